What follows belongs to an exercise in optimizing a design on an open flow for small area, a short achievable clock period and few clock cycles per item; a production flow would make more cautious choices.
Where RTL was checked, it was by simulation tests only, not by an equivalence proof against the original.
Order is by start time. A run may have started before the one above it ended, and the first run may already hold edits.
The series may have gaps, and a smaller design here may also do less where the tests do not look.
For runs 2, 6 to 9, 12 to 21, 26, 27, 31, 37, 40, 41, 43 and 44, only the layout was checked, not whether the RTL still works.
Power and IR drop assume default switching activity.

$ cat flow/design.v
module fft_4pt #(
    parameter DATA_WIDTH = 16
) (
    input clk,
    input rst_n,
    input data_valid_in,
    input  signed [DATA_WIDTH-1:0] x0_r,
    input  signed [DATA_WIDTH-1:0] x0_i,
    input  signed [DATA_WIDTH-1:0] x1_r,
    input  signed [DATA_WIDTH-1:0] x1_i,
    input  signed [DATA_WIDTH-1:0] x2_r,
    input  signed [DATA_WIDTH-1:0] x2_i,
    input  signed [DATA_WIDTH-1:0] x3_r,
    input  signed [DATA_WIDTH-1:0] x3_i,
    output data_valid_out,
    output signed [DATA_WIDTH+1:0] X0_r,
    output signed [DATA_WIDTH+1:0] X0_i,
    output signed [DATA_WIDTH+1:0] X1_r,
    output signed [DATA_WIDTH+1:0] X1_i,
    output signed [DATA_WIDTH+1:0] X2_r,
    output signed [DATA_WIDTH+1:0] X2_i,
    output signed [DATA_WIDTH+1:0] X3_r,
    output signed [DATA_WIDTH+1:0] X3_i
);
    localparam S1_WIDTH = DATA_WIDTH + 1;
    localparam S2_WIDTH = DATA_WIDTH + 2;
    reg signed [DATA_WIDTH-1:0] x0_r_reg, x0_i_reg;
    reg signed [DATA_WIDTH-1:0] x2_r_reg, x2_i_reg;
    reg signed [DATA_WIDTH-1:0] x1_r_reg, x1_i_reg;
    reg signed [DATA_WIDTH-1:0] x3_r_reg, x3_i_reg;
    reg valid_s0;
    always @(posedge clk or negedge rst_n) begin
        if (!rst_n) begin
            x0_r_reg <= 0; x0_i_reg <= 0;
            x2_r_reg <= 0; x2_i_reg <= 0;
            x1_r_reg <= 0; x1_i_reg <= 0;
            x3_r_reg <= 0; x3_i_reg <= 0;
            valid_s0 <= 1'b0;
        end else begin
            x0_r_reg <= x0_r; x0_i_reg <= x0_i;
            x2_r_reg <= x2_r; x2_i_reg <= x2_i;
            x1_r_reg <= x1_r; x1_i_reg <= x1_i;
            x3_r_reg <= x3_r; x3_i_reg <= x3_i;
            valid_s0 <= data_valid_in;
        end
    end
    wire signed [S1_WIDTH-1:0] A_r, A_i, B_r, B_i;
    wire signed [S1_WIDTH-1:0] C_r, C_i, D_r, D_i;
    assign A_r = x0_r_reg + x2_r_reg;
    assign A_i = x0_i_reg + x2_i_reg;
    assign B_r = x0_r_reg - x2_r_reg;
    assign B_i = x0_i_reg - x2_i_reg;
    assign C_r = x1_r_reg + x3_r_reg;
    assign C_i = x1_i_reg + x3_i_reg;
    assign D_r = x1_r_reg - x3_r_reg;
    assign D_i = x1_i_reg - x3_i_reg;
    reg signed [S1_WIDTH-1:0] A_r_reg, A_i_reg, B_r_reg, B_i_reg;
    reg signed [S1_WIDTH-1:0] C_r_reg, C_i_reg, D_r_reg, D_i_reg;
    reg valid_s1;
    always @(posedge clk or negedge rst_n) begin
        if (!rst_n) begin
            A_r_reg <= 0; A_i_reg <= 0;
            B_r_reg <= 0; B_i_reg <= 0;
            C_r_reg <= 0; C_i_reg <= 0;
            D_r_reg <= 0; D_i_reg <= 0;
            valid_s1 <= 1'b0;
        end else begin
            A_r_reg <= A_r; A_i_reg <= A_i;
            B_r_reg <= B_r; B_i_reg <= B_i;
            C_r_reg <= C_r; C_i_reg <= C_i;
            D_r_reg <= D_r; D_i_reg <= D_i;
            valid_s1 <= valid_s0;
        end
    end
    wire signed [S2_WIDTH-1:0] X0_r_w, X0_i_w;
    wire signed [S2_WIDTH-1:0] X1_r_w, X1_i_w;
    wire signed [S2_WIDTH-1:0] X2_r_w, X2_i_w;
    wire signed [S2_WIDTH-1:0] X3_r_w, X3_i_w;
    assign X0_r_w = A_r_reg + C_r_reg;
    assign X0_i_w = A_i_reg + C_i_reg;
    assign X1_r_w = B_r_reg + D_i_reg;
    assign X1_i_w = B_i_reg - D_r_reg;
    assign X2_r_w = A_r_reg - C_r_reg;
    assign X2_i_w = A_i_reg - C_i_reg;
    assign X3_r_w = B_r_reg - D_i_reg;
    assign X3_i_w = B_i_reg + D_r_reg;
    reg signed [S2_WIDTH-1:0] X0_r_reg, X0_i_reg;
    reg signed [S2_WIDTH-1:0] X1_r_reg, X1_i_reg;
    reg signed [S2_WIDTH-1:0] X2_r_reg, X2_i_reg;
    reg signed [S2_WIDTH-1:0] X3_r_reg, X3_i_reg;
    reg valid_s2;
    always @(posedge clk or negedge rst_n) begin
        if (!rst_n) begin
            X0_r_reg <= 0; X0_i_reg <= 0;
            X1_r_reg <= 0; X1_i_reg <= 0;
            X2_r_reg <= 0; X2_i_reg <= 0;
            X3_r_reg <= 0; X3_i_reg <= 0;
            valid_s2 <= 1'b0;
        end else begin
            X0_r_reg <= X0_r_w; X0_i_reg <= X0_i_w;
            X1_r_reg <= X1_r_w; X1_i_reg <= X1_i_w;
            X2_r_reg <= X2_r_w; X2_i_reg <= X2_i_w;
            X3_r_reg <= X3_r_w; X3_i_reg <= X3_i_w;
            valid_s2 <= valid_s1;
        end
    end
    assign X0_r = X0_r_reg;
    assign X0_i = X0_i_reg;
    assign X1_r = X1_r_reg;
    assign X1_i = X1_i_reg;
    assign X2_r = X2_r_reg;
    assign X2_i = X2_i_reg;
    assign X3_r = X3_r_reg;
    assign X3_i = X3_i_reg;
    assign data_valid_out = valid_s2;
endmodule
$ cat flow/run.sh
#!/bin/bash
# synth_recipe.tcl (not shown) runs the flow's synth.tcl, then flattens the netlist and writes it again
# the make line also repeats each setting of config.mk as NAME=value (left out here)
make -C /OpenROAD-flow-scripts/flow DESIGN_CONFIG=/design/flow/config.mk WORK_HOME=/design/flow/orfs CLKGATE_MAP_FILE= SYNTH_SCRIPT=/design/flow/synth_recipe.tcl finish
$ cat flow/config.mk
export PLATFORM = sky130hd
export DESIGN_NAME = fft_4pt
export DESIGN_NICKNAME = fft_4pt
export VERILOG_FILES = /design/flow/design.v
export SDC_FILE = /design/flow/constraint.sdc
export NUM_CORES = 4
export LEC_CHECK = 0
export CAP_MARGIN = 20
export CORE_MARGIN = 2
export CORE_UTILIZATION = 40
export SLEW_MARGIN = 20
$ cat flow/constraint.sdc
create_clock -name core_clock -period 3.0 [get_ports {clk}]
set_input_delay 0.6000 -clock core_clock [delete_from_list [all_inputs] [get_ports {clk}]]
set_output_delay 0.6000 -clock core_clock [all_outputs]
set_load 0.01 [all_outputs]
==> results of run 1 <==
[worst max-delay path, cell delays in order, from the launching register on]
cell and delay, ns:
dfrtp_1 0.40, inv_1 0.10, ha_1 0.18, inv_1 0.06, fa_1 0.40, a21o_1 0.19
a21oi_1 0.30, o21ai_0 0.21, a41oi_2 0.34, o21ba_2 0.19, o21ai_0 0.11, xnor2_1 0.15
[per-stage QoR]
step,cell area [um2],hold WS [ns],setup WS (ns)
after floorplan,23500,0.3044,0.6010
after global placement,27120,0.3387,0.1989
after detailed placement,27120,0.3372,0.1658
after CTS,28670,0.3500,0.1552
after global routing,28680,0.3593,0.07787
final,28680,0.3472,0.2322
[placed cells by master, fill, tap and decap left out, types with 10 or more instances in the layout]
cell	netlist	layout
xnor2_1	145	145
nand2_1	78	78
a21o_1	40	40
fa_1	16	16
o21ai_0	79	79
o31ai_1	25	25
a211oi_1	25	25
o31a_1	13	13
nor2b_1	42	42
xor2_1	45	45
a211o_1	10	10
o211ai_1	21	21
inv_1	261	261
nor4_1	24	24
buf_4	6	25
nor3_1	68	68
clkbuf_8	0	10
o21a_1	28	28
nand2b_1	42	42
clkbuf_16	0	49
nand4_1	10	10
nand3_1	29	29
or3_1	20	20
a21oi_1	184	184
a31oi_1	24	24
and3_1	12	12
nor2_1	184	184
o21ai_1	10	10
o21bai_1	34	34
dfrtp_1	403	403
clkdlybuf4s50_1	0	274
ha_1	264	264
[path summary, 6_finish.rpt]
kind / end / from
min in group asynchronous: X0_r_reg[9] / rst_n
max in group asynchronous: X2_i_reg[8] / rst_n
min: valid_s1 / valid_s0
min reg2reg: valid_s1 / valid_s0
max reg2reg: X1_i_reg[14] / B_i_reg[0]
max: X1_i_reg[14] / B_i_reg[0]
[power by group through the flow]
stage	clock (mW)	combinational, mW	sequential [mW]
after CTS	5.81	10.4	7.71
final	5.60	10.4	7.67
after detailed placement	0	10.3	7.77
after global placement	0	10.3	7.77
after floorplan	0	5.81	7.95
after global routing	6.02	11.4	7.81
[per-layer routing]
metal,wire (um),up-vias
li1,-,8644
met1,29360,8599
met2,28840,394
met3,3022,91
met4,1874,8
met5,47,-
[cell type report]
cell class / count / area (um2) / share of cell area (%)
inverters: 263 / 987.2 / 3.442
clock buffers: 66 / 1390 / 4.847
flip-flops and latches: 403 / 10080 / 35.16
well taps: 765 / 957.2 / 3.337
multi-input cells: 1613 / 12060 / 42.05
clock inverters: 17 / 146.4 / 0.5104
repair buffers: 306 / 3055 / 10.65
[timing repair]
| action | CTS | global route |
|---|---|---|
| resized for setup | 0 | 1 |
| endpoints found under the setup margin | 0 | 4 |
| buffers inserted | 0 | 1 |
| hold endpoints to repair | 11 | 0 |
| hold buffers | 1 | 0 |
[kinds of logic (layout without fill, tap and decap cells)]
family,Yosys count,in the layout,synth area share [%]
AOI/OAI and AO/OA,586,586,16.79
and+or+nand+nor,548,548,11.60
muxes,9,9,0.3886
adders and majority gates,280,280,15.42
buffers and inverters,350,652,5.813
xor gates and xnor gates,190,190,7.081
DFF,403,403,42.91
==> impl_metrics.env, run 1 <==
export IMPL_outcome="no timing/DRC/antenna violations"
export IMPL_place_inst=3348
export IMPL_clock_fmax_mhz=361.3
export IMPL_grt_pass1_vias=18060
export IMPL_io_buffers=275
export IMPL_worst_clock_skew_ns=0.01716
export IMPL_finalNetCount=3045
export IMPL_async_reset_ff_share_pct=100.0
export IMPL_die_y_um=246.4
export IMPL_final_setup_viol_count=0
export IMPL_seq_power_share_pct=32.4
export IMPL_synth_cell_area_um2=23500
export IMPL_cts_max_level=2
export IMPL_power_mw=23.65
export IMPL_synth_area_leaders="dfrtp_1, ha_1, xnor2_1"
export IMPL_drc=0
export IMPL_drive_above_1_share_pct=5.247
export IMPL_grt_overflow_total=0
export IMPL_worstPathArrival_ns=3.21
export IMPL_grt_pass1_wl_mm=99.42
export IMPL_clockRootBuffer="clkbuf_16"
export IMPL_drt_wl_total_mm=63.14
export IMPL_clockBufferDepth=3
export IMPL_max_slew_margin_rel_pct=55.55
export IMPL_antenna_found_initial=5
export IMPL_crit_required_ns=3.44
export IMPL_seq_area_frac_synth_pct=42.91
export IMPL_clock_sinks=403
export IMPL_fin_tns_setup_ns=0
export IMPL_path_class="flip-flop to flip-flop"
export IMPL_fin_crit_sh_pct=92.26
export IMPL_rsz0062_at_grt="no"
export IMPL_fp_dieW_um=246.4
export IMPL_num_rows=88
export IMPL_max_vdd_ir_drop_uv=509.9
export IMPL_final_hold_violation_count=0
export IMPL_synth_cells_most_frequent="dfrtp_1, ha_1, inv_1, a21oi_1, nor2_1"
export IMPL_ant_nets=0
export IMPL_clk_pin_slew_worst_paths_ns=0.06
export IMPL_n_fill_cell=5354
export IMPL_area_growth_pct=22.03
export IMPL_r2r_cells=11
export IMPL_synth_warnings=1
export IMPL_crit_fanout=3
export IMPL_drv_slew=0
export IMPL_yosysTopAreaCell="dfrtp_1"
export IMPL_power_switching_mw=8.622
export IMPL_grt_max_degree=74
export IMPL_synth_cells=2366
export IMPL_cts_buffers_inserted=47
export IMPL_insertion_delay_ns=0.58
export IMPL_hold_class="flip-flop to flip-flop"
export IMPL_synth_edf_count=0
export IMPL_power_internal_mw=15.03
export IMPL_fin_cells=3433
export IMPL_grt_use_met2_pct=33.30
export IMPL_synth_top_area_share_pct=42.91
export IMPL_hpwl_mm=49.25
export IMPL_p_comb_share_pct=43.9
export IMPL_antennaDiodeCount=0
export IMPL_dieArea_um2=60710
export IMPL_drv_cap=0
export IMPL_dominantRegCellSynth="dfrtp_1"
export IMPL_final_core_util_pct=49.52
export IMPL_ys_seq_elements=403
export IMPL_worstMarginPinSlew_ns=0.6582
export IMPL_via_count=17740
export IMPL_post_drt_wl_per_cell_um=18.39
export IMPL_drt_pre_antenna_iters=5
export IMPL_grt_use_met3_pct=3.486
export IMPL_synth_distinct_cells=87
export IMPL_sw_frac_of_total_pct=36.46
export IMPL_cellLeakagePower_nw=12.99
export IMPL_gp_congestion=0.8987
export IMPL_core_area_um2=57920
export IMPL_worstHoldPathCells=0
export IMPL_r2r_slack_ns=0.23
export IMPL_start_util_pct=40.58
export IMPL_drtIter0Drc=974
export IMPL_powerDensity_nw_per_um2=824.7
export IMPL_power_share_clock_pct=23.7
export IMPL_endpoint_kind="flip-flop"
export IMPL_syn_area_per_cell_um2=9.933
export IMPL_synth_most_common_cell="dfrtp_1"
export IMPL_avgViaCountPerCell=5.166
export IMPL_cts_tree="yes"
export IMPL_use_met1_pct=29.16
export IMPL_syn_nets=2777
export IMPL_busiest_layer="met2"
export IMPL_min_period_ns=2.768
export IMPL_start_kind="flip-flop"
export IMPL_ios=276
export IMPL_grt_usage_pct=20.99
Testbench counts, summed over its fixed seeds: cycles 8,024, items 8,000.
==> run 2, diff against run 1 <==
--- a/flow/design.v
+++ b/flow/design.v
@@ -31,16 +31,13 @@
     reg valid_s0;
     always @(posedge clk or negedge rst_n) begin
-        if (!rst_n) begin
-            x0_r_reg <= 0; x0_i_reg <= 0;
-            x2_r_reg <= 0; x2_i_reg <= 0;
-            x1_r_reg <= 0; x1_i_reg <= 0;
-            x3_r_reg <= 0; x3_i_reg <= 0;
-            valid_s0 <= 1'b0;
-        end else begin
+        if (!rst_n) valid_s0 <= 1'b0;
+        else        valid_s0 <= data_valid_in;
+    end
+    always @(posedge clk) begin
+        begin
             x0_r_reg <= x0_r; x0_i_reg <= x0_i;
             x2_r_reg <= x2_r; x2_i_reg <= x2_i;
             x1_r_reg <= x1_r; x1_i_reg <= x1_i;
             x3_r_reg <= x3_r; x3_i_reg <= x3_i;
-            valid_s0 <= data_valid_in;
         end
     end
@@ -59,16 +56,13 @@
     reg valid_s1;
     always @(posedge clk or negedge rst_n) begin
-        if (!rst_n) begin
-            A_r_reg <= 0; A_i_reg <= 0;
-            B_r_reg <= 0; B_i_reg <= 0;
-            C_r_reg <= 0; C_i_reg <= 0;
-            D_r_reg <= 0; D_i_reg <= 0;
-            valid_s1 <= 1'b0;
-        end else begin
+        if (!rst_n) valid_s1 <= 1'b0;
+        else        valid_s1 <= valid_s0;
+    end
+    always @(posedge clk) begin
+        begin
             A_r_reg <= A_r; A_i_reg <= A_i;
             B_r_reg <= B_r; B_i_reg <= B_i;
             C_r_reg <= C_r; C_i_reg <= C_i;
             D_r_reg <= D_r; D_i_reg <= D_i;
-            valid_s1 <= valid_s0;
         end
     end
@@ -91,16 +85,13 @@
     reg valid_s2;
     always @(posedge clk or negedge rst_n) begin
-        if (!rst_n) begin
-            X0_r_reg <= 0; X0_i_reg <= 0;
-            X1_r_reg <= 0; X1_i_reg <= 0;
-            X2_r_reg <= 0; X2_i_reg <= 0;
-            X3_r_reg <= 0; X3_i_reg <= 0;
-            valid_s2 <= 1'b0;
-        end else begin
+        if (!rst_n) valid_s2 <= 1'b0;
+        else        valid_s2 <= valid_s1;
+    end
+    always @(posedge clk) begin
+        begin
             X0_r_reg <= X0_r_w; X0_i_reg <= X0_i_w;
             X1_r_reg <= X1_r_w; X1_i_reg <= X1_i_w;
             X2_r_reg <= X2_r_w; X2_i_reg <= X2_i_w;
             X3_r_reg <= X3_r_w; X3_i_reg <= X3_i_w;
-            valid_s2 <= valid_s1;
         end
     end
==> impl_metrics.env, run 2 <==
export IMPL_outcome="no timing/DRC/antenna violations"
export IMPL_final_setup_viol_count=0
export IMPL_holdBufCountCts=0
export IMPL_cts_max_level=2
export IMPL_drc=0
export IMPL_dr_max_layer_used="met5"
export IMPL_core_area_um2=52660
export IMPL_cts_tree="yes"
export IMPL_rsz0062_at_grt="no"
export IMPL_antenna_found_initial=4
export IMPL_worst_clock_skew_ns=0.02298
export IMPL_via_count=16520
export IMPL_path_class="flip-flop to flip-flop"
export IMPL_grt_usage_pct=19.68
export IMPL_ios=276
export IMPL_drive_above_1_share_pct=4.784
export IMPL_clockRootBuffer="clkbuf_16"
export IMPL_final_hold_violation_count=0
export IMPL_wl_met3_mm=2.727
export IMPL_hpwl_mm=44.49
export IMPL_synth_top_area_share_pct=37.54
export IMPL_max_stage_delay_ns=0.45
export IMPL_crit_fanout=4
export IMPL_cts_buffers_inserted=45
export IMPL_reg2reg_from="D_i_reg[0]"
export IMPL_synth_cells_most_frequent="dfxtp_1, ha_1, inv_1, nor2_1, a21oi_1"
export IMPL_dp_slack_ns=0.3068
export IMPL_cp_startpoint="D_i_reg[0]"
export IMPL_seq_area_frac_synth_pct=37.90
export IMPL_syn_nets=2717
export IMPL_area_growth_pct=22.35
export IMPL_final_common_cell="dfxtp_1"
export IMPL_avgViaCountPerCell=5.034
export IMPL_crit_chain="ha_1, inv_1, fa_1, a21o_1, a21oi_2, o211ai_1, a221oi_2, o21ai_1, a211o_1"
export IMPL_grt_max_degree=21
export IMPL_start_kind="flip-flop"
export IMPL_clock_fmax_mhz=366.1
export IMPL_synth_area_leaders="dfxtp_1, ha_1, xnor2_1"
export IMPL_gp_congestion=0.8834
export IMPL_synth_warnings=1
export IMPL_ant_nets=0
export IMPL_io_buffers=275
export IMPL_clk_pin_slew_worst_paths_ns=0.06
export IMPL_fin_ws_ns=0.2684
export IMPL_cts_resized=0
export IMPL_r2r_slack_ns=0.27
export IMPL_clock_sinks=403
export IMPL_num_rows=84
export IMPL_grt_pass1_wl_mm=87.29
export IMPL_fp_dieW_um=234.9
export IMPL_clockBufferDepth=3
export IMPL_max_vdd_ir_drop_uv=538.3
export IMPL_hold_class="input port to asynchronous set/reset pin"
export IMPL_most_common_layout_cells="dfxtp_1, clkdlybuf4s50_1, ha_1"
export IMPL_dominantRegCellSynth="dfxtp_1"
export IMPL_drv_slew=0
export IMPL_wl_met1_mm=25.98
export IMPL_final_area_um2=26100
export IMPL_drv_cap=0
export IMPL_synth_cells=2306
export IMPL_drt_wl_total_mm=55.79
export IMPL_synth_edf_count=0
export IMPL_worstMarginPinSlew_ns=0.7862
export IMPL_synth_cell_area_um2=21330
export IMPL_endpoint_kind="flip-flop"
export IMPL_ys_seq_elements=403
export IMPL_yosysTopAreaCell="dfxtp_1"
export IMPL_cellLeakagePower_nw=11.44
export IMPL_synth_distinct_cells=90
export IMPL_post_drt_wl_per_cell_um=17.00
export IMPL_postCtsSetupRepairBufs=0
export IMPL_drtIter0Drc=962
export IMPL_max_slew_margin_rel_pct=47.03
export IMPL_syn_area_per_cell_um2=9.249
export IMPL_fin_tns_setup_ns=0
export IMPL_min_period_ns=2.732
export IMPL_start_util_pct=40.51
export IMPL_final_core_util_pct=49.56
export IMPL_synth_most_common_cell="dfxtp_1"
export IMPL_worstPathArrival_ns=3.19
export IMPL_die_y_um=234.9
export IMPL_crit_required_ns=3.46
export IMPL_powerDensity_nw_per_um2=889.3
export IMPL_grt_pass1_vias=16290
export IMPL_placed_area_um2=24600
export IMPL_fin_crit_sh_pct=91.05
export IMPL_grt_overflow_total=0
export IMPL_power_mw=23.21
export IMPL_slowest_stage="a221oi_2"
export IMPL_insertion_delay_ns=0.58
export IMPL_drt_pre_antenna_iters=6
export IMPL_dieArea_um2=55190
export IMPL_met2_length_mm=25.75
export IMPL_async_reset_ff_share_pct=0.7444
export IMPL_finalNetCount=2970
run 2: cell count changes after synthesis, sizes merged, moves of 9 or more:
cell    previous run  this run
dfrtp            403         3
dfxtp              0       400
clkbuf            59        47
nor3              68        57
a31oi             24        15
run 2: layer usage:
metal | vias up | global-route usage [%]
met3 | 75 | 3.454
met5 | - | 0
met2 | 371 | 32.38
li1 | 8380 | -
met4 | 4 | 5.792
met1 | 7685 | 26.33
run 2: final cells by class:
cell class	count	area [um2]
Antenna cell	1	2.502
Clock buffer	63	1304
Clock inverter	17	187.7
Fill cell	4918	26560
Inverter	263	987.2
Multi-Input combinational cell	1563	11860
Sequential cell	403	8083
Tap cell	688	860.8
Timing Repair Buffer	283	2813
run 2: critical path: cells and delay by family, from the launching register on:
family	cells	cell delay [ns]
flops	1	0.40
compound gates	6	1.50
buf+inv	1	0.07
fa+ha+maj	2	0.64
run 2: cells by family after synthesis:
logic type | Yosys count | synth area share [%]
xor+xnor | 192 | 7.884
buf+inv | 340 | 6.506
simple gates | 528 | 12.48
fa+ha+maj | 280 | 16.99
compound gates | 557 | 17.97
mux | 6 | 0.2816
flops | 403 | 37.90
run 2: stage by stage:
stage / hold slack (ns) / std cells
4_1_cts: 0.1810 / 3280
3_5_place_dp: 0.3389 / 3200
3_3_place_gp: 0.3421 / 3200
5_1_grt: 0.2034 / 3280
6_report: 0.2152 / 3281
2_1_floorplan: 0.3044 / 2306
run 2: final timing paths:
| path | endpoint | depth (start not counted) |
|---|---|---|
| max | X3_r_reg[16] | 9 |
| min | valid_s0 | 1 |
| max reg2reg | X3_r_reg[16] | 9 |
| min reg2reg | valid_s2 | 0 |
| max in group asynchronous | valid_s2 | 1 |
| min in group core_clock | valid_s2 | 0 |
run 2: report_power, final:
group	total (mW)	switching, mW	leakage (nW)	internal [mW]
combinational	10.0	5.27	7.31	4.76
sequential	7.63	0.747	3.41	6.88
clock	5.55	2.25	0.722	3.29
total	23.2	8.27	11.4	14.9
==> run 3, diff against run 2 <==
==> flow/design.v (replaced) <==
module fft_4pt #(
    parameter DATA_WIDTH = 16
) (
    input clk,
    input rst_n,
    input data_valid_in,
    input  signed [DATA_WIDTH-1:0] x0_r,
    input  signed [DATA_WIDTH-1:0] x0_i,
    input  signed [DATA_WIDTH-1:0] x1_r,
    input  signed [DATA_WIDTH-1:0] x1_i,
    input  signed [DATA_WIDTH-1:0] x2_r,
    input  signed [DATA_WIDTH-1:0] x2_i,
    input  signed [DATA_WIDTH-1:0] x3_r,
    input  signed [DATA_WIDTH-1:0] x3_i,
    output data_valid_out,
    output signed [DATA_WIDTH+1:0] X0_r,
    output signed [DATA_WIDTH+1:0] X0_i,
    output signed [DATA_WIDTH+1:0] X1_r,
    output signed [DATA_WIDTH+1:0] X1_i,
    output signed [DATA_WIDTH+1:0] X2_r,
    output signed [DATA_WIDTH+1:0] X2_i,
    output signed [DATA_WIDTH+1:0] X3_r,
    output signed [DATA_WIDTH+1:0] X3_i
);
    localparam S1 = DATA_WIDTH + 1;
    reg signed [S1-1:0] A_r, A_i, B_r, B_i, C_r, C_i, D_r, D_i;
    always @(posedge clk) begin
        A_r <= x0_r + x2_r;  A_i <= x0_i + x2_i;
        B_r <= x0_r - x2_r;  B_i <= x0_i - x2_i;
        C_r <= x1_r + x3_r;  C_i <= x1_i + x3_i;
        D_r <= x1_r - x3_r;  D_i <= x1_i - x3_i;
    end
    reg valid_s1;
    always @(posedge clk or negedge rst_n) begin
        if (!rst_n) valid_s1 <= 1'b0;
        else        valid_s1 <= data_valid_in;
    end
    reg signed [S1:0] Y0_r, Y0_i, Y1_r, Y1_i, Y2_r, Y2_i, Y3_r, Y3_i;
    always @(posedge clk) begin
        Y0_r <= A_r + C_r;  Y0_i <= A_i + C_i;
        Y1_r <= B_r + D_i;  Y1_i <= B_i - D_r;
        Y2_r <= A_r - C_r;  Y2_i <= A_i - C_i;
        Y3_r <= B_r - D_i;  Y3_i <= B_i + D_r;
    end
    reg valid_s2;
    always @(posedge clk or negedge rst_n) begin
        if (!rst_n) valid_s2 <= 1'b0;
        else        valid_s2 <= valid_s1;
    end
    assign X0_r = Y0_r;  assign X0_i = Y0_i;
    assign X1_r = Y1_r;  assign X1_i = Y1_i;
    assign X2_r = Y2_r;  assign X2_i = Y2_i;
    assign X3_r = Y3_r;  assign X3_i = Y3_i;
    assign data_valid_out = valid_s2;
endmodule
==> impl_metrics.env, run 3 <==
export IMPL_synth_distinct_cells=78
export IMPL_most_common_layout_cells="clkdlybuf4s50_1, dfxtp_1, ha_1"
export IMPL_core_area_um2=44320
export IMPL_io_buffers=275
export IMPL_max_vdd_ir_drop_uv=608.1
export IMPL_grt_max_degree=16
export IMPL_power_share_clock_pct=21.9
export IMPL_die_y_um=216.2
export IMPL_drt_wl_total_mm=53.28
export IMPL_syn_nets=2522
export IMPL_outcome="no timing/DRC/antenna violations"
export IMPL_grt_pass1_vias=15620
export IMPL_insertion_delay_ns=0.54
export IMPL_cts_buffers_inserted=34
export IMPL_seq_area_frac_synth_pct=30.51
export IMPL_p_comb_share_pct=49.5
export IMPL_final_hold_violation_count=0
export IMPL_postCtsSetupRepairBufs=0
export IMPL_synth_cells_most_frequent="dfxtp_1, ha_1, inv_1, nor2_1, a21oi_1"
export IMPL_grt_pass1_wl_mm=83.32
export IMPL_crit_required_ns=3.47
export IMPL_ys_seq_elements=274
export IMPL_via_count=15730
export IMPL_cts_resized=0
export IMPL_cts_tree="yes"
export IMPL_min_period_ns=2.848
export IMPL_drt_pre_antenna_iters=5
export IMPL_synth_top_area_share_pct=30.23
export IMPL_worst_clock_skew_ns=0.01314
export IMPL_cellLeakagePower_nw=10.55
export IMPL_finalNetCount=2879
export IMPL_worstMarginPinSlew_ns=0.5581
export IMPL_synth_warnings=1
export IMPL_grt_usage_pct=22.41
export IMPL_fin_crit_sh_pct=94.92
export IMPL_yosysTopAreaCell="dfxtp_1"
export IMPL_holdBufCountCts=0
export IMPL_drive_above_1_share_pct=8.868
export IMPL_hold_class="input port to asynchronous set/reset pin"
export IMPL_area_growth_pct=29.67
export IMPL_final_setup_viol_count=0
export IMPL_antenna_found_initial=0
export IMPL_whs_ns=0.2310
export IMPL_ios=276
export IMPL_synth_most_common_cell="dfxtp_1"
export IMPL_syn_area_per_cell_um2=8.531
export IMPL_sw_frac_of_total_pct=37.27
export IMPL_drv_cap=0
export IMPL_power_internal_mw=12.65
export IMPL_clock_sinks=274
export IMPL_post_drt_wl_per_cell_um=17.27
export IMPL_synth_area_leaders="dfxtp_1, ha_1, xnor2_1"
export IMPL_cts_max_level=2
export IMPL_worstPathArrival_ns=3.32
export IMPL_endpoint_kind="flip-flop"
export IMPL_synth_cell_area_um2=18010
export IMPL_drtIter0Drc=935
export IMPL_power_switching_mw=7.515
export IMPL_clockRootBuffer="clkbuf_16"
export IMPL_final_common_cell="clkdlybuf4s50_1"
export IMPL_crit_fanout=3
export IMPL_final_area_um2=23350
export IMPL_clockBufferDepth=3
export IMPL_clock_fmax_mhz=351.2
export IMPL_ant_nets=0
export IMPL_antennaDiodeCount=0
export IMPL_avgViaCountPerCell=5.101
export IMPL_gp_congestion=0.9550
export IMPL_drv_slew=0
export IMPL_synth_edf_count=0
export IMPL_num_rows=77
export IMPL_start_kind="flip-flop"
export IMPL_hpwl_mm=43.45
export IMPL_grt_overflow_total=0
export IMPL_r2r_slack_ns=0.15
export IMPL_drc=0
export IMPL_rsz0062_at_grt="yes"
export IMPL_start_util_pct=40.64
export IMPL_clk_pin_slew_worst_paths_ns=0.06
export IMPL_dominantRegCellSynth="dfxtp_1"
export IMPL_placed_area_um2=22140
export IMPL_max_slew_margin_rel_pct=61.83
export IMPL_synth_cells=2111
export IMPL_powerDensity_nw_per_um2=863.5
export IMPL_fp_dieW_um=216.2
export IMPL_path_class="flip-flop to flip-flop"
export IMPL_dieArea_um2=46740
export IMPL_seq_power_share_pct=28.6
export IMPL_async_reset_ff_share_pct=0.7299
==> run 3: cell types whose count changed in the layout (fill, tap and decap cells not counted), sizes merged, moves of 14 or more <==
| cell | previous run | this run |
|---|---|---|
| buf | 8 | 137 |
| clkbuf | 63 | 45 |
| dfxtp | 400 | 272 |
| inv | 266 | 246 |
| nor3 | 57 | 43 |
| o21a | 26 | 11 |
| xor2 | 43 | 59 |
==> run 3: path summary, 6_finish.rpt <==
check | endpoint | start | cells past startpoint
max in group asynchronous | valid_s2 | rst_n | 1
hold / removal | valid_s1 | rst_n | 1
setup reg to reg | Y1_i[16] | B_i[0] | 11
hold reg to reg | valid_s2 | valid_s1 | 0
min in group core_clock | valid_s2 | valid_s1 | 0
setup / recovery | Y1_i[16] | B_i[0] | 11
==> run 3: power by group through the flow <==
stage / clock network [mW] / logic, mW / registers, mW
2_1_floorplan: 0 / 5.37 / 6.08
3_3_place_gp: 0 / 9.93 / 5.84
3_5_place_dp: 0 / 9.92 / 5.85
4_1_cts: 4.54 / 10.0 / 5.80
5_1_grt: 4.66 / 10.9 / 5.90
6_report: 4.41 / 9.99 / 5.77
==> run 3: critical path, stage by stage, from the launching register on <==
cell,delay (ns)
dfxtp_1,0.35
inv_1,0.12
ha_1,0.21
inv_1,0.07
fa_1,0.40
a21oi_1,0.19
o21ai_0,0.21
o41ai_1,0.35
buf_4,0.20
nor4_1,0.06
o41ai_1,0.46
xnor2_1,0.16
==> run 3: cells by family (layout without fill, tap and decap cells) <==
| family | count (synthesis) | after routing | synth area share, % |
|---|---|---|---|
| AO/OA/AOI/OAI | 527 | 527 | 18.88 |
| AND/OR/NAND/NOR | 474 | 474 | 12.62 |
| buffers and inverters | 340 | 721 | 7.343 |
| adder cells (fa/ha/maj) | 280 | 280 | 20.12 |
| flip-flops | 274 | 274 | 30.51 |
| XOR/XNOR | 213 | 213 | 10.36 |
| multiplexers | 3 | 3 | 0.1667 |
==> run 3: per-layer routing <==
layer / GRT usage, % / routed length [um]
met5: 0 / 0
met4: 7.009 / 1518
met3: 3.593 / 2413
met2: 36.45 / 24110
met1: 30.39 / 25230
==> run 3: area by class of cell <==
cell class | count | area, um2
Clock buffer | 45 | 993.5
Clock inverter | 15 | 214.0
Fill cell | 4261 | 20970
Inverter | 249 | 934.6
Multi-Input combinational cell | 1497 | 11190
Sequential cell | 274 | 5497
Tap cell | 592 | 740.7
Timing Repair Buffer | 412 | 3781
==> run 3: stage by stage <==
step                       TNS, ns  util (%)  cells  total power, mW  setup slack (ns)
after floorplan                  0         -   2111            11.45            0.4837
after global placement      -1.733     49.97   3024            15.78           -0.2153
after detailed placement    -2.857     49.97   3024            15.78           -0.2666
after CTS                        0     52.69   3084            20.35            0.1269
after global routing      -0.01238     52.69   3084            21.49          -0.01238
final                            0     52.69   3084            20.16            0.1523
Testbench counts for the RTL of run 3, summed over its fixed seeds: cycles 8,016, items 8,000.
==> run 4, diff against run 3 <==
--- a/flow/config.mk
+++ b/flow/config.mk
@@ -8,4 +8,5 @@
 export CAP_MARGIN = 20
 export CORE_MARGIN = 2
-export CORE_UTILIZATION = 40
+export CORE_UTILIZATION = 65
+export CTS_BUF_LIST = sky130_fd_sc_hd__clkbuf_4 sky130_fd_sc_hd__clkbuf_8
 export SLEW_MARGIN = 20
==> impl_metrics.env, run 4 <==
export IMPL_drc=0
export IMPL_grt_max_degree=16
export IMPL_clockRootBuffer="clkbuf_8"
export IMPL_max_vdd_ir_drop_uv=661.9
export IMPL_syn_area_per_cell_um2=8.531
export IMPL_clk_pin_slew_worst_paths_ns=0.06
export IMPL_clockBufferDepth=3
export IMPL_core_area_um2=27100
export IMPL_outcome="no timing/DRC/antenna violations"
export IMPL_yosysTopAreaCell="dfxtp_1"
export IMPL_drt_wl_total_mm=51.58
export IMPL_powerDensity_nw_per_um2=851.5
export IMPL_die_y_um=170.5
export IMPL_crit_fanout=2
export IMPL_final_setup_viol_count=0
export IMPL_antennaDiodeCount=0
export IMPL_worstPathArrival_ns=3.32
export IMPL_crit_required_ns=3.45
export IMPL_post_drt_wl_per_cell_um=18.09
export IMPL_seq_area_frac_synth_pct=30.51
export IMPL_fp_dieW_um=170.5
export IMPL_worst_clock_skew_ns=0.01461
export IMPL_cts_resized=0
export IMPL_reg2reg_from="D_r[0]"
export IMPL_synth_area_leaders="dfxtp_1, ha_1, xnor2_1"
export IMPL_drt_pre_antenna_iters=6
export IMPL_hpwl_mm=40.27
export IMPL_cts_buffers_inserted=46
export IMPL_r2r_cells=9
export IMPL_seq_power_share_pct=29.7
export IMPL_synth_edf_count=0
export IMPL_synth_cells=2111
export IMPL_drive_above_1_share_pct=8.431
export IMPL_dieArea_um2=29050
export IMPL_insertion_delay_ns=0.56
export IMPL_power_mw=19.31
export IMPL_worstMarginPinSlew_ns=0.6791
export IMPL_drtIter0Drc=1477
export IMPL_synth_warnings=1
export IMPL_start_util_pct=66.45
export IMPL_endpoint_kind="flip-flop"
export IMPL_syn_nets=2522
export IMPL_synth_cell_area_um2=18010
export IMPL_antenna_found_initial=0
export IMPL_finalNetCount=2858
export IMPL_sw_frac_of_total_pct=37.82
export IMPL_avgViaCountPerCell=5.851
export IMPL_cts_max_level=2
export IMPL_fin_crit_sh_pct=95.52
export IMPL_ant_nets=0
export IMPL_postCtsSetupRepairBufs=0
export IMPL_r2r_slack_ns=0.16
export IMPL_io_buffers=275
export IMPL_grt_usage_pct=34.78
export IMPL_synth_cells_most_frequent="dfxtp_1, ha_1, inv_1, nor2_1, a21oi_1"
export IMPL_ys_seq_elements=274
export IMPL_clock_fmax_mhz=349.0
export IMPL_final_hold_violation_count=0
export IMPL_start_kind="input port"
export IMPL_hold_class="input port to asynchronous set/reset pin"
export IMPL_num_rows=60
export IMPL_synth_distinct_cells=78
export IMPL_grt_pass1_vias=16280
export IMPL_drv_cap=0
export IMPL_min_period_ns=2.866
export IMPL_p_comb_share_pct=51.2
export IMPL_dominantRegCellSynth="dfxtp_1"
export IMPL_async_reset_ff_share_pct=0.7299
export IMPL_grt_pass1_wl_mm=81.25
export IMPL_gp_congestion=1.012
export IMPL_grt_overflow_total=0
export IMPL_max_slew_margin_rel_pct=54.45
export IMPL_synth_top_area_share_pct=30.23
export IMPL_clock_sinks=274
export IMPL_most_common_layout_cells="clkdlybuf4s50_1, dfxtp_1, ha_1"
export IMPL_rsz0062_at_grt="no"
export IMPL_power_internal_mw=12.00
export IMPL_synth_most_common_cell="dfxtp_1"
export IMPL_fin_tns_setup_ns=0
export IMPL_cellLeakagePower_nw=10.35
export IMPL_holdBufCountCts=0
export IMPL_via_count=16680
export IMPL_final_common_cell="clkdlybuf4s50_1"
export IMPL_ios=276
export IMPL_n_fill_cell=1636
export IMPL_timing_rr_end="Y0_r[14]"
export IMPL_power_share_clock_pct=19.1
export IMPL_area_growth_pct=25.89
export IMPL_cts_tree="yes"
export IMPL_path_class="input port to flip-flop"
export IMPL_power_switching_mw=7.301
export IMPL_drv_slew=0
==> run 4: cell counts after synthesis <==
Identical to the previous run, type by type.
==> run 4: cells by family after synthesis <==
kind of cell    count (synthesis)  share of synthesized area, %
mux                             3                        0.1667
buf+inv                       340                         7.343
simple gates                  474                         12.62
flops                         274                         30.51
fa+ha+maj                     280                         20.12
xor+xnor                      213                         10.36
compound gates                527                         18.88
==> run 4: worst max-delay path: stages <==
cell             delay, ns
clkdlybuf4s50_1       0.47
inv_1                 0.06
ha_1                  0.22
fa_1                  0.42
nand2b_1              0.19
a21oi_1               0.20
o211a_1               0.22
o211ai_1              0.09
a21boi_0              0.32
o21ai_0               0.24
a31o_2                0.29
==> run 4: area by class of cell <==
cell class	instances	area (um2)	area share, %
clock inverter	6	82.58	0.3642
multi-input combinational	1497	11190	49.37
timing repair buffer	379	3533	15.59
sequential	274	5495	24.24
inverter	249	934.6	4.123
tap	372	465.4	2.053
clock buffer	74	968.4	4.272
==> run 4: worst max path at each step <==
stage / start / end / slack [ns] / depth (start not counted)
2_1_floorplan: x0_r[0] / B_r[16] / 0.48 / 10
3_3_place_gp: x0_r[0] / B_r[16] / -0.13 / 11
3_5_place_dp: x0_r[0] / B_r[16] / -0.21 / 11
4_1_cts: D_r[0] / Y0_r[14] / 0.20 / 9
5_1_grt: x0_r[0] / B_r[16] / 0.01 / 11
6_report: x0_r[0] / B_r[16] / 0.13 / 11
==> run 4: through the flow <==
step           std cells  setup slack, ns  util, %  hold slack (ns)  area (um2)
6_report            2851           0.1344    83.66           0.2024       22670
5_1_grt             2851          0.01006    83.66           0.2027       22670
4_1_cts             2851           0.2042    83.66           0.1941       22670
3_5_place_dp        2771          -0.2148    79.78           0.3509       21620
3_3_place_gp        2771          -0.1300    79.78           0.3422       21620
2_1_floorplan       2111           0.4837        -           0.3044       18010
==> run 4: per-layer routing <==
layer,track usage (%),wire [um],part of all wire [%]
met1,41.75,20500,40
met2,61.33,25060,49
met3,5.581,3843,7.5
met4,15.27,2184,4.2
met5,0,0,0
==> run 4: power groups by stage <==
stage	registers, mW	clock network [mW]	logic (mW)
floorplan	6.08	0	5.37
global placement	5.73	0	9.38
detailed placement	5.78	0	9.61
CTS	5.73	3.73	9.75
global route	5.83	3.90	10.6
finish	5.73	3.70	9.88
==> run 5, diff against run 4 <==
==> flow/flow/run.sh (new file) <==
#!/bin/bash
# The standard layout (standard.sh), with the port buffers that buffer_ports
# inserts made of plain buf_2 cells instead of its default delay buffer.
set -euo pipefail
cd "$(dirname "$0")/.."
echo "export BUFFER_PORTS_ARGS = -buffer_cell sky130_fd_sc_hd__buf_2" >> config.mk
bash standard.sh > standard.log 2>&1
==> flow/standard.sh (new file) <==
#!/bin/bash
# synth_recipe.tcl (not shown) runs the flow's synth.tcl, then flattens the netlist and writes it again
# the make line also repeats each setting of config.mk as NAME=value (left out here)
make -C /OpenROAD-flow-scripts/flow DESIGN_CONFIG=/design/flow/config.mk WORK_HOME=/design/flow/orfs CLKGATE_MAP_FILE= SYNTH_SCRIPT=/design/flow/synth_recipe.tcl "${@:-finish}"
--- a/flow/config.mk
+++ b/flow/config.mk
@@ -11,2 +11,3 @@
 export CTS_BUF_LIST = sky130_fd_sc_hd__clkbuf_4 sky130_fd_sc_hd__clkbuf_8
 export SLEW_MARGIN = 20
+export BUFFER_PORTS_ARGS = -buffer_cell sky130_fd_sc_hd__buf_2
removed: flow/run.sh
==> impl_metrics.env, run 5 <==
export IMPL_gp_congestion=0.9669
export IMPL_fp_dieW_um=170.5
export IMPL_dp_slack_ns=0.1545
export IMPL_n_fill_cell=2042
export IMPL_dieArea_um2=29050
export IMPL_grt_pass1_wl_mm=76.54
export IMPL_fin_tns_setup_ns=0
export IMPL_crit_required_ns=3.44
export IMPL_seq_area_frac_synth_pct=30.51
export IMPL_hold_class="input port to flip-flop"
export IMPL_num_rows=60
export IMPL_powerDensity_nw_per_um2=860.0
export IMPL_min_period_ns=2.725
export IMPL_area_growth_pct=14.42
export IMPL_drc=0
export IMPL_synth_cells=2111
export IMPL_worst_clock_skew_ns=0.03032
export IMPL_grt_pass1_vias=15390
export IMPL_drtIter0Drc=1235
export IMPL_final_hold_violation_count=0
export IMPL_drv_slew=0
export IMPL_avgViaCountPerCell=5.787
export IMPL_ant_nets=0
export IMPL_grt_overflow_total=0
export IMPL_async_reset_ff_share_pct=0.7299
export IMPL_syn_nets=2522
export IMPL_via_count=16050
export IMPL_clockRootBuffer="clkbuf_8"
export IMPL_synth_cells_most_frequent="dfxtp_1, ha_1, inv_1, nor2_1, a21oi_1"
export IMPL_post_drt_wl_per_cell_um=17.75
export IMPL_max_vdd_ir_drop_uv=585.1
export IMPL_synth_most_common_cell="dfxtp_1"
export IMPL_clockBufferDepth=3
export IMPL_finalNetCount=2779
export IMPL_start_kind="flip-flop"
export IMPL_path_class="flip-flop to flip-flop"
export IMPL_worstPathArrival_ns=3.17
export IMPL_die_y_um=170.5
export IMPL_synth_cell_area_um2=18010
export IMPL_max_slew_margin_rel_pct=56.82
export IMPL_synth_area_leaders="dfxtp_1, ha_1, xnor2_1"
export IMPL_insertion_delay_ns=0.56
export IMPL_ios=276
export IMPL_final_common_cell="buf_2"
export IMPL_yosysTopAreaCell="dfxtp_1"
export IMPL_cellLeakagePower_nw=9.942
export IMPL_drv_cap=0
export IMPL_place_inst=2693
export IMPL_grt_usage_pct=32.83
export IMPL_drive_above_1_share_pct=16.87
export IMPL_most_common_layout_cells="buf_2, dfxtp_1, ha_1"
export IMPL_endpoint_kind="flip-flop"
export IMPL_clock_sinks=274
export IMPL_synth_warnings=1
export IMPL_syn_area_per_cell_um2=8.531
export IMPL_crit_fanout=3
export IMPL_core_area_um2=27100
export IMPL_hpwl_mm=39.09
export IMPL_cts_tree="yes"
export IMPL_clock_fmax_mhz=367.0
export IMPL_fin_ws_ns=0.2750
export IMPL_synth_distinct_cells=78
export IMPL_fin_cells=2773
export IMPL_outcome="no timing/DRC/antenna violations"
export IMPL_cts_max_level=2
export IMPL_antenna_found_initial=0
export IMPL_final_setup_viol_count=0
export IMPL_rsz0062_at_grt="no"
export IMPL_io_buffers=275
export IMPL_synth_top_area_share_pct=30.23
export IMPL_r2r_slack_ns=0.28
export IMPL_grt_max_degree=16
export IMPL_cts_buffers_inserted=44
export IMPL_drt_pre_antenna_iters=6
export IMPL_worstMarginPinSlew_ns=0.6314
export IMPL_fin_crit_sh_pct=90.83
export IMPL_ys_seq_elements=274
export IMPL_clk_pin_slew_worst_paths_ns=0.07
export IMPL_synth_edf_count=0
export IMPL_dominantRegCellSynth="dfxtp_1"
export IMPL_antennaDiodeCount=0
export IMPL_start_util_pct=66.45
export IMPL_drt_wl_total_mm=49.22
## run 5: critical path, cell delays in order, from the launching register on
cell and delay (ns):
dfxtp_1 0.42, inv_1 0.11, ha_1 0.29, nor2b_1 0.15, o31ai_1 0.44, a21oi_1 0.20
and3_1 0.22, o22ai_1 0.27, o21ai_0 0.23, a221oi_1 0.29
## run 5: through the flow
step / instance area [um2] / hold WS (ns) / util, % / total power, mW
final: 20610 / 0.1766 / 76.03 / 17.72
after CTS: 20610 / 0.1570 / 76.03 / 17.67
after global placement: 19660 / 0.3426 / 72.54 / 14.02
after detailed placement: 19660 / 0.3386 / 72.54 / 14.21
after global routing: 20610 / 0.1575 / 76.03 / 18.85
after floorplan: 18010 / 0.3044 / - / 11.45
## run 5: layout make-up
class | instances | area, um2 | area share (%)
timing repair buffer | 302 | 1582 | 7.675
sequential | 274 | 5495 | 26.67
tap | 372 | 465.4 | 2.259
clock buffer | 65 | 838.3 | 4.068
clock inverter | 14 | 98.84 | 0.4797
inverter | 249 | 934.6 | 4.536
multi-input combinational | 1497 | 11190 | 54.31
## run 5: what timing repair did
action,in CTS,in global routing
gates resized for setup,0,0
buffers inserted,0,0
hold buffers,1,0
hold endpoints to repair,2,0
## run 5: worst paths after layout
kind,start,end,cells past startpoint
worst min-delay path,data_valid_in,valid_s1,1
worst max register to register,C_r[1],Y2_r[17],9
worst max-delay path,C_r[1],Y2_r[17],9
max in group asynchronous,rst_n,valid_s2,2
min in group asynchronous,rst_n,valid_s1,2
worst min register to register,valid_s1,valid_s2,0
## run 5: cells by family after synthesis
| family | after synthesis | share of synthesized area (%) |
|---|---|---|
| simple gates | 474 | 12.62 |
| xor+xnor | 213 | 10.36 |
| flops | 274 | 30.51 |
| buf+inv | 340 | 7.343 |
| compound gates | 527 | 18.88 |
| mux | 3 | 0.1667 |
| fa+ha+maj | 280 | 20.12 |
## run 5: report_power, final
part | switching, mW | total (mW) | leakage, nW | internal, mW
clock | 1.50 | 3.38 | 0.509 | 1.88
sequential | 0.611 | 5.68 | 2.32 | 5.07
combinational | 5.05 | 8.66 | 7.11 | 3.61
total | 7.15 | 17.7 | 9.94 | 10.6
## run 5: layer usage
metal  track usage [%]  wire length (um)  vias to the layer above
met2             56.47             23240                      692
li1                  -                 -                     7657
met1             41.24             20510                     7553
met3             5.116              3510                      144
met4             12.93              1953                        0
met5                 0                 0                        -
==> run 6, diff against run 5 <==
==> flow/design.v (replaced) <==
module fft_4pt #(
    parameter DATA_WIDTH = 16
) (
    input clk,
    input rst_n,
    input data_valid_in,
    input  signed [DATA_WIDTH-1:0] x0_r,
    input  signed [DATA_WIDTH-1:0] x0_i,
    input  signed [DATA_WIDTH-1:0] x1_r,
    input  signed [DATA_WIDTH-1:0] x1_i,
    input  signed [DATA_WIDTH-1:0] x2_r,
    input  signed [DATA_WIDTH-1:0] x2_i,
    input  signed [DATA_WIDTH-1:0] x3_r,
    input  signed [DATA_WIDTH-1:0] x3_i,
    output data_valid_out,
    output signed [DATA_WIDTH+1:0] X0_r,
    output signed [DATA_WIDTH+1:0] X0_i,
    output signed [DATA_WIDTH+1:0] X1_r,
    output signed [DATA_WIDTH+1:0] X1_i,
    output signed [DATA_WIDTH+1:0] X2_r,
    output signed [DATA_WIDTH+1:0] X2_i,
    output signed [DATA_WIDTH+1:0] X3_r,
    output signed [DATA_WIDTH+1:0] X3_i
);
    localparam K  = 8;                      
    localparam S1 = DATA_WIDTH + 1;         
    localparam HW = S1 - K;                 
    wire signed [S1-1:0] A_r = x0_r + x2_r, A_i = x0_i + x2_i;
    wire signed [S1-1:0] B_r = x0_r - x2_r, B_i = x0_i - x2_i;
    wire signed [S1-1:0] C_r = x1_r + x3_r, C_i = x1_i + x3_i;
    wire signed [S1-1:0] D_r = x1_r - x3_r, D_i = x1_i - x3_i;
    wire [K-1:0] Al_r = x0_r[K-1:0] + x2_r[K-1:0], Al_i = x0_i[K-1:0] + x2_i[K-1:0];
    wire [K-1:0] Bl_r = x0_r[K-1:0] - x2_r[K-1:0], Bl_i = x0_i[K-1:0] - x2_i[K-1:0];
    wire [K-1:0] Cl_r = x1_r[K-1:0] + x3_r[K-1:0], Cl_i = x1_i[K-1:0] + x3_i[K-1:0];
    wire [K-1:0] Dl_r = x1_r[K-1:0] - x3_r[K-1:0], Dl_i = x1_i[K-1:0] - x3_i[K-1:0];
    wire [K:0] L0_r = {1'b0, Al_r} + {1'b0, Cl_r};
    wire [K:0] L0_i = {1'b0, Al_i} + {1'b0, Cl_i};
    wire [K:0] L1_r = {1'b0, Bl_r} + {1'b0, Dl_i};
    wire [K:0] L1_i = {1'b0, Bl_i} + {1'b0, ~Dl_r} + 1'b1;
    wire [K:0] L2_r = {1'b0, Al_r} + {1'b0, ~Cl_r} + 1'b1;
    wire [K:0] L2_i = {1'b0, Al_i} + {1'b0, ~Cl_i} + 1'b1;
    wire [K:0] L3_r = {1'b0, Bl_r} + {1'b0, ~Dl_i} + 1'b1;
    wire [K:0] L3_i = {1'b0, Bl_i} + {1'b0, Dl_r};
    reg [K:0] R0_r, R0_i, R1_r, R1_i, R2_r, R2_i, R3_r, R3_i;
    reg [HW-1:0] Ah_r, Ah_i, Bh_r, Bh_i, Ch_r, Ch_i, Dh_r, Dh_i;
    always @(posedge clk) begin
        R0_r <= L0_r;  R0_i <= L0_i;  R1_r <= L1_r;  R1_i <= L1_i;
        R2_r <= L2_r;  R2_i <= L2_i;  R3_r <= L3_r;  R3_i <= L3_i;
        Ah_r <= A_r[S1-1:K];  Ah_i <= A_i[S1-1:K];
        Bh_r <= B_r[S1-1:K];  Bh_i <= B_i[S1-1:K];
        Ch_r <= C_r[S1-1:K];  Ch_i <= C_i[S1-1:K];
        Dh_r <= D_r[S1-1:K];  Dh_i <= D_i[S1-1:K];
    end
    reg valid_s1;
    always @(posedge clk or negedge rst_n) begin
        if (!rst_n) valid_s1 <= 1'b0;
        else        valid_s1 <= data_valid_in;
    end
    function automatic [HW:0] hadd(input [HW-1:0] p, input [HW-1:0] q, input ci);
        hadd = {p[HW-1], p} + {q[HW-1], q} + {{HW{1'b0}}, ci};
    endfunction
    wire [HW:0] H0_r = hadd(Ah_r,  Ch_r, R0_r[K]);
    wire [HW:0] H0_i = hadd(Ah_i,  Ch_i, R0_i[K]);
    wire [HW:0] H1_r = hadd(Bh_r,  Dh_i, R1_r[K]);
    wire [HW:0] H1_i = hadd(Bh_i, ~Dh_r, R1_i[K]);
    wire [HW:0] H2_r = hadd(Ah_r, ~Ch_r, R2_r[K]);
    wire [HW:0] H2_i = hadd(Ah_i, ~Ch_i, R2_i[K]);
    wire [HW:0] H3_r = hadd(Bh_r, ~Dh_i, R3_r[K]);
    wire [HW:0] H3_i = hadd(Bh_i,  Dh_r, R3_i[K]);
    assign X0_r = {H0_r, R0_r[K-1:0]};  assign X0_i = {H0_i, R0_i[K-1:0]};
    assign X1_r = {H1_r, R1_r[K-1:0]};  assign X1_i = {H1_i, R1_i[K-1:0]};
    assign X2_r = {H2_r, R2_r[K-1:0]};  assign X2_i = {H2_i, R2_i[K-1:0]};
    assign X3_r = {H3_r, R3_r[K-1:0]};  assign X3_i = {H3_i, R3_i[K-1:0]};
    assign data_valid_out = valid_s1;
endmodule
==> impl_metrics.env, run 6 <==
export IMPL_outcome="finished with violations"
export IMPL_so_violations="negative setup slack"
export IMPL_worstMarginPinSlew_ns=0.5818
export IMPL_fin_cells=2473
export IMPL_drt_pre_antenna_iters=5
export IMPL_num_rows=55
export IMPL_clk_pin_slew_worst_paths_ns=0.09
export IMPL_core_area_um2=22500
export IMPL_placed_area_um2=16760
export IMPL_grt_pass1_vias=12810
export IMPL_die_y_um=155.1
export IMPL_n_fill_cell=1606
export IMPL_dieArea_um2=24060
export IMPL_cts_max_level=4
export IMPL_rsz0062_at_grt="yes"
export IMPL_final_hold_violation_count=0
export IMPL_path_class="flip-flop to primary output"
export IMPL_max_vdd_ir_drop_uv=695.8
export IMPL_seq_power_share_pct=21.4
export IMPL_sw_frac_of_total_pct=44.59
export IMPL_synth_cell_area_um2=14840
export IMPL_grt_pass1_wl_mm=61.08
export IMPL_max_slew_margin_rel_pct=60.21
export IMPL_synth_top_area_share_pct=21.58
export IMPL_drv_slew=0
export IMPL_power_mw=13.92
export IMPL_clock_sinks=141
export IMPL_post_drt_wl_per_cell_um=16.00
export IMPL_final_common_cell="buf_2"
export IMPL_drive_above_1_share_pct=27.70
export IMPL_synth_distinct_cells=79
export IMPL_finalNetCount=2590
export IMPL_fin_tns_setup_ns=-1.323
export IMPL_via_count=13670
export IMPL_synth_cells=1839
export IMPL_power_internal_mw=7.714
export IMPL_place_inst=2396
export IMPL_crit_chain="inv_1, ha_2, inv_1, a21oi_1, o21bai_1, a21oi_2, a31oi_4, xnor2_1, buf_2"
export IMPL_grt_usage_pct=31.21
export IMPL_max_stage_delay_ns=0.38
export IMPL_seq_area_frac_synth_pct=19.05
export IMPL_fin_crit_sh_pct=105.7
export IMPL_clockRootBuffer="clkbuf_8"
export IMPL_ios=276
export IMPL_whs_ns=0.2418
export IMPL_syn_nets=2258
export IMPL_syn_area_per_cell_um2=8.071
export IMPL_cellLeakagePower_nw=9.001
export IMPL_power_switching_mw=6.208
export IMPL_yosysTopAreaCell="ha_1"
export IMPL_antenna_found_initial=4
export IMPL_drtIter0Drc=810
export IMPL_grt_max_degree=17
export IMPL_fin_ws_ns=-0.1705
export IMPL_cts_buffers_inserted=17
export IMPL_final_setup_viol_count=21
export IMPL_powerDensity_nw_per_um2=776.2
export IMPL_synth_most_common_cell="inv_1"
export IMPL_min_period_ns=3.171
export IMPL_final_area_um2=17940
export IMPL_worstHoldPathCells=1
export IMPL_crit_top_cell="inv_1"
export IMPL_slowest_stage="ha_2"
export IMPL_dominantRegCellSynth="dfxtp_1"
export IMPL_final_core_util_pct=79.71
export IMPL_crit_required_ns=2.40
export IMPL_power_share_clock_pct=11.2
export IMPL_drt_wl_total_mm=39.57
export IMPL_synth_warnings=1
export IMPL_most_common_layout_cells="buf_2, inv_1, ha_1"
export IMPL_drv_cap=0
export IMPL_clockBufferDepth=2
export IMPL_p_comb_share_pct=67.4
export IMPL_area_growth_pct=20.85
export IMPL_ys_seq_elements=141
export IMPL_endpoint_kind="primary output"
export IMPL_synth_cells_most_frequent="inv_1, ha_1, nor2_1, a21oi_1, xnor2_1"
export IMPL_grt_overflow_total=0
export IMPL_ant_nets=0
export IMPL_dp_slack_ns=-0.2130
export IMPL_synth_edf_count=0
export IMPL_gp_congestion=0.9513
export IMPL_cts_tree="yes"
export IMPL_async_reset_ff_share_pct=0.7092
export IMPL_fp_dieW_um=155.1
export IMPL_synth_area_leaders="ha_1, dfxtp_1, xnor2_1"
export IMPL_io_buffers=275
export IMPL_clock_fmax_mhz=315.4
export IMPL_hold_class="input port to flip-flop"
export IMPL_crit_fanout=5
export IMPL_start_util_pct=65.95
export IMPL_hpwl_mm=30.42
export IMPL_avgViaCountPerCell=5.527
export IMPL_drc=0
export IMPL_start_kind="flip-flop"
export IMPL_worstPathArrival_ns=2.57
-- run 6: worst max-delay path, delay by kind of cell, from the launching register on --
family                   cells  cell delay, ns
AO/OA/AOI/OAI                4            0.77
adder cells (fa/ha/maj)      1            0.38
buffers and inverters        3            0.32
flip-flops                   1            0.35
XOR/XNOR                     1            0.30
-- run 6: layer usage --
metal,global-route usage (%),vias to the layer above,share of wire [%]
met5,0,-,0
met4,9.259,0,2.6
met3,3.733,76,5.6
met2,54.56,488,48
met1,40.48,6342,44
li1,-,6763,-
-- run 6: timing repair --
item / 4_1_cts / 5_1_grt
hold endpoints to repair: 1 / 0
hold buffers: 1 / 0
buffers inserted: 21 / 21
resized for setup: 94 / 57
setup endpoints to repair: 33 / 33
cloned: 0 / 0
pin swaps: 44 / 52
-- run 6: final timing paths --
path                             to     startpoint
max in group asynchronous  valid_s1          rst_n
worst max-delay path       X0_i[15]        Ch_i[2]
worst min-delay path       valid_s1  data_valid_in
min in group asynchronous  valid_s1          rst_n
-- run 6: logic make-up (layout without fill, tap and decap cells) --
family | after synthesis | count (layout) | synth area share, %
other cells | 0 | 4 | 0
mux | 2 | 2 | 0.1349
compound gates | 444 | 444 | 19.37
buf+inv | 395 | 740 | 11.79
xor+xnor | 196 | 196 | 11.57
flops | 141 | 141 | 19.05
simple gates | 373 | 373 | 12.18
fa+ha+maj | 288 | 288 | 25.90
-- run 6: power by group through the flow --
stage / Combinational, mW / Clock, mW / Sequential, mW
after global routing: 10.2 / 1.66 / 3.03
after global placement: 7.99 / 0 / 2.97
after floorplan: 5.86 / 0 / 2.82
after CTS: 8.68 / 1.58 / 2.96
final: 9.38 / 1.56 / 2.98
after detailed placement: 8.17 / 0 / 2.97
-- run 6: area by class of cell --
| type | count | area [um2] | area share [%] |
|---|---|---|---|
| antenna | 4 | 10.01 | 0.05581 |
| clock buffer | 20 | 256.5 | 1.430 |
| clock inverter | 12 | 138.9 | 0.7743 |
| inverter | 271 | 1017 | 5.671 |
| multi-input combinational | 1303 | 10690 | 59.61 |
| sequential | 141 | 2860 | 15.95 |
| tap | 285 | 356.6 | 1.988 |
| timing repair buffer | 437 | 2605 | 14.52 |
==> run 7, diff against run 6 <==
--- a/flow/design.v
+++ b/flow/design.v
@@ -23,5 +23,5 @@
     output signed [DATA_WIDTH+1:0] X3_i
 );
-    localparam K  = 8;                      
+    localparam K  = 7;                      
     localparam S1 = DATA_WIDTH + 1;         
     localparam HW = S1 - K;                 
==> impl_metrics.env, run 7 <==
export IMPL_ys_seq_elements=141
export IMPL_crit_required_ns=2.40
export IMPL_drt_wl_total_mm=40.89
export IMPL_min_period_ns=3.466
export IMPL_fin_ws_ns=-0.4665
export IMPL_synth_fa_ha_area_share_pct=25.32
export IMPL_async_reset_ff_share_pct=0.7092
export IMPL_worstPathArrival_ns=2.87
export IMPL_cp_startpoint="Dh_i[0]"
export IMPL_start_util_pct=66.64
export IMPL_hpwl_mm=31.14
export IMPL_final_hold_violation_count=0
export IMPL_synth_simple_gate_area_share_pct=13.56
export IMPL_clock_sinks=141
export IMPL_hold_class="input port to flip-flop"
export IMPL_slowest_stage="or4_4"
export IMPL_synth_area_leaders="ha_1, dfxtp_1, xnor2_1"
export IMPL_syn_area_per_cell_um2=8.066
export IMPL_grt_max_degree=17
export IMPL_clk_pin_slew_worst_paths_ns=0.09
export IMPL_met2_length_mm=19.58
export IMPL_io_buffers=275
export IMPL_synth_cells=1882
export IMPL_clock_fmax_mhz=288.5
export IMPL_grt_pass1_vias=13080
export IMPL_cellLeakagePower_nw=8.820
export IMPL_drtIter0Drc=916
export IMPL_cts_buffers_inserted=17
export IMPL_max_slew_margin_rel_pct=61.98
export IMPL_clockBufferDepth=2
export IMPL_cp_num_buf_inv=2
export IMPL_final_setup_viol_count=38
export IMPL_post_drt_wl_per_cell_um=16.66
export IMPL_synth_most_common_cell="inv_1"
export IMPL_wl_met1_mm=17.32
export IMPL_die_y_um=156.8
export IMPL_clockRootBuffer="clkbuf_8"
export IMPL_hold_start="data_valid_in"
export IMPL_max_stage_delay_ns=0.46
export IMPL_synth_cell_area_um2=15180
export IMPL_synth_compound_area_share_pct=19.89
export IMPL_drive_above_1_share_pct=24.35
export IMPL_rsz0062_at_grt="yes"
export IMPL_synth_warnings=1
export IMPL_crit_fanout=3
export IMPL_most_common_layout_cells="buf_2, ha_1, inv_1"
export IMPL_ant_nets=0
export IMPL_so_violations="negative setup slack"
export IMPL_antenna_found_initial=1
export IMPL_register_area_um2=2854
export IMPL_start_kind="flip-flop"
export IMPL_crit_chain="inv_2, fa_2, a21oi_2, nor2b_1, o31a_1, or4_4, nand4_1, or3b_4, buf_6"
export IMPL_via_count=13740
export IMPL_synthMuxAreaShare_pct=0.3462
export IMPL_wl_met3_mm=2.523
export IMPL_synth_xor_area_share_pct=11.02
export IMPL_cp_top_family="simple AND/OR/NAND/NOR gates"
export IMPL_final_common_cell="buf_2"
export IMPL_dominantRegCellSynth="dfxtp_1"
export IMPL_synth_edf_count=0
export IMPL_powerDensity_nw_per_um2=799.2
export IMPL_fin_cells=2455
export IMPL_multiInputGateArea_um2=11130
export IMPL_dieArea_um2=24590
export IMPL_drt_pre_antenna_iters=5
export IMPL_fp_dieW_um=156.8
export IMPL_ios=276
export IMPL_finalNetCount=2546
export IMPL_core_area_um2=22780
export IMPL_grt_usage_pct=31.62
export IMPL_area_growth_pct=17.03
export IMPL_outcome="finished with violations"
export IMPL_cts_tree="yes"
export IMPL_fin_tns_setup_ns=-8.979
export IMPL_gp_congestion=0.9360
export IMPL_avgViaCountPerCell=5.598
export IMPL_synth_distinct_cells=79
export IMPL_synth_top_family_by_area="adder cells"
export IMPL_dr_max_layer_used="met4"
export IMPL_path_class="flip-flop to primary output"
export IMPL_syn_nets=2301
export IMPL_grt_pass1_wl_mm=62.38
export IMPL_place_inst=2386
export IMPL_max_vdd_ir_drop_uv=686.3
export IMPL_drv_cap=0
export IMPL_endpoint_kind="primary output"
export IMPL_synth_top_area_share_pct=21.10
export IMPL_synth_cells_most_frequent="inv_1, ha_1, a21oi_1, xnor2_1, dfxtp_1"
export IMPL_drc=0
export IMPL_drv_slew=0
export IMPL_fin_crit_sh_pct=115.5
export IMPL_num_rows=55
export IMPL_n_fill_cell=1617
export IMPL_cts_max_level=4
export IMPL_yosysTopAreaCell="ha_1"
export IMPL_worstMarginPinSlew_ns=0.5643
export IMPL_grt_overflow_total=0
export IMPL_seq_area_frac_synth_pct=18.63
run 7: cell count changes in the layout (fill, tap and decap cells not counted), moves of 10 or more:
cell      previous run  this run
a211oi_1            14         4
a21oi_1            124       139
a21oi_2             22        11
a31oi_1             12        22
buf_4              160        67
nand2_1             45        61
nor2_1             145       123
nor2b_1             25        37
o31a_1               9        19
run 7: power breakdown:
group	switching, mW	internal [mW]
combinational	5.29	4.37
sequential	0.357	2.56
clock	0.857	0.764
run 7: metal layers:
layer | global-route usage [%] | up-vias
li1 | - | 6761
met1 | 39.43 | 6389
met2 | 54.55 | 484
met3 | 5.566 | 108
met4 | 11.53 | 0
met5 | 0 | -
run 7: layout make-up:
cell class,count,share of cell area (%)
antenna,2,0.02817
clock buffer,18,1.359
clock inverter,14,0.8804
inverter,269,5.712
multi-input combinational,1349,62.65
sequential,141,16.07
tap,313,2.205
timing repair buffer,349,11.10
run 7: repair_timing:
item                                   4_1_cts  5_1_grt
setup buffers                               27       17
resized for setup                          108       46
endpoints found under the hold margin        1        0
hold buffers                                 1        0
setup endpoints to repair                   39       42
pin swaps                                   45       52
run 7: worst paths after layout:
kind | slack, ns | to | depth (start not counted)
max | -0.47 | X3_r[16] | 9
min | 0.22 | valid_s1 | 1
max in group asynchronous | 2.51 | valid_s1 | 2
min in group asynchronous | 0.41 | valid_s1 | 2
run 7: per-stage QoR:
stage	hold slack (ns)	util, %	setup WS [ns]	power [mW]	cell area [um2]
3_5_place_dp	0.3776	72.63	-0.05444	11.20	16540
4_1_cts	0.2083	76.63	-0.3525	13.53	17450
5_1_grt	0.2080	77.97	-0.5072	15.17	17760
6_report	0.2213	77.99	-0.4665	14.20	17760
2_1_floorplan	0.3044	-	0.2292	8.816	15180
3_3_place_gp	0.3750	72.63	0.01633	11.04	16540
run 7: kinds of logic after synthesis:
family	Yosys count
xor+xnor	191
mux	5
compound gates	457
flops	141
simple gates	408
buf+inv	392
fa+ha+maj	288
==> run 8, diff against run 7 <==
--- a/flow/design.v
+++ b/flow/design.v
@@ -23,5 +23,5 @@
     output signed [DATA_WIDTH+1:0] X3_i
 );
-    localparam K  = 7;                      
+    localparam K  = 9;                      
     localparam S1 = DATA_WIDTH + 1;         
     localparam HW = S1 - K;                 
==> flow/flow/run.sh (replaced) <==
#!/bin/bash
# The standard layout (standard.sh), with the port buffers that buffer_ports
# inserts made of plain buf_1 cells instead of its default delay buffer.
set -euo pipefail
cd "$(dirname "$0")/.."
echo "export BUFFER_PORTS_ARGS = -buffer_cell sky130_fd_sc_hd__buf_1" >> config.mk
bash standard.sh > standard.log 2>&1
--- a/flow/config.mk
+++ b/flow/config.mk
@@ -8,6 +8,8 @@
 export CAP_MARGIN = 20
 export CORE_MARGIN = 2
-export CORE_UTILIZATION = 65
+export CORE_UTILIZATION = 75
 export CTS_BUF_LIST = sky130_fd_sc_hd__clkbuf_4 sky130_fd_sc_hd__clkbuf_8
+export CTS_CLUSTER_DIAMETER = 80
+export CTS_CLUSTER_SIZE = 25
 export SLEW_MARGIN = 20
-export BUFFER_PORTS_ARGS = -buffer_cell sky130_fd_sc_hd__buf_2
+export BUFFER_PORTS_ARGS = -buffer_cell sky130_fd_sc_hd__buf_1
==> impl_metrics.env, run 8 <==
export IMPL_gp_congestion=0.9598
export IMPL_cts_buffers_inserted=17
export IMPL_yosysTopAreaCell="ha_1"
export IMPL_clockBufferDepth=2
export IMPL_synth_area_leaders="ha_1, dfxtp_1, xnor2_1"
export IMPL_synth_cells_most_frequent="inv_1, ha_1, nor2_1, xnor2_1, dfxtp_1"
export IMPL_grt_max_degree=17
export IMPL_seq_area_frac_synth_pct=18.75
export IMPL_dominantRegCellSynth="dfxtp_1"
export IMPL_clockRootBuffer="clkbuf_8"
export IMPL_error_line="[ERROR GRT-0232] Routing congestion too high. Check the congestion heatmap in the GUI."
export IMPL_num_rows=51
export IMPL_grt_overflow_total=117
export IMPL_cts_max_level=4
export IMPL_ys_seq_elements=141
export IMPL_synth_distinct_cells=82
export IMPL_async_reset_ff_share_pct=0.7092
export IMPL_synth_top_area_share_pct=21.24
export IMPL_start_util_pct=76.97
export IMPL_synth_warnings=1
export IMPL_die_y_um=145.8
export IMPL_synth_edf_count=0
export IMPL_syn_nets=2272
export IMPL_synth_cell_area_um2=15080
export IMPL_fp_dieW_um=145.8
export IMPL_postGrtWorstEndpoint="X1_i[17]"
export IMPL_lastStage="global routing"
export IMPL_ios=276
export IMPL_clock_sinks=141
export IMPL_outcome="aborted with a tool error"
export IMPL_io_buffers=275
export IMPL_synth_most_common_cell="inv_1"
export IMPL_syn_area_per_cell_um2=8.137
export IMPL_grt_usage_pct=81.47
export IMPL_hpwl_mm=36.30
export IMPL_worstEndpointType="primary output"
export IMPL_synth_cells=1853
==> run 8: cell count changes after synthesis, sizes merged, moves of 8 or more <==
cell     before  now
a2111oi      13    4
a211oi        7   15
a21oi       151  123
a221oi        5   17
buf          78   93
nand2        64   43
nand3        17    5
nor2        129  158
o211ai       16    5
o31a         19    7
xnor2       143  155
==> run 8: how the worst max path moves through the flow <==
stage	from	end	slack, ns	depth (start not counted)
CTS	Dh_r[0]	X1_i[17]	-0.16	11
detailed placement	x3_r[0]	R2_r[7]	-0.37	13
global placement	x0_r[0]	R1_r[9]	-0.26	15
floorplan	x2_r[2]	R3_r[8]	0.006	13
==> run 8: what timing repair did <==
item                                   4_1_cts
hold buffers                                 1
pin swaps                                   41
setup buffers                               23
resized for setup                          140
setup endpoints to repair                   33
endpoints found under the hold margin        1
gates cloned                                 0
==> run 8: metrics by stage <==
step / cells / hold slack (ns) / setup slack [ns] / instance area [um2]
detailed placement: 2467 / 0.3639 / -0.3703 / 17200
global placement: 2467 / 0.3619 / -0.2618 / 17200
floorplan: 1853 / 0.3044 / 0.005644 / 15100
CTS: 2523 / 0.2167 / -0.1591 / 18110
==> run 8: logic make-up after synthesis <==
| kind of cell | after synthesis | synth area share [%] |
|---|---|---|
| and+or+nand+nor | 384 | 12.51 |
| muxes | 6 | 0.3983 |
| buffers and inverters | 406 | 12.26 |
| adders and majority gates | 288 | 25.49 |
| AOI/OAI and AO/OA | 429 | 19.04 |
| xor gates and xnor gates | 199 | 11.56 |
| DFF | 141 | 18.75 |
==> run 8: layer usage <==
metal | GRT overflow | GRT usage, %
met5 | 0 | 35.91
met4 | 53 | 84.95
met2 | 58 | 96.72
met1 | 2 | 78.20
met3 | 4 | 70.50
==> run 8: power by group through the flow <==
| stage | registers [mW] | clock network [mW] | logic (mW) |
|---|---|---|---|
| global placement | 2.98 | 0 | 8.16 |
| floorplan | 2.87 | 0 | 6.07 |
| detailed placement | 3.01 | 0 | 8.62 |
| CTS | 3.02 | 1.52 | 9.41 |
==> run 9, diff against run 8 <==
--- a/flow/config.mk
+++ b/flow/config.mk
@@ -8,5 +8,5 @@
 export CAP_MARGIN = 20
 export CORE_MARGIN = 2
-export CORE_UTILIZATION = 75
+export CORE_UTILIZATION = 62
 export CTS_BUF_LIST = sky130_fd_sc_hd__clkbuf_4 sky130_fd_sc_hd__clkbuf_8
 export CTS_CLUSTER_DIAMETER = 80
==> impl_metrics.env, run 9 <==
export IMPL_fin_cells=2583
export IMPL_clock_fmax_mhz=320.5
export IMPL_synth_top_family_by_area="adder cells"
export IMPL_crit_fanout=2
export IMPL_max_vdd_ir_drop_uv=481.4
export IMPL_clockRootBuffer="clkbuf_8"
export IMPL_ys_seq_elements=141
export IMPL_hold_class="input port to flip-flop"
export IMPL_place_inst=2524
export IMPL_grt_usage_pct=29.60
export IMPL_clock_sinks=141
export IMPL_synth_area_leaders="ha_1, dfxtp_1, xnor2_1"
export IMPL_syn_nets=2272
export IMPL_core_area_um2=24110
export IMPL_io_buffers=275
export IMPL_whs_ns=0.2284
export IMPL_cts_tree="yes"
export IMPL_cts_buffers_inserted=17
export IMPL_hpwl_mm=31.76
export IMPL_ios=276
export IMPL_worstPathArrival_ns=2.52
export IMPL_drc=0
export IMPL_die_y_um=159.9
export IMPL_seq_area_frac_synth_pct=18.75
export IMPL_fin_crit_sh_pct=104.0
export IMPL_cellLeakagePower_nw=8.720
export IMPL_final_hold_violation_count=0
export IMPL_finalNetCount=2665
export IMPL_start_kind="flip-flop"
export IMPL_dominantRegCellSynth="dfxtp_1"
export IMPL_synth_fa_ha_area_share_pct=25.49
export IMPL_synth_xor_area_share_pct=11.56
export IMPL_synthMuxAreaShare_pct=0.3983
export IMPL_dp_slack_ns=-0.3797
export IMPL_drt_pre_antenna_iters=7
export IMPL_drtIter0Drc=776
export IMPL_min_period_ns=3.120
export IMPL_cts_max_level=4
export IMPL_avgViaCountPerCell=5.308
export IMPL_dieArea_um2=25580
export IMPL_max_slew_margin_rel_pct=68.26
export IMPL_grt_overflow_total=0
export IMPL_synth_cell_area_um2=15080
export IMPL_clk_pin_slew_worst_paths_ns=0.09
export IMPL_placed_area_um2=17260
export IMPL_worstMarginPinSlew_ns=0.4641
export IMPL_crit_required_ns=2.40
export IMPL_syn_area_per_cell_um2=8.137
export IMPL_area_growth_pct=21.89
export IMPL_cp_num_buf_inv=3
export IMPL_path_class="flip-flop to primary output"
export IMPL_drv_slew=0
export IMPL_synth_warnings=1
export IMPL_fp_dieW_um=159.9
export IMPL_synth_simple_gate_area_share_pct=12.51
export IMPL_synth_cells_most_frequent="inv_1, ha_1, nor2_1, xnor2_1, dfxtp_1"
export IMPL_outcome="finished with violations"
export IMPL_start_util_pct=62.55
export IMPL_ant_nets=0
export IMPL_grt_pass1_vias=13120
export IMPL_powerDensity_nw_per_um2=762.6
export IMPL_grt_max_degree=17
export IMPL_synth_most_common_cell="inv_1"
export IMPL_so_violations="negative setup slack"
export IMPL_most_common_layout_cells="ha_1, inv_1, buf_1"
export IMPL_final_area_um2=18380
export IMPL_max_stage_delay_ns=0.41
export IMPL_fin_ws_ns=-0.1198
export IMPL_synth_edf_count=0
export IMPL_crit_chain="inv_2, fa_2, buf_4, o21ba_2, o21ai_2, a221oi_2, o21bai_1, a21oi_1, xor2_1, buf_2"
export IMPL_endpoint_kind="primary output"
export IMPL_final_setup_viol_count=16
export IMPL_synth_cells=1853
export IMPL_synth_distinct_cells=82
export IMPL_synth_compound_area_share_pct=19.04
export IMPL_grt_pass1_wl_mm=61.67
export IMPL_final_core_util_pct=76.24
export IMPL_final_common_cell="ha_1"
export IMPL_slowest_stage="fa_2"
export IMPL_drive_above_1_share_pct=19.34
export IMPL_num_rows=57
export IMPL_antenna_found_initial=0
export IMPL_async_reset_ff_share_pct=0.7092
export IMPL_antennaDiodeCount=0
export IMPL_rsz0062_at_grt="yes"
export IMPL_post_drt_wl_per_cell_um=15.13
export IMPL_via_count=13710
export IMPL_cp_top_family="compound AO/OA/AOI/OAI gates"
export IMPL_gp_congestion=0.9694
export IMPL_drv_cap=0
export IMPL_yosysTopAreaCell="ha_1"
export IMPL_clockBufferDepth=2
export IMPL_synth_top_area_share_pct=21.24
export IMPL_drt_wl_total_mm=39.08
==> run 9: cell counts after synthesis <==
No cell type changed its count.
==> run 9: routing by layer <==
metal,vias up,routed length [um],track usage [%]
met1,6356,17130,36.63
li1,6928,-,-
met5,-,0,0
met3,50,2153,5.532
met2,377,18900,52.48
met4,0,889,8.600
==> run 9: stage by stage <==
stage,setup TNS [ns],power [mW]
floorplan,0,8.933
global placement,-5.868,11.24
detailed placement,-8.040,11.40
CTS,-0.9934,13.62
global route,-3.373,15.02
finish,-0.7626,14.02
==> run 9: final cells by class <==
class                   instances  area, um2
fillers                      1823       5727
well taps                     324      405.4
clock buffers                  19      255.2
repair buffers                508       2835
flip-flops and latches        141       2861
multi-input cells            1306      10830
inverters                     272       1023
clock inverters                13      166.4
==> run 9: cells by family after synthesis <==
family          count (synthesis)
buf+inv                       406
mux                             6
flops                         141
simple gates                  384
compound gates                429
xor+xnor                      199
fa+ha+maj                     288
==> run 9: timing repair <==
item	in CTS	in global routing
endpoints found under the hold margin	1	0
pin swaps	46	45
buffers inserted	15	11
resized for setup	112	55
hold buffers	1	0
setup endpoints to repair	29	39
==> run 9: worst paths after layout <==
| kind | start | end | slack (ns) | cells after the start |
|---|---|---|---|---|
| setup / recovery | Bh_i[0] | X3_i[16] | -0.12 | 10 |
| hold / removal | data_valid_in | valid_s1 | 0.23 | 1 |
| max in group asynchronous | rst_n | valid_s1 | 2.48 | 2 |
| min in group asynchronous | rst_n | valid_s1 | 0.42 | 2 |
==> run 9: power breakdown <==
group	internal (mW)	total, mW	switching (mW)
Sequential	2.64	2.97	0.333
Clock	0.857	1.65	0.793
Combinational	4.29	9.40	5.11
==> run 10, diff against run 9 <==
==> flow/design.v (replaced) <==
module fft_4pt #(
    parameter DATA_WIDTH = 16
) (
    input clk,
    input rst_n,
    input data_valid_in,
    input  signed [DATA_WIDTH-1:0] x0_r,
    input  signed [DATA_WIDTH-1:0] x0_i,
    input  signed [DATA_WIDTH-1:0] x1_r,
    input  signed [DATA_WIDTH-1:0] x1_i,
    input  signed [DATA_WIDTH-1:0] x2_r,
    input  signed [DATA_WIDTH-1:0] x2_i,
    input  signed [DATA_WIDTH-1:0] x3_r,
    input  signed [DATA_WIDTH-1:0] x3_i,
    output data_valid_out,
    output signed [DATA_WIDTH+1:0] X0_r,
    output signed [DATA_WIDTH+1:0] X0_i,
    output signed [DATA_WIDTH+1:0] X1_r,
    output signed [DATA_WIDTH+1:0] X1_i,
    output signed [DATA_WIDTH+1:0] X2_r,
    output signed [DATA_WIDTH+1:0] X2_i,
    output signed [DATA_WIDTH+1:0] X3_r,
    output signed [DATA_WIDTH+1:0] X3_i
);
    localparam S1 = DATA_WIDTH + 1;
    reg signed [S1-1:0] A_r, A_i, B_r, B_i, C_r, C_i, D_r, D_i;
    always @(posedge clk) begin
        A_r <= x0_r + x2_r;  A_i <= x0_i + x2_i;
        B_r <= x0_r - x2_r;  B_i <= x0_i - x2_i;
        C_r <= x1_r + x3_r;  C_i <= x1_i + x3_i;
        D_r <= x1_r - x3_r;  D_i <= x1_i - x3_i;
    end
    reg valid_s1;
    always @(posedge clk or negedge rst_n) begin
        if (!rst_n) valid_s1 <= 1'b0;
        else        valid_s1 <= data_valid_in;
    end
    reg signed [S1:0] Y0_r, Y0_i, Y1_r, Y1_i, Y2_r, Y2_i, Y3_r, Y3_i;
    always @(posedge clk) begin
        Y0_r <= A_r + C_r;  Y0_i <= A_i + C_i;
        Y1_r <= B_r + D_i;  Y1_i <= B_i - D_r;
        Y2_r <= A_r - C_r;  Y2_i <= A_i - C_i;
        Y3_r <= B_r - D_i;  Y3_i <= B_i + D_r;
    end
    reg valid_s2;
    always @(posedge clk or negedge rst_n) begin
        if (!rst_n) valid_s2 <= 1'b0;
        else        valid_s2 <= valid_s1;
    end
    assign X0_r = Y0_r;  assign X0_i = Y0_i;
    assign X1_r = Y1_r;  assign X1_i = Y1_i;
    assign X2_r = Y2_r;  assign X2_i = Y2_i;
    assign X3_r = Y3_r;  assign X3_i = Y3_i;
    assign data_valid_out = valid_s2;
endmodule
--- a/flow/config.mk
+++ b/flow/config.mk
@@ -10,6 +10,6 @@
 export CORE_UTILIZATION = 62
 export CTS_BUF_LIST = sky130_fd_sc_hd__clkbuf_4 sky130_fd_sc_hd__clkbuf_8
-export CTS_CLUSTER_DIAMETER = 80
-export CTS_CLUSTER_SIZE = 25
+export CTS_CLUSTER_DIAMETER = 60
+export CTS_CLUSTER_SIZE = 16
 export SLEW_MARGIN = 20
 export BUFFER_PORTS_ARGS = -buffer_cell sky130_fd_sc_hd__buf_1
==> impl_metrics.env, run 10 <==
export IMPL_outcome="no timing/DRC/antenna violations"
export IMPL_dominantRegCellSynth="dfxtp_1"
export IMPL_clockBufferDepth=3
export IMPL_max_slew_margin_rel_pct=60.96
export IMPL_synth_cells=2111
export IMPL_worstPathArrival_ns=3.26
export IMPL_hpwl_mm=38.27
export IMPL_clockRootBuffer="clkbuf_8"
export IMPL_drt_wl_total_mm=47.08
export IMPL_drc=0
export IMPL_async_reset_ff_share_pct=0.7299
export IMPL_synth_area_leaders="dfxtp_1, ha_1, xnor2_1"
export IMPL_fp_dieW_um=174.4
export IMPL_grt_pass1_vias=14840
export IMPL_drt_pre_antenna_iters=6
export IMPL_grt_usage_pct=30.24
export IMPL_slowest_stage="o41ai_1"
export IMPL_register_area_um2=5495
export IMPL_grt_pass1_wl_mm=75.35
export IMPL_fin_crit_sh_pct=91.58
export IMPL_clock_fmax_mhz=364.0
export IMPL_synth_distinct_cells=78
export IMPL_postCtsSetupRepairBufs=0
export IMPL_crit_required_ns=3.51
export IMPL_max_vdd_ir_drop_uv=570.8
export IMPL_final_common_cell="buf_1"
export IMPL_worstMarginPinSlew_ns=0.5709
export IMPL_dieArea_um2=30430
export IMPL_synth_cell_area_um2=18010
export IMPL_ant_nets=0
export IMPL_synth_most_common_cell="dfxtp_1"
export IMPL_crit_chain="inv_1, ha_1, nand2b_1, a221oi_1, nor2_1, o41ai_1, a21oi_1, a21oi_1, xnor2_1"
export IMPL_cellLeakagePower_nw=8.938
export IMPL_worstHoldPathCells=1
export IMPL_endpoint_kind="flip-flop"
export IMPL_cts_tree="yes"
export IMPL_clk_pin_slew_worst_paths_ns=0.09
export IMPL_drv_cap=0
export IMPL_crit_top_cell="a21oi_1"
export IMPL_rsz0062_at_grt="no"
export IMPL_r2r_cells=9
export IMPL_start_kind="flip-flop"
export IMPL_area_growth_pct=10.21
export IMPL_cts_buffers_inserted=24
export IMPL_final_hold_violation_count=0
export IMPL_final_core_util_pct=69.34
export IMPL_n_fill_cell=2409
export IMPL_antennaDiodeCount=0
export IMPL_gp_congestion=0.9726
export IMPL_drive_above_1_share_pct=3.893
export IMPL_ys_seq_elements=274
export IMPL_seq_area_frac_synth_pct=30.51
export IMPL_avgViaCountPerCell=5.620
export IMPL_antenna_found_initial=0
export IMPL_finalNetCount=2763
export IMPL_num_rows=62
export IMPL_via_count=15440
export IMPL_syn_nets=2522
export IMPL_max_stage_delay_ns=0.53
export IMPL_cts_resized=0
export IMPL_holdBufCountCts=1
export IMPL_multiInputGateArea_um2=11190
export IMPL_synth_edf_count=0
export IMPL_synth_warnings=1
export IMPL_min_period_ns=2.747
export IMPL_io_buffers=275
export IMPL_fin_tns_setup_ns=0
export IMPL_post_drt_wl_per_cell_um=17.14
export IMPL_cts_max_level=1
export IMPL_grt_max_degree=17
export IMPL_path_class="flip-flop to flip-flop"
export IMPL_powerDensity_nw_per_um2=816.1
export IMPL_start_util_pct=62.92
export IMPL_drv_slew=0
export IMPL_yosysTopAreaCell="dfxtp_1"
export IMPL_syn_area_per_cell_um2=8.531
export IMPL_worst_clock_skew_ns=0.02888
export IMPL_hold_class="input port to flip-flop"
export IMPL_core_area_um2=28630
export IMPL_synth_cells_most_frequent="dfxtp_1, ha_1, inv_1, nor2_1, a21oi_1"
export IMPL_final_setup_viol_count=0
export IMPL_grt_overflow_total=0
export IMPL_clock_sinks=274
export IMPL_die_y_um=174.4
export IMPL_most_common_layout_cells="buf_1, dfxtp_1, ha_1"
export IMPL_synth_top_area_share_pct=30.23
export IMPL_ios=276
export IMPL_crit_fanout=3
export IMPL_insertion_delay_ns=0.58
export IMPL_drtIter0Drc=952
## run 10: cell count changes after synthesis, moves of 22 or more
cell / before / now
inv_1: 268 / 244
buf_4: 74 / 5
o21ai_0: 58 / 98
o21ai_1: 24 / 1
dfxtp_1: 140 / 272
a21oi_1: 123 / 179
nand2_1: 43 / 81
nor2_1: 158 / 180
## run 10: path summary, 6_finish.rpt
check                               from       end  slack [ns]
setup reg to reg                  C_i[1]  Y0_i[15]        0.25
min in group asynchronous          rst_n  valid_s2        0.35
max in group asynchronous          rst_n  valid_s1        2.51
setup / recovery                  C_i[1]  Y0_i[15]        0.25
hold / removal             data_valid_in  valid_s1        0.14
hold reg to reg                 valid_s1  valid_s2        0.37
## run 10: where the power goes
group | total [mW] | switching, mW | internal [mW]
Combinational | 8.27 | 4.94 | 3.33
Clock | 2.23 | 1.28 | 0.951
Sequential | 5.70 | 0.639 | 5.06
Total | 16.2 | 6.86 | 9.34
## run 10: cells by family after synthesis
family | count (synthesis) | share of synthesized area, %
fa+ha+maj | 280 | 20.12
buf+inv | 340 | 7.343
mux | 3 | 0.1667
flops | 274 | 30.51
xor+xnor | 213 | 10.36
simple gates | 474 | 12.62
compound gates | 527 | 18.88
## run 10: cell type report
type,count,area share [%]
tap,384,2.421
clock inverter,8,0.4980
inverter,249,4.709
sequential,274,27.69
multi-input combinational,1497,56.39
clock buffer,29,1.916
timing repair buffer,306,6.386
## run 10: metrics by stage
stage | power (mW) | setup slack (ns) | cell area, um2 | instances | hold WS [ns]
2_1_floorplan | 11.45 | 0.4837 | 18010 | 2111 | 0.3044
3_3_place_gp | 13.78 | 0.2273 | 19360 | 2709 | 0.3432
3_5_place_dp | 13.94 | 0.09809 | 19360 | 2709 | 0.3425
4_1_cts | 16.22 | 0.2670 | 19850 | 2747 | 0.1056
5_1_grt | 17.35 | 0.04232 | 19850 | 2747 | 0.1063
6_report | 16.20 | 0.2526 | 19850 | 2747 | 0.1402
## run 10: worst max-delay path: cells and delay by family (launching register included)
| kind | cells | cell delay (ns) |
|---|---|---|
| xor+xnor | 1 | 0.13 |
| fa+ha+maj | 1 | 0.29 |
| simple gates | 2 | 0.35 |
| buf+inv | 1 | 0.10 |
| flops | 1 | 0.39 |
| compound gates | 4 | 1.44 |
## run 10: layer usage
layer	part of all wire [%]	track usage (%)	vias to the layer above	wire, um
li1	-	-	7610	-
met5	0	0	-	0
met1	44	39.81	7194	20480
met3	6.3	3.850	83	2984
met2	47	51.62	550	22080
met4	3.3	9.419	0	1531
Testbench counts for the RTL of run 10, summed over its fixed seeds: cycles 8,016, items 8,000.
==> run 11, diff against run 10 <==
--- a/flow/config.mk
+++ b/flow/config.mk
@@ -6,5 +6,5 @@
 export NUM_CORES = 4
 export LEC_CHECK = 0
-export CAP_MARGIN = 20
+export CAP_MARGIN = 0
 export CORE_MARGIN = 2
 export CORE_UTILIZATION = 62
@@ -12,4 +12,5 @@
 export CTS_CLUSTER_DIAMETER = 60
 export CTS_CLUSTER_SIZE = 16
-export SLEW_MARGIN = 20
+export GPL_TIMING_DRIVEN = 0
+export SLEW_MARGIN = 0
 export BUFFER_PORTS_ARGS = -buffer_cell sky130_fd_sc_hd__buf_1
==> impl_metrics.env, run 11 <==
export IMPL_synth_most_common_cell="dfxtp_1"
export IMPL_max_vdd_ir_drop_uv=650.9
export IMPL_async_reset_ff_share_pct=0.7299
export IMPL_p_comb_share_pct=50.2
export IMPL_start_util_pct=62.92
export IMPL_worst_clock_skew_ns=0.04238
export IMPL_crit_fanout=8
export IMPL_fin_crit_sh_pct=94.47
export IMPL_die_y_um=174.4
export IMPL_n_fill_cell=2374
export IMPL_whs_ns=0.1260
export IMPL_grt_pass1_vias=14980
export IMPL_clock_fmax_mhz=352.9
export IMPL_crit_required_ns=3.49
export IMPL_synth_cells=2111
export IMPL_synth_cells_most_frequent="dfxtp_1, ha_1, inv_1, nor2_1, a21oi_1"
export IMPL_ant_nets=0
export IMPL_dieArea_um2=30430
export IMPL_drt_wl_total_mm=46.04
export IMPL_grt_overflow_total=0
export IMPL_cts_max_level=1
export IMPL_avgViaCountPerCell=5.545
export IMPL_clk_pin_slew_worst_paths_ns=0.11
export IMPL_syn_area_per_cell_um2=8.531
export IMPL_clockRootBuffer="clkbuf_8"
export IMPL_grt_max_degree=17
export IMPL_final_setup_viol_count=0
export IMPL_gp_congestion=0.9509
export IMPL_antenna_found_initial=3
export IMPL_post_drt_wl_per_cell_um=16.35
export IMPL_synth_cell_area_um2=18010
export IMPL_synth_warnings=1
export IMPL_sw_frac_of_total_pct=41.94
export IMPL_path_class="flip-flop to flip-flop"
export IMPL_via_count=15610
export IMPL_seq_power_share_pct=35.0
export IMPL_most_common_layout_cells="buf_1, dfxtp_1, ha_1"
export IMPL_finalNetCount=2824
export IMPL_drive_above_1_share_pct=3.748
export IMPL_num_rows=62
export IMPL_yosysTopAreaCell="dfxtp_1"
export IMPL_outcome="no timing/DRC/antenna violations"
export IMPL_area_growth_pct=11.65
export IMPL_drv_slew=0
export IMPL_grt_usage_pct=29.47
export IMPL_min_period_ns=2.834
export IMPL_worstMarginPinSlew_ns=0.9211
export IMPL_postCtsSetupRepairBufs=0
export IMPL_core_area_um2=28630
export IMPL_clockBufferDepth=3
export IMPL_max_slew_margin_rel_pct=37.79
export IMPL_cts_buffers_inserted=24
export IMPL_drv_cap=0
export IMPL_final_common_cell="buf_1"
export IMPL_clock_sinks=274
export IMPL_synth_edf_count=0
export IMPL_cellLeakagePower_nw=9.016
export IMPL_power_switching_mw=6.837
export IMPL_rsz0062_at_grt="yes"
export IMPL_final_hold_violation_count=0
export IMPL_seq_area_frac_synth_pct=30.51
export IMPL_cts_tree="yes"
export IMPL_grt_pass1_wl_mm=73.13
export IMPL_endpoint_kind="flip-flop"
export IMPL_start_kind="flip-flop"
export IMPL_insertion_delay_ns=0.59
export IMPL_power_share_clock_pct=14.8
export IMPL_fp_dieW_um=174.4
export IMPL_drtIter0Drc=907
export IMPL_synth_area_leaders="dfxtp_1, ha_1, xnor2_1"
export IMPL_io_buffers=275
export IMPL_drt_pre_antenna_iters=7
export IMPL_ys_seq_elements=274
export IMPL_hpwl_mm=37.33
export IMPL_power_internal_mw=9.463
export IMPL_synth_top_area_share_pct=30.23
export IMPL_dominantRegCellSynth="dfxtp_1"
export IMPL_ios=276
export IMPL_final_area_um2=20110
export IMPL_synth_distinct_cells=78
export IMPL_hold_class="input port to flip-flop"
export IMPL_syn_nets=2522
export IMPL_placed_area_um2=19520
export IMPL_powerDensity_nw_per_um2=810.6
export IMPL_worstPathArrival_ns=3.33
export IMPL_drc=0
run 11: layout make-up:
cell class	count	area, um2	area share, %
Multi-Input combinational cell	1497	11210	55.76
Sequential cell	274	5495	27.33
Timing Repair Buffer	276	1042	5.183
Inverter	249	934.6	4.648
Tap cell	384	480.5	2.389
Clock buffer	29	399.1	1.985
Buffer	91	387.9	1.929
Clock inverter	12	148.9	0.7405
Antenna cell	3	7.507	0.03733
run 11: through the flow:
step | util, % | instances | setup slack [ns] | setup TNS (ns) | power, mW
2_1_floorplan | - | 2111 | 0.4837 | 0 | 11.45
3_3_place_gp | 68.20 | 2770 | -0.06632 | -0.1147 | 13.67
3_5_place_dp | 68.20 | 2770 | -0.1860 | -0.3627 | 13.83
4_1_cts | 70.15 | 2812 | 0.01630 | 0 | 16.30
5_1_grt | 70.25 | 2815 | -0.005384 | -0.005384 | 17.52
6_report | 70.25 | 2815 | 0.1660 | 0 | 16.30
run 11: layer usage:
| metal | up-vias | wire, um | GRT usage (%) | part of all wire, % |
|---|---|---|---|---|
| met5 | - | 0 | 0 | 0 |
| li1 | 7751 | - | - | - |
| met4 | 0 | 1686 | 11.55 | 3.7 |
| met1 | 7256 | 19660 | 37.10 | 43 |
| met2 | 505 | 22020 | 51.47 | 48 |
| met3 | 96 | 2665 | 3.456 | 5.8 |
run 11: repair_timing:
action / 4_1_cts / 5_1_grt
hold endpoints to repair: 2 / 0
endpoints found under the setup margin: 0 / 5
resized for setup: 0 / 3
hold buffers: 1 / 0
run 11: power by group through the flow:
stage	Sequential (mW)	Clock (mW)	Combinational [mW]
floorplan	6.08	0	5.37
global placement	5.75	0	7.92
detailed placement	5.78	0	8.04
CTS	5.71	2.46	8.13
global route	5.82	2.60	9.11
finish	5.71	2.41	8.18
run 11: path summary, 6_finish.rpt:
| path | slack, ns | from | cells past startpoint | endpoint |
|---|---|---|---|---|
| worst max register to register | 0.17 | D_r[2] | 10 | Y1_i[13] |
| min in group asynchronous | 0.34 | rst_n | 2 | valid_s2 |
| worst min register to register | 0.37 | valid_s1 | 0 | valid_s2 |
| worst max-delay path | 0.17 | D_r[2] | 10 | Y1_i[13] |
| max in group asynchronous | 2.53 | rst_n | 2 | valid_s1 |
| worst min-delay path | 0.13 | data_valid_in | 1 | valid_s1 |
run 11: cells by family after synthesis:
kind of cell	synth area share, %
AOI/OAI and AO/OA	18.88
xor gates and xnor gates	10.36
adders and majority gates	20.12
buffers and inverters	7.343
DFF	30.51
muxes	0.1667
and+or+nand+nor	12.62
run 11: worst max-delay path: stages (launching register included):
cell	delay (ns)
dfxtp_1	0.36
inv_1	0.05
ha_1	0.26
buf_2	0.19
o21a_1	0.13
o31a_2	0.17
nor4_1	0.07
o41ai_1	0.87
a21boi_1	0.21
o21ai_0	0.27
xnor2_1	0.15
==> run 12, diff against run 11 <==
==> flow/design.v: back to that of run 8 <==
==> impl_metrics.env, run 12 <==
export IMPL_dieArea_um2=25580
export IMPL_dominantRegCellSynth="dfxtp_1"
export IMPL_final_setup_viol_count=14
export IMPL_sw_frac_of_total_pct=45.22
export IMPL_so_violations="negative setup slack"
export IMPL_antennaDiodeCount=0
export IMPL_core_area_um2=24110
export IMPL_cts_max_level=4
export IMPL_worstMarginPinSlew_ns=0.7530
export IMPL_endpoint_kind="primary output"
export IMPL_crit_fanout=2
export IMPL_drc=0
export IMPL_die_y_um=159.9
export IMPL_clockBufferDepth=2
export IMPL_outcome="finished with violations"
export IMPL_via_count=13450
export IMPL_cellLeakagePower_nw=8.303
export IMPL_power_share_clock_pct=10.9
export IMPL_max_vdd_ir_drop_uv=475.6
export IMPL_crit_required_ns=2.40
export IMPL_syn_area_per_cell_um2=8.137
export IMPL_seq_area_frac_synth_pct=18.75
export IMPL_clock_sinks=141
export IMPL_power_mw=14.07
export IMPL_final_hold_violation_count=0
export IMPL_slowest_stage="dfxtp_4"
export IMPL_final_core_util_pct=74.72
export IMPL_io_buffers=275
export IMPL_ios=276
export IMPL_min_period_ns=3.085
export IMPL_area_growth_pct=19.46
export IMPL_grt_overflow_total=0
export IMPL_most_common_layout_cells="buf_1, inv_1, ha_1"
export IMPL_drive_above_1_share_pct=17.21
export IMPL_worstPathArrival_ns=2.49
export IMPL_grt_max_degree=17
export IMPL_multiInputGateArea_um2=11160
export IMPL_start_util_pct=62.55
export IMPL_drv_cap=0
export IMPL_avgViaCountPerCell=5.350
export IMPL_synth_distinct_cells=82
export IMPL_power_internal_mw=7.706
export IMPL_rsz0062_at_grt="yes"
export IMPL_drt_pre_antenna_iters=5
export IMPL_ys_seq_elements=141
export IMPL_cts_buffers_inserted=17
export IMPL_cts_tree="yes"
export IMPL_synth_warnings=1
export IMPL_start_kind="flip-flop"
export IMPL_max_stage_delay_ns=0.38
export IMPL_power_switching_mw=6.361
export IMPL_drt_wl_total_mm=38.90
export IMPL_crit_chain="inv_2, fa_2, inv_2, fa_2, nand2b_1, a21oi_2, o21ai_2, a21oi_2, o21bai_1, a22o_1, clkbuf_2"
export IMPL_grt_pass1_vias=12550
export IMPL_fin_ws_ns=-0.08503
export IMPL_async_reset_ff_share_pct=0.7092
export IMPL_register_area_um2=2863
export IMPL_drtIter0Drc=759
export IMPL_p_comb_share_pct=68.2
export IMPL_grt_usage_pct=28.66
export IMPL_whs_ns=0.2312
export IMPL_powerDensity_nw_per_um2=781.0
export IMPL_num_rows=57
export IMPL_fin_crit_sh_pct=102.8
export IMPL_drv_slew=0
export IMPL_syn_nets=2272
export IMPL_max_slew_margin_rel_pct=49.67
export IMPL_fp_dieW_um=159.9
export IMPL_clockRootBuffer="clkbuf_8"
export IMPL_synth_edf_count=0
export IMPL_hold_class="input port to flip-flop"
export IMPL_ant_nets=0
export IMPL_synth_cells=1853
export IMPL_synth_cells_most_frequent="inv_1, ha_1, nor2_1, xnor2_1, dfxtp_1"
export IMPL_gp_congestion=0.9202
export IMPL_post_drt_wl_per_cell_um=15.47
export IMPL_path_class="flip-flop to primary output"
export IMPL_final_common_cell="buf_1"
export IMPL_antenna_found_initial=0
export IMPL_hpwl_mm=31.04
export IMPL_clock_fmax_mhz=324.1
export IMPL_grt_pass1_wl_mm=59.67
export IMPL_synth_top_area_share_pct=21.24
export IMPL_n_fill_cell=1905
export IMPL_synth_cell_area_um2=15080
export IMPL_yosysTopAreaCell="ha_1"
export IMPL_synth_area_leaders="ha_1, dfxtp_1, xnor2_1"
export IMPL_clk_pin_slew_worst_paths_ns=0.09
export IMPL_synth_most_common_cell="inv_1"
export IMPL_seq_power_share_pct=21.0
export IMPL_finalNetCount=2597
==> run 12: cell count changes after synthesis, moves of 14 or more <==
cell and delta:
fa_1 +16, inv_1 +24, nor2_1 -22, clkbuf_1 -19, dfxtp_1 -132, nand2_1 -38, nand3_1 -14, buf_4 +69
a21oi_1 -56, o21ai_0 -40, o21ai_1 +23, xor2_1 -15
==> run 12: power by group through the flow <==
stage          clock (mW)  combinational [mW]  sequential (mW)
3_3_place_gp            0                8.13             2.94
2_1_floorplan           0                6.07             2.87
6_report             1.53                9.59             2.95
4_1_cts              1.56                8.79             2.95
5_1_grt              1.65                10.4             3.04
3_5_place_dp            0                8.28             2.96
==> run 12: cells by family after synthesis <==
logic type                 count (synthesis)  share of synthesized area [%]
AOI/OAI and AO/OA                        429                          19.04
xor gates and xnor gates                 199                          11.56
adders and majority gates                288                          25.49
buffers and inverters                    406                          12.26
DFF                                      141                          18.75
muxes                                      6                         0.3983
and+or+nand+nor                          384                          12.51
==> run 12: critical path: cells and delay by family (launching register included) <==
kind | cells | cell delay, ns
compound gates | 5 | 0.71
simple gates | 1 | 0.10
flops | 1 | 0.38
fa+ha+maj | 2 | 0.58
buf+inv | 3 | 0.24
==> run 12: layout make-up <==
type / count / share of cell area (%)
plain buffers: 127 / 4.460
clock buffers: 18 / 1.341
clock inverters: 14 / 0.8197
inverters: 272 / 5.668
multi-input cells: 1306 / 61.98
flip-flops and latches: 141 / 15.89
well taps: 324 / 2.251
repair buffers: 313 / 7.585
==> run 12: worst paths after layout <==
check	startpoint	endpoint	slack (ns)	cells past startpoint
setup / recovery	Ah_r[0]	X0_r[17]	-0.09	11
hold / removal	data_valid_in	valid_s1	0.23	1
max in group asynchronous	rst_n	valid_s1	2.48	2
min in group asynchronous	rst_n	valid_s1	0.42	2
==> run 12: what timing repair did <==
item	CTS	global route
endpoints found under the hold margin	1	0
pin swaps	36	68
gates resized for setup	107	122
hold buffers	1	0
setup endpoints to repair	36	53
buffers inserted	13	25
==> run 12: routing by layer <==
layer  vias to the layer above  wire length (um)  track usage [%]
met5                         -                 0                0
met1                      6243             17210            36.07
met3                        64              2043            4.909
li1                       6786                 -                -
met2                       361             18370            48.94
met4                         0              1285            11.30
==> run 12: per-stage QoR <==
stage / setup TNS, ns / area (um2) / worst slack (ns) / std cells
finish: -0.6020 / 18010 / -0.08503 / 2515
CTS: -0.5078 / 17340 / -0.08734 / 2498
floorplan: 0 / 15100 / 0.005644 / 1853
detailed placement: -13.11 / 16540 / -0.6005 / 2452
global placement: -11.47 / 16540 / -0.5501 / 2452
global route: -3.006 / 18010 / -0.2269 / 2515
==> run 13, diff against run 12 <==
==> flow/design.v (replaced) <==
module fft_4pt #(
    parameter DATA_WIDTH = 16
) (
    input clk,
    input rst_n,
    input data_valid_in,
    input  signed [DATA_WIDTH-1:0] x0_r,
    input  signed [DATA_WIDTH-1:0] x0_i,
    input  signed [DATA_WIDTH-1:0] x1_r,
    input  signed [DATA_WIDTH-1:0] x1_i,
    input  signed [DATA_WIDTH-1:0] x2_r,
    input  signed [DATA_WIDTH-1:0] x2_i,
    input  signed [DATA_WIDTH-1:0] x3_r,
    input  signed [DATA_WIDTH-1:0] x3_i,
    output data_valid_out,
    output signed [DATA_WIDTH+1:0] X0_r,
    output signed [DATA_WIDTH+1:0] X0_i,
    output signed [DATA_WIDTH+1:0] X1_r,
    output signed [DATA_WIDTH+1:0] X1_i,
    output signed [DATA_WIDTH+1:0] X2_r,
    output signed [DATA_WIDTH+1:0] X2_i,
    output signed [DATA_WIDTH+1:0] X3_r,
    output signed [DATA_WIDTH+1:0] X3_i
);
    localparam S1 = DATA_WIDTH + 1;    
    localparam S2 = DATA_WIDTH + 2;    
    localparam K  = 9;                 
    localparam HW = S2 - K;            
    reg signed [S1-1:0] A_r, A_i, B_r, B_i, C_r, C_i, D_r, D_i;
    always @(posedge clk) begin
        A_r <= x0_r + x2_r;  A_i <= x0_i + x2_i;
        B_r <= x0_r - x2_r;  B_i <= x0_i - x2_i;
        C_r <= x1_r + x3_r;  C_i <= x1_i + x3_i;
        D_r <= x1_r - x3_r;  D_i <= x1_i - x3_i;
    end
    function automatic [S2:0] bfly(input [S1-1:0] p, input [S1-1:0] q, input sub);
        reg [S1-1:0] qq;
        reg [K:0]    lo;
        reg [HW-1:0] hi;
        begin
            qq = sub ? ~q : q;
            lo = {1'b0, p[K-1:0]} + {1'b0, qq[K-1:0]} + {{K{1'b0}}, sub};
            hi = {p[S1-1], p[S1-1:K]} + {qq[S1-1], qq[S1-1:K]};
            bfly = {hi, lo};
        end
    endfunction
    reg [S2:0] Y0_r, Y0_i, Y1_r, Y1_i, Y2_r, Y2_i, Y3_r, Y3_i;
    always @(posedge clk) begin
        Y0_r <= bfly(A_r, C_r, 1'b0);  Y0_i <= bfly(A_i, C_i, 1'b0);
        Y1_r <= bfly(B_r, D_i, 1'b0);  Y1_i <= bfly(B_i, D_r, 1'b1);
        Y2_r <= bfly(A_r, C_r, 1'b1);  Y2_i <= bfly(A_i, C_i, 1'b1);
        Y3_r <= bfly(B_r, D_i, 1'b1);  Y3_i <= bfly(B_i, D_r, 1'b0);
    end
    reg valid_s1, valid_s2;
    always @(posedge clk or negedge rst_n) begin
        if (!rst_n) begin
            valid_s1 <= 1'b0;
            valid_s2 <= 1'b0;
        end else begin
            valid_s1 <= data_valid_in;
            valid_s2 <= valid_s1;
        end
    end
    function automatic [S2-1:0] fin(input [S2:0] y);
        fin = {y[S2:K+1] + {{(HW-1){1'b0}}, y[K]}, y[K-1:0]};
    endfunction
    assign X0_r = fin(Y0_r);  assign X0_i = fin(Y0_i);
    assign X1_r = fin(Y1_r);  assign X1_i = fin(Y1_i);
    assign X2_r = fin(Y2_r);  assign X2_i = fin(Y2_i);
    assign X3_r = fin(Y3_r);  assign X3_i = fin(Y3_i);
    assign data_valid_out = valid_s2;
endmodule
--- a/flow/config.mk
+++ b/flow/config.mk
@@ -13,4 +13,5 @@
 export CTS_CLUSTER_SIZE = 16
 export GPL_TIMING_DRIVEN = 0
+export SETUP_SLACK_MARGIN = 0.4
 export SLEW_MARGIN = 0
 export BUFFER_PORTS_ARGS = -buffer_cell sky130_fd_sc_hd__buf_1
==> impl_metrics.env, run 13 <==
export IMPL_fp_dieW_um=179.1
export IMPL_clock_fmax_mhz=399.7
export IMPL_whs_ns=0.1178
export IMPL_start_kind="flip-flop"
export IMPL_powerDensity_nw_per_um2=793.2
export IMPL_clk_pin_slew_worst_paths_ns=0.10
export IMPL_n_fill_cell=2596
export IMPL_crit_fanout=4
export IMPL_grt_usage_pct=26.59
export IMPL_antenna_found_initial=1
export IMPL_cp_num_buf_inv=1
export IMPL_hold_class="input port to flip-flop"
export IMPL_cts_max_level=1
export IMPL_slowest_stage="dfxtp_1"
export IMPL_synth_distinct_cells=75
export IMPL_power_mw=16.76
export IMPL_gp_congestion=0.9311
export IMPL_drive_above_1_share_pct=6.888
export IMPL_seq_area_frac_synth_pct=29.75
export IMPL_core_area_um2=30350
export IMPL_drtIter0Drc=830
export IMPL_final_area_um2=21130
export IMPL_max_stage_delay_ns=0.32
export IMPL_dominantRegCellSynth="dfxtp_1"
export IMPL_area_growth_pct=11.19
export IMPL_synth_area_leaders="dfxtp_1, ha_1, xnor2_1"
export IMPL_crit_chain="ha_1, ha_4, nand3_1, xnor2_1, buf_1"
export IMPL_synth_cells=2181
export IMPL_synth_cells_most_frequent="dfxtp_1, ha_1, inv_1, xnor2_1, nor2_1"
export IMPL_worstMarginPinSlew_ns=0.5844
export IMPL_grt_max_degree=18
export IMPL_path_class="flip-flop to primary output"
export IMPL_final_hold_violation_count=0
export IMPL_synth_cell_area_um2=19010
export IMPL_max_vdd_ir_drop_uv=806.8
export IMPL_fin_cells=2894
export IMPL_num_rows=64
export IMPL_hpwl_mm=35.80
export IMPL_synth_top_area_share_pct=29.49
export IMPL_async_reset_ff_share_pct=0.7092
export IMPL_drv_slew=0
export IMPL_final_core_util_pct=69.64
export IMPL_grt_pass1_wl_mm=68.88
export IMPL_fin_crit_sh_pct=83.39
export IMPL_drt_wl_total_mm=44.05
export IMPL_yosysTopAreaCell="dfxtp_1"
export IMPL_min_period_ns=2.502
export IMPL_die_y_um=179.1
export IMPL_ios=276
export IMPL_clockRootBuffer="clkbuf_8"
export IMPL_placed_area_um2=20530
export IMPL_drt_pre_antenna_iters=5
export IMPL_drv_cap=0
export IMPL_start_util_pct=62.63
export IMPL_avgViaCountPerCell=5.347
export IMPL_cellLeakagePower_nw=9.651
export IMPL_synth_warnings=1
export IMPL_crit_required_ns=2.40
export IMPL_final_setup_viol_count=0
export IMPL_final_common_cell="buf_1"
export IMPL_post_drt_wl_per_cell_um=15.22
export IMPL_ant_nets=0
export IMPL_worstPathArrival_ns=1.90
export IMPL_rsz0062_at_grt="no"
export IMPL_clock_sinks=282
export IMPL_most_common_layout_cells="buf_1, dfxtp_1, inv_1, ha_1, xnor2_1"
export IMPL_io_buffers=275
export IMPL_ys_seq_elements=282
export IMPL_cp_top_family="adder cells"
export IMPL_dieArea_um2=32070
export IMPL_place_inst=2852
export IMPL_grt_pass1_vias=14390
export IMPL_cts_tree="yes"
export IMPL_multiInputGateArea_um2=11600
export IMPL_synth_edf_count=0
export IMPL_clockBufferDepth=3
export IMPL_via_count=15470
export IMPL_drc=0
export IMPL_outcome="no timing/DRC/antenna violations"
export IMPL_syn_area_per_cell_um2=8.715
export IMPL_syn_nets=2616
export IMPL_worst_clock_skew_ns=0.01597
export IMPL_cts_buffers_inserted=25
export IMPL_grt_overflow_total=0
export IMPL_finalNetCount=2919
export IMPL_max_slew_margin_rel_pct=60.68
export IMPL_register_area_um2=5660
export IMPL_endpoint_kind="primary output"
export IMPL_insertion_delay_ns=0.57
## run 13: path summary, 6_finish.rpt
path | from | to | slack (ns) | cells past startpoint
max in group asynchronous | rst_n | valid_s2 | 2.55 | 2
min | data_valid_in | valid_s1 | 0.12 | 1
min reg2reg | valid_s1 | valid_s2 | 0.36 | 0
min in group asynchronous | rst_n | valid_s1 | 0.33 | 2
max reg2reg | B_r[0] | Y3_r[8] | 0.58 | 10
max | Y2_r[9] | X2_r[13] | 0.50 | 5
## run 13: metrics by stage
| stage | TNS (ns) | setup slack, ns |
|---|---|---|
| final | 0 | 0.4983 |
| after global routing | 0 | 0.4009 |
| after CTS | 0 | 0.4177 |
| after detailed placement | -0.04779 | -0.04779 |
| after global placement | 0 | 0.02617 |
| after floorplan | 0 | 0.4813 |
## run 13: kinds of logic (layout without fill, tap and decap cells)
kind of cell / after synthesis / in the layout / share of synthesized area [%]
simple gates: 491 / 491 / 12.80
buf+inv: 406 / 722 / 9.604
flops: 282 / 282 / 29.75
compound gates: 458 / 458 / 15.81
xor+xnor: 238 / 238 / 10.97
fa+ha+maj: 304 / 304 / 20.96
other cells: 0 / 1 / 0
mux: 2 / 2 / 0.1053
## run 13: layout make-up
class,instances,share of cell area (%)
Multi-Input combinational cell,1493,54.88
Timing Repair Buffer,276,4.955
Buffer,134,3.807
Clock buffer,30,1.865
Sequential cell,282,26.78
Clock inverter,10,0.5210
Tap cell,396,2.344
Inverter,272,4.831
Antenna cell,1,0.01184
## run 13: power by group
part,internal (mW),total [mW],switching (mW),leakage [nW]
sequential,5.21,6.10,0.886,2.38
combinational,3.81,8.37,4.55,7.00
clock,0.989,2.30,1.31,0.266
total,10.0,16.8,6.75,9.65
## run 13: per-layer routing
layer | track usage, % | vias up | routed length (um)
met5 | 0 | - | 0
met4 | 8.501 | 0 | 1317
met3 | 3.478 | 72 | 2610
met2 | 46.03 | 431 | 20580
met1 | 34.30 | 7131 | 19540
li1 | - | 7839 | -
## run 13: repair_timing
action,in CTS,in global routing
endpoints found under the hold margin,2,0
gates resized for setup,2,21
buffers inserted,0,0
hold buffers,1,0
endpoints found under the setup margin,2,14
pin swaps,0,1
gates cloned,0,0
==> run 14, diff against run 13 <==
--- a/flow/config.mk
+++ b/flow/config.mk
@@ -13,5 +13,4 @@
 export CTS_CLUSTER_SIZE = 16
 export GPL_TIMING_DRIVEN = 0
-export SETUP_SLACK_MARGIN = 0.4
 export SLEW_MARGIN = 0
 export BUFFER_PORTS_ARGS = -buffer_cell sky130_fd_sc_hd__buf_1
==> impl_metrics.env, run 14 <==
export IMPL_outcome="no timing/DRC/antenna violations"
export IMPL_via_count=15480
export IMPL_grt_pass1_wl_mm=68.90
export IMPL_drt_pre_antenna_iters=5
export IMPL_worst_clock_skew_ns=0.01624
export IMPL_drt_wl_total_mm=44.00
export IMPL_n_fill_cell=2612
export IMPL_final_common_cell="buf_1"
export IMPL_final_core_util_pct=69.36
export IMPL_syn_area_per_cell_um2=8.715
export IMPL_drive_above_1_share_pct=6.047
export IMPL_grt_usage_pct=26.59
export IMPL_post_drt_wl_per_cell_um=15.20
export IMPL_endpoint_kind="primary output"
export IMPL_io_buffers=275
export IMPL_async_reset_ff_share_pct=0.7092
export IMPL_max_vdd_ir_drop_uv=804.1
export IMPL_antenna_found_initial=1
export IMPL_fp_dieW_um=179.1
export IMPL_avgViaCountPerCell=5.347
export IMPL_start_util_pct=62.63
export IMPL_clockBufferDepth=3
export IMPL_powerDensity_nw_per_um2=792.4
export IMPL_fin_ws_ns=0.4016
export IMPL_reg2reg_from="B_r[0]"
export IMPL_area_growth_pct=10.76
export IMPL_clock_sinks=282
export IMPL_grt_overflow_total=0
export IMPL_gp_congestion=0.9311
export IMPL_start_kind="flip-flop"
export IMPL_ios=276
export IMPL_synth_top_area_share_pct=29.49
export IMPL_insertion_delay_ns=0.57
export IMPL_drtIter0Drc=855
export IMPL_placed_area_um2=20530
export IMPL_cts_tree="yes"
export IMPL_ys_seq_elements=282
export IMPL_dieArea_um2=32070
export IMPL_most_common_layout_cells="buf_1, dfxtp_1, ha_1"
export IMPL_synth_cell_area_um2=19010
export IMPL_fin_crit_sh_pct=86.61
export IMPL_crit_required_ns=2.40
export IMPL_dominantRegCellSynth="dfxtp_1"
export IMPL_min_period_ns=2.598
export IMPL_cellLeakagePower_nw=9.627
export IMPL_max_slew_margin_rel_pct=60.50
export IMPL_drv_slew=0
export IMPL_drc=0
export IMPL_power_mw=16.68
export IMPL_hold_class="input port to flip-flop"
export IMPL_cp_startpoint="Y0_r[9]"
export IMPL_fin_tns_setup_ns=0
export IMPL_syn_nets=2616
export IMPL_worstPathArrival_ns=2.00
export IMPL_hpwl_mm=35.80
export IMPL_drv_cap=0
export IMPL_synth_cells_most_frequent="dfxtp_1, ha_1, inv_1, xnor2_1, nor2_1"
export IMPL_cts_buffers_inserted=25
export IMPL_yosysTopAreaCell="dfxtp_1"
export IMPL_final_setup_viol_count=0
export IMPL_path_class="flip-flop to primary output"
export IMPL_dp_slack_ns=-0.04779
export IMPL_finalNetCount=2919
export IMPL_core_area_um2=30350
export IMPL_worstMarginPinSlew_ns=0.5871
export IMPL_final_hold_violation_count=0
export IMPL_crit_end="X0_r[17]"
export IMPL_r2r_slack_ns=0.58
export IMPL_synth_warnings=1
export IMPL_crit_fanout=4
export IMPL_clk_pin_slew_worst_paths_ns=0.10
export IMPL_clock_fmax_mhz=384.9
export IMPL_rsz0062_at_grt="no"
export IMPL_synth_cells=2181
export IMPL_grt_max_degree=18
export IMPL_timing_rr_end="Y3_r[8]"
export IMPL_synth_area_leaders="dfxtp_1, ha_1, xnor2_1"
export IMPL_synth_distinct_cells=75
export IMPL_final_area_um2=21050
export IMPL_cts_resized=0
export IMPL_num_rows=64
export IMPL_ant_nets=0
export IMPL_clockRootBuffer="clkbuf_8"
export IMPL_seq_area_frac_synth_pct=29.75
export IMPL_synth_edf_count=0
export IMPL_cts_max_level=1
export IMPL_die_y_um=179.1
export IMPL_grt_pass1_vias=14390
export IMPL_r2r_cells=10
[run 14: logic make-up after synthesis]
| group | Yosys count | synth area share, % |
|---|---|---|
| AO/OA/AOI/OAI | 458 | 15.81 |
| flip-flops | 282 | 29.75 |
| multiplexers | 2 | 0.1053 |
| XOR/XNOR | 238 | 10.97 |
| buffers and inverters | 406 | 9.604 |
| adder cells (fa/ha/maj) | 304 | 20.96 |
| AND/OR/NAND/NOR | 491 | 12.80 |
[run 14: repair_timing]
action,CTS,global route
setup buffers,0,0
hold endpoints to repair,2,0
hold buffers,1,0
[run 14: worst min-delay path by stage]
stage / start / endpoint / slack (ns) / cells past startpoint
2_1_floorplan: rst_n / valid_s1 / 0.30 / 0
3_3_place_gp: valid_s1 / valid_s2 / 0.34 / 0
3_5_place_dp: valid_s1 / valid_s2 / 0.34 / 0
4_1_cts: data_valid_in / valid_s1 / 0.07 / 1
5_1_grt: data_valid_in / valid_s1 / 0.09 / 1
6_report: data_valid_in / valid_s1 / 0.12 / 1
[run 14: worst max-delay path, cell delays in order, from the launching register on]
cell	delay (ns)
dfxtp_1	0.32
ha_1	0.24
ha_1	0.26
nand4_1	0.17
xnor2_1	0.17
buf_1	0.27
[run 14: routing by layer]
metal	track usage (%)	up-vias	share of wire (%)
li1	-	7846	-
met4	8.501	0	3.0
met3	3.478	72	5.9
met5	0	-	0
met2	46.04	431	47
met1	34.30	7126	44
[run 14: stage by stage]
stage | cells | hold slack, ns
final | 2894 | 0.1167
after global routing | 2893 | 0.08735
after CTS | 2893 | 0.06899
after detailed placement | 2852 | 0.3393
after global placement | 2852 | 0.3359
after floorplan | 2181 | 0.3044
[run 14: layout make-up]
class,instances,area (um2),share of cell area [%]
Antenna cell,1,2.502,0.01189
Buffer,134,804.5,3.822
Clock buffer,30,394.1,1.872
Clock inverter,10,110.1,0.5230
Inverter,272,1021,4.850
Multi-Input combinational cell,1493,11530,54.75
Sequential cell,282,5655,26.86
Tap cell,396,495.5,2.354
Timing Repair Buffer,276,1042,4.951
[run 14: power breakdown]
group / switching [mW] / internal, mW
registers: 0.867 / 5.20
clock network: 1.31 / 0.989
logic: 4.55 / 3.76
total: 6.73 / 9.95
==> run 15, diff against run 14 <==
--- a/flow/config.mk
+++ b/flow/config.mk
@@ -6,5 +6,5 @@
 export NUM_CORES = 4
 export LEC_CHECK = 0
-export CAP_MARGIN = 0
+export CAP_MARGIN = 20
 export CORE_MARGIN = 2
 export CORE_UTILIZATION = 62
@@ -12,5 +12,5 @@
 export CTS_CLUSTER_DIAMETER = 60
 export CTS_CLUSTER_SIZE = 16
-export GPL_TIMING_DRIVEN = 0
-export SLEW_MARGIN = 0
+export SETUP_SLACK_MARGIN = 0.7
+export SLEW_MARGIN = 20
 export BUFFER_PORTS_ARGS = -buffer_cell sky130_fd_sc_hd__buf_1
==> impl_metrics.env, run 15 <==
export IMPL_drt_wl_total_mm=45.81
export IMPL_drive_above_1_share_pct=11.81
export IMPL_die_y_um=179.1
export IMPL_antenna_found_initial=1
export IMPL_cellLeakagePower_nw=9.691
export IMPL_post_drt_wl_per_cell_um=16.30
export IMPL_start_kind="flip-flop"
export IMPL_synth_top_family_by_area="adder cells"
export IMPL_synth_cell_area_um2=19010
export IMPL_via_count=15380
export IMPL_max_slew_margin_rel_pct=63.66
export IMPL_avgViaCountPerCell=5.473
export IMPL_n_fill_cell=2501
export IMPL_reg2reg_from="D_r[10]"
export IMPL_gp_congestion=0.9080
export IMPL_endpoint_kind="primary output"
export IMPL_hpwl_mm=35.56
export IMPL_final_setup_viol_count=0
export IMPL_synthMuxAreaShare_pct=0.1053
export IMPL_clock_fmax_mhz=416.2
export IMPL_cp_top_family="simple AND/OR/NAND/NOR gates"
export IMPL_grt_use_met3_pct=4.750
export IMPL_powerDensity_nw_per_um2=825.6
export IMPL_start_util_pct=62.63
export IMPL_max_stage_delay_ns=0.36
export IMPL_crit_fanout=3
export IMPL_seq_area_frac_synth_pct=29.75
export IMPL_final_hold_violation_count=0
export IMPL_cts_buffers_inserted=27
export IMPL_worstMarginPinSlew_ns=0.5381
export IMPL_cp_startpoint="Y2_r[12]"
export IMPL_grt_overflow_total=0
export IMPL_fin_crit_sh_pct=80.10
export IMPL_drt_pre_antenna_iters=5
export IMPL_drc=0
export IMPL_clockBufferDepth=3
export IMPL_async_reset_ff_share_pct=0.7092
export IMPL_hold_start="data_valid_in"
export IMPL_use_met1_pct=35.10
export IMPL_crit_required_ns=2.40
export IMPL_worstPathArrival_ns=1.80
export IMPL_worst_clock_skew_ns=0.01380
export IMPL_syn_area_per_cell_um2=8.715
export IMPL_synth_fa_ha_area_share_pct=20.96
export IMPL_final_common_cell="inv_1"
export IMPL_synth_cells_most_frequent="dfxtp_1, ha_1, inv_1, xnor2_1, nor2_1"
export IMPL_crit_chain="and3_4, and2_4, buf_4, nand2_2, xnor2_2, buf_2"
export IMPL_synth_top_area_share_pct=29.49
export IMPL_drtIter0Drc=853
export IMPL_clockRootBuffer="clkbuf_8"
export IMPL_outcome="no timing/DRC/antenna violations"
export IMPL_place_inst=2726
export IMPL_synth_simple_gate_area_share_pct=12.80
export IMPL_area_growth_pct=12.80
export IMPL_clk_pin_slew_worst_paths_ns=0.09
export IMPL_placed_area_um2=19900
export IMPL_drv_cap=0
export IMPL_cts_max_level=1
export IMPL_path_class="flip-flop to primary output"
export IMPL_rsz0062_at_grt="yes"
export IMPL_grt_max_degree=17
export IMPL_synth_distinct_cells=75
export IMPL_dieArea_um2=32070
export IMPL_fin_cells=2811
export IMPL_slowest_stage="dfxtp_4"
export IMPL_dominantRegCellSynth="dfxtp_1"
export IMPL_io_buffers=275
export IMPL_drv_slew=0
export IMPL_power_mw=17.70
export IMPL_most_common_layout_cells="inv_1, ha_1, dfxtp_1"
export IMPL_synth_compound_area_share_pct=15.81
export IMPL_yosysTopAreaCell="dfxtp_1"
export IMPL_insertion_delay_ns=0.58
export IMPL_grt_pass1_wl_mm=70.87
export IMPL_max_vdd_ir_drop_uv=644.0
export IMPL_synth_area_leaders="dfxtp_1, ha_1, xnor2_1"
export IMPL_min_period_ns=2.403
export IMPL_fin_ws_ns=0.5971
export IMPL_num_rows=64
export IMPL_clock_sinks=282
export IMPL_ios=276
export IMPL_cp_num_buf_inv=2
export IMPL_synth_warnings=1
export IMPL_core_area_um2=30350
export IMPL_hold_class="input port to flip-flop"
export IMPL_grt_use_met2_pct=47.95
export IMPL_synth_xor_area_share_pct=10.97
export IMPL_grt_usage_pct=27.55
export IMPL_synth_cells=2181
export IMPL_synth_edf_count=0
export IMPL_cts_tree="yes"
export IMPL_fp_dieW_um=179.1
export IMPL_syn_nets=2616
export IMPL_grt_pass1_vias=14430
export IMPL_dp_slack_ns=0.2347
export IMPL_ant_nets=0
export IMPL_ys_seq_elements=282
export IMPL_busiest_layer="met2"
export IMPL_fin_tns_setup_ns=0
export IMPL_finalNetCount=2831
export IMPL_final_area_um2=21440
[run 15: cell count changes in the layout (fill, tap and decap cells not counted), moves of 9 or more]
cell and delta:
dfxtp_1 -42, ha_1 -20, buf_1 -56, buf_4 -30, dfxtp_2 +40, buf_2 +21, xnor2_2 +11, nand3_1 -9
xnor2_1 -11, ha_4 +19, clkbuf_1 -34
[run 15: report_power, final]
group,switching [mW],total [mW],internal (mW)
Clock,1.43,2.65,1.22
Combinational,4.78,8.75,3.97
Sequential,1.03,6.30,5.27
[run 15: cell families (layout without fill, tap and decap cells)]
logic type                 after synthesis  in the layout
and+or+nand+nor                        491            491
AOI/OAI and AO/OA                      458            458
buffers and inverters                  406            639
adders and majority gates              304            304
DFF                                    282            282
xor gates and xnor gates               238            238
muxes                                    2              2
other                                    0              1
[run 15: worst paths after layout]
check	cells past startpoint	end	slack, ns
max reg2reg	7	Y1_i[17]	0.76
min in group asynchronous	2	valid_s1	0.33
max in group asynchronous	2	valid_s2	2.54
max	6	X2_r[15]	0.60
min reg2reg	0	valid_s2	0.37
min	1	valid_s1	0.13
[run 15: cell type report]
type	count	area [um2]	area share, %
timing repair buffer	320	1456	6.793
clock buffer	30	406.6	1.897
clock inverter	17	203.9	0.9513
inverter	272	1033	4.821
tap	396	495.5	2.311
sequential	282	5713	26.65
multi-input combinational	1493	12130	56.57
antenna	1	2.502	0.01167
[run 15: through the flow]
step	hold slack (ns)	util (%)
detailed placement	0.3433	65.56
finish	0.1253	70.64
global placement	0.3447	65.56
CTS	0.1005	69.46
floorplan	0.3044	-
global route	0.09422	70.63
[run 15: what timing repair did]
action	4_1_cts	5_1_grt
endpoints found under the hold margin	2	0
setup endpoints to repair	46	59
gates resized for setup	121	98
pin swaps	27	48
hold buffers	1	0
setup buffers	22	14
[run 15: metal layers]
metal | routed length, um | vias to the layer above
li1 | - | 7674
met1 | 19680 | 7172
met2 | 22090 | 464
met3 | 2883 | 74
met4 | 1149 | 0
met5 | 0 | -
==> run 16, diff against run 15 <==
--- a/flow/config.mk
+++ b/flow/config.mk
@@ -6,5 +6,5 @@
 export NUM_CORES = 4
 export LEC_CHECK = 0
-export CAP_MARGIN = 20
+export CAP_MARGIN = 0
 export CORE_MARGIN = 2
 export CORE_UTILIZATION = 62
@@ -12,5 +12,6 @@
 export CTS_CLUSTER_DIAMETER = 60
 export CTS_CLUSTER_SIZE = 16
+export GPL_TIMING_DRIVEN = 0
 export SETUP_SLACK_MARGIN = 0.7
-export SLEW_MARGIN = 20
+export SLEW_MARGIN = 0
 export BUFFER_PORTS_ARGS = -buffer_cell sky130_fd_sc_hd__buf_1
==> impl_metrics.env, run 16 <==
export IMPL_powerDensity_nw_per_um2=809.8
export IMPL_clockRootBuffer="clkbuf_8"
export IMPL_avgViaCountPerCell=5.376
export IMPL_most_common_layout_cells="inv_1, ha_1, buf_1"
export IMPL_via_count=15770
export IMPL_crit_end="X2_r[16]"
export IMPL_drtIter0Drc=1023
export IMPL_worstMarginPinSlew_ns=0.5564
export IMPL_area_growth_pct=16.10
export IMPL_dieArea_um2=32070
export IMPL_synth_warnings=1
export IMPL_r2r_slack_ns=0.81
export IMPL_synth_top_area_share_pct=29.49
export IMPL_final_core_util_pct=72.71
export IMPL_reg2reg_from="B_r[0]"
export IMPL_power_share_clock_pct=12.9
export IMPL_finalNetCount=2958
export IMPL_syn_nets=2616
export IMPL_start_util_pct=62.63
export IMPL_clockBufferDepth=3
export IMPL_worst_clock_skew_ns=0.02912
export IMPL_post_drt_wl_per_cell_um=15.17
export IMPL_crit_required_ns=2.40
export IMPL_final_hold_violation_count=0
export IMPL_seq_area_frac_synth_pct=29.75
export IMPL_drc=0
export IMPL_clock_fmax_mhz=416.9
export IMPL_r2r_cells=10
export IMPL_cts_max_level=1
export IMPL_synth_cells_most_frequent="dfxtp_1, ha_1, inv_1, xnor2_1, nor2_1"
export IMPL_grt_pass1_wl_mm=69.01
export IMPL_synth_area_leaders="dfxtp_1, ha_1, xnor2_1"
export IMPL_antenna_found_initial=0
export IMPL_drt_pre_antenna_iters=5
export IMPL_cp_startpoint="Y2_r[12]"
export IMPL_hold_class="input port to flip-flop"
export IMPL_async_reset_ff_share_pct=0.7092
export IMPL_start_kind="flip-flop"
export IMPL_drive_above_1_share_pct=13.60
export IMPL_core_area_um2=30350
export IMPL_drv_cap=0
export IMPL_grt_pass1_vias=14690
export IMPL_max_vdd_ir_drop_uv=592.7
export IMPL_io_buffers=275
export IMPL_yosysTopAreaCell="dfxtp_1"
export IMPL_cellLeakagePower_nw=10.04
export IMPL_rsz0062_at_grt="yes"
export IMPL_path_class="flip-flop to primary output"
export IMPL_drt_wl_total_mm=44.49
export IMPL_synth_cell_area_um2=19010
export IMPL_p_comb_share_pct=52.5
export IMPL_power_internal_mw=10.70
export IMPL_worstHoldPathCells=1
export IMPL_antennaDiodeCount=0
export IMPL_cts_buffers_inserted=26
export IMPL_min_period_ns=2.398
export IMPL_fin_crit_sh_pct=79.95
export IMPL_clock_sinks=282
export IMPL_power_switching_mw=7.169
export IMPL_synth_edf_count=0
export IMPL_cts_tree="yes"
export IMPL_seq_power_share_pct=34.6
export IMPL_clk_pin_slew_worst_paths_ns=0.10
export IMPL_grt_overflow_total=0
export IMPL_grt_max_degree=18
export IMPL_hpwl_mm=35.25
export IMPL_gp_congestion=0.8965
export IMPL_worstPathArrival_ns=1.80
export IMPL_crit_fanout=3
export IMPL_timing_rr_end="Y2_r[8]"
export IMPL_drv_slew=0
export IMPL_dominantRegCellSynth="dfxtp_1"
export IMPL_outcome="no timing/DRC/antenna violations"
export IMPL_power_mw=17.87
export IMPL_fp_dieW_um=179.1
export IMPL_insertion_delay_ns=0.59
export IMPL_ant_nets=0
export IMPL_syn_area_per_cell_um2=8.715
export IMPL_final_setup_viol_count=0
export IMPL_max_slew_margin_rel_pct=62.52
export IMPL_synth_distinct_cells=75
export IMPL_ys_seq_elements=282
export IMPL_num_rows=64
export IMPL_ios=276
export IMPL_sw_frac_of_total_pct=40.12
export IMPL_grt_usage_pct=26.51
export IMPL_die_y_um=179.1
export IMPL_synth_cells=2181
export IMPL_fin_tns_setup_ns=0
export IMPL_endpoint_kind="primary output"
export IMPL_final_common_cell="inv_1"
-- run 16: cell count changes in the layout (fill, tap and decap cells not counted), sizes merged --
cell and change:
bufinv -2, diode -1, buf +94, clkinvlp +2, inv -4, clkbuf +33
-- run 16: cell families (layout without fill, tap and decap cells) --
kind of cell               count (synthesis)  in the layout  synth area share, %
and+or+nand+nor                          491            491                12.80
AOI/OAI and AO/OA                        458            458                15.81
DFF                                      282            282                29.75
buffers and inverters                    406            762                9.604
muxes                                      2              2               0.1053
adders and majority gates                304            304                20.96
xor gates and xnor gates                 238            238                10.97
-- run 16: worst max-delay path, stage by stage, from the launching register on --
cell	delay (ns)
dfxtp_2	0.34
and3_4	0.19
and2_4	0.14
nand4_1	0.14
xnor2_2	0.24
buf_2	0.18
-- run 16: routing by layer --
layer	track usage, %	part of all wire, %
met4	7.695	2.8
met3	3.478	5.9
met1	34.53	44
met5	0	0
met2	45.82	47
-- run 16: timing repair --
action	4_1_cts	5_1_grt
gates resized for setup	116	69
setup endpoints to repair	46	51
pin swaps	22	45
buffers inserted	22	16
endpoints found under the hold margin	2	0
hold buffers	1	0
-- run 16: power by group through the flow --
| stage | Sequential [mW] | Combinational (mW) | Clock (mW) |
|---|---|---|---|
| finish | 6.18 | 9.38 | 2.31 |
| global route | 6.34 | 10.4 | 2.51 |
| CTS | 6.17 | 8.95 | 2.38 |
| detailed placement | 6.15 | 8.29 | 0 |
| global placement | 6.10 | 8.16 | 0 |
| floorplan | 5.86 | 6.22 | 0 |
-- run 16: area by class of cell --
type | count | area, um2
Clock buffer | 29 | 380.4
Sequential cell | 282 | 5703
Timing Repair Buffer | 314 | 1401
Buffer | 134 | 804.5
Inverter | 272 | 1037
Multi-Input combinational cell | 1493 | 12110
Tap cell | 396 | 495.5
Fill cell | 2447 | 8282
Clock inverter | 13 | 133.9
-- run 16: how the worst min path moves through the flow --
stage,startpoint,to
2_1_floorplan,rst_n,valid_s1
3_3_place_gp,valid_s1,valid_s2
3_5_place_dp,valid_s1,valid_s2
4_1_cts,data_valid_in,valid_s1
5_1_grt,data_valid_in,valid_s1
6_report,data_valid_in,valid_s1
-- run 16: per-stage QoR --
step           cells  cell area [um2]  setup slack, ns  hold WS [ns]
2_1_floorplan   2181            19110           0.6484        0.3044
3_3_place_gp    2852            20640           0.1630        0.3445
3_5_place_dp    2852            20640           0.1050        0.3372
4_1_cts         2917            21720           0.5715       0.09786
5_1_grt         2933            22070           0.5228       0.09836
6_report        2933            22070           0.6016        0.1309
==> run 17, diff against run 16 <==
--- a/flow/config.mk
+++ b/flow/config.mk
@@ -6,12 +6,11 @@
 export NUM_CORES = 4
 export LEC_CHECK = 0
-export CAP_MARGIN = 0
+export CAP_MARGIN = 20
 export CORE_MARGIN = 2
-export CORE_UTILIZATION = 62
+export CORE_UTILIZATION = 68
 export CTS_BUF_LIST = sky130_fd_sc_hd__clkbuf_4 sky130_fd_sc_hd__clkbuf_8
 export CTS_CLUSTER_DIAMETER = 60
 export CTS_CLUSTER_SIZE = 16
-export GPL_TIMING_DRIVEN = 0
 export SETUP_SLACK_MARGIN = 0.7
-export SLEW_MARGIN = 0
+export SLEW_MARGIN = 20
 export BUFFER_PORTS_ARGS = -buffer_cell sky130_fd_sc_hd__buf_1
==> impl_metrics.env, run 17 <==
export IMPL_io_buffers=275
export IMPL_cp_num_buf_inv=3
export IMPL_antennaDiodeCount=0
export IMPL_worstPathArrival_ns=1.92
export IMPL_slowest_stage="dfxtp_2"
export IMPL_ys_seq_elements=282
export IMPL_syn_nets=2616
export IMPL_antenna_found_initial=0
export IMPL_fin_ws_ns=0.4780
export IMPL_cts_tree="yes"
export IMPL_ios=276
export IMPL_min_period_ns=2.522
export IMPL_drtIter0Drc=988
export IMPL_cp_top_family="buffers and inverters"
export IMPL_dp_slack_ns=0.2691
export IMPL_max_slew_margin_rel_pct=61.72
export IMPL_power_internal_mw=10.24
export IMPL_grt_pass1_wl_mm=69.82
export IMPL_worst_clock_skew_ns=0.02254
export IMPL_synth_edf_count=0
export IMPL_n_fill_cell=2088
export IMPL_clk_pin_slew_worst_paths_ns=0.11
export IMPL_p_comb_share_pct=50.0
export IMPL_cts_buffers_inserted=26
export IMPL_place_inst=2711
export IMPL_dominantRegCellSynth="dfxtp_1"
export IMPL_fin_crit_sh_pct=84.07
export IMPL_die_y_um=171.2
export IMPL_grt_overflow_total=0
export IMPL_clockBufferDepth=3
export IMPL_max_stage_delay_ns=0.34
export IMPL_crit_chain="and2_4, buf_4, buf_4, nand4_1, xnor2_1, buf_4"
export IMPL_syn_area_per_cell_um2=8.715
export IMPL_insertion_delay_ns=0.60
export IMPL_final_core_util_pct=76.98
export IMPL_cellLeakagePower_nw=9.606
export IMPL_finalNetCount=2834
export IMPL_rsz0062_at_grt="yes"
export IMPL_num_rows=61
export IMPL_start_util_pct=68.79
export IMPL_drv_slew=0
export IMPL_sw_frac_of_total_pct=41.23
export IMPL_via_count=15550
export IMPL_endpoint_kind="primary output"
export IMPL_seq_area_frac_synth_pct=29.75
export IMPL_outcome="no timing/DRC/antenna violations"
export IMPL_yosysTopAreaCell="dfxtp_1"
export IMPL_r2r_slack_ns=0.79
export IMPL_grt_max_degree=18
export IMPL_gp_congestion=0.9231
export IMPL_ant_nets=0
export IMPL_core_area_um2=27630
export IMPL_avgViaCountPerCell=5.569
export IMPL_worstMarginPinSlew_ns=0.5683
export IMPL_hold_class="input port to flip-flop"
export IMPL_dieArea_um2=29300
export IMPL_power_share_clock_pct=14.0
export IMPL_grt_usage_pct=29.57
export IMPL_drc=0
export IMPL_fin_tns_setup_ns=0
export IMPL_seq_power_share_pct=36.0
export IMPL_crit_required_ns=2.40
export IMPL_synth_distinct_cells=75
export IMPL_synth_cells_most_frequent="dfxtp_1, ha_1, inv_1, xnor2_1, nor2_1"
export IMPL_clock_fmax_mhz=396.5
export IMPL_synth_warnings=1
export IMPL_max_vdd_ir_drop_uv=595.0
export IMPL_async_reset_ff_share_pct=0.7092
export IMPL_drive_above_1_share_pct=10.77
export IMPL_drt_wl_total_mm=45.76
export IMPL_power_switching_mw=7.188
export IMPL_clock_sinks=282
export IMPL_synth_top_area_share_pct=29.49
export IMPL_grt_pass1_vias=14920
export IMPL_multiInputGateArea_um2=12030
export IMPL_crit_fanout=2
export IMPL_clockRootBuffer="clkbuf_8"
export IMPL_drt_pre_antenna_iters=7
export IMPL_final_common_cell="inv_1"
export IMPL_synth_area_leaders="dfxtp_1, ha_1, xnor2_1"
export IMPL_area_growth_pct=11.90
export IMPL_fp_dieW_um=171.2
export IMPL_powerDensity_nw_per_um2=819.6
export IMPL_path_class="flip-flop to primary output"
export IMPL_hpwl_mm=35.48
export IMPL_cts_max_level=1
export IMPL_register_area_um2=5709
export IMPL_drv_cap=0
export IMPL_synth_cell_area_um2=19010
export IMPL_fin_cells=2793
export IMPL_most_common_layout_cells="inv_1, ha_1, dfxtp_1"
export IMPL_post_drt_wl_per_cell_um=16.38
export IMPL_start_kind="flip-flop"
export IMPL_crit_top_cell="buf_4"
export IMPL_final_setup_viol_count=0
export IMPL_final_hold_violation_count=0
export IMPL_synth_cells=2181
-- run 17: cell count changes in the layout (fill, tap and decap cells not counted), sizes merged --
cell and delta:
inv +3, clkinvlp -3, buf -91, clkbuf -31
-- run 17: layer usage --
metal,share of wire [%],track usage [%],vias to the layer above,routed length [um]
li1,-,-,7678,-
met1,41,34.38,7273,18700
met2,49,54.00,495,22370
met3,6.8,6.075,107,3134
met4,3.4,9.912,0,1559
met5,0,0,-,0
-- run 17: worst paths after layout --
check | startpoint | end | cells after the start
max in group asynchronous | rst_n | valid_s2 | 2
worst min register to register | valid_s1 | valid_s2 | 0
worst min-delay path | data_valid_in | valid_s1 | 1
worst max-delay path | Y0_r[12] | X0_r[14] | 6
worst max register to register | D_r[11] | Y1_i[18] | 8
min in group asynchronous | rst_n | valid_s1 | 2
-- run 17: stage by stage --
stage                     instance area, um2  hold WS (ns)  total power [mW]
after global routing                   21270       0.07405             18.62
after floorplan                        19110        0.3044             12.08
after global placement                 19900        0.3438             13.62
final                                  21270       0.09217             17.43
after CTS                              20920       0.06975             16.89
after detailed placement               19900        0.3418             13.81
-- run 17: cell type report --
class                      instances  area share (%)
sequential                       282           26.84
tap                              378           2.224
timing repair buffer             324           6.983
clock inverter                    13          0.6236
multi-input combinational       1493           56.55
inverter                         272           4.859
clock buffer                      31           1.918
-- run 17: repair_timing --
action / 4_1_cts / 5_1_grt
pin swaps: 16 / 39
endpoints found under the setup margin: 46 / 48
buffers inserted: 17 / 20
hold buffers: 1 / 0
hold endpoints to repair: 2 / 0
resized for setup: 103 / 77
-- run 17: cells by family (layout without fill, tap and decap cells) --
group | count (synthesis) | in the layout | synth area share [%]
buf+inv | 406 | 640 | 9.604
mux | 2 | 2 | 0.1053
xor+xnor | 238 | 238 | 10.97
fa+ha+maj | 304 | 304 | 20.96
flops | 282 | 282 | 29.75
simple gates | 491 | 491 | 12.80
compound gates | 458 | 458 | 15.81
-- run 17: power groups by stage --
stage               registers, mW  clock network, mW  logic, mW
floorplan                    5.86                  0       6.22
global placement             6.14                  0       7.48
detailed placement           6.18                  0       7.63
CTS                          6.20               2.48       8.21
global route                 6.41               2.62       9.59
finish                       6.28               2.44       8.72
==> run 18, diff against run 17 <==
--- a/flow/config.mk
+++ b/flow/config.mk
@@ -8,9 +8,9 @@
 export CAP_MARGIN = 20
 export CORE_MARGIN = 2
-export CORE_UTILIZATION = 68
+export CORE_UTILIZATION = 62
 export CTS_BUF_LIST = sky130_fd_sc_hd__clkbuf_4 sky130_fd_sc_hd__clkbuf_8
 export CTS_CLUSTER_DIAMETER = 60
 export CTS_CLUSTER_SIZE = 16
-export SETUP_SLACK_MARGIN = 0.7
+export SETUP_SLACK_MARGIN = 1.0
 export SLEW_MARGIN = 20
 export BUFFER_PORTS_ARGS = -buffer_cell sky130_fd_sc_hd__buf_1
==> impl_metrics.env, run 18 <==
export IMPL_synth_edf_count=0
export IMPL_avgViaCountPerCell=5.511
export IMPL_cp_top_family="simple AND/OR/NAND/NOR gates"
export IMPL_clock_sinks=282
export IMPL_start_util_pct=62.63
export IMPL_endpoint_kind="primary output"
export IMPL_synth_top_area_share_pct=29.49
export IMPL_hold_class="input port to flip-flop"
export IMPL_path_class="flip-flop to primary output"
export IMPL_clock_fmax_mhz=399.6
export IMPL_grt_pass1_wl_mm=73.47
export IMPL_via_count=15750
export IMPL_outcome="no timing/DRC/antenna violations"
export IMPL_syn_nets=2616
export IMPL_drive_above_1_share_pct=24.10
export IMPL_grt_overflow_total=0
export IMPL_drc=0
export IMPL_dominantRegCellSynth="dfxtp_1"
export IMPL_drt_wl_total_mm=48.77
export IMPL_cts_max_level=1
export IMPL_grt_usage_pct=28.62
export IMPL_hpwl_mm=35.78
export IMPL_synth_cells_most_frequent="dfxtp_1, ha_1, inv_1, xnor2_1, nor2_1"
export IMPL_die_y_um=179.1
export IMPL_cp_num_buf_inv=1
export IMPL_syn_area_per_cell_um2=8.715
export IMPL_ant_nets=0
export IMPL_dieArea_um2=32070
export IMPL_most_common_layout_cells="inv_1, dfxtp_1, ha_1"
export IMPL_worstMarginPinSlew_ns=0.4985
export IMPL_drt_pre_antenna_iters=7
export IMPL_max_vdd_ir_drop_uv=662.0
export IMPL_crit_fanout=3
export IMPL_powerDensity_nw_per_um2=817.6
export IMPL_area_growth_pct=22.79
export IMPL_fin_crit_sh_pct=83.41
export IMPL_drtIter0Drc=787
export IMPL_seq_area_frac_synth_pct=29.75
export IMPL_final_setup_viol_count=0
export IMPL_async_reset_ff_share_pct=0.7092
export IMPL_drv_slew=0
export IMPL_cts_tree="yes"
export IMPL_antenna_found_initial=1
export IMPL_yosysTopAreaCell="dfxtp_1"
export IMPL_max_stage_delay_ns=0.35
export IMPL_min_period_ns=2.502
export IMPL_gp_congestion=0.9289
export IMPL_synth_cell_area_um2=19010
export IMPL_clockRootBuffer="clkbuf_8"
export IMPL_final_area_um2=23340
export IMPL_core_area_um2=30350
export IMPL_place_inst=2723
export IMPL_rsz0062_at_grt="yes"
export IMPL_synth_warnings=1
export IMPL_cellLeakagePower_nw=10.33
export IMPL_post_drt_wl_per_cell_um=17.07
export IMPL_io_buffers=275
export IMPL_power_mw=19.08
export IMPL_fp_dieW_um=179.1
export IMPL_num_rows=64
export IMPL_slowest_stage="xnor2_1"
export IMPL_grt_max_degree=17
export IMPL_clk_pin_slew_worst_paths_ns=0.09
export IMPL_cts_buffers_inserted=27
export IMPL_final_hold_violation_count=0
export IMPL_finalNetCount=2878
export IMPL_placed_area_um2=20540
export IMPL_grt_pass1_vias=15210
export IMPL_insertion_delay_ns=0.61
export IMPL_n_fill_cell=2154
export IMPL_start_kind="flip-flop"
export IMPL_clockBufferDepth=3
export IMPL_synth_cells=2181
export IMPL_crit_chain="and2_4, and3_4, nand2_1, xnor2_1, buf_1"
export IMPL_drv_cap=0
export IMPL_worst_clock_skew_ns=0.02438
export IMPL_crit_required_ns=2.40
export IMPL_worstPathArrival_ns=1.90
export IMPL_fin_cells=2858
export IMPL_max_slew_margin_rel_pct=66.70
export IMPL_synth_area_leaders="dfxtp_1, ha_1, xnor2_1"
export IMPL_ios=276
export IMPL_synth_distinct_cells=75
export IMPL_ys_seq_elements=282
export IMPL_final_common_cell="inv_1"
export IMPL_fin_tns_setup_ns=0
run 18: path summary, 6_finish.rpt:
check | from | endpoint | slack, ns | cells past startpoint
worst max-delay path | Y0_r[13] | X0_r[15] | 0.50 | 5
worst min-delay path | data_valid_in | valid_s1 | 0.1 | 1
worst max register to register | B_r[9] | Y3_r[16] | 0.96 | 9
worst min register to register | valid_s1 | valid_s2 | 0.38 | 0
max in group asynchronous | rst_n | valid_s1 | 2.54 | 2
min in group asynchronous | rst_n | valid_s2 | 0.33 | 2
run 18: area by class of cell:
type / instances / area, um2 / share of cell area [%]
Sequential cell: 282 / 5742 / 24.60
Clock inverter: 16 / 205.2 / 0.8792
Multi-Input combinational cell: 1493 / 13380 / 57.33
Timing Repair Buffer: 367 / 1993 / 8.540
Tap cell: 396 / 495.5 / 2.123
Antenna cell: 1 / 2.502 / 0.01072
Inverter: 272 / 1114 / 4.771
Clock buffer: 31 / 407.9 / 1.748
run 18: worst reg2reg max path: stages, from the launching register on:
cell	delay [ns]
dfxtp_4	0.39
ha_1	0.17
inv_1	0.06
fa_2	0.35
nor2b_2	0.13
o21ai_1	0.08
a21boi_1	0.20
o21ai_1	0.09
nand2b_1	0.15
xor2_1	0.31
run 18: per-stage QoR:
step | setup WS (ns) | util, % | hold WS (ns)
floorplan | 0.6537 | - | 0.3044
global placement | 0.3416 | 67.68 | 0.3432
detailed placement | 0.2530 | 67.68 | 0.3505
CTS | 0.4808 | 74.06 | 0.06469
global route | 0.4403 | 76.90 | 0.07434
finish | 0.4978 | 76.90 | 0.09725
run 18: cell families (layout without fill, tap and decap cells):
family | Yosys count | in the layout | synth area share (%)
muxes | 2 | 2 | 0.1053
xor gates and xnor gates | 238 | 238 | 10.97
other | 0 | 1 | 0
AOI/OAI and AO/OA | 458 | 458 | 15.81
and+or+nand+nor | 491 | 491 | 12.80
adders and majority gates | 304 | 304 | 20.96
DFF | 282 | 282 | 29.75
buffers and inverters | 406 | 686 | 9.604
run 18: timing repair:
item                                    CTS  global route
cloned                                    0             0
endpoints found under the setup margin   95           141
hold buffers                              1             0
hold endpoints to repair                  2             0
gates resized for setup                 281           166
setup buffers                            54            32
pin swaps                                94           108
run 18: power breakdown:
| part | switching (mW) | total [mW] | internal, mW | leakage [nW] |
|---|---|---|---|---|
| clock network | 1.47 | 2.69 | 1.22 | 0.307 |
| registers | 1.02 | 6.30 | 5.27 | 2.39 |
| logic | 5.28 | 10.1 | 4.82 | 7.63 |
run 18: routing by layer:
layer	vias up	global-route usage, %	part of all wire [%]
li1	7769	-	-
met1	7434	34.06	41
met2	445	51.22	50
met3	103	4.856	6.0
met4	0	11.06	3.7
met5	-	0	0
==> run 19, diff against run 18 <==
--- a/flow/design.v
+++ b/flow/design.v
@@ -25,5 +25,5 @@
     localparam S1 = DATA_WIDTH + 1;    
     localparam S2 = DATA_WIDTH + 2;    
-    localparam K  = 9;                 
+    localparam K  = 10;                 
     localparam HW = S2 - K;            
     reg signed [S1-1:0] A_r, A_i, B_r, B_i, C_r, C_i, D_r, D_i;
--- a/flow/config.mk
+++ b/flow/config.mk
@@ -12,5 +12,5 @@
 export CTS_CLUSTER_DIAMETER = 60
 export CTS_CLUSTER_SIZE = 16
-export SETUP_SLACK_MARGIN = 1.0
+export SETUP_SLACK_MARGIN = 0.7
 export SLEW_MARGIN = 20
 export BUFFER_PORTS_ARGS = -buffer_cell sky130_fd_sc_hd__buf_1
==> impl_metrics.env, run 19 <==
export IMPL_powerDensity_nw_per_um2=817.2
export IMPL_synth_top_area_share_pct=29.28
export IMPL_clockRootBuffer="clkbuf_8"
export IMPL_io_buffers=275
export IMPL_crit_chain="ha_4, and3_4, nand3_4, or2_4, xnor2_1, buf_2"
export IMPL_grt_max_degree=18
export IMPL_post_drt_wl_per_cell_um=16.37
export IMPL_grt_pass1_wl_mm=72.48
export IMPL_drtIter0Drc=738
export IMPL_dominantRegCellSynth="dfxtp_1"
export IMPL_start_kind="flip-flop"
export IMPL_endpoint_kind="primary output"
export IMPL_cellLeakagePower_nw=9.750
export IMPL_final_setup_viol_count=0
export IMPL_place_inst=2717
export IMPL_hold_class="input port to flip-flop"
export IMPL_fin_ws_ns=0.4959
export IMPL_drive_above_1_share_pct=11.17
export IMPL_yosysTopAreaCell="dfxtp_1"
export IMPL_cp_top_family="simple AND/OR/NAND/NOR gates"
export IMPL_cp_depth=6
export IMPL_n_fill_cell=2400
export IMPL_dp_slack_ns=0.2645
export IMPL_dieArea_um2=32300
export IMPL_start_util_pct=62.76
export IMPL_fin_crit_sh_pct=83.47
export IMPL_worstMarginPinSlew_ns=0.7522
export IMPL_max_slew_margin_rel_pct=49.22
export IMPL_synth_most_common_cell="inv_1"
export IMPL_clk_pin_slew_worst_paths_ns=0.10
export IMPL_most_common_layout_cells="inv_1, dfxtp_1, ha_1"
export IMPL_hpwl_mm=35.72
export IMPL_multiInputGateArea_um2=12200
export IMPL_async_reset_ff_share_pct=0.7092
export IMPL_crit_end="X2_i[17]"
export IMPL_grt_pass1_vias=14630
export IMPL_timing_rr_end="Y2_r[10]"
export IMPL_synth_cell_area_um2=19150
export IMPL_cp_startpoint="Y2_i[11]"
export IMPL_gp_congestion=0.9564
export IMPL_ant_nets=0
export IMPL_antenna_found_initial=1
export IMPL_drv_slew=0
export IMPL_grt_overflow_total=0
export IMPL_syn_nets=2619
export IMPL_drt_pre_antenna_iters=5
export IMPL_worst_clock_skew_ns=0.02048
export IMPL_fin_tns_setup_ns=0
export IMPL_final_common_cell="inv_1"
export IMPL_synth_area_leaders="dfxtp_1, ha_1, xnor2_1"
export IMPL_syn_area_per_cell_um2=8.767
export IMPL_r2r_slack_ns=0.75
export IMPL_placed_area_um2=19960
export IMPL_num_rows=64
export IMPL_via_count=15240
export IMPL_crit_required_ns=2.40
export IMPL_whs_ns=0.1103
export IMPL_ys_seq_elements=282
export IMPL_reg2reg_from="B_r[0]"
export IMPL_synth_edf_count=0
export IMPL_synth_warnings=1
export IMPL_path_class="flip-flop to primary output"
export IMPL_min_period_ns=2.504
export IMPL_worstHoldPathCells=1
export IMPL_cts_tree="yes"
export IMPL_worstPathArrival_ns=1.90
export IMPL_finalNetCount=2805
export IMPL_fin_cells=2787
export IMPL_crit_fanout=2
export IMPL_die_y_um=179.7
export IMPL_grt_usage_pct=26.92
export IMPL_area_growth_pct=12.29
export IMPL_synth_cells=2184
export IMPL_cts_buffers_inserted=28
export IMPL_max_vdd_ir_drop_uv=656.0
export IMPL_cts_max_level=1
export IMPL_final_area_um2=21500
export IMPL_register_area_um2=5685
export IMPL_ios=276
export IMPL_core_area_um2=30510
export IMPL_final_core_util_pct=70.47
export IMPL_max_stage_delay_ns=0.36
export IMPL_clock_fmax_mhz=399.4
export IMPL_final_hold_violation_count=0
export IMPL_drc=0
export IMPL_seq_area_frac_synth_pct=29.54
export IMPL_clockBufferDepth=3
export IMPL_fp_dieW_um=179.7
export IMPL_rsz0062_at_grt="yes"
export IMPL_outcome="no timing/DRC/antenna violations"
export IMPL_drv_cap=0
export IMPL_r2r_cells=10
export IMPL_drt_wl_total_mm=45.63
export IMPL_avgViaCountPerCell=5.467
export IMPL_synth_cells_most_frequent="inv_1, dfxtp_1, ha_1, xnor2_1, a21oi_1"
export IMPL_slowest_stage="dfxtp_2"
export IMPL_power_mw=17.57
export IMPL_cp_num_buf_inv=1
export IMPL_insertion_delay_ns=0.58
export IMPL_clock_sinks=282
export IMPL_synth_distinct_cells=80
run 19: cell count changes after synthesis, moves of 18 or more:
cell and delta:
nand2b_1 -24, nand2_1 -19, a21oi_1 +36, o21bai_1 +29
nor2b_1 -18, o21ai_0 -27, a21o_1 +18
run 19: final cells by class:
type | instances | area share (%)
Clock buffer | 37 | 2.223
Multi-Input combinational cell | 1466 | 56.75
Timing Repair Buffer | 307 | 6.338
Tap cell | 396 | 2.305
Inverter | 285 | 5.046
Clock inverter | 13 | 0.8788
Sequential cell | 282 | 26.44
Antenna cell | 1 | 0.01164
run 19: kinds of logic after synthesis:
group	count (synthesis)	share of synthesized area [%]
AND/OR/NAND/NOR	421	10.81
multiplexers	2	0.1111
XOR/XNOR	243	11.12
buffers and inverters	436	10.29
AO/OA/AOI/OAI	496	17.33
flip-flops	282	29.54
adder cells (fa/ha/maj)	304	20.81
run 19: worst min-delay path by stage:
stage                        startpoint  endpoint  slack, ns
after floorplan                   rst_n  valid_s1       0.30
after global placement         valid_s1  valid_s2       0.33
after detailed placement       valid_s1  valid_s2       0.35
after CTS                 data_valid_in  valid_s1       0.07
after global routing      data_valid_in  valid_s1       0.08
final                     data_valid_in  valid_s1       0.11
run 19: power breakdown:
part / switching, mW / internal (mW) / total [mW] / leakage [nW]
registers: 1.09 / 5.24 / 6.34 / 2.39
logic: 4.72 / 3.77 / 8.49 / 7.03
clock network: 1.46 / 1.28 / 2.74 / 0.335
total: 7.27 / 10.3 / 17.6 / 9.75
run 19: per-layer routing:
layer / track usage (%) / routed length, um / part of all wire [%]
met4: 9.919 / 1781 / 3.9
met1: 35.26 / 20260 / 44
met3: 3.971 / 2307 / 5.1
met2: 45.10 / 21290 / 47
met5: 0 / 0 / 0
run 19: what timing repair did:
item | 4_1_cts | 5_1_grt
hold buffers | 1 | 0
resized for setup | 114 | 79
endpoints found under the hold margin | 2 | 0
setup endpoints to repair | 43 | 50
gates cloned | 0 | 0
pin swaps | 32 | 31
buffers inserted | 7 | 11
==> run 20, diff against run 19 <==
--- a/flow/design.v
+++ b/flow/design.v
@@ -25,5 +25,5 @@
     localparam S1 = DATA_WIDTH + 1;    
     localparam S2 = DATA_WIDTH + 2;    
-    localparam K  = 10;                 
+    localparam K  = 9;                 
     localparam HW = S2 - K;            
     reg signed [S1-1:0] A_r, A_i, B_r, B_i, C_r, C_i, D_r, D_i;
--- a/flow/config.mk
+++ b/flow/config.mk
@@ -6,4 +6,5 @@
 export NUM_CORES = 4
 export LEC_CHECK = 0
+export ABC_AREA = 1
 export CAP_MARGIN = 20
 export CORE_MARGIN = 2
@@ -12,5 +13,5 @@
 export CTS_CLUSTER_DIAMETER = 60
 export CTS_CLUSTER_SIZE = 16
-export SETUP_SLACK_MARGIN = 0.7
+export SETUP_SLACK_MARGIN = 1.0
 export SLEW_MARGIN = 20
 export BUFFER_PORTS_ARGS = -buffer_cell sky130_fd_sc_hd__buf_1
==> impl_metrics.env, run 20 <==
export IMPL_reg2reg_from="C_i[0]"
export IMPL_antenna_found_initial=2
export IMPL_final_core_util_pct=71.02
export IMPL_grt_pass1_wl_mm=86.48
export IMPL_final_hold_violation_count=0
export IMPL_fin_cells=3763
export IMPL_die_y_um=189.2
export IMPL_hold_class="input port to flip-flop"
export IMPL_outcome="no timing/DRC/antenna violations"
export IMPL_final_area_um2=23870
export IMPL_grt_pass1_vias=18130
export IMPL_wl_met1_mm=23.65
export IMPL_synth_most_common_cell="nand2_1"
export IMPL_crit_required_ns=2.40
export IMPL_crit_fanout=2
export IMPL_min_period_ns=2.685
export IMPL_syn_nets=3506
export IMPL_synth_area_leaders="dfxtp_1, ha_1, nand2_1"
export IMPL_drive_above_1_share_pct=10.56
export IMPL_post_drt_wl_per_cell_um=14.56
export IMPL_ios=276
export IMPL_seq_area_frac_synth_pct=26.60
export IMPL_avgViaCountPerCell=5.001
export IMPL_grt_max_degree=17
export IMPL_ys_seq_elements=282
export IMPL_worstMarginPinSlew_ns=0.5409
export IMPL_whs_ns=0.09393
export IMPL_drt_wl_total_mm=54.79
export IMPL_fin_tns_setup_ns=0
export IMPL_finalNetCount=3728
export IMPL_synth_edf_count=0
export IMPL_area_growth_pct=12.29
export IMPL_grt_overflow_total=0
export IMPL_worstPathArrival_ns=2.09
export IMPL_insertion_delay_ns=0.62
export IMPL_start_kind="flip-flop"
export IMPL_synth_distinct_cells=33
export IMPL_async_reset_ff_share_pct=0.7092
export IMPL_synth_cells_most_frequent="nand2_1, inv_1, dfxtp_1, ha_1, nand3_1"
export IMPL_fp_dieW_um=189.2
export IMPL_clock_sinks=282
export IMPL_max_slew_margin_rel_pct=63.56
export IMPL_core_area_um2=33620
export IMPL_synth_cell_area_um2=21260
export IMPL_powerDensity_nw_per_um2=752.1
export IMPL_most_common_layout_cells="nand2_1, inv_1, ha_1"
export IMPL_io_buffers=275
export IMPL_cts_tree="yes"
export IMPL_path_class="flip-flop to primary output"
export IMPL_dieArea_um2=35790
export IMPL_final_setup_viol_count=0
export IMPL_endpoint_kind="primary output"
export IMPL_cts_buffers_inserted=29
export IMPL_dr_max_layer_used="met4"
export IMPL_grt_usage_pct=29.55
export IMPL_max_vdd_ir_drop_uv=768.2
export IMPL_cp_startpoint="Y2_i[9]"
export IMPL_drtIter0Drc=1084
export IMPL_dominantRegCellSynth="dfxtp_1"
export IMPL_n_fill_cell=2892
export IMPL_synth_warnings=1
export IMPL_rsz0062_at_grt="yes"
export IMPL_hold_start="data_valid_in"
export IMPL_wl_met3_mm=2.619
export IMPL_clk_pin_slew_worst_paths_ns=0.09
export IMPL_num_rows=67
export IMPL_synth_cells=3071
export IMPL_drv_cap=0
export IMPL_ant_nets=0
export IMPL_worst_clock_skew_ns=0.02305
export IMPL_cts_max_level=1
export IMPL_yosysTopAreaCell="dfxtp_1"
export IMPL_fin_crit_sh_pct=89.50
export IMPL_placed_area_um2=21910
export IMPL_via_count=18820
export IMPL_start_util_pct=63.24
export IMPL_hpwl_mm=42.34
export IMPL_clockRootBuffer="clkbuf_8"
export IMPL_drv_slew=0
export IMPL_gp_congestion=0.9862
export IMPL_synth_top_area_share_pct=26.37
export IMPL_drc=0
export IMPL_place_inst=3660
export IMPL_worstHoldPathCells=1
export IMPL_cellLeakagePower_nw=13.41
export IMPL_final_common_cell="nand2_1"
export IMPL_met2_length_mm=26.41
export IMPL_clockBufferDepth=3
export IMPL_drt_pre_antenna_iters=5
export IMPL_r2r_cells=7
export IMPL_syn_area_per_cell_um2=6.923
export IMPL_clock_fmax_mhz=372.4
run 20: cell count changes after synthesis, sizes merged, moves of 28 or more:
cell	change
nand2	+828
inv	+326
nor2b	-28
a21oi	-34
a21o	-33
nand3	+152
xnor2	-149
xor2	+98
nor2	+28
o21bai	-48
run 20: report_power, final:
part           total (mW)  switching (mW)  leakage, nW  internal (mW)
logic                9.00            5.41         10.7           3.60
registers            6.26            1.07         2.39           5.18
clock network        2.69            1.55        0.327           1.14
total                18.0            8.03         13.4           9.92
run 20: worst paths after layout:
check / end / slack, ns
worst max register to register: Y3_r[6] / 1.10
max in group asynchronous: valid_s1 / 2.57
worst min-delay path: valid_s1 / 0.09
worst max-delay path: X2_i[17] / 0.31
worst min register to register: valid_s2 / 0.37
min in group asynchronous: valid_s2 / 0.30
run 20: critical path, stage by stage, from the launching register on:
cell     delay [ns]
dfxtp_2        0.36
ha_4           0.16
ha_4           0.16
nand3_4        0.11
nor2_4         0.12
nand2_2        0.08
nor3_2         0.16
xor2_1         0.16
buf_2          0.15
run 20: kinds of logic (layout without fill, tap and decap cells):
family | after synthesis | count (layout) | synth area share (%)
flops | 282 | 282 | 26.60
xor+xnor | 192 | 192 | 7.910
buf+inv | 744 | 986 | 15.23
fa+ha+maj | 304 | 304 | 18.74
compound gates | 214 | 214 | 5.579
simple gates | 1335 | 1335 | 25.94
other cells | 0 | 2 | 0
run 20: cell type report:
class                      instances  area [um2]  share of cell area, %
multi-input combinational       2045       13000                  54.46
sequential                       282        5682                  23.80
inverter                         609        2286                  9.575
timing repair buffer             326        1713                  7.175
tap                              448       560.5                  2.348
clock buffer                      32       434.2                  1.819
clock inverter                    19       192.7                 0.8071
antenna                            2       5.005                0.02096
run 20: layer usage:
metal	global-route usage [%]	vias to the layer above
met4	11.00	0
met5	0	-
met3	3.744	114
met1	36.62	8492
met2	52.32	523
li1	-	9688
run 20: metrics by stage:
step | total power, mW | setup slack, ns
after floorplan | 12.02 | 1.028
after global placement | 13.60 | 0.7657
after detailed placement | 13.73 | 0.7496
after CTS | 17.36 | 0.3638
after global routing | 19.24 | 0.2343
final | 17.95 | 0.3149
run 20: repair_timing:
action	4_1_cts	5_1_grt
pin swaps	59	53
gates cloned	0	0
hold buffers	1	0
endpoints found under the setup margin	69	70
gates resized for setup	186	68
buffers inserted	27	22
hold endpoints to repair	2	0
==> run 21, diff against run 20 <==
--- a/flow/config.mk
+++ b/flow/config.mk
@@ -13,5 +13,5 @@
 export CTS_CLUSTER_DIAMETER = 60
 export CTS_CLUSTER_SIZE = 16
-export SETUP_SLACK_MARGIN = 1.0
+export SETUP_SLACK_MARGIN = 0.7
 export SLEW_MARGIN = 20
 export BUFFER_PORTS_ARGS = -buffer_cell sky130_fd_sc_hd__buf_1
==> impl_metrics.env, run 21 <==
export IMPL_seq_area_frac_synth_pct=26.60
export IMPL_worstHoldPathCells=1
export IMPL_grt_usage_pct=29.29
export IMPL_area_growth_pct=11.72
export IMPL_met2_length_mm=25.94
export IMPL_drv_cap=0
export IMPL_avgViaCountPerCell=4.996
export IMPL_most_common_layout_cells="nand2_1, inv_1, ha_1"
export IMPL_core_area_um2=33620
export IMPL_drt_wl_total_mm=54.03
export IMPL_worstMarginPinSlew_ns=0.5567
export IMPL_async_reset_ff_share_pct=0.7092
export IMPL_n_fill_cell=2912
export IMPL_clockBufferDepth=3
export IMPL_insertion_delay_ns=0.61
export IMPL_gp_congestion=0.9862
export IMPL_grt_overflow_total=0
export IMPL_synth_cells_most_frequent="nand2_1, inv_1, dfxtp_1, ha_1, nand3_1"
export IMPL_min_to="valid_s1"
export IMPL_max_vdd_ir_drop_uv=757.9
export IMPL_wl_met3_mm=2.774
export IMPL_syn_nets=3506
export IMPL_start_util_pct=63.24
export IMPL_drtIter0Drc=1020
export IMPL_synth_most_common_cell="nand2_1"
export IMPL_r2r_cells=8
export IMPL_synth_distinct_cells=33
export IMPL_fp_dieW_um=189.2
export IMPL_dominantRegCellSynth="dfxtp_1"
export IMPL_cts_max_level=1
export IMPL_io_buffers=275
export IMPL_hold_start="data_valid_in"
export IMPL_rsz0062_at_grt="yes"
export IMPL_post_drt_wl_per_cell_um=14.37
export IMPL_worst_clock_skew_ns=0.01877
export IMPL_wl_met1_mm=23.25
export IMPL_fin_tns_setup_ns=0
export IMPL_via_count=18790
export IMPL_drc=0
export IMPL_clock_fmax_mhz=383.9
export IMPL_dp_slack_ns=0.7496
export IMPL_final_setup_viol_count=0
export IMPL_synth_top_area_share_pct=26.37
export IMPL_r2r_slack_ns=1.08
export IMPL_synth_cell_area_um2=21260
export IMPL_synth_cells=3071
export IMPL_power_mw=17.62
export IMPL_ios=276
export IMPL_fin_cells=3760
export IMPL_grt_max_degree=17
export IMPL_dr_max_layer_used="met4"
export IMPL_crit_fanout=2
export IMPL_hpwl_mm=42.34
export IMPL_timing_rr_end="Y3_r[6]"
export IMPL_final_common_cell="nand2_1"
export IMPL_max_slew_margin_rel_pct=62.49
export IMPL_grt_pass1_vias=18040
export IMPL_syn_area_per_cell_um2=6.923
export IMPL_outcome="no timing/DRC/antenna violations"
export IMPL_drv_slew=0
export IMPL_clk_pin_slew_worst_paths_ns=0.09
export IMPL_dieArea_um2=35790
export IMPL_final_core_util_pct=70.65
export IMPL_path_class="flip-flop to primary output"
export IMPL_synth_area_leaders="dfxtp_1, ha_1, nand2_1"
export IMPL_cellLeakagePower_nw=13.33
export IMPL_drt_pre_antenna_iters=5
export IMPL_ant_nets=0
export IMPL_finalNetCount=3725
export IMPL_final_hold_violation_count=0
export IMPL_fin_crit_sh_pct=86.83
export IMPL_powerDensity_nw_per_um2=741.9
export IMPL_start_kind="flip-flop"
export IMPL_num_rows=67
export IMPL_fin_ws_ns=0.3951
export IMPL_place_inst=3660
export IMPL_endpoint_kind="primary output"
export IMPL_clockRootBuffer="clkbuf_8"
export IMPL_ys_seq_elements=282
export IMPL_worstPathArrival_ns=2.00
export IMPL_cts_buffers_inserted=29
export IMPL_crit_required_ns=2.40
export IMPL_cts_tree="yes"
export IMPL_drive_above_1_share_pct=10.00
export IMPL_synth_warnings=1
export IMPL_reg2reg_from="B_r[0]"
export IMPL_clock_sinks=282
export IMPL_min_period_ns=2.605
export IMPL_antenna_found_initial=2
export IMPL_grt_pass1_wl_mm=85.86
export IMPL_die_y_um=189.2
export IMPL_hold_class="input port to flip-flop"
export IMPL_synth_edf_count=0
export IMPL_yosysTopAreaCell="dfxtp_1"
## run 21: cell counts after synthesis
Identical to the previous run, type by type.
## run 21: report_power, final
group | switching (mW) | internal (mW) | leakage, nW | total (mW)
combinational | 5.35 | 3.35 | 10.6 | 8.70
sequential | 1.05 | 5.18 | 2.39 | 6.23
clock | 1.55 | 1.14 | 0.327 | 2.69
total | 7.94 | 9.68 | 13.3 | 17.6
## run 21: how the worst max path moves through the flow
stage,endpoint,startpoint,slack [ns]
after global placement,B_r[14],x0_r[0],0.77
after global routing,X1_r[17],Y1_r[10],0.28
after floorplan,X0_i[17],Y0_i[9],1.03
final,X2_i[17],Y2_i[9],0.40
after detailed placement,B_r[14],x0_r[0],0.75
after CTS,X0_i[17],Y0_i[10],0.36
## run 21: worst max-delay path, cell delays in order (launching register included)
cell and delay, ns:
dfxtp_2 0.36, ha_4 0.15, ha_4 0.15, nand3_4 0.09, nor2_4 0.10, nand2_2 0.07, nor3_2 0.14, xor2_1 0.17
buf_2 0.16
## run 21: logic make-up after synthesis
| kind of cell | synth area share (%) |
|---|---|
| buf+inv | 15.23 |
| fa+ha+maj | 18.74 |
| flops | 26.60 |
| xor+xnor | 7.910 |
| simple gates | 25.94 |
| compound gates | 5.579 |
## run 21: layout make-up
| type | instances | area [um2] | area share (%) |
|---|---|---|---|
| multi-input cells | 2045 | 13010 | 54.77 |
| flip-flops and latches | 282 | 5679 | 23.91 |
| inverters | 609 | 2286 | 9.625 |
| repair buffers | 323 | 1585 | 6.675 |
| well taps | 448 | 560.5 | 2.360 |
| clock buffers | 32 | 434.2 | 1.828 |
| clock inverters | 19 | 192.7 | 0.8113 |
| diodes | 2 | 5.005 | 0.02107 |
## run 21: stage by stage
stage / cell area, um2 / hold slack (ns)
2_1_floorplan: 21260 / 0.3044
3_3_place_gp: 21910 / 0.3399
3_5_place_dp: 21910 / 0.3562
4_1_cts: 23290 / 0.05470
5_1_grt: 23750 / 0.07055
6_report: 23750 / 0.09807
## run 21: routing by layer
metal | GRT usage (%) | vias to the layer above
met3 | 3.503 | 114
met4 | 10.46 | 0
met5 | 0 | -
met1 | 36.54 | 8442
met2 | 51.93 | 554
li1 | - | 9675
## run 21: what timing repair did
action	CTS	global route
hold endpoints to repair	2	0
gates resized for setup	146	83
endpoints found under the setup margin	43	53
pin swaps	53	46
setup buffers	26	20
hold buffers	1	0
==> run 22, diff against run 21 <==
--- a/flow/design.v
+++ b/flow/design.v
@@ -25,5 +25,5 @@
     localparam S1 = DATA_WIDTH + 1;    
     localparam S2 = DATA_WIDTH + 2;    
-    localparam K  = 9;                 
+    localparam K  = 11;                 
     localparam HW = S2 - K;            
     reg signed [S1-1:0] A_r, A_i, B_r, B_i, C_r, C_i, D_r, D_i;
--- a/flow/config.mk
+++ b/flow/config.mk
@@ -6,5 +6,4 @@
 export NUM_CORES = 4
 export LEC_CHECK = 0
-export ABC_AREA = 1
 export CAP_MARGIN = 20
 export CORE_MARGIN = 2
==> impl_metrics.env, run 22 <==
export IMPL_dieArea_um2=32570
export IMPL_antenna_found_initial=1
export IMPL_grt_overflow_total=0
export IMPL_outcome="no timing/DRC/antenna violations"
export IMPL_drtIter0Drc=941
export IMPL_drv_cap=0
export IMPL_hold_class="input port to flip-flop"
export IMPL_io_buffers=275
export IMPL_drc=0
export IMPL_yosysTopAreaCell="dfxtp_1"
export IMPL_synth_top_area_share_pct=29.03
export IMPL_drive_above_1_share_pct=10.05
export IMPL_cellLeakagePower_nw=9.601
export IMPL_rsz0062_at_grt="yes"
export IMPL_ys_seq_elements=282
export IMPL_synth_xor_area_share_pct=10.39
export IMPL_synth_cell_area_um2=19310
export IMPL_drv_slew=0
export IMPL_synth_area_leaders="dfxtp_1, ha_1, xnor2_1"
export IMPL_fin_tns_setup_ns=0
export IMPL_die_y_um=180.5
export IMPL_start_kind="flip-flop"
export IMPL_seq_area_frac_synth_pct=29.29
export IMPL_synth_fa_ha_area_share_pct=20.64
export IMPL_dominantRegCellSynth="dfxtp_1"
export IMPL_synth_cells=2206
export IMPL_fin_cells=2784
export IMPL_insertion_delay_ns=0.60
export IMPL_syn_area_per_cell_um2=8.752
export IMPL_synth_simple_gate_area_share_pct=12.42
export IMPL_gp_congestion=0.9604
export IMPL_crit_fanout=3
export IMPL_most_common_layout_cells="ha_1, inv_1, dfxtp_1, buf_1, xnor2_1"
export IMPL_endpoint_kind="primary output"
export IMPL_worstPathArrival_ns=1.80
export IMPL_avgViaCountPerCell=5.560
export IMPL_clockRootBuffer="clkbuf_8"
export IMPL_ios=276
export IMPL_drt_pre_antenna_iters=5
export IMPL_grt_max_degree=18
export IMPL_busiest_layer="met2"
export IMPL_cts_tree="yes"
export IMPL_worstMarginPinSlew_ns=0.6492
export IMPL_crit_required_ns=2.40
export IMPL_grt_pass1_wl_mm=74.26
export IMPL_whs_ns=0.1179
export IMPL_min_period_ns=2.403
export IMPL_synthMuxAreaShare_pct=0.4731
export IMPL_final_common_cell="ha_1"
export IMPL_start_util_pct=63.11
export IMPL_path_class="flip-flop to primary output"
export IMPL_cts_max_level=1
export IMPL_place_inst=2721
export IMPL_grt_use_met2_pct=45.33
export IMPL_hpwl_mm=36.89
export IMPL_post_drt_wl_per_cell_um=16.82
export IMPL_finalNetCount=2805
export IMPL_cts_buffers_inserted=27
export IMPL_grt_usage_pct=27.59
export IMPL_synth_compound_area_share_pct=16.18
export IMPL_core_area_um2=30590
export IMPL_clock_fmax_mhz=416.2
export IMPL_final_setup_viol_count=0
export IMPL_drt_wl_total_mm=46.83
export IMPL_area_growth_pct=10.02
export IMPL_final_hold_violation_count=0
export IMPL_fin_crit_sh_pct=80.09
export IMPL_via_count=15480
export IMPL_grt_use_met3_pct=3.416
export IMPL_fp_dieW_um=180.5
export IMPL_syn_nets=2641
export IMPL_clk_pin_slew_worst_paths_ns=0.09
export IMPL_powerDensity_nw_per_um2=826.6
export IMPL_grt_pass1_vias=14810
export IMPL_synth_warnings=1
export IMPL_async_reset_ff_share_pct=0.7092
export IMPL_synth_top_family_by_area="adder cells"
export IMPL_clockBufferDepth=3
export IMPL_max_vdd_ir_drop_uv=711.5
export IMPL_ant_nets=0
export IMPL_synth_cells_most_frequent="dfxtp_1, ha_1, inv_1, xnor2_1, nor2_1"
export IMPL_num_rows=64
export IMPL_use_met1_pct=36.82
export IMPL_r2r_slack_ns=0.78
export IMPL_max_slew_margin_rel_pct=55.60
export IMPL_synth_distinct_cells=79
export IMPL_synth_edf_count=0
export IMPL_worst_clock_skew_ns=0.03686
export IMPL_clock_sinks=282
run 22: changes by cell type in the layout (fill, tap and decap cells not counted), sizes merged, moves of 24 or more:
cell,before,now
xor2,157,48
xnor2,35,181
inv,619,285
nand2b,0,26
buf,322,292
nand2,900,59
a21o,4,31
nor2b,0,39
o31ai,0,24
o21bai,3,28
nand3,187,43
run 22: layer usage:
layer,vias up,routed length (um)
met3,117,2551
met5,-,0
met1,7135,20920
met2,563,21250
li1,7664,-
met4,0,2105
run 22: cell type report:
cell class | count | area, um2
well taps | 396 | 495.5
inverters | 280 | 1054
clock buffers | 30 | 400.4
repair buffers | 295 | 1234
fillers | 2492 | 9349
flip-flops and latches | 282 | 5710
clock inverters | 16 | 216.5
multi-input cells | 1484 | 12130
diodes | 1 | 2.502
run 22: final timing paths:
check,end,cells after the start,from
setup / recovery,X3_r[15],6,Y3_r[11]
hold / removal,valid_s1,1,data_valid_in
setup reg to reg,Y0_i[10],8,B_i[0]
hold reg to reg,valid_s2,0,valid_s1
max in group asynchronous,valid_s1,2,rst_n
min in group asynchronous,valid_s2,2,rst_n
run 22: worst max-delay path, cell delays in order (launching register included):
cell,delay (ns)
dfxtp_2,0.34
ha_4,0.17
ha_4,0.15
and3_4,0.18
buf_4,0.13
xor2_1,0.12
buf_2,0.13
run 22: stage by stage:
step / worst slack (ns) / util, % / cell area (um2) / total power [mW]
floorplan: 0.7065 / - / 19310 / 12.48
global placement: 0.3346 / 64.96 / 19870 / 13.96
detailed placement: 0.2767 / 64.96 / 19870 / 14.08
CTS: 0.5720 / 68.28 / 20890 / 17.21
global route: 0.5107 / 69.44 / 21240 / 18.83
finish: 0.5973 / 69.44 / 21240 / 17.56
run 22: timing repair:
item,4_1_cts,5_1_grt
hold buffers,1,0
buffers inserted,10,5
endpoints found under the setup margin,29,48
pin swaps,20,30
cloned,0,0
resized for setup,80,94
endpoints found under the hold margin,2,0
run 22: cells by family (layout without fill, tap and decap cells):
kind of cell,after synthesis,count (layout)
compound gates,460,460
xor+xnor,229,229
simple gates,482,482
buf+inv,440,621
flops,282,282
mux,9,9
other cells,0,1
fa+ha+maj,304,304
run 22: report_power, final:
part	total (mW)	switching, mW	internal (mW)
clock network	2.65	1.43	1.22
registers	6.23	0.970	5.26
logic	8.68	4.92	3.76
Testbench counts for the RTL of run 22, summed over its fixed seeds: cycles 8,016, items 8,000.
==> run 23, diff against run 22 <==
--- a/flow/design.v
+++ b/flow/design.v
@@ -63,5 +63,12 @@
     end
     function automatic [S2-1:0] fin(input [S2:0] y);
-        fin = {y[S2:K+1] + {{(HW-1){1'b0}}, y[K]}, y[K-1:0]};
+        reg [HW-1:0] h, t;
+        integer i;
+        begin
+            h = y[S2:K+1];
+            for (i = 0; i < HW; i = i + 1)
+                t[i] = y[K] & ((h & ((1 << i) - 1)) == ((1 << i) - 1));
+            fin = {h ^ t, y[K-1:0]};
+        end
     endfunction
     assign X0_r = fin(Y0_r);  assign X0_i = fin(Y0_i);
--- a/flow/config.mk
+++ b/flow/config.mk
@@ -9,5 +9,5 @@
 export CORE_MARGIN = 2
 export CORE_UTILIZATION = 62
-export CTS_BUF_LIST = sky130_fd_sc_hd__clkbuf_4 sky130_fd_sc_hd__clkbuf_8
+export CTS_BUF_LIST = sky130_fd_sc_hd__clkbuf_4 sky130_fd_sc_hd__clkbuf_8 sky130_fd_sc_hd__clkbuf_16
 export CTS_CLUSTER_DIAMETER = 60
 export CTS_CLUSTER_SIZE = 16
==> impl_metrics.env, run 23 <==
export IMPL_insertion_delay_ns=0.55
export IMPL_grt_pass1_vias=15030
export IMPL_drt_wl_total_mm=47.07
export IMPL_syn_nets=2664
export IMPL_cellLeakagePower_nw=9.849
export IMPL_ys_seq_elements=282
export IMPL_die_y_um=180.2
export IMPL_grt_pass1_wl_mm=74.89
export IMPL_dieArea_um2=32490
export IMPL_ios=276
export IMPL_rsz0062_at_grt="yes"
export IMPL_antennaDiodeCount=0
export IMPL_synth_area_leaders="dfxtp_1, ha_1, xnor2_1"
export IMPL_drc=0
export IMPL_endpoint_kind="primary output"
export IMPL_final_common_cell="ha_1"
export IMPL_seq_area_frac_synth_pct=29.37
export IMPL_start_util_pct=62.96
export IMPL_synth_top_area_share_pct=29.11
export IMPL_clk_pin_slew_worst_paths_ns=0.07
export IMPL_outcome="no timing/DRC/antenna violations"
export IMPL_synth_distinct_cells=75
export IMPL_io_buffers=275
export IMPL_synth_cells_most_frequent="dfxtp_1, ha_1, inv_1, nor2_1, xnor2_1"
export IMPL_gp_congestion=0.9654
export IMPL_drive_above_1_share_pct=10.24
export IMPL_finalNetCount=2858
export IMPL_fin_tns_setup_ns=0
export IMPL_cts_tree="yes"
export IMPL_syn_area_per_cell_um2=8.609
export IMPL_synth_warnings=1
export IMPL_fp_dieW_um=180.2
export IMPL_avgViaCountPerCell=5.540
export IMPL_cts_buffers_inserted=28
export IMPL_clock_fmax_mhz=430.1
export IMPL_area_growth_pct=13.75
export IMPL_place_inst=2763
export IMPL_cts_max_level=1
export IMPL_drv_slew=0
export IMPL_synth_cell_area_um2=19260
export IMPL_clock_sinks=282
export IMPL_drtIter0Drc=898
export IMPL_grt_max_degree=18
export IMPL_start_kind="flip-flop"
export IMPL_async_reset_ff_share_pct=0.7092
export IMPL_synth_edf_count=0
export IMPL_crit_required_ns=2.40
export IMPL_core_area_um2=30590
export IMPL_drt_pre_antenna_iters=5
export IMPL_worst_clock_skew_ns=0.02131
export IMPL_min_period_ns=2.325
export IMPL_num_rows=64
export IMPL_drv_cap=0
export IMPL_max_vdd_ir_drop_uv=637.0
export IMPL_hold_class="input port to flip-flop"
export IMPL_final_setup_viol_count=0
export IMPL_final_hold_violation_count=0
export IMPL_worstPathArrival_ns=1.73
export IMPL_clockRootBuffer="clkbuf_16"
export IMPL_powerDensity_nw_per_um2=848.3
export IMPL_grt_usage_pct=27.66
export IMPL_hpwl_mm=36.18
export IMPL_antenna_found_initial=0
export IMPL_synth_cells=2237
export IMPL_grt_overflow_total=0
export IMPL_crit_fanout=3
export IMPL_path_class="flip-flop to primary output"
export IMPL_yosysTopAreaCell="dfxtp_1"
export IMPL_worstMarginPinSlew_ns=0.6142
export IMPL_fin_crit_sh_pct=77.50
export IMPL_most_common_layout_cells="ha_1, inv_1, buf_1"
export IMPL_dominantRegCellSynth="dfxtp_1"
export IMPL_post_drt_wl_per_cell_um=16.53
export IMPL_ant_nets=0
export IMPL_synth_most_common_cell="dfxtp_1"
export IMPL_clockBufferDepth=3
export IMPL_via_count=15770
export IMPL_max_slew_margin_rel_pct=57.99
export IMPL_fin_cells=2847
run 23: timing repair:
action	4_1_cts	5_1_grt
hold endpoints to repair	2	0
endpoints found under the setup margin	28	44
gates cloned	0	0
gates resized for setup	65	77
pin swaps	16	34
hold buffers	1	0
buffers inserted	16	17
run 23: worst max-delay path, cell delays in order, from the launching register on:
cell and delay, ns:
dfxtp_2 0.34, and3_4 0.19, and3_4 0.22, nand2_1 0.09, xnor2_1 0.17, buf_2 0.17
run 23: area by class of cell:
type / count / area [um2]
clock buffers: 30 / 733.2
well taps: 396 / 495.5
flip-flops and latches: 282 / 5700
repair buffers: 327 / 1471
fillers: 2453 / 8683
multi-input cells: 1521 / 12140
inverters: 271 / 1030
clock inverters: 20 / 332.8
run 23: final timing paths:
kind                          startpoint        to  slack, ns  depth (start not counted)
setup / recovery                Y2_i[11]  X2_i[16]       0.67                          5
hold / removal             data_valid_in  valid_s1       0.14                          1
setup reg to reg                  D_i[0]  Y3_r[10]       0.67                         10
max in group asynchronous          rst_n  valid_s1       2.54                          2
min in group asynchronous          rst_n  valid_s2       0.35                          2
hold reg to reg                 valid_s1  valid_s2       0.36                          0
run 23: metrics by stage:
stage / area, um2 / total power [mW] / util (%) / hold slack [ns] / setup WS [ns]
final: 21910 / 18.58 / 71.61 / 0.1371 / 0.6749
after global routing: 21910 / 19.78 / 71.61 / 0.1375 / 0.5818
after CTS: 21480 / 18.21 / 70.23 / 0.1250 / 0.6908
after detailed placement: 20100 / 13.86 / 65.70 / 0.3418 / 0.2020
after global placement: 20100 / 13.71 / 65.70 / 0.3446 / 0.2361
after floorplan: 19420 / 12.28 / - / 0.3044 / 0.4979
run 23: cell families (layout without fill, tap and decap cells):
family                     Yosys count  after routing  share of synthesized area [%]
AOI/OAI and AO/OA                  450            450                          14.99
xor gates and xnor gates           234            234                          10.64
adders and majority gates          296            296                          20.17
buffers and inverters              434            648                          10.36
DFF                                282            282                          29.37
muxes                               11             11                         0.5977
and+or+nand+nor                    530            530                          13.88
run 23: power breakdown:
part	total [mW]	internal [mW]	switching (mW)
sequential	6.17	5.24	0.927
clock	3.98	2.41	1.57
combinational	8.43	3.67	4.77
run 23: layer usage:
layer	global-route usage, %	vias up	part of all wire [%]
met1	37.21	7425	45
met5	0	-	0
met4	7.355	0	2.8
met2	47.18	456	47
li1	-	7810	-
met3	3.173	81	5.0
Testbench counts for the RTL of run 23, summed over its fixed seeds: cycles 8,016, items 8,000.
==> run 24, diff against run 23 <==
--- a/flow/config.mk
+++ b/flow/config.mk
@@ -9,5 +9,5 @@
 export CORE_MARGIN = 2
 export CORE_UTILIZATION = 62
-export CTS_BUF_LIST = sky130_fd_sc_hd__clkbuf_4 sky130_fd_sc_hd__clkbuf_8 sky130_fd_sc_hd__clkbuf_16
+export CTS_BUF_LIST = sky130_fd_sc_hd__clkbuf_4 sky130_fd_sc_hd__clkbuf_8
 export CTS_CLUSTER_DIAMETER = 60
 export CTS_CLUSTER_SIZE = 16
==> impl_metrics.env, run 24 <==
export IMPL_start_kind="flip-flop"
export IMPL_synth_cells_most_frequent="dfxtp_1, ha_1, inv_1, nor2_1, xnor2_1"
export IMPL_drv_cap=0
export IMPL_min_to="valid_s1"
export IMPL_antennaDiodeCount=0
export IMPL_dieArea_um2=32490
export IMPL_power_internal_mw=10.52
export IMPL_syn_nets=2664
export IMPL_final_area_um2=21550
export IMPL_r2r_cells=10
export IMPL_worstHoldPathCells=1
export IMPL_sw_frac_of_total_pct=40.32
export IMPL_min_period_ns=2.359
export IMPL_synth_cell_area_um2=19260
export IMPL_ios=276
export IMPL_register_area_um2=5700
export IMPL_synth_cells=2237
export IMPL_r2r_slack_ns=0.70
export IMPL_synth_area_leaders="dfxtp_1, ha_1, xnor2_1"
export IMPL_gp_congestion=0.9654
export IMPL_final_common_cell="ha_1"
export IMPL_n_fill_cell=2525
export IMPL_clock_fmax_mhz=424.0
export IMPL_reg2reg_from="D_i[0]"
export IMPL_fin_crit_sh_pct=78.62
export IMPL_async_reset_ff_share_pct=0.7092
export IMPL_start_util_pct=62.96
export IMPL_ant_nets=0
export IMPL_avgViaCountPerCell=5.512
export IMPL_drt_wl_total_mm=46.50
export IMPL_outcome="no timing/DRC/antenna violations"
export IMPL_final_setup_viol_count=0
export IMPL_hpwl_mm=36.18
export IMPL_endpoint_kind="primary output"
export IMPL_worst_clock_skew_ns=0.02423
export IMPL_grt_overflow_total=0
export IMPL_rsz0062_at_grt="yes"
export IMPL_synth_distinct_cells=75
export IMPL_crit_chain="and3_4, and3_4, nand3_4, xnor2_2, buf_2"
export IMPL_antenna_found_initial=0
export IMPL_drv_slew=0
export IMPL_drtIter0Drc=854
export IMPL_clk_pin_slew_worst_paths_ns=0.09
export IMPL_yosysTopAreaCell="dfxtp_1"
export IMPL_via_count=15680
export IMPL_final_hold_violation_count=0
export IMPL_worstPathArrival_ns=1.76
export IMPL_p_comb_share_pct=47.9
export IMPL_whs_ns=0.09921
export IMPL_crit_top_cell="and3_4"
export IMPL_synth_xor_area_share_pct=10.64
export IMPL_grt_pass1_wl_mm=74.06
export IMPL_io_buffers=275
export IMPL_cts_buffers_inserted=28
export IMPL_post_drt_wl_per_cell_um=16.35
export IMPL_drc=0
export IMPL_seq_power_share_pct=35.0
export IMPL_finalNetCount=2856
export IMPL_crit_required_ns=2.40
export IMPL_synth_edf_count=0
export IMPL_synth_compound_area_share_pct=14.99
export IMPL_power_switching_mw=7.109
export IMPL_fp_dieW_um=180.2
export IMPL_seq_area_frac_synth_pct=29.37
export IMPL_synth_top_family_by_area="adder cells"
export IMPL_syn_area_per_cell_um2=8.609
export IMPL_cts_tree="yes"
export IMPL_cts_max_level=1
export IMPL_synth_top_area_share_pct=29.11
export IMPL_max_slew_margin_rel_pct=58.76
export IMPL_synth_simple_gate_area_share_pct=13.88
export IMPL_hold_class="input port to flip-flop"
export IMPL_grt_usage_pct=27.39
export IMPL_synth_fa_ha_area_share_pct=20.17
export IMPL_num_rows=64
export IMPL_synth_most_common_cell="dfxtp_1"
export IMPL_placed_area_um2=20100
export IMPL_multiInputGateArea_um2=12140
export IMPL_most_common_layout_cells="ha_1, inv_1, dfxtp_1"
export IMPL_timing_rr_end="Y0_i[10]"
export IMPL_fin_tns_setup_ns=0
export IMPL_drt_pre_antenna_iters=5
export IMPL_max_vdd_ir_drop_uv=685.0
export IMPL_path_class="flip-flop to primary output"
export IMPL_slowest_stage="dfxtp_2"
export IMPL_power_share_clock_pct=17.1
export IMPL_synth_warnings=1
export IMPL_insertion_delay_ns=0.59
export IMPL_hold_start="data_valid_in"
export IMPL_die_y_um=180.2
export IMPL_grt_max_degree=18
export IMPL_worstMarginPinSlew_ns=0.6031
export IMPL_cellLeakagePower_nw=9.741
export IMPL_core_area_um2=30590
export IMPL_dominantRegCellSynth="dfxtp_1"
export IMPL_clockRootBuffer="clkbuf_8"
export IMPL_clockBufferDepth=3
export IMPL_grt_pass1_vias=14900
export IMPL_max_stage_delay_ns=0.35
export IMPL_ys_seq_elements=282
export IMPL_clock_sinks=282
export IMPL_powerDensity_nw_per_um2=818.2
export IMPL_cp_startpoint="Y2_i[13]"
export IMPL_drive_above_1_share_pct=10.78
export IMPL_synthMuxAreaShare_pct=0.5977
export IMPL_area_growth_pct=11.90
export IMPL_crit_fanout=3
-- run 24: how the worst max path moves through the flow --
stage,endpoint,depth (start not counted)
2_1_floorplan,A_r[15],9
4_1_cts,X2_r[17],5
5_1_grt,X2_i[17],5
3_3_place_gp,A_r[15],8
3_5_place_dp,A_r[15],8
6_report,X2_i[17],5
-- run 24: timing repair --
action,4_1_cts,5_1_grt
setup endpoints to repair,32,47
hold endpoints to repair,2,0
pin swaps,19,32
hold buffers,1,0
gates resized for setup,83,69
gates cloned,0,0
buffers inserted,21,10
-- run 24: cells by family (layout without fill, tap and decap cells) --
group / Yosys count / in the layout
XOR/XNOR: 234 / 234
adder cells (fa/ha/maj): 296 / 296
buffers and inverters: 434 / 646
multiplexers: 11 / 11
AO/OA/AOI/OAI: 450 / 450
AND/OR/NAND/NOR: 530 / 530
flip-flops: 282 / 282
-- run 24: per-layer routing --
metal / vias to the layer above / GRT usage (%) / wire, um
met3: 74 / 3.112 / 2524
met2: 489 / 46.64 / 22070
met1: 7319 / 36.95 / 20600
met4: 0 / 7.226 / 1302
li1: 7799 / - / -
met5: - / 0 / 0
-- run 24: power groups by stage --
stage               logic, mW  registers (mW)  clock network, mW
floorplan                6.48            5.80                  0
global placement         7.63            6.08                  0
detailed placement       7.75            6.11                  0
CTS                      8.11            6.10               3.10
global route             9.30            6.31               3.22
finish                   8.44            6.18               3.01
-- run 24: worst max-delay path: cells and delay by family (launching register included) --
kind / cells / cell delay, ns
buf+inv: 1 / 0.16
xor+xnor: 1 / 0.14
flops: 1 / 0.35
simple gates: 3 / 0.53
-- run 24: final cells by class --
type,instances,share of cell area [%]
multi-input cells,1521,56.31
well taps,396,2.299
clock buffers,30,1.887
repair buffers,325,6.724
clock inverters,20,1.544
flip-flops and latches,282,26.45
inverters,271,4.779
-- run 24: per-stage QoR --
step | power, mW | instances | utilization, % | setup slack (ns)
after detailed placement | 13.86 | 2763 | 65.70 | 0.2020
after global routing | 18.84 | 2845 | 70.45 | 0.5641
final | 17.63 | 2845 | 70.45 | 0.6414
after global placement | 13.71 | 2763 | 65.70 | 0.2361
after CTS | 17.31 | 2835 | 69.35 | 0.6031
after floorplan | 12.28 | 2237 | - | 0.4979
==> run 25, diff against run 24 <==
--- a/flow/config.mk
+++ b/flow/config.mk
@@ -12,5 +12,5 @@
 export CTS_CLUSTER_DIAMETER = 60
 export CTS_CLUSTER_SIZE = 16
-export SETUP_SLACK_MARGIN = 0.7
+export SETUP_SLACK_MARGIN = 0.85
 export SLEW_MARGIN = 20
 export BUFFER_PORTS_ARGS = -buffer_cell sky130_fd_sc_hd__buf_1
==> impl_metrics.env, run 25 <==
export IMPL_outcome="no timing/DRC/antenna violations"
export IMPL_gp_congestion=0.9441
export IMPL_clk_pin_slew_worst_paths_ns=0.10
export IMPL_worstPathArrival_ns=1.89
export IMPL_drt_wl_total_mm=47.31
export IMPL_power_switching_mw=7.473
export IMPL_clock_sinks=282
export IMPL_grt_max_degree=18
export IMPL_synth_distinct_cells=75
export IMPL_drv_slew=0
export IMPL_max_stage_delay_ns=0.36
export IMPL_power_share_clock_pct=15.9
export IMPL_cp_top_family="simple AND/OR/NAND/NOR gates"
export IMPL_synth_warnings=1
export IMPL_min_period_ns=2.489
export IMPL_powerDensity_nw_per_um2=810.8
export IMPL_dominantRegCellSynth="dfxtp_1"
export IMPL_synth_top_area_share_pct=29.11
export IMPL_final_hold_violation_count=0
export IMPL_fin_cells=2868
export IMPL_synth_cell_area_um2=19260
export IMPL_final_common_cell="inv_1"
export IMPL_insertion_delay_ns=0.62
export IMPL_crit_top_cell="and3_4"
export IMPL_seq_area_frac_synth_pct=29.37
export IMPL_drtIter0Drc=840
export IMPL_max_slew_margin_rel_pct=67.00
export IMPL_synth_most_common_cell="dfxtp_1"
export IMPL_crit_required_ns=2.40
export IMPL_worst_clock_skew_ns=0.03586
export IMPL_synth_cells=2237
export IMPL_dp_slack_ns=0.1829
export IMPL_slowest_stage="dfxtp_1"
export IMPL_hpwl_mm=35.94
export IMPL_drc=0
export IMPL_start_util_pct=62.96
export IMPL_final_core_util_pct=73.45
export IMPL_fp_dieW_um=180.2
export IMPL_cts_buffers_inserted=29
export IMPL_async_reset_ff_share_pct=0.7092
export IMPL_syn_nets=2664
export IMPL_ant_nets=0
export IMPL_clockRootBuffer="clkbuf_8"
export IMPL_cellLeakagePower_nw=9.936
export IMPL_core_area_um2=30590
export IMPL_cp_num_buf_inv=1
export IMPL_rsz0062_at_grt="yes"
export IMPL_grt_pass1_vias=14790
export IMPL_drv_cap=0
export IMPL_endpoint_kind="primary output"
export IMPL_avgViaCountPerCell=5.512
export IMPL_die_y_um=180.2
export IMPL_antenna_found_initial=2
export IMPL_finalNetCount=2875
export IMPL_grt_overflow_total=0
export IMPL_clock_fmax_mhz=401.7
export IMPL_io_buffers=275
export IMPL_drt_pre_antenna_iters=5
export IMPL_syn_area_per_cell_um2=8.609
export IMPL_dieArea_um2=32490
export IMPL_max_vdd_ir_drop_uv=667.5
export IMPL_cts_tree="yes"
export IMPL_synth_cells_most_frequent="dfxtp_1, ha_1, inv_1, nor2_1, xnor2_1"
export IMPL_drive_above_1_share_pct=16.60
export IMPL_synth_area_leaders="dfxtp_1, ha_1, xnor2_1"
export IMPL_start_kind="flip-flop"
export IMPL_p_comb_share_pct=50.2
export IMPL_grt_pass1_wl_mm=73.13
export IMPL_hold_class="input port to flip-flop"
export IMPL_power_internal_mw=10.74
export IMPL_yosysTopAreaCell="dfxtp_1"
export IMPL_fin_crit_sh_pct=82.98
export IMPL_post_drt_wl_per_cell_um=16.49
export IMPL_cts_max_level=1
export IMPL_ios=276
export IMPL_worstMarginPinSlew_ns=0.4826
export IMPL_clockBufferDepth=3
export IMPL_fin_tns_setup_ns=0
export IMPL_crit_fanout=3
export IMPL_synth_edf_count=0
export IMPL_ys_seq_elements=282
export IMPL_via_count=15810
export IMPL_final_setup_viol_count=0
export IMPL_crit_chain="and3_4, and3_4, xor2_1, buf_1"
export IMPL_grt_usage_pct=27.22
export IMPL_fin_ws_ns=0.5105
export IMPL_sw_frac_of_total_pct=41.02
export IMPL_area_growth_pct=16.67
export IMPL_path_class="flip-flop to primary output"
export IMPL_most_common_layout_cells="inv_1, dfxtp_1, ha_1"
export IMPL_num_rows=64
export IMPL_place_inst=2756
export IMPL_seq_power_share_pct=33.8
## run 25: per-layer routing
layer  part of all wire (%)  track usage [%]  vias up  wire [um]
met5                      0                0        -          0
met4                    4.1            9.839        0       1936
met3                    4.5            2.546      124       2122
met2                     48            46.95      445      22660
met1                     44            35.53     7397      20590
li1                       -                -     7842          -
## run 25: per-stage QoR
| step | hold WS [ns] | instance area [um2] | total power [mW] |
|---|---|---|---|
| after CTS | 0.03098 | 21660 | 17.43 |
| after global routing | 0.04819 | 22470 | 19.41 |
| final | 0.06377 | 22470 | 18.22 |
| after global placement | 0.3443 | 20370 | 13.78 |
| after floorplan | 0.3044 | 19820 | 12.36 |
| after detailed placement | 0.3563 | 20370 | 13.94 |
## run 25: kinds of logic (layout without fill, tap and decap cells)
| group | after synthesis | count (layout) | synth area share (%) |
|---|---|---|---|
| compound gates | 450 | 450 | 14.99 |
| xor+xnor | 234 | 234 | 10.64 |
| fa+ha+maj | 296 | 296 | 20.17 |
| buf+inv | 434 | 667 | 10.36 |
| flops | 282 | 282 | 29.37 |
| mux | 11 | 11 | 0.5977 |
| other cells | 0 | 2 | 0 |
| simple gates | 530 | 530 | 13.88 |
## run 25: final cells by class
| cell class | count | area, um2 |
|---|---|---|
| well taps | 396 | 495.5 |
| repair buffers | 343 | 1695 |
| clock buffers | 34 | 455.4 |
| inverters | 271 | 1065 |
| diodes | 2 | 5.005 |
| multi-input cells | 1521 | 12790 |
| fillers | 2331 | 8120 |
| clock inverters | 19 | 244.0 |
| flip-flops and latches | 282 | 5715 |
## run 25: path summary, 6_finish.rpt
path,start,end,slack (ns),cells after the start
setup reg to reg,D_r[0],Y0_r[10],0.78,9
hold reg to reg,valid_s1,valid_s2,0.37,0
min in group asynchronous,rst_n,valid_s1,0.28,2
max in group asynchronous,rst_n,valid_s2,2.60,2
hold / removal,data_valid_in,valid_s1,0.06,1
setup / recovery,Y3_r[12],X3_r[15],0.51,4
## run 25: power groups by stage
stage	sequential, mW	clock (mW)	combinational, mW
floorplan	5.80	0	6.56
global placement	6.03	0	7.75
detailed placement	6.07	0	7.87
CTS	6.09	2.94	8.40
global route	6.30	3.09	10.0
finish	6.16	2.90	9.15
## run 25: worst register-to-register path, delay by kind of cell (launching register included)
kind,cells,cell delay [ns]
AO/OA/AOI/OAI,5,1.05
adder cells (fa/ha/maj),2,0.48
flip-flops,1,0.40
XOR/XNOR,1,0.19
buffers and inverters,1,0.04
## run 25: repair_timing
| item | in CTS | in global routing |
|---|---|---|
| hold buffers | 1 | 0 |
| pin swaps | 28 | 61 |
| hold endpoints to repair | 2 | 0 |
| endpoints found under the setup margin | 60 | 78 |
| gates resized for setup | 150 | 127 |
| setup buffers | 21 | 35 |
==> run 26, diff against run 25 <==
--- a/flow/design.v
+++ b/flow/design.v
@@ -27,28 +27,88 @@
     localparam K  = 11;                 
     localparam HW = S2 - K;            
+    function automatic [2*S1-1:0] sumdiff(input [S1-1:0] a, input [S1-1:0] b);
+        reg [S1-1:0] p, gs, gd, Gs, Ps, Gd, Pd, Gs2, Ps2, Gd2, Pd2;
+        integer i, d;
+        begin
+            p  = a ^ b;
+            gs = a & b;   Gs = gs;  Ps = p;
+            gd = a & ~b;  Gd = gd;  Pd = ~p;
+            Gd[0] = gd[0] | ~p[0];           
+            for (d = 1; d < S1; d = d * 2) begin
+                Gs2 = Gs;  Ps2 = Ps;  Gd2 = Gd;  Pd2 = Pd;
+                for (i = d; i < S1; i = i + 1) begin
+                    Gs2[i] = Gs[i] | (Ps[i] & Gs[i-d]);  Ps2[i] = Ps[i] & Ps[i-d];
+                    Gd2[i] = Gd[i] | (Pd[i] & Gd[i-d]);  Pd2[i] = Pd[i] & Pd[i-d];
+                end
+                Gs = Gs2;  Ps = Ps2;  Gd = Gd2;  Pd = Pd2;
+            end
+            sumdiff = {~p ^ {Gd[S1-2:0], 1'b1}, p ^ {Gs[S1-2:0], 1'b0}};
+        end
+    endfunction
+    wire [2*S1-1:0] ab_r = sumdiff({x0_r[DATA_WIDTH-1], x0_r}, {x2_r[DATA_WIDTH-1], x2_r});
+    wire [2*S1-1:0] ab_i = sumdiff({x0_i[DATA_WIDTH-1], x0_i}, {x2_i[DATA_WIDTH-1], x2_i});
+    wire [2*S1-1:0] cd_r = sumdiff({x1_r[DATA_WIDTH-1], x1_r}, {x3_r[DATA_WIDTH-1], x3_r});
+    wire [2*S1-1:0] cd_i = sumdiff({x1_i[DATA_WIDTH-1], x1_i}, {x3_i[DATA_WIDTH-1], x3_i});
     reg signed [S1-1:0] A_r, A_i, B_r, B_i, C_r, C_i, D_r, D_i;
     always @(posedge clk) begin
-        A_r <= x0_r + x2_r;  A_i <= x0_i + x2_i;
-        B_r <= x0_r - x2_r;  B_i <= x0_i - x2_i;
-        C_r <= x1_r + x3_r;  C_i <= x1_i + x3_i;
-        D_r <= x1_r - x3_r;  D_i <= x1_i - x3_i;
+        A_r <= ab_r[S1-1:0];  A_i <= ab_i[S1-1:0];
+        B_r <= ab_r[2*S1-1:S1];  B_i <= ab_i[2*S1-1:S1];
+        C_r <= cd_r[S1-1:0];  C_i <= cd_i[S1-1:0];
+        D_r <= cd_r[2*S1-1:S1];  D_i <= cd_i[2*S1-1:S1];
     end
-    function automatic [S2:0] bfly(input [S1-1:0] p, input [S1-1:0] q, input sub);
-        reg [S1-1:0] qq;
-        reg [K:0]    lo;
-        reg [HW-1:0] hi;
+    function automatic [2*K+1:0] lowsd(input [K-1:0] a, input [K-1:0] b);
+        reg [K-1:0] p, Gs, Ps, Gd, Pd, Gs2, Ps2, Gd2, Pd2;
+        integer i, d;
         begin
-            qq = sub ? ~q : q;
-            lo = {1'b0, p[K-1:0]} + {1'b0, qq[K-1:0]} + {{K{1'b0}}, sub};
-            hi = {p[S1-1], p[S1-1:K]} + {qq[S1-1], qq[S1-1:K]};
-            bfly = {hi, lo};
+            p  = a ^ b;
+            Gs = a & b;   Ps = p;
+            Gd = a & ~b;  Pd = ~p;
+            Gd[0] = Gd[0] | ~p[0];
+            for (d = 1; d < K; d = d * 2) begin
+                Gs2 = Gs;  Ps2 = Ps;  Gd2 = Gd;  Pd2 = Pd;
+                for (i = d; i < K; i = i + 1) begin
+                    Gs2[i] = Gs[i] | (Ps[i] & Gs[i-d]);  Ps2[i] = Ps[i] & Ps[i-d];
+                    Gd2[i] = Gd[i] | (Pd[i] & Gd[i-d]);  Pd2[i] = Pd[i] & Pd[i-d];
+                end
+                Gs = Gs2;  Ps = Ps2;  Gd = Gd2;  Pd = Pd2;
+            end
+            lowsd = {Gd[K-1], ~p ^ {Gd[K-2:0], 1'b1}, Gs[K-1], p ^ {Gs[K-2:0], 1'b0}};
         end
     endfunction
+    function automatic [2*HW-1:0] highsd(input [HW-1:0] a, input [HW-1:0] b);
+        reg [HW-1:0] p, Gs, Ps, Gd, Pd, Gs2, Ps2, Gd2, Pd2;
+        integer i, d;
+        begin
+            p  = a ^ b;
+            Gs = a & b;   Ps = p;
+            Gd = a & ~b;  Pd = ~p;
+            for (d = 1; d < HW; d = d * 2) begin
+                Gs2 = Gs;  Ps2 = Ps;  Gd2 = Gd;  Pd2 = Pd;
+                for (i = d; i < HW; i = i + 1) begin
+                    Gs2[i] = Gs[i] | (Ps[i] & Gs[i-d]);  Ps2[i] = Ps[i] & Ps[i-d];
+                    Gd2[i] = Gd[i] | (Pd[i] & Gd[i-d]);  Pd2[i] = Pd[i] & Pd[i-d];
+                end
+                Gs = Gs2;  Ps = Ps2;  Gd = Gd2;  Pd = Pd2;
+            end
+            highsd = {~p ^ {Gd[HW-2:0], 1'b0}, p ^ {Gs[HW-2:0], 1'b0}};
+        end
+    endfunction
+    function automatic [2*S2+1:0] bfly2(input [S1-1:0] p, input [S1-1:0] q);
+        reg [2*K+1:0]  lo;
+        reg [2*HW-1:0] hi;
+        begin
+            lo = lowsd(p[K-1:0], q[K-1:0]);
+            hi = highsd({p[S1-1], p[S1-1:K]}, {q[S1-1], q[S1-1:K]});
+            bfly2 = {hi[2*HW-1:HW], lo[2*K+1:K+1], hi[HW-1:0], lo[K:0]};
+        end
+    endfunction
+    wire [2*S2+1:0] ac_r = bfly2(A_r, C_r), ac_i = bfly2(A_i, C_i);
+    wire [2*S2+1:0] bd_r = bfly2(B_r, D_i), bd_i = bfly2(B_i, D_r);
     reg [S2:0] Y0_r, Y0_i, Y1_r, Y1_i, Y2_r, Y2_i, Y3_r, Y3_i;
     always @(posedge clk) begin
-        Y0_r <= bfly(A_r, C_r, 1'b0);  Y0_i <= bfly(A_i, C_i, 1'b0);
-        Y1_r <= bfly(B_r, D_i, 1'b0);  Y1_i <= bfly(B_i, D_r, 1'b1);
-        Y2_r <= bfly(A_r, C_r, 1'b1);  Y2_i <= bfly(A_i, C_i, 1'b1);
-        Y3_r <= bfly(B_r, D_i, 1'b1);  Y3_i <= bfly(B_i, D_r, 1'b0);
+        Y0_r <= ac_r[S2:0];  Y2_r <= ac_r[2*S2+1:S2+1];
+        Y0_i <= ac_i[S2:0];  Y2_i <= ac_i[2*S2+1:S2+1];
+        Y1_r <= bd_r[S2:0];  Y3_r <= bd_r[2*S2+1:S2+1];
+        Y3_i <= bd_i[S2:0];  Y1_i <= bd_i[2*S2+1:S2+1];
     end
     reg valid_s1, valid_s2;
--- a/flow/config.mk
+++ b/flow/config.mk
@@ -12,5 +12,5 @@
 export CTS_CLUSTER_DIAMETER = 60
 export CTS_CLUSTER_SIZE = 16
-export SETUP_SLACK_MARGIN = 0.85
+export SETUP_SLACK_MARGIN = 0.7
 export SLEW_MARGIN = 20
 export BUFFER_PORTS_ARGS = -buffer_cell sky130_fd_sc_hd__buf_1
==> impl_metrics.env, run 26 <==
export IMPL_hold_class="input port to flip-flop"
export IMPL_timing_rr_end="Y1_i[10]"
export IMPL_ys_seq_elements=282
export IMPL_die_y_um=178.5
export IMPL_drv_slew=0
export IMPL_synth_warnings=1
export IMPL_crit_fanout=3
export IMPL_synth_cell_area_um2=18870
export IMPL_yosysTopAreaCell="dfxtp_1"
export IMPL_power_share_clock_pct=13.9
export IMPL_max_vdd_ir_drop_uv=606.7
export IMPL_dp_slack_ns=0.03744
export IMPL_synth_edf_count=0
export IMPL_hpwl_mm=34.06
export IMPL_dr_max_layer_used="met4"
export IMPL_num_rows=63
export IMPL_min_period_ns=2.392
export IMPL_grt_usage_pct=26.14
export IMPL_synth_cells=2178
export IMPL_ant_nets=0
export IMPL_drt_wl_total_mm=43.74
export IMPL_r2r_cells=10
export IMPL_seq_area_frac_synth_pct=29.97
export IMPL_most_common_layout_cells="inv_1, ha_1, buf_1"
export IMPL_async_reset_ff_share_pct=0.7092
export IMPL_drt_pre_antenna_iters=7
export IMPL_path_class="flip-flop to flip-flop"
export IMPL_finalNetCount=2824
export IMPL_start_util_pct=63.32
export IMPL_clockRootBuffer="clkbuf_8"
export IMPL_core_area_um2=29800
export IMPL_synth_distinct_cells=71
export IMPL_whs_ns=0.1386
export IMPL_synth_cells_most_frequent="dfxtp_1, ha_1, inv_1, xnor2_1, a21oi_1"
export IMPL_seq_power_share_pct=35.6
export IMPL_gp_congestion=0.9776
export IMPL_sw_frac_of_total_pct=40.83
export IMPL_wl_met3_mm=1.888
export IMPL_area_growth_pct=14.89
export IMPL_avgViaCountPerCell=5.386
export IMPL_power_mw=17.27
export IMPL_final_setup_viol_count=0
export IMPL_fin_tns_setup_ns=0
export IMPL_cts_max_level=1
export IMPL_cts_buffers_inserted=26
export IMPL_dominantRegCellSynth="dfxtp_1"
export IMPL_io_buffers=275
export IMPL_ios=276
export IMPL_clock_sinks=282
export IMPL_dieArea_um2=31840
export IMPL_drtIter0Drc=692
export IMPL_max_slew_margin_rel_pct=66.07
export IMPL_worstHoldPathCells=1
export IMPL_outcome="no timing/DRC/antenna violations"
export IMPL_endpoint_kind="flip-flop"
export IMPL_final_common_cell="inv_1"
export IMPL_met2_length_mm=21.67
export IMPL_post_drt_wl_per_cell_um=15.59
export IMPL_clock_fmax_mhz=418.1
export IMPL_fp_dieW_um=178.5
export IMPL_grt_overflow_total=0
export IMPL_synth_area_leaders="dfxtp_1, ha_1, xnor2_1"
export IMPL_final_area_um2=21680
export IMPL_syn_nets=2605
export IMPL_final_hold_violation_count=0
export IMPL_placed_area_um2=19950
export IMPL_start_kind="flip-flop"
export IMPL_clockBufferDepth=3
export IMPL_power_internal_mw=10.22
export IMPL_wl_met1_mm=18.77
export IMPL_grt_pass1_vias=14210
export IMPL_drive_above_1_share_pct=15.41
export IMPL_drc=0
export IMPL_rsz0062_at_grt="yes"
export IMPL_worst_clock_skew_ns=0.01674
export IMPL_antenna_found_initial=1
export IMPL_power_switching_mw=7.052
export IMPL_insertion_delay_ns=0.57
export IMPL_cts_tree="yes"
export IMPL_via_count=15110
export IMPL_fin_ws_ns=0.6084
export IMPL_clk_pin_slew_worst_paths_ns=0.09
export IMPL_powerDensity_nw_per_um2=796.7
export IMPL_min_to="valid_s1"
export IMPL_hold_start="data_valid_in"
export IMPL_drv_cap=0
export IMPL_syn_area_per_cell_um2=8.663
export IMPL_synth_top_area_share_pct=29.71
export IMPL_r2r_slack_ns=0.61
export IMPL_grt_max_degree=17
export IMPL_grt_pass1_wl_mm=67.38
export IMPL_cellLeakagePower_nw=9.765
export IMPL_n_fill_cell=2316
export IMPL_worstPathArrival_ns=2.83
export IMPL_synth_most_common_cell="dfxtp_1"
export IMPL_reg2reg_from="B_i[0]"
export IMPL_worstMarginPinSlew_ns=0.5043
export IMPL_fin_crit_sh_pct=79.72
export IMPL_crit_required_ns=3.44
export IMPL_p_comb_share_pct=50.5
export IMPL_cp_startpoint="B_i[0]"
==> run 26: cell count changes in the layout (fill, tap and decap cells not counted), sizes merged, moves of 7 or more <==
| cell | previous run | this run |
|---|---|---|
| nor2b | 52 | 42 |
| a21oi | 166 | 154 |
| o21ai | 72 | 93 |
| a2111oi | 12 | 5 |
| clkinv | 12 | 5 |
| xor2 | 66 | 58 |
| nand2 | 64 | 95 |
| o31ai | 18 | 6 |
| nand3 | 29 | 22 |
| nor3 | 58 | 51 |
| nor2 | 171 | 135 |
==> run 26: timing repair <==
item                                    CTS  global route
endpoints found under the setup margin   41            52
setup buffers                            30            25
hold buffers                              1             0
pin swaps                                36            73
endpoints found under the hold margin     2             0
gates resized for setup                 115           109
==> run 26: cell type report <==
type                       count  area, um2  share of cell area (%)
inverter                     271       1072                   4.947
tap                          390      488.0                   2.251
timing repair buffer         345       1624                   7.492
sequential                   282       5715                   26.37
clock buffer                  32      415.4                   1.916
multi-input combinational   1471      12230                   56.40
clock inverter                13      131.4                  0.6061
antenna                        2      5.005                 0.02309
==> run 26: worst max-delay path, stage by stage, from the launching register on <==
cell	delay [ns]
dfxtp_2	0.35
inv_2	0.06
ha_2	0.20
fa_2	0.37
nor2b_2	0.13
o21ai_2	0.08
a21boi_2	0.19
o21ai_2	0.10
a21oi_2	0.21
nor4_1	0.06
or4_1	0.50
==> run 26: how the worst max path moves through the flow <==
stage	cells past startpoint	slack (ns)	endpoint
after CTS	10	0.55	Y1_i[10]
final	10	0.61	Y1_i[10]
after detailed placement	12	0.04	D_r[16]
after global routing	10	0.48	Y1_i[10]
after global placement	12	0.1	D_r[16]
after floorplan	11	0.48	D_r[10]
==> run 26: logic make-up after synthesis <==
kind of cell    after synthesis  share of synthesized area (%)
fa+ha+maj                   296                          20.58
flops                       282                          29.97
mux                           3                         0.1592
compound gates              460                          15.50
buf+inv                     425                          10.34
simple gates                484                          12.86
xor+xnor                    228                          10.58
==> run 26: power by group through the flow <==
stage	combinational [mW]	clock (mW)	sequential (mW)
after floorplan	6.43	0	5.80
after global placement	7.59	0	6.05
after detailed placement	7.74	0	6.08
after CTS	8.22	2.47	6.09
after global routing	9.63	2.63	6.32
final	8.72	2.40	6.15
==> run 26: routing by layer <==
metal  up-vias  track usage, %
li1       7627               -
met1      7064           32.91
met2       339           46.54
met3        84           2.749
met4         0           8.638
met5         -               0
==> run 26: metrics by stage <==
| stage | instances | utilization [%] |
|---|---|---|
| final | 2806 | 72.75 |
| after global routing | 2804 | 72.73 |
| after CTS | 2779 | 70.76 |
| after detailed placement | 2703 | 66.94 |
| after global placement | 2703 | 66.94 |
| after floorplan | 2178 | - |
==> run 27, diff against run 26 <==
--- a/flow/design.v
+++ b/flow/design.v
@@ -57,58 +57,21 @@
         D_r <= cd_r[2*S1-1:S1];  D_i <= cd_i[2*S1-1:S1];
     end
-    function automatic [2*K+1:0] lowsd(input [K-1:0] a, input [K-1:0] b);
-        reg [K-1:0] p, Gs, Ps, Gd, Pd, Gs2, Ps2, Gd2, Pd2;
-        integer i, d;
+    function automatic [S2:0] bfly(input [S1-1:0] p, input [S1-1:0] q, input sub);
+        reg [S1-1:0] qq;
+        reg [K:0]    lo;
+        reg [HW-1:0] hi;
         begin
-            p  = a ^ b;
-            Gs = a & b;   Ps = p;
-            Gd = a & ~b;  Pd = ~p;
-            Gd[0] = Gd[0] | ~p[0];
-            for (d = 1; d < K; d = d * 2) begin
-                Gs2 = Gs;  Ps2 = Ps;  Gd2 = Gd;  Pd2 = Pd;
-                for (i = d; i < K; i = i + 1) begin
-                    Gs2[i] = Gs[i] | (Ps[i] & Gs[i-d]);  Ps2[i] = Ps[i] & Ps[i-d];
-                    Gd2[i] = Gd[i] | (Pd[i] & Gd[i-d]);  Pd2[i] = Pd[i] & Pd[i-d];
-                end
-                Gs = Gs2;  Ps = Ps2;  Gd = Gd2;  Pd = Pd2;
-            end
-            lowsd = {Gd[K-1], ~p ^ {Gd[K-2:0], 1'b1}, Gs[K-1], p ^ {Gs[K-2:0], 1'b0}};
+            qq = sub ? ~q : q;
+            lo = {1'b0, p[K-1:0]} + {1'b0, qq[K-1:0]} + {{K{1'b0}}, sub};
+            hi = {p[S1-1], p[S1-1:K]} + {qq[S1-1], qq[S1-1:K]};
+            bfly = {hi, lo};
         end
     endfunction
-    function automatic [2*HW-1:0] highsd(input [HW-1:0] a, input [HW-1:0] b);
-        reg [HW-1:0] p, Gs, Ps, Gd, Pd, Gs2, Ps2, Gd2, Pd2;
-        integer i, d;
-        begin
-            p  = a ^ b;
-            Gs = a & b;   Ps = p;
-            Gd = a & ~b;  Pd = ~p;
-            for (d = 1; d < HW; d = d * 2) begin
-                Gs2 = Gs;  Ps2 = Ps;  Gd2 = Gd;  Pd2 = Pd;
-                for (i = d; i < HW; i = i + 1) begin
-                    Gs2[i] = Gs[i] | (Ps[i] & Gs[i-d]);  Ps2[i] = Ps[i] & Ps[i-d];
-                    Gd2[i] = Gd[i] | (Pd[i] & Gd[i-d]);  Pd2[i] = Pd[i] & Pd[i-d];
-                end
-                Gs = Gs2;  Ps = Ps2;  Gd = Gd2;  Pd = Pd2;
-            end
-            highsd = {~p ^ {Gd[HW-2:0], 1'b0}, p ^ {Gs[HW-2:0], 1'b0}};
-        end
-    endfunction
-    function automatic [2*S2+1:0] bfly2(input [S1-1:0] p, input [S1-1:0] q);
-        reg [2*K+1:0]  lo;
-        reg [2*HW-1:0] hi;
-        begin
-            lo = lowsd(p[K-1:0], q[K-1:0]);
-            hi = highsd({p[S1-1], p[S1-1:K]}, {q[S1-1], q[S1-1:K]});
-            bfly2 = {hi[2*HW-1:HW], lo[2*K+1:K+1], hi[HW-1:0], lo[K:0]};
-        end
-    endfunction
-    wire [2*S2+1:0] ac_r = bfly2(A_r, C_r), ac_i = bfly2(A_i, C_i);
-    wire [2*S2+1:0] bd_r = bfly2(B_r, D_i), bd_i = bfly2(B_i, D_r);
     reg [S2:0] Y0_r, Y0_i, Y1_r, Y1_i, Y2_r, Y2_i, Y3_r, Y3_i;
     always @(posedge clk) begin
-        Y0_r <= ac_r[S2:0];  Y2_r <= ac_r[2*S2+1:S2+1];
-        Y0_i <= ac_i[S2:0];  Y2_i <= ac_i[2*S2+1:S2+1];
-        Y1_r <= bd_r[S2:0];  Y3_r <= bd_r[2*S2+1:S2+1];
-        Y3_i <= bd_i[S2:0];  Y1_i <= bd_i[2*S2+1:S2+1];
+        Y0_r <= bfly(A_r, C_r, 1'b0);  Y0_i <= bfly(A_i, C_i, 1'b0);
+        Y1_r <= bfly(B_r, D_i, 1'b0);  Y1_i <= bfly(B_i, D_r, 1'b1);
+        Y2_r <= bfly(A_r, C_r, 1'b1);  Y2_i <= bfly(A_i, C_i, 1'b1);
+        Y3_r <= bfly(B_r, D_i, 1'b1);  Y3_i <= bfly(B_i, D_r, 1'b0);
     end
     reg valid_s1, valid_s2;
==> impl_metrics.env, run 27 <==
export IMPL_synth_area_leaders="dfxtp_1, ha_1, xnor2_1"
export IMPL_cts_tree="yes"
export IMPL_power_switching_mw=6.992
export IMPL_r2r_cells=10
export IMPL_clockRootBuffer="clkbuf_8"
export IMPL_r2r_slack_ns=0.57
export IMPL_rsz0062_at_grt="yes"
export IMPL_synth_most_common_cell="dfxtp_1"
export IMPL_synth_warnings=1
export IMPL_synth_top_area_share_pct=29.89
export IMPL_cts_buffers_inserted=27
export IMPL_max_vdd_ir_drop_uv=600.2
export IMPL_hold_class="input port to flip-flop"
export IMPL_powerDensity_nw_per_um2=811.5
export IMPL_drive_above_1_share_pct=12.27
export IMPL_min_period_ns=2.426
export IMPL_worst_clock_skew_ns=0.03487
export IMPL_power_share_clock_pct=14.8
export IMPL_num_rows=63
export IMPL_clk_pin_slew_worst_paths_ns=0.10
export IMPL_drv_cap=0
export IMPL_grt_overflow_total=0
export IMPL_final_common_cell="ha_1"
export IMPL_drt_wl_total_mm=42.06
export IMPL_worstMarginPinSlew_ns=0.5275
export IMPL_finalNetCount=2788
export IMPL_async_reset_ff_share_pct=0.7092
export IMPL_area_growth_pct=11.96
export IMPL_insertion_delay_ns=0.59
export IMPL_p_comb_share_pct=49.2
export IMPL_synth_cells=2153
export IMPL_final_core_util_pct=70.65
export IMPL_hpwl_mm=33.04
export IMPL_endpoint_kind="flip-flop"
export IMPL_seq_area_frac_synth_pct=30.16
export IMPL_start_kind="flip-flop"
export IMPL_antenna_found_initial=6
export IMPL_grt_pass1_wl_mm=65.76
export IMPL_start_util_pct=63.11
export IMPL_core_area_um2=29720
export IMPL_syn_area_per_cell_um2=8.711
export IMPL_synth_cells_most_frequent="dfxtp_1, ha_1, inv_1, xnor2_1, a21oi_1"
export IMPL_ys_seq_elements=282
export IMPL_yosysTopAreaCell="dfxtp_1"
export IMPL_ant_nets=0
export IMPL_min_to="valid_s1"
export IMPL_final_hold_violation_count=0
export IMPL_synth_distinct_cells=76
export IMPL_synth_cell_area_um2=18750
export IMPL_fin_crit_sh_pct=80.87
export IMPL_grt_usage_pct=25.76
export IMPL_n_fill_cell=2431
export IMPL_path_class="flip-flop to flip-flop"
export IMPL_via_count=14590
export IMPL_ios=276
export IMPL_worstPathArrival_ns=2.93
export IMPL_grt_pass1_vias=13840
export IMPL_clock_fmax_mhz=412.2
export IMPL_grt_max_degree=18
export IMPL_drc=0
export IMPL_synth_edf_count=0
export IMPL_post_drt_wl_per_cell_um=15.15
export IMPL_crit_fanout=4
export IMPL_fin_tns_setup_ns=0
export IMPL_timing_rr_end="Y2_i[10]"
export IMPL_gp_congestion=0.8648
export IMPL_sw_frac_of_total_pct=41.03
export IMPL_power_internal_mw=10.05
export IMPL_drt_pre_antenna_iters=5
export IMPL_dominantRegCellSynth="dfxtp_1"
export IMPL_io_buffers=275
export IMPL_cellLeakagePower_nw=9.705
export IMPL_syn_nets=2580
export IMPL_clockBufferDepth=3
export IMPL_final_setup_viol_count=0
export IMPL_most_common_layout_cells="ha_1, dfxtp_1, inv_1"
export IMPL_crit_required_ns=3.50
export IMPL_dieArea_um2=31660
export IMPL_seq_power_share_pct=36.0
export IMPL_drv_slew=0
export IMPL_max_slew_margin_rel_pct=63.92
export IMPL_worstHoldPathCells=1
export IMPL_cts_max_level=1
export IMPL_reg2reg_from="D_i[0]"
export IMPL_clock_sinks=282
export IMPL_fp_dieW_um=177.9
export IMPL_drtIter0Drc=680
export IMPL_outcome="no timing/DRC/antenna violations"
export IMPL_hold_start="data_valid_in"
export IMPL_die_y_um=177.9
export IMPL_avgViaCountPerCell=5.254
-- run 27: cell count changes after synthesis, moves of 10 or more --
cell      before  now
a21boi_0      10    0
inv_2          0   12
o21ai_1        4   43
nor2b_1       42   29
nor3_1        51   61
nor2_1       135  154
o21ai_0       89   32
inv_1        271  258
-- run 27: repair_timing --
item	CTS	global route
gates resized for setup	88	74
hold endpoints to repair	2	0
buffers inserted	35	10
gates cloned	0	0
endpoints found under the setup margin	35	47
pin swaps	35	41
hold buffers	1	0
-- run 27: per-layer routing --
| metal | vias up | track usage [%] | routed length [um] |
|---|---|---|---|
| li1 | 7467 | - | - |
| met1 | 6647 | 34.12 | 19110 |
| met2 | 402 | 43.44 | 19380 |
| met3 | 70 | 3.642 | 2358 |
| met4 | 0 | 7.787 | 1218 |
| met5 | - | 0 | 0 |
-- run 27: cell type report --
cell class / instances / area, um2 / share of cell area [%]
inverter: 271 / 1032 / 4.916
tap: 390 / 488.0 / 2.324
clock buffer: 33 / 429.2 / 2.044
clock inverter: 15 / 155.1 / 0.7389
sequential: 282 / 5695 / 27.13
timing repair buffer: 325 / 1458 / 6.942
multi-input combinational: 1454 / 11720 / 55.84
antenna: 6 / 15.01 / 0.07151
-- run 27: metrics by stage --
stage | cell area [um2] | hold slack (ns) | instances | setup slack (ns) | power, mW
4_1_cts | 20630 | 0.06359 | 2760 | 0.6221 | 16.70
3_3_place_gp | 19520 | 0.3396 | 2676 | 0.1243 | 13.57
5_1_grt | 21000 | 0.07137 | 2776 | 0.4906 | 18.35
2_1_floorplan | 18890 | 0.3044 | 2153 | 0.6218 | 12.20
6_report | 21000 | 0.1111 | 2776 | 0.5740 | 17.04
3_5_place_dp | 19520 | 0.3630 | 2676 | 0.1061 | 13.69
-- run 27: logic make-up after synthesis --
| kind of cell | share of synthesized area, % |
|---|---|
| buffers and inverters | 10.23 |
| AOI/OAI and AO/OA | 15.25 |
| and+or+nand+nor | 12.30 |
| muxes | 0.3269 |
| DFF | 30.16 |
| xor gates and xnor gates | 11.02 |
| adders and majority gates | 20.71 |
-- run 27: worst max-delay path, stage by stage (launching register included) --
cell and delay, ns:
dfxtp_4 0.42, ha_4 0.15, inv_2 0.03, fa_2 0.34
a21o_1 0.19, a21oi_2 0.14, o21bai_1 0.10, a2111o_1 0.41
a31o_1 0.26, a21oi_2 0.16, xnor2_1 0.13
-- run 27: how the worst max path moves through the flow --
stage            start       end  slack (ns)  cells past startpoint
2_1_floorplan  x3_i[2]   C_i[16]        0.62                     10
3_3_place_gp   x1_r[0]   D_r[16]        0.12                     12
3_5_place_dp   x1_r[0]   D_r[16]        0.11                     12
4_1_cts         D_i[0]  Y2_i[10]        0.62                     10
5_1_grt         B_r[0]  Y2_r[10]        0.49                     11
6_report        D_i[0]  Y2_i[10]        0.57                     10
-- run 27: power by group through the flow --
stage	registers, mW	clock network, mW	logic, mW
2_1_floorplan	5.79	0	6.41
3_3_place_gp	6.05	0	7.51
3_5_place_dp	6.09	0	7.60
4_1_cts	6.08	2.59	8.03
5_1_grt	6.28	2.73	9.34
6_report	6.13	2.52	8.39
==> run 28, diff against run 27 <==
--- a/flow/design.v
+++ b/flow/design.v
@@ -27,33 +27,10 @@
     localparam K  = 11;                 
     localparam HW = S2 - K;            
-    function automatic [2*S1-1:0] sumdiff(input [S1-1:0] a, input [S1-1:0] b);
-        reg [S1-1:0] p, gs, gd, Gs, Ps, Gd, Pd, Gs2, Ps2, Gd2, Pd2;
-        integer i, d;
-        begin
-            p  = a ^ b;
-            gs = a & b;   Gs = gs;  Ps = p;
-            gd = a & ~b;  Gd = gd;  Pd = ~p;
-            Gd[0] = gd[0] | ~p[0];           
-            for (d = 1; d < S1; d = d * 2) begin
-                Gs2 = Gs;  Ps2 = Ps;  Gd2 = Gd;  Pd2 = Pd;
-                for (i = d; i < S1; i = i + 1) begin
-                    Gs2[i] = Gs[i] | (Ps[i] & Gs[i-d]);  Ps2[i] = Ps[i] & Ps[i-d];
-                    Gd2[i] = Gd[i] | (Pd[i] & Gd[i-d]);  Pd2[i] = Pd[i] & Pd[i-d];
-                end
-                Gs = Gs2;  Ps = Ps2;  Gd = Gd2;  Pd = Pd2;
-            end
-            sumdiff = {~p ^ {Gd[S1-2:0], 1'b1}, p ^ {Gs[S1-2:0], 1'b0}};
-        end
-    endfunction
-    wire [2*S1-1:0] ab_r = sumdiff({x0_r[DATA_WIDTH-1], x0_r}, {x2_r[DATA_WIDTH-1], x2_r});
-    wire [2*S1-1:0] ab_i = sumdiff({x0_i[DATA_WIDTH-1], x0_i}, {x2_i[DATA_WIDTH-1], x2_i});
-    wire [2*S1-1:0] cd_r = sumdiff({x1_r[DATA_WIDTH-1], x1_r}, {x3_r[DATA_WIDTH-1], x3_r});
-    wire [2*S1-1:0] cd_i = sumdiff({x1_i[DATA_WIDTH-1], x1_i}, {x3_i[DATA_WIDTH-1], x3_i});
     reg signed [S1-1:0] A_r, A_i, B_r, B_i, C_r, C_i, D_r, D_i;
     always @(posedge clk) begin
-        A_r <= ab_r[S1-1:0];  A_i <= ab_i[S1-1:0];
-        B_r <= ab_r[2*S1-1:S1];  B_i <= ab_i[2*S1-1:S1];
-        C_r <= cd_r[S1-1:0];  C_i <= cd_i[S1-1:0];
-        D_r <= cd_r[2*S1-1:S1];  D_i <= cd_i[2*S1-1:S1];
+        A_r <= x0_r + x2_r;  A_i <= x0_i + x2_i;
+        B_r <= x0_r - x2_r;  B_i <= x0_i - x2_i;
+        C_r <= x1_r + x3_r;  C_i <= x1_i + x3_i;
+        D_r <= x1_r - x3_r;  D_i <= x1_i - x3_i;
     end
     function automatic [S2:0] bfly(input [S1-1:0] p, input [S1-1:0] q, input sub);
--- a/flow/config.mk
+++ b/flow/config.mk
@@ -12,5 +12,5 @@
 export CTS_CLUSTER_DIAMETER = 60
 export CTS_CLUSTER_SIZE = 16
-export SETUP_SLACK_MARGIN = 0.7
+export SETUP_SLACK_MARGIN = 0.6
 export SLEW_MARGIN = 20
 export BUFFER_PORTS_ARGS = -buffer_cell sky130_fd_sc_hd__buf_1
==> impl_metrics.env, run 28 <==
export IMPL_most_common_layout_cells="ha_1, inv_1, buf_1"
export IMPL_avgViaCountPerCell=5.512
export IMPL_gp_congestion=1.003
export IMPL_ant_nets=0
export IMPL_drive_above_1_share_pct=7.623
export IMPL_grt_usage_pct=26.55
export IMPL_placed_area_um2=20020
export IMPL_start_util_pct=62.96
export IMPL_finalNetCount=2838
export IMPL_powerDensity_nw_per_um2=788.6
export IMPL_outcome="no timing/DRC/antenna violations"
export IMPL_core_area_um2=30590
export IMPL_antenna_found_initial=2
export IMPL_cts_max_level=1
export IMPL_area_growth_pct=8.842
export IMPL_min_period_ns=2.422
export IMPL_worst_clock_skew_ns=0.03246
export IMPL_cellLeakagePower_nw=9.445
export IMPL_clockRootBuffer="clkbuf_8"
export IMPL_async_reset_ff_share_pct=0.7092
export IMPL_whs_ns=0.08769
export IMPL_syn_nets=2664
export IMPL_yosysTopAreaCell="dfxtp_1"
export IMPL_seq_area_frac_synth_pct=29.37
export IMPL_clock_sinks=282
export IMPL_clockBufferDepth=3
export IMPL_ys_seq_elements=282
export IMPL_crit_top_cell="and3_4"
export IMPL_worstMarginPinSlew_ns=0.7004
export IMPL_syn_area_per_cell_um2=8.609
export IMPL_endpoint_kind="primary output"
export IMPL_drt_wl_total_mm=45.39
export IMPL_r2r_slack_ns=0.65
export IMPL_slowest_stage="dfxtp_2"
export IMPL_drtIter0Drc=900
export IMPL_grt_overflow_total=0
export IMPL_num_rows=64
export IMPL_hold_class="input port to flip-flop"
export IMPL_io_buffers=275
export IMPL_final_common_cell="ha_1"
export IMPL_synth_top_area_share_pct=29.11
export IMPL_path_class="flip-flop to primary output"
export IMPL_drt_pre_antenna_iters=5
export IMPL_max_vdd_ir_drop_uv=630.6
export IMPL_die_y_um=180.2
export IMPL_via_count=15570
export IMPL_cts_tree="yes"
export IMPL_synth_most_common_cell="dfxtp_1"
export IMPL_synth_cells=2237
export IMPL_ios=276
export IMPL_synth_cell_area_um2=19260
export IMPL_drc=0
export IMPL_drv_slew=0
export IMPL_synth_area_leaders="dfxtp_1, ha_1, xnor2_1"
export IMPL_dominantRegCellSynth="dfxtp_1"
export IMPL_final_hold_violation_count=0
export IMPL_dieArea_um2=32490
export IMPL_drv_cap=0
export IMPL_fin_crit_sh_pct=80.74
export IMPL_crit_chain="and3_4, and3_4, buf_4, xor2_1, buf_1"
export IMPL_grt_pass1_wl_mm=71.72
export IMPL_synth_warnings=1
export IMPL_final_area_um2=20960
export IMPL_synth_cells_most_frequent="dfxtp_1, ha_1, inv_1, nor2_1, xnor2_1"
export IMPL_crit_required_ns=2.40
export IMPL_final_core_util_pct=68.53
export IMPL_insertion_delay_ns=0.60
export IMPL_fin_tns_setup_ns=0
export IMPL_clock_fmax_mhz=412.8
export IMPL_clk_pin_slew_worst_paths_ns=0.10
export IMPL_max_stage_delay_ns=0.34
export IMPL_hpwl_mm=36.23
export IMPL_synth_edf_count=0
export IMPL_cts_buffers_inserted=26
export IMPL_worstPathArrival_ns=1.82
export IMPL_crit_fanout=3
export IMPL_fp_dieW_um=180.2
export IMPL_final_setup_viol_count=0
export IMPL_max_slew_margin_rel_pct=52.10
export IMPL_start_kind="flip-flop"
export IMPL_rsz0062_at_grt="yes"
export IMPL_post_drt_wl_per_cell_um=16.07
export IMPL_grt_max_degree=17
export IMPL_synth_distinct_cells=75
export IMPL_grt_pass1_vias=14660
-- run 28: cell types whose count changed after synthesis, sizes merged, moves of 8 or more --
cell,previous run,this run
nor4,12,22
a221oi,4,12
nor2,154,171
or3,7,15
nor2b,29,52
o21bai,47,34
o21a,11,19
clkbuf,44,55
nand2b,27,40
a21o,29,16
nand2,94,64
-- run 28: metal layers --
| metal | up-vias | wire length, um | global-route usage (%) |
|---|---|---|---|
| met2 | 525 | 21100 | 45.27 |
| met3 | 110 | 2494 | 3.517 |
| met4 | 0 | 1874 | 9.839 |
| met5 | - | 0 | 0 |
| li1 | 7751 | - | - |
| met1 | 7185 | 19910 | 34.31 |
-- run 28: report_power, final --
group	leakage (nW)	total, mW	internal [mW]	switching [mW]
logic	6.78	8.05	3.48	4.56
clock network	0.273	2.34	0.986	1.36
registers	2.39	6.14	5.23	0.907
total	9.45	16.5	9.70	6.83
-- run 28: stage by stage --
step | cells | setup WS, ns | power, mW
final | 2825 | 0.5777 | 16.53
after global routing | 2825 | 0.5026 | 17.76
after CTS | 2816 | 0.5928 | 16.41
after detailed placement | 2765 | 0.1748 | 13.81
after global placement | 2765 | 0.2195 | 13.67
after floorplan | 2237 | 0.4979 | 12.26
-- run 28: cell type report --
| class | count | area, um2 |
|---|---|---|
| Clock buffer | 28 | 379.1 |
| Timing Repair Buffer | 309 | 1310 |
| Tap cell | 396 | 495.5 |
| Fill cell | 2564 | 9628 |
| Multi-Input combinational cell | 1521 | 11900 |
| Antenna cell | 2 | 5.005 |
| Inverter | 271 | 1030 |
| Sequential cell | 282 | 5689 |
| Clock inverter | 16 | 148.9 |
-- run 28: logic make-up after synthesis --
logic type / Yosys count / synth area share, %
multiplexers: 11 / 0.5977
AND/OR/NAND/NOR: 530 / 13.88
adder cells (fa/ha/maj): 296 / 20.17
flip-flops: 282 / 29.37
AO/OA/AOI/OAI: 450 / 14.99
XOR/XNOR: 234 / 10.64
buffers and inverters: 434 / 10.36
-- run 28: what timing repair did --
action | 4_1_cts | 5_1_grt
setup buffers | 6 | 7
endpoints found under the hold margin | 2 | 0
pin swaps | 5 | 15
endpoints found under the setup margin | 20 | 28
resized for setup | 47 | 48
hold buffers | 1 | 0
-- run 28: worst max-delay path, delay by kind of cell (launching register included) --
kind,cells,cell delay [ns]
xor gates and xnor gates,1,0.19
buffers and inverters,2,0.29
and+or+nand+nor,2,0.41
DFF,1,0.34
-- run 28: path summary, 6_finish.rpt --
kind                       cells past startpoint        to           from
hold / removal                                 1  valid_s1  data_valid_in
setup reg to reg                              10  Y0_i[10]         B_i[0]
hold reg to reg                                0  valid_s2       valid_s1
max in group asynchronous                      2  valid_s2          rst_n
min in group asynchronous                      2  valid_s1          rst_n
setup / recovery                               5  X3_i[15]       Y3_i[13]
Testbench counts for the RTL of run 28, summed over its fixed seeds: cycles 8,016, items 8,000.
==> run 29, diff against run 28 <==
--- a/flow/design.v
+++ b/flow/design.v
@@ -27,10 +27,94 @@
     localparam K  = 11;                 
     localparam HW = S2 - K;            
+    function automatic [17:0] add17(input [16:0] a, input [16:0] b, input ci);
+        reg [16:0] p, G, P, G2, P2;
+        integer i, d;
+        begin
+            p = a ^ b;  G = a & b;  P = p;
+            G[0] = G[0] | (p[0] & ci);
+            for (d = 1; d < 17; d = d * 2) begin
+                G2 = G;  P2 = P;
+                for (i = 0; i < 17; i = i + 1)
+                    if (((i + 1) % (2 * d)) == 0) begin
+                        G2[i] = G[i] | (P[i] & G[i-d]);  P2[i] = P[i] & P[i-d];
+                    end
+                G = G2;  P = P2;
+            end
+            for (d = 16; d >= 1; d = d / 2) begin
+                G2 = G;  P2 = P;
+                for (i = 0; i < 17; i = i + 1)
+                    if (((i + 1) % (2 * d)) == d && i >= 2 * d) begin
+                        G2[i] = G[i] | (P[i] & G[i-d]);  P2[i] = P[i] & P[i-d];
+                    end
+                G = G2;  P = P2;
+            end
+            add17 = {G[16], p ^ {G[15:0], ci}};
+        end
+    endfunction
+    function automatic [11:0] addk(input [10:0] a, input [10:0] b, input ci);
+        reg [10:0] p, G, P, G2, P2;
+        integer i, d;
+        begin
+            p = a ^ b;  G = a & b;  P = p;
+            G[0] = G[0] | (p[0] & ci);
+            for (d = 1; d < 11; d = d * 2) begin
+                G2 = G;  P2 = P;
+                for (i = 0; i < 11; i = i + 1)
+                    if (((i + 1) % (2 * d)) == 0) begin
+                        G2[i] = G[i] | (P[i] & G[i-d]);  P2[i] = P[i] & P[i-d];
+                    end
+                G = G2;  P = P2;
+            end
+            for (d = 16; d >= 1; d = d / 2) begin
+                G2 = G;  P2 = P;
+                for (i = 0; i < 11; i = i + 1)
+                    if (((i + 1) % (2 * d)) == d && i >= 2 * d) begin
+                        G2[i] = G[i] | (P[i] & G[i-d]);  P2[i] = P[i] & P[i-d];
+                    end
+                G = G2;  P = P2;
+            end
+            addk = {G[10], p ^ {G[9:0], ci}};
+        end
+    endfunction
+    function automatic [7:0] addh(input [6:0] a, input [6:0] b, input ci);
+        reg [6:0] p, G, P, G2, P2;
+        integer i, d;
+        begin
+            p = a ^ b;  G = a & b;  P = p;
+            G[0] = G[0] | (p[0] & ci);
+            for (d = 1; d < 7; d = d * 2) begin
+                G2 = G;  P2 = P;
+                for (i = 0; i < 7; i = i + 1)
+                    if (((i + 1) % (2 * d)) == 0) begin
+                        G2[i] = G[i] | (P[i] & G[i-d]);  P2[i] = P[i] & P[i-d];
+                    end
+                G = G2;  P = P2;
+            end
+            for (d = 16; d >= 1; d = d / 2) begin
+                G2 = G;  P2 = P;
+                for (i = 0; i < 7; i = i + 1)
+                    if (((i + 1) % (2 * d)) == d && i >= 2 * d) begin
+                        G2[i] = G[i] | (P[i] & G[i-d]);  P2[i] = P[i] & P[i-d];
+                    end
+                G = G2;  P = P2;
+            end
+            addh = {G[6], p ^ {G[5:0], ci}};
+        end
+    endfunction
+    function automatic [S1-1:0] bf1(input [DATA_WIDTH-1:0] a, input [DATA_WIDTH-1:0] b, input sub);
+        reg [S1-1:0] bb;
+        reg [S1:0]   t;
+        begin
+            bb = {b[DATA_WIDTH-1], b} ^ {S1{sub}};
+            t = add17({a[DATA_WIDTH-1], a}, bb, sub);
+            bf1 = t[S1-1:0];
+        end
+    endfunction
     reg signed [S1-1:0] A_r, A_i, B_r, B_i, C_r, C_i, D_r, D_i;
     always @(posedge clk) begin
-        A_r <= x0_r + x2_r;  A_i <= x0_i + x2_i;
-        B_r <= x0_r - x2_r;  B_i <= x0_i - x2_i;
-        C_r <= x1_r + x3_r;  C_i <= x1_i + x3_i;
-        D_r <= x1_r - x3_r;  D_i <= x1_i - x3_i;
+        A_r <= bf1(x0_r, x2_r, 1'b0);  A_i <= bf1(x0_i, x2_i, 1'b0);
+        B_r <= bf1(x0_r, x2_r, 1'b1);  B_i <= bf1(x0_i, x2_i, 1'b1);
+        C_r <= bf1(x1_r, x3_r, 1'b0);  C_i <= bf1(x1_i, x3_i, 1'b0);
+        D_r <= bf1(x1_r, x3_r, 1'b1);  D_i <= bf1(x1_i, x3_i, 1'b1);
     end
     function automatic [S2:0] bfly(input [S1-1:0] p, input [S1-1:0] q, input sub);
@@ -40,6 +124,6 @@
         begin
             qq = sub ? ~q : q;
-            lo = {1'b0, p[K-1:0]} + {1'b0, qq[K-1:0]} + {{K{1'b0}}, sub};
-            hi = {p[S1-1], p[S1-1:K]} + {qq[S1-1], qq[S1-1:K]};
+            lo = addk(p[K-1:0], qq[K-1:0], sub);
+            hi = addh({p[S1-1], p[S1-1:K]}, {qq[S1-1], qq[S1-1:K]}, 1'b0);
             bfly = {hi, lo};
         end
--- a/flow/config.mk
+++ b/flow/config.mk
@@ -12,5 +12,5 @@
 export CTS_CLUSTER_DIAMETER = 60
 export CTS_CLUSTER_SIZE = 16
-export SETUP_SLACK_MARGIN = 0.6
+export SETUP_SLACK_MARGIN = 0.8
 export SLEW_MARGIN = 20
 export BUFFER_PORTS_ARGS = -buffer_cell sky130_fd_sc_hd__buf_1
==> impl_metrics.env, run 29 <==
export IMPL_drv_cap=0
export IMPL_synth_cells_most_frequent="inv_1, dfxtp_1, ha_1, fa_1, xnor2_1"
export IMPL_synth_cell_area_um2=17520
export IMPL_n_fill_cell=2043
export IMPL_final_area_um2=20890
export IMPL_synth_edf_count=0
export IMPL_post_drt_wl_per_cell_um=15.18
export IMPL_via_count=11750
export IMPL_clockRootBuffer="clkbuf_8"
export IMPL_syn_area_per_cell_um2=10.11
export IMPL_synth_distinct_cells=48
export IMPL_gp_congestion=0.8656
export IMPL_drive_above_1_share_pct=22.61
export IMPL_final_setup_viol_count=0
export IMPL_rsz0062_at_grt="yes"
export IMPL_ys_seq_elements=282
export IMPL_endpoint_kind="flip-flop"
export IMPL_cp_startpoint="B_i[0]"
export IMPL_max_slew_margin_rel_pct=76.46
export IMPL_placed_area_um2=19040
export IMPL_powerDensity_nw_per_um2=784.8
export IMPL_fin_crit_sh_pct=81.32
export IMPL_cts_max_level=1
export IMPL_synth_cells=1734
export IMPL_insertion_delay_ns=0.60
export IMPL_drtIter0Drc=389
export IMPL_core_area_um2=27780
export IMPL_final_hold_violation_count=0
export IMPL_clockBufferDepth=3
export IMPL_power_mw=16.39
export IMPL_min_period_ns=2.440
export IMPL_grt_overflow_total=0
export IMPL_reg2reg_from="B_i[0]"
export IMPL_dominantRegCellSynth="dfxtp_1"
export IMPL_synth_area_leaders="dfxtp_1, ha_1, fa_1"
export IMPL_clock_sinks=282
export IMPL_fin_cells=2389
export IMPL_drc=0
export IMPL_worstPathArrival_ns=2.93
export IMPL_fp_dieW_um=172.1
export IMPL_start_kind="flip-flop"
export IMPL_ant_nets=0
export IMPL_num_rows=61
export IMPL_yosysTopAreaCell="dfxtp_1"
export IMPL_antenna_found_initial=2
export IMPL_syn_nets=2241
export IMPL_drt_pre_antenna_iters=6
export IMPL_hold_start="data_valid_in"
export IMPL_crit_fanout=3
export IMPL_grt_usage_pct=24.07
export IMPL_most_common_layout_cells="inv_1, dfxtp_1, buf_1"
export IMPL_clk_pin_slew_worst_paths_ns=0.10
export IMPL_cts_buffers_inserted=28
export IMPL_cts_tree="yes"
export IMPL_drt_wl_total_mm=36.26
export IMPL_synth_warnings=1
export IMPL_drv_slew=0
export IMPL_hpwl_mm=28.37
export IMPL_synth_top_area_share_pct=31.99
export IMPL_synth_most_common_cell="inv_1"
export IMPL_grt_pass1_vias=11900
export IMPL_multiInputGateArea_um2=11020
export IMPL_register_area_um2=5702
export IMPL_place_inst=2290
export IMPL_ios=276
export IMPL_die_y_um=172.1
export IMPL_start_util_pct=63.07
export IMPL_hold_class="input port to flip-flop"
export IMPL_crit_required_ns=3.49
export IMPL_max_vdd_ir_drop_uv=707.9
export IMPL_io_buffers=275
export IMPL_worstMarginPinSlew_ns=0.3531
export IMPL_path_class="flip-flop to flip-flop"
export IMPL_final_common_cell="inv_1"
export IMPL_outcome="no timing/DRC/antenna violations"
export IMPL_clock_fmax_mhz=409.9
export IMPL_seq_area_frac_synth_pct=32.27
export IMPL_finalNetCount=2496
export IMPL_grt_pass1_wl_mm=56.01
export IMPL_area_growth_pct=19.20
export IMPL_worst_clock_skew_ns=0.03765
export IMPL_avgViaCountPerCell=4.918
export IMPL_grt_max_degree=17
export IMPL_cellLeakagePower_nw=9.933
export IMPL_dieArea_um2=29620
export IMPL_async_reset_ff_share_pct=0.7092
[run 29: changes by cell type after synthesis, moves of 31 or more]
cell / previous run / this run
o21ai_0: 72 / 31
nor2b_1: 52 / 16
xnor2_1: 168 / 104
clkbuf_1: 53 / 9
ha_1: 272 / 240
nor2_1: 171 / 56
nor3_1: 58 / 27
inv_1: 263 / 367
fa_1: 24 / 136
a21oi_1: 166 / 91
[run 29: cell families after synthesis]
logic type	after synthesis	share of synthesized area, %
DFF	282	32.27
xor gates and xnor gates	152	7.597
muxes	8	0.4855
and+or+nand+nor	219	6.405
adders and majority gates	376	32.67
AOI/OAI and AO/OA	221	8.111
buffers and inverters	476	12.45
[run 29: area by class of cell]
class                      count  share of cell area [%]
sequential                   282                   27.30
clock inverter                18                  0.8506
antenna                        3                 0.03594
multi-input combinational    976                   52.74
timing repair buffer         330                   7.667
inverter                     371                   7.104
tap                          378                   2.264
clock buffer                  31                   2.043
[run 29: metrics by stage]
stage	util (%)	setup slack, ns	hold WS, ns	setup TNS [ns]
6_report	75.18	0.5604	0.09307	0
4_1_cts	73.08	0.5335	0.06229	0
2_1_floorplan	-	0.5412	0.3044	0
3_5_place_dp	68.52	-0.03452	0.3472	-0.05042
3_3_place_gp	68.52	-0.01009	0.3393	-0.01009
5_1_grt	75.18	0.4860	0.08008	0
[run 29: critical path: stages, from the launching register on]
cell and delay, ns:
dfxtp_4 0.38, ha_1 0.15, inv_1 0.05, fa_2 0.35
o21ba_4 0.21, o21ai_4 0.15, a21oi_4 0.09, a2111oi_4 0.32
nor3_2 0.09, fa_1 0.49, inv_1 0.04
[run 29: final timing paths]
check	end	slack [ns]	cells after the start
worst max-delay path	Y3_i[10]	0.56	10
worst min-delay path	valid_s1	0.09	1
worst max register to register	Y3_i[10]	0.56	10
worst min register to register	valid_s2	0.37	0
max in group asynchronous	valid_s2	2.57	2
min in group asynchronous	valid_s1	0.31	2
[run 29: what timing repair did]
action / 4_1_cts / 5_1_grt
setup endpoints to repair: 85 / 106
hold buffers: 1 / 0
buffers inserted: 22 / 24
pin swaps: 47 / 58
hold endpoints to repair: 2 / 0
resized for setup: 152 / 110
[run 29: metal layers]
metal | vias up | routed length [um] | track usage (%)
met4 | 0 | 1217 | 7.563
met3 | 77 | 1609 | 3.365
met1 | 5644 | 15310 | 30.37
met5 | - | 0 | 0
met2 | 244 | 18120 | 42.74
li1 | 5783 | - | -
[run 29: report_power, final]
| group | internal, mW | switching, mW |
|---|---|---|
| Combinational | 3.51 | 4.02 |
| Clock | 1.11 | 1.50 |
| Sequential | 5.23 | 1.02 |
Testbench counts for the RTL of run 29, summed over its fixed seeds: cycles 8,016, items 8,000.
==> run 30, diff against run 29 <==
--- a/flow/config.mk
+++ b/flow/config.mk
@@ -12,5 +12,5 @@
 export CTS_CLUSTER_DIAMETER = 60
 export CTS_CLUSTER_SIZE = 16
-export SETUP_SLACK_MARGIN = 0.8
+export SETUP_SLACK_MARGIN = 0.6
 export SLEW_MARGIN = 20
 export BUFFER_PORTS_ARGS = -buffer_cell sky130_fd_sc_hd__buf_1
==> impl_metrics.env, run 30 <==
export IMPL_synth_cells_most_frequent="inv_1, dfxtp_1, ha_1, fa_1, xnor2_1"
export IMPL_cts_max_level=1
export IMPL_die_y_um=172.1
export IMPL_synth_cell_area_um2=17520
export IMPL_grt_pass1_wl_mm=53.82
export IMPL_finalNetCount=2467
export IMPL_grt_pass1_vias=11390
export IMPL_fp_dieW_um=172.1
export IMPL_dieArea_um2=29620
export IMPL_crit_required_ns=3.47
export IMPL_seq_area_frac_synth_pct=32.27
export IMPL_drv_slew=0
export IMPL_r2r_slack_ns=0.59
export IMPL_cp_startpoint="A_r[0]"
export IMPL_cellLeakagePower_nw=9.473
export IMPL_cts_buffers_inserted=27
export IMPL_clockRootBuffer="clkbuf_8"
export IMPL_synth_cells=1734
export IMPL_syn_nets=2241
export IMPL_most_common_layout_cells="inv_1, buf_1, dfxtp_1"
export IMPL_via_count=11430
export IMPL_grt_overflow_total=0
export IMPL_synth_top_area_share_pct=31.99
export IMPL_crit_chain="ha_2, fa_2, nand2b_1, a21oi_2, o31ai_4, nand2b_1, a221o_1, fa_2, xnor2_2"
export IMPL_crit_end="Y0_r[9]"
export IMPL_gp_congestion=0.8647
export IMPL_outcome="no timing/DRC/antenna violations"
export IMPL_min_period_ns=2.406
export IMPL_cp_top_family="adder cells"
export IMPL_syn_area_per_cell_um2=10.11
export IMPL_synth_distinct_cells=48
export IMPL_worstPathArrival_ns=2.87
export IMPL_core_area_um2=27780
export IMPL_synth_edf_count=0
export IMPL_area_growth_pct=13.46
export IMPL_final_hold_violation_count=0
export IMPL_place_inst=2285
export IMPL_clockBufferDepth=3
export IMPL_antenna_found_initial=3
export IMPL_num_rows=61
export IMPL_powerDensity_nw_per_um2=786.0
export IMPL_synth_warnings=1
export IMPL_max_stage_delay_ns=0.37
export IMPL_final_common_cell="inv_1"
export IMPL_ant_nets=0
export IMPL_drtIter0Drc=401
export IMPL_drc=0
export IMPL_drv_cap=0
export IMPL_rsz0062_at_grt="yes"
export IMPL_slowest_stage="dfxtp_4"
export IMPL_hold_class="input port to flip-flop"
export IMPL_fin_ws_ns=0.5939
export IMPL_insertion_delay_ns=0.59
export IMPL_timing_rr_end="Y0_r[9]"
export IMPL_clock_fmax_mhz=415.6
export IMPL_r2r_cells=9
export IMPL_grt_max_degree=17
export IMPL_cts_tree="yes"
export IMPL_endpoint_kind="flip-flop"
export IMPL_cp_depth=9
export IMPL_fin_tns_setup_ns=0
export IMPL_ys_seq_elements=282
export IMPL_reg2reg_from="A_r[0]"
export IMPL_io_buffers=275
export IMPL_worst_clock_skew_ns=0.01599
export IMPL_hpwl_mm=27.51
export IMPL_grt_usage_pct=23.22
export IMPL_async_reset_ff_share_pct=0.7092
export IMPL_max_vdd_ir_drop_uv=479.6
export IMPL_yosysTopAreaCell="dfxtp_1"
export IMPL_fin_crit_sh_pct=80.20
export IMPL_dp_slack_ns=0.02534
export IMPL_post_drt_wl_per_cell_um=14.45
export IMPL_final_core_util_pct=71.56
export IMPL_fin_cells=2359
export IMPL_n_fill_cell=2195
export IMPL_crit_fanout=3
export IMPL_drive_above_1_share_pct=13.56
export IMPL_drt_wl_total_mm=34.10
export IMPL_synth_most_common_cell="inv_1"
export IMPL_ios=276
export IMPL_path_class="flip-flop to flip-flop"
export IMPL_final_setup_viol_count=0
export IMPL_drt_pre_antenna_iters=4
export IMPL_clock_sinks=282
export IMPL_avgViaCountPerCell=4.845
export IMPL_start_kind="flip-flop"
export IMPL_dominantRegCellSynth="dfxtp_1"
export IMPL_worstMarginPinSlew_ns=0.3841
export IMPL_start_util_pct=63.07
export IMPL_synth_area_leaders="dfxtp_1, ha_1, fa_1"
export IMPL_clk_pin_slew_worst_paths_ns=0.10
export IMPL_max_slew_margin_rel_pct=74.16
export IMPL_cp_num_buf_inv=0
## run 30: changes by cell type in the layout (fill, tap and decap cells not counted), moves of 16 or more
| cell | change |
|---|---|
| buf_1 | +41 |
| buf_2 | -31 |
| buf_6 | -16 |
| fa_1 | +26 |
| fa_2 | -26 |
| inv_1 | +17 |
## run 30: per-stage QoR
step / power [mW] / hold slack [ns] / instance area [um2]
final: 15.63 / 0.09736 / 19880
after global routing: 16.96 / 0.07277 / 19880
after CTS: 15.45 / 0.05758 / 19540
after detailed placement: 12.41 / 0.3434 / 18600
after global placement: 12.25 / 0.3381 / 18600
after floorplan: 11.06 / 0.3044 / 17860
## run 30: what timing repair did
item | 4_1_cts | 5_1_grt
pin swaps | 31 | 34
endpoints found under the hold margin | 2 | 0
setup buffers | 8 | 15
gates resized for setup | 79 | 69
endpoints found under the setup margin | 45 | 44
hold buffers | 1 | 0
## run 30: worst min-delay path by stage
| stage | slack [ns] | cells past startpoint | to | startpoint |
|---|---|---|---|---|
| floorplan | 0.30 | 0 | valid_s1 | rst_n |
| global placement | 0.34 | 0 | valid_s2 | valid_s1 |
| detailed placement | 0.34 | 0 | valid_s2 | valid_s1 |
| CTS | 0.06 | 1 | valid_s1 | data_valid_in |
| global route | 0.07 | 1 | valid_s1 | data_valid_in |
| finish | 0.1 | 1 | valid_s1 | data_valid_in |
## run 30: cell type report
type / instances / area, um2 / share of cell area [%]
clock buffer: 29 / 392.9 / 1.976
multi-input combinational: 976 / 10380 / 52.22
clock inverter: 17 / 206.4 / 1.038
tap: 378 / 473.0 / 2.379
timing repair buffer: 302 / 1262 / 6.350
inverter: 371 / 1453 / 7.306
antenna: 4 / 10.01 / 0.05035
sequential: 282 / 5702 / 28.68
## run 30: metal layers
layer  track usage, %  wire length, um  part of all wire [%]
met4            7.673             1195                   3.5
met1            29.04            14690                    43
met2            41.17            16680                    49
met5                0                0                     0
met3            3.502             1530                   4.5
## run 30: worst reg2reg max path, stage by stage, from the launching register on
cell      delay [ns]
dfxtp_4         0.37
ha_2            0.18
fa_2            0.37
nand2b_1        0.11
a21oi_2         0.08
o31ai_4         0.24
nand2b_1        0.12
a221o_1         0.33
fa_2            0.36
xnor2_2         0.14
## run 30: where the power goes
| part | switching (mW) | internal (mW) | total (mW) |
|---|---|---|---|
| clock | 1.44 | 1.20 | 2.64 |
| combinational | 3.77 | 3.08 | 6.84 |
| sequential | 0.913 | 5.23 | 6.15 |
| total | 6.12 | 9.51 | 15.6 |
## run 30: cell families (layout without fill, tap and decap cells)
group	after synthesis	in the layout	synth area share, %
mux	8	8	0.4855
xor+xnor	152	152	7.597
compound gates	221	221	8.111
buf+inv	476	719	12.45
other cells	0	4	0
fa+ha+maj	376	376	32.67
flops	282	282	32.27
simple gates	219	219	6.405
==> run 31, diff against run 30 <==
--- a/flow/design.v
+++ b/flow/design.v
@@ -25,5 +25,5 @@
     localparam S1 = DATA_WIDTH + 1;    
     localparam S2 = DATA_WIDTH + 2;    
-    localparam K  = 11;                 
+    localparam K  = 10;                 
     localparam HW = S2 - K;            
     function automatic [17:0] add17(input [16:0] a, input [16:0] b, input ci);
@@ -52,13 +52,13 @@
         end
     endfunction
-    function automatic [11:0] addk(input [10:0] a, input [10:0] b, input ci);
-        reg [10:0] p, G, P, G2, P2;
+    function automatic [10:0] addk(input [9:0] a, input [9:0] b, input ci);
+        reg [9:0] p, G, P, G2, P2;
         integer i, d;
         begin
             p = a ^ b;  G = a & b;  P = p;
             G[0] = G[0] | (p[0] & ci);
-            for (d = 1; d < 11; d = d * 2) begin
+            for (d = 1; d < 10; d = d * 2) begin
                 G2 = G;  P2 = P;
-                for (i = 0; i < 11; i = i + 1)
+                for (i = 0; i < 10; i = i + 1)
                     if (((i + 1) % (2 * d)) == 0) begin
                         G2[i] = G[i] | (P[i] & G[i-d]);  P2[i] = P[i] & P[i-d];
@@ -68,5 +68,5 @@
             for (d = 16; d >= 1; d = d / 2) begin
                 G2 = G;  P2 = P;
-                for (i = 0; i < 11; i = i + 1)
+                for (i = 0; i < 10; i = i + 1)
                     if (((i + 1) % (2 * d)) == d && i >= 2 * d) begin
                         G2[i] = G[i] | (P[i] & G[i-d]);  P2[i] = P[i] & P[i-d];
@@ -74,16 +74,16 @@
                 G = G2;  P = P2;
             end
-            addk = {G[10], p ^ {G[9:0], ci}};
+            addk = {G[9], p ^ {G[8:0], ci}};
         end
     endfunction
-    function automatic [7:0] addh(input [6:0] a, input [6:0] b, input ci);
-        reg [6:0] p, G, P, G2, P2;
+    function automatic [8:0] addh(input [7:0] a, input [7:0] b, input ci);
+        reg [7:0] p, G, P, G2, P2;
         integer i, d;
         begin
             p = a ^ b;  G = a & b;  P = p;
             G[0] = G[0] | (p[0] & ci);
-            for (d = 1; d < 7; d = d * 2) begin
+            for (d = 1; d < 8; d = d * 2) begin
                 G2 = G;  P2 = P;
-                for (i = 0; i < 7; i = i + 1)
+                for (i = 0; i < 8; i = i + 1)
                     if (((i + 1) % (2 * d)) == 0) begin
                         G2[i] = G[i] | (P[i] & G[i-d]);  P2[i] = P[i] & P[i-d];
@@ -93,5 +93,5 @@
             for (d = 16; d >= 1; d = d / 2) begin
                 G2 = G;  P2 = P;
-                for (i = 0; i < 7; i = i + 1)
+                for (i = 0; i < 8; i = i + 1)
                     if (((i + 1) % (2 * d)) == d && i >= 2 * d) begin
                         G2[i] = G[i] | (P[i] & G[i-d]);  P2[i] = P[i] & P[i-d];
@@ -99,5 +99,5 @@
                 G = G2;  P = P2;
             end
-            addh = {G[6], p ^ {G[5:0], ci}};
+            addh = {G[7], p ^ {G[6:0], ci}};
         end
     endfunction
==> impl_metrics.env, run 31 <==
export IMPL_gp_congestion=0.8764
export IMPL_die_y_um=172.9
export IMPL_drt_wl_total_mm=36.07
export IMPL_cts_buffers_inserted=29
export IMPL_synth_cells_most_frequent="inv_1, dfxtp_1, ha_1, fa_1, xnor2_1"
export IMPL_outcome="no timing/DRC/antenna violations"
export IMPL_synth_area_leaders="dfxtp_1, ha_1, fa_1"
export IMPL_post_drt_wl_per_cell_um=14.91
export IMPL_drive_above_1_share_pct=17.75
export IMPL_async_reset_ff_share_pct=0.7092
export IMPL_synth_edf_count=0
export IMPL_via_count=11830
export IMPL_dominantRegCellSynth="dfxtp_1"
export IMPL_r2r_cells=9
export IMPL_drv_slew=0
export IMPL_powerDensity_nw_per_um2=790.6
export IMPL_yosysTopAreaCell="dfxtp_1"
export IMPL_hold_start="data_valid_in"
export IMPL_grt_max_degree=17
export IMPL_most_common_layout_cells="inv_1, buf_1, dfxtp_1"
export IMPL_clk_pin_slew_worst_paths_ns=0.09
export IMPL_fin_ws_ns=0.4840
export IMPL_antenna_found_initial=2
export IMPL_grt_overflow_total=0
export IMPL_r2r_slack_ns=0.48
export IMPL_min_to="valid_s1"
export IMPL_num_rows=61
export IMPL_syn_area_per_cell_um2=10.17
export IMPL_synth_top_area_share_pct=31.70
export IMPL_syn_nets=2254
export IMPL_worstHoldPathCells=1
export IMPL_final_area_um2=20700
export IMPL_clock_sinks=282
export IMPL_endpoint_kind="flip-flop"
export IMPL_dp_slack_ns=0.06962
export IMPL_placed_area_um2=18810
export IMPL_timing_rr_end="Y0_r[9]"
export IMPL_io_buffers=275
export IMPL_hpwl_mm=27.69
export IMPL_synth_warnings=1
export IMPL_ant_nets=0
export IMPL_synth_most_common_cell="inv_1"
export IMPL_max_vdd_ir_drop_uv=621.2
export IMPL_final_setup_viol_count=0
export IMPL_worstPathArrival_ns=3.02
export IMPL_reg2reg_from="B_r[0]"
export IMPL_cts_max_level=1
export IMPL_max_slew_margin_rel_pct=65.07
export IMPL_rsz0062_at_grt="yes"
export IMPL_drtIter0Drc=401
export IMPL_clockRootBuffer="clkbuf_8"
export IMPL_dieArea_um2=29890
export IMPL_grt_usage_pct=23.61
export IMPL_synth_cells=1739
export IMPL_worstMarginPinSlew_ns=0.5107
export IMPL_ys_seq_elements=282
export IMPL_core_area_um2=27930
export IMPL_seq_area_frac_synth_pct=31.98
export IMPL_hold_class="input port to flip-flop"
export IMPL_grt_pass1_wl_mm=57.24
export IMPL_cp_startpoint="B_r[0]"
export IMPL_place_inst=2293
export IMPL_area_growth_pct=17.08
export IMPL_clockBufferDepth=3
export IMPL_min_period_ns=2.516
export IMPL_drc=0
export IMPL_insertion_delay_ns=0.62
export IMPL_final_hold_violation_count=0
export IMPL_final_core_util_pct=74.12
export IMPL_worst_clock_skew_ns=0.03592
export IMPL_n_fill_cell=2039
export IMPL_path_class="flip-flop to flip-flop"
export IMPL_final_common_cell="inv_1"
export IMPL_fin_crit_sh_pct=83.87
export IMPL_synth_distinct_cells=46
export IMPL_avgViaCountPerCell=4.889
export IMPL_crit_fanout=3
export IMPL_finalNetCount=2531
export IMPL_cellLeakagePower_nw=9.870
export IMPL_ios=276
export IMPL_fin_tns_setup_ns=0
export IMPL_fin_cells=2420
export IMPL_start_util_pct=63.31
export IMPL_drv_cap=0
export IMPL_synth_cell_area_um2=17680
export IMPL_clock_fmax_mhz=397.5
export IMPL_drt_pre_antenna_iters=4
export IMPL_crit_required_ns=3.50
export IMPL_fp_dieW_um=172.9
export IMPL_cts_tree="yes"
export IMPL_grt_pass1_vias=12320
export IMPL_start_kind="flip-flop"
==> run 31: cell types whose count changed after synthesis, moves of 6 or more <==
cell and delta:
fa_1 +8, nor2_1 +10, nor3_1 -15, a21oi_1 +6, nand3_1 +8, nand2b_1 -8
buf_4 -8, o21bai_1 +11, inv_1 -7, and3_1 -8, xnor2_1 +16, xor2_1 -8
==> run 31: how the worst max path moves through the flow <==
stage	end	cells after the start
final	Y0_r[9]	9
after global routing	Y0_r[9]	9
after CTS	Y0_i[9]	9
after detailed placement	D_r[15]	11
after global placement	C_r[15]	10
after floorplan	C_i[10]	10
==> run 31: cells by family (layout without fill, tap and decap cells) <==
group	Yosys count	count (layout)	synth area share, %
AO/OA/AOI/OAI	235	235	8.504
XOR/XNOR	160	160	7.924
adder cells (fa/ha/maj)	384	384	33.28
buffers and inverters	464	764	11.94
flip-flops	282	282	31.98
multiplexers	4	4	0.2264
other	0	3	0
AND/OR/NAND/NOR	210	210	6.148
==> run 31: per-stage QoR <==
stage | hold WS (ns) | power, mW
final | 0.1177 | 16.37
after global routing | 0.08402 | 17.62
after CTS | 0.07533 | 15.95
after detailed placement | 0.3536 | 12.54
after global placement | 0.3448 | 12.36
after floorplan | 0.3044 | 11.11
==> run 31: worst max-delay path, stage by stage (launching register included) <==
cell and delay [ns]:
dfxtp_4 0.38, ha_4 0.16, fa_2 0.38, nor2b_4 0.14
o21bai_4 0.14, a221oi_2 0.10, or2_4 0.26, a221o_1 0.32
fa_2 0.39, xnor2_1 0.12
==> run 31: where the power goes <==
| group | total [mW] | switching, mW | internal (mW) |
|---|---|---|---|
| Sequential | 6.35 | 1.10 | 5.25 |
| Clock | 2.69 | 1.55 | 1.14 |
| Combinational | 7.32 | 3.93 | 3.39 |
| Total | 16.4 | 6.59 | 9.78 |
==> run 31: layout make-up <==
| type | count | area [um2] | area share, % |
|---|---|---|---|
| multi-input cells | 993 | 10830 | 52.32 |
| inverters | 364 | 1425 | 6.883 |
| flip-flops and latches | 282 | 5712 | 27.59 |
| diodes | 3 | 7.507 | 0.03626 |
| clock inverters | 21 | 202.7 | 0.9790 |
| well taps | 378 | 473.0 | 2.284 |
| clock buffers | 33 | 435.4 | 2.103 |
| repair buffers | 346 | 1617 | 7.808 |
==> run 31: routing by layer <==
| metal | vias up | track usage, % | routed length (um) |
|---|---|---|---|
| met5 | - | 0 | 0 |
| met4 | 0 | 8.651 | 1408 |
| met3 | 87 | 3.540 | 1597 |
| met2 | 278 | 41.42 | 17660 |
| met1 | 5611 | 29.59 | 15410 |
| li1 | 5856 | - | - |
==> run 31: what timing repair did <==
item	in CTS	in global routing
hold endpoints to repair	2	0
pin swaps	53	37
endpoints found under the setup margin	46	54
buffers inserted	53	16
hold buffers	1	0
gates resized for setup	122	88
==> run 32, diff against run 31 <==
--- a/flow/design.v
+++ b/flow/design.v
@@ -25,5 +25,5 @@
     localparam S1 = DATA_WIDTH + 1;    
     localparam S2 = DATA_WIDTH + 2;    
-    localparam K  = 10;                 
+    localparam K  = 12;                 
     localparam HW = S2 - K;            
     function automatic [17:0] add17(input [16:0] a, input [16:0] b, input ci);
@@ -52,13 +52,13 @@
         end
     endfunction
-    function automatic [10:0] addk(input [9:0] a, input [9:0] b, input ci);
-        reg [9:0] p, G, P, G2, P2;
+    function automatic [12:0] addk(input [11:0] a, input [11:0] b, input ci);
+        reg [11:0] p, G, P, G2, P2;
         integer i, d;
         begin
             p = a ^ b;  G = a & b;  P = p;
             G[0] = G[0] | (p[0] & ci);
-            for (d = 1; d < 10; d = d * 2) begin
+            for (d = 1; d < 12; d = d * 2) begin
                 G2 = G;  P2 = P;
-                for (i = 0; i < 10; i = i + 1)
+                for (i = 0; i < 12; i = i + 1)
                     if (((i + 1) % (2 * d)) == 0) begin
                         G2[i] = G[i] | (P[i] & G[i-d]);  P2[i] = P[i] & P[i-d];
@@ -68,5 +68,5 @@
             for (d = 16; d >= 1; d = d / 2) begin
                 G2 = G;  P2 = P;
-                for (i = 0; i < 10; i = i + 1)
+                for (i = 0; i < 12; i = i + 1)
                     if (((i + 1) % (2 * d)) == d && i >= 2 * d) begin
                         G2[i] = G[i] | (P[i] & G[i-d]);  P2[i] = P[i] & P[i-d];
@@ -74,16 +74,16 @@
                 G = G2;  P = P2;
             end
-            addk = {G[9], p ^ {G[8:0], ci}};
+            addk = {G[11], p ^ {G[10:0], ci}};
         end
     endfunction
-    function automatic [8:0] addh(input [7:0] a, input [7:0] b, input ci);
-        reg [7:0] p, G, P, G2, P2;
+    function automatic [6:0] addh(input [5:0] a, input [5:0] b, input ci);
+        reg [5:0] p, G, P, G2, P2;
         integer i, d;
         begin
             p = a ^ b;  G = a & b;  P = p;
             G[0] = G[0] | (p[0] & ci);
-            for (d = 1; d < 8; d = d * 2) begin
+            for (d = 1; d < 6; d = d * 2) begin
                 G2 = G;  P2 = P;
-                for (i = 0; i < 8; i = i + 1)
+                for (i = 0; i < 6; i = i + 1)
                     if (((i + 1) % (2 * d)) == 0) begin
                         G2[i] = G[i] | (P[i] & G[i-d]);  P2[i] = P[i] & P[i-d];
@@ -93,5 +93,5 @@
             for (d = 16; d >= 1; d = d / 2) begin
                 G2 = G;  P2 = P;
-                for (i = 0; i < 8; i = i + 1)
+                for (i = 0; i < 6; i = i + 1)
                     if (((i + 1) % (2 * d)) == d && i >= 2 * d) begin
                         G2[i] = G[i] | (P[i] & G[i-d]);  P2[i] = P[i] & P[i-d];
@@ -99,5 +99,5 @@
                 G = G2;  P = P2;
             end
-            addh = {G[7], p ^ {G[6:0], ci}};
+            addh = {G[5], p ^ {G[4:0], ci}};
         end
     endfunction
==> impl_metrics.env, run 32 <==
export IMPL_die_y_um=172.9
export IMPL_fin_crit_sh_pct=81.89
export IMPL_antenna_found_initial=3
export IMPL_synth_top_area_share_pct=31.68
export IMPL_drt_pre_antenna_iters=5
export IMPL_fp_dieW_um=172.9
export IMPL_clock_sinks=282
export IMPL_grt_usage_pct=23.38
export IMPL_clock_fmax_mhz=407.0
export IMPL_outcome="no timing/DRC/antenna violations"
export IMPL_hold_start="data_valid_in"
export IMPL_seq_area_frac_synth_pct=31.96
export IMPL_crit_fanout=3
export IMPL_min_period_ns=2.457
export IMPL_synth_cells_most_frequent="inv_1, dfxtp_1, ha_1, fa_1, xnor2_1"
export IMPL_ant_nets=0
export IMPL_rsz0062_at_grt="yes"
export IMPL_drt_wl_total_mm=34.87
export IMPL_final_core_util_pct=69.63
export IMPL_cts_max_level=1
export IMPL_synth_warnings=1
export IMPL_reg2reg_from="A_r[0]"
export IMPL_start_kind="flip-flop"
export IMPL_synth_distinct_cells=52
export IMPL_crit_required_ns=3.50
export IMPL_synth_cell_area_um2=17700
export IMPL_area_growth_pct=9.920
export IMPL_syn_area_per_cell_um2=10.09
export IMPL_post_drt_wl_per_cell_um=14.86
export IMPL_grt_max_degree=17
export IMPL_ios=276
export IMPL_synth_edf_count=0
export IMPL_drc=0
export IMPL_worstMarginPinSlew_ns=0.4339
export IMPL_dominantRegCellSynth="dfxtp_1"
export IMPL_start_util_pct=63.35
export IMPL_powerDensity_nw_per_um2=778.9
export IMPL_endpoint_kind="flip-flop"
export IMPL_avgViaCountPerCell=4.893
export IMPL_whs_ns=0.1122
export IMPL_grt_overflow_total=0
export IMPL_fin_tns_setup_ns=0
export IMPL_hpwl_mm=28.69
export IMPL_drv_slew=0
export IMPL_final_area_um2=19450
export IMPL_max_vdd_ir_drop_uv=622.5
export IMPL_final_common_cell="inv_1"
export IMPL_insertion_delay_ns=0.60
export IMPL_finalNetCount=2463
export IMPL_num_rows=61
export IMPL_cts_buffers_inserted=27
export IMPL_drtIter0Drc=523
export IMPL_clockBufferDepth=3
export IMPL_most_common_layout_cells="inv_1, dfxtp_1, buf_1"
export IMPL_worstPathArrival_ns=2.95
export IMPL_cp_startpoint="A_r[0]"
export IMPL_ys_seq_elements=282
export IMPL_syn_nets=2269
export IMPL_async_reset_ff_share_pct=0.7092
export IMPL_grt_pass1_vias=11830
export IMPL_synth_cells=1754
export IMPL_synth_area_leaders="dfxtp_1, ha_1, fa_1"
export IMPL_grt_pass1_wl_mm=56.39
export IMPL_via_count=11480
export IMPL_placed_area_um2=18510
export IMPL_cellLeakagePower_nw=9.309
export IMPL_cts_tree="yes"
export IMPL_gp_congestion=0.8817
export IMPL_core_area_um2=27930
export IMPL_drive_above_1_share_pct=8.952
export IMPL_clockRootBuffer="clkbuf_8"
export IMPL_synth_most_common_cell="inv_1"
export IMPL_worst_clock_skew_ns=0.02181
export IMPL_clk_pin_slew_worst_paths_ns=0.09
export IMPL_path_class="flip-flop to flip-flop"
export IMPL_final_setup_viol_count=0
export IMPL_drv_cap=0
export IMPL_io_buffers=275
export IMPL_max_slew_margin_rel_pct=71.02
export IMPL_hold_class="input port to flip-flop"
export IMPL_yosysTopAreaCell="dfxtp_1"
export IMPL_final_hold_violation_count=0
export IMPL_dieArea_um2=29910
-- run 32: changes by cell type in the layout (fill, tap and decap cells not counted), moves of 10 or more --
cell and change:
a31oi_1 +16, buf_4 -49, a21oi_1 -14, nand4_1 +22, buf_2 -20, buf_1 +26
nand3_1 +15, o31ai_1 +12, dfxtp_1 +29, xnor2_2 -10, nor2_1 +16, inv_1 +16
dfxtp_2 -25
-- run 32: final timing paths --
check,end,slack [ns],cells after the start
max in group asynchronous,valid_s1,2.54,2
worst min-delay path,valid_s1,0.11,1
worst max register to register,Y3_r[10],0.54,10
min in group asynchronous,valid_s2,0.34,2
worst max-delay path,Y3_r[10],0.54,10
worst min register to register,valid_s2,0.36,0
-- run 32: layout make-up --
type | count | area (um2)
Antenna cell | 3 | 7.507
Clock buffer | 32 | 415.4
Clock inverter | 15 | 145.1
Fill cell | 2274 | 8483
Inverter | 372 | 1424
Multi-Input combinational cell | 972 | 10150
Sequential cell | 282 | 5665
Tap cell | 378 | 473.0
Timing Repair Buffer | 293 | 1171
-- run 32: repair_timing --
item,in CTS,in global routing
hold buffers,1,0
pin swaps,19,18
hold endpoints to repair,2,0
setup endpoints to repair,31,36
gates resized for setup,40,36
setup buffers,9,6
-- run 32: per-stage QoR --
step	instances	power (mW)	worst slack, ns
6_report	2347	15.15	0.5432
3_5_place_dp	2281	12.52	0.004020
3_3_place_gp	2281	12.35	0.05654
2_1_floorplan	1754	11.21	0.5388
5_1_grt	2347	16.42	0.4478
4_1_cts	2338	15.24	0.5342
-- run 32: where the power goes --
group	switching, mW	internal, mW	total (mW)
logic	3.72	2.85	6.56
registers	0.909	5.20	6.11
clock network	1.42	1.05	2.48
total	6.05	9.10	15.1
-- run 32: cell families (layout without fill, tap and decap cells) --
group	count (synthesis)	count (layout)	share of synthesized area [%]
AO/OA/AOI/OAI	223	223	8.174
XOR/XNOR	144	144	7.127
adder cells (fa/ha/maj)	384	384	33.26
buffers and inverters	500	712	12.95
flip-flops	282	282	31.96
multiplexers	4	4	0.2263
other	0	3	0
AND/OR/NAND/NOR	217	217	6.307
-- run 32: per-layer routing --
layer | wire [um] | part of all wire [%] | vias up | global-route usage [%]
li1 | - | - | 5726 | -
met1 | 15520 | 44 | 5431 | 29.87
met3 | 1493 | 4.3 | 71 | 3.364
met4 | 1098 | 3.1 | 0 | 7.451
met5 | 0 | 0 | - | 0
met2 | 16760 | 48 | 255 | 40.95
-- run 32: worst max-delay path, stage by stage, from the launching register on --
cell	delay, ns
dfxtp_4	0.43
inv_6	0.06
ha_2	0.18
fa_2	0.36
inv_2	0.05
a21o_1	0.12
a21oi_2	0.07
o211a_1	0.27
o211a_1	0.24
fa_2	0.53
inv_1	0.04
Testbench counts for the RTL of run 32, summed over its fixed seeds: cycles 8,016, items 8,000.
==> run 33, diff against run 32 <==
==> flow/design.v: back to that of run 29 <==
--- a/flow/config.mk
+++ b/flow/config.mk
@@ -6,4 +6,5 @@
 export NUM_CORES = 4
 export LEC_CHECK = 0
+export ABC_AREA = 1
 export CAP_MARGIN = 20
 export CORE_MARGIN = 2
@@ -12,5 +13,5 @@
 export CTS_CLUSTER_DIAMETER = 60
 export CTS_CLUSTER_SIZE = 16
-export SETUP_SLACK_MARGIN = 0.6
+export SETUP_SLACK_MARGIN = 0.9
 export SLEW_MARGIN = 20
 export BUFFER_PORTS_ARGS = -buffer_cell sky130_fd_sc_hd__buf_1
==> impl_metrics.env, run 33 <==
export IMPL_crit_fanout=3
export IMPL_post_drt_wl_per_cell_um=13.67
export IMPL_slowest_stage="dfxtp_2"
export IMPL_clock_fmax_mhz=413.8
export IMPL_register_area_um2=5713
export IMPL_synth_top_area_share_pct=30.90
export IMPL_crit_required_ns=2.40
export IMPL_seq_power_share_pct=37.7
export IMPL_synth_cells=2009
export IMPL_ios=276
export IMPL_via_count=12430
export IMPL_synth_distinct_cells=38
export IMPL_start_util_pct=63.03
export IMPL_clockBufferDepth=3
export IMPL_final_area_um2=21360
export IMPL_cp_top_family="simple AND/OR/NAND/NOR gates"
export IMPL_cp_startpoint="Y0_r[13]"
export IMPL_powerDensity_nw_per_um2=785.2
export IMPL_clock_sinks=282
export IMPL_drc=0
export IMPL_cellLeakagePower_nw=10.96
export IMPL_drt_wl_total_mm=36.66
export IMPL_place_inst=2561
export IMPL_power_switching_mw=6.788
export IMPL_ant_nets=0
export IMPL_area_growth_pct=17.73
export IMPL_dp_slack_ns=0.1878
export IMPL_cts_tree="yes"
export IMPL_ys_seq_elements=282
export IMPL_fin_cells=2681
export IMPL_placed_area_um2=19180
export IMPL_cts_max_level=1
export IMPL_path_class="flip-flop to primary output"
export IMPL_seq_area_frac_synth_pct=31.17
export IMPL_multiInputGateArea_um2=10680
export IMPL_min_period_ns=2.416
export IMPL_synth_edf_count=0
export IMPL_worstPathArrival_ns=1.82
export IMPL_power_internal_mw=9.983
export IMPL_reg2reg_from="C_i[0]"
export IMPL_endpoint_kind="primary output"
export IMPL_crit_end="X0_r[16]"
export IMPL_synth_cells_most_frequent="inv_1, dfxtp_1, nand2_1, ha_1, fa_1"
export IMPL_p_comb_share_pct=46.1
export IMPL_fin_ws_ns=0.5836
export IMPL_most_common_layout_cells="inv_1, dfxtp_1, nand2_1"
export IMPL_worstMarginPinSlew_ns=0.3487
export IMPL_async_reset_ff_share_pct=0.7092
export IMPL_dieArea_um2=30640
export IMPL_start_kind="flip-flop"
export IMPL_yosysTopAreaCell="dfxtp_1"
export IMPL_r2r_slack_ns=0.74
export IMPL_synth_warnings=1
export IMPL_final_setup_viol_count=0
export IMPL_num_rows=62
export IMPL_antenna_found_initial=0
export IMPL_clockRootBuffer="clkbuf_8"
export IMPL_final_common_cell="inv_1"
export IMPL_crit_chain="nand3_4, nor2_4, nand2_1, nor2_2, buf_4, xor2_2, buf_2"
export IMPL_drv_slew=0
export IMPL_timing_rr_end="Y2_i[8]"
export IMPL_drtIter0Drc=528
export IMPL_grt_pass1_vias=12320
export IMPL_grt_overflow_total=0
export IMPL_grt_pass1_wl_mm=58.45
export IMPL_syn_area_per_cell_um2=9.030
export IMPL_cts_buffers_inserted=28
export IMPL_power_share_clock_pct=16.2
export IMPL_cp_num_buf_inv=2
export IMPL_synth_most_common_cell="inv_1"
export IMPL_sw_frac_of_total_pct=40.48
export IMPL_rsz0062_at_grt="yes"
export IMPL_worstHoldPathCells=1
export IMPL_outcome="no timing/DRC/antenna violations"
export IMPL_fp_dieW_um=175.1
export IMPL_clk_pin_slew_worst_paths_ns=0.09
export IMPL_worst_clock_skew_ns=0.03590
export IMPL_drv_cap=0
export IMPL_whs_ns=0.1106
export IMPL_max_slew_margin_rel_pct=76.75
export IMPL_r2r_cells=9
export IMPL_die_y_um=175.1
export IMPL_grt_usage_pct=23.72
export IMPL_fin_crit_sh_pct=80.55
export IMPL_hold_class="input port to flip-flop"
export IMPL_io_buffers=275
export IMPL_final_core_util_pct=74.21
export IMPL_core_area_um2=28780
export IMPL_n_fill_cell=2149
export IMPL_avgViaCountPerCell=4.638
export IMPL_gp_congestion=0.8933
export IMPL_cp_depth=7
export IMPL_max_stage_delay_ns=0.37
export IMPL_dominantRegCellSynth="dfxtp_1"
export IMPL_antennaDiodeCount=0
export IMPL_hpwl_mm=28.46
export IMPL_power_mw=16.77
export IMPL_finalNetCount=2785
export IMPL_max_vdd_ir_drop_uv=649.1
export IMPL_insertion_delay_ns=0.61
export IMPL_drt_pre_antenna_iters=4
export IMPL_drive_above_1_share_pct=20.24
export IMPL_syn_nets=2516
export IMPL_synth_cell_area_um2=18140
export IMPL_final_hold_violation_count=0
export IMPL_fin_tns_setup_ns=0
export IMPL_grt_max_degree=18
export IMPL_synth_area_leaders="dfxtp_1, ha_1, fa_1"
==> run 33: cell types whose count changed in the layout (fill, tap and decap cells not counted), moves of 23 or more <==
cell / change
buf_6: +36
nand2_2: +49
nand2_1: +216
inv_1: +126
nand2b_1: -30
dfxtp_1: -28
a21oi_1: -30
buf_2: +40
inv_2: +35
dfxtp_2: +23
buf_1: -50
==> run 33: worst min-delay path by stage <==
| stage | slack (ns) | startpoint | end |
|---|---|---|---|
| after floorplan | 0.30 | rst_n | valid_s1 |
| after global placement | 0.34 | valid_s1 | valid_s2 |
| after detailed placement | 0.37 | valid_s1 | valid_s2 |
| after CTS | 0.08 | data_valid_in | valid_s1 |
| after global routing | 0.09 | data_valid_in | valid_s1 |
| final | 0.11 | data_valid_in | valid_s1 |
==> run 33: cells by family (layout without fill, tap and decap cells) <==
family / Yosys count / after routing / share of synthesized area [%]
buffers and inverters: 640 / 928 / 15.37
and+or+nand+nor: 444 / 444 / 10.75
adders and majority gates: 376 / 376 / 31.56
DFF: 282 / 282 / 31.17
xor gates and xnor gates: 145 / 145 / 7.000
AOI/OAI and AO/OA: 122 / 122 / 4.138
==> run 33: power by group through the flow <==
stage	logic (mW)	registers, mW	clock network [mW]
after detailed placement	6.43	6.20	0
after CTS	7.13	6.25	2.79
final	7.74	6.32	2.72
after global placement	6.27	6.19	0
after floorplan	5.33	5.90	0
after global routing	8.73	6.47	2.92
==> run 33: timing repair <==
action | in CTS | in global routing
cloned | 0 | 0
endpoints found under the hold margin | 2 | 0
pin swaps | 76 | 85
gates resized for setup | 178 | 133
setup buffers | 39 | 31
setup endpoints to repair | 89 | 104
hold buffers | 1 | 0
==> run 33: layout make-up <==
class | count | area share, %
Tap cell | 384 | 2.250
Clock inverter | 16 | 0.9256
Multi-Input combinational cell | 1087 | 50.02
Timing Repair Buffer | 346 | 8.342
Clock buffer | 33 | 2.097
Sequential cell | 282 | 26.75
Inverter | 533 | 9.613
==> run 33: layer usage <==
layer,up-vias,global-route usage (%),part of all wire [%]
met5,-,0,0
met2,249,41.77,49
met1,5796,30.47,43
li1,6325,-,-
met3,64,3.438,4.9
met4,0,6.563,2.6
Testbench counts for the RTL of run 33, summed over its fixed seeds: cycles 8,016, items 8,000.
==> run 34, diff against run 33 <==
--- a/flow/config.mk
+++ b/flow/config.mk
@@ -13,5 +13,5 @@
 export CTS_CLUSTER_DIAMETER = 60
 export CTS_CLUSTER_SIZE = 16
-export SETUP_SLACK_MARGIN = 0.9
+export SETUP_SLACK_MARGIN = 0.6
 export SLEW_MARGIN = 20
 export BUFFER_PORTS_ARGS = -buffer_cell sky130_fd_sc_hd__buf_1
==> impl_metrics.env, run 34 <==
export IMPL_worstMarginPinSlew_ns=0.3585
export IMPL_finalNetCount=2749
export IMPL_grt_overflow_total=0
export IMPL_p_comb_share_pct=42.9
export IMPL_clock_fmax_mhz=426.9
export IMPL_grt_pass1_wl_mm=56.21
export IMPL_fin_crit_sh_pct=78.07
export IMPL_grt_pass1_vias=12210
export IMPL_async_reset_ff_share_pct=0.7092
export IMPL_r2r_slack_ns=0.69
export IMPL_powerDensity_nw_per_um2=784.4
export IMPL_final_hold_violation_count=0
export IMPL_drt_pre_antenna_iters=5
export IMPL_synth_cells_most_frequent="inv_1, dfxtp_1, nand2_1, ha_1, fa_1"
export IMPL_syn_nets=2516
export IMPL_hold_start="data_valid_in"
export IMPL_io_buffers=275
export IMPL_hpwl_mm=28.31
export IMPL_dieArea_um2=30640
export IMPL_grt_use_met2_pct=39.97
export IMPL_whs_ns=0.1115
export IMPL_final_common_cell="inv_1"
export IMPL_dominantRegCellSynth="dfxtp_1"
export IMPL_crit_chain="nand3_4, nor2_4, nand2_2, nor2_4, nand2_2, xnor2_2, buf_2"
export IMPL_most_common_layout_cells="inv_1, buf_1, dfxtp_1"
export IMPL_clock_sinks=282
export IMPL_grt_usage_pct=22.90
export IMPL_synth_area_leaders="dfxtp_1, ha_1, fa_1"
export IMPL_n_fill_cell=2383
export IMPL_clockRootBuffer="clkbuf_8"
export IMPL_sw_frac_of_total_pct=40.51
export IMPL_crit_fanout=3
export IMPL_max_slew_margin_rel_pct=76.10
export IMPL_drv_slew=0
export IMPL_worstHoldPathCells=1
export IMPL_timing_rr_end="Y2_r[6]"
export IMPL_drive_above_1_share_pct=11.26
export IMPL_cts_max_level=1
export IMPL_cts_tree="yes"
export IMPL_slowest_stage="dfxtp_2"
export IMPL_fin_tns_setup_ns=0
export IMPL_synth_warnings=1
export IMPL_max_stage_delay_ns=0.36
export IMPL_via_count=12150
export IMPL_crit_required_ns=2.40
export IMPL_synth_cells=2009
export IMPL_seq_power_share_pct=39.4
export IMPL_path_class="flip-flop to primary output"
export IMPL_register_area_um2=5697
export IMPL_busiest_layer="met2"
export IMPL_power_share_clock_pct=17.7
export IMPL_hold_class="input port to flip-flop"
export IMPL_synth_cell_area_um2=18140
export IMPL_worstPathArrival_ns=1.74
export IMPL_drc=0
export IMPL_drtIter0Drc=370
export IMPL_core_area_um2=28780
export IMPL_cts_buffers_inserted=29
export IMPL_antenna_found_initial=2
export IMPL_power_switching_mw=6.401
export IMPL_multiInputGateArea_um2=9955
export IMPL_synth_most_common_cell="inv_1"
export IMPL_post_drt_wl_per_cell_um=13.03
export IMPL_num_rows=62
export IMPL_rsz0062_at_grt="yes"
export IMPL_ios=276
export IMPL_die_y_um=175.1
export IMPL_area_growth_pct=11.04
export IMPL_ant_nets=0
export IMPL_reg2reg_from="A_r[0]"
export IMPL_drt_wl_total_mm=34.54
export IMPL_clk_pin_slew_worst_paths_ns=0.10
export IMPL_clockBufferDepth=3
export IMPL_synth_distinct_cells=38
export IMPL_ys_seq_elements=282
export IMPL_min_to="valid_s1"
export IMPL_synth_edf_count=0
export IMPL_start_kind="flip-flop"
export IMPL_avgViaCountPerCell=4.582
export IMPL_use_met1_pct=29.51
export IMPL_syn_area_per_cell_um2=9.030
export IMPL_cellLeakagePower_nw=10.63
export IMPL_r2r_cells=10
export IMPL_worst_clock_skew_ns=0.02090
export IMPL_min_period_ns=2.342
export IMPL_outcome="no timing/DRC/antenna violations"
export IMPL_insertion_delay_ns=0.59
export IMPL_seq_area_frac_synth_pct=31.17
export IMPL_gp_congestion=0.8888
export IMPL_fp_dieW_um=175.1
export IMPL_grt_max_degree=17
export IMPL_power_internal_mw=9.400
export IMPL_synth_top_area_share_pct=30.90
export IMPL_final_setup_viol_count=0
export IMPL_grt_use_met3_pct=3.503
export IMPL_endpoint_kind="primary output"
export IMPL_yosysTopAreaCell="dfxtp_1"
export IMPL_start_util_pct=63.03
export IMPL_max_vdd_ir_drop_uv=555.3
export IMPL_drv_cap=0
==> run 34: what timing repair did <==
| item | CTS | global route |
|---|---|---|
| setup endpoints to repair | 21 | 42 |
| pin swaps | 21 | 31 |
| hold endpoints to repair | 2 | 0 |
| hold buffers | 1 | 0 |
| gates resized for setup | 58 | 50 |
| buffers inserted | 20 | 13 |
==> run 34: cell families after synthesis <==
family | share of synthesized area, %
compound gates | 4.138
xor+xnor | 7.000
fa+ha+maj | 31.56
buf+inv | 15.37
flops | 31.17
simple gates | 10.75
==> run 34: power groups by stage <==
stage	clock network, mW	logic [mW]	registers, mW
floorplan	0	5.29	5.90
global placement	0	6.25	6.16
detailed placement	0	6.38	6.18
CTS	2.88	6.66	6.20
global route	3.06	7.75	6.39
finish	2.80	6.77	6.23
==> run 34: worst max path at each step <==
| stage | startpoint | to | slack (ns) | depth (start not counted) |
|---|---|---|---|---|
| after floorplan | x0_i[0] | B_i[15] | 0.69 | 13 |
| after global placement | x0_i[0] | B_i[15] | 0.36 | 14 |
| after detailed placement | x1_r[0] | D_r[15] | 0.32 | 14 |
| after CTS | Y0_r[12] | X0_r[17] | 0.55 | 7 |
| after global routing | Y3_i[11] | X3_i[17] | 0.52 | 7 |
| final | Y0_r[12] | X0_r[17] | 0.66 | 7 |
==> run 34: cell type report <==
class	count	share of cell area [%]
multi-input combinational	1087	49.42
sequential	282	28.28
inverter	533	9.932
timing repair buffer	309	6.528
tap	384	2.385
clock buffer	35	2.329
clock inverter	18	1.093
antenna	3	0.03727
==> run 34: metal layers <==
layer / up-vias / part of all wire, %
met4: 0 / 2.3
met3: 44 / 5.2
met5: - / 0
met2: 250 / 48
li1: 6255 / -
met1: 5599 / 44
==> run 34: critical path: cells and delay by family (launching register included) <==
family,cells,cell delay (ns)
and+or+nand+nor,5,0.50
DFF,1,0.36
xor gates and xnor gates,1,0.15
buffers and inverters,1,0.15
==> run 34: through the flow <==
step                      area, um2  setup slack [ns]  cells  power (mW)  utilization, %
after detailed placement      18870            0.3166   2561       12.56           65.55
after CTS                     19890            0.5478   2635       15.75           69.12
after global placement        18870            0.3558   2561       12.41           65.55
after floorplan               18140            0.6868   2009       11.19               -
final                         20140            0.6578   2651       15.80           69.99
after global routing          20140            0.5216   2650       17.20           69.99
==> run 35, diff against run 34 <==
--- a/flow/config.mk
+++ b/flow/config.mk
@@ -13,5 +13,5 @@
 export CTS_CLUSTER_DIAMETER = 60
 export CTS_CLUSTER_SIZE = 16
-export SETUP_SLACK_MARGIN = 0.6
+export SETUP_SLACK_MARGIN = 0.45
 export SLEW_MARGIN = 20
 export BUFFER_PORTS_ARGS = -buffer_cell sky130_fd_sc_hd__buf_1
==> impl_metrics.env, run 35 <==
export IMPL_min_period_ns=2.412
export IMPL_synth_warnings=1
export IMPL_cts_tree="yes"
export IMPL_io_buffers=275
export IMPL_max_slew_margin_rel_pct=70.55
export IMPL_cts_buffers_inserted=29
export IMPL_worstPathArrival_ns=2.90
export IMPL_synth_top_area_share_pct=30.90
export IMPL_drc=0
export IMPL_hold_class="input port to flip-flop"
export IMPL_grt_max_degree=17
export IMPL_antenna_found_initial=2
export IMPL_crit_required_ns=3.48
export IMPL_whs_ns=0.1160
export IMPL_synth_cells=2009
export IMPL_yosysTopAreaCell="dfxtp_1"
export IMPL_synth_distinct_cells=38
export IMPL_finalNetCount=2719
export IMPL_outcome="no timing/DRC/antenna violations"
export IMPL_synth_cell_area_um2=18140
export IMPL_max_vdd_ir_drop_uv=521.5
export IMPL_hpwl_mm=28.31
export IMPL_final_hold_violation_count=0
export IMPL_r2r_slack_ns=0.59
export IMPL_timing_rr_end="Y3_i[10]"
export IMPL_ant_nets=0
export IMPL_final_common_cell="inv_1"
export IMPL_grt_overflow_total=0
export IMPL_seq_area_frac_synth_pct=31.17
export IMPL_powerDensity_nw_per_um2=779.8
export IMPL_start_util_pct=63.03
export IMPL_r2r_cells=9
export IMPL_fin_tns_setup_ns=0
export IMPL_fp_dieW_um=175.1
export IMPL_path_class="flip-flop to flip-flop"
export IMPL_synth_cells_most_frequent="inv_1, dfxtp_1, nand2_1, ha_1, fa_1"
export IMPL_ys_seq_elements=282
export IMPL_drv_slew=0
export IMPL_drv_cap=0
export IMPL_clk_pin_slew_worst_paths_ns=0.09
export IMPL_clock_fmax_mhz=414.6
export IMPL_gp_congestion=0.8888
export IMPL_num_rows=62
export IMPL_grt_usage_pct=22.63
export IMPL_final_core_util_pct=68.46
export IMPL_worst_clock_skew_ns=0.01890
export IMPL_post_drt_wl_per_cell_um=12.90
export IMPL_drt_wl_total_mm=33.80
export IMPL_clockRootBuffer="clkbuf_8"
export IMPL_start_kind="flip-flop"
export IMPL_grt_pass1_vias=12060
export IMPL_synth_edf_count=0
export IMPL_clock_sinks=282
export IMPL_clockBufferDepth=3
export IMPL_worstMarginPinSlew_ns=0.4372
export IMPL_synth_area_leaders="dfxtp_1, ha_1, fa_1"
export IMPL_power_mw=15.36
export IMPL_drive_above_1_share_pct=7.565
export IMPL_ios=276
export IMPL_min_to="valid_s1"
export IMPL_fin_crit_sh_pct=80.39
export IMPL_drt_pre_antenna_iters=5
export IMPL_syn_nets=2516
export IMPL_reg2reg_from="D_r[0]"
export IMPL_final_area_um2=19700
export IMPL_die_y_um=175.1
export IMPL_hold_start="data_valid_in"
export IMPL_via_count=11970
export IMPL_grt_pass1_wl_mm=55.59
export IMPL_avgViaCountPerCell=4.568
export IMPL_async_reset_ff_share_pct=0.7092
export IMPL_final_setup_viol_count=0
export IMPL_synth_most_common_cell="inv_1"
export IMPL_drtIter0Drc=356
export IMPL_area_growth_pct=8.607
export IMPL_worstHoldPathCells=1
export IMPL_placed_area_um2=18870
export IMPL_cts_max_level=1
export IMPL_insertion_delay_ns=0.58
export IMPL_dieArea_um2=30640
export IMPL_cellLeakagePower_nw=10.43
export IMPL_dominantRegCellSynth="dfxtp_1"
export IMPL_most_common_layout_cells="inv_1, dfxtp_1, buf_1"
export IMPL_crit_fanout=4
export IMPL_syn_area_per_cell_um2=9.030
export IMPL_endpoint_kind="flip-flop"
export IMPL_core_area_um2=28780
export IMPL_rsz0062_at_grt="yes"
## run 35: worst max-delay path by stage
stage,start,to,slack [ns]
2_1_floorplan,x0_i[0],B_i[15],0.69
3_3_place_gp,x0_i[0],B_i[15],0.36
6_report,D_r[0],Y3_i[10],0.59
5_1_grt,Y3_i[11],X3_i[17],0.38
4_1_cts,Y0_r[11],X0_r[16],0.45
3_5_place_dp,x1_r[0],D_r[15],0.32
## run 35: metal layers
metal	part of all wire [%]	vias up	GRT usage (%)
met3	5.2	44	3.481
met5	0	-	0
li1	-	6195	-
met2	48	238	39.31
met4	2.4	0	6.285
met1	45	5497	29.39
## run 35: what timing repair did
item | CTS | global route
buffers inserted | 2 | 1
hold endpoints to repair | 2 | 0
hold buffers | 1 | 0
pin swaps | 2 | 2
gates cloned | 0 | 0
setup endpoints to repair | 4 | 15
gates resized for setup | 3 | 29
## run 35: layout make-up
class | instances | area, um2
Clock buffer | 35 | 469.2
Sequential cell | 282 | 5668
Inverter | 533 | 2001
Timing Repair Buffer | 279 | 1072
Multi-Input combinational cell | 1087 | 9784
Tap cell | 384 | 480.5
Fill cell | 2436 | 9077
Antenna cell | 3 | 7.507
Clock inverter | 18 | 220.2
## run 35: metrics by stage
step	cells	setup WS [ns]
global route	2620	0.3831
CTS	2617	0.4483
detailed placement	2561	0.3166
global placement	2561	0.3558
finish	2621	0.5883
floorplan	2009	0.6868
## run 35: cells by family (layout without fill, tap and decap cells)
kind of cell / Yosys count / after routing / synth area share (%)
buffers and inverters: 640 / 865 / 15.37
and+or+nand+nor: 444 / 444 / 10.75
adders and majority gates: 376 / 376 / 31.56
DFF: 282 / 282 / 31.17
xor gates and xnor gates: 145 / 145 / 7.000
AOI/OAI and AO/OA: 122 / 122 / 4.138
other: 0 / 3 / 0
## run 35: where the power goes
part           internal, mW  total (mW)  switching (mW)  leakage (nW)
Clock                  1.29        2.80            1.51         0.345
Sequential             5.23        6.12           0.889          2.39
Combinational          2.62        6.44            3.83          7.70
Total                  9.14        15.4            6.22          10.4
## run 35: worst max-delay path, stage by stage, from the launching register on
cell     delay (ns)
dfxtp_1        0.45
ha_1           0.19
inv_1          0.05
fa_1           0.44
o31ai_4        0.32
nand2_1        0.08
nand2_1        0.12
a21oi_1        0.10
fa_1           0.50
inv_1          0.05
==> run 36, diff against run 35 <==
--- a/flow/config.mk
+++ b/flow/config.mk
@@ -13,5 +13,5 @@
 export CTS_CLUSTER_DIAMETER = 60
 export CTS_CLUSTER_SIZE = 16
-export SETUP_SLACK_MARGIN = 0.45
+export SETUP_SLACK_MARGIN = 0.75
 export SLEW_MARGIN = 20
 export BUFFER_PORTS_ARGS = -buffer_cell sky130_fd_sc_hd__buf_1
==> impl_metrics.env, run 36 <==
export IMPL_fp_dieW_um=175.1
export IMPL_worstPathArrival_ns=1.79
export IMPL_drv_cap=0
export IMPL_grt_overflow_total=0
export IMPL_drt_pre_antenna_iters=5
export IMPL_cp_startpoint="Y0_r[12]"
export IMPL_ys_seq_elements=282
export IMPL_drv_slew=0
export IMPL_r2r_slack_ns=0.73
export IMPL_path_class="flip-flop to primary output"
export IMPL_insertion_delay_ns=0.58
export IMPL_drt_wl_total_mm=35.23
export IMPL_powerDensity_nw_per_um2=783.3
export IMPL_synth_top_area_share_pct=30.90
export IMPL_post_drt_wl_per_cell_um=13.27
export IMPL_seq_area_frac_synth_pct=31.17
export IMPL_clock_fmax_mhz=417.8
export IMPL_rsz0062_at_grt="yes"
export IMPL_final_area_um2=20490
export IMPL_synth_edf_count=0
export IMPL_placed_area_um2=18910
export IMPL_finalNetCount=2759
export IMPL_crit_required_ns=2.40
export IMPL_cellLeakagePower_nw=10.74
export IMPL_yosysTopAreaCell="dfxtp_1"
export IMPL_antennaDiodeCount=0
export IMPL_drc=0
export IMPL_crit_end="X0_r[17]"
export IMPL_worstMarginPinSlew_ns=0.3456
export IMPL_grt_pass1_wl_mm=58.28
export IMPL_grt_pass1_vias=12610
export IMPL_grt_max_degree=18
export IMPL_synth_warnings=1
export IMPL_worst_clock_skew_ns=0.01924
export IMPL_r2r_cells=9
export IMPL_grt_use_met2_pct=41.45
export IMPL_io_buffers=275
export IMPL_avgViaCountPerCell=4.607
export IMPL_worstHoldPathCells=1
export IMPL_hpwl_mm=28.59
export IMPL_final_core_util_pct=71.20
export IMPL_grt_usage_pct=23.56
export IMPL_busiest_layer="met2"
export IMPL_n_fill_cell=2358
export IMPL_cts_buffers_inserted=28
export IMPL_synth_distinct_cells=38
export IMPL_most_common_layout_cells="inv_1, dfxtp_1, buf_1"
export IMPL_timing_rr_end="Y2_i[8]"
export IMPL_outcome="no timing/DRC/antenna violations"
export IMPL_grt_use_met3_pct=4.156
export IMPL_via_count=12240
export IMPL_crit_fanout=3
export IMPL_area_growth_pct=12.96
export IMPL_num_rows=62
export IMPL_fin_crit_sh_pct=79.78
export IMPL_ios=276
export IMPL_clk_pin_slew_worst_paths_ns=0.10
export IMPL_synth_cells_most_frequent="inv_1, dfxtp_1, nand2_1, ha_1, fa_1"
export IMPL_dominantRegCellSynth="dfxtp_1"
export IMPL_syn_area_per_cell_um2=9.030
export IMPL_antenna_found_initial=0
export IMPL_async_reset_ff_share_pct=0.7092
export IMPL_max_slew_margin_rel_pct=76.86
export IMPL_fin_tns_setup_ns=0
export IMPL_clockBufferDepth=3
export IMPL_syn_nets=2516
export IMPL_cts_max_level=1
export IMPL_gp_congestion=0.8456
export IMPL_synth_cells=2009
export IMPL_clockRootBuffer="clkbuf_8"
export IMPL_final_setup_viol_count=0
export IMPL_synth_most_common_cell="inv_1"
export IMPL_die_y_um=175.1
export IMPL_hold_class="input port to flip-flop"
export IMPL_synth_area_leaders="dfxtp_1, ha_1, fa_1"
export IMPL_drive_above_1_share_pct=14.74
export IMPL_core_area_um2=28780
export IMPL_min_period_ns=2.393
export IMPL_synth_cell_area_um2=18140
export IMPL_start_util_pct=63.03
export IMPL_reg2reg_from="C_i[0]"
export IMPL_start_kind="flip-flop"
export IMPL_ant_nets=0
export IMPL_cts_tree="yes"
export IMPL_drtIter0Drc=412
export IMPL_final_common_cell="inv_1"
export IMPL_final_hold_violation_count=0
export IMPL_max_vdd_ir_drop_uv=588.7
export IMPL_dieArea_um2=30640
export IMPL_endpoint_kind="primary output"
export IMPL_clock_sinks=282
export IMPL_use_met1_pct=29.92
==> run 36: cell type report <==
| cell class | instances | area [um2] | area share (%) |
|---|---|---|---|
| tap | 384 | 480.5 | 2.345 |
| clock buffer | 33 | 447.9 | 2.186 |
| timing repair buffer | 320 | 1490 | 7.272 |
| sequential | 282 | 5697 | 27.80 |
| clock inverter | 17 | 200.2 | 0.9769 |
| inverter | 533 | 2006 | 9.787 |
| multi-input combinational | 1087 | 10170 | 49.63 |
==> run 36: logic make-up after synthesis <==
logic type / after synthesis / share of synthesized area (%)
fa+ha+maj: 376 / 31.56
simple gates: 444 / 10.75
buf+inv: 640 / 15.37
flops: 282 / 31.17
compound gates: 122 / 4.138
xor+xnor: 145 / 7.000
==> run 36: per-layer routing <==
| metal | share of wire (%) | up-vias | wire [um] |
|---|---|---|---|
| met4 | 2.1 | 0 | 755 |
| li1 | - | 6269 | - |
| met3 | 5.5 | 50 | 1926 |
| met2 | 48 | 248 | 17050 |
| met5 | 0 | - | 0 |
| met1 | 44 | 5670 | 15500 |
==> run 36: repair_timing <==
action | 4_1_cts | 5_1_grt
hold buffers | 1 | 0
endpoints found under the hold margin | 2 | 0
pin swaps | 32 | 49
resized for setup | 94 | 100
buffers inserted | 27 | 17
endpoints found under the setup margin | 46 | 68
==> run 36: worst max-delay path: stages, from the launching register on <==
cell and delay, ns:
dfxtp_2 0.37, nand3_4 0.10, nor2_4 0.12, nand2_2 0.08, nor2_4 0.16, nand2_2 0.08
xnor2_2 0.15, buf_2 0.16
==> run 36: worst min-delay path by stage <==
stage	slack [ns]	to	start
global route	0.05	valid_s1	data_valid_in
detailed placement	0.35	valid_s2	valid_s1
CTS	0.06	valid_s1	data_valid_in
finish	0.11	valid_s1	data_valid_in
global placement	0.34	valid_s2	valid_s1
floorplan	0.30	valid_s1	rst_n
==> run 36: where the power goes <==
| group | leakage (nW) | internal (mW) | switching (mW) |
|---|---|---|---|
| combinational | 8.03 | 3.03 | 4.03 |
| sequential | 2.39 | 5.26 | 1.02 |
| clock | 0.327 | 1.24 | 1.47 |
==> run 36: stage by stage <==
step / hold WS (ns) / worst slack [ns] / cells / power, mW
after floorplan: 0.3044 / 0.7507 / 2009 / 11.19
after global placement: 0.3412 / 0.4452 / 2561 / 12.41
after detailed placement: 0.3524 / 0.3637 / 2561 / 12.59
after CTS: 0.06390 / 0.5224 / 2639 / 15.82
after global routing: 0.05315 / 0.5069 / 2656 / 17.45
final: 0.1110 / 0.6066 / 2656 / 16.05
==> run 37, diff against run 36 <==
==> flow/design.v: back to that of run 31 <==
--- a/flow/config.mk
+++ b/flow/config.mk
@@ -13,5 +13,5 @@
 export CTS_CLUSTER_DIAMETER = 60
 export CTS_CLUSTER_SIZE = 16
-export SETUP_SLACK_MARGIN = 0.75
+export SETUP_SLACK_MARGIN = 0.6
 export SLEW_MARGIN = 20
 export BUFFER_PORTS_ARGS = -buffer_cell sky130_fd_sc_hd__buf_1
==> impl_metrics.env, run 37 <==
export IMPL_fin_tns_setup_ns=0
export IMPL_synth_cell_area_um2=18370
export IMPL_start_util_pct=62.46
export IMPL_min_period_ns=2.474
export IMPL_fin_cells=2708
export IMPL_cts_buffers_inserted=31
export IMPL_synth_cells=2043
export IMPL_num_rows=63
export IMPL_crit_chain="inv_2, nor2_4, nand2_2, nor2_4, nand4_1, xor2_1, buf_2"
export IMPL_avgViaCountPerCell=4.578
export IMPL_hpwl_mm=28.42
export IMPL_final_common_cell="inv_1"
export IMPL_crit_required_ns=2.40
export IMPL_worstHoldPathCells=1
export IMPL_final_area_um2=20580
export IMPL_cts_max_level=1
export IMPL_ant_nets=0
export IMPL_synth_cells_most_frequent="inv_1, nand2_1, dfxtp_1, ha_1, fa_1"
export IMPL_cp_depth=7
export IMPL_async_reset_ff_share_pct=0.7092
export IMPL_fp_dieW_um=176.1
export IMPL_synth_most_common_cell="inv_1"
export IMPL_seq_area_frac_synth_pct=30.79
export IMPL_worstPathArrival_ns=1.87
export IMPL_synth_distinct_cells=36
export IMPL_syn_area_per_cell_um2=8.989
export IMPL_max_slew_margin_rel_pct=74.59
export IMPL_gp_congestion=0.8732
export IMPL_grt_pass1_wl_mm=56.95
export IMPL_via_count=12400
export IMPL_max_vdd_ir_drop_uv=633.9
export IMPL_whs_ns=0.09342
export IMPL_worst_clock_skew_ns=0.01621
export IMPL_worstMarginPinSlew_ns=0.3795
export IMPL_r2r_cells=10
export IMPL_most_common_layout_cells="inv_1, nand2_1, dfxtp_1"
export IMPL_dp_slack_ns=0.2653
export IMPL_rsz0062_at_grt="yes"
export IMPL_ios=276
export IMPL_insertion_delay_ns=0.61
export IMPL_cts_tree="yes"
export IMPL_place_inst=2605
export IMPL_clk_pin_slew_worst_paths_ns=0.09
export IMPL_clock_fmax_mhz=404.2
export IMPL_cp_top_family="simple AND/OR/NAND/NOR gates"
export IMPL_yosysTopAreaCell="dfxtp_1"
export IMPL_die_y_um=176.1
export IMPL_outcome="no timing/DRC/antenna violations"
export IMPL_clockRootBuffer="clkbuf_8"
export IMPL_cellLeakagePower_nw=10.96
export IMPL_crit_fanout=5
export IMPL_antenna_found_initial=2
export IMPL_grt_max_degree=17
export IMPL_slowest_stage="dfxtp_2"
export IMPL_post_drt_wl_per_cell_um=12.98
export IMPL_syn_nets=2558
export IMPL_grt_pass1_vias=12200
export IMPL_drt_pre_antenna_iters=5
export IMPL_path_class="flip-flop to primary output"
export IMPL_drive_above_1_share_pct=11.02
export IMPL_final_hold_violation_count=0
export IMPL_cp_num_buf_inv=2
export IMPL_ys_seq_elements=282
export IMPL_grt_overflow_total=0
export IMPL_start_kind="flip-flop"
export IMPL_clockBufferDepth=3
export IMPL_endpoint_kind="primary output"
export IMPL_fin_ws_ns=0.5260
export IMPL_area_growth_pct=12.04
export IMPL_dominantRegCellSynth="dfxtp_1"
export IMPL_max_stage_delay_ns=0.36
export IMPL_drtIter0Drc=424
export IMPL_synth_warnings=1
export IMPL_crit_top_cell="nor2_4"
export IMPL_dieArea_um2=31010
export IMPL_powerDensity_nw_per_um2=792.4
export IMPL_core_area_um2=29400
export IMPL_finalNetCount=2805
export IMPL_drt_wl_total_mm=35.15
export IMPL_grt_usage_pct=22.89
export IMPL_clock_sinks=282
export IMPL_final_setup_viol_count=0
export IMPL_drc=0
export IMPL_synth_area_leaders="dfxtp_1, ha_1, fa_1"
export IMPL_synth_top_area_share_pct=30.52
export IMPL_placed_area_um2=19180
export IMPL_synth_edf_count=0
export IMPL_io_buffers=275
export IMPL_drv_slew=0
export IMPL_fin_crit_sh_pct=82.47
export IMPL_hold_class="input port to flip-flop"
export IMPL_drv_cap=0
==> run 37: logic make-up after synthesis <==
kind of cell / after synthesis / share of synthesized area, %
AOI/OAI and AO/OA: 117 / 3.904
adders and majority gates: 384 / 32.05
DFF: 282 / 30.79
and+or+nand+nor: 476 / 11.32
xor gates and xnor gates: 150 / 7.235
buffers and inverters: 634 / 14.70
==> run 37: what timing repair did <==
| item | in CTS | in global routing |
|---|---|---|
| setup buffers | 25 | 16 |
| hold buffers | 1 | 0 |
| endpoints found under the hold margin | 2 | 0 |
| pin swaps | 27 | 39 |
| gates resized for setup | 72 | 53 |
| setup endpoints to repair | 38 | 46 |
==> run 37: metal layers <==
layer  vias to the layer above  global-route usage, %  part of all wire, %  wire, um
met4                         0                  7.300                  3.0      1063
met1                      5730                  29.54                   44     15470
li1                       6362                      -                    -         -
met3                        58                  3.941                  5.4      1902
met5                         -                      0                    0         0
met2                       247                  39.25                   48     16710
==> run 37: final timing paths <==
check                                    from       end  slack [ns]
worst max-delay path                 Y0_i[12]  X0_i[17]        0.53
worst min-delay path            data_valid_in  valid_s1        0.09
worst max register to register         B_r[0]   Y2_r[8]        0.66
worst min register to register       valid_s1  valid_s2        0.36
max in group asynchronous               rst_n  valid_s1        2.57
min in group asynchronous               rst_n  valid_s2        0.31
==> run 37: metrics by stage <==
stage,util (%),power [mW]
CTS,69.07,16.29
finish,69.98,16.30
global placement,65.23,12.57
detailed placement,65.23,12.77
floorplan,-,11.31
global route,69.97,17.72
==> run 37: cell type report <==
class / count / area, um2
Timing Repair Buffer: 317 / 1409
Tap cell: 390 / 488.0
Antenna cell: 3 / 7.507
Multi-Input combinational cell: 1127 / 10210
Sequential cell: 282 / 5694
Clock buffer: 33 / 441.7
Fill cell: 2447 / 8826
Clock inverter: 25 / 329.1
Inverter: 531 / 1996
==> run 37: power by group <==
part / internal [mW] / switching [mW]
clock: 1.52 / 1.58
sequential: 5.25 / 1.01
combinational: 2.96 / 3.98
total: 9.74 / 6.57
==> run 38, diff against run 37 <==
==> flow/design.v: back to that of run 32 <==
==> impl_metrics.env, run 38 <==
export IMPL_outcome="no timing/DRC/antenna violations"
export IMPL_powerDensity_nw_per_um2=784.4
export IMPL_power_mw=15.54
export IMPL_crit_fanout=4
export IMPL_endpoint_kind="flip-flop"
export IMPL_whs_ns=0.09820
export IMPL_grt_pass1_wl_mm=55.66
export IMPL_synth_most_common_cell="inv_1"
export IMPL_max_vdd_ir_drop_uv=515.4
export IMPL_hpwl_mm=28.13
export IMPL_clock_fmax_mhz=433.9
export IMPL_io_buffers=275
export IMPL_dp_slack_ns=0.3059
export IMPL_placed_area_um2=18860
export IMPL_n_fill_cell=2433
export IMPL_fin_cells=2606
export IMPL_worst_clock_skew_ns=0.02778
export IMPL_avgViaCountPerCell=4.575
export IMPL_drtIter0Drc=457
export IMPL_syn_area_per_cell_um2=9.120
export IMPL_min_period_ns=2.305
export IMPL_start_kind="flip-flop"
export IMPL_drv_cap=0
export IMPL_grt_pass1_vias=11990
export IMPL_core_area_um2=28860
export IMPL_ys_seq_elements=282
export IMPL_cts_tree="yes"
export IMPL_final_common_cell="inv_1"
export IMPL_synth_top_area_share_pct=30.75
export IMPL_final_area_um2=19810
export IMPL_crit_chain="ha_1, fa_1, nand3_1, nand2_1, nand3_1, nand3_1, nand2_1, nand2_1, fa_1, xnor2_1"
export IMPL_yosysTopAreaCell="dfxtp_1"
export IMPL_synth_edf_count=0
export IMPL_crit_required_ns=3.50
export IMPL_most_common_layout_cells="inv_1, buf_1, dfxtp_1"
export IMPL_num_rows=62
export IMPL_drt_wl_total_mm=34.01
export IMPL_synth_cell_area_um2=18230
export IMPL_worstMarginPinSlew_ns=0.4388
export IMPL_post_drt_wl_per_cell_um=13.05
export IMPL_syn_nets=2514
export IMPL_synth_cells=1999
export IMPL_insertion_delay_ns=0.62
export IMPL_ant_nets=0
export IMPL_grt_overflow_total=0
export IMPL_clock_sinks=282
export IMPL_dominantRegCellSynth="dfxtp_1"
export IMPL_synth_area_leaders="dfxtp_1, ha_1, fa_1"
export IMPL_register_area_um2=5683
export IMPL_fin_crit_sh_pct=76.82
export IMPL_synth_distinct_cells=38
export IMPL_path_class="flip-flop to flip-flop"
export IMPL_grt_usage_pct=22.54
export IMPL_clk_pin_slew_worst_paths_ns=0.09
export IMPL_grt_max_degree=17
export IMPL_fin_ws_ns=0.6955
export IMPL_gp_congestion=0.8567
export IMPL_finalNetCount=2711
export IMPL_clockBufferDepth=3
export IMPL_hold_class="input port to flip-flop"
export IMPL_drive_above_1_share_pct=8.968
export IMPL_cp_top_family="adder cells"
export IMPL_ios=276
export IMPL_cts_max_level=1
export IMPL_drt_pre_antenna_iters=5
export IMPL_slowest_stage="fa_1"
export IMPL_cellLeakagePower_nw=10.32
export IMPL_max_slew_margin_rel_pct=70.57
export IMPL_rsz0062_at_grt="yes"
export IMPL_fin_tns_setup_ns=0
export IMPL_clockRootBuffer="clkbuf_8"
export IMPL_die_y_um=175.5
export IMPL_fp_dieW_um=175.5
export IMPL_final_hold_violation_count=0
export IMPL_multiInputGateArea_um2=9910
export IMPL_final_setup_viol_count=0
export IMPL_antenna_found_initial=8
export IMPL_via_count=11920
export IMPL_max_stage_delay_ns=0.41
export IMPL_async_reset_ff_share_pct=0.7092
export IMPL_start_util_pct=63.18
export IMPL_place_inst=2538
export IMPL_area_growth_pct=8.682
export IMPL_drc=0
export IMPL_dieArea_um2=30790
export IMPL_drv_slew=0
export IMPL_synth_cells_most_frequent="inv_1, dfxtp_1, nand2_1, ha_1, fa_1"
export IMPL_cp_num_buf_inv=0
export IMPL_seq_area_frac_synth_pct=31.02
export IMPL_synth_warnings=1
export IMPL_worstPathArrival_ns=2.80
export IMPL_final_core_util_pct=68.66
export IMPL_cts_buffers_inserted=31
## run 38: cell count changes after synthesis, moves of 6 or more
cell | previous run | this run
a21oi_1 | 65 | 56
inv_2 | 10 | 29
a211oi_1 | 0 | 6
a21oi_2 | 5 | 12
xor2_1 | 55 | 48
a21o_1 | 8 | 2
nand2_2 | 6 | 21
clkbuf_1 | 14 | 4
o21bai_1 | 14 | 22
nand2_1 | 305 | 260
buf_4 | 83 | 100
nor2_4 | 9 | 0
inv_1 | 521 | 485
## run 38: worst paths after layout
check / startpoint / endpoint / slack (ns) / cells past startpoint
max: D_i[0] / Y0_i[11] / 0.70 / 10
min: data_valid_in / valid_s1 / 0.1 / 1
max reg2reg: D_i[0] / Y0_i[11] / 0.70 / 10
min reg2reg: valid_s1 / valid_s2 / 0.37 / 0
max in group asynchronous: rst_n / valid_s1 / 2.58 / 2
min in group asynchronous: rst_n / valid_s2 / 0.30 / 2
## run 38: repair_timing
action                                  4_1_cts  5_1_grt
buffers inserted                              1        7
resized for setup                             7       64
endpoints found under the setup margin        9       38
pin swaps                                     1       18
hold endpoints to repair                      2        0
hold buffers                                  1        0
## run 38: cell families (layout without fill, tap and decap cells)
family	Yosys count	in the layout	synth area share [%]
AO/OA/AOI/OAI	123	123	4.351
adder cells (fa/ha/maj)	384	384	32.28
XOR/XNOR	144	144	6.918
AND/OR/NAND/NOR	432	432	10.01
other	0	3	0
buffers and inverters	634	854	15.41
flip-flops	282	282	31.02
## run 38: layout make-up
class,instances,area share (%)
multi-input combinational,1083,50.01
sequential,282,28.68
inverter,514,9.737
timing repair buffer,284,5.595
tap,384,2.425
clock buffer,34,2.330
clock inverter,22,1.181
antenna,3,0.03789
## run 38: layer usage
| metal | vias to the layer above | global-route usage, % | part of all wire, % |
|---|---|---|---|
| met5 | - | 0 | 0.21 |
| met2 | 254 | 39.71 | 48 |
| li1 | 6151 | - | - |
| met3 | 60 | 4.091 | 5.5 |
| met1 | 5445 | 28.73 | 45 |
| met4 | 12 | 5.544 | 1.9 |
## run 38: worst register-to-register path: cells and delay by family, from the launching register on
family                     cells  cell delay (ns)
adders and majority gates      3             1.00
and+or+nand+nor                6             0.67
DFF                            1             0.37
xor gates and xnor gates       1             0.14
## run 38: report_power, final
| part | total [mW] | switching [mW] | leakage, nW | internal [mW] |
|---|---|---|---|---|
| sequential | 6.16 | 0.910 | 2.39 | 5.25 |
| combinational | 6.55 | 3.83 | 7.59 | 2.73 |
| clock | 2.83 | 1.61 | 0.342 | 1.23 |
Testbench counts for the RTL of run 38, summed over its fixed seeds: cycles 8,016, items 8,000.
==> run 39, diff against run 38 <==
--- a/flow/design.v
+++ b/flow/design.v
@@ -25,5 +25,5 @@
     localparam S1 = DATA_WIDTH + 1;    
     localparam S2 = DATA_WIDTH + 2;    
-    localparam K  = 12;                 
+    localparam K  = 13;                 
     localparam HW = S2 - K;            
     function automatic [17:0] add17(input [16:0] a, input [16:0] b, input ci);
@@ -52,13 +52,13 @@
         end
     endfunction
-    function automatic [12:0] addk(input [11:0] a, input [11:0] b, input ci);
-        reg [11:0] p, G, P, G2, P2;
+    function automatic [13:0] addk(input [12:0] a, input [12:0] b, input ci);
+        reg [12:0] p, G, P, G2, P2;
         integer i, d;
         begin
             p = a ^ b;  G = a & b;  P = p;
             G[0] = G[0] | (p[0] & ci);
-            for (d = 1; d < 12; d = d * 2) begin
+            for (d = 1; d < 13; d = d * 2) begin
                 G2 = G;  P2 = P;
-                for (i = 0; i < 12; i = i + 1)
+                for (i = 0; i < 13; i = i + 1)
                     if (((i + 1) % (2 * d)) == 0) begin
                         G2[i] = G[i] | (P[i] & G[i-d]);  P2[i] = P[i] & P[i-d];
@@ -68,5 +68,5 @@
             for (d = 16; d >= 1; d = d / 2) begin
                 G2 = G;  P2 = P;
-                for (i = 0; i < 12; i = i + 1)
+                for (i = 0; i < 13; i = i + 1)
                     if (((i + 1) % (2 * d)) == d && i >= 2 * d) begin
                         G2[i] = G[i] | (P[i] & G[i-d]);  P2[i] = P[i] & P[i-d];
@@ -74,16 +74,16 @@
                 G = G2;  P = P2;
             end
-            addk = {G[11], p ^ {G[10:0], ci}};
+            addk = {G[12], p ^ {G[11:0], ci}};
         end
     endfunction
-    function automatic [6:0] addh(input [5:0] a, input [5:0] b, input ci);
-        reg [5:0] p, G, P, G2, P2;
+    function automatic [5:0] addh(input [4:0] a, input [4:0] b, input ci);
+        reg [4:0] p, G, P, G2, P2;
         integer i, d;
         begin
             p = a ^ b;  G = a & b;  P = p;
             G[0] = G[0] | (p[0] & ci);
-            for (d = 1; d < 6; d = d * 2) begin
+            for (d = 1; d < 5; d = d * 2) begin
                 G2 = G;  P2 = P;
-                for (i = 0; i < 6; i = i + 1)
+                for (i = 0; i < 5; i = i + 1)
                     if (((i + 1) % (2 * d)) == 0) begin
                         G2[i] = G[i] | (P[i] & G[i-d]);  P2[i] = P[i] & P[i-d];
@@ -93,5 +93,5 @@
             for (d = 16; d >= 1; d = d / 2) begin
                 G2 = G;  P2 = P;
-                for (i = 0; i < 6; i = i + 1)
+                for (i = 0; i < 5; i = i + 1)
                     if (((i + 1) % (2 * d)) == d && i >= 2 * d) begin
                         G2[i] = G[i] | (P[i] & G[i-d]);  P2[i] = P[i] & P[i-d];
@@ -99,5 +99,5 @@
                 G = G2;  P = P2;
             end
-            addh = {G[5], p ^ {G[4:0], ci}};
+            addh = {G[4], p ^ {G[3:0], ci}};
         end
     endfunction
==> impl_metrics.env, run 39 <==
export IMPL_outcome="no timing/DRC/antenna violations"
export IMPL_r2r_slack_ns=0.67
export IMPL_cts_tree="yes"
export IMPL_drv_slew=0
export IMPL_ant_nets=0
export IMPL_reg2reg_from="B_i[0]"
export IMPL_die_y_um=174.9
export IMPL_drc=0
export IMPL_drt_wl_total_mm=33.89
export IMPL_clock_fmax_mhz=429.3
export IMPL_grt_pass1_vias=12050
export IMPL_multiInputGateArea_um2=9641
export IMPL_synth_compound_area_share_pct=4.443
export IMPL_synth_fa_ha_area_share_pct=31.62
export IMPL_clockBufferDepth=3
export IMPL_cellLeakagePower_nw=10.25
export IMPL_synth_xor_area_share_pct=6.578
export IMPL_synth_area_leaders="dfxtp_1, ha_1, fa_1"
export IMPL_whs_ns=0.1237
export IMPL_insertion_delay_ns=0.58
export IMPL_final_common_cell="inv_1"
export IMPL_start_kind="flip-flop"
export IMPL_synth_most_common_cell="inv_1"
export IMPL_fin_tns_setup_ns=0
export IMPL_ios=276
export IMPL_slowest_stage="fa_1"
export IMPL_grt_usage_pct=22.64
export IMPL_worstPathArrival_ns=2.79
export IMPL_drv_cap=0
export IMPL_synth_top_area_share_pct=30.96
export IMPL_clockRootBuffer="clkbuf_8"
export IMPL_hold_start="data_valid_in"
export IMPL_grt_overflow_total=0
export IMPL_crit_chain="inv_1, ha_1, fa_2, inv_2, nand3_1, o211ai_1, nand2_1, nand2_2, inv_2, nor2_1, nor2_1, fa_1, xnor2_1"
export IMPL_synth_distinct_cells=38
export IMPL_fin_crit_sh_pct=77.65
export IMPL_clock_sinks=282
export IMPL_synthMuxAreaShare_pct=0
export IMPL_synth_cells=2007
export IMPL_synth_cell_area_um2=18110
export IMPL_max_vdd_ir_drop_uv=545.0
export IMPL_avgViaCountPerCell=4.555
export IMPL_min_period_ns=2.330
export IMPL_rsz0062_at_grt="yes"
export IMPL_worst_clock_skew_ns=0.02654
export IMPL_hpwl_mm=28.39
export IMPL_yosysTopAreaCell="dfxtp_1"
export IMPL_area_growth_pct=6.931
export IMPL_seq_area_frac_synth_pct=31.23
export IMPL_dieArea_um2=30590
export IMPL_max_slew_margin_rel_pct=74.51
export IMPL_ys_seq_elements=282
export IMPL_cts_buffers_inserted=26
export IMPL_start_util_pct=63.09
export IMPL_endpoint_kind="flip-flop"
export IMPL_synth_warnings=1
export IMPL_antenna_found_initial=0
export IMPL_num_rows=62
export IMPL_final_hold_violation_count=0
export IMPL_synth_edf_count=0
export IMPL_register_area_um2=5663
export IMPL_drive_above_1_share_pct=6.754
export IMPL_grt_pass1_wl_mm=55.99
export IMPL_final_setup_viol_count=0
export IMPL_synth_top_family_by_area="adder cells"
export IMPL_hold_class="input port to flip-flop"
export IMPL_dominantRegCellSynth="dfxtp_1"
export IMPL_grt_max_degree=18
export IMPL_crit_fanout=3
export IMPL_post_drt_wl_per_cell_um=13.08
export IMPL_timing_rr_end="Y1_i[11]"
export IMPL_via_count=11800
export IMPL_drt_pre_antenna_iters=5
export IMPL_clk_pin_slew_worst_paths_ns=0.10
export IMPL_n_fill_cell=2480
export IMPL_cts_max_level=1
export IMPL_min_to="valid_s1"
export IMPL_worstMarginPinSlew_ns=0.3800
export IMPL_async_reset_ff_share_pct=0.7092
export IMPL_r2r_cells=13
export IMPL_path_class="flip-flop to flip-flop"
export IMPL_gp_congestion=0.8808
export IMPL_io_buffers=275
export IMPL_core_area_um2=28700
export IMPL_worstHoldPathCells=1
export IMPL_powerDensity_nw_per_um2=765.6
export IMPL_fin_cells=2591
export IMPL_syn_nets=2514
export IMPL_place_inst=2541
export IMPL_fp_dieW_um=174.9
export IMPL_max_stage_delay_ns=0.37
export IMPL_synth_simple_gate_area_share_pct=10.19
export IMPL_finalNetCount=2697
export IMPL_power_mw=14.82
export IMPL_synth_cells_most_frequent="inv_1, dfxtp_1, nand2_1, ha_1, fa_1"
export IMPL_crit_required_ns=3.46
export IMPL_most_common_layout_cells="inv_1, dfxtp_1, buf_1"
export IMPL_drtIter0Drc=392
export IMPL_syn_area_per_cell_um2=9.022
## run 39: final cells by class
type / count / area share (%)
antenna: 1 / 0.01292
clock buffer: 32 / 2.210
clock inverter: 12 / 0.5234
inverter: 525 / 10.18
multi-input combinational: 1075 / 49.79
sequential: 282 / 29.25
tap: 384 / 2.481
timing repair buffer: 280 / 5.557
## run 39: per-stage QoR
stage                     area (um2)  util, %  setup slack, ns
after floorplan                18110        -           0.6868
after global placement         18700    65.17           0.3441
after detailed placement       18700    65.17           0.2983
after CTS                      19270    67.15           0.5982
after global routing           19360    67.45           0.5563
final                          19360    67.46           0.6704
## run 39: report_power, final
group	internal [mW]	leakage (nW)	switching (mW)	total (mW)
combinational	2.61	7.59	3.80	6.41
clock	0.988	0.271	1.37	2.36
sequential	5.22	2.39	0.832	6.05
## run 39: kinds of logic (layout without fill, tap and decap cells)
| family | after synthesis | after routing |
|---|---|---|
| other cells | 0 | 1 |
| fa+ha+maj | 376 | 376 |
| flops | 282 | 282 |
| buf+inv | 650 | 849 |
| compound gates | 125 | 125 |
| xor+xnor | 136 | 136 |
| simple gates | 438 | 438 |
## run 39: timing repair
item,in CTS,in global routing
endpoints found under the hold margin,2,0
hold buffers,1,0
pin swaps,0,6
buffers inserted,0,4
resized for setup,7,21
setup endpoints to repair,7,28
## run 39: worst max-delay path, delay by kind of cell, from the launching register on
| kind | cells | cell delay, ns |
|---|---|---|
| AOI/OAI and AO/OA | 1 | 0.15 |
| xor gates and xnor gates | 1 | 0.14 |
| adders and majority gates | 3 | 0.92 |
| buffers and inverters | 3 | 0.20 |
| DFF | 1 | 0.36 |
| and+or+nand+nor | 5 | 0.45 |
## run 39: how the worst max path moves through the flow
| stage | start | endpoint | slack (ns) | cells past startpoint |
|---|---|---|---|---|
| global route | C_i[3] | Y0_i[11] | 0.56 | 11 |
| CTS | B_i[0] | Y1_i[11] | 0.60 | 13 |
| global placement | x1_r[0] | D_r[15] | 0.34 | 14 |
| detailed placement | x1_r[0] | D_r[15] | 0.30 | 14 |
| finish | B_i[0] | Y1_i[11] | 0.67 | 13 |
| floorplan | x0_i[0] | B_i[15] | 0.69 | 13 |
## run 39: metal layers
layer	routed length, um	up-vias	share of wire, %	global-route usage [%]
li1	-	6119	-	-
met1	15360	5409	45	29.36
met2	16280	229	48	39.97
met3	1609	46	4.7	3.655
met4	644	0	1.9	4.826
met5	0	-	0	0
Testbench counts for the RTL of run 39, summed over its fixed seeds: cycles 8,016, items 8,000.
==> run 40, diff against run 39 <==
--- a/flow/design.v
+++ b/flow/design.v
@@ -25,5 +25,5 @@
     localparam S1 = DATA_WIDTH + 1;    
     localparam S2 = DATA_WIDTH + 2;    
-    localparam K  = 13;                 
+    localparam K  = 14;                 
     localparam HW = S2 - K;            
     function automatic [17:0] add17(input [16:0] a, input [16:0] b, input ci);
@@ -52,13 +52,13 @@
         end
     endfunction
-    function automatic [13:0] addk(input [12:0] a, input [12:0] b, input ci);
-        reg [12:0] p, G, P, G2, P2;
+    function automatic [14:0] addk(input [13:0] a, input [13:0] b, input ci);
+        reg [13:0] p, G, P, G2, P2;
         integer i, d;
         begin
             p = a ^ b;  G = a & b;  P = p;
             G[0] = G[0] | (p[0] & ci);
-            for (d = 1; d < 13; d = d * 2) begin
+            for (d = 1; d < 14; d = d * 2) begin
                 G2 = G;  P2 = P;
-                for (i = 0; i < 13; i = i + 1)
+                for (i = 0; i < 14; i = i + 1)
                     if (((i + 1) % (2 * d)) == 0) begin
                         G2[i] = G[i] | (P[i] & G[i-d]);  P2[i] = P[i] & P[i-d];
@@ -68,5 +68,5 @@
             for (d = 16; d >= 1; d = d / 2) begin
                 G2 = G;  P2 = P;
-                for (i = 0; i < 13; i = i + 1)
+                for (i = 0; i < 14; i = i + 1)
                     if (((i + 1) % (2 * d)) == d && i >= 2 * d) begin
                         G2[i] = G[i] | (P[i] & G[i-d]);  P2[i] = P[i] & P[i-d];
@@ -74,16 +74,16 @@
                 G = G2;  P = P2;
             end
-            addk = {G[12], p ^ {G[11:0], ci}};
+            addk = {G[13], p ^ {G[12:0], ci}};
         end
     endfunction
-    function automatic [5:0] addh(input [4:0] a, input [4:0] b, input ci);
-        reg [4:0] p, G, P, G2, P2;
+    function automatic [4:0] addh(input [3:0] a, input [3:0] b, input ci);
+        reg [3:0] p, G, P, G2, P2;
         integer i, d;
         begin
             p = a ^ b;  G = a & b;  P = p;
             G[0] = G[0] | (p[0] & ci);
-            for (d = 1; d < 5; d = d * 2) begin
+            for (d = 1; d < 4; d = d * 2) begin
                 G2 = G;  P2 = P;
-                for (i = 0; i < 5; i = i + 1)
+                for (i = 0; i < 4; i = i + 1)
                     if (((i + 1) % (2 * d)) == 0) begin
                         G2[i] = G[i] | (P[i] & G[i-d]);  P2[i] = P[i] & P[i-d];
@@ -93,5 +93,5 @@
             for (d = 16; d >= 1; d = d / 2) begin
                 G2 = G;  P2 = P;
-                for (i = 0; i < 5; i = i + 1)
+                for (i = 0; i < 4; i = i + 1)
                     if (((i + 1) % (2 * d)) == d && i >= 2 * d) begin
                         G2[i] = G[i] | (P[i] & G[i-d]);  P2[i] = P[i] & P[i-d];
@@ -99,5 +99,5 @@
                 G = G2;  P = P2;
             end
-            addh = {G[4], p ^ {G[3:0], ci}};
+            addh = {G[3], p ^ {G[2:0], ci}};
         end
     endfunction
==> impl_metrics.env, run 40 <==
export IMPL_dieArea_um2=31140
export IMPL_avgViaCountPerCell=4.564
export IMPL_r2r_slack_ns=0.71
export IMPL_max_slew_margin_rel_pct=76.80
export IMPL_cts_tree="yes"
export IMPL_powerDensity_nw_per_um2=768.8
export IMPL_synth_edf_count=0
export IMPL_outcome="no timing/DRC/antenna violations"
export IMPL_min_period_ns=2.294
export IMPL_ys_seq_elements=282
export IMPL_core_area_um2=29480
export IMPL_cts_max_level=1
export IMPL_via_count=12100
export IMPL_seq_area_frac_synth_pct=30.67
export IMPL_cp_top_family="adder cells"
export IMPL_clk_pin_slew_worst_paths_ns=0.10
export IMPL_start_kind="flip-flop"
export IMPL_worstHoldPathCells=1
export IMPL_grt_pass1_wl_mm=56.58
export IMPL_seq_power_share_pct=39.8
export IMPL_place_inst=2594
export IMPL_most_common_layout_cells="inv_1, nand2_1, dfxtp_1"
export IMPL_hpwl_mm=28.85
export IMPL_final_common_cell="inv_1"
export IMPL_dominantRegCellSynth="dfxtp_1"
export IMPL_fin_cells=2652
export IMPL_drc=0
export IMPL_final_hold_violation_count=0
export IMPL_insertion_delay_ns=0.59
export IMPL_cp_num_buf_inv=2
export IMPL_area_growth_pct=6.785
export IMPL_drt_wl_total_mm=34.46
export IMPL_synth_top_area_share_pct=30.40
export IMPL_slowest_stage="fa_2"
export IMPL_synth_cells=2064
export IMPL_antenna_found_initial=6
export IMPL_clock_sinks=282
export IMPL_max_vdd_ir_drop_uv=613.0
export IMPL_clock_fmax_mhz=435.9
export IMPL_placed_area_um2=18970
export IMPL_synth_warnings=1
export IMPL_multiInputGateArea_um2=9797
export IMPL_crit_chain="inv_1, ha_1, fa_2, o21ai_2, nand3_1, nand2_2, nand2_1, nand2_1, inv_1, fa_1, xnor2_1"
export IMPL_final_area_um2=19690
export IMPL_crit_fanout=3
export IMPL_ios=276
export IMPL_n_fill_cell=2547
export IMPL_hold_class="input port to flip-flop"
export IMPL_fin_crit_sh_pct=76.47
export IMPL_synth_most_common_cell="inv_1"
export IMPL_start_util_pct=62.55
export IMPL_drive_above_1_share_pct=6.430
export IMPL_cts_buffers_inserted=27
export IMPL_power_internal_mw=9.069
export IMPL_worst_clock_skew_ns=0.02861
export IMPL_power_share_clock_pct=17.8
export IMPL_power_mw=15.14
export IMPL_worstMarginPinSlew_ns=0.3455
export IMPL_p_comb_share_pct=42.4
export IMPL_r2r_cells=11
export IMPL_num_rows=63
export IMPL_clockBufferDepth=3
export IMPL_gp_congestion=0.9035
export IMPL_clockRootBuffer="clkbuf_8"
export IMPL_endpoint_kind="flip-flop"
export IMPL_grt_pass1_vias=12040
export IMPL_fp_dieW_um=176.5
export IMPL_synth_distinct_cells=30
export IMPL_drtIter0Drc=462
export IMPL_cp_depth=11
export IMPL_power_switching_mw=6.071
export IMPL_finalNetCount=2751
export IMPL_fin_tns_setup_ns=0
export IMPL_async_reset_ff_share_pct=0.7092
export IMPL_rsz0062_at_grt="no"
export IMPL_grt_usage_pct=22.65
export IMPL_io_buffers=275
export IMPL_syn_nets=2579
export IMPL_yosysTopAreaCell="dfxtp_1"
export IMPL_ant_nets=0
export IMPL_max_stage_delay_ns=0.39
export IMPL_drt_pre_antenna_iters=5
export IMPL_synth_area_leaders="dfxtp_1, ha_1, fa_1"
export IMPL_worstPathArrival_ns=2.76
export IMPL_syn_area_per_cell_um2=8.935
export IMPL_drv_cap=0
export IMPL_grt_overflow_total=0
export IMPL_grt_max_degree=18
export IMPL_die_y_um=176.5
export IMPL_synth_cells_most_frequent="inv_1, nand2_1, dfxtp_1, ha_1, fa_1"
export IMPL_register_area_um2=5658
export IMPL_sw_frac_of_total_pct=40.10
export IMPL_path_class="flip-flop to flip-flop"
export IMPL_final_setup_viol_count=0
export IMPL_cellLeakagePower_nw=10.51
export IMPL_synth_cell_area_um2=18440
export IMPL_crit_required_ns=3.47
export IMPL_post_drt_wl_per_cell_um=13.00
export IMPL_drv_slew=0
## run 40: metal layers
| layer | vias to the layer above | part of all wire, % | GRT usage [%] |
|---|---|---|---|
| li1 | 6222 | - | - |
| met1 | 5605 | 46 | 30.36 |
| met2 | 237 | 48 | 38.25 |
| met3 | 36 | 4.9 | 3.553 |
| met4 | 4 | 1.7 | 6.095 |
| met5 | - | 0.067 | 0 |
## run 40: per-stage QoR
| stage | setup slack, ns | utilization, % | hold WS, ns |
|---|---|---|---|
| global placement | 0.3489 | 64.35 | 0.3405 |
| CTS | 0.6102 | 66.61 | 0.08206 |
| global route | 0.5979 | 66.76 | 0.07872 |
| detailed placement | 0.2638 | 64.35 | 0.3371 |
| floorplan | 0.6852 | - | 0.3044 |
| finish | 0.7059 | 66.80 | 0.1241 |
## run 40: power groups by stage
stage,Sequential [mW],Combinational [mW],Clock [mW]
after detailed placement,6.12,6.41,0
after global placement,6.10,6.25,0
after floorplan,5.85,5.57,0
final,6.03,6.42,2.69
after global routing,6.21,7.38,2.94
after CTS,6.05,6.49,2.78
## run 40: area by class of cell
| class | count | area share [%] |
|---|---|---|
| sequential | 282 | 28.73 |
| timing repair buffer | 278 | 5.369 |
| clock buffer | 33 | 2.211 |
| multi-input combinational | 1105 | 49.75 |
| inverter | 542 | 10.33 |
| tap | 390 | 2.478 |
| antenna | 7 | 0.08895 |
| clock inverter | 15 | 1.042 |
## run 40: repair_timing
action,CTS,global route
gates resized for setup,11,8
pin swaps,1,2
hold buffers,1,0
buffers inserted,0,2
endpoints found under the setup margin,21,11
hold endpoints to repair,2,0
cloned,0,0
## run 40: cell families (layout without fill, tap and decap cells)
group	after synthesis	count (layout)	synth area share, %
buffers and inverters	677	868	16.41
AND/OR/NAND/NOR	491	491	11.42
adder cells (fa/ha/maj)	384	384	31.92
flip-flops	282	282	30.67
XOR/XNOR	128	128	6.079
AO/OA/AOI/OAI	102	102	3.508
other	0	7	0
## run 40: worst reg2reg max path: cells and delay by family, from the launching register on
| kind | cells | cell delay (ns) |
|---|---|---|
| adder cells (fa/ha/maj) | 3 | 0.98 |
| AND/OR/NAND/NOR | 4 | 0.41 |
| flip-flops | 1 | 0.36 |
| AO/OA/AOI/OAI | 1 | 0.18 |
| XOR/XNOR | 1 | 0.13 |
| buffers and inverters | 2 | 0.11 |
## run 40: final timing paths
kind | start | end
max reg2reg | A_i[0] | Y2_i[13]
max in group asynchronous | rst_n | valid_s1
min | data_valid_in | valid_s1
min reg2reg | valid_s1 | valid_s2
min in group asynchronous | rst_n | valid_s2
max | A_i[0] | Y2_i[13]
==> run 41, diff against run 40 <==
--- a/flow/design.v
+++ b/flow/design.v
@@ -25,5 +25,5 @@
     localparam S1 = DATA_WIDTH + 1;    
     localparam S2 = DATA_WIDTH + 2;    
-    localparam K  = 14;                 
+    localparam K  = 16;                 
     localparam HW = S2 - K;            
     function automatic [17:0] add17(input [16:0] a, input [16:0] b, input ci);
@@ -52,13 +52,13 @@
         end
     endfunction
-    function automatic [14:0] addk(input [13:0] a, input [13:0] b, input ci);
-        reg [13:0] p, G, P, G2, P2;
+    function automatic [16:0] addk(input [15:0] a, input [15:0] b, input ci);
+        reg [15:0] p, G, P, G2, P2;
         integer i, d;
         begin
             p = a ^ b;  G = a & b;  P = p;
             G[0] = G[0] | (p[0] & ci);
-            for (d = 1; d < 14; d = d * 2) begin
+            for (d = 1; d < 16; d = d * 2) begin
                 G2 = G;  P2 = P;
-                for (i = 0; i < 14; i = i + 1)
+                for (i = 0; i < 16; i = i + 1)
                     if (((i + 1) % (2 * d)) == 0) begin
                         G2[i] = G[i] | (P[i] & G[i-d]);  P2[i] = P[i] & P[i-d];
@@ -68,5 +68,5 @@
             for (d = 16; d >= 1; d = d / 2) begin
                 G2 = G;  P2 = P;
-                for (i = 0; i < 14; i = i + 1)
+                for (i = 0; i < 16; i = i + 1)
                     if (((i + 1) % (2 * d)) == d && i >= 2 * d) begin
                         G2[i] = G[i] | (P[i] & G[i-d]);  P2[i] = P[i] & P[i-d];
@@ -74,16 +74,16 @@
                 G = G2;  P = P2;
             end
-            addk = {G[13], p ^ {G[12:0], ci}};
+            addk = {G[15], p ^ {G[14:0], ci}};
         end
     endfunction
-    function automatic [4:0] addh(input [3:0] a, input [3:0] b, input ci);
-        reg [3:0] p, G, P, G2, P2;
+    function automatic [2:0] addh(input [1:0] a, input [1:0] b, input ci);
+        reg [1:0] p, G, P, G2, P2;
         integer i, d;
         begin
             p = a ^ b;  G = a & b;  P = p;
             G[0] = G[0] | (p[0] & ci);
-            for (d = 1; d < 4; d = d * 2) begin
+            for (d = 1; d < 2; d = d * 2) begin
                 G2 = G;  P2 = P;
-                for (i = 0; i < 4; i = i + 1)
+                for (i = 0; i < 2; i = i + 1)
                     if (((i + 1) % (2 * d)) == 0) begin
                         G2[i] = G[i] | (P[i] & G[i-d]);  P2[i] = P[i] & P[i-d];
@@ -93,5 +93,5 @@
             for (d = 16; d >= 1; d = d / 2) begin
                 G2 = G;  P2 = P;
-                for (i = 0; i < 4; i = i + 1)
+                for (i = 0; i < 2; i = i + 1)
                     if (((i + 1) % (2 * d)) == d && i >= 2 * d) begin
                         G2[i] = G[i] | (P[i] & G[i-d]);  P2[i] = P[i] & P[i-d];
@@ -99,5 +99,5 @@
                 G = G2;  P = P2;
             end
-            addh = {G[3], p ^ {G[2:0], ci}};
+            addh = {G[1], p ^ {G[0:0], ci}};
         end
     endfunction
==> impl_metrics.env, run 41 <==
export IMPL_place_inst=2585
export IMPL_max_vdd_ir_drop_uv=513.7
export IMPL_crit_chain="buf_4, ha_1, fa_2, nand2_1, nand2_2, nand2_1, nand2_2, nand2_2, nand2_2, nand2_1, nand2_1, fa_2, xnor2_1"
export IMPL_synth_cells_most_frequent="inv_1, nand2_1, dfxtp_1, ha_1, buf_4"
export IMPL_crit_required_ns=3.48
export IMPL_synth_top_area_share_pct=30.46
export IMPL_max_slew_margin_rel_pct=78.12
export IMPL_syn_nets=2592
export IMPL_drv_slew=0
export IMPL_ios=276
export IMPL_worst_clock_skew_ns=0.01541
export IMPL_hold_class="input port to flip-flop"
export IMPL_max_stage_delay_ns=0.36
export IMPL_hpwl_mm=28.64
export IMPL_final_hold_violation_count=0
export IMPL_crit_fanout=3
export IMPL_cts_buffers_inserted=28
export IMPL_start_util_pct=62.59
export IMPL_grt_pass1_wl_mm=57.82
export IMPL_synth_cell_area_um2=18400
export IMPL_multiInputGateArea_um2=9727
export IMPL_cp_num_buf_inv=1
export IMPL_fin_crit_sh_pct=75.67
export IMPL_avgViaCountPerCell=4.580
export IMPL_drtIter0Drc=398
export IMPL_rsz0062_at_grt="no"
export IMPL_clockRootBuffer="clkbuf_8"
export IMPL_finalNetCount=2749
export IMPL_synth_distinct_cells=29
export IMPL_synth_cells=2077
export IMPL_grt_usage_pct=23.05
export IMPL_endpoint_kind="flip-flop"
export IMPL_outcome="no timing/DRC/antenna violations"
export IMPL_dp_slack_ns=0.3341
export IMPL_gp_congestion=0.8852
export IMPL_cts_tree="yes"
export IMPL_num_rows=63
export IMPL_start_kind="flip-flop"
export IMPL_seq_area_frac_synth_pct=30.73
export IMPL_n_fill_cell=2527
export IMPL_drive_above_1_share_pct=7.890
export IMPL_clock_sinks=282
export IMPL_synth_most_common_cell="inv_1"
export IMPL_antenna_found_initial=1
export IMPL_synth_warnings=1
export IMPL_fin_ws_ns=0.7300
export IMPL_clock_fmax_mhz=440.5
export IMPL_most_common_layout_cells="inv_1, nand2_1, dfxtp_1"
export IMPL_fin_tns_setup_ns=0
export IMPL_die_y_um=176.3
export IMPL_dieArea_um2=31080
export IMPL_final_common_cell="inv_1"
export IMPL_yosysTopAreaCell="dfxtp_1"
export IMPL_post_drt_wl_per_cell_um=13.04
export IMPL_synth_area_leaders="dfxtp_1, ha_1, fa_1"
export IMPL_register_area_um2=5663
export IMPL_cts_max_level=1
export IMPL_drc=0
export IMPL_fin_cells=2647
export IMPL_grt_pass1_vias=12280
export IMPL_dominantRegCellSynth="dfxtp_1"
export IMPL_grt_max_degree=18
export IMPL_powerDensity_nw_per_um2=776.3
export IMPL_worstPathArrival_ns=2.75
export IMPL_min_period_ns=2.270
export IMPL_drt_wl_total_mm=34.51
export IMPL_ys_seq_elements=282
export IMPL_area_growth_pct=6.724
export IMPL_insertion_delay_ns=0.59
export IMPL_ant_nets=0
export IMPL_final_area_um2=19640
export IMPL_synth_edf_count=0
export IMPL_grt_overflow_total=0
export IMPL_cellLeakagePower_nw=10.51
export IMPL_drt_pre_antenna_iters=5
export IMPL_final_core_util_pct=66.80
export IMPL_placed_area_um2=18780
export IMPL_slowest_stage="fa_2"
export IMPL_core_area_um2=29400
export IMPL_path_class="flip-flop to flip-flop"
export IMPL_final_setup_viol_count=0
export IMPL_via_count=12120
export IMPL_clockBufferDepth=3
export IMPL_syn_area_per_cell_um2=8.861
export IMPL_worstMarginPinSlew_ns=0.3282
export IMPL_async_reset_ff_share_pct=0.7092
export IMPL_fp_dieW_um=176.3
export IMPL_clk_pin_slew_worst_paths_ns=0.10
export IMPL_io_buffers=275
export IMPL_drv_cap=0
export IMPL_cp_top_family="adder cells"
## run 41: changes by cell type in the layout (fill, tap and decap cells not counted), sizes merged, moves of 6 or more
| cell | change |
|---|---|
| a21o | +9 |
| ha | +16 |
| a21oi | +16 |
| fa | -16 |
| buf | +6 |
| diode | -6 |
| nand3 | -13 |
| inv | -8 |
| xnor2 | -10 |
## run 41: metal layers
metal,wire (um),track usage [%]
met1,15930,31.18
met2,15810,38.97
met5,0,0
met4,795,5.406
met3,1965,3.639
## run 41: layout make-up
cell class	instances	area share (%)
well taps	390	2.484
clock buffers	35	2.325
clock inverters	17	1.121
repair buffers	284	5.612
multi-input cells	1110	49.52
diodes	1	0.01274
flip-flops and latches	282	28.83
inverters	528	10.09
## run 41: final timing paths
| path | from | end | slack [ns] | cells past startpoint |
|---|---|---|---|---|
| max | B_i[0] | Y0_i[15] | 0.73 | 13 |
| min reg2reg | valid_s1 | valid_s2 | 0.38 | 0 |
| min in group asynchronous | rst_n | valid_s1 | 0.32 | 2 |
| max in group asynchronous | rst_n | valid_s2 | 2.56 | 2 |
| max reg2reg | B_i[0] | Y0_i[15] | 0.73 | 13 |
| min | data_valid_in | valid_s1 | 0.11 | 1 |
## run 41: power breakdown
part	total (mW)	internal, mW	switching [mW]
clock network	2.79	1.33	1.46
registers	5.97	5.18	0.784
logic	6.49	2.64	3.85
## run 41: worst reg2reg max path, cell delays in order, from the launching register on
cell,delay (ns)
dfxtp_2,0.34
buf_4,0.14
ha_1,0.21
fa_2,0.34
nand2_1,0.09
nand2_2,0.07
nand2_1,0.09
nand2_2,0.09
nand2_2,0.08
nand2_2,0.08
nand2_1,0.07
nand2_1,0.08
fa_2,0.36
xnor2_1,0.13
## run 41: logic make-up (layout without fill, tap and decap cells)
group / count (synthesis) / in the layout / share of synthesized area [%]
buffers and inverters: 685 / 864 / 17.01
AND/OR/NAND/NOR: 481 / 481 / 11.01
adder cells (fa/ha/maj): 384 / 384 / 31.33
flip-flops: 282 / 282 / 30.73
AO/OA/AOI/OAI: 125 / 125 / 4.208
XOR/XNOR: 120 / 120 / 5.711
other: 0 / 1 / 0
## run 41: through the flow
step / hold WS, ns / power (mW)
3_3_place_gp: 0.3441 / 12.29
4_1_cts: 0.07837 / 15.33
6_report: 0.1119 / 15.25
3_5_place_dp: 0.3582 / 12.42
5_1_grt: 0.06829 / 16.67
2_1_floorplan: 0.3044 / 11.49
## run 41: repair_timing
| action | CTS | global route |
|---|---|---|
| hold buffers | 1 | 0 |
| setup buffers | 1 | 7 |
| endpoints found under the hold margin | 2 | 0 |
| pin swaps | 0 | 6 |
| cloned | 0 | 0 |
| endpoints found under the setup margin | 14 | 27 |
| gates resized for setup | 7 | 34 |
==> run 42, diff against run 41 <==
--- a/flow/design.v
+++ b/flow/design.v
@@ -25,5 +25,5 @@
     localparam S1 = DATA_WIDTH + 1;    
     localparam S2 = DATA_WIDTH + 2;    
-    localparam K  = 16;                 
+    localparam K  = 15;                 
     localparam HW = S2 - K;            
     function automatic [17:0] add17(input [16:0] a, input [16:0] b, input ci);
@@ -52,13 +52,13 @@
         end
     endfunction
-    function automatic [16:0] addk(input [15:0] a, input [15:0] b, input ci);
-        reg [15:0] p, G, P, G2, P2;
+    function automatic [15:0] addk(input [14:0] a, input [14:0] b, input ci);
+        reg [14:0] p, G, P, G2, P2;
         integer i, d;
         begin
             p = a ^ b;  G = a & b;  P = p;
             G[0] = G[0] | (p[0] & ci);
-            for (d = 1; d < 16; d = d * 2) begin
+            for (d = 1; d < 15; d = d * 2) begin
                 G2 = G;  P2 = P;
-                for (i = 0; i < 16; i = i + 1)
+                for (i = 0; i < 15; i = i + 1)
                     if (((i + 1) % (2 * d)) == 0) begin
                         G2[i] = G[i] | (P[i] & G[i-d]);  P2[i] = P[i] & P[i-d];
@@ -68,5 +68,5 @@
             for (d = 16; d >= 1; d = d / 2) begin
                 G2 = G;  P2 = P;
-                for (i = 0; i < 16; i = i + 1)
+                for (i = 0; i < 15; i = i + 1)
                     if (((i + 1) % (2 * d)) == d && i >= 2 * d) begin
                         G2[i] = G[i] | (P[i] & G[i-d]);  P2[i] = P[i] & P[i-d];
@@ -74,16 +74,16 @@
                 G = G2;  P = P2;
             end
-            addk = {G[15], p ^ {G[14:0], ci}};
+            addk = {G[14], p ^ {G[13:0], ci}};
         end
     endfunction
-    function automatic [2:0] addh(input [1:0] a, input [1:0] b, input ci);
-        reg [1:0] p, G, P, G2, P2;
+    function automatic [3:0] addh(input [2:0] a, input [2:0] b, input ci);
+        reg [2:0] p, G, P, G2, P2;
         integer i, d;
         begin
             p = a ^ b;  G = a & b;  P = p;
             G[0] = G[0] | (p[0] & ci);
-            for (d = 1; d < 2; d = d * 2) begin
+            for (d = 1; d < 3; d = d * 2) begin
                 G2 = G;  P2 = P;
-                for (i = 0; i < 2; i = i + 1)
+                for (i = 0; i < 3; i = i + 1)
                     if (((i + 1) % (2 * d)) == 0) begin
                         G2[i] = G[i] | (P[i] & G[i-d]);  P2[i] = P[i] & P[i-d];
@@ -93,5 +93,5 @@
             for (d = 16; d >= 1; d = d / 2) begin
                 G2 = G;  P2 = P;
-                for (i = 0; i < 2; i = i + 1)
+                for (i = 0; i < 3; i = i + 1)
                     if (((i + 1) % (2 * d)) == d && i >= 2 * d) begin
                         G2[i] = G[i] | (P[i] & G[i-d]);  P2[i] = P[i] & P[i-d];
@@ -99,5 +99,5 @@
                 G = G2;  P = P2;
             end
-            addh = {G[1], p ^ {G[0:0], ci}};
+            addh = {G[2], p ^ {G[1:0], ci}};
         end
     endfunction
==> impl_metrics.env, run 42 <==
export IMPL_outcome="no timing/DRC/antenna violations"
export IMPL_max_stage_delay_ns=0.51
export IMPL_io_buffers=275
export IMPL_r2r_slack_ns=0.72
export IMPL_postCtsSetupRepairBufs=0
export IMPL_worst_clock_skew_ns=0.01677
export IMPL_clk_pin_slew_worst_paths_ns=0.10
export IMPL_power_switching_mw=6.029
export IMPL_synth_area_leaders="dfxtp_1, ha_1, fa_1"
export IMPL_ios=276
export IMPL_most_common_layout_cells="inv_1, dfxtp_1, buf_1"
export IMPL_drt_wl_total_mm=33.75
export IMPL_grt_pass1_wl_mm=56.06
export IMPL_min_period_ns=2.276
export IMPL_antenna_found_initial=0
export IMPL_num_rows=62
export IMPL_grt_pass1_vias=11810
export IMPL_clockBufferDepth=3
export IMPL_final_common_cell="inv_1"
export IMPL_fin_crit_sh_pct=75.88
export IMPL_grt_overflow_total=0
export IMPL_start_util_pct=63.15
export IMPL_fin_tns_setup_ns=0
export IMPL_clock_fmax_mhz=439.3
export IMPL_power_internal_mw=9.031
export IMPL_ys_seq_elements=282
export IMPL_synth_most_common_cell="inv_1"
export IMPL_die_y_um=175.2
export IMPL_seq_power_share_pct=39.9
export IMPL_ant_nets=0
export IMPL_drive_above_1_share_pct=5.978
export IMPL_drt_pre_antenna_iters=5
export IMPL_synth_edf_count=0
export IMPL_hold_class="input port to flip-flop"
export IMPL_dieArea_um2=30700
export IMPL_p_comb_share_pct=41.4
export IMPL_drv_slew=0
export IMPL_synth_top_area_share_pct=30.84
export IMPL_grt_usage_pct=22.74
export IMPL_endpoint_kind="flip-flop"
export IMPL_powerDensity_nw_per_um2=778.1
export IMPL_antennaDiodeCount=0
export IMPL_crit_chain="inv_1, ha_1, fa_2, o21ai_2, nand3_1, nand3_2, a31oi_1, fa_1, inv_1"
export IMPL_fin_cells=2542
export IMPL_area_growth_pct=6.485
export IMPL_dominantRegCellSynth="dfxtp_1"
export IMPL_synth_cell_area_um2=18170
export IMPL_crit_top_cell="inv_1"
export IMPL_worstPathArrival_ns=2.74
export IMPL_start_kind="flip-flop"
export IMPL_synth_warnings=1
export IMPL_drc=0
export IMPL_power_share_clock_pct=18.6
export IMPL_grt_max_degree=18
export IMPL_worstMarginPinSlew_ns=0.3370
export IMPL_n_fill_cell=2473
export IMPL_syn_nets=2494
export IMPL_sw_frac_of_total_pct=40.03
export IMPL_avgViaCountPerCell=4.589
export IMPL_register_area_um2=5662
export IMPL_synth_cells=1979
export IMPL_final_hold_violation_count=0
export IMPL_clock_sinks=282
export IMPL_cts_buffers_inserted=29
export IMPL_synth_distinct_cells=33
export IMPL_cellLeakagePower_nw=10.10
export IMPL_fp_dieW_um=175.2
export IMPL_clockRootBuffer="clkbuf_8"
export IMPL_final_setup_viol_count=0
export IMPL_path_class="flip-flop to flip-flop"
export IMPL_drtIter0Drc=426
export IMPL_rsz0062_at_grt="yes"
export IMPL_crit_required_ns=3.46
export IMPL_post_drt_wl_per_cell_um=13.28
export IMPL_hpwl_mm=28.17
export IMPL_multiInputGateArea_um2=9598
export IMPL_crit_fanout=3
export IMPL_core_area_um2=28780
export IMPL_cts_max_level=1
export IMPL_seq_area_frac_synth_pct=31.12
export IMPL_drv_cap=0
export IMPL_max_vdd_ir_drop_uv=573.1
export IMPL_via_count=11660
export IMPL_insertion_delay_ns=0.59
export IMPL_yosysTopAreaCell="dfxtp_1"
export IMPL_finalNetCount=2653
export IMPL_synth_cells_most_frequent="inv_1, dfxtp_1, nand2_1, ha_1, fa_1"
export IMPL_place_inst=2490
export IMPL_cts_tree="yes"
export IMPL_syn_area_per_cell_um2=9.184
export IMPL_async_reset_ff_share_pct=0.7092
export IMPL_gp_congestion=0.8961
export IMPL_max_slew_margin_rel_pct=77.53
export IMPL_slowest_stage="fa_1"
## run 42: cell count changes after synthesis, sizes merged, moves of 15 or more
cell / previous run / this run
buf: 156 / 141
nand3: 31 / 51
nand2: 343 / 267
ha: 256 / 240
fa: 128 / 144
inv: 528 / 502
## run 42: timing repair
| action | 4_1_cts | 5_1_grt |
|---|---|---|
| pin swaps | 0 | 0 |
| hold endpoints to repair | 2 | 0 |
| resized for setup | 9 | 12 |
| setup endpoints to repair | 20 | 24 |
| hold buffers | 1 | 0 |
## run 42: logic make-up (layout without fill, tap and decap cells)
kind of cell	after synthesis	in the layout	synth area share, %
AOI/OAI and AO/OA	133	133	4.812
xor gates and xnor gates	120	120	5.783
and+or+nand+nor	410	410	9.569
DFF	282	282	31.12
buffers and inverters	650	829	16.34
adders and majority gates	384	384	32.38
## run 42: cell type report
cell class                      count  share of cell area [%]
Multi-Input combinational cell   1047                   49.59
Clock inverter                     18                   1.267
Clock buffer                       33                   2.282
Tap cell                          384                   2.483
Inverter                          502                   9.736
Sequential cell                   282                   29.25
Timing Repair Buffer              276                   5.385
## run 42: power by group through the flow
stage	Sequential, mW	Combinational (mW)	Clock [mW]
after CTS	6.03	6.33	2.91
after global routing	6.17	7.19	3.07
after detailed placement	6.10	6.25	0
final	6.01	6.24	2.81
after global placement	6.08	6.08	0
after floorplan	5.80	5.52	0
## run 42: per-layer routing
metal	vias to the layer above	routed length [um]	part of all wire (%)	track usage, %
met3	40	1917	5.7	4.199
li1	5988	-	-	-
met1	5404	15280	45	30.15
met2	232	15920	47	38.75
met4	0	629	1.9	5.139
met5	-	0	0	0
## run 42: path summary, 6_finish.rpt
kind / start / endpoint / depth (start not counted)
hold reg to reg: valid_s1 / valid_s2 / 0
hold / removal: data_valid_in / valid_s1 / 1
min in group asynchronous: rst_n / valid_s1 / 2
setup / recovery: B_r[0] / Y2_r[10] / 9
setup reg to reg: B_r[0] / Y2_r[10] / 9
max in group asynchronous: rst_n / valid_s2 / 2
## run 42: critical path: cells and delay by family (launching register included)
kind | cells | cell delay [ns]
AOI/OAI and AO/OA | 2 | 0.32
adders and majority gates | 3 | 1.10
DFF | 1 | 0.36
buffers and inverters | 2 | 0.12
and+or+nand+nor | 2 | 0.25
## run 42: metrics by stage
| step | setup slack (ns) | util [%] | hold WS [ns] | total power [mW] | instance area (um2) |
|---|---|---|---|---|---|
| finish | 0.7237 | 67.25 | 0.1217 | 15.06 | 19350 |
| global route | 0.5851 | 67.25 | 0.07280 | 16.43 | 19350 |
| CTS | 0.6071 | 67.15 | 0.07214 | 15.27 | 19330 |
| detailed placement | 0.2093 | 64.64 | 0.3594 | 12.35 | 18600 |
| global placement | 0.2644 | 64.64 | 0.3437 | 12.16 | 18600 |
| floorplan | 0.6545 | - | 0.3044 | 11.32 | 18170 |
Testbench counts for the RTL of run 42, summed over its fixed seeds: cycles 8,016, items 8,000.
==> run 43, diff against run 42 <==
--- a/flow/design.v
+++ b/flow/design.v
@@ -25,6 +25,4 @@
     localparam S1 = DATA_WIDTH + 1;    
     localparam S2 = DATA_WIDTH + 2;    
-    localparam K  = 15;                 
-    localparam HW = S2 - K;            
     function automatic [17:0] add17(input [16:0] a, input [16:0] b, input ci);
         reg [16:0] p, G, P, G2, P2;
@@ -52,13 +50,13 @@
         end
     endfunction
-    function automatic [15:0] addk(input [14:0] a, input [14:0] b, input ci);
-        reg [14:0] p, G, P, G2, P2;
+    function automatic [18:0] add18(input [17:0] a, input [17:0] b, input ci);
+        reg [17:0] p, G, P, G2, P2;
         integer i, d;
         begin
             p = a ^ b;  G = a & b;  P = p;
             G[0] = G[0] | (p[0] & ci);
-            for (d = 1; d < 15; d = d * 2) begin
+            for (d = 1; d < 18; d = d * 2) begin
                 G2 = G;  P2 = P;
-                for (i = 0; i < 15; i = i + 1)
+                for (i = 0; i < 18; i = i + 1)
                     if (((i + 1) % (2 * d)) == 0) begin
                         G2[i] = G[i] | (P[i] & G[i-d]);  P2[i] = P[i] & P[i-d];
@@ -68,5 +66,5 @@
             for (d = 16; d >= 1; d = d / 2) begin
                 G2 = G;  P2 = P;
-                for (i = 0; i < 15; i = i + 1)
+                for (i = 0; i < 18; i = i + 1)
                     if (((i + 1) % (2 * d)) == d && i >= 2 * d) begin
                         G2[i] = G[i] | (P[i] & G[i-d]);  P2[i] = P[i] & P[i-d];
@@ -74,30 +72,5 @@
                 G = G2;  P = P2;
             end
-            addk = {G[14], p ^ {G[13:0], ci}};
-        end
-    endfunction
-    function automatic [3:0] addh(input [2:0] a, input [2:0] b, input ci);
-        reg [2:0] p, G, P, G2, P2;
-        integer i, d;
-        begin
-            p = a ^ b;  G = a & b;  P = p;
-            G[0] = G[0] | (p[0] & ci);
-            for (d = 1; d < 3; d = d * 2) begin
-                G2 = G;  P2 = P;
-                for (i = 0; i < 3; i = i + 1)
-                    if (((i + 1) % (2 * d)) == 0) begin
-                        G2[i] = G[i] | (P[i] & G[i-d]);  P2[i] = P[i] & P[i-d];
-                    end
-                G = G2;  P = P2;
-            end
-            for (d = 16; d >= 1; d = d / 2) begin
-                G2 = G;  P2 = P;
-                for (i = 0; i < 3; i = i + 1)
-                    if (((i + 1) % (2 * d)) == d && i >= 2 * d) begin
-                        G2[i] = G[i] | (P[i] & G[i-d]);  P2[i] = P[i] & P[i-d];
-                    end
-                G = G2;  P = P2;
-            end
-            addh = {G[2], p ^ {G[1:0], ci}};
+            add18 = {G[17], p ^ {G[16:0], ci}};
         end
     endfunction
@@ -118,16 +91,14 @@
         D_r <= bf1(x1_r, x3_r, 1'b1);  D_i <= bf1(x1_i, x3_i, 1'b1);
     end
-    function automatic [S2:0] bfly(input [S1-1:0] p, input [S1-1:0] q, input sub);
-        reg [S1-1:0] qq;
-        reg [K:0]    lo;
-        reg [HW-1:0] hi;
+    function automatic [S2-1:0] bfly(input [S1-1:0] p, input [S1-1:0] q, input sub);
+        reg [S2-1:0] qq;
+        reg [S2:0]   t;
         begin
-            qq = sub ? ~q : q;
-            lo = addk(p[K-1:0], qq[K-1:0], sub);
-            hi = addh({p[S1-1], p[S1-1:K]}, {qq[S1-1], qq[S1-1:K]}, 1'b0);
-            bfly = {hi, lo};
+            qq = {q[S1-1], q} ^ {S2{sub}};
+            t = add18({p[S1-1], p}, qq, sub);
+            bfly = t[S2-1:0];
         end
     endfunction
-    reg [S2:0] Y0_r, Y0_i, Y1_r, Y1_i, Y2_r, Y2_i, Y3_r, Y3_i;
+    reg [S2-1:0] Y0_r, Y0_i, Y1_r, Y1_i, Y2_r, Y2_i, Y3_r, Y3_i;
     always @(posedge clk) begin
         Y0_r <= bfly(A_r, C_r, 1'b0);  Y0_i <= bfly(A_i, C_i, 1'b0);
@@ -146,18 +117,8 @@
         end
     end
-    function automatic [S2-1:0] fin(input [S2:0] y);
-        reg [HW-1:0] h, t;
-        integer i;
-        begin
-            h = y[S2:K+1];
-            for (i = 0; i < HW; i = i + 1)
-                t[i] = y[K] & ((h & ((1 << i) - 1)) == ((1 << i) - 1));
-            fin = {h ^ t, y[K-1:0]};
-        end
-    endfunction
-    assign X0_r = fin(Y0_r);  assign X0_i = fin(Y0_i);
-    assign X1_r = fin(Y1_r);  assign X1_i = fin(Y1_i);
-    assign X2_r = fin(Y2_r);  assign X2_i = fin(Y2_i);
-    assign X3_r = fin(Y3_r);  assign X3_i = fin(Y3_i);
+    assign X0_r = Y0_r;  assign X0_i = Y0_i;
+    assign X1_r = Y1_r;  assign X1_i = Y1_i;
+    assign X2_r = Y2_r;  assign X2_i = Y2_i;
+    assign X3_r = Y3_r;  assign X3_i = Y3_i;
     assign data_valid_out = valid_s2;
 endmodule
==> impl_metrics.env, run 43 <==
export IMPL_outcome="no timing/DRC/antenna violations"
export IMPL_avgViaCountPerCell=4.579
export IMPL_drive_above_1_share_pct=8.270
export IMPL_hold_class="input port to flip-flop"
export IMPL_place_inst=2566
export IMPL_grt_pass1_wl_mm=56.29
export IMPL_power_switching_mw=6.078
export IMPL_drv_slew=0
export IMPL_fin_crit_sh_pct=77.25
export IMPL_synth_area_leaders="dfxtp_1, ha_1, fa_1"
export IMPL_cts_tree="yes"
export IMPL_die_y_um=171.5
export IMPL_synth_warnings=1
export IMPL_clock_fmax_mhz=431.5
export IMPL_dominantRegCellSynth="dfxtp_1"
export IMPL_synth_cells_most_frequent="inv_1, nand2_1, dfxtp_1, ha_1, fa_1"
export IMPL_sw_frac_of_total_pct=40.01
export IMPL_drv_cap=0
export IMPL_insertion_delay_ns=0.61
export IMPL_ys_seq_elements=274
export IMPL_num_rows=61
export IMPL_cellLeakagePower_nw=10.53
export IMPL_dp_slack_ns=0.2747
export IMPL_hpwl_mm=28.51
export IMPL_clk_pin_slew_worst_paths_ns=0.09
export IMPL_yosysTopAreaCell="dfxtp_1"
export IMPL_clock_sinks=274
export IMPL_synth_cell_area_um2=17390
export IMPL_power_share_clock_pct=18.7
export IMPL_max_slew_margin_rel_pct=76.30
export IMPL_min_period_ns=2.318
export IMPL_area_growth_pct=12.88
export IMPL_grt_pass1_vias=11970
export IMPL_grt_max_degree=17
export IMPL_r2r_cells=13
export IMPL_fin_ws_ns=0.6824
export IMPL_io_buffers=275
export IMPL_final_core_util_pct=70.85
export IMPL_rsz0062_at_grt="yes"
export IMPL_clockRootBuffer="clkbuf_8"
export IMPL_placed_area_um2=18670
export IMPL_worstHoldPathCells=1
export IMPL_start_kind="flip-flop"
export IMPL_drc=0
export IMPL_post_drt_wl_per_cell_um=13.05
export IMPL_finalNetCount=2744
export IMPL_seq_area_frac_synth_pct=31.60
export IMPL_dieArea_um2=29400
export IMPL_grt_usage_pct=24.00
export IMPL_ios=276
export IMPL_synth_distinct_cells=31
export IMPL_power_mw=15.19
export IMPL_drt_wl_total_mm=34.31
export IMPL_core_area_um2=27710
export IMPL_n_fill_cell=2298
export IMPL_hold_start="data_valid_in"
export IMPL_fp_dieW_um=171.5
export IMPL_worstPathArrival_ns=2.80
export IMPL_crit_fanout=3
export IMPL_r2r_slack_ns=0.68
export IMPL_min_to="valid_s1"
export IMPL_max_vdd_ir_drop_uv=636.4
export IMPL_timing_rr_end="Y2_r[14]"
export IMPL_via_count=12040
export IMPL_syn_area_per_cell_um2=8.936
export IMPL_final_area_um2=19630
export IMPL_synth_cells=1946
export IMPL_most_common_layout_cells="inv_1, nand2_1, buf_1"
export IMPL_crit_required_ns=3.49
export IMPL_grt_overflow_total=0
export IMPL_synth_top_area_share_pct=31.31
export IMPL_final_hold_violation_count=0
export IMPL_synth_edf_count=0
export IMPL_antenna_found_initial=3
export IMPL_start_util_pct=62.76
export IMPL_clockBufferDepth=3
export IMPL_worstMarginPinSlew_ns=0.3528
export IMPL_cts_max_level=1
export IMPL_endpoint_kind="flip-flop"
export IMPL_reg2reg_from="A_r[0]"
export IMPL_drtIter0Drc=424
export IMPL_synth_most_common_cell="inv_1"
export IMPL_whs_ns=0.09525
export IMPL_fin_tns_setup_ns=0
export IMPL_ant_nets=0
export IMPL_fin_cells=2629
export IMPL_final_setup_viol_count=0
export IMPL_path_class="flip-flop to flip-flop"
export IMPL_worst_clock_skew_ns=0.03209
export IMPL_power_internal_mw=9.115
export IMPL_cts_buffers_inserted=28
export IMPL_gp_congestion=0.8615
export IMPL_powerDensity_nw_per_um2=774.0
export IMPL_drt_pre_antenna_iters=6
export IMPL_seq_power_share_pct=38.0
export IMPL_syn_nets=2461
export IMPL_async_reset_ff_share_pct=0.7299
export IMPL_final_common_cell="inv_1"
export IMPL_p_comb_share_pct=43.3
run 43: repair_timing:
| item | 4_1_cts | 5_1_grt |
|---|---|---|
| setup endpoints to repair | 21 | 30 |
| pin swaps | 1 | 9 |
| setup buffers | 1 | 9 |
| hold buffers | 1 | 0 |
| hold endpoints to repair | 2 | 0 |
| gates resized for setup | 10 | 50 |
run 43: power groups by stage:
stage | combinational (mW) | sequential, mW | clock (mW)
global route | 7.60 | 5.94 | 3.06
global placement | 6.17 | 5.85 | 0
finish | 6.58 | 5.78 | 2.84
detailed placement | 6.32 | 5.86 | 0
floorplan | 4.01 | 6.19 | 0
CTS | 6.41 | 5.79 | 2.93
run 43: worst max path at each step:
stage / endpoint / slack, ns / from / cells after the start
3_5_place_dp: D_r[15] / 0.27 / x1_r[0] / 14
2_1_floorplan: B_r[15] / 0.67 / x0_r[0] / 13
6_report: Y2_r[14] / 0.68 / A_r[0] / 13
4_1_cts: Y3_r[16] / 0.58 / A_r[0] / 13
3_3_place_gp: D_r[15] / 0.33 / x1_r[0] / 14
5_1_grt: Y0_r[15] / 0.56 / D_r[0] / 12
run 43: cell families after synthesis:
logic type      count (synthesis)  synth area share [%]
simple gates                  478                 11.44
buf+inv                       575                 12.97
compound gates                123                 4.497
xor+xnor                      112                 5.641
flops                         274                 31.60
fa+ha+maj                     384                 33.85
run 43: area by class of cell:
| cell class | count | area, um2 | area share, % |
|---|---|---|---|
| inverter | 542 | 2034 | 10.36 |
| multi-input combinational | 1097 | 9809 | 49.97 |
| tap | 378 | 473.0 | 2.409 |
| clock buffer | 34 | 449.2 | 2.288 |
| antenna | 2 | 5.005 | 0.02550 |
| sequential | 274 | 5505 | 28.05 |
| timing repair buffer | 286 | 1117 | 5.692 |
| clock inverter | 16 | 235.2 | 1.198 |
run 43: worst max-delay path: stages (launching register included):
cell and delay [ns]:
dfxtp_2 0.36, inv_2 0.05, ha_2 0.19, fa_2 0.42
inv_1 0.07, nand3_1 0.07, nand2_2 0.09, nand2_1 0.06
nand2_2 0.10, nand2_2 0.08, nand2_4 0.09, a21oi_2 0.06
fa_2 0.52, inv_1 0.04
run 43: per-layer routing:
layer	GRT usage (%)	vias up	wire length, um	share of wire [%]
met4	6.448	2	882	2.6
li1	-	6196	-	-
met2	40.96	244	16150	47
met1	31.72	5553	15470	45
met3	3.866	43	1795	5.2
met5	0	-	8	0.023
==> run 44, diff against run 43 <==
--- a/flow/design.v
+++ b/flow/design.v
@@ -25,4 +25,6 @@
     localparam S1 = DATA_WIDTH + 1;    
     localparam S2 = DATA_WIDTH + 2;    
+    localparam K  = 15;                 
+    localparam HW = S2 - K;            
     function automatic [17:0] add17(input [16:0] a, input [16:0] b, input ci);
         reg [16:0] p, G, P, G2, P2;
@@ -50,13 +52,31 @@
         end
     endfunction
-    function automatic [18:0] add18(input [17:0] a, input [17:0] b, input ci);
-        reg [17:0] p, G, P, G2, P2;
+    function automatic [15:0] addk(input [14:0] a, input [14:0] b, input ci);
+        reg [14:0] p, G, P, G2, P2;
+        integer i, d, k;
+        begin
+            p = a ^ b;  G = a & b;  P = p;
+            G[0] = G[0] | (p[0] & ci);
+            for (d = 1; d < 15; d = d * 2) begin
+                G2 = G;  P2 = P;
+                for (i = 0; i < 15; i = i + 1)
+                    if (i & d) begin
+                        k = (i & ~(d - 1)) - 1;
+                        G2[i] = G[i] | (P[i] & G[k]);  P2[i] = P[i] & P[k];
+                    end
+                G = G2;  P = P2;
+            end
+            addk = {G[14], p ^ {G[13:0], ci}};
+        end
+    endfunction
+    function automatic [3:0] addh(input [2:0] a, input [2:0] b, input ci);
+        reg [2:0] p, G, P, G2, P2;
         integer i, d;
         begin
             p = a ^ b;  G = a & b;  P = p;
             G[0] = G[0] | (p[0] & ci);
-            for (d = 1; d < 18; d = d * 2) begin
+            for (d = 1; d < 3; d = d * 2) begin
                 G2 = G;  P2 = P;
-                for (i = 0; i < 18; i = i + 1)
+                for (i = 0; i < 3; i = i + 1)
                     if (((i + 1) % (2 * d)) == 0) begin
                         G2[i] = G[i] | (P[i] & G[i-d]);  P2[i] = P[i] & P[i-d];
@@ -66,5 +86,5 @@
             for (d = 16; d >= 1; d = d / 2) begin
                 G2 = G;  P2 = P;
-                for (i = 0; i < 18; i = i + 1)
+                for (i = 0; i < 3; i = i + 1)
                     if (((i + 1) % (2 * d)) == d && i >= 2 * d) begin
                         G2[i] = G[i] | (P[i] & G[i-d]);  P2[i] = P[i] & P[i-d];
@@ -72,5 +92,5 @@
                 G = G2;  P = P2;
             end
-            add18 = {G[17], p ^ {G[16:0], ci}};
+            addh = {G[2], p ^ {G[1:0], ci}};
         end
     endfunction
@@ -91,14 +111,16 @@
         D_r <= bf1(x1_r, x3_r, 1'b1);  D_i <= bf1(x1_i, x3_i, 1'b1);
     end
-    function automatic [S2-1:0] bfly(input [S1-1:0] p, input [S1-1:0] q, input sub);
-        reg [S2-1:0] qq;
-        reg [S2:0]   t;
+    function automatic [S2:0] bfly(input [S1-1:0] p, input [S1-1:0] q, input sub);
+        reg [S1-1:0] qq;
+        reg [K:0]    lo;
+        reg [HW-1:0] hi;
         begin
-            qq = {q[S1-1], q} ^ {S2{sub}};
-            t = add18({p[S1-1], p}, qq, sub);
-            bfly = t[S2-1:0];
+            qq = sub ? ~q : q;
+            lo = addk(p[K-1:0], qq[K-1:0], sub);
+            hi = addh({p[S1-1], p[S1-1:K]}, {qq[S1-1], qq[S1-1:K]}, 1'b0);
+            bfly = {hi, lo};
         end
     endfunction
-    reg [S2-1:0] Y0_r, Y0_i, Y1_r, Y1_i, Y2_r, Y2_i, Y3_r, Y3_i;
+    reg [S2:0] Y0_r, Y0_i, Y1_r, Y1_i, Y2_r, Y2_i, Y3_r, Y3_i;
     always @(posedge clk) begin
         Y0_r <= bfly(A_r, C_r, 1'b0);  Y0_i <= bfly(A_i, C_i, 1'b0);
@@ -117,8 +139,18 @@
         end
     end
-    assign X0_r = Y0_r;  assign X0_i = Y0_i;
-    assign X1_r = Y1_r;  assign X1_i = Y1_i;
-    assign X2_r = Y2_r;  assign X2_i = Y2_i;
-    assign X3_r = Y3_r;  assign X3_i = Y3_i;
+    function automatic [S2-1:0] fin(input [S2:0] y);
+        reg [HW-1:0] h, t;
+        integer i;
+        begin
+            h = y[S2:K+1];
+            for (i = 0; i < HW; i = i + 1)
+                t[i] = y[K] & ((h & ((1 << i) - 1)) == ((1 << i) - 1));
+            fin = {h ^ t, y[K-1:0]};
+        end
+    endfunction
+    assign X0_r = fin(Y0_r);  assign X0_i = fin(Y0_i);
+    assign X1_r = fin(Y1_r);  assign X1_i = fin(Y1_i);
+    assign X2_r = fin(Y2_r);  assign X2_i = fin(Y2_i);
+    assign X3_r = fin(Y3_r);  assign X3_i = fin(Y3_i);
     assign data_valid_out = valid_s2;
 endmodule
==> impl_metrics.env, run 44 <==
export IMPL_drive_above_1_share_pct=5.475
export IMPL_synth_edf_count=0
export IMPL_drt_pre_antenna_iters=6
export IMPL_most_common_layout_cells="inv_1, nand2_1, dfxtp_1"
export IMPL_path_class="flip-flop to flip-flop"
export IMPL_die_y_um=178.1
export IMPL_fp_dieW_um=178.1
export IMPL_outcome="no timing/DRC/antenna violations"
export IMPL_ys_seq_elements=282
export IMPL_grt_max_degree=17
export IMPL_num_rows=63
export IMPL_reg2reg_from="D_r[0]"
export IMPL_clock_fmax_mhz=433.8
export IMPL_syn_nets=2784
export IMPL_dieArea_um2=31730
export IMPL_gp_congestion=0.8664
export IMPL_rsz0062_at_grt="no"
export IMPL_grt_pass1_wl_mm=60.63
export IMPL_drtIter0Drc=628
export IMPL_grt_overflow_total=0
export IMPL_cts_tree="yes"
export IMPL_final_hold_violation_count=0
export IMPL_worstPathArrival_ns=2.78
export IMPL_area_growth_pct=6.324
export IMPL_insertion_delay_ns=0.60
export IMPL_crit_chain="ha_1, inv_1, fa_1, nor2_1, nand2_1, nand2_1, nand2_2, nand2_4, fa_1"
export IMPL_yosysTopAreaCell="dfxtp_1"
export IMPL_final_core_util_pct=67.25
export IMPL_synth_warnings=1
export IMPL_clockRootBuffer="clkbuf_8"
export IMPL_dp_slack_ns=0.2471
export IMPL_endpoint_kind="flip-flop"
export IMPL_cp_num_buf_inv=1
export IMPL_final_setup_viol_count=0
export IMPL_via_count=13380
export IMPL_clk_pin_slew_worst_paths_ns=0.09
export IMPL_io_buffers=275
export IMPL_fin_tns_setup_ns=0
export IMPL_min_to="valid_s1"
export IMPL_clock_sinks=282
export IMPL_fin_ws_ns=0.6950
export IMPL_multiInputGateArea_um2=10160
export IMPL_ant_nets=0
export IMPL_slowest_stage="dfxtp_1"
export IMPL_antenna_found_initial=9
export IMPL_hold_start="data_valid_in"
export IMPL_timing_rr_end="Y3_i[8]"
export IMPL_worstHoldPathCells=1
export IMPL_core_area_um2=29720
export IMPL_hold_class="input port to flip-flop"
export IMPL_max_vdd_ir_drop_uv=632.7
export IMPL_fin_cells=2880
export IMPL_cellLeakagePower_nw=11.06
export IMPL_synth_top_area_share_pct=29.82
export IMPL_drv_cap=0
export IMPL_synth_cell_area_um2=18800
export IMPL_cp_depth=9
export IMPL_start_util_pct=63.25
export IMPL_whs_ns=0.1353
export IMPL_synth_cells=2293
export IMPL_max_slew_margin_rel_pct=76.28
export IMPL_fin_crit_sh_pct=76.83
export IMPL_async_reset_ff_share_pct=0.7092
export IMPL_r2r_cells=9
export IMPL_power_mw=15.60
export IMPL_max_stage_delay_ns=0.44
export IMPL_dominantRegCellSynth="dfxtp_1"
export IMPL_drv_slew=0
export IMPL_drc=0
export IMPL_r2r_slack_ns=0.70
export IMPL_register_area_um2=5660
export IMPL_avgViaCountPerCell=4.645
export IMPL_n_fill_cell=2638
export IMPL_crit_required_ns=3.47
export IMPL_worstMarginPinSlew_ns=0.3532
export IMPL_place_inst=2825
export IMPL_cp_top_family="adder cells"
export IMPL_seq_area_frac_synth_pct=30.09
export IMPL_synth_most_common_cell="inv_1"
export IMPL_worst_clock_skew_ns=0.02781
export IMPL_grt_usage_pct=23.99
export IMPL_synth_area_leaders="dfxtp_1, ha_1, fa_1"
export IMPL_crit_fanout=6
export IMPL_ios=276
export IMPL_clockBufferDepth=3
export IMPL_cts_buffers_inserted=28
export IMPL_synth_cells_most_frequent="inv_1, nand2_1, dfxtp_1, ha_1, buf_4"
export IMPL_final_area_um2=19980
export IMPL_cts_max_level=1
export IMPL_powerDensity_nw_per_um2=780.6
export IMPL_drt_wl_total_mm=36.99
export IMPL_min_period_ns=2.305
export IMPL_syn_area_per_cell_um2=8.197
export IMPL_hpwl_mm=30.87
export IMPL_placed_area_um2=19340
export IMPL_synth_distinct_cells=32
export IMPL_grt_pass1_vias=13020
export IMPL_finalNetCount=2957
export IMPL_final_common_cell="inv_1"
export IMPL_start_kind="flip-flop"
export IMPL_post_drt_wl_per_cell_um=12.84
## run 44: logic make-up (layout without fill, tap and decap cells)
logic type / Yosys count / count (layout) / share of synthesized area [%]
xor gates and xnor gates: 107 / 107 / 4.986
AOI/OAI and AO/OA: 133 / 133 / 4.041
other: 0 / 6 / 0
adders and majority gates: 360 / 360 / 28.44
buffers and inverters: 678 / 869 / 16.09
DFF: 282 / 282 / 30.09
and+or+nand+nor: 733 / 733 / 16.36
## run 44: layout make-up
class	instances	area share (%)
Antenna cell	6	0.07513
Clock buffer	32	2.141
Clock inverter	16	0.7451
Inverter	545	10.24
Multi-Input combinational cell	1333	50.82
Sequential cell	282	28.32
Tap cell	390	2.442
Timing Repair Buffer	276	5.215
## run 44: worst max path at each step
stage | end | startpoint
floorplan | D_r[15] | x1_r[0]
global placement | D_r[15] | x1_r[0]
detailed placement | D_r[15] | x1_r[0]
CTS | Y2_r[9] | B_r[0]
global route | Y3_r[8] | B_r[0]
finish | Y3_i[8] | D_r[0]
## run 44: timing repair
action,in CTS,in global routing
setup buffers,0,0
setup endpoints to repair,4,8
pin swaps,0,1
gates resized for setup,6,9
hold endpoints to repair,2,0
hold buffers,1,0
## run 44: where the power goes
| group | switching (mW) | internal [mW] |
|---|---|---|
| Sequential | 0.725 | 5.18 |
| Clock | 1.48 | 1.03 |
| Combinational | 4.51 | 2.68 |
| Total | 6.72 | 8.88 |
## run 44: metal layers
layer | vias up | wire length (um) | track usage (%)
met1 | 6056 | 16770 | 31.53
met3 | 63 | 1832 | 3.602
met4 | 6 | 902 | 7.036
met2 | 287 | 17440 | 40.96
li1 | 6965 | - | -
met5 | - | 40 | 0
==> run 45, diff against run 44 <==
--- a/flow/design.v
+++ b/flow/design.v
@@ -54,5 +54,5 @@
     function automatic [15:0] addk(input [14:0] a, input [14:0] b, input ci);
         reg [14:0] p, G, P, G2, P2;
-        integer i, d, k;
+        integer i, d;
         begin
             p = a ^ b;  G = a & b;  P = p;
@@ -61,7 +61,14 @@
                 G2 = G;  P2 = P;
                 for (i = 0; i < 15; i = i + 1)
-                    if (i & d) begin
-                        k = (i & ~(d - 1)) - 1;
-                        G2[i] = G[i] | (P[i] & G[k]);  P2[i] = P[i] & P[k];
+                    if (((i + 1) % (2 * d)) == 0) begin
+                        G2[i] = G[i] | (P[i] & G[i-d]);  P2[i] = P[i] & P[i-d];
+                    end
+                G = G2;  P = P2;
+            end
+            for (d = 16; d >= 1; d = d / 2) begin
+                G2 = G;  P2 = P;
+                for (i = 0; i < 15; i = i + 1)
+                    if (((i + 1) % (2 * d)) == d && i >= 2 * d) begin
+                        G2[i] = G[i] | (P[i] & G[i-d]);  P2[i] = P[i] & P[i-d];
                     end
                 G = G2;  P = P2;
--- a/flow/config.mk
+++ b/flow/config.mk
@@ -9,5 +9,5 @@
 export CAP_MARGIN = 20
 export CORE_MARGIN = 2
-export CORE_UTILIZATION = 62
+export CORE_UTILIZATION = 56
 export CTS_BUF_LIST = sky130_fd_sc_hd__clkbuf_4 sky130_fd_sc_hd__clkbuf_8
 export CTS_CLUSTER_DIAMETER = 60
==> impl_metrics.env, run 45 <==
export IMPL_outcome="no timing/DRC/antenna violations"
export IMPL_syn_nets=2494
export IMPL_placed_area_um2=18630
export IMPL_r2r_slack_ns=0.72
export IMPL_final_core_util_pct=61.38
export IMPL_min_period_ns=2.277
export IMPL_cp_startpoint="B_i[0]"
export IMPL_grt_pass1_vias=11660
export IMPL_yosysTopAreaCell="dfxtp_1"
export IMPL_finalNetCount=2655
export IMPL_final_setup_viol_count=0
export IMPL_endpoint_kind="flip-flop"
export IMPL_crit_fanout=3
export IMPL_rsz0062_at_grt="no"
export IMPL_final_area_um2=19470
export IMPL_drv_slew=0
export IMPL_cts_tree="yes"
export IMPL_synth_distinct_cells=33
export IMPL_path_class="flip-flop to flip-flop"
export IMPL_r2r_cells=12
export IMPL_core_area_um2=31720
export IMPL_synth_most_common_cell="inv_1"
export IMPL_clock_sinks=282
export IMPL_clockRootBuffer="clkbuf_8"
export IMPL_cellLeakagePower_nw=10.14
export IMPL_grt_overflow_total=0
export IMPL_hpwl_mm=28.35
export IMPL_clk_pin_slew_worst_paths_ns=0.09
export IMPL_synth_top_area_share_pct=30.84
export IMPL_post_drt_wl_per_cell_um=13.20
export IMPL_gp_congestion=0.8847
export IMPL_ys_seq_elements=282
export IMPL_fin_ws_ns=0.7228
export IMPL_synth_edf_count=0
export IMPL_fin_crit_sh_pct=75.91
export IMPL_drtIter0Drc=337
export IMPL_crit_end="Y2_i[12]"
export IMPL_synth_cells_most_frequent="inv_1, dfxtp_1, nand2_1, ha_1, fa_1"
export IMPL_synth_area_leaders="dfxtp_1, ha_1, fa_1"
export IMPL_fin_tns_setup_ns=0
export IMPL_seq_area_frac_synth_pct=31.12
export IMPL_avgViaCountPerCell=4.489
export IMPL_drive_above_1_share_pct=6.605
export IMPL_timing_rr_end="Y2_i[12]"
export IMPL_final_common_cell="inv_1"
export IMPL_start_util_pct=57.30
export IMPL_grt_max_degree=17
export IMPL_area_growth_pct=7.125
export IMPL_grt_pass1_wl_mm=55.78
export IMPL_powerDensity_nw_per_um2=782.4
export IMPL_clockBufferDepth=3
export IMPL_grt_usage_pct=20.73
export IMPL_reg2reg_from="B_i[0]"
export IMPL_drt_wl_total_mm=33.90
export IMPL_clock_fmax_mhz=439.1
export IMPL_drt_pre_antenna_iters=4
export IMPL_synth_warnings=1
export IMPL_drc=0
export IMPL_hold_class="input port to flip-flop"
export IMPL_max_vdd_ir_drop_uv=520.0
export IMPL_synth_cell_area_um2=18170
export IMPL_dominantRegCellSynth="dfxtp_1"
export IMPL_num_rows=65
export IMPL_worstMarginPinSlew_ns=0.3600
export IMPL_crit_required_ns=3.51
export IMPL_worst_clock_skew_ns=0.01962
export IMPL_dieArea_um2=33910
export IMPL_worstPathArrival_ns=2.78
export IMPL_synth_cells=1979
export IMPL_async_reset_ff_share_pct=0.7092
export IMPL_syn_area_per_cell_um2=9.184
export IMPL_cts_buffers_inserted=31
export IMPL_via_count=11530
export IMPL_final_hold_violation_count=0
export IMPL_ios=276
export IMPL_insertion_delay_ns=0.61
export IMPL_max_slew_margin_rel_pct=75.92
export IMPL_start_kind="flip-flop"
export IMPL_ant_nets=0
export IMPL_fp_dieW_um=184.2
export IMPL_most_common_layout_cells="inv_1, buf_1, dfxtp_1"
export IMPL_cts_max_level=1
export IMPL_drv_cap=0
export IMPL_die_y_um=184.2
export IMPL_io_buffers=275
export IMPL_dp_slack_ns=0.1870
export IMPL_antenna_found_initial=1
[run 45: critical path, stage by stage, from the launching register on]
cell and delay [ns]:
dfxtp_2 0.35, inv_1 0.07, ha_1 0.21, fa_2 0.36
nand3b_1 0.19, nand2_2 0.10, nand2_1 0.07, nand2_2 0.11
nand2_1 0.08, nand2_2 0.07, inv_1 0.05, fa_1 0.48
inv_1 0.04
[run 45: stage by stage]
stage / power (mW) / instances / hold WS, ns
final: 15.23 / 2568 / 0.09066
after global routing: 16.67 / 2568 / 0.05573
after CTS: 15.47 / 2567 / 0.03420
after detailed placement: 12.34 / 2508 / 0.3480
after global placement: 12.22 / 2508 / 0.3436
after floorplan: 11.32 / 1979 / 0.3044
[run 45: layer usage]
layer,global-route usage (%),wire [um],vias up
met5,0,0,-
met1,27.08,15630,5264
met3,3.991,1750,48
met2,35.47,15710,213
met4,5.088,819,0
li1,-,-,6003
[run 45: cell families (layout without fill, tap and decap cells)]
kind of cell | after synthesis | in the layout | synth area share, %
DFF | 282 | 282 | 31.12
other | 0 | 1 | 0
buffers and inverters | 650 | 836 | 16.34
adders and majority gates | 384 | 384 | 32.38
xor gates and xnor gates | 120 | 120 | 5.783
AOI/OAI and AO/OA | 133 | 133 | 4.812
and+or+nand+nor | 410 | 410 | 9.569
[run 45: power by group]
| group | internal (mW) | switching (mW) | total (mW) |
|---|---|---|---|
| Sequential | 5.20 | 0.768 | 5.97 |
| Clock | 1.45 | 1.53 | 2.98 |
| Combinational | 2.52 | 3.76 | 6.28 |
[run 45: worst min path at each step]
| stage | end | slack [ns] | start | cells past startpoint |
|---|---|---|---|---|
| after global placement | valid_s2 | 0.34 | valid_s1 | 0 |
| after CTS | valid_s1 | 0.03 | data_valid_in | 1 |
| after global routing | valid_s1 | 0.06 | data_valid_in | 1 |
| after floorplan | valid_s1 | 0.30 | rst_n | 0 |
| after detailed placement | valid_s2 | 0.35 | valid_s1 | 0 |
| final | valid_s1 | 0.09 | data_valid_in | 1 |
[run 45: area by class of cell]
class                   instances  area [um2]
fillers                      2895       12250
diodes                          1       2.502
multi-input cells            1047        9618
flip-flops and latches        282        5668
clock inverters                20       247.7
inverters                     502        1884
repair buffers                276        1042
well taps                     402       503.0
clock buffers                  38       504.2
[run 45: what timing repair did]
item                                    in CTS  in global routing
hold endpoints to repair                     2                  0
hold buffers                                 1                  0
endpoints found under the setup margin      21                 20
gates resized for setup                     13                 17
setup buffers                                0                  0
pin swaps                                    0                  4
Testbench counts for the RTL of run 45, summed over its fixed seeds: cycles 8,016, items 8,000.

afterwards: timing with drivers on the ports:
In the flow no input, the clock included, has a driving cell. The finished layouts below were timed again as built, in two steps. Step 1 assumes that a clkbuf_16 drives the clock port and a buf_2 every other input. Step 2 times the ports against the registers' clock, not the clock port: input delays grow and output delays shrink by t, the midpoint of the rising clock arrivals with the driver on. a / b / c = ideal ports / drivers / drivers and shift; a / b = the first two.
run | shift t [ns] | setup slack, ns | hold slack, ns | worst setup path after step 2 | worst register clock-pin slew, ns
run 1 | 0.625 | 0.232 / 0.232 / 0.232 | 0.347 / 0.347 / 0.347 | register to register | 0.06 / 0.06
run 2 | 0.621 | 0.268 / 0.268 / 0.268 | 0.215 / 0.186 / 0.351 | register to register | 0.06 / 0.06
run 3 | 0.591 | 0.152 / 0.152 / -0.259 | 0.231 / 0.209 / 0.359 | input to register | 0.07 / 0.07
run 4 | 0.605 | 0.134 / 0.155 / -0.450 | 0.202 / 0.188 / 0.371 | input to register | 0.07 / 0.07
run 5 | 0.589 | 0.275 / 0.275 / 0.013 | 0.177 / 0.161 / 0.357 | input to register | 0.07 / 0.07
run 6 | 0.498 | -0.171 / -0.216 / -0.247 | 0.242 / 0.220 / 0.718 | input to register | 0.09 / 0.09
run 7 | 0.520 | -0.466 / -0.513 / -0.125 | 0.221 / 0.197 / 0.717 | input to register | 0.11 / 0.11
run 9 | 0.500 | -0.120 / -0.166 / -0.377 | 0.228 / 0.204 / 0.705 | input to register | 0.10 / 0.10
run 10 | 0.613 | 0.253 / 0.253 / 0.065 | 0.140 / 0.120 / 0.372 | input to register | 0.10 / 0.10
run 11 | 0.613 | 0.166 / 0.166 / -0.250 | 0.126 / 0.101 / 0.371 | input to register | 0.11 / 0.11
run 12 | 0.500 | -0.085 / -0.132 / -0.411 | 0.231 / 0.212 / 0.712 | input to register | 0.09 / 0.09
run 13 | 0.612 | 0.498 / 0.451 / -0.078 | 0.118 / 0.094 / 0.359 | input to register | 0.10 / 0.10
run 14 | 0.613 | 0.402 / 0.355 / -0.092 | 0.117 / 0.093 / 0.360 | input to register | 0.10 / 0.10
run 15 | 0.623 | 0.597 / 0.547 / 0.173 | 0.125 / 0.098 / 0.371 | input to register | 0.10 / 0.10
run 16 | 0.621 | 0.602 / 0.551 / 0.089 | 0.131 / 0.103 / 0.359 | input to register | 0.10 / 0.10
run 17 | 0.628 | 0.478 / 0.430 / 0.230 | 0.092 / 0.070 / 0.370 | input to register | 0.11 / 0.11
run 18 | 0.645 | 0.498 / 0.449 / 0.418 | 0.097 / 0.070 / 0.380 | input to register | 0.10 / 0.10
run 19 | 0.625 | 0.496 / 0.447 / 0.168 | 0.110 / 0.084 / 0.361 | input to register | 0.10 / 0.10
run 20 | 0.657 | 0.315 / 0.265 / 0.739 | 0.094 / 0.069 / 0.374 | input to register | 0.10 / 0.10
run 21 | 0.659 | 0.395 / 0.343 / 0.738 | 0.098 / 0.068 / 0.374 | input to register | 0.10 / 0.10
run 22 | 0.635 | 0.597 / 0.548 / 0.205 | 0.118 / 0.091 / 0.366 | input to register | 0.10 / 0.10
run 23 | 0.599 | 0.675 / 0.623 / 0.186 | 0.137 / 0.109 / 0.363 | input to register | 0.07 / 0.07
run 24 | 0.628 | 0.641 / 0.593 / 0.188 | 0.099 / 0.075 / 0.370 | input to register | 0.10 / 0.10
run 25 | 0.661 | 0.511 / 0.458 / 0.277 | 0.064 / 0.035 / 0.372 | input to register | 0.11 / 0.11
run 26 | 0.615 | 0.608 / 0.581 / 0.130 | 0.139 / 0.108 / 0.372 | input to register | 0.10 / 0.10
run 27 | 0.622 | 0.574 / 0.574 / 0.198 | 0.111 / 0.086 / 0.380 | input to register | 0.11 / 0.11
run 28 | 0.627 | 0.578 / 0.529 / 0.194 | 0.088 / 0.062 / 0.371 | input to register | 0.10 / 0.10
run 29 | 0.631 | 0.560 / 0.528 / 0.205 | 0.093 / 0.072 / 0.367 | input to register | 0.11 / 0.11
run 30 | 0.625 | 0.594 / 0.591 / 0.096 | 0.097 / 0.078 / 0.362 | input to register | 0.10 / 0.10
run 31 | 0.645 | 0.484 / 0.484 / 0.066 | 0.118 / 0.101 / 0.381 | input to register | 0.11 / 0.11
run 32 | 0.633 | 0.543 / 0.543 / 0.136 | 0.112 / 0.095 / 0.364 | input to register | 0.10 / 0.10
run 33 | 0.635 | 0.584 / 0.539 / 0.403 | 0.111 / 0.086 / 0.380 | input to register | 0.10 / 0.10
run 34 | 0.629 | 0.658 / 0.608 / 0.340 | 0.112 / 0.087 / 0.363 | input to register | 0.10 / 0.10
run 35 | 0.625 | 0.588 / 0.547 / 0.337 | 0.116 / 0.093 / 0.363 | input to register | 0.10 / 0.10
run 36 | 0.621 | 0.607 / 0.558 / 0.373 | 0.111 / 0.089 / 0.371 | input to register | 0.10 / 0.10
run 37 | 0.645 | 0.526 / 0.480 / 0.263 | 0.093 / 0.070 / 0.362 | input to register | 0.09 / 0.09
run 38 | 0.652 | 0.695 / 0.652 / 0.319 | 0.098 / 0.077 / 0.367 | input to register | 0.10 / 0.10
run 39 | 0.618 | 0.670 / 0.670 / 0.308 | 0.124 / 0.101 / 0.390 | input to register | 0.10 / 0.10
run 40 | 0.619 | 0.706 / 0.706 / 0.298 | 0.124 / 0.098 / 0.357 | input to register | 0.11 / 0.11
run 41 | 0.625 | 0.730 / 0.730 / 0.350 | 0.112 / 0.093 / 0.380 | input to register | 0.10 / 0.10
run 42 | 0.623 | 0.724 / 0.724 / 0.218 | 0.122 / 0.097 / 0.382 | input to register | 0.10 / 0.10
run 43 | 0.635 | 0.682 / 0.682 / 0.268 | 0.095 / 0.071 / 0.363 | input to register | 0.10 / 0.10
run 44 | 0.640 | 0.695 / 0.695 / 0.284 | 0.135 / 0.106 / 0.377 | input to register | 0.11 / 0.11
run 45 | 0.644 | 0.723 / 0.697 / 0.195 | 0.091 / 0.076 / 0.367 | input to register | 0.10 / 0.10
With both steps, setup timing fails in 5 of these runs, where it was met with ideal ports. The setup slack of run 4, which loses most, moves by +0.021 ns with the drivers and by -0.584 ns with both steps.
